What follows belongs to an exercise in optimizing a design on an open flow for small area; a production flow would make more cautious choices.
At most, simulation tests tie the RTL to the original design; equivalence was not proved.
Runs are listed by start time; runs that overlapped did not see each other's results, and the first one shown may already differ from the original design.
Not every run is shown, and edits may drop behaviour that the tests do not exercise.
For run 1, only the layout was checked, not whether the RTL still works.
No activity file was given, so power comes from the tool's default toggle rates.

===== design.v =====
module activation
    #(
        parameter int MATRIX_WIDTH = 14
    )(
        input   logic clk,
        input   logic rst,
        input   logic enable,
        input   logic [3:0] activation_function,
        input   logic is_signed,
        input   logic [32*MATRIX_WIDTH-1:0] data_in,
        output  logic [8*MATRIX_WIDTH-1:0] data_out
    );
    localparam logic [3:0] NO_ACTIVATION = 4'd0;
    localparam logic [3:0] RELU          = 4'd1;
    localparam logic [3:0] SIGMOID       = 4'd9;
    function automatic logic [7:0] sigmoid_unsigned_lut(input logic [8:0] idx);
        case (idx)
            9'd0: sigmoid_unsigned_lut = 8'd128;
            9'd1: sigmoid_unsigned_lut = 8'd130;
            9'd2: sigmoid_unsigned_lut = 8'd132;
            9'd3: sigmoid_unsigned_lut = 8'd134;
            9'd4: sigmoid_unsigned_lut = 8'd136;
            9'd5: sigmoid_unsigned_lut = 8'd138;
            9'd6: sigmoid_unsigned_lut = 8'd140;
            9'd7: sigmoid_unsigned_lut = 8'd142;
            9'd8: sigmoid_unsigned_lut = 8'd144;
            9'd9: sigmoid_unsigned_lut = 8'd146;
            9'd10: sigmoid_unsigned_lut = 8'd148;
            9'd11: sigmoid_unsigned_lut = 8'd150;
            9'd12: sigmoid_unsigned_lut = 8'd152;
            9'd13: sigmoid_unsigned_lut = 8'd154;
            9'd14: sigmoid_unsigned_lut = 8'd156;
            9'd15: sigmoid_unsigned_lut = 8'd157;
            9'd16: sigmoid_unsigned_lut = 8'd159;
            9'd17: sigmoid_unsigned_lut = 8'd161;
            9'd18: sigmoid_unsigned_lut = 8'd163;
            9'd19: sigmoid_unsigned_lut = 8'd165;
            9'd20: sigmoid_unsigned_lut = 8'd167;
            9'd21: sigmoid_unsigned_lut = 8'd169;
            9'd22: sigmoid_unsigned_lut = 8'd170;
            9'd23: sigmoid_unsigned_lut = 8'd172;
            9'd24: sigmoid_unsigned_lut = 8'd174;
            9'd25: sigmoid_unsigned_lut = 8'd176;
            9'd26: sigmoid_unsigned_lut = 8'd177;
            9'd27: sigmoid_unsigned_lut = 8'd179;
            9'd28: sigmoid_unsigned_lut = 8'd181;
            9'd29: sigmoid_unsigned_lut = 8'd182;
            9'd30: sigmoid_unsigned_lut = 8'd184;
            9'd31: sigmoid_unsigned_lut = 8'd186;
            9'd32: sigmoid_unsigned_lut = 8'd187;
            9'd33: sigmoid_unsigned_lut = 8'd189;
            9'd34: sigmoid_unsigned_lut = 8'd190;
            9'd35: sigmoid_unsigned_lut = 8'd192;
            9'd36: sigmoid_unsigned_lut = 8'd193;
            9'd37: sigmoid_unsigned_lut = 8'd195;
            9'd38: sigmoid_unsigned_lut = 8'd196;
            9'd39: sigmoid_unsigned_lut = 8'd198;
            9'd40: sigmoid_unsigned_lut = 8'd199;
            9'd41: sigmoid_unsigned_lut = 8'd200;
            9'd42: sigmoid_unsigned_lut = 8'd202;
            9'd43: sigmoid_unsigned_lut = 8'd203;
            9'd44: sigmoid_unsigned_lut = 8'd204;
            9'd45: sigmoid_unsigned_lut = 8'd206;
            9'd46: sigmoid_unsigned_lut = 8'd207;
            9'd47: sigmoid_unsigned_lut = 8'd208;
            9'd48: sigmoid_unsigned_lut = 8'd209;
            9'd49: sigmoid_unsigned_lut = 8'd210;
            9'd50: sigmoid_unsigned_lut = 8'd212;
            9'd51: sigmoid_unsigned_lut = 8'd213;
            9'd52: sigmoid_unsigned_lut = 8'd214;
            9'd53: sigmoid_unsigned_lut = 8'd215;
            9'd54: sigmoid_unsigned_lut = 8'd216;
            9'd55: sigmoid_unsigned_lut = 8'd217;
            9'd56: sigmoid_unsigned_lut = 8'd218;
            9'd57: sigmoid_unsigned_lut = 8'd219;
            9'd58: sigmoid_unsigned_lut = 8'd220;
            9'd59: sigmoid_unsigned_lut = 8'd221;
            9'd60: sigmoid_unsigned_lut = 8'd222;
            9'd61: sigmoid_unsigned_lut = 8'd223;
            9'd62: sigmoid_unsigned_lut = 8'd224;
            9'd63: sigmoid_unsigned_lut = 8'd225;
            9'd64: sigmoid_unsigned_lut = 8'd225;
            9'd65: sigmoid_unsigned_lut = 8'd226;
            9'd66: sigmoid_unsigned_lut = 8'd227;
            9'd67: sigmoid_unsigned_lut = 8'd228;
            9'd68: sigmoid_unsigned_lut = 8'd229;
            9'd69: sigmoid_unsigned_lut = 8'd229;
            9'd70: sigmoid_unsigned_lut = 8'd230;
            9'd71: sigmoid_unsigned_lut = 8'd231;
            9'd72: sigmoid_unsigned_lut = 8'd232;
            9'd73: sigmoid_unsigned_lut = 8'd232;
            9'd74: sigmoid_unsigned_lut = 8'd233;
            9'd75: sigmoid_unsigned_lut = 8'd234;
            9'd76: sigmoid_unsigned_lut = 8'd234;
            9'd77: sigmoid_unsigned_lut = 8'd235;
            9'd78: sigmoid_unsigned_lut = 8'd235;
            9'd79: sigmoid_unsigned_lut = 8'd236;
            9'd80: sigmoid_unsigned_lut = 8'd237;
            9'd81: sigmoid_unsigned_lut = 8'd237;
            9'd82: sigmoid_unsigned_lut = 8'd238;
            9'd83: sigmoid_unsigned_lut = 8'd238;
            9'd84: sigmoid_unsigned_lut = 8'd239;
            9'd85: sigmoid_unsigned_lut = 8'd239;
            9'd86: sigmoid_unsigned_lut = 8'd240;
            9'd87: sigmoid_unsigned_lut = 8'd240;
            9'd88: sigmoid_unsigned_lut = 8'd241;
            9'd89: sigmoid_unsigned_lut = 8'd241;
            9'd90: sigmoid_unsigned_lut = 8'd241;
            9'd91: sigmoid_unsigned_lut = 8'd242;
            9'd92: sigmoid_unsigned_lut = 8'd242;
            9'd93: sigmoid_unsigned_lut = 8'd243;
            9'd94: sigmoid_unsigned_lut = 8'd243;
            9'd95: sigmoid_unsigned_lut = 8'd243;
            9'd96: sigmoid_unsigned_lut = 8'd244;
            9'd97: sigmoid_unsigned_lut = 8'd244;
            9'd98: sigmoid_unsigned_lut = 8'd245;
            9'd99: sigmoid_unsigned_lut = 8'd245;
            9'd100: sigmoid_unsigned_lut = 8'd245;
            9'd101: sigmoid_unsigned_lut = 8'd246;
            9'd102: sigmoid_unsigned_lut = 8'd246;
            9'd103: sigmoid_unsigned_lut = 8'd246;
            9'd104: sigmoid_unsigned_lut = 8'd246;
            9'd105: sigmoid_unsigned_lut = 8'd247;
            9'd106: sigmoid_unsigned_lut = 8'd247;
            9'd107: sigmoid_unsigned_lut = 8'd247;
            9'd108: sigmoid_unsigned_lut = 8'd248;
            9'd109: sigmoid_unsigned_lut = 8'd248;
            9'd110: sigmoid_unsigned_lut = 8'd248;
            9'd111: sigmoid_unsigned_lut = 8'd248;
            9'd112: sigmoid_unsigned_lut = 8'd248;
            9'd113: sigmoid_unsigned_lut = 8'd249;
            9'd114: sigmoid_unsigned_lut = 8'd249;
            9'd115: sigmoid_unsigned_lut = 8'd249;
            9'd116: sigmoid_unsigned_lut = 8'd249;
            9'd117: sigmoid_unsigned_lut = 8'd250;
            9'd118: sigmoid_unsigned_lut = 8'd250;
            9'd119: sigmoid_unsigned_lut = 8'd250;
            9'd120: sigmoid_unsigned_lut = 8'd250;
            9'd121: sigmoid_unsigned_lut = 8'd250;
            9'd122: sigmoid_unsigned_lut = 8'd250;
            9'd123: sigmoid_unsigned_lut = 8'd251;
            9'd124: sigmoid_unsigned_lut = 8'd251;
            9'd125: sigmoid_unsigned_lut = 8'd251;
            9'd126: sigmoid_unsigned_lut = 8'd251;
            9'd127: sigmoid_unsigned_lut = 8'd251;
            9'd128: sigmoid_unsigned_lut = 8'd251;
            9'd129: sigmoid_unsigned_lut = 8'd252;
            9'd130: sigmoid_unsigned_lut = 8'd252;
            9'd131: sigmoid_unsigned_lut = 8'd252;
            9'd132: sigmoid_unsigned_lut = 8'd252;
            9'd133: sigmoid_unsigned_lut = 8'd252;
            9'd134: sigmoid_unsigned_lut = 8'd252;
            9'd135: sigmoid_unsigned_lut = 8'd252;
            9'd136: sigmoid_unsigned_lut = 8'd252;
            9'd137: sigmoid_unsigned_lut = 8'd253;
            9'd138: sigmoid_unsigned_lut = 8'd253;
            9'd139: sigmoid_unsigned_lut = 8'd253;
            9'd140: sigmoid_unsigned_lut = 8'd253;
            9'd141: sigmoid_unsigned_lut = 8'd253;
            9'd142: sigmoid_unsigned_lut = 8'd253;
            9'd143: sigmoid_unsigned_lut = 8'd253;
            9'd144: sigmoid_unsigned_lut = 8'd253;
            9'd145: sigmoid_unsigned_lut = 8'd253;
            9'd146: sigmoid_unsigned_lut = 8'd253;
            9'd147: sigmoid_unsigned_lut = 8'd253;
            9'd148: sigmoid_unsigned_lut = 8'd254;
            9'd149: sigmoid_unsigned_lut = 8'd254;
            9'd150: sigmoid_unsigned_lut = 8'd254;
            9'd151: sigmoid_unsigned_lut = 8'd254;
            9'd152: sigmoid_unsigned_lut = 8'd254;
            9'd153: sigmoid_unsigned_lut = 8'd254;
            9'd154: sigmoid_unsigned_lut = 8'd254;
            9'd155: sigmoid_unsigned_lut = 8'd254;
            9'd156: sigmoid_unsigned_lut = 8'd254;
            9'd157: sigmoid_unsigned_lut = 8'd254;
            9'd158: sigmoid_unsigned_lut = 8'd254;
            9'd159: sigmoid_unsigned_lut = 8'd254;
            9'd160: sigmoid_unsigned_lut = 8'd254;
            9'd161: sigmoid_unsigned_lut = 8'd254;
            9'd162: sigmoid_unsigned_lut = 8'd254;
            9'd163: sigmoid_unsigned_lut = 8'd254;
            9'd164: sigmoid_unsigned_lut = 8'd254;
            default: sigmoid_unsigned_lut = 8'd0;
        endcase
    endfunction
    function automatic logic [7:0] sigmoid_signed_lut(input logic signed [7:0] idx);
        case (idx)
            -8'sd88: sigmoid_signed_lut = 8'd1;
            -8'sd87: sigmoid_signed_lut = 8'd1;
            -8'sd86: sigmoid_signed_lut = 8'd1;
            -8'sd85: sigmoid_signed_lut = 8'd1;
            -8'sd84: sigmoid_signed_lut = 8'd1;
            -8'sd83: sigmoid_signed_lut = 8'd1;
            -8'sd82: sigmoid_signed_lut = 8'd1;
            -8'sd81: sigmoid_signed_lut = 8'd1;
            -8'sd80: sigmoid_signed_lut = 8'd1;
            -8'sd79: sigmoid_signed_lut = 8'd1;
            -8'sd78: sigmoid_signed_lut = 8'd1;
            -8'sd77: sigmoid_signed_lut = 8'd1;
            -8'sd76: sigmoid_signed_lut = 8'd1;
            -8'sd75: sigmoid_signed_lut = 8'd1;
            -8'sd74: sigmoid_signed_lut = 8'd1;
            -8'sd73: sigmoid_signed_lut = 8'd1;
            -8'sd72: sigmoid_signed_lut = 8'd1;
            -8'sd71: sigmoid_signed_lut = 8'd1;
            -8'sd70: sigmoid_signed_lut = 8'd2;
            -8'sd69: sigmoid_signed_lut = 8'd2;
            -8'sd68: sigmoid_signed_lut = 8'd2;
            -8'sd67: sigmoid_signed_lut = 8'd2;
            -8'sd66: sigmoid_signed_lut = 8'd2;
            -8'sd65: sigmoid_signed_lut = 8'd2;
            -8'sd64: sigmoid_signed_lut = 8'd2;
            -8'sd63: sigmoid_signed_lut = 8'd2;
            -8'sd62: sigmoid_signed_lut = 8'd3;
            -8'sd61: sigmoid_signed_lut = 8'd3;
            -8'sd60: sigmoid_signed_lut = 8'd3;
            -8'sd59: sigmoid_signed_lut = 8'd3;
            -8'sd58: sigmoid_signed_lut = 8'd3;
            -8'sd57: sigmoid_signed_lut = 8'd4;
            -8'sd56: sigmoid_signed_lut = 8'd4;
            -8'sd55: sigmoid_signed_lut = 8'd4;
            -8'sd54: sigmoid_signed_lut = 8'd4;
            -8'sd53: sigmoid_signed_lut = 8'd4;
            -8'sd52: sigmoid_signed_lut = 8'd5;
            -8'sd51: sigmoid_signed_lut = 8'd5;
            -8'sd50: sigmoid_signed_lut = 8'd5;
            -8'sd49: sigmoid_signed_lut = 8'd6;
            -8'sd48: sigmoid_signed_lut = 8'd6;
            -8'sd47: sigmoid_signed_lut = 8'd6;
            -8'sd46: sigmoid_signed_lut = 8'd7;
            -8'sd45: sigmoid_signed_lut = 8'd7;
            -8'sd44: sigmoid_signed_lut = 8'd8;
            -8'sd43: sigmoid_signed_lut = 8'd8;
            -8'sd42: sigmoid_signed_lut = 8'd9;
            -8'sd41: sigmoid_signed_lut = 8'd9;
            -8'sd40: sigmoid_signed_lut = 8'd10;
            -8'sd39: sigmoid_signed_lut = 8'd10;
            -8'sd38: sigmoid_signed_lut = 8'd11;
            -8'sd37: sigmoid_signed_lut = 8'd12;
            -8'sd36: sigmoid_signed_lut = 8'd12;
            -8'sd35: sigmoid_signed_lut = 8'd13;
            -8'sd34: sigmoid_signed_lut = 8'd14;
            -8'sd33: sigmoid_signed_lut = 8'd14;
            -8'sd32: sigmoid_signed_lut = 8'd15;
            -8'sd31: sigmoid_signed_lut = 8'd16;
            -8'sd30: sigmoid_signed_lut = 8'd17;
            -8'sd29: sigmoid_signed_lut = 8'd18;
            -8'sd28: sigmoid_signed_lut = 8'd19;
            -8'sd27: sigmoid_signed_lut = 8'd20;
            -8'sd26: sigmoid_signed_lut = 8'd21;
            -8'sd25: sigmoid_signed_lut = 8'd22;
            -8'sd24: sigmoid_signed_lut = 8'd23;
            -8'sd23: sigmoid_signed_lut = 8'd25;
            -8'sd22: sigmoid_signed_lut = 8'd26;
            -8'sd21: sigmoid_signed_lut = 8'd27;
            -8'sd20: sigmoid_signed_lut = 8'd29;
            -8'sd19: sigmoid_signed_lut = 8'd30;
            -8'sd18: sigmoid_signed_lut = 8'd31;
            -8'sd17: sigmoid_signed_lut = 8'd33;
            -8'sd16: sigmoid_signed_lut = 8'd34;
            -8'sd15: sigmoid_signed_lut = 8'd36;
            -8'sd14: sigmoid_signed_lut = 8'd38;
            -8'sd13: sigmoid_signed_lut = 8'd39;
            -8'sd12: sigmoid_signed_lut = 8'd41;
            -8'sd11: sigmoid_signed_lut = 8'd43;
            -8'sd10: sigmoid_signed_lut = 8'd45;
            -8'sd9: sigmoid_signed_lut = 8'd46;
            -8'sd8: sigmoid_signed_lut = 8'd48;
            -8'sd7: sigmoid_signed_lut = 8'd50;
            -8'sd6: sigmoid_signed_lut = 8'd52;
            -8'sd5: sigmoid_signed_lut = 8'd54;
            -8'sd4: sigmoid_signed_lut = 8'd56;
            -8'sd3: sigmoid_signed_lut = 8'd58;
            -8'sd2: sigmoid_signed_lut = 8'd60;
            -8'sd1: sigmoid_signed_lut = 8'd62;
            8'sd0: sigmoid_signed_lut = 8'd64;
            8'sd1: sigmoid_signed_lut = 8'd66;
            8'sd2: sigmoid_signed_lut = 8'd68;
            8'sd3: sigmoid_signed_lut = 8'd70;
            8'sd4: sigmoid_signed_lut = 8'd72;
            8'sd5: sigmoid_signed_lut = 8'd74;
            8'sd6: sigmoid_signed_lut = 8'd76;
            8'sd7: sigmoid_signed_lut = 8'd78;
            8'sd8: sigmoid_signed_lut = 8'd80;
            8'sd9: sigmoid_signed_lut = 8'd82;
            8'sd10: sigmoid_signed_lut = 8'd83;
            8'sd11: sigmoid_signed_lut = 8'd85;
            8'sd12: sigmoid_signed_lut = 8'd87;
            8'sd13: sigmoid_signed_lut = 8'd89;
            8'sd14: sigmoid_signed_lut = 8'd90;
            8'sd15: sigmoid_signed_lut = 8'd92;
            8'sd16: sigmoid_signed_lut = 8'd94;
            8'sd17: sigmoid_signed_lut = 8'd95;
            8'sd18: sigmoid_signed_lut = 8'd97;
            8'sd19: sigmoid_signed_lut = 8'd98;
            8'sd20: sigmoid_signed_lut = 8'd99;
            8'sd21: sigmoid_signed_lut = 8'd101;
            8'sd22: sigmoid_signed_lut = 8'd102;
            8'sd23: sigmoid_signed_lut = 8'd103;
            8'sd24: sigmoid_signed_lut = 8'd105;
            8'sd25: sigmoid_signed_lut = 8'd106;
            8'sd26: sigmoid_signed_lut = 8'd107;
            8'sd27: sigmoid_signed_lut = 8'd108;
            8'sd28: sigmoid_signed_lut = 8'd109;
            8'sd29: sigmoid_signed_lut = 8'd110;
            8'sd30: sigmoid_signed_lut = 8'd111;
            8'sd31: sigmoid_signed_lut = 8'd112;
            8'sd32: sigmoid_signed_lut = 8'd113;
            8'sd33: sigmoid_signed_lut = 8'd114;
            8'sd34: sigmoid_signed_lut = 8'd114;
            8'sd35: sigmoid_signed_lut = 8'd115;
            8'sd36: sigmoid_signed_lut = 8'd116;
            8'sd37: sigmoid_signed_lut = 8'd116;
            8'sd38: sigmoid_signed_lut = 8'd117;
            8'sd39: sigmoid_signed_lut = 8'd118;
            8'sd40: sigmoid_signed_lut = 8'd118;
            8'sd41: sigmoid_signed_lut = 8'd119;
            8'sd42: sigmoid_signed_lut = 8'd119;
            8'sd43: sigmoid_signed_lut = 8'd120;
            8'sd44: sigmoid_signed_lut = 8'd120;
            8'sd45: sigmoid_signed_lut = 8'd121;
            8'sd46: sigmoid_signed_lut = 8'd121;
            8'sd47: sigmoid_signed_lut = 8'd122;
            8'sd48: sigmoid_signed_lut = 8'd122;
            8'sd49: sigmoid_signed_lut = 8'd122;
            8'sd50: sigmoid_signed_lut = 8'd123;
            8'sd51: sigmoid_signed_lut = 8'd123;
            8'sd52: sigmoid_signed_lut = 8'd123;
            8'sd53: sigmoid_signed_lut = 8'd124;
            8'sd54: sigmoid_signed_lut = 8'd124;
            8'sd55: sigmoid_signed_lut = 8'd124;
            8'sd56: sigmoid_signed_lut = 8'd124;
            8'sd57: sigmoid_signed_lut = 8'd124;
            8'sd58: sigmoid_signed_lut = 8'd125;
            8'sd59: sigmoid_signed_lut = 8'd125;
            8'sd60: sigmoid_signed_lut = 8'd125;
            8'sd61: sigmoid_signed_lut = 8'd125;
            8'sd62: sigmoid_signed_lut = 8'd125;
            8'sd63: sigmoid_signed_lut = 8'd126;
            8'sd64: sigmoid_signed_lut = 8'd126;
            8'sd65: sigmoid_signed_lut = 8'd126;
            8'sd66: sigmoid_signed_lut = 8'd126;
            8'sd67: sigmoid_signed_lut = 8'd126;
            8'sd68: sigmoid_signed_lut = 8'd126;
            8'sd69: sigmoid_signed_lut = 8'd126;
            8'sd70: sigmoid_signed_lut = 8'd126;
            default: sigmoid_signed_lut = 8'd0;
        endcase
    endfunction
    logic [31:0] input_reg_cs [MATRIX_WIDTH-1:0];
    logic [31:0] input_reg_ns [MATRIX_WIDTH-1:0];
    logic [7:0] input_pipe0_cs [MATRIX_WIDTH-1:0];
    logic [7:0] input_pipe0_ns [MATRIX_WIDTH-1:0];
    logic [23:0] relu_round_reg_cs [MATRIX_WIDTH-1:0];
    logic [23:0] relu_round_reg_ns [MATRIX_WIDTH-1:0];
    logic [20:0] sigmoid_round_reg_cs [MATRIX_WIDTH-1:0];
    logic [20:0] sigmoid_round_reg_ns [MATRIX_WIDTH-1:0];
    logic [7:0] relu_out [MATRIX_WIDTH-1:0];
    logic [7:0] sigmoid_out [MATRIX_WIDTH-1:0];
    logic [7:0] output_reg_cs [MATRIX_WIDTH-1:0];
    logic [7:0] output_reg_ns [MATRIX_WIDTH-1:0];
    logic [3:0] activation_function_reg0_cs;
    logic [3:0] activation_function_reg0_ns;
    logic [3:0] activation_function_reg1_cs;
    logic [3:0] activation_function_reg1_ns;
    logic [1:0] is_signed_reg_cs;
    logic [1:0] is_signed_reg_ns;
    always_comb
    begin
        for(int i=0; i<MATRIX_WIDTH; i++)
        begin
            input_reg_ns[i] = data_in[32*i +: 32];
            input_pipe0_ns[i] = input_reg_cs[i][31:24];
            relu_round_reg_ns[i] = 24'(input_reg_cs[i][31:8]) + 24'(input_reg_cs[i][7]);
            if(is_signed_reg_cs[0])
                sigmoid_round_reg_ns[i] = {20'(input_reg_cs[i][31:12]) + 20'(input_reg_cs[i][11]), 1'b0};
            else
                sigmoid_round_reg_ns[i] = 21'(input_reg_cs[i][31:11]) + 21'(input_reg_cs[i][10]);
        end
    end
    assign activation_function_reg0_ns  = activation_function;
    assign activation_function_reg1_ns  = activation_function_reg0_cs;
    assign is_signed_reg_ns[0] = is_signed;
    assign is_signed_reg_ns[1] = is_signed_reg_cs[0]; 
    always_comb
    begin
        for(int i=0; i<MATRIX_WIDTH; i++)
        begin
            if(is_signed_reg_cs[1])
            begin
                if($signed(relu_round_reg_cs[i]) < 0)
                    relu_out[i] = 8'd0;
                else if($signed(relu_round_reg_cs[i]) > 127)
                    relu_out[i] = 8'd127;
                else
                    relu_out[i] = relu_round_reg_cs[i][7:0];
            end
            else
            begin
                if($unsigned(relu_round_reg_cs[i]) > 255)
                    relu_out[i] = 8'd255;
                else
                    relu_out[i] = relu_round_reg_cs[i][7:0];
            end
        end
    end
    always_comb
    begin
        for(int i=0; i<MATRIX_WIDTH; i++)
        begin
            if(is_signed_reg_cs[1])
            begin
                if($signed(sigmoid_round_reg_cs[i][20:1]) < -88)
                    sigmoid_out[i] = 8'd0;
                else if($signed(sigmoid_round_reg_cs[i][20:1]) > 70)
                    sigmoid_out[i] = 8'd127;
                else
                    sigmoid_out[i] = sigmoid_signed_lut(sigmoid_round_reg_cs[i][8:1]);
            end
            else
            begin
                if($unsigned(sigmoid_round_reg_cs[i]) > 164)
                    sigmoid_out[i] = 8'd255;
                else
                    sigmoid_out[i] = sigmoid_unsigned_lut(sigmoid_round_reg_cs[i][8:0]);
            end
        end
    end
    always_comb
    begin
        for(int i=0; i<MATRIX_WIDTH; i++)
        begin
            case(activation_function_reg1_cs)
                RELU:           output_reg_ns[i] = relu_out[i];
                SIGMOID:        output_reg_ns[i] = sigmoid_out[i];
                default:        output_reg_ns[i] = input_pipe0_cs[i];
            endcase
        end
    end
    always_comb
    begin
        for(int i=0; i<MATRIX_WIDTH; i++)
            data_out[8*i +: 8] = output_reg_cs[i];
    end
    always_ff @(posedge clk)
    begin
        if(rst)
        begin
            for(int i=0; i<MATRIX_WIDTH; i++)
            begin
                output_reg_cs[i]        <= '0;
                input_reg_cs[i]         <= '0;
                input_pipe0_cs[i]       <= '0;
                relu_round_reg_cs[i]    <= '0;
                sigmoid_round_reg_cs[i] <= '0;
            end
            is_signed_reg_cs            <= '0;
            activation_function_reg0_cs <= NO_ACTIVATION;
            activation_function_reg1_cs <= NO_ACTIVATION;
        end
        else if(enable)
        begin
            for(int i=0; i<MATRIX_WIDTH; i++)
            begin
                output_reg_cs[i]        <= output_reg_ns[i];
                input_reg_cs[i]         <= input_reg_ns[i];
                input_pipe0_cs[i]       <= input_pipe0_ns[i];
                relu_round_reg_cs[i]    <= relu_round_reg_ns[i];
                sigmoid_round_reg_cs[i] <= sigmoid_round_reg_ns[i];
            end
            is_signed_reg_cs            <= is_signed_reg_ns;
            activation_function_reg0_cs <= activation_function_reg0_ns;
            activation_function_reg1_cs <= activation_function_reg1_ns;
        end
    end
endmodule

===== run.sh =====
#!/bin/bash
# synth_recipe.tcl (not shown) runs the flow's synth.tcl, then flattens the netlist and writes it again
# the make line also repeats each setting of config.mk as NAME=value (left out here)
make -C /OpenROAD-flow-scripts/flow DESIGN_CONFIG=/design/flow/config.mk WORK_HOME=/design/flow/orfs CLKGATE_MAP_FILE= SYNTH_SCRIPT=/design/flow/synth_recipe.tcl finish

===== config.mk =====
export PLATFORM = sky130hd
export DESIGN_NAME = activation
export DESIGN_NICKNAME = activation
export VERILOG_FILES = /design/flow/design.v
export SDC_FILE = /design/flow/constraint.sdc
export NUM_CORES = 4
export LEC_CHECK = 0
export CAP_MARGIN = 20
export CORE_MARGIN = 2
export CORE_UTILIZATION = 40
export SLEW_MARGIN = 20

===== constraint.sdc =====
create_clock -name core_clock -period 5.0 [get_ports {clk}]
set_input_delay 1.0000 -clock core_clock [delete_from_list [all_inputs] [get_ports {clk}]]
set_output_delay 1.0000 -clock core_clock [all_outputs]
set_load 0.01 [all_outputs]

==> results of run 1 <==
-- worst max-delay path, delay by kind of cell (launching register included) --
kind,cells,cell delay (ps)
flops,1,880
mux,2,860
fa+ha+maj,2,680
compound gates,4,650
simple gates,2,610
buf+inv,2,500
-- through the flow --
step           instances  worst slack, ps
2_1_floorplan      11370            698.2
3_3_place_gp       14240            531.6
3_5_place_dp       14240            464.2
4_1_cts            14540            698.6
5_1_grt            14550            495.6
6_report           14560            659.0
-- routing by layer --
layer | wire, um | part of all wire
met1 | 149000 | 0.45
met4 | 11810 | 0.036
met2 | 150200 | 0.45
met5 | 32 | 0.000096
met3 | 21200 | 0.064
-- cell type report --
cell class              instances  area share
flip-flops and latches       1424      0.2787
well taps                    2975     0.03639
repair buffers                816     0.07353
inverters                     361     0.01340
clock buffers                 224     0.04597
multi-input cells            8664      0.5418
diodes                         15   0.0003669
clock inverters                79    0.009797
-- placed cells by master, fill, tap and decap left out, types with 35 or more instances in the layout --
cell type,n
a211o_1,67
a211oi_1,461
a21o_1,43
a21oi_1,665
a221oi_1,108
a311oi_1,169
a31oi_1,133
and2_1,105
and3_1,74
buf_4,331
clkbuf_16,167
clkdlybuf4s50_1,467
clkinv_2,35
dfxtp_1,1422
ha_1,435
inv_1,301
inv_2,46
mux2_2,68
mux2i_1,575
nand2_1,810
nand2b_1,49
nand3_1,259
nand4_1,274
nor2_1,1579
nor2b_1,49
nor3_1,356
nor4_1,122
o211ai_1,135
o21ai_0,841
o221ai_1,42
o22ai_1,69
o31ai_1,49
or3_1,132
xnor2_1,161
xor2_1,161
-- Yosys cell counts, types with 74 or more instances --
cell type and n:
a211oi_1 463, a21oi_1 665, a221oi_1 108, a311oi_1 169, a31oi_1 133, and2_1 106
and3_1 74, buf_2 319, clkbuf_1 498, dfxtp_1 1424, ha_1 435, inv_1 303
mux2i_1 575, nand2_1 812, nand3_1 259, nand4_1 274, nor2_1 1581, nor3_1 356
nor4_1 122, o211ai_1 135, o21ai_0 841, or3_1 132, xnor2_1 161, xor2_1 161
-- power by group --
part,internal [W],switching [W],leakage (nW),total (W)
combinational,0.00219,0.00337,25.0,0.00556
clock,0.00744,0.00530,2.81,0.0127
sequential,0.0121,0.000766,11.7,0.0129
-- path summary, 6_finish.rpt --
check | from | endpoint | slack [ps]
worst max register to register | is_signed_reg_cs[0] | flip-flop | 660
worst min register to register | input_pipe0_cs[8][3] | input_pipe0_cs[8][3] | 470
worst max-delay path | is_signed_reg_cs[0] | flip-flop | 660
worst min-delay path | input_pipe0_cs[8][3] | input_pipe0_cs[8][3] | 470
-- cells by family after synthesis --
family | Yosys count
and+or+nand+nor | 3982
AOI/OAI and AO/OA | 3273
DFF | 1424
buffers and inverters | 1278
muxes | 652
adders and majority gates | 435
xor gates and xnor gates | 322
==> run notes, run 1 <==
Post-CTS Setup Bufs=0; endpoints failing hold=0; initial DRC count=8767; largest net degree at the start of global routing=142; WL final=332.3 mm; EDFF count, synth=0; crit path capture type=flip-flop; PD cells=304.9 nW/um2; Worst Reg-to-Reg Cells=12; hold buffer count at cts=0; Synthesized Nets=12.26k; Top Ports=568; Worst Setup Start Kind=flip-flop; Worst Path Required=5720 ps; fillers=22.20k; crit path DAT=5060 ps; TritonCTS Buffers=164; largest family of logic cells by synthesized area=compound AO/OA/AOI/OAI gates; CTS Buffer Depth=3; busiest layer in global routing=met2; simple-gate share of the synthesized area=0.2070; Initial Utilization=0.4022; Placer Congestion=0.9465; GR Util All Layers=0.2786; dominant cell type by area after synthesis=dfxtp_1; Synth top area share=0.3192; run status=timing/DRC/antenna clean; CTS tree=done; Synth Area per Inst=7.858 um2; GRT overflow=0; Final Cell Area=102300 um2; post-synthesis sequential area ratio=0.3192; Synth Warn #=13; Max Cap Viol=0; clock-pin transition on the worst setup and hold timing paths=60 ps; clk sink count=1424; Mapped Cells=11.37k; slowest CP cell=dfxtp_4; DP HPWL=238.5 mm; Crit Path Class=flip-flop to flip-flop; fin crit share=0.8682; Root Driver=clkbuf_16; DR DRC count=0; library cells used by synthesis=111; number of routed nets with antenna violations=0; Worst-Margin Slew=1079 ps; VDD IR max=0.0003011 V; initial antenna violation count=23; vias=88.40k; Hold Crit Depth=2; Post-Synth XOR/XNOR Area=0.03157; Port Buffers=469; adder-cell share of the synthesized area=0.06094; chip height=476.5 um; max_slew headroom=0.2783; Die W=476.5 um; GRT met1 Usage=0.3855; Routed WL per cell=22.83 um; core area=222100 um2; fmax=0.2304 GHz; multi-input logic area=55430 um2; CTS resizes=0; #FFs+latches synth=1424; CP max stage delay=880 ps; Avg Vias per Cell=6.072; CP max FO=36; proportion of synthesized area in mux cells=0.07483; Power, Total=0.03119 W; Worst-Skew Late Latency=850 ps; share of layout cells above drive strength 1=0.07771; dpl cell area=96560 um2; Synth Flop Type=dfxtp_1; Global Route met3 Usage=0.03605; clk_skew=37.09 ps; Mapped Area=89320 um2; main area contributors after synthesis=dfxtp_1 (32%), nor2_1 (6.6%), mux2i_1 (6.4%); Slew Viols, Final=0; first-pass GRT wire length=510.4 mm; die area=227100 um2; grt met2 use=0.4397; Final Core Density=0.4606; Fin Hold WS=470.5 ps; post-synthesis compound-gate area fraction=0.2454; Pleak=39.52 nW; CP cell instances=buf_4 -> mux2_2 -> mux2i_1 -> or2_2 -> inv_1 -> ha_1 -> ha_1 -> nor2_1 -> a21oi_1 -> a21oi_1 -> a311oi_1 -> a311o_1; RSZ-0062 raised after global routing=false; final setup fails=0; H-tree Lvls=4; Fin Setup TNS=0 ps; vias in the first global route=83.54k; row count=173; 1st-pass router iterations=9; Layout Area Growth over Synthesis=14.54%; register area=28510 um2; post-synthesis async set-or-reset flop share=0; Period minus WS final=4341 ps; nets=12.32k; Hold Path Class=flip-flop to flip-flop
==> inputs of run 2 (changes only) <==
--- a/design.v
+++ b/design.v
@@ -10,9 +10,8 @@
         input   logic [32*MATRIX_WIDTH-1:0] data_in,
         output  logic [8*MATRIX_WIDTH-1:0] data_out
     );
-    localparam logic [3:0] NO_ACTIVATION = 4'd0;
-    localparam logic [3:0] RELU          = 4'd1;
-    localparam logic [3:0] SIGMOID       = 4'd9;
+    localparam logic [3:0] RELU    = 4'd1;
+    localparam logic [3:0] SIGMOID = 4'd9;
     function automatic logic [7:0] sigmoid_unsigned_lut(input logic [8:0] idx);
         case (idx)
             9'd0: sigmoid_unsigned_lut = 8'd128;
@@ -347,130 +346,67 @@
             default: sigmoid_signed_lut = 8'd0;
         endcase
     endfunction
-    logic [31:0] input_reg_cs [MATRIX_WIDTH-1:0];
-    logic [31:0] input_reg_ns [MATRIX_WIDTH-1:0];
-    logic [7:0] input_pipe0_cs [MATRIX_WIDTH-1:0];
-    logic [7:0] input_pipe0_ns [MATRIX_WIDTH-1:0];
-    logic [23:0] relu_round_reg_cs [MATRIX_WIDTH-1:0];
-    logic [23:0] relu_round_reg_ns [MATRIX_WIDTH-1:0];
-    logic [20:0] sigmoid_round_reg_cs [MATRIX_WIDTH-1:0];
-    logic [20:0] sigmoid_round_reg_ns [MATRIX_WIDTH-1:0];
-    logic [7:0] relu_out [MATRIX_WIDTH-1:0];
-    logic [7:0] sigmoid_out [MATRIX_WIDTH-1:0];
-    logic [7:0] output_reg_cs [MATRIX_WIDTH-1:0];
-    logic [7:0] output_reg_ns [MATRIX_WIDTH-1:0];
-    logic [3:0] activation_function_reg0_cs;
-    logic [3:0] activation_function_reg0_ns;
-    logic [3:0] activation_function_reg1_cs;
-    logic [3:0] activation_function_reg1_ns;
-    logic [1:0] is_signed_reg_cs;
-    logic [1:0] is_signed_reg_ns;
-    always_comb
-    begin
-        for(int i=0; i<MATRIX_WIDTH; i++)
-        begin
-            input_reg_ns[i] = data_in[32*i +: 32];
-            input_pipe0_ns[i] = input_reg_cs[i][31:24];
-            relu_round_reg_ns[i] = 24'(input_reg_cs[i][31:8]) + 24'(input_reg_cs[i][7]);
-            if(is_signed_reg_cs[0])
-                sigmoid_round_reg_ns[i] = {20'(input_reg_cs[i][31:12]) + 20'(input_reg_cs[i][11]), 1'b0};
-            else
-                sigmoid_round_reg_ns[i] = 21'(input_reg_cs[i][31:11]) + 21'(input_reg_cs[i][10]);
-        end
-    end
-    assign activation_function_reg0_ns  = activation_function;
-    assign activation_function_reg1_ns  = activation_function_reg0_cs;
-    assign is_signed_reg_ns[0] = is_signed;
-    assign is_signed_reg_ns[1] = is_signed_reg_cs[0]; 
-    always_comb
-    begin
-        for(int i=0; i<MATRIX_WIDTH; i++)
-        begin
-            if(is_signed_reg_cs[1])
-            begin
-                if($signed(relu_round_reg_cs[i]) < 0)
-                    relu_out[i] = 8'd0;
-                else if($signed(relu_round_reg_cs[i]) > 127)
-                    relu_out[i] = 8'd127;
-                else
-                    relu_out[i] = relu_round_reg_cs[i][7:0];
+    function automatic logic [7:0] act(input logic [31:0] x, input logic relu,
+                                       input logic sigm, input logic sgn);
+        logic [23:0] r;
+        logic [19:0] q;
+        logic [20:0] u;
+        r = x[31:8] + 24'(x[7]);
+        q = x[31:12] + 20'(x[11]);
+        u = x[31:11] + 21'(x[10]);
+        if (relu) begin
+            if (sgn) begin
+                if (r[23])                     act = 8'd0;
+                else if (|r[22:7])             act = 8'd127;
+                else                           act = r[7:0];
+            end else begin
+                if (|r[23:8])                  act = 8'd255;
+                else                           act = r[7:0];
             end
-            else
-            begin
-                if($unsigned(relu_round_reg_cs[i]) > 255)
-                    relu_out[i] = 8'd255;
-                else
-                    relu_out[i] = relu_round_reg_cs[i][7:0];
+        end else if (sigm) begin
+            if (sgn) begin
+                if ($signed(q) < -88)          act = 8'd0;
+                else if ($signed(q) > 70)      act = 8'd127;
+                else                           act = sigmoid_signed_lut(q[7:0]);
+            end else begin
+                if (u > 164)                   act = 8'd255;
+                else                           act = sigmoid_unsigned_lut(u[8:0]);
             end
-        end
-    end
-    always_comb
+        end else
+            act = x[31:24];
+    endfunction
+    logic [7:0] st1 [MATRIX_WIDTH-1:0];
+    logic [7:0] st2 [MATRIX_WIDTH-1:0];
+    logic [7:0] st3 [MATRIX_WIDTH-1:0];
+    logic       v1, v2;
+    wire relu_sel = (activation_function == RELU);
+    wire sigm_sel = (activation_function == SIGMOID);
+    always_ff @(posedge clk)
     begin
-        for(int i=0; i<MATRIX_WIDTH; i++)
-        begin
-            if(is_signed_reg_cs[1])
-            begin
-                if($signed(sigmoid_round_reg_cs[i][20:1]) < -88)
-                    sigmoid_out[i] = 8'd0;
-                else if($signed(sigmoid_round_reg_cs[i][20:1]) > 70)
-                    sigmoid_out[i] = 8'd127;
-                else
-                    sigmoid_out[i] = sigmoid_signed_lut(sigmoid_round_reg_cs[i][8:1]);
-            end
-            else
-            begin
-                if($unsigned(sigmoid_round_reg_cs[i]) > 164)
-                    sigmoid_out[i] = 8'd255;
-                else
-                    sigmoid_out[i] = sigmoid_unsigned_lut(sigmoid_round_reg_cs[i][8:0]);
-            end
+        if (rst) begin
+            v1 <= 1'b0;
+            v2 <= 1'b0;
+        end else if (enable) begin
+            v1 <= 1'b1;
+            v2 <= v1;
         end
     end
-    always_comb
+    always_ff @(posedge clk)
     begin
-        for(int i=0; i<MATRIX_WIDTH; i++)
-        begin
-            case(activation_function_reg1_cs)
-                RELU:           output_reg_ns[i] = relu_out[i];
-                SIGMOID:        output_reg_ns[i] = sigmoid_out[i];
-                default:        output_reg_ns[i] = input_pipe0_cs[i];
-            endcase
+        for (int i=0; i<MATRIX_WIDTH; i++) begin
+            if (enable) begin
+                st1[i] <= act(data_in[32*i +: 32], relu_sel, sigm_sel, is_signed);
+                st2[i] <= st1[i];
+            end
+            if (rst)
+                st3[i] <= '0;
+            else if (enable)
+                st3[i] <= v2 ? st2[i] : 8'd0;
         end
     end
     always_comb
     begin
-        for(int i=0; i<MATRIX_WIDTH; i++)
-            data_out[8*i +: 8] = output_reg_cs[i];
-    end
-    always_ff @(posedge clk)
-    begin
-        if(rst)
-        begin
-            for(int i=0; i<MATRIX_WIDTH; i++)
-            begin
-                output_reg_cs[i]        <= '0;
-                input_reg_cs[i]         <= '0;
-                input_pipe0_cs[i]       <= '0;
-                relu_round_reg_cs[i]    <= '0;
-                sigmoid_round_reg_cs[i] <= '0;
-            end
-            is_signed_reg_cs            <= '0;
-            activation_function_reg0_cs <= NO_ACTIVATION;
-            activation_function_reg1_cs <= NO_ACTIVATION;
-        end
-        else if(enable)
-        begin
-            for(int i=0; i<MATRIX_WIDTH; i++)
-            begin
-                output_reg_cs[i]        <= output_reg_ns[i];
-                input_reg_cs[i]         <= input_reg_ns[i];
-                input_pipe0_cs[i]       <= input_pipe0_ns[i];
-                relu_round_reg_cs[i]    <= relu_round_reg_ns[i];
-                sigmoid_round_reg_cs[i] <= sigmoid_round_reg_ns[i];
-            end
-            is_signed_reg_cs            <= is_signed_reg_ns;
-            activation_function_reg0_cs <= activation_function_reg0_ns;
-            activation_function_reg1_cs <= activation_function_reg1_ns;
-        end
+        for (int i=0; i<MATRIX_WIDTH; i++)
+            data_out[8*i +: 8] = st3[i];
     end
 endmodule
==> run 2 against run 1 <==
Compared with the run above: still clean on timing, DRC and antenna; register-to-register slack better by 2400 ps; die area is 31% lower; flip-flop and latch count shrank 1086; sequential share of layout area down 15 points.
==> run notes, run 2 <==
clock-pin transition on the worst setup and hold timing paths=80 ps (+20 ps); CP max FO=7 (-81%); Worst Setup Start Kind=input pin; Synth Warn #=4 (-9); number of routed nets with antenna violations=0 (unchanged); library cells used by synthesis=117 (+5.4%); Post-CTS Setup Bufs=0 (unchanged); Mapped Cells=8850 (-22%); first-pass GRT wire length=391.4 mm (-23%); RSZ-0062 raised after global routing=false; Initial Utilization=0.4037 (+0.001528); max_slew headroom=0.2333 (-0.04495); Worst-Skew Late Latency=650 ps (-200 ps); share of layout cells above drive strength 1=0.1020 (+0.02430); clk_skew=28.14 ps (-8.951 ps); wire length on met2=110.2 mm (-27%); run status=timing/DRC/antenna clean; GR Util All Layers=0.3054 (+0.02683); count leader, synth=nand2_1; post-synthesis sequential area ratio=0.1466 (-0.1726); fmax=0.2303 GHz (about the same); Synth top area share=0.1094 (-0.2097); biggest regs=st1: 112 flops, st2: 112 flops, st3: 112 flops; Period minus WS final=4342 ps (+0.7800 ps); Die W=396.0 um (-17%); vias in the first global route=66.45k (-20%); Placer Congestion=0.9878 (+4.4%); most frequent cells in the layout=nand2_1 (879), nor2_1 (788), a21oi_1 (708), buf_4 (684), o21ai_0 (637); Fin Setup TNS=0 ps (unchanged); clk sink count=338 (-76%); initial antenna violation count=26 (+13%); H-tree Lvls=2 (-2); Crit Path Class=input pin to flip-flop; TritonCTS Buffers=44 (-73%); Avg Vias per Cell=6.392 (+5.3%); commonest non-fill, non-tap cell in the layout=nand2_1; crit path DAT=4730 ps (-330 ps); endpoints failing hold=0 (unchanged); main area contributors after synthesis=edfxtp_1 (11%), ha_1 (9.1%), xnor2_1 (6.3%); EDFF count, synth=224 (+224); PD cells=176.5 nW/um2 (-42%); die area=156800 um2 (-31%); uppermost layer routed=met5; WL final=253.9 mm (-24%); Synth Flop Type=edfxtp_1; Worst Path Required=5390 ps (-330 ps); DP HPWL=191.6 mm (-20%); met3 WL=24.96 mm (+18%); final setup fails=0 (unchanged); nets=10.21k (-17%); crit path capture type=flip-flop; Slew Viols, Final=0 (unchanged); CTS resizes=0 (unchanged); fin crit share=0.8684 (about the same); Port Buffers=469 (unchanged); Post-synth top cells=nand2_1 (882), nor2_1 (795), a21oi_1 (708); row count=143 (-17%); chip height=396.0 um (-17%); Hold Path Class=flip-flop to flip-flop; Synth Area per Inst=6.946 um2 (-12%); Max Cap Viol=0 (unchanged); dominant cell type by area after synthesis=edfxtp_1; Mapped Area=61470 um2 (-31%); Synthesized Nets=9755 (-20%); VDD IR max=0.0002121 V (-30%); Routed WL per cell=22.30 um (-2.3%); DR DRC count=0 (unchanged); core area=152300 um2 (-31%); Worst-Margin Slew=1142 ps (+63.21 ps); DRT met1 WL=110.3 mm (-26%); 1st-pass router iterations=7 (-2); Fin Hold WS=398.1 ps (-72.39 ps); post-synthesis async set-or-reset flop share=0 (unchanged); Pleak=25.93 nW (-34%); CTS tree=done; #FFs+latches synth=338 (-76%); CTS Buffer Depth=3 (unchanged); vias=72.78k (-18%); Root Driver=clkbuf_16; largest net degree at the start of global routing=161 (+13%); Top Ports=568 (unchanged); GRT overflow=0 (unchanged); hold buffer count at cts=0 (unchanged); initial DRC count=8280 (-5.6%); Layout Area Growth over Synthesis=17.99%
==> run 2: kinds of logic (layout without fill, tap and decap cells) <==
group / after synthesis / after routing / synth area share
compound gates: 2921 / 2921 / 0.3138
mux: 86 / 86 / 0.01602
fa+ha+maj: 452 / 452 / 0.09188
buf+inv: 996 / 1488 / 0.06536
other cells: 0 / 14 / 0
simple gates: 3375 / 3375 / 0.2684
xor+xnor: 682 / 682 / 0.09803
flops: 338 / 338 / 0.1466
==> run 2: final timing paths <==
kind	endpoint	depth (start not counted)	slack, ps	start
setup / recovery	st1[12][6]	12	660	data_in[395]
hold / removal	st2[5][6]	0	400	st1[5][6]
setup reg to reg	st3[7][4]	4	3020	v2
hold reg to reg	st2[5][6]	0	400	st1[5][6]
==> run 2: layer usage <==
| layer | GRT usage | vias to the layer above |
|---|---|---|
| met5 | 0 | - |
| met4 | 0.09506 | 24 |
| met3 | 0.05195 | 461 |
| met2 | 0.4682 | 3642 |
| met1 | 0.4329 | 34440 |
| li1 | - | 34210 |
==> run 2: worst max-delay path, stage by stage <==
cell	delay (ps)
clkdlybuf4s50_1	600
ha_1	330
and2_1	180
nand3_1	140
or4_1	540
xnor2_1	150
a2111o_1	380
nor4_1	480
o211ai_1	360
o21ai_0	240
a31oi_1	120
buf_4	190
==> run 2: through the flow <==
stage / setup WS (ps) / std cells / util / area, um2 / power (W)
2_1_floorplan: 712.5 / 8850 / - / 61470 / 0.007233
3_3_place_gp: 93.41 / 11290 / 0.4663 / 70990 / 0.009300
3_5_place_dp: 82.48 / 11290 / 0.4663 / 70990 / 0.009329
4_1_cts: 750.7 / 11370 / 0.4761 / 72490 / 0.01276
5_1_grt: 430.8 / 11380 / 0.4763 / 72520 / 0.01355
6_report: 658.2 / 11390 / 0.4763 / 72530 / 0.01280
==> run 2: cell type report <==
cell class	instances	area [um2]
Fill cell	15400	79730
Tap cell	2030	2540
Clock inverter	30	331.6
Multi-Input combinational cell	7516	48570
Timing Repair Buffer	1160	9958
Sequential cell	338	9009
Clock buffer	52	1161
Inverter	246	923.4
Antenna cell	14	35.03
==> run 2: power breakdown <==
part	total (W)	switching, W	internal (W)
clock	0.00335	0.00145	0.00190
sequential	0.00328	0.0000823	0.00320
combinational	0.00617	0.00381	0.00236
==> inputs of run 3 (changes only) <==
==> design.v (replaced) <==
module activation
    #(
        parameter int MATRIX_WIDTH = 14
    )(
        input   logic clk,
        input   logic rst,
        input   logic enable,
        input   logic [3:0] activation_function,
        input   logic is_signed,
        input   logic [32*MATRIX_WIDTH-1:0] data_in,
        output  logic [8*MATRIX_WIDTH-1:0] data_out
    );
    logic v1, v2;
    logic v1_d, v2_d;
    logic relu, sigm, en, k3, h3;
    act_ctrl ctrl (
        .rst(rst), .enable(enable), .af(activation_function), .v1(v1), .v2(v2),
        .relu(relu), .sigm(sigm), .en(en), .k3(k3), .h3(h3), .v1_d(v1_d), .v2_d(v2_d)
    );
    always_ff @(posedge clk)
    begin
        v1 <= v1_d;
        v2 <= v2_d;
    end
    logic [7:0] st1 [MATRIX_WIDTH-1:0];
    logic [7:0] st2 [MATRIX_WIDTH-1:0];
    logic [7:0] st3 [MATRIX_WIDTH-1:0];
    genvar g;
    generate
        for (g = 0; g < MATRIX_WIDTH; g++) begin : lane
            logic [7:0] d1, d2, d3;
            act_lane l (
                .x(data_in[32*g +: 32]), .relu(relu), .sigm(sigm), .sgn(is_signed),
                .en(en), .k3(k3), .h3(h3),
                .q1(st1[g]), .q2(st2[g]), .q3(st3[g]),
                .d1(d1), .d2(d2), .d3(d3)
            );
            always_ff @(posedge clk)
            begin
                st1[g] <= d1;
                st2[g] <= d2;
                st3[g] <= d3;
            end
            assign data_out[8*g +: 8] = st3[g];
        end
    endgenerate
endmodule
module act_lane(x, relu, sigm, sgn, en, k3, h3, q1, q2, q3, d1, d2, d3);
  input [31:0] x;
  wire [31:0] x;
  input relu;
  wire relu;
  input sigm;
  wire sigm;
  input sgn;
  wire sgn;
  input en;
  wire en;
  input k3;
  wire k3;
  input h3;
  wire h3;
  input [7:0] q1;
  wire [7:0] q1;
  input [7:0] q2;
  wire [7:0] q2;
  input [7:0] q3;
  wire [7:0] q3;
  output [7:0] d1;
  wire [7:0] d1;
  output [7:0] d2;
  wire [7:0] d2;
  output [7:0] d3;
  wire [7:0] d3;
  wire _0000_;
  wire _0001_;
  wire _0002_;
  wire _0003_;
  wire _0004_;
  wire _0005_;
  wire _0006_;
  wire _0007_;
  wire _0008_;
  wire _0009_;
  wire _0010_;
  wire _0011_;
  wire _0012_;
  wire _0013_;
  wire _0014_;
  wire _0015_;
  wire _0016_;
  wire _0017_;
  wire _0018_;
  wire _0019_;
  wire _0020_;
  wire _0021_;
  wire _0022_;
  wire _0023_;
  wire _0024_;
  wire _0025_;
  wire _0026_;
  wire _0027_;
  wire _0028_;
  wire _0029_;
  wire _0030_;
  wire _0031_;
  wire _0032_;
  wire _0033_;
  wire _0034_;
  wire _0035_;
  wire _0036_;
  wire _0037_;
  wire _0038_;
  wire _0039_;
  wire _0040_;
  wire _0041_;
  wire _0042_;
  wire _0043_;
  wire _0044_;
  wire _0045_;
  wire _0046_;
  wire _0047_;
  wire _0048_;
  wire _0049_;
  wire _0050_;
  wire _0051_;
  wire _0052_;
  wire _0053_;
  wire _0054_;
  wire _0055_;
  wire _0056_;
  wire _0057_;
  wire _0058_;
  wire _0059_;
  wire _0060_;
  wire _0061_;
  wire _0062_;
  wire _0063_;
  wire _0064_;
  wire _0065_;
  wire _0066_;
  wire _0067_;
  wire _0068_;
  wire _0069_;
  wire _0070_;
  wire _0071_;
  wire _0072_;
  wire _0073_;
  wire _0074_;
  wire _0075_;
  wire _0076_;
  wire _0077_;
  wire _0078_;
  wire _0079_;
  wire _0080_;
  wire _0081_;
  wire _0082_;
  wire _0083_;
  wire _0084_;
  wire _0085_;
  wire _0086_;
  wire _0087_;
  wire _0088_;
  wire _0089_;
  wire _0090_;
  wire _0091_;
  wire _0092_;
  wire _0093_;
  wire _0094_;
  wire _0095_;
  wire _0096_;
  wire _0097_;
  wire _0098_;
  wire _0099_;
  wire _0100_;
  wire _0101_;
  wire _0102_;
  wire _0103_;
  wire _0104_;
  wire _0105_;
  wire _0106_;
  wire _0107_;
  wire _0108_;
  wire _0109_;
  wire _0110_;
  wire _0111_;
  wire _0112_;
  wire _0113_;
  wire _0114_;
  wire _0115_;
  wire _0116_;
  wire _0117_;
  wire _0118_;
  wire _0119_;
  wire _0120_;
  wire _0121_;
  wire _0122_;
  wire _0123_;
  wire _0124_;
  wire _0125_;
  wire _0126_;
  wire _0127_;
  wire _0128_;
  wire _0129_;
  wire _0130_;
  wire _0131_;
  wire _0132_;
  wire _0133_;
  wire _0134_;
  wire _0135_;
  wire _0136_;
  wire _0137_;
  wire _0138_;
  wire _0139_;
  wire _0140_;
  wire _0141_;
  wire _0142_;
  wire _0143_;
  wire _0144_;
  wire _0145_;
  wire _0146_;
  wire _0147_;
  wire _0148_;
  wire _0149_;
  wire _0150_;
  wire _0151_;
  wire _0152_;
  wire _0153_;
  wire _0154_;
  wire _0155_;
  wire _0156_;
  wire _0157_;
  wire _0158_;
  wire _0159_;
  wire _0160_;
  wire _0161_;
  wire _0162_;
  wire _0163_;
  wire _0164_;
  wire _0165_;
  wire _0166_;
  wire _0167_;
  wire _0168_;
  wire _0169_;
  wire _0170_;
  wire _0171_;
  wire _0172_;
  wire _0173_;
  wire _0174_;
  wire _0175_;
  wire _0176_;
  wire _0177_;
  wire _0178_;
  wire _0179_;
  wire _0180_;
  wire _0181_;
  wire _0182_;
  wire _0183_;
  wire _0184_;
  wire _0185_;
  wire _0186_;
  wire _0187_;
  wire _0188_;
  wire _0189_;
  wire _0190_;
  wire _0191_;
  wire _0192_;
  wire _0193_;
  wire _0194_;
  wire _0195_;
  wire _0196_;
  wire _0197_;
  wire _0198_;
  wire _0199_;
  wire _0200_;
  wire _0201_;
  wire _0202_;
  wire _0203_;
  wire _0204_;
  wire _0205_;
  wire _0206_;
  wire _0207_;
  wire _0208_;
  wire _0209_;
  wire _0210_;
  wire _0211_;
  wire _0212_;
  wire _0213_;
  wire _0214_;
  wire _0215_;
  wire _0216_;
  wire _0217_;
  wire _0218_;
  wire _0219_;
  wire _0220_;
  wire _0221_;
  wire _0222_;
  wire _0223_;
  wire _0224_;
  wire _0225_;
  wire _0226_;
  wire _0227_;
  wire _0228_;
  wire _0229_;
  wire _0230_;
  wire _0231_;
  wire _0232_;
  wire _0233_;
  wire _0234_;
  wire _0235_;
  wire _0236_;
  wire _0237_;
  wire _0238_;
  wire _0239_;
  wire _0240_;
  wire _0241_;
  wire _0242_;
  wire _0243_;
  wire _0244_;
  wire _0245_;
  wire _0246_;
  wire _0247_;
  wire _0248_;
  wire _0249_;
  wire _0250_;
  wire _0251_;
  wire _0252_;
  wire _0253_;
  wire _0254_;
  wire _0255_;
  wire _0256_;
  wire _0257_;
  wire _0258_;
  wire _0259_;
  wire _0260_;
  wire _0261_;
  wire _0262_;
  wire _0263_;
  wire _0264_;
  wire _0265_;
  wire _0266_;
  wire _0267_;
  wire _0268_;
  wire _0269_;
  wire _0270_;
  wire _0271_;
  wire _0272_;
  wire _0273_;
  wire _0274_;
  wire _0275_;
  wire _0276_;
  wire _0277_;
  wire _0278_;
  wire _0279_;
  wire _0280_;
  wire _0281_;
  wire _0282_;
  wire _0283_;
  wire _0284_;
  wire _0285_;
  wire _0286_;
  wire _0287_;
  wire _0288_;
  wire _0289_;
  wire _0290_;
  wire _0291_;
  wire _0292_;
  wire _0293_;
  wire _0294_;
  wire _0295_;
  wire _0296_;
  wire _0297_;
  wire _0298_;
  wire _0299_;
  wire _0300_;
  wire _0301_;
  wire _0302_;
  wire _0303_;
  wire _0304_;
  wire _0305_;
  wire _0306_;
  wire _0307_;
  wire _0308_;
  wire _0309_;
  wire _0310_;
  wire _0311_;
  wire _0312_;
  wire _0313_;
  wire _0314_;
  wire _0315_;
  wire _0316_;
  wire _0317_;
  wire _0318_;
  wire _0319_;
  wire _0320_;
  wire _0321_;
  wire _0322_;
  wire _0323_;
  wire _0324_;
  wire _0325_;
  wire _0326_;
  wire _0327_;
  wire _0328_;
  wire _0329_;
  wire _0330_;
  wire _0331_;
  wire _0332_;
  wire _0333_;
  wire _0334_;
  wire _0335_;
  wire _0336_;
  wire _0337_;
  wire _0338_;
  wire _0339_;
  wire _0340_;
  wire _0341_;
  wire _0342_;
  wire _0343_;
  wire _0344_;
  wire _0345_;
  wire _0346_;
  wire _0347_;
  wire _0348_;
  wire _0349_;
  wire _0350_;
  wire _0351_;
  wire _0352_;
  wire _0353_;
  wire _0354_;
  wire _0355_;
  wire _0356_;
  wire _0357_;
  wire _0358_;
  wire _0359_;
  wire _0360_;
  wire _0361_;
  wire _0362_;
  wire _0363_;
  wire _0364_;
  wire _0365_;
  wire _0366_;
  wire _0367_;
  wire _0368_;
  wire _0369_;
  wire _0370_;
  wire _0371_;
  wire _0372_;
  wire _0373_;
  wire _0374_;
  wire _0375_;
  wire _0376_;
  wire _0377_;
  wire _0378_;
  wire _0379_;
  wire _0380_;
  wire _0381_;
  wire _0382_;
  wire _0383_;
  wire _0384_;
  wire _0385_;
  wire _0386_;
  wire _0387_;
  wire _0388_;
  wire _0389_;
  wire _0390_;
  wire _0391_;
  wire _0392_;
  wire _0393_;
  wire _0394_;
  wire _0395_;
  wire _0396_;
  wire _0397_;
  wire _0398_;
  wire _0399_;
  wire _0400_;
  wire _0401_;
  wire _0402_;
  wire _0403_;
  wire _0404_;
  wire _0405_;
  wire _0406_;
  wire _0407_;
  wire _0408_;
  wire _0409_;
  wire _0410_;
  wire _0411_;
  wire _0412_;
  wire _0413_;
  wire _0414_;
  wire _0415_;
  wire _0416_;
  wire _0417_;
  wire _0418_;
  wire _0419_;
  wire _0420_;
  wire _0421_;
  wire _0422_;
  wire _0423_;
  wire _0424_;
  wire _0425_;
  wire _0426_;
  wire _0427_;
  wire _0428_;
  wire _0429_;
  wire _0430_;
  wire _0431_;
  wire _0432_;
  wire _0433_;
  wire _0434_;
  wire _0435_;
  wire _0436_;
  wire _0437_;
  wire _0438_;
  wire _0439_;
  wire _0440_;
  wire _0441_;
  wire _0442_;
  wire _0443_;
  wire _0444_;
  wire _0445_;
  wire _0446_;
  wire _0447_;
  wire _0448_;
  wire _0449_;
  wire _0450_;
  wire _0451_;
  wire _0452_;
  wire _0453_;
  wire _0454_;
  wire _0455_;
  wire _0456_;
  wire _0457_;
  wire _0458_;
  wire _0459_;
  wire _0460_;
  wire _0461_;
  wire _0462_;
  wire _0463_;
  wire _0464_;
  wire _0465_;
  wire _0466_;
  wire _0467_;
  wire _0468_;
  wire _0469_;
  wire _0470_;
  wire _0471_;
  wire _0472_;
  wire _0473_;
  wire _0474_;
  wire _0475_;
  wire _0476_;
  wire _0477_;
  wire _0478_;
  wire _0479_;
  wire _0480_;
  wire _0481_;
  wire _0482_;
  wire _0483_;
  wire _0484_;
  wire _0485_;
  wire _0486_;
  wire _0487_;
  wire _0488_;
  wire _0489_;
  wire _0490_;
  wire _0491_;
  wire _0492_;
  wire _0493_;
  wire _0494_;
  wire _0495_;
  wire _0496_;
  wire _0497_;
  wire _0498_;
  wire _0499_;
  wire _0500_;
  wire _0501_;
  wire _0502_;
  wire _0503_;
  wire _0504_;
  wire _0505_;
  wire _0506_;
  wire _0507_;
  wire _0508_;
  wire _0509_;
  wire [9:0] \tab_s.i ;
  g_inv _0510_ (
    .A(q2[3]),
    .Y(_0496_)
  );
  g_nand2 _0511_ (
    .A(q1[3]),
    .B(en),
    .Y(_0497_)
  );
  g_o21ai _0512_ (
    .A1(en),
    .A2(_0496_),
    .B1(_0497_),
    .Y(d2[3])
  );
  g_inv _0513_ (
    .A(q2[2]),
    .Y(_0498_)
  );
  g_nand2 _0514_ (
    .A(en),
    .B(q1[2]),
    .Y(_0499_)
  );
  g_o21ai _0515_ (
    .A1(en),
    .A2(_0498_),
    .B1(_0499_),
    .Y(d2[2])
  );
  g_inv _0516_ (
    .A(q2[1]),
    .Y(_0500_)
  );
  g_nand2 _0517_ (
    .A(en),
    .B(q1[1]),
    .Y(_0501_)
  );
  g_o21ai _0518_ (
    .A1(en),
    .A2(_0500_),
    .B1(_0501_),
    .Y(d2[1])
  );
  g_inv _0519_ (
    .A(q2[0]),
    .Y(_0502_)
  );
  g_nand2 _0520_ (
    .A(en),
    .B(q1[0]),
    .Y(_0503_)
  );
  g_o21ai _0521_ (
    .A1(en),
    .A2(_0502_),
    .B1(_0503_),
    .Y(d2[0])
  );
  g_inv _0522_ (
    .A(q2[6]),
    .Y(_0504_)
  );
  g_nand2 _0523_ (
    .A(en),
    .B(q1[6]),
    .Y(_0505_)
  );
  g_o21ai _0524_ (
    .A1(en),
    .A2(_0504_),
    .B1(_0505_),
    .Y(d2[6])
  );
  g_inv _0525_ (
    .A(q2[5]),
    .Y(_0506_)
  );
  g_nand2 _0526_ (
    .A(en),
    .B(q1[5]),
    .Y(_0507_)
  );
  g_o21ai _0527_ (
    .A1(en),
    .A2(_0506_),
    .B1(_0507_),
    .Y(d2[5])
  );
  g_inv _0528_ (
    .A(q2[4]),
    .Y(_0508_)
  );
  g_nand2 _0529_ (
    .A(en),
    .B(q1[4]),
    .Y(_0509_)
  );
  g_o21ai _0530_ (
    .A1(en),
    .A2(_0508_),
    .B1(_0509_),
    .Y(d2[4])
  );
  g_inv _0531_ (
    .A(en),
    .Y(_0000_)
  );
  g_inv _0532_ (
    .A(relu),
    .Y(_0001_)
  );
  g_inv _0533_ (
    .A(sigm),
    .Y(_0002_)
  );
  g_nand2 _0534_ (
    .A(_0002_),
    .B(x[30]),
    .Y(_0003_)
  );
  g_inv _0535_ (
    .A(x[20]),
    .Y(_0004_)
  );
  g_inv _0536_ (
    .A(x[23]),
    .Y(_0005_)
  );
  g_nor2 _0537_ (
    .A(x[25]),
    .B(x[26]),
    .Y(_0006_)
  );
  g_nor2 _0538_ (
    .A(x[24]),
    .B(x[27]),
    .Y(_0007_)
  );
  g_nand4 _0539_ (
    .A(_0006_),
    .B(_0007_),
    .C(_0004_),
    .D(_0005_),
    .Y(_0008_)
  );
  g_inv _0540_ (
    .A(x[22]),
    .Y(_0009_)
  );
  g_inv _0541_ (
    .A(x[21]),
    .Y(_0010_)
  );
  g_inv _0542_ (
    .A(x[29]),
    .Y(_0011_)
  );
  g_nor2 _0543_ (
    .A(x[28]),
    .B(x[30]),
    .Y(_0012_)
  );
  g_nand4 _0544_ (
    .A(_0012_),
    .B(_0009_),
    .C(_0010_),
    .D(_0011_),
    .Y(_0013_)
  );
  g_nor2 _0545_ (
    .A(_0013_),
    .B(_0008_),
    .Y(_0014_)
  );
  g_inv _0546_ (
    .A(_0014_),
    .Y(_0015_)
  );
  g_nor2 _0547_ (
    .A(x[31]),
    .B(_0015_),
    .Y(_0016_)
  );
  g_inv _0548_ (
    .A(sgn),
    .Y(_0017_)
  );
  g_inv _0549_ (
    .A(x[31]),
    .Y(_0018_)
  );
  g_nand4 _0550_ (
    .A(x[24]),
    .B(x[25]),
    .C(x[26]),
    .D(x[27]),
    .Y(_0019_)
  );
  g_inv _0551_ (
    .A(_0019_),
    .Y(_0020_)
  );
  g_nor2 _0552_ (
    .A(_0004_),
    .B(_0009_),
    .Y(_0021_)
  );
  g_nand4 _0553_ (
    .A(_0020_),
    .B(_0021_),
    .C(x[21]),
    .D(x[23]),
    .Y(_0022_)
  );
  g_nand3 _0554_ (
    .A(x[28]),
    .B(x[29]),
    .C(x[30]),
    .Y(_0023_)
  );
  g_nor2 _0555_ (
    .A(_0023_),
    .B(_0022_),
    .Y(_0024_)
  );
  g_inv _0556_ (
    .A(x[16]),
    .Y(_0025_)
  );
  g_inv _0557_ (
    .A(x[17]),
    .Y(_0026_)
  );
  g_nor2 _0558_ (
    .A(_0025_),
    .B(_0026_),
    .Y(_0027_)
  );
  g_inv _0559_ (
    .A(x[19]),
    .Y(_0028_)
  );
  g_inv _0560_ (
    .A(x[18]),
    .Y(_0029_)
  );
  g_nor2 _0561_ (
    .A(_0028_),
    .B(_0029_),
    .Y(_0030_)
  );
  g_nand2 _0562_ (
    .A(_0027_),
    .B(_0030_),
    .Y(_0031_)
  );
  g_inv _0563_ (
    .A(x[14]),
    .Y(_0032_)
  );
  g_nor2 _0564_ (
    .A(x[12]),
    .B(x[11]),
    .Y(_0033_)
  );
  g_inv _0565_ (
    .A(_0033_),
    .Y(_0034_)
  );
  g_nor2 _0566_ (
    .A(x[13]),
    .B(_0034_),
    .Y(_0035_)
  );
  g_nand2 _0567_ (
    .A(_0035_),
    .B(_0032_),
    .Y(_0036_)
  );
  g_inv _0568_ (
    .A(x[13]),
    .Y(_0037_)
  );
  g_inv _0569_ (
    .A(x[12]),
    .Y(_0038_)
  );
  g_inv _0570_ (
    .A(x[11]),
    .Y(_0039_)
  );
  g_nor2 _0571_ (
    .A(_0038_),
    .B(_0039_),
    .Y(_0040_)
  );
  g_inv _0572_ (
    .A(_0040_),
    .Y(_0041_)
  );
  g_nor2 _0573_ (
    .A(_0037_),
    .B(_0041_),
    .Y(_0042_)
  );
  g_inv _0574_ (
    .A(_0042_),
    .Y(_0043_)
  );
  g_nor2 _0575_ (
    .A(_0032_),
    .B(_0043_),
    .Y(_0044_)
  );
  g_nor2 _0576_ (
    .A(x[14]),
    .B(_0042_),
    .Y(_0045_)
  );
  g_inv _0577_ (
    .A(_0045_),
    .Y(_0046_)
  );
  g_nor2 _0578_ (
    .A(x[15]),
    .B(_0046_),
    .Y(_0047_)
  );
  g_nor2 _0579_ (
    .A(_0032_),
    .B(_0035_),
    .Y(_0048_)
  );
  g_inv _0580_ (
    .A(_0048_),
    .Y(_0049_)
  );
  g_nand2 _0581_ (
    .A(_0049_),
    .B(_0036_),
    .Y(_0050_)
  );
  g_nand3 _0582_ (
    .A(_0047_),
    .B(x[17]),
    .C(_0050_),
    .Y(_0051_)
  );
  g_o21a _0583_ (
    .A1(_0025_),
    .A2(_0044_),
    .B1(_0051_),
    .X(_0052_)
  );
  g_inv _0584_ (
    .A(_0052_),
    .Y(_0053_)
  );
  g_nor2 _0585_ (
    .A(_0037_),
    .B(_0033_),
    .Y(_0054_)
  );
  g_inv _0586_ (
    .A(_0054_),
    .Y(_0055_)
  );
  g_nor2 _0587_ (
    .A(_0032_),
    .B(_0055_),
    .Y(_0056_)
  );
  g_inv _0588_ (
    .A(_0056_),
    .Y(_0057_)
  );
  g_inv _0589_ (
    .A(x[15]),
    .Y(_0058_)
  );
  g_nor2 _0590_ (
    .A(_0058_),
    .B(_0026_),
    .Y(_0059_)
  );
  g_a31oi _0591_ (
    .A1(_0036_),
    .A2(_0057_),
    .A3(_0059_),
    .B1(_0053_),
    .Y(_0060_)
  );
  g_nor2 _0592_ (
    .A(x[13]),
    .B(_0040_),
    .Y(_0061_)
  );
  g_inv _0593_ (
    .A(_0061_),
    .Y(_0062_)
  );
  g_nor2 _0594_ (
    .A(x[14]),
    .B(_0062_),
    .Y(_0063_)
  );
  g_nor2 _0595_ (
    .A(_0058_),
    .B(_0063_),
    .Y(_0064_)
  );
  g_nand2 _0596_ (
    .A(_0060_),
    .B(_0064_),
    .Y(_0065_)
  );
  g_nor2 _0597_ (
    .A(_0031_),
    .B(_0065_),
    .Y(_0066_)
  );
  g_nand2 _0598_ (
    .A(_0066_),
    .B(_0024_),
    .Y(_0067_)
  );
  g_a31oi _0599_ (
    .A1(_0067_),
    .A2(_0018_),
    .A3(_0015_),
    .B1(_0017_),
    .Y(_0068_)
  );
  g_inv _0600_ (
    .A(_0068_),
    .Y(_0069_)
  );
  g_nor2 _0601_ (
    .A(_0016_),
    .B(_0069_),
    .Y(_0070_)
  );
  g_inv _0602_ (
    .A(_0022_),
    .Y(_0071_)
  );
  g_nor2 _0603_ (
    .A(_0023_),
    .B(_0031_),
    .Y(_0072_)
  );
  g_and4 _0604_ (
    .A(_0044_),
    .B(x[15]),
    .C(_0071_),
    .D(_0072_),
    .X(_0073_)
  );
  g_nand2 _0605_ (
    .A(_0073_),
    .B(x[31]),
    .Y(_0074_)
  );
  g_nand2 _0606_ (
    .A(x[14]),
    .B(x[15]),
    .Y(_0075_)
  );
  g_inv _0607_ (
    .A(x[10]),
    .Y(_0076_)
  );
  g_nor2 _0608_ (
    .A(_0076_),
    .B(_0043_),
    .Y(_0077_)
  );
  g_inv _0609_ (
    .A(_0077_),
    .Y(_0078_)
  );
  g_nor2 _0610_ (
    .A(_0075_),
    .B(_0078_),
    .Y(_0079_)
  );
  g_nor2 _0611_ (
    .A(x[16]),
    .B(_0079_),
    .Y(_0080_)
  );
  g_inv _0612_ (
    .A(_0079_),
    .Y(_0081_)
  );
  g_nor2 _0613_ (
    .A(_0025_),
    .B(_0081_),
    .Y(_0082_)
  );
  g_nor2 _0614_ (
    .A(_0080_),
    .B(_0082_),
    .Y(_0083_)
  );
  g_nor2 _0615_ (
    .A(_0032_),
    .B(_0078_),
    .Y(_0084_)
  );
  g_nor2 _0616_ (
    .A(x[15]),
    .B(_0084_),
    .Y(_0085_)
  );
  g_nor2 _0617_ (
    .A(_0079_),
    .B(_0085_),
    .Y(_0086_)
  );
  g_nor2 _0618_ (
    .A(x[14]),
    .B(_0077_),
    .Y(_0087_)
  );
  g_nor2 _0619_ (
    .A(_0087_),
    .B(_0084_),
    .Y(_0088_)
  );
  g_nor2 _0620_ (
    .A(_0088_),
    .B(_0086_),
    .Y(_0089_)
  );
  g_nor2 _0621_ (
    .A(_0039_),
    .B(_0076_),
    .Y(_0090_)
  );
  g_nor2 _0622_ (
    .A(x[11]),
    .B(x[10]),
    .Y(_0091_)
  );
  g_nor2 _0623_ (
    .A(_0091_),
    .B(_0090_),
    .Y(_0092_)
  );
  g_inv _0624_ (
    .A(_0092_),
    .Y(_0093_)
  );
  g_nor2 _0625_ (
    .A(_0038_),
    .B(_0093_),
    .Y(_0094_)
  );
  g_inv _0626_ (
    .A(_0090_),
    .Y(_0095_)
  );
  g_nor2 _0627_ (
    .A(_0038_),
    .B(_0095_),
    .Y(_0096_)
  );
  g_nor2 _0628_ (
    .A(x[13]),
    .B(_0096_),
    .Y(_0097_)
  );
  g_nor2 _0629_ (
    .A(_0097_),
    .B(_0077_),
    .Y(_0098_)
  );
  g_nor2 _0630_ (
    .A(_0094_),
    .B(_0098_),
    .Y(_0099_)
  );
  g_nand3 _0631_ (
    .A(_0089_),
    .B(_0083_),
    .C(_0099_),
    .Y(_0100_)
  );
  g_nand2 _0632_ (
    .A(_0100_),
    .B(_0083_),
    .Y(_0101_)
  );
  g_inv _0633_ (
    .A(_0027_),
    .Y(_0102_)
  );
  g_nor2 _0634_ (
    .A(_0102_),
    .B(_0081_),
    .Y(_0103_)
  );
  g_inv _0635_ (
    .A(_0103_),
    .Y(_0104_)
  );
  g_nor2 _0636_ (
    .A(_0029_),
    .B(_0104_),
    .Y(_0105_)
  );
  g_nand2 _0637_ (
    .A(_0016_),
    .B(_0028_),
    .Y(_0106_)
  );
  g_inv _0638_ (
    .A(_0030_),
    .Y(_0107_)
  );
  g_nor2 _0639_ (
    .A(_0026_),
    .B(_0107_),
    .Y(_0108_)
  );
  g_nand4 _0640_ (
    .A(_0082_),
    .B(x[31]),
    .C(_0024_),
    .D(_0108_),
    .Y(_0109_)
  );
  g_o21ai _0641_ (
    .A1(_0106_),
    .A2(_0105_),
    .B1(_0109_),
    .Y(_0110_)
  );
  g_nand2 _0642_ (
    .A(_0110_),
    .B(_0017_),
    .Y(_0111_)
  );
  g_nor2 _0643_ (
    .A(x[17]),
    .B(_0082_),
    .Y(_0112_)
  );
  g_nor2 _0644_ (
    .A(_0103_),
    .B(_0112_),
    .Y(_0113_)
  );
  g_nor2 _0645_ (
    .A(x[18]),
    .B(_0103_),
    .Y(_0114_)
  );
  g_nor2 _0646_ (
    .A(_0114_),
    .B(_0105_),
    .Y(_0115_)
  );
  g_nor2 _0647_ (
    .A(_0113_),
    .B(_0115_),
    .Y(_0116_)
  );
  g_inv _0648_ (
    .A(_0116_),
    .Y(_0117_)
  );
  g_nor2 _0649_ (
    .A(_0111_),
    .B(_0117_),
    .Y(_0118_)
  );
  g_a221o _0650_ (
    .A1(_0101_),
    .A2(_0118_),
    .B1(_0070_),
    .B2(_0074_),
    .C1(_0002_),
    .X(_0119_)
  );
  g_nand2 _0651_ (
    .A(_0119_),
    .B(_0003_),
    .Y(_0120_)
  );
  g_nand2 _0652_ (
    .A(_0120_),
    .B(_0001_),
    .Y(_0121_)
  );
  g_and2 _0653_ (
    .A(x[8]),
    .B(x[7]),
    .X(_0122_)
  );
  g_nand2 _0654_ (
    .A(_0122_),
    .B(x[9]),
    .Y(_0123_)
  );
  g_nor2 _0655_ (
    .A(_0076_),
    .B(_0123_),
    .Y(_0124_)
  );
  g_inv _0656_ (
    .A(_0124_),
    .Y(_0125_)
  );
  g_nor2 _0657_ (
    .A(_0125_),
    .B(_0043_),
    .Y(_0126_)
  );
  g_xor2 _0658_ (
    .A(x[14]),
    .B(_0126_),
    .X(_0127_)
  );
  g_nand2 _0659_ (
    .A(_0073_),
    .B(_0124_),
    .Y(_0128_)
  );
  g_nand2 _0660_ (
    .A(_0128_),
    .B(x[31]),
    .Y(_0129_)
  );
  g_nand3 _0661_ (
    .A(_0073_),
    .B(_0018_),
    .C(_0124_),
    .Y(_0130_)
  );
  g_nand3 _0662_ (
    .A(_0129_),
    .B(sgn),
    .C(_0130_),
    .Y(_0131_)
  );
  g_nor2 _0663_ (
    .A(_0001_),
    .B(_0131_),
    .Y(_0132_)
  );
  g_inv _0664_ (
    .A(_0123_),
    .Y(_0133_)
  );
  g_nand2 _0665_ (
    .A(_0079_),
    .B(_0133_),
    .Y(_0134_)
  );
  g_nor2 _0666_ (
    .A(x[19]),
    .B(x[18]),
    .Y(_0135_)
  );
  g_nand2 _0667_ (
    .A(_0135_),
    .B(_0026_),
    .Y(_0136_)
  );
  g_inv _0668_ (
    .A(_0136_),
    .Y(_0137_)
  );
  g_nand4 _0669_ (
    .A(_0134_),
    .B(_0025_),
    .C(_0014_),
    .D(_0137_),
    .Y(_0138_)
  );
  g_inv _0670_ (
    .A(_0126_),
    .Y(_0139_)
  );
  g_o21ai _0671_ (
    .A1(_0032_),
    .A2(_0139_),
    .B1(_0058_),
    .Y(_0140_)
  );
  g_o21a _0672_ (
    .A1(_0075_),
    .A2(_0139_),
    .B1(_0140_),
    .X(_0141_)
  );
  g_a21o _0673_ (
    .A1(_0138_),
    .A2(_0128_),
    .B1(_0141_),
    .X(_0142_)
  );
  g_o21ai _0674_ (
    .A1(_0127_),
    .A2(_0142_),
    .B1(_0132_),
    .Y(_0143_)
  );
  g_nor2 _0675_ (
    .A(sgn),
    .B(_0001_),
    .Y(_0144_)
  );
  g_nand2 _0676_ (
    .A(_0138_),
    .B(_0074_),
    .Y(_0145_)
  );
  g_nand2 _0677_ (
    .A(_0134_),
    .B(x[31]),
    .Y(_0146_)
  );
  g_nand2 _0678_ (
    .A(_0145_),
    .B(_0146_),
    .Y(_0147_)
  );
  g_o21ai _0679_ (
    .A1(_0127_),
    .A2(_0147_),
    .B1(_0144_),
    .Y(_0148_)
  );
  g_a31oi _0680_ (
    .A1(_0121_),
    .A2(_0143_),
    .A3(_0148_),
    .B1(_0000_),
    .Y(_0149_)
  );
  g_a21o _0681_ (
    .A1(_0000_),
    .A2(q1[6]),
    .B1(_0149_),
    .X(d1[6])
  );
  g_nor2 _0682_ (
    .A(en),
    .B(q1[5]),
    .Y(_0150_)
  );
  g_nor2 _0683_ (
    .A(sigm),
    .B(_0011_),
    .Y(_0151_)
  );
  g_inv _0684_ (
    .A(_0086_),
    .Y(_0152_)
  );
  g_nor2 _0685_ (
    .A(_0025_),
    .B(_0152_),
    .Y(_0153_)
  );
  g_inv _0686_ (
    .A(_0153_),
    .Y(_0154_)
  );
  g_o21ai _0687_ (
    .A1(_0152_),
    .A2(_0088_),
    .B1(_0154_),
    .Y(_0155_)
  );
  g_inv _0688_ (
    .A(_0088_),
    .Y(_0156_)
  );
  g_nor2 _0689_ (
    .A(x[15]),
    .B(_0156_),
    .Y(_0157_)
  );
  g_nand3 _0690_ (
    .A(_0157_),
    .B(_0094_),
    .C(_0098_),
    .Y(_0158_)
  );
  g_inv _0691_ (
    .A(_0158_),
    .Y(_0159_)
  );
  g_nor2 _0692_ (
    .A(_0159_),
    .B(_0117_),
    .Y(_0160_)
  );
  g_inv _0693_ (
    .A(_0083_),
    .Y(_0161_)
  );
  g_nor2 _0694_ (
    .A(_0088_),
    .B(_0161_),
    .Y(_0162_)
  );
  g_nor2 _0695_ (
    .A(x[12]),
    .B(_0090_),
    .Y(_0163_)
  );
  g_nor2 _0696_ (
    .A(_0163_),
    .B(_0096_),
    .Y(_0164_)
  );
  g_inv _0697_ (
    .A(_0164_),
    .Y(_0165_)
  );
  g_nor2 _0698_ (
    .A(_0037_),
    .B(_0165_),
    .Y(_0166_)
  );
  g_inv _0699_ (
    .A(_0166_),
    .Y(_0167_)
  );
  g_nor2 _0700_ (
    .A(x[14]),
    .B(_0167_),
    .Y(_0168_)
  );
  g_inv _0701_ (
    .A(_0168_),
    .Y(_0169_)
  );
  g_inv _0702_ (
    .A(_0098_),
    .Y(_0170_)
  );
  g_nor2 _0703_ (
    .A(_0092_),
    .B(_0164_),
    .Y(_0171_)
  );
  g_nand2 _0704_ (
    .A(_0170_),
    .B(_0171_),
    .Y(_0172_)
  );
  g_o21ai _0705_ (
    .A1(_0172_),
    .A2(_0162_),
    .B1(_0169_),
    .Y(_0173_)
  );
  g_nand4 _0706_ (
    .A(_0083_),
    .B(x[14]),
    .C(_0098_),
    .D(_0165_),
    .Y(_0174_)
  );
  g_nor2 _0707_ (
    .A(x[16]),
    .B(_0152_),
    .Y(_0175_)
  );
  g_nand2 _0708_ (
    .A(_0175_),
    .B(_0168_),
    .Y(_0176_)
  );
  g_nand3 _0709_ (
    .A(_0155_),
    .B(_0113_),
    .C(_0176_),
    .Y(_0177_)
  );
  g_nand2 _0710_ (
    .A(_0177_),
    .B(_0174_),
    .Y(_0178_)
  );
  g_a31oi _0711_ (
    .A1(_0026_),
    .A2(_0086_),
    .A3(_0173_),
    .B1(_0178_),
    .Y(_0179_)
  );
  g_nand2 _0712_ (
    .A(_0179_),
    .B(_0101_),
    .Y(_0180_)
  );
  g_nand2 _0713_ (
    .A(_0180_),
    .B(_0160_),
    .Y(_0181_)
  );
  g_nor2 _0714_ (
    .A(_0167_),
    .B(_0162_),
    .Y(_0182_)
  );
  g_nor2 _0715_ (
    .A(_0182_),
    .B(_0181_),
    .Y(_0183_)
  );
  g_nand2 _0716_ (
    .A(_0183_),
    .B(_0155_),
    .Y(_0184_)
  );
  g_nand2 _0717_ (
    .A(_0184_),
    .B(_0086_),
    .Y(_0185_)
  );
  g_nand2 _0718_ (
    .A(_0024_),
    .B(x[31]),
    .Y(_0186_)
  );
  g_o21ai _0719_ (
    .A1(x[31]),
    .A2(_0015_),
    .B1(_0186_),
    .Y(_0187_)
  );
  g_nand2 _0720_ (
    .A(_0065_),
    .B(_0102_),
    .Y(_0188_)
  );
  g_nor2 _0721_ (
    .A(x[16]),
    .B(_0026_),
    .Y(_0189_)
  );
  g_o21ai _0722_ (
    .A1(_0065_),
    .A2(_0189_),
    .B1(_0188_),
    .Y(_0190_)
  );
  g_o21ai _0723_ (
    .A1(_0107_),
    .A2(_0190_),
    .B1(x[31]),
    .Y(_0191_)
  );
  g_inv _0724_ (
    .A(_0063_),
    .Y(_0192_)
  );
  g_nor2 _0725_ (
    .A(x[15]),
    .B(_0025_),
    .Y(_0193_)
  );
  g_inv _0726_ (
    .A(_0193_),
    .Y(_0194_)
  );
  g_nor2 _0727_ (
    .A(_0194_),
    .B(_0192_),
    .Y(_0195_)
  );
  g_nor2 _0728_ (
    .A(_0025_),
    .B(_0195_),
    .Y(_0196_)
  );
  g_inv _0729_ (
    .A(_0196_),
    .Y(_0197_)
  );
  g_nand2 _0730_ (
    .A(_0197_),
    .B(_0137_),
    .Y(_0198_)
  );
  g_a31oi _0731_ (
    .A1(_0191_),
    .A2(_0187_),
    .A3(_0198_),
    .B1(_0069_),
    .Y(_0199_)
  );
  g_a311oi _0732_ (
    .A1(_0185_),
    .A2(_0100_),
    .A3(_0118_),
    .B1(_0002_),
    .C1(_0199_),
    .Y(_0200_)
  );
  g_o21ai _0733_ (
    .A1(_0151_),
    .A2(_0200_),
    .B1(_0001_),
    .Y(_0201_)
  );
  g_inv _0734_ (
    .A(_0132_),
    .Y(_0202_)
  );
  g_o21ai _0735_ (
    .A1(sgn),
    .A2(_0001_),
    .B1(_0202_),
    .Y(_0203_)
  );
  g_inv _0736_ (
    .A(_0147_),
    .Y(_0204_)
  );
  g_a31oi _0737_ (
    .A1(_0133_),
    .A2(x[12]),
    .A3(_0090_),
    .B1(x[13]),
    .Y(_0205_)
  );
  g_o21ai _0738_ (
    .A1(_0126_),
    .A2(_0205_),
    .B1(_0204_),
    .Y(_0206_)
  );
  g_nand2 _0739_ (
    .A(_0206_),
    .B(_0203_),
    .Y(_0207_)
  );
  g_a31oi _0740_ (
    .A1(_0132_),
    .A2(_0134_),
    .A3(_0140_),
    .B1(_0000_),
    .Y(_0208_)
  );
  g_a31oi _0741_ (
    .A1(_0201_),
    .A2(_0207_),
    .A3(_0208_),
    .B1(_0150_),
    .Y(d1[5])
  );
  g_nor2 _0742_ (
    .A(en),
    .B(q1[4]),
    .Y(_0209_)
  );
  g_inv _0743_ (
    .A(_0111_),
    .Y(_0210_)
  );
  g_inv _0744_ (
    .A(_0195_),
    .Y(_0211_)
  );
  g_nor2 _0745_ (
    .A(_0054_),
    .B(_0035_),
    .Y(_0212_)
  );
  g_inv _0746_ (
    .A(_0212_),
    .Y(_0213_)
  );
  g_nor2 _0747_ (
    .A(x[17]),
    .B(_0196_),
    .Y(_0214_)
  );
  g_inv _0748_ (
    .A(_0214_),
    .Y(_0215_)
  );
  g_nor2 _0749_ (
    .A(x[14]),
    .B(_0054_),
    .Y(_0216_)
  );
  g_nor2 _0750_ (
    .A(_0216_),
    .B(_0056_),
    .Y(_0217_)
  );
  g_nor2 _0751_ (
    .A(x[17]),
    .B(_0217_),
    .Y(_0218_)
  );
  g_o22ai _0752_ (
    .A1(_0032_),
    .A2(_0042_),
    .B1(_0218_),
    .B2(_0047_),
    .Y(_0219_)
  );
  g_inv _0753_ (
    .A(_0219_),
    .Y(_0220_)
  );
  g_nor2 _0754_ (
    .A(x[15]),
    .B(x[17]),
    .Y(_0221_)
  );
  g_nor2 _0755_ (
    .A(_0221_),
    .B(_0213_),
    .Y(_0222_)
  );
  g_inv _0756_ (
    .A(_0222_),
    .Y(_0223_)
  );
  g_nor2 _0757_ (
    .A(_0033_),
    .B(_0040_),
    .Y(_0224_)
  );
  g_inv _0758_ (
    .A(_0224_),
    .Y(_0225_)
  );
  g_nor2 _0759_ (
    .A(_0026_),
    .B(_0225_),
    .Y(_0226_)
  );
  g_nor2 _0760_ (
    .A(_0027_),
    .B(_0226_),
    .Y(_0227_)
  );
  g_a31oi _0761_ (
    .A1(_0220_),
    .A2(_0223_),
    .A3(_0227_),
    .B1(_0048_),
    .Y(_0228_)
  );
  g_o21ai _0762_ (
    .A1(_0193_),
    .A2(_0220_),
    .B1(_0228_),
    .Y(_0229_)
  );
  g_o21ai _0763_ (
    .A1(x[17]),
    .A2(_0064_),
    .B1(_0229_),
    .Y(_0230_)
  );
  g_nand2 _0764_ (
    .A(_0230_),
    .B(_0215_),
    .Y(_0231_)
  );
  g_o21ai _0765_ (
    .A1(x[15]),
    .A2(_0056_),
    .B1(_0231_),
    .Y(_0232_)
  );
  g_inv _0766_ (
    .A(_0232_),
    .Y(_0233_)
  );
  g_inv _0767_ (
    .A(_0217_),
    .Y(_0234_)
  );
  g_o21ai _0768_ (
    .A1(_0045_),
    .A2(_0234_),
    .B1(x[17]),
    .Y(_0235_)
  );
  g_nor2 _0769_ (
    .A(_0075_),
    .B(_0035_),
    .Y(_0236_)
  );
  g_nor2 _0770_ (
    .A(_0045_),
    .B(_0234_),
    .Y(_0237_)
  );
  g_nor2 _0771_ (
    .A(_0225_),
    .B(_0237_),
    .Y(_0238_)
  );
  g_inv _0772_ (
    .A(_0238_),
    .Y(_0239_)
  );
  g_nand2 _0773_ (
    .A(_0239_),
    .B(_0059_),
    .Y(_0240_)
  );
  g_o21a _0774_ (
    .A1(_0222_),
    .A2(_0236_),
    .B1(_0240_),
    .X(_0241_)
  );
  g_nand4 _0775_ (
    .A(_0233_),
    .B(_0213_),
    .C(_0235_),
    .D(_0241_),
    .Y(_0242_)
  );
  g_o21ai _0776_ (
    .A1(_0029_),
    .A2(_0224_),
    .B1(_0025_),
    .Y(_0243_)
  );
  g_nor2 _0777_ (
    .A(x[15]),
    .B(_0044_),
    .Y(_0244_)
  );
  g_nor2 _0778_ (
    .A(_0243_),
    .B(_0244_),
    .Y(_0245_)
  );
  g_nor2 _0779_ (
    .A(_0136_),
    .B(_0245_),
    .Y(_0246_)
  );
  g_a31oi _0780_ (
    .A1(_0242_),
    .A2(_0211_),
    .A3(_0246_),
    .B1(x[31]),
    .Y(_0247_)
  );
  g_nor2 _0781_ (
    .A(x[15]),
    .B(_0052_),
    .Y(_0248_)
  );
  g_nand2 _0782_ (
    .A(_0065_),
    .B(_0108_),
    .Y(_0249_)
  );
  g_nor2 _0783_ (
    .A(_0248_),
    .B(_0249_),
    .Y(_0250_)
  );
  g_o21ai _0784_ (
    .A1(_0250_),
    .A2(_0247_),
    .B1(_0187_),
    .Y(_0251_)
  );
  g_inv _0785_ (
    .A(_0115_),
    .Y(_0252_)
  );
  g_nor2 _0786_ (
    .A(_0088_),
    .B(_0083_),
    .Y(_0253_)
  );
  g_nand3 _0787_ (
    .A(_0252_),
    .B(_0176_),
    .C(_0253_),
    .Y(_0254_)
  );
  g_inv _0788_ (
    .A(_0113_),
    .Y(_0255_)
  );
  g_nor2 _0789_ (
    .A(x[18]),
    .B(_0255_),
    .Y(_0256_)
  );
  g_inv _0790_ (
    .A(_0256_),
    .Y(_0257_)
  );
  g_o311ai _0791_ (
    .A1(_0083_),
    .A2(_0086_),
    .A3(_0257_),
    .B1(_0254_),
    .C1(_0181_),
    .Y(_0258_)
  );
  g_a32oi _0792_ (
    .A1(_0184_),
    .A2(_0210_),
    .A3(_0258_),
    .B1(_0068_),
    .B2(_0251_),
    .Y(_0259_)
  );
  g_nor2 _0793_ (
    .A(x[28]),
    .B(sigm),
    .Y(_0260_)
  );
  g_nor2 _0794_ (
    .A(relu),
    .B(_0260_),
    .Y(_0261_)
  );
  g_o21ai _0795_ (
    .A1(_0002_),
    .A2(_0259_),
    .B1(_0261_),
    .Y(_0262_)
  );
  g_o21ai _0796_ (
    .A1(_0123_),
    .A2(_0095_),
    .B1(_0038_),
    .Y(_0263_)
  );
  g_o21ai _0797_ (
    .A1(_0041_),
    .A2(_0125_),
    .B1(_0263_),
    .Y(_0264_)
  );
  g_nand2 _0798_ (
    .A(_0204_),
    .B(_0264_),
    .Y(_0265_)
  );
  g_nand2 _0799_ (
    .A(_0203_),
    .B(_0265_),
    .Y(_0266_)
  );
  g_a31oi _0800_ (
    .A1(_0262_),
    .A2(_0208_),
    .A3(_0266_),
    .B1(_0209_),
    .Y(d1[4])
  );
  g_nand2 _0801_ (
    .A(_0125_),
    .B(_0039_),
    .Y(_0267_)
  );
  g_o21ai _0802_ (
    .A1(_0095_),
    .A2(_0123_),
    .B1(_0267_),
    .Y(_0268_)
  );
  g_nand2 _0803_ (
    .A(_0204_),
    .B(_0268_),
    .Y(_0269_)
  );
  g_nand2 _0804_ (
    .A(_0269_),
    .B(_0144_),
    .Y(_0270_)
  );
  g_nor2 _0805_ (
    .A(_0141_),
    .B(_0269_),
    .Y(_0271_)
  );
  g_o21ai _0806_ (
    .A1(_0131_),
    .A2(_0271_),
    .B1(_0270_),
    .Y(_0272_)
  );
  g_nand2 _0807_ (
    .A(_0272_),
    .B(relu),
    .Y(_0273_)
  );
  g_nor2 _0808_ (
    .A(_0193_),
    .B(_0057_),
    .Y(_0274_)
  );
  g_nor2 _0809_ (
    .A(x[17]),
    .B(_0025_),
    .Y(_0275_)
  );
  g_inv _0810_ (
    .A(_0275_),
    .Y(_0276_)
  );
  g_nor2 _0811_ (
    .A(_0276_),
    .B(_0063_),
    .Y(_0277_)
  );
  g_o21ai _0812_ (
    .A1(_0274_),
    .A2(_0248_),
    .B1(_0277_),
    .Y(_0278_)
  );
  g_inv _0813_ (
    .A(_0221_),
    .Y(_0279_)
  );
  g_a311oi _0814_ (
    .A1(_0217_),
    .A2(x[15]),
    .A3(x[17]),
    .B1(x[16]),
    .C1(_0236_),
    .Y(_0280_)
  );
  g_o21ai _0815_ (
    .A1(_0279_),
    .A2(_0220_),
    .B1(_0280_),
    .Y(_0281_)
  );
  g_nand2 _0816_ (
    .A(_0278_),
    .B(_0281_),
    .Y(_0282_)
  );
  g_a31oi _0817_ (
    .A1(_0282_),
    .A2(_0028_),
    .A3(_0029_),
    .B1(x[31]),
    .Y(_0283_)
  );
  g_inv _0818_ (
    .A(_0047_),
    .Y(_0284_)
  );
  g_a31oi _0819_ (
    .A1(_0032_),
    .A2(x[16]),
    .A3(_0043_),
    .B1(_0060_),
    .Y(_0285_)
  );
  g_a31oi _0820_ (
    .A1(x[16]),
    .A2(_0026_),
    .A3(_0284_),
    .B1(_0285_),
    .Y(_0286_)
  );
  g_nor2 _0821_ (
    .A(_0107_),
    .B(_0286_),
    .Y(_0287_)
  );
  g_o21ai _0822_ (
    .A1(_0283_),
    .A2(_0287_),
    .B1(_0187_),
    .Y(_0288_)
  );
  g_nor2 _0823_ (
    .A(x[16]),
    .B(_0170_),
    .Y(_0289_)
  );
  g_inv _0824_ (
    .A(_0289_),
    .Y(_0290_)
  );
  g_nor2 _0825_ (
    .A(_0098_),
    .B(_0161_),
    .Y(_0291_)
  );
  g_inv _0826_ (
    .A(_0291_),
    .Y(_0292_)
  );
  g_o21ai _0827_ (
    .A1(_0156_),
    .A2(_0292_),
    .B1(_0290_),
    .Y(_0293_)
  );
  g_nor2 _0828_ (
    .A(_0171_),
    .B(_0170_),
    .Y(_0294_)
  );
  g_inv _0829_ (
    .A(_0294_),
    .Y(_0295_)
  );
  g_nor2 _0830_ (
    .A(_0295_),
    .B(_0161_),
    .Y(_0296_)
  );
  g_nor2 _0831_ (
    .A(_0092_),
    .B(_0292_),
    .Y(_0297_)
  );
  g_nor2 _0832_ (
    .A(_0086_),
    .B(_0297_),
    .Y(_0298_)
  );
  g_nor2 _0833_ (
    .A(_0088_),
    .B(_0291_),
    .Y(_0299_)
  );
  g_inv _0834_ (
    .A(_0299_),
    .Y(_0300_)
  );
  g_nand4 _0835_ (
    .A(_0298_),
    .B(_0093_),
    .C(_0296_),
    .D(_0300_),
    .Y(_0301_)
  );
  g_nand3 _0836_ (
    .A(_0173_),
    .B(_0152_),
    .C(_0291_),
    .Y(_0302_)
  );
  g_nand3 _0837_ (
    .A(_0301_),
    .B(_0255_),
    .C(_0302_),
    .Y(_0303_)
  );
  g_nor2 _0838_ (
    .A(_0164_),
    .B(_0098_),
    .Y(_0304_)
  );
  g_o21ai _0839_ (
    .A1(_0304_),
    .A2(_0156_),
    .B1(_0092_),
    .Y(_0305_)
  );
  g_inv _0840_ (
    .A(_0175_),
    .Y(_0306_)
  );
  g_nor2 _0841_ (
    .A(_0164_),
    .B(_0306_),
    .Y(_0307_)
  );
  g_a21o _0842_ (
    .A1(_0305_),
    .A2(_0307_),
    .B1(_0303_),
    .X(_0308_)
  );
  g_xor2 _0843_ (
    .A(_0293_),
    .B(_0308_),
    .X(_0309_)
  );
  g_inv _0844_ (
    .A(_0189_),
    .Y(_0310_)
  );
  g_nand3 _0845_ (
    .A(_0252_),
    .B(_0100_),
    .C(_0310_),
    .Y(_0311_)
  );
  g_o22ai _0846_ (
    .A1(_0157_),
    .A2(_0257_),
    .B1(_0311_),
    .B2(_0309_),
    .Y(_0312_)
  );
  g_a32oi _0847_ (
    .A1(_0312_),
    .A2(_0210_),
    .A3(_0179_),
    .B1(_0068_),
    .B2(_0288_),
    .Y(_0313_)
  );
  g_nor2 _0848_ (
    .A(x[27]),
    .B(sigm),
    .Y(_0314_)
  );
  g_nor2 _0849_ (
    .A(relu),
    .B(_0314_),
    .Y(_0315_)
  );
  g_o21ai _0850_ (
    .A1(_0002_),
    .A2(_0313_),
    .B1(_0315_),
    .Y(_0316_)
  );
  g_nor2 _0851_ (
    .A(q1[3]),
    .B(en),
    .Y(_0317_)
  );
  g_a31oi _0852_ (
    .A1(_0316_),
    .A2(en),
    .A3(_0273_),
    .B1(_0317_),
    .Y(d1[3])
  );
  g_nor2 _0853_ (
    .A(en),
    .B(q1[2]),
    .Y(_0318_)
  );
  g_nand2 _0854_ (
    .A(_0002_),
    .B(x[26]),
    .Y(_0319_)
  );
  g_nand3 _0855_ (
    .A(_0050_),
    .B(x[17]),
    .C(_0075_),
    .Y(_0320_)
  );
  g_nor2 _0856_ (
    .A(_0310_),
    .B(_0237_),
    .Y(_0321_)
  );
  g_o21ai _0857_ (
    .A1(_0321_),
    .A2(_0232_),
    .B1(_0320_),
    .Y(_0322_)
  );
  g_o21bai _0858_ (
    .A1(_0025_),
    .A2(_0284_),
    .B1_N(_0322_),
    .Y(_0323_)
  );
  g_nor2 _0859_ (
    .A(_0061_),
    .B(_0042_),
    .Y(_0324_)
  );
  g_nor2 _0860_ (
    .A(_0102_),
    .B(_0324_),
    .Y(_0325_)
  );
  g_nand2 _0861_ (
    .A(_0322_),
    .B(_0325_),
    .Y(_0326_)
  );
  g_nand3 _0862_ (
    .A(_0323_),
    .B(_0030_),
    .C(_0326_),
    .Y(_0327_)
  );
  g_nand2 _0863_ (
    .A(_0327_),
    .B(x[31]),
    .Y(_0328_)
  );
  g_inv _0864_ (
    .A(_0281_),
    .Y(_0329_)
  );
  g_nor2 _0865_ (
    .A(_0221_),
    .B(_0063_),
    .Y(_0330_)
  );
  g_o21ai _0866_ (
    .A1(x[17]),
    .A2(_0055_),
    .B1(x[15]),
    .Y(_0331_)
  );
  g_o21ai _0867_ (
    .A1(_0324_),
    .A2(_0330_),
    .B1(_0331_),
    .Y(_0332_)
  );
  g_a32oi _0868_ (
    .A1(_0230_),
    .A2(_0048_),
    .A3(_0215_),
    .B1(_0329_),
    .B2(_0332_),
    .Y(_0333_)
  );
  g_o21ai _0869_ (
    .A1(_0220_),
    .A2(_0333_),
    .B1(_0135_),
    .Y(_0334_)
  );
  g_nand2 _0870_ (
    .A(_0332_),
    .B(_0025_),
    .Y(_0335_)
  );
  g_a31o _0871_ (
    .A1(_0231_),
    .A2(_0278_),
    .A3(_0335_),
    .B1(_0334_),
    .X(_0336_)
  );
  g_a31oi _0872_ (
    .A1(_0328_),
    .A2(_0336_),
    .A3(_0187_),
    .B1(_0069_),
    .Y(_0337_)
  );
  g_inv _0873_ (
    .A(_0253_),
    .Y(_0338_)
  );
  g_o21ai _0874_ (
    .A1(_0086_),
    .A2(_0115_),
    .B1(_0167_),
    .Y(_0339_)
  );
  g_nor2 _0875_ (
    .A(_0338_),
    .B(_0339_),
    .Y(_0340_)
  );
  g_o21ai _0876_ (
    .A1(_0086_),
    .A2(_0292_),
    .B1(_0113_),
    .Y(_0341_)
  );
  g_nand2 _0877_ (
    .A(_0153_),
    .B(_0037_),
    .Y(_0342_)
  );
  g_o21ai _0878_ (
    .A1(_0083_),
    .A2(_0086_),
    .B1(_0342_),
    .Y(_0343_)
  );
  g_nand2 _0879_ (
    .A(_0343_),
    .B(_0164_),
    .Y(_0344_)
  );
  g_nand2 _0880_ (
    .A(_0253_),
    .B(_0094_),
    .Y(_0345_)
  );
  g_inv _0881_ (
    .A(_0089_),
    .Y(_0346_)
  );
  g_nand4 _0882_ (
    .A(_0346_),
    .B(_0083_),
    .C(_0098_),
    .D(_0165_),
    .Y(_0347_)
  );
  g_nand3 _0883_ (
    .A(_0344_),
    .B(_0345_),
    .C(_0347_),
    .Y(_0348_)
  );
  g_o22ai _0884_ (
    .A1(_0340_),
    .A2(_0341_),
    .B1(_0348_),
    .B2(_0308_),
    .Y(_0349_)
  );
  g_nor2 _0885_ (
    .A(_0099_),
    .B(_0346_),
    .Y(_0350_)
  );
  g_o21ai _0886_ (
    .A1(_0166_),
    .A2(_0113_),
    .B1(_0350_),
    .Y(_0351_)
  );
  g_o21ai _0887_ (
    .A1(_0172_),
    .A2(_0338_),
    .B1(_0115_),
    .Y(_0352_)
  );
  g_inv _0888_ (
    .A(_0352_),
    .Y(_0353_)
  );
  g_nor2 _0889_ (
    .A(_0171_),
    .B(_0100_),
    .Y(_0354_)
  );
  g_nor2 _0890_ (
    .A(_0354_),
    .B(_0353_),
    .Y(_0355_)
  );
  g_nor2 _0891_ (
    .A(_0083_),
    .B(_0158_),
    .Y(_0356_)
  );
  g_nor2 _0892_ (
    .A(_0356_),
    .B(_0111_),
    .Y(_0357_)
  );
  g_nand4 _0893_ (
    .A(_0349_),
    .B(_0351_),
    .C(_0355_),
    .D(_0357_),
    .Y(_0358_)
  );
  g_nand2 _0894_ (
    .A(_0358_),
    .B(sigm),
    .Y(_0359_)
  );
  g_o21ai _0895_ (
    .A1(_0337_),
    .A2(_0359_),
    .B1(_0319_),
    .Y(_0360_)
  );
  g_nand2 _0896_ (
    .A(_0360_),
    .B(_0001_),
    .Y(_0361_)
  );
  g_nor2 _0897_ (
    .A(x[10]),
    .B(_0133_),
    .Y(_0362_)
  );
  g_o21ai _0898_ (
    .A1(_0124_),
    .A2(_0362_),
    .B1(_0204_),
    .Y(_0363_)
  );
  g_nand2 _0899_ (
    .A(_0363_),
    .B(_0144_),
    .Y(_0364_)
  );
  g_nor2 _0900_ (
    .A(_0141_),
    .B(_0363_),
    .Y(_0365_)
  );
  g_o21ai _0901_ (
    .A1(_0131_),
    .A2(_0365_),
    .B1(_0364_),
    .Y(_0366_)
  );
  g_nand2 _0902_ (
    .A(_0366_),
    .B(relu),
    .Y(_0367_)
  );
  g_a31oi _0903_ (
    .A1(_0361_),
    .A2(en),
    .A3(_0367_),
    .B1(_0318_),
    .Y(d1[2])
  );
  g_nor2 _0904_ (
    .A(en),
    .B(q1[1]),
    .Y(_0368_)
  );
  g_nand2 _0905_ (
    .A(_0062_),
    .B(x[14]),
    .Y(_0369_)
  );
  g_nand2 _0906_ (
    .A(_0369_),
    .B(_0058_),
    .Y(_0370_)
  );
  g_nand2 _0907_ (
    .A(_0284_),
    .B(_0213_),
    .Y(_0371_)
  );
  g_o21ai _0908_ (
    .A1(_0213_),
    .A2(_0370_),
    .B1(_0371_),
    .Y(_0372_)
  );
  g_a31oi _0909_ (
    .A1(_0372_),
    .A2(x[17]),
    .A3(_0224_),
    .B1(_0025_),
    .Y(_0373_)
  );
  g_nand2 _0910_ (
    .A(_0224_),
    .B(x[15]),
    .Y(_0374_)
  );
  g_o21ai _0911_ (
    .A1(x[15]),
    .A2(_0372_),
    .B1(_0374_),
    .Y(_0375_)
  );
  g_nand2 _0912_ (
    .A(_0375_),
    .B(_0026_),
    .Y(_0376_)
  );
  g_nand3 _0913_ (
    .A(_0326_),
    .B(_0373_),
    .C(_0376_),
    .Y(_0377_)
  );
  g_nand2 _0914_ (
    .A(_0377_),
    .B(_0234_),
    .Y(_0378_)
  );
  g_inv _0915_ (
    .A(_0377_),
    .Y(_0379_)
  );
  g_o21ai _0916_ (
    .A1(_0058_),
    .A2(_0217_),
    .B1(_0379_),
    .Y(_0380_)
  );
  g_a32oi _0917_ (
    .A1(_0380_),
    .A2(_0046_),
    .A3(_0378_),
    .B1(_0232_),
    .B2(_0324_),
    .Y(_0381_)
  );
  g_nand2 _0918_ (
    .A(_0227_),
    .B(_0030_),
    .Y(_0382_)
  );
  g_nor2 _0919_ (
    .A(_0276_),
    .B(_0372_),
    .Y(_0383_)
  );
  g_o211a _0920_ (
    .A1(_0382_),
    .A2(_0381_),
    .B1(_0328_),
    .C1(_0383_),
    .X(_0384_)
  );
  g_o21ai _0921_ (
    .A1(_0274_),
    .A2(_0334_),
    .B1(_0136_),
    .Y(_0385_)
  );
  g_nand2 _0922_ (
    .A(_0239_),
    .B(x[16]),
    .Y(_0386_)
  );
  g_inv _0923_ (
    .A(_0064_),
    .Y(_0387_)
  );
  g_nand2 _0924_ (
    .A(_0387_),
    .B(_0225_),
    .Y(_0388_)
  );
  g_nand2 _0925_ (
    .A(_0064_),
    .B(_0224_),
    .Y(_0389_)
  );
  g_nand4 _0926_ (
    .A(_0386_),
    .B(_0026_),
    .C(_0388_),
    .D(_0389_),
    .Y(_0390_)
  );
  g_nand3 _0927_ (
    .A(_0385_),
    .B(_0229_),
    .C(_0390_),
    .Y(_0391_)
  );
  g_nand2 _0928_ (
    .A(_0391_),
    .B(_0018_),
    .Y(_0392_)
  );
  g_nand3 _0929_ (
    .A(_0233_),
    .B(_0213_),
    .C(_0235_),
    .Y(_0393_)
  );
  g_inv _0930_ (
    .A(_0241_),
    .Y(_0394_)
  );
  g_o21ai _0931_ (
    .A1(_0226_),
    .A2(_0220_),
    .B1(_0196_),
    .Y(_0395_)
  );
  g_nand3 _0932_ (
    .A(_0242_),
    .B(x[18]),
    .C(_0395_),
    .Y(_0396_)
  );
  g_a31oi _0933_ (
    .A1(_0197_),
    .A2(_0393_),
    .A3(_0394_),
    .B1(_0396_),
    .Y(_0397_)
  );
  g_o21ai _0934_ (
    .A1(_0102_),
    .A2(_0387_),
    .B1(_0029_),
    .Y(_0398_)
  );
  g_nand2 _0935_ (
    .A(_0398_),
    .B(x[19]),
    .Y(_0399_)
  );
  g_o21ai _0936_ (
    .A1(_0399_),
    .A2(_0397_),
    .B1(_0392_),
    .Y(_0400_)
  );
  g_o21ai _0937_ (
    .A1(_0400_),
    .A2(_0384_),
    .B1(_0187_),
    .Y(_0401_)
  );
  g_o21ai _0938_ (
    .A1(_0164_),
    .A2(_0299_),
    .B1(_0169_),
    .Y(_0402_)
  );
  g_nand2 _0939_ (
    .A(_0402_),
    .B(_0093_),
    .Y(_0403_)
  );
  g_nor2 _0940_ (
    .A(_0088_),
    .B(_0152_),
    .Y(_0404_)
  );
  g_nand2 _0941_ (
    .A(_0292_),
    .B(_0404_),
    .Y(_0405_)
  );
  g_nand2 _0942_ (
    .A(_0405_),
    .B(_0158_),
    .Y(_0406_)
  );
  g_a31oi _0943_ (
    .A1(_0298_),
    .A2(_0083_),
    .A3(_0294_),
    .B1(_0406_),
    .Y(_0407_)
  );
  g_nor2 _0944_ (
    .A(_0058_),
    .B(_0156_),
    .Y(_0408_)
  );
  g_o21ai _0945_ (
    .A1(_0304_),
    .A2(_0297_),
    .B1(_0408_),
    .Y(_0409_)
  );
  g_nand3 _0946_ (
    .A(_0101_),
    .B(_0037_),
    .C(_0092_),
    .Y(_0410_)
  );
  g_nand4 _0947_ (
    .A(_0407_),
    .B(_0403_),
    .C(_0409_),
    .D(_0410_),
    .Y(_0411_)
  );
  g_a31oi _0948_ (
    .A1(_0058_),
    .A2(_0088_),
    .A3(_0172_),
    .B1(_0296_),
    .Y(_0412_)
  );
  g_nand2 _0949_ (
    .A(_0353_),
    .B(_0412_),
    .Y(_0413_)
  );
  g_nand3 _0950_ (
    .A(_0291_),
    .B(_0088_),
    .C(_0094_),
    .Y(_0414_)
  );
  g_a31oi _0951_ (
    .A1(_0083_),
    .A2(_0089_),
    .A3(_0165_),
    .B1(_0115_),
    .Y(_0415_)
  );
  g_o311ai _0952_ (
    .A1(_0304_),
    .A2(_0294_),
    .A3(_0306_),
    .B1(_0414_),
    .C1(_0415_),
    .Y(_0416_)
  );
  g_nand2 _0953_ (
    .A(_0404_),
    .B(_0304_),
    .Y(_0417_)
  );
  g_a32oi _0954_ (
    .A1(_0092_),
    .A2(_0153_),
    .A3(_0417_),
    .B1(_0413_),
    .B2(_0416_),
    .Y(_0418_)
  );
  g_nand3 _0955_ (
    .A(_0411_),
    .B(_0170_),
    .C(_0404_),
    .Y(_0419_)
  );
  g_nor2 _0956_ (
    .A(_0356_),
    .B(_0303_),
    .Y(_0420_)
  );
  g_a32oi _0957_ (
    .A1(_0419_),
    .A2(_0418_),
    .A3(_0420_),
    .B1(_0256_),
    .B2(_0411_),
    .Y(_0421_)
  );
  g_nand2 _0958_ (
    .A(_0421_),
    .B(_0164_),
    .Y(_0422_)
  );
  g_nand2 _0959_ (
    .A(_0292_),
    .B(_0092_),
    .Y(_0423_)
  );
  g_nand3 _0960_ (
    .A(_0422_),
    .B(_0298_),
    .C(_0423_),
    .Y(_0424_)
  );
  g_nand2 _0961_ (
    .A(_0153_),
    .B(_0164_),
    .Y(_0425_)
  );
  g_o21ai _0962_ (
    .A1(_0306_),
    .A2(_0305_),
    .B1(_0160_),
    .Y(_0426_)
  );
  g_a31oi _0963_ (
    .A1(_0086_),
    .A2(_0093_),
    .A3(_0300_),
    .B1(_0426_),
    .Y(_0427_)
  );
  g_nand3 _0964_ (
    .A(_0424_),
    .B(_0425_),
    .C(_0427_),
    .Y(_0428_)
  );
  g_nand3 _0965_ (
    .A(_0419_),
    .B(_0086_),
    .C(_0418_),
    .Y(_0429_)
  );
  g_a31oi _0966_ (
    .A1(_0429_),
    .A2(_0161_),
    .A3(_0255_),
    .B1(_0252_),
    .Y(_0430_)
  );
  g_nor2 _0967_ (
    .A(_0171_),
    .B(_0088_),
    .Y(_0431_)
  );
  g_nor2 _0968_ (
    .A(_0094_),
    .B(_0431_),
    .Y(_0432_)
  );
  g_nand3 _0969_ (
    .A(_0292_),
    .B(_0290_),
    .C(_0432_),
    .Y(_0433_)
  );
  g_inv _0970_ (
    .A(_0433_),
    .Y(_0434_)
  );
  g_nand2 _0971_ (
    .A(_0434_),
    .B(_0340_),
    .Y(_0435_)
  );
  g_nand3 _0972_ (
    .A(_0089_),
    .B(_0165_),
    .C(_0289_),
    .Y(_0436_)
  );
  g_nand4 _0973_ (
    .A(_0433_),
    .B(_0113_),
    .C(_0176_),
    .D(_0436_),
    .Y(_0437_)
  );
  g_o311ai _0974_ (
    .A1(_0058_),
    .A2(_0156_),
    .A3(_0179_),
    .B1(_0435_),
    .C1(_0437_),
    .Y(_0438_)
  );
  g_nor2 _0975_ (
    .A(_0162_),
    .B(_0350_),
    .Y(_0439_)
  );
  g_o21a _0976_ (
    .A1(_0098_),
    .A2(_0439_),
    .B1(_0417_),
    .X(_0440_)
  );
  g_a31oi _0977_ (
    .A1(_0158_),
    .A2(_0438_),
    .A3(_0440_),
    .B1(_0430_),
    .Y(_0441_)
  );
  g_a32oi _0978_ (
    .A1(_0428_),
    .A2(_0210_),
    .A3(_0441_),
    .B1(_0401_),
    .B2(_0068_),
    .Y(_0442_)
  );
  g_nor2 _0979_ (
    .A(x[25]),
    .B(sigm),
    .Y(_0443_)
  );
  g_nor2 _0980_ (
    .A(relu),
    .B(_0443_),
    .Y(_0444_)
  );
  g_o21ai _0981_ (
    .A1(_0002_),
    .A2(_0442_),
    .B1(_0444_),
    .Y(_0445_)
  );
  g_nor2 _0982_ (
    .A(x[9]),
    .B(_0122_),
    .Y(_0446_)
  );
  g_nor2 _0983_ (
    .A(_0446_),
    .B(_0133_),
    .Y(_0447_)
  );
  g_o21ai _0984_ (
    .A1(_0447_),
    .A2(_0147_),
    .B1(_0144_),
    .Y(_0448_)
  );
  g_nor2 _0985_ (
    .A(_0447_),
    .B(_0142_),
    .Y(_0449_)
  );
  g_nor2 _0986_ (
    .A(_0202_),
    .B(_0449_),
    .Y(_0450_)
  );
  g_nor2 _0987_ (
    .A(_0000_),
    .B(_0450_),
    .Y(_0451_)
  );
  g_a31oi _0988_ (
    .A1(_0445_),
    .A2(_0448_),
    .A3(_0451_),
    .B1(_0368_),
    .Y(d1[1])
  );
  g_nor2 _0989_ (
    .A(en),
    .B(q1[0]),
    .Y(_0452_)
  );
  g_nand3b _0990_ (
    .A_N(_0429_),
    .B(_0303_),
    .C(_0434_),
    .Y(_0453_)
  );
  g_nor2 _0991_ (
    .A(_0154_),
    .B(_0252_),
    .Y(_0454_)
  );
  g_a31oi _0992_ (
    .A1(_0156_),
    .A2(_0252_),
    .A3(_0307_),
    .B1(_0454_),
    .Y(_0455_)
  );
  g_nor2 _0993_ (
    .A(_0111_),
    .B(_0421_),
    .Y(_0456_)
  );
  g_nand3 _0994_ (
    .A(_0327_),
    .B(x[17]),
    .C(_0245_),
    .Y(_0457_)
  );
  g_nand3 _0995_ (
    .A(_0234_),
    .B(x[16]),
    .C(x[18]),
    .Y(_0458_)
  );
  g_nand4 _0996_ (
    .A(_0387_),
    .B(_0458_),
    .C(x[17]),
    .D(_0243_),
    .Y(_0459_)
  );
  g_a31oi _0997_ (
    .A1(_0457_),
    .A2(x[31]),
    .A3(_0459_),
    .B1(_0028_),
    .Y(_0460_)
  );
  g_nor2 _0998_ (
    .A(_0310_),
    .B(_0372_),
    .Y(_0461_)
  );
  g_o21ai _0999_ (
    .A1(_0215_),
    .A2(_0323_),
    .B1(x[18]),
    .Y(_0462_)
  );
  g_nand2 _1000_ (
    .A(_0379_),
    .B(_0320_),
    .Y(_0463_)
  );
  g_o21ai _1001_ (
    .A1(_0102_),
    .A2(_0387_),
    .B1(_0065_),
    .Y(_0464_)
  );
  g_nand2 _1002_ (
    .A(_0464_),
    .B(_0369_),
    .Y(_0465_)
  );
  g_nand3 _1003_ (
    .A(_0463_),
    .B(_0462_),
    .C(_0465_),
    .Y(_0466_)
  );
  g_o21ai _1004_ (
    .A1(_0461_),
    .A2(_0466_),
    .B1(_0018_),
    .Y(_0467_)
  );
  g_o21ai _1005_ (
    .A1(_0382_),
    .A2(_0381_),
    .B1(_0467_),
    .Y(_0468_)
  );
  g_o21ai _1006_ (
    .A1(_0460_),
    .A2(_0468_),
    .B1(_0187_),
    .Y(_0469_)
  );
  g_a32oi _1007_ (
    .A1(_0453_),
    .A2(_0455_),
    .A3(_0456_),
    .B1(_0469_),
    .B2(_0068_),
    .Y(_0470_)
  );
  g_nor2 _1008_ (
    .A(x[24]),
    .B(sigm),
    .Y(_0471_)
  );
  g_nor2 _1009_ (
    .A(relu),
    .B(_0471_),
    .Y(_0472_)
  );
  g_o21ai _1010_ (
    .A1(_0002_),
    .A2(_0470_),
    .B1(_0472_),
    .Y(_0473_)
  );
  g_nor2 _1011_ (
    .A(x[8]),
    .B(x[7]),
    .Y(_0474_)
  );
  g_o21ai _1012_ (
    .A1(_0122_),
    .A2(_0474_),
    .B1(_0204_),
    .Y(_0475_)
  );
  g_nand2 _1013_ (
    .A(_0475_),
    .B(_0144_),
    .Y(_0476_)
  );
  g_nor2 _1014_ (
    .A(_0141_),
    .B(_0475_),
    .Y(_0477_)
  );
  g_o21ai _1015_ (
    .A1(_0131_),
    .A2(_0477_),
    .B1(_0476_),
    .Y(_0478_)
  );
  g_nand2 _1016_ (
    .A(_0478_),
    .B(relu),
    .Y(_0479_)
  );
  g_a31oi _1017_ (
    .A1(_0473_),
    .A2(en),
    .A3(_0479_),
    .B1(_0452_),
    .Y(d1[0])
  );
  g_inv _1018_ (
    .A(k3),
    .Y(_0480_)
  );
  g_nand2 _1019_ (
    .A(q3[2]),
    .B(h3),
    .Y(_0481_)
  );
  g_o21ai _1020_ (
    .A1(_0498_),
    .A2(_0480_),
    .B1(_0481_),
    .Y(d3[2])
  );
  g_nand2 _1021_ (
    .A(h3),
    .B(q3[6]),
    .Y(_0482_)
  );
  g_o21ai _1022_ (
    .A1(_0504_),
    .A2(_0480_),
    .B1(_0482_),
    .Y(d3[6])
  );
  g_nand2 _1023_ (
    .A(h3),
    .B(q3[5]),
    .Y(_0483_)
  );
  g_o21ai _1024_ (
    .A1(_0506_),
    .A2(_0480_),
    .B1(_0483_),
    .Y(d3[5])
  );
  g_nand2 _1025_ (
    .A(h3),
    .B(q3[0]),
    .Y(_0484_)
  );
  g_o21ai _1026_ (
    .A1(_0502_),
    .A2(_0480_),
    .B1(_0484_),
    .Y(d3[0])
  );
  g_nand2 _1027_ (
    .A(h3),
    .B(q3[4]),
    .Y(_0485_)
  );
  g_o21ai _1028_ (
    .A1(_0508_),
    .A2(_0480_),
    .B1(_0485_),
    .Y(d3[4])
  );
  g_nand2 _1029_ (
    .A(h3),
    .B(q3[3]),
    .Y(_0486_)
  );
  g_o21ai _1030_ (
    .A1(_0496_),
    .A2(_0480_),
    .B1(_0486_),
    .Y(d3[3])
  );
  g_nand2 _1031_ (
    .A(h3),
    .B(q3[1]),
    .Y(_0487_)
  );
  g_o21ai _1032_ (
    .A1(_0500_),
    .A2(_0480_),
    .B1(_0487_),
    .Y(d3[1])
  );
  g_inv _1033_ (
    .A(q2[7]),
    .Y(_0488_)
  );
  g_nand2 _1034_ (
    .A(h3),
    .B(q3[7]),
    .Y(_0489_)
  );
  g_o21ai _1035_ (
    .A1(_0480_),
    .A2(_0488_),
    .B1(_0489_),
    .Y(d3[7])
  );
  g_nand2 _1036_ (
    .A(en),
    .B(q1[7]),
    .Y(_0490_)
  );
  g_o21ai _1037_ (
    .A1(en),
    .A2(_0488_),
    .B1(_0490_),
    .Y(d2[7])
  );
  g_nor2 _1038_ (
    .A(en),
    .B(q1[7]),
    .Y(_0491_)
  );
  g_o21ai _1039_ (
    .A1(_0141_),
    .A2(_0147_),
    .B1(_0144_),
    .Y(_0492_)
  );
  g_nand2 _1040_ (
    .A(_0018_),
    .B(_0002_),
    .Y(_0493_)
  );
  g_nand2 _1041_ (
    .A(sgn),
    .B(sigm),
    .Y(_0494_)
  );
  g_nand3 _1042_ (
    .A(_0493_),
    .B(_0001_),
    .C(_0494_),
    .Y(_0495_)
  );
  g_a31oi _1043_ (
    .A1(_0492_),
    .A2(en),
    .A3(_0495_),
    .B1(_0491_),
    .Y(d1[7])
  );
  assign \tab_s.i  = { x[31], x[19:11] };
endmodule
module act_ctrl(rst, enable, af, v1, v2, relu, sigm, en, k3, h3, v1_d, v2_d);
  input rst;
  wire rst;
  input enable;
  wire enable;
  input [3:0] af;
  wire [3:0] af;
  input v1;
  wire v1;
  input v2;
  wire v2;
  output relu;
  wire relu;
  output sigm;
  wire sigm;
  output en;
  wire en;
  output k3;
  wire k3;
  output h3;
  wire h3;
  output v1_d;
  wire v1_d;
  output v2_d;
  wire v2_d;
  wire _00_;
  wire _01_;
  wire _02_;
  wire _03_;
  wire _04_;
  wire _05_;
  wire _06_;
  wire _07_;
  wire _08_;
  wire _09_;
  g_inv _10_ (
    .A(v1),
    .Y(_00_)
  );
  g_inv _11_ (
    .A(rst),
    .Y(_01_)
  );
  g_nand2 _12_ (
    .A(_01_),
    .B(enable),
    .Y(_02_)
  );
  g_o21ai _13_ (
    .A1(rst),
    .A2(_00_),
    .B1(_02_),
    .Y(v1_d)
  );
  g_nor2 _14_ (
    .A(rst),
    .B(enable),
    .Y(h3)
  );
  g_nand2 _15_ (
    .A(h3),
    .B(v2),
    .Y(_03_)
  );
  g_o21ai _16_ (
    .A1(_00_),
    .A2(_02_),
    .B1(_03_),
    .Y(v2_d)
  );
  g_nand2 _17_ (
    .A(enable),
    .B(v2),
    .Y(_04_)
  );
  g_nor2 _18_ (
    .A(rst),
    .B(_04_),
    .Y(k3)
  );
  g_inv _19_ (
    .A(af[0]),
    .Y(_05_)
  );
  g_nor2 _20_ (
    .A(af[1]),
    .B(_05_),
    .Y(_06_)
  );
  g_nand2 _21_ (
    .A(_06_),
    .B(af[3]),
    .Y(_07_)
  );
  g_nor2 _22_ (
    .A(af[2]),
    .B(_07_),
    .Y(sigm)
  );
  g_inv _23_ (
    .A(af[3]),
    .Y(_08_)
  );
  g_nand2 _24_ (
    .A(_06_),
    .B(_08_),
    .Y(_09_)
  );
  g_nor2 _25_ (
    .A(af[2]),
    .B(_09_),
    .Y(relu)
  );
  assign en = enable;
endmodule
module g_a21o (input logic A1, input logic A2, input logic B1, output logic X);
    assign X = (A1&A2) | (B1);
endmodule
module g_a221o (input logic A1, input logic A2, input logic B1, input logic B2, input logic C1, output logic X);
    assign X = (B1&B2) | (A1&A2) | (C1);
endmodule
module g_a311oi (input logic A1, input logic A2, input logic A3, input logic B1, input logic C1, output logic Y);
    assign Y = (~A1&~B1&~C1) | (~A2&~B1&~C1) | (~A3&~B1&~C1);
endmodule
module g_a31o (input logic A1, input logic A2, input logic A3, input logic B1, output logic X);
    assign X = (A1&A2&A3) | (B1);
endmodule
module g_a31oi (input logic A1, input logic A2, input logic A3, input logic B1, output logic Y);
    assign Y = (~A1&~B1) | (~A2&~B1) | (~A3&~B1);
endmodule
module g_a32oi (input logic A1, input logic A2, input logic A3, input logic B1, input logic B2, output logic Y);
    assign Y = (~A1&~B1) | (~A1&~B2) | (~A2&~B1) | (~A3&~B1) | (~A2&~B2) | (~A3&~B2);
endmodule
module g_and2 (input logic A, input logic B, output logic X);
    assign X = (A&B);
endmodule
module g_and4 (input logic A, input logic B, input logic C, input logic D, output logic X);
    assign X = (A&B&C&D);
endmodule
module g_inv (input logic A, output logic Y);
    assign Y = (~A);
endmodule
module g_nand2 (input logic A, input logic B, output logic Y);
    assign Y = (~A) | (~B);
endmodule
module g_nand3 (input logic A, input logic B, input logic C, output logic Y);
    assign Y = (~A) | (~B) | (~C);
endmodule
module g_nand3b (input logic A_N, input logic B, input logic C, output logic Y);
    assign Y = (A_N) | (~B) | (~C);
endmodule
module g_nand4 (input logic A, input logic B, input logic C, input logic D, output logic Y);
    assign Y = (~A) | (~B) | (~C) | (~D);
endmodule
module g_nor2 (input logic A, input logic B, output logic Y);
    assign Y = (~A&~B);
endmodule
module g_o211a (input logic A1, input logic A2, input logic B1, input logic C1, output logic X);
    assign X = (A1&B1&C1) | (A2&B1&C1);
endmodule
module g_o21a (input logic A1, input logic A2, input logic B1, output logic X);
    assign X = (A1&B1) | (A2&B1);
endmodule
module g_o21ai (input logic A1, input logic A2, input logic B1, output logic Y);
    assign Y = (~A1&~A2) | (~B1);
endmodule
module g_o21bai (input logic A1, input logic A2, input logic B1_N, output logic Y);
    assign Y = (~A1&~A2) | (B1_N);
endmodule
module g_o22ai (input logic A1, input logic A2, input logic B1, input logic B2, output logic Y);
    assign Y = (~B1&~B2) | (~A1&~A2);
endmodule
module g_o311ai (input logic A1, input logic A2, input logic A3, input logic B1, input logic C1, output logic Y);
    assign Y = (~A1&~A2&~A3) | (~B1) | (~C1);
endmodule
module g_xor2 (input logic A, input logic B, output logic X);
    assign X = (A&~B) | (~A&B);
endmodule
--- a/config.mk
+++ b/config.mk
@@ -9,3 +9,4 @@
 export CORE_MARGIN = 2
 export CORE_UTILIZATION = 40
 export SLEW_MARGIN = 20
+export SYNTH_HIERARCHICAL = 1
==> run 3 against run 2 <==
Compared with the run above: highest routed layer unchanged; critical path depth rose by 15; area after synthesis shrank 34%; cell count shrank 8.4%; maximum frequency is 3.3% lower; total power shrank 18%; design area is 26% lower; core utilization is 6.3 points higher; worst setup slack got worse by 150 ps; synthesized cell count decreased by 12%; still clean on timing, DRC and antenna; wire length down 30%.
==> run notes, run 3 <==
Synth Area per Inst=5.154 um2 (-26%); Slew Viols, Final=0 (unchanged); Avg Vias per Cell=5.618 (-12%); crit path capture type=flip-flop; share of layout cells above drive strength 1=0.09136 (-0.01066); main area contributors after synthesis=nor2_1 (20%), dfxtp_1 (17%), o21ai_1 (14%); Top Ports=568 (unchanged); most frequent cells in the layout=nor2_1 (2157), inv_1 (1376), nand2_1 (1349), o21ai_1 (1108), buf_4 (749); number of routed nets with antenna violations=0 (unchanged); Final Cell Area=53930 um2 (-26%); Synth Warn #=13 (+9); library cells used by synthesis=23 (-80%); endpoints failing hold=0 (unchanged); GR Util All Layers=0.3277 (+0.02227); TritonCTS Buffers=42 (-4.5%); post-synthesis async set-or-reset flop share=0 (unchanged); RSZ-0062 raised after global routing=false; multi-input logic area=28450 um2 (-41%); internal power=0.006416 W (-14%); fillers=10.61k (-31%); H-tree Lvls=2 (unchanged); DP HPWL=143.7 mm (-25%); clk sink count=338 (unchanged); max_slew headroom=0.3109 (+0.07760); largest net degree at the start of global routing=172 (+6.8%); core area=100000 um2 (-34%); Synthesized Nets=8287 (-15%); Gate power share=0.399 (-0.083); Worst-Skew Late Latency=640 ps (about the same); final setup fails=0 (unchanged); hold buffer count at cts=0 (unchanged); Root Driver=clkbuf_16; nets=9554 (-6.4%); row count=116 (-19%); Fin Setup TNS=0 ps (unchanged); Worst Setup Start Kind=input pin; Power, Total=0.01046 W (-18%); dominant cell type by area after synthesis=nor2_1; initial antenna violation count=18 (-31%); CP max FO=3 (-4); Mapped Cells=7831 (-12%); CTS Buffer Depth=3 (unchanged); 1st-pass router iterations=7 (unchanged); CTS resizes=0 (unchanged); Initial Utilization=0.4036 (about the same); CTS tree=done; die area=103500 um2 (-34%); Mapped Area=40360 um2 (-34%); Pleak=25.65 nW (-1.1%); Die W=321.7 um (-19%); register area=6766 um2 (-25%); initial DRC count=7540 (-8.9%); Placer Congestion=1.043 (+5.6%); Worst Path Required=5560 ps (+170 ps); Net Sw Frac=0.3867 (-0.03080); Worst-Margin Slew=1031 ps (-110.6 ps); Layout Area Growth over Synthesis=33.62%; chip height=321.7 um (-19%); clk_skew=43.04 ps (+14.90 ps); Crit Path Class=input pin to flip-flop; Reg power frac=0.290 (+0.034); EDFF count, synth=0 (-100%); Setup WS pre-CTS=63.71 ps (-18.76 ps); CP dominant cell by count=o21ai_1; run status=timing/DRC/antenna clean; Port Buffers=469 (unchanged); first-pass GRT wire length=279.9 mm (-28%); Synth Flop Type=dfxtp_1; WL final=178.9 mm (-30%); PD cells=194.0 nW/um2 (+9.9%); VDD IR max=0.0002243 V (+5.7%); Synth top area share=0.2010 (+0.09153); count leader, synth=nor2_1; dpl cell area=52460 um2 (-26%); slowest CP cell=clkdlybuf4s50_1; Routed WL per cell=17.14 um (-23%); Post-CTS Setup Bufs=0 (unchanged); fmax=0.2226 GHz (-3.3%); vias=58.63k (-19%); Period minus WS final=4492 ps (+150.2 ps); fin crit share=0.8984 (+0.03004); Net Sw Power=0.004045 W (-24%); #FFs+latches synth=338 (unchanged); clock-pin transition on the worst setup and hold timing paths=70 ps (about the same); Post-synth top cells=nor2_1 (2161), inv_1 (1376), nand2_1 (1349); vias in the first global route=53.19k (-20%); Max Cap Viol=0 (unchanged); GRT overflow=0 (unchanged); biggest regs=st1: 112 flops, st2: 112 flops, st3: 112 flops; CP max stage delay=530 ps (-70 ps); post-synthesis sequential area ratio=0.1676 (+0.02108); Hold Path Class=flip-flop to flip-flop; crit path DAT=5050 ps (+320 ps); DR DRC count=0 (unchanged); commonest non-fill, non-tap cell in the layout=nor2_1; final worst slack=508.0 ps (-150.2 ps); clock network power share=0.311 (+0.049)
[run 3: cell types whose count changed after synthesis, sizes merged, moves of 451 or more]
cell,delta
nand2,+467
o21ai,+460
inv,+1141
clkbuf,-522
a21oi,-709
nor2,+1365
xnor2,-451
[run 3: kinds of logic after synthesis]
group	after synthesis	synth area share
xor+xnor	28	0.006076
simple gates	4182	0.4188
flops	338	0.1676
compound gates	1906	0.2793
buf+inv	1377	0.1281
[run 3: layer usage]
| metal | part of all wire | vias to the layer above | wire, um | track usage |
|---|---|---|---|---|
| met1 | 0.43 | 26220 | 76120 | 0.4405 |
| li1 | - | 28660 | - | - |
| met2 | 0.44 | 3240 | 78690 | 0.5278 |
| met5 | 0.00071 | - | 127 | 0 |
| met4 | 0.038 | 20 | 6846 | 0.1224 |
| met3 | 0.096 | 486 | 17090 | 0.04848 |
[run 3: worst paths after layout]
check,from,slack [ps],cells past startpoint,end
max reg2reg,v2,2920,4,st3[5][2]
min,st1[5][7],420,2,st2[5][7]
max,data_in[299],510,27,st1[9][1]
min reg2reg,st1[5][7],420,2,st2[5][7]
[run 3: power by group through the flow]
stage                     clock [W]  sequential (W)  combinational, W
after floorplan                   0         0.00307           0.00225
after CTS                   0.00333         0.00303           0.00407
after global routing        0.00343         0.00305           0.00457
final                       0.00325         0.00303           0.00418
after detailed placement          0         0.00309           0.00404
after global placement            0         0.00308           0.00407
[run 3: Yosys stat by module (local to each module, per instance), a selection]
module    cells inside  flops+latches  times used  cell area [um2]
g_nor2               1              0        2161            3.754
g_a21o               1              0          42            7.507
g_a31oi              1              0         420            6.256
act_ctrl             1              0           1            7.507
g_and4               1              0          14            8.758
g_a31o               1              0          14            8.758
g_nand3              1              0         420            5.005
g_o22ai              1              0          42            6.256
g_a221o              1              0          14            10.01
g_nand4              1              0         210            6.256
g_a32oi              1              0         112            8.758
[run 3: critical path, delay by kind of cell]
kind	cells	cell delay, ps
compound gates	13	1970
buf+inv	7	1170
simple gates	7	880
[run 3: through the flow]
| step | instances | util | hold WS (ps) |
|---|---|---|---|
| floorplan | 7831 | - | 425.7 |
| global placement | 10350 | 0.5246 | 432.4 |
| detailed placement | 10350 | 0.5246 | 437.3 |
| CTS | 10430 | 0.5391 | 411.9 |
| global route | 10430 | 0.5393 | 438.6 |
| finish | 10440 | 0.5393 | 418.0 |
[run 3: final cells by class]
type | instances | share of cell area
diodes | 8 | 0.0003712
clock buffers | 49 | 0.02090
clock inverters | 26 | 0.006008
inverters | 1376 | 0.09576
multi-input cells | 6116 | 0.5276
flip-flops and latches | 338 | 0.1255
well taps | 1298 | 0.03011
repair buffers | 1224 | 0.1938
==> run 4: too many edits to list; what changed since run 3 <==
design.v: 3599 -> 3476 lines; modules unchanged: 18
  activation: edited, 47 -> 50 lines
  act_lane: edited, 3374 -> 3203 lines, shown in part
  act_ctrl: edited, 115 -> 148 lines
  g_a2111o: new, 3 lines
  g_and3: new, 3 lines
  g_mux2i: new, 3 lines
  g_o31a: new, 3 lines
  g_or2: new, 3 lines
  g_or3: new, 3 lines
  g_xnor2: new, 3 lines
  removed: g_a21o, g_a31o, g_o211a
==> module activation as of run 4 <==
module activation
    #(
        parameter int MATRIX_WIDTH = 14
    )(
        input   logic clk,
        input   logic rst,
        input   logic enable,
        input   logic [3:0] activation_function,
        input   logic is_signed,
        input   logic [32*MATRIX_WIDTH-1:0] data_in,
        output  logic [8*MATRIX_WIDTH-1:0] data_out
    );
    logic v1, v2;
    logic v1_d, v2_d;
    logic s_rs, s_ru, s_ss, s_su, s_x, s_h, en, hn, k3, h3;
    act_ctrl ctrl (
        .rst(rst), .enable(enable), .sgn(is_signed), .af(activation_function),
        .v1(v1), .v2(v2),
        .s_rs(s_rs), .s_ru(s_ru), .s_ss(s_ss), .s_su(s_su), .s_x(s_x), .s_h(s_h),
        .en(en), .hn(hn), .k3(k3), .h3(h3), .v1_d(v1_d), .v2_d(v2_d)
    );
    always_ff @(posedge clk)
    begin
        v1 <= v1_d;
        v2 <= v2_d;
    end
    logic [7:0] st1 [MATRIX_WIDTH-1:0];
    logic [7:0] st2 [MATRIX_WIDTH-1:0];
    logic [7:0] st3 [MATRIX_WIDTH-1:0];
    genvar g;
    generate
        for (g = 0; g < MATRIX_WIDTH; g++) begin : lane
            logic [7:0] d1, d2, d3;
            act_lane l (
                .x(data_in[32*g +: 32]),
                .s_rs(s_rs), .s_ru(s_ru), .s_ss(s_ss), .s_su(s_su), .s_x(s_x), .s_h(s_h),
                .en(en), .hn(hn), .k3(k3), .h3(h3),
                .q1(st1[g]), .q2(st2[g]), .q3(st3[g]),
                .d1(d1), .d2(d2), .d3(d3)
            );
            always_ff @(posedge clk)
            begin
                st1[g] <= d1;
                st2[g] <= d2;
                st3[g] <= d3;
            end
            assign data_out[8*g +: 8] = st3[g];
        end
    endgenerate
endmodule
==> module act_lane, changes in run 4, first 106 of 6317 lines <==
@@ -1,14 +1,22 @@
-module act_lane(x, relu, sigm, sgn, en, k3, h3, q1, q2, q3, d1, d2, d3);
+module act_lane(x, s_rs, s_ru, s_ss, s_su, s_x, s_h, en, hn, k3, h3, q1, q2, q3, d1, d2, d3);
   input [31:0] x;
   wire [31:0] x;
-  input relu;
-  wire relu;
-  input sigm;
-  wire sigm;
-  input sgn;
-  wire sgn;
+  input s_rs;
+  wire s_rs;
+  input s_ru;
+  wire s_ru;
+  input s_ss;
+  wire s_ss;
+  input s_su;
+  wire s_su;
+  input s_x;
+  wire s_x;
+  input s_h;
+  wire s_h;
   input en;
   wire en;
+  input hn;
+  wire hn;
   input k3;
   wire k3;
   input h3;
@@ -25,3350 +33,3171 @@
   wire [7:0] d2;
   output [7:0] d3;
   wire [7:0] d3;
-  wire _0000_;
-  wire _0001_;
-  wire _0002_;
-  wire _0003_;
-  wire _0004_;
-  wire _0005_;
-  wire _0006_;
-  wire _0007_;
-  wire _0008_;
-  wire _0009_;
-  wire _0010_;
-  wire _0011_;
-  wire _0012_;
-  wire _0013_;
-  wire _0014_;
-  wire _0015_;
-  wire _0016_;
-  wire _0017_;
-  wire _0018_;
-  wire _0019_;
-  wire _0020_;
-  wire _0021_;
-  wire _0022_;
-  wire _0023_;
-  wire _0024_;
-  wire _0025_;
-  wire _0026_;
-  wire _0027_;
-  wire _0028_;
-  wire _0029_;
-  wire _0030_;
-  wire _0031_;
-  wire _0032_;
-  wire _0033_;
-  wire _0034_;
-  wire _0035_;
-  wire _0036_;
-  wire _0037_;
-  wire _0038_;
-  wire _0039_;
-  wire _0040_;
-  wire _0041_;
-  wire _0042_;
-  wire _0043_;
-  wire _0044_;
-  wire _0045_;
-  wire _0046_;
-  wire _0047_;
-  wire _0048_;
-  wire _0049_;
-  wire _0050_;
-  wire _0051_;
-  wire _0052_;
-  wire _0053_;
-  wire _0054_;
-  wire _0055_;
-  wire _0056_;
-  wire _0057_;
-  wire _0058_;
-  wire _0059_;
-  wire _0060_;
-  wire _0061_;
-  wire _0062_;
-  wire _0063_;
-  wire _0064_;
-  wire _0065_;
-  wire _0066_;
-  wire _0067_;
-  wire _0068_;
-  wire _0069_;
-  wire _0070_;
-  wire _0071_;
==> module act_ctrl as of run 4 <==
module act_ctrl(rst, enable, sgn, af, v1, v2, s_rs, s_ru, s_ss, s_su, s_x, s_h, en, hn, k3, h3, v1_d, v2_d);
  input rst;
  wire rst;
  input enable;
  wire enable;
  input sgn;
  wire sgn;
  input [3:0] af;
  wire [3:0] af;
  input v1;
  wire v1;
  input v2;
  wire v2;
  output s_rs;
  wire s_rs;
  output s_ru;
  wire s_ru;
  output s_ss;
  wire s_ss;
  output s_su;
  wire s_su;
  output s_x;
  wire s_x;
  output s_h;
  wire s_h;
  output en;
  wire en;
  output hn;
  wire hn;
  output k3;
  wire k3;
  output h3;
  wire h3;
  output v1_d;
  wire v1_d;
  output v2_d;
  wire v2_d;
  wire _00_;
  wire _01_;
  wire _02_;
  wire _03_;
  wire _04_;
  wire _05_;
  wire _06_;
  wire _07_;
  wire _08_;
  wire _09_;
  g_inv _10_ (
    .A(enable),
    .Y(hn)
  );
  g_nand2 _11_ (
    .A(enable),
    .B(v2),
    .Y(_00_)
  );
  g_nor2 _12_ (
    .A(rst),
    .B(_00_),
    .Y(k3)
  );
  g_nor2 _13_ (
    .A(enable),
    .B(v1),
    .Y(_01_)
  );
  g_nor2 _14_ (
    .A(rst),
    .B(_01_),
    .Y(v1_d)
  );
  g_inv _15_ (
    .A(af[1]),
    .Y(_02_)
  );
  g_inv _16_ (
    .A(af[2]),
    .Y(_03_)
  );
  g_a31oi _17_ (
    .A1(_02_),
    .A2(_03_),
    .A3(af[0]),
    .B1(hn),
    .Y(s_x)
  );
  g_nor2 _18_ (
    .A(hn),
    .B(s_x),
    .Y(_04_)
  );
  g_nand2 _19_ (
    .A(_04_),
    .B(af[3]),
    .Y(_05_)
  );
  g_nor2 _20_ (
    .A(sgn),
    .B(_05_),
    .Y(s_su)
  );
  g_inv _21_ (
    .A(sgn),
    .Y(_06_)
  );
  g_nor2 _22_ (
    .A(_06_),
    .B(_05_),
    .Y(s_ss)
  );
  g_mux2i _23_ (
    .A0(v2),
    .A1(v1),
    .S(enable),
    .Y(_07_)
  );
  g_nor2 _24_ (
    .A(rst),
    .B(_07_),
    .Y(v2_d)
  );
  g_inv _25_ (
    .A(af[3]),
    .Y(_08_)
  );
  g_nand2 _26_ (
    .A(_04_),
    .B(_08_),
    .Y(_09_)
  );
  g_nor2 _27_ (
    .A(sgn),
    .B(_09_),
    .Y(s_ru)
  );
  g_nor2 _28_ (
    .A(enable),
    .B(rst),
    .Y(h3)
  );
  g_nor2 _29_ (
    .A(_06_),
    .B(_09_),
    .Y(s_rs)
  );
  assign en = enable;
  assign s_h = hn;
endmodule
==> module g_a2111o as of run 4 <==
module g_a2111o (input logic A1, input logic A2, input logic B1, input logic C1, input logic D1, output logic X);
    assign X = (A1&A2) | (B1) | (C1) | (D1);
endmodule
==> module g_and3 as of run 4 <==
module g_and3 (input logic A, input logic B, input logic C, output logic X);
    assign X = (A&B&C);
endmodule
==> module g_mux2i as of run 4 <==
module g_mux2i (input logic A0, input logic A1, input logic S, output logic Y);
    assign Y = (~A0&~S) | (~A1&S);
endmodule
==> module g_o31a as of run 4 <==
module g_o31a (input logic A1, input logic A2, input logic A3, input logic B1, output logic X);
    assign X = (A1&B1) | (A2&B1) | (A3&B1);
endmodule
==> module g_or2 as of run 4 <==
module g_or2 (input logic A, input logic B, output logic X);
    assign X = (A) | (B);
endmodule
==> module g_or3 as of run 4 <==
module g_or3 (input logic A, input logic B, input logic C, output logic X);
    assign X = (A) | (B) | (C);
endmodule
==> module g_xnor2 as of run 4 <==
module g_xnor2 (input logic A, input logic B, output logic Y);
    assign Y = (~A&~B) | (A&B);
endmodule
--- a/config.mk
+++ b/config.mk
@@ -8,5 +8,6 @@
 export CAP_MARGIN = 20
 export CORE_MARGIN = 2
 export CORE_UTILIZATION = 40
+export GPL_TIMING_DRIVEN = 0
 export SLEW_MARGIN = 20
 export SYNTH_HIERARCHICAL = 1
==> run 4 against run 3 <==
Compared with the run above: worst setup slack worse by 320 ps; design area is 9.6% lower; flip-flop and latch count stayed put; wire length is 2.3% lower; via count is 6.6% lower; critical path type unchanged; largest cell class unchanged.
==> run notes, run 4 <==
1st-pass router iterations=6 (-1); Post-Synth XOR/XNOR Area=0.01585 (+0.009776); initial antenna violation count=26 (+8); run status=timing/DRC/antenna clean; H-tree Lvls=2 (unchanged); Hold Path Class=flip-flop to flip-flop; post-synthesis compound-gate area fraction=0.2565 (-0.02278); Synth Warn #=13 (unchanged); nets=8476 (-11%); crit path DAT=5310 ps (+260 ps); Placer Congestion=1.010 (-3.1%); Worst Setup Start Kind=input pin; Root Driver=clkbuf_16; RSZ-0062 raised after global routing=true; post-synthesis async set-or-reset flop share=0 (unchanged); CTS Buffer Depth=3 (unchanged); Avg Vias per Cell=5.861 (+4.3%); Worst-Skew Late Latency=630 ps (about the same); #FFs+latches synth=338 (unchanged); post-synthesis sequential area ratio=0.1750 (+0.007316); initial DRC count=6857 (-9.1%); biggest regs=st1: 112 flops, st2: 112 flops, st3: 112 flops; Routed WL per cell=18.71 um (+9.1%); Reg2Reg Launch Point=v2; Final Non-Filler Cells=9343 (-10%); dominant cell type by area after synthesis=dfxtp_1; row count=114 (-1.7%); VDD IR max=0.0001694 V (-24%); clock-pin transition on the worst setup and hold timing paths=60 ps (about the same); clk sink count=338 (unchanged); Die W=315.0 um (-2.1%); Fin Setup TNS=0 ps (unchanged); Port Buffers=469 (unchanged); fillers=10.37k (-2.2%); CP max FO=11 (+8); endpoints failing hold=0 (unchanged); Setup WS pre-CTS=-1590 ps (-1654 ps); placed cells=9184 (-11%); proportion of synthesized area in mux cells=0.0002588 (+0.0002588); vias in the first global route=49.12k (-7.7%); R2R Setup Slk=3290 ps (+370 ps); crit path capture type=flip-flop; share of layout cells above drive strength 1=0.04717 (-0.04419); Synthesized Nets=7872 (-5.0%); main area contributors after synthesis=dfxtp_1 (17%), nor2_1 (17%), o21ai_1 (15%); vias=54.76k (-6.6%); Worst-Margin Slew=1113 ps (+82.26 ps); GR Util All Layers=0.3304 (+0.002703); fin crit share=0.9623 (+0.06386); Max Cap Viol=0 (unchanged); Top Ports=568 (unchanged); hold buffer count at cts=0 (unchanged); PD cells=216.2 nW/um2 (+11%); library cells used by synthesis=27 (+17%); Setup crit end=st1[11][1]; final setup fails=0 (unchanged); largest family of logic cells by synthesized area=simple AND/OR/NAND/NOR gates; Layout Area Growth over Synthesis=26.01%; Post-synth top cells=nor2_1 (1760), nand2_1 (1487), inv_1 (1209); count leader, synth=nor2_1; Slew Viols, Final=0 (unchanged); multi-input logic area=28250 um2 (-0.73%); Period minus WS final=4811 ps (+319.3 ps); number of routed nets with antenna violations=0 (unchanged); DP HPWL=136.6 mm (-4.9%); GRT overflow=0 (unchanged); Mapped Cells=7416 (-5.3%); register area=6766 um2 (unchanged); Crit Path Class=input pin to flip-flop; Pleak=22.01 nW (-14%); Worst R2R End=st3[6][2]; first-pass GRT wire length=268.8 mm (-4.0%); most frequent cells in the layout=nor2_1 (1621), nand2_1 (1487), inv_1 (1171), o21ai_1 (1147), clkdlybuf4s50_1 (443); fmax=0.2078 GHz (-6.6%); final worst slack=188.7 ps (-319.3 ps); DR DRC count=0 (unchanged); Mapped Area=38680 um2 (-4.2%); Synth top area share=0.1750 (-0.02601); clk_skew=24.17 ps (-18.87 ps); Synth Area per Inst=5.215 um2 (+1.2%); Worst Reg-to-Reg Cells=4 (unchanged); worst setup path start=data_in[365]; die area=99190 um2 (-4.1%); simple-gate share of the synthesized area=0.4347 (+0.01585); adder-cell share of the synthesized area=0 (unchanged); Synth Flop Type=dfxtp_1; Worst Path Required=5500 ps (-60 ps); EDFF count, synth=0 (unchanged); largest net degree at the start of global routing=113 (-34%); TritonCTS Buffers=44 (+4.8%); core area=96280 um2 (-3.7%); max_slew headroom=0.2577 (-0.05321); commonest non-fill, non-tap cell in the layout=nor2_1; WL final=174.8 mm (-2.3%); Initial Utilization=0.4017 (-0.001931); chip height=315.0 um (-2.1%); CTS tree=done
[run 4: critical path: stages]
cell and delay [ps]:
clkdlybuf4s50_1 630, inv_1 220, nor2_4 220, inv_2 130, nor2_2 160, nor2_1 60, nor2_1 620, nor2_1 220
nand3_1 240, inv_1 80, nor2_1 150, inv_1 80, a31oi_1 230, nand4_1 200, nand4_1 130, nand2_1 100
o21ai_1 180, or2_1 130, a311oi_1 110, o21ai_1 270, nand4_1 130
[run 4: metrics by stage]
step | instance area [um2] | total power [W] | utilization | hold slack, ps
2_1_floorplan | 38700 | 0.005367 | - | 427.8
3_3_place_gp | 44990 | 0.006703 | 0.4673 | 432.5
3_5_place_dp | 45630 | 0.006693 | 0.4739 | 438.8
4_1_cts | 47670 | 0.01040 | 0.4951 | 445.5
5_1_grt | 48720 | 0.01108 | 0.5060 | 465.8
6_report | 48740 | 0.01053 | 0.5062 | 443.3
[run 4: routing by layer]
layer	vias to the layer above	track usage	wire length, um
met2	3301	0.5395	78400
li1	26150	-	-
met1	24760	0.4374	72430
met3	523	0.05611	17220
met5	-	0	174
met4	28	0.1144	6556
[run 4: modules after synthesis (local to each module, per instance), a selection]
| module | copies in the design | flip-flops and latches |
|---|---|---|
| g_a31oi | 337 | 0 |
| g_nand4 | 280 | 0 |
| g_a221o | 28 | 0 |
| g_o22ai | 70 | 0 |
| g_xor2 | 42 | 0 |
| g_o21bai | 14 | 0 |
| g_mux2i | 1 | 0 |
| g_o21ai | 1148 | 0 |
| g_or2 | 14 | 0 |
| act_ctrl | 1 | 0 |
| g_a2111o | 14 | 0 |
| g_nor2 | 1760 | 0 |
[run 4: worst min path at each step]
stage | start | end | slack (ps) | cells past startpoint
after floorplan | st2[0][0] | st3[0][0] | 430 | 2
after global placement | st3[4][4] | st3[4][4] | 430 | 2
after detailed placement | st3[2][1] | st3[2][1] | 440 | 2
after CTS | st1[2][0] | st2[2][0] | 450 | 2
after global routing | st1[10][0] | st2[10][0] | 470 | 2
final | st3[4][4] | st3[4][4] | 440 | 2
[run 4: logic make-up after synthesis]
group | after synthesis
muxes | 1
xor gates and xnor gates | 70
and+or+nand+nor | 4059
DFF | 338
AOI/OAI and AO/OA | 1737
buffers and inverters | 1211
[run 4: repair_timing]
| action | in CTS | in global routing |
|---|---|---|
| hold endpoints to repair | 0 | 0 |
| pin swaps | 3 | 38 |
| gates resized for setup | 119 | 170 |
| buffers inserted | 4 | 62 |
| endpoints found under the setup margin | 67 | 75 |
[run 4: report_power, final]
part	total (W)	internal, W	leakage, nW	switching, W
sequential	0.00310	0.00298	2.81	0.000115
clock	0.00363	0.00226	0.808	0.00138
combinational	0.00381	0.00128	18.4	0.00252
[run 4: cell type report]
type,count,share of cell area
Tap cell,1276,0.03276
Sequential cell,338,0.1388
Inverter,1209,0.09394
Clock buffer,53,0.02472
Multi-Input combinational cell,5867,0.5796
Buffer,2,0.0004621
Timing Repair Buffer,558,0.1198
Clock inverter,29,0.009319
Antenna cell,11,0.0005648
==> inputs of run 5 (changes only) <==
==> design.v (replaced) <==
module activation
    #(
        parameter int MATRIX_WIDTH = 14
    )(
        input   logic clk,
        input   logic rst,
        input   logic enable,
        input   logic [3:0] activation_function,
        input   logic is_signed,
        input   logic [32*MATRIX_WIDTH-1:0] data_in,
        output  logic [8*MATRIX_WIDTH-1:0] data_out
    );
    logic v1, v2;
    logic v1_d, v2_d;
    logic s_rs, s_ru, s_ss, s_su, s_x, s_h, en, hn, k3, h3;
    act_ctrl ctrl (
        .rst(rst), .enable(enable), .sgn(is_signed), .af(activation_function),
        .v1(v1), .v2(v2),
        .s_rs(s_rs), .s_ru(s_ru), .s_ss(s_ss), .s_su(s_su), .s_x(s_x), .s_h(s_h),
        .en(en), .hn(hn), .k3(k3), .h3(h3), .v1_d(v1_d), .v2_d(v2_d)
    );
    always_ff @(posedge clk)
    begin
        v1 <= v1_d;
        v2 <= v2_d;
    end
    logic [7:0] st1 [MATRIX_WIDTH-1:0];
    logic [7:0] st2 [MATRIX_WIDTH-1:0];
    logic [7:0] st3 [MATRIX_WIDTH-1:0];
    genvar g;
    generate
        for (g = 0; g < MATRIX_WIDTH; g++) begin : lane
            logic [7:0] d1, d2, d3;
            act_lane l (
                .x(data_in[32*g +: 32]),
                .s_rs(s_rs), .s_ru(s_ru), .s_ss(s_ss), .s_su(s_su), .s_x(s_x), .s_h(s_h),
                .en(en), .hn(hn), .k3(k3), .h3(h3),
                .q1(st1[g]), .q2(st2[g]), .q3(st3[g]),
                .d1(d1), .d2(d2), .d3(d3)
            );
            always_ff @(posedge clk)
            begin
                st1[g] <= d1;
                st2[g] <= d2;
                st3[g] <= d3;
            end
            assign data_out[8*g +: 8] = st3[g];
        end
    endgenerate
endmodule
module act_lane(x, s_rs, s_ru, s_ss, s_su, s_x, s_h, en, hn, k3, h3, q1, q2, q3, d1, d2, d3);
  input [31:0] x;
  wire [31:0] x;
  input s_rs;
  wire s_rs;
  input s_ru;
  wire s_ru;
  input s_ss;
  wire s_ss;
  input s_su;
  wire s_su;
  input s_x;
  wire s_x;
  input s_h;
  wire s_h;
  input en;
  wire en;
  input hn;
  wire hn;
  input k3;
  wire k3;
  input h3;
  wire h3;
  input [7:0] q1;
  wire [7:0] q1;
  input [7:0] q2;
  wire [7:0] q2;
  input [7:0] q3;
  wire [7:0] q3;
  output [7:0] d1;
  wire [7:0] d1;
  output [7:0] d2;
  wire [7:0] d2;
  output [7:0] d3;
  wire [7:0] d3;
  wire _000_;
  wire _001_;
  wire _002_;
  wire _003_;
  wire _004_;
  wire _005_;
  wire _006_;
  wire _007_;
  wire _008_;
  wire _009_;
  wire _010_;
  wire _011_;
  wire _012_;
  wire _013_;
  wire _014_;
  wire _015_;
  wire _016_;
  wire _017_;
  wire _018_;
  wire _019_;
  wire _020_;
  wire _021_;
  wire _022_;
  wire _023_;
  wire _024_;
  wire _025_;
  wire _026_;
  wire _027_;
  wire _028_;
  wire _029_;
  wire _030_;
  wire _031_;
  wire _032_;
  wire _033_;
  wire _034_;
  wire _035_;
  wire _036_;
  wire _037_;
  wire _038_;
  wire _039_;
  wire _040_;
  wire _041_;
  wire _042_;
  wire _043_;
  wire _044_;
  wire _045_;
  wire _046_;
  wire _047_;
  wire _048_;
  wire _049_;
  wire _050_;
  wire _051_;
  wire _052_;
  wire _053_;
  wire _054_;
  wire _055_;
  wire _056_;
  wire _057_;
  wire _058_;
  wire _059_;
  wire _060_;
  wire _061_;
  wire _062_;
  wire _063_;
  wire _064_;
  wire _065_;
  wire _066_;
  wire _067_;
  wire _068_;
  wire _069_;
  wire _070_;
  wire _071_;
  wire _072_;
  wire _073_;
  wire _074_;
  wire _075_;
  wire _076_;
  wire _077_;
  wire _078_;
  wire _079_;
  wire _080_;
  wire _081_;
  wire _082_;
  wire _083_;
  wire _084_;
  wire _085_;
  wire _086_;
  wire _087_;
  wire _088_;
  wire _089_;
  wire _090_;
  wire _091_;
  wire _092_;
  wire _093_;
  wire _094_;
  wire _095_;
  wire _096_;
  wire _097_;
  wire _098_;
  wire _099_;
  wire _100_;
  wire _101_;
  wire _102_;
  wire _103_;
  wire _104_;
  wire _105_;
  wire _106_;
  wire _107_;
  wire _108_;
  wire _109_;
  wire _110_;
  wire _111_;
  wire _112_;
  wire _113_;
  wire _114_;
  wire _115_;
  wire _116_;
  wire _117_;
  wire _118_;
  wire _119_;
  wire _120_;
  wire _121_;
  wire _122_;
  wire _123_;
  wire _124_;
  wire _125_;
  wire _126_;
  wire _127_;
  wire _128_;
  wire _129_;
  wire _130_;
  wire _131_;
  wire _132_;
  wire _133_;
  wire _134_;
  wire _135_;
  wire _136_;
  wire _137_;
  wire _138_;
  wire _139_;
  wire _140_;
  wire _141_;
  wire _142_;
  wire _143_;
  wire _144_;
  wire _145_;
  wire _146_;
  wire _147_;
  wire _148_;
  wire _149_;
  wire _150_;
  wire _151_;
  wire _152_;
  wire _153_;
  wire _154_;
  wire _155_;
  wire _156_;
  wire _157_;
  wire _158_;
  wire _159_;
  wire _160_;
  wire _161_;
  wire _162_;
  wire _163_;
  wire _164_;
  wire _165_;
  wire _166_;
  wire _167_;
  wire _168_;
  wire _169_;
  wire _170_;
  wire _171_;
  wire _172_;
  wire _173_;
  wire _174_;
  wire _175_;
  wire _176_;
  wire _177_;
  wire _178_;
  wire _179_;
  wire _180_;
  wire _181_;
  wire _182_;
  wire _183_;
  wire _184_;
  wire _185_;
  wire _186_;
  wire _187_;
  wire _188_;
  wire _189_;
  wire _190_;
  wire _191_;
  wire _192_;
  wire _193_;
  wire _194_;
  wire _195_;
  wire _196_;
  wire _197_;
  wire _198_;
  wire _199_;
  wire _200_;
  wire _201_;
  wire _202_;
  wire _203_;
  wire _204_;
  wire _205_;
  wire _206_;
  wire _207_;
  wire _208_;
  wire _209_;
  wire _210_;
  wire _211_;
  wire _212_;
  wire _213_;
  wire _214_;
  wire _215_;
  wire _216_;
  wire _217_;
  wire _218_;
  wire _219_;
  wire _220_;
  wire _221_;
  wire _222_;
  wire _223_;
  wire _224_;
  wire _225_;
  wire _226_;
  wire _227_;
  wire _228_;
  wire _229_;
  wire _230_;
  wire _231_;
  wire _232_;
  wire _233_;
  wire _234_;
  wire _235_;
  wire _236_;
  wire _237_;
  wire _238_;
  wire _239_;
  wire _240_;
  wire _241_;
  wire _242_;
  wire _243_;
  wire _244_;
  wire _245_;
  wire _246_;
  wire _247_;
  wire _248_;
  wire _249_;
  wire _250_;
  wire _251_;
  wire _252_;
  wire _253_;
  wire _254_;
  wire _255_;
  wire _256_;
  wire _257_;
  wire _258_;
  wire _259_;
  wire _260_;
  wire _261_;
  wire _262_;
  wire _263_;
  wire _264_;
  wire _265_;
  wire _266_;
  wire _267_;
  wire _268_;
  wire _269_;
  wire _270_;
  wire _271_;
  wire _272_;
  wire _273_;
  wire _274_;
  wire _275_;
  wire _276_;
  wire _277_;
  wire _278_;
  wire _279_;
  wire _280_;
  wire _281_;
  wire _282_;
  wire _283_;
  wire _284_;
  wire _285_;
  wire _286_;
  wire _287_;
  wire _288_;
  wire _289_;
  wire _290_;
  wire _291_;
  wire _292_;
  wire _293_;
  wire _294_;
  wire _295_;
  wire _296_;
  wire _297_;
  wire _298_;
  wire _299_;
  wire _300_;
  wire _301_;
  wire _302_;
  wire _303_;
  wire _304_;
  wire _305_;
  wire _306_;
  wire _307_;
  wire _308_;
  wire _309_;
  wire _310_;
  wire _311_;
  wire _312_;
  wire _313_;
  wire _314_;
  wire _315_;
  wire _316_;
  wire _317_;
  wire _318_;
  wire _319_;
  wire _320_;
  wire _321_;
  wire _322_;
  wire _323_;
  wire _324_;
  wire _325_;
  wire _326_;
  wire _327_;
  wire _328_;
  wire _329_;
  wire _330_;
  wire _331_;
  wire _332_;
  wire _333_;
  wire _334_;
  wire _335_;
  wire _336_;
  wire _337_;
  wire _338_;
  wire _339_;
  wire _340_;
  wire _341_;
  wire _342_;
  wire _343_;
  wire _344_;
  wire _345_;
  wire _346_;
  wire _347_;
  wire _348_;
  wire _349_;
  wire _350_;
  wire _351_;
  wire _352_;
  wire [9:0] \tab_s.i ;
  g_inv _353_ (
    .A(x[16]),
    .Y(_341_)
  );
  g_inv _354_ (
    .A(x[17]),
    .Y(_342_)
  );
  g_inv _355_ (
    .A(x[18]),
    .Y(_343_)
  );
  g_inv _356_ (
    .A(x[19]),
    .Y(_344_)
  );
  g_inv _357_ (
    .A(x[11]),
    .Y(_345_)
  );
  g_inv _358_ (
    .A(x[10]),
    .Y(_346_)
  );
  g_inv _359_ (
    .A(x[13]),
    .Y(_347_)
  );
  g_inv _360_ (
    .A(x[15]),
    .Y(_348_)
  );
  g_inv _361_ (
    .A(x[14]),
    .Y(_349_)
  );
  g_inv _362_ (
    .A(x[31]),
    .Y(_350_)
  );
  g_inv _363_ (
    .A(s_rs),
    .Y(_351_)
  );
  g_inv _364_ (
    .A(s_su),
    .Y(_352_)
  );
  g_a22o _365_ (
    .A1(q2[6]),
    .A2(hn),
    .B1(q1[6]),
    .B2(en),
    .X(d2[6])
  );
  g_a22o _366_ (
    .A1(hn),
    .A2(q2[5]),
    .B1(en),
    .B2(q1[5]),
    .X(d2[5])
  );
  g_a22o _367_ (
    .A1(hn),
    .A2(q2[4]),
    .B1(en),
    .B2(q1[4]),
    .X(d2[4])
  );
  g_a22o _368_ (
    .A1(hn),
    .A2(q2[3]),
    .B1(en),
    .B2(q1[3]),
    .X(d2[3])
  );
  g_a22o _369_ (
    .A1(hn),
    .A2(q2[2]),
    .B1(en),
    .B2(q1[2]),
    .X(d2[2])
  );
  g_a22o _370_ (
    .A1(hn),
    .A2(q2[1]),
    .B1(en),
    .B2(q1[1]),
    .X(d2[1])
  );
  g_a22o _371_ (
    .A1(hn),
    .A2(q2[0]),
    .B1(en),
    .B2(q1[0]),
    .X(d2[0])
  );
  g_nor2 _372_ (
    .A(_345_),
    .B(_346_),
    .Y(_000_)
  );
  g_nand2 _373_ (
    .A(x[11]),
    .B(x[12]),
    .Y(_001_)
  );
  g_inv _374_ (
    .A(_001_),
    .Y(_002_)
  );
  g_nor2 _375_ (
    .A(_346_),
    .B(_001_),
    .Y(_003_)
  );
  g_inv _376_ (
    .A(_003_),
    .Y(_004_)
  );
  g_nor2 _377_ (
    .A(_347_),
    .B(_001_),
    .Y(_005_)
  );
  g_inv _378_ (
    .A(_005_),
    .Y(_006_)
  );
  g_nor2 _379_ (
    .A(_347_),
    .B(_004_),
    .Y(_007_)
  );
  g_inv _380_ (
    .A(_007_),
    .Y(_008_)
  );
  g_nor2 _381_ (
    .A(_349_),
    .B(_008_),
    .Y(_009_)
  );
  g_nand2 _382_ (
    .A(x[15]),
    .B(_009_),
    .Y(_010_)
  );
  g_nor2 _383_ (
    .A(_341_),
    .B(_010_),
    .Y(_011_)
  );
  g_inv _384_ (
    .A(_011_),
    .Y(_012_)
  );
  g_nor2 _385_ (
    .A(_342_),
    .B(_012_),
    .Y(_013_)
  );
  g_nand2 _386_ (
    .A(x[18]),
    .B(_013_),
    .Y(_014_)
  );
  g_o21ai _387_ (
    .A1(x[18]),
    .A2(_013_),
    .B1(_014_),
    .Y(_015_)
  );
  g_inv _388_ (
    .A(_015_),
    .Y(_016_)
  );
  g_o22ai _389_ (
    .A1(_342_),
    .A2(_012_),
    .B1(x[17]),
    .B2(_011_),
    .Y(_017_)
  );
  g_inv _390_ (
    .A(_017_),
    .Y(_018_)
  );
  g_nor2 _391_ (
    .A(_016_),
    .B(_018_),
    .Y(_019_)
  );
  g_or4 _392_ (
    .A(x[21]),
    .B(x[24]),
    .C(x[20]),
    .D(x[25]),
    .X(_020_)
  );
  g_or3 _393_ (
    .A(x[26]),
    .B(x[27]),
    .C(x[23]),
    .X(_021_)
  );
  g_or3 _394_ (
    .A(x[28]),
    .B(x[30]),
    .C(x[29]),
    .X(_022_)
  );
  g_or4 _395_ (
    .A(_020_),
    .B(_021_),
    .C(x[22]),
    .D(_022_),
    .X(_023_)
  );
  g_nor2 _396_ (
    .A(x[31]),
    .B(_023_),
    .Y(_024_)
  );
  g_nand3 _397_ (
    .A(x[24]),
    .B(x[25]),
    .C(x[26]),
    .Y(_025_)
  );
  g_nand3 _398_ (
    .A(x[28]),
    .B(x[30]),
    .C(x[29]),
    .Y(_026_)
  );
  g_and4 _399_ (
    .A(x[20]),
    .B(x[21]),
    .C(x[22]),
    .D(x[23]),
    .X(_027_)
  );
  g_nand4bb _400_ (
    .A_N(_026_),
    .B_N(_025_),
    .C(_027_),
    .D(x[27]),
    .Y(_028_)
  );
  g_nor2 _401_ (
    .A(_350_),
    .B(_028_),
    .Y(_029_)
  );
  g_nor2 _402_ (
    .A(_343_),
    .B(_344_),
    .Y(_030_)
  );
  g_inv _403_ (
    .A(_030_),
    .Y(_031_)
  );
  g_nor2 _404_ (
    .A(_344_),
    .B(_014_),
    .Y(_032_)
  );
  g_a32oi _405_ (
    .A1(_344_),
    .A2(_024_),
    .A3(_014_),
    .B1(_029_),
    .B2(_032_),
    .Y(_033_)
  );
  g_inv _406_ (
    .A(_033_),
    .Y(_034_)
  );
  g_nand2 _407_ (
    .A(_019_),
    .B(_034_),
    .Y(_035_)
  );
  g_nand2 _408_ (
    .A(_341_),
    .B(_010_),
    .Y(_036_)
  );
  g_nand2 _409_ (
    .A(_012_),
    .B(_036_),
    .Y(_037_)
  );
  g_inv _410_ (
    .A(_037_),
    .Y(_038_)
  );
  g_o22ai _411_ (
    .A1(_349_),
    .A2(_008_),
    .B1(x[14]),
    .B2(_007_),
    .Y(_039_)
  );
  g_inv _412_ (
    .A(_039_),
    .Y(_040_)
  );
  g_nor2 _413_ (
    .A(x[15]),
    .B(_039_),
    .Y(_041_)
  );
  g_o22ai _414_ (
    .A1(_345_),
    .A2(_346_),
    .B1(x[11]),
    .B2(x[10]),
    .Y(_042_)
  );
  g_inv _415_ (
    .A(_042_),
    .Y(_043_)
  );
  g_nand2 _416_ (
    .A(_041_),
    .B(_042_),
    .Y(_044_)
  );
  g_o21ai _417_ (
    .A1(x[12]),
    .A2(_000_),
    .B1(_004_),
    .Y(_045_)
  );
  g_inv _418_ (
    .A(_045_),
    .Y(_046_)
  );
  g_nor2 _419_ (
    .A(_018_),
    .B(_045_),
    .Y(_047_)
  );
  g_a31oi _420_ (
    .A1(_041_),
    .A2(_042_),
    .A3(_047_),
    .B1(_016_),
    .Y(_048_)
  );
  g_o21ai _421_ (
    .A1(x[13]),
    .A2(_003_),
    .B1(_008_),
    .Y(_049_)
  );
  g_inv _422_ (
    .A(_049_),
    .Y(_050_)
  );
  g_o21ai _423_ (
    .A1(x[15]),
    .A2(_009_),
    .B1(_010_),
    .Y(_051_)
  );
  g_inv _424_ (
    .A(_051_),
    .Y(_052_)
  );
  g_nor2 _425_ (
    .A(_037_),
    .B(_050_),
    .Y(_053_)
  );
  g_inv _426_ (
    .A(_053_),
    .Y(_054_)
  );
  g_nor2 _427_ (
    .A(_052_),
    .B(_053_),
    .Y(_055_)
  );
  g_nor2 _428_ (
    .A(_341_),
    .B(_051_),
    .Y(_056_)
  );
  g_inv _429_ (
    .A(_056_),
    .Y(_057_)
  );
  g_o21ai _430_ (
    .A1(_055_),
    .A2(_056_),
    .B1(_049_),
    .Y(_058_)
  );
  g_nor2 _431_ (
    .A(_038_),
    .B(_042_),
    .Y(_059_)
  );
  g_nand3 _432_ (
    .A(_039_),
    .B(_059_),
    .C(_017_),
    .Y(_060_)
  );
  g_nor2 _433_ (
    .A(_040_),
    .B(_052_),
    .Y(_061_)
  );
  g_inv _434_ (
    .A(_061_),
    .Y(_062_)
  );
  g_nor2 _435_ (
    .A(x[13]),
    .B(_042_),
    .Y(_063_)
  );
  g_o21ai _436_ (
    .A1(x[13]),
    .A2(_042_),
    .B1(_017_),
    .Y(_064_)
  );
  g_nor2 _437_ (
    .A(x[16]),
    .B(x[15]),
    .Y(_065_)
  );
  g_nand2 _438_ (
    .A(_341_),
    .B(_041_),
    .Y(_066_)
  );
  g_o2111a _439_ (
    .A1(_062_),
    .A2(_064_),
    .B1(_066_),
    .C1(_060_),
    .D1(_058_),
    .X(_067_)
  );
  g_inv _440_ (
    .A(_067_),
    .Y(_068_)
  );
  g_nor2 _441_ (
    .A(_042_),
    .B(_045_),
    .Y(_069_)
  );
  g_inv _442_ (
    .A(_069_),
    .Y(_070_)
  );
  g_nand3 _443_ (
    .A(x[13]),
    .B(_041_),
    .C(_069_),
    .Y(_071_)
  );
  g_inv _444_ (
    .A(_071_),
    .Y(_072_)
  );
  g_nor2 _445_ (
    .A(_047_),
    .B(_072_),
    .Y(_073_)
  );
  g_nor2 _446_ (
    .A(_067_),
    .B(_073_),
    .Y(_074_)
  );
  g_nor2 _447_ (
    .A(_046_),
    .B(_050_),
    .Y(_075_)
  );
  g_o22ai _448_ (
    .A1(_052_),
    .A2(_053_),
    .B1(_039_),
    .B2(_075_),
    .Y(_076_)
  );
  g_o21ai _449_ (
    .A1(_061_),
    .A2(_076_),
    .B1(_063_),
    .Y(_077_)
  );
  g_nand2 _450_ (
    .A(_341_),
    .B(_040_),
    .Y(_078_)
  );
  g_o22ai _451_ (
    .A1(_039_),
    .A2(_054_),
    .B1(x[16]),
    .B2(_040_),
    .Y(_079_)
  );
  g_nand2 _452_ (
    .A(_039_),
    .B(_054_),
    .Y(_080_)
  );
  g_nor2 _453_ (
    .A(_043_),
    .B(_046_),
    .Y(_081_)
  );
  g_o21ai _454_ (
    .A1(_043_),
    .A2(_046_),
    .B1(_050_),
    .Y(_082_)
  );
  g_a32oi _455_ (
    .A1(_051_),
    .A2(_081_),
    .A3(_080_),
    .B1(_052_),
    .B2(_079_),
    .Y(_083_)
  );
  g_o311ai _456_ (
    .A1(_040_),
    .A2(_082_),
    .A3(_059_),
    .B1(_077_),
    .C1(_083_),
    .Y(_084_)
  );
  g_inv _457_ (
    .A(_084_),
    .Y(_085_)
  );
  g_o21ai _458_ (
    .A1(_040_),
    .A2(_051_),
    .B1(_038_),
    .Y(_086_)
  );
  g_a222oi _459_ (
    .A1(x[13]),
    .A2(_003_),
    .B1(_018_),
    .B2(_086_),
    .C1(_347_),
    .C2(_004_),
    .Y(_087_)
  );
  g_nor2 _460_ (
    .A(_052_),
    .B(_087_),
    .Y(_088_)
  );
  g_a31o _461_ (
    .A1(_017_),
    .A2(_088_),
    .A3(_085_),
    .B1(_048_),
    .X(_089_)
  );
  g_nor2 _462_ (
    .A(_040_),
    .B(_046_),
    .Y(_090_)
  );
  g_nor2 _463_ (
    .A(_061_),
    .B(_090_),
    .Y(_091_)
  );
  g_nand3 _464_ (
    .A(_050_),
    .B(_078_),
    .C(_091_),
    .Y(_092_)
  );
  g_o21ai _465_ (
    .A1(_056_),
    .A2(_092_),
    .B1(_018_),
    .Y(_093_)
  );
  g_nand2 _466_ (
    .A(_039_),
    .B(_057_),
    .Y(_094_)
  );
  g_a222oi _467_ (
    .A1(_068_),
    .A2(_070_),
    .B1(_064_),
    .B2(_094_),
    .C1(_046_),
    .C2(_093_),
    .Y(_095_)
  );
  g_nor2 _468_ (
    .A(_074_),
    .B(_095_),
    .Y(_096_)
  );
  g_o311ai _469_ (
    .A1(_019_),
    .A2(_068_),
    .A3(_054_),
    .B1(_096_),
    .C1(_089_),
    .Y(_097_)
  );
  g_nor2 _470_ (
    .A(_040_),
    .B(_050_),
    .Y(_098_)
  );
  g_inv _471_ (
    .A(_098_),
    .Y(_099_)
  );
  g_nand2 _472_ (
    .A(_052_),
    .B(_099_),
    .Y(_100_)
  );
  g_a41o _473_ (
    .A1(_017_),
    .A2(_037_),
    .A3(_100_),
    .A4(_097_),
    .B1(_048_),
    .X(_101_)
  );
  g_inv _474_ (
    .A(_101_),
    .Y(_102_)
  );
  g_o21ai _475_ (
    .A1(_018_),
    .A2(_086_),
    .B1(_087_),
    .Y(_103_)
  );
  g_nand3b _476_ (
    .A_N(_088_),
    .B(_095_),
    .C(_103_),
    .Y(_104_)
  );
  g_o21ai _477_ (
    .A1(_052_),
    .A2(_069_),
    .B1(_098_),
    .Y(_105_)
  );
  g_nand3 _478_ (
    .A(_053_),
    .B(_105_),
    .C(_044_),
    .Y(_106_)
  );
  g_a32o _479_ (
    .A1(_018_),
    .A2(_057_),
    .A3(_066_),
    .B1(_019_),
    .B2(_106_),
    .X(_107_)
  );
  g_and3 _480_ (
    .A(_104_),
    .B(_107_),
    .C(_101_),
    .X(_108_)
  );
  g_o21a _481_ (
    .A1(_040_),
    .A2(_108_),
    .B1(_038_),
    .X(_109_)
  );
  g_o21ai _482_ (
    .A1(_035_),
    .A2(_109_),
    .B1(s_su),
    .Y(_110_)
  );
  g_and2 _483_ (
    .A(x[8]),
    .B(x[7]),
    .X(_111_)
  );
  g_nand2 _484_ (
    .A(x[9]),
    .B(_111_),
    .Y(_112_)
  );
  g_nor2 _485_ (
    .A(_346_),
    .B(_112_),
    .Y(_113_)
  );
  g_inv _486_ (
    .A(_113_),
    .Y(_114_)
  );
  g_nor2 _487_ (
    .A(_001_),
    .B(_114_),
    .Y(_115_)
  );
  g_and3 _488_ (
    .A(x[13]),
    .B(_115_),
    .C(x[14]),
    .X(_116_)
  );
  g_a31oi _489_ (
    .A1(x[13]),
    .A2(_113_),
    .A3(_002_),
    .B1(x[14]),
    .Y(_117_)
  );
  g_nor2 _490_ (
    .A(_116_),
    .B(_117_),
    .Y(_118_)
  );
  g_nand2 _491_ (
    .A(x[15]),
    .B(_116_),
    .Y(_119_)
  );
  g_nor2 _492_ (
    .A(x[18]),
    .B(x[19]),
    .Y(_120_)
  );
  g_inv _493_ (
    .A(_120_),
    .Y(_121_)
  );
  g_nor2 _494_ (
    .A(x[16]),
    .B(x[17]),
    .Y(_122_)
  );
  g_inv _495_ (
    .A(_122_),
    .Y(_123_)
  );
  g_and4b _496_ (
    .A_N(_023_),
    .B(_122_),
    .C(_120_),
    .D(_119_),
    .X(_124_)
  );
  g_nor2 _497_ (
    .A(x[13]),
    .B(_002_),
    .Y(_125_)
  );
  g_inv _498_ (
    .A(_125_),
    .Y(_126_)
  );
  g_nor2 _499_ (
    .A(x[11]),
    .B(x[12]),
    .Y(_127_)
  );
  g_inv _500_ (
    .A(_127_),
    .Y(_128_)
  );
  g_nor2 _501_ (
    .A(x[15]),
    .B(x[14]),
    .Y(_129_)
  );
  g_a221o _502_ (
    .A1(_006_),
    .A2(_126_),
    .B1(_128_),
    .B2(_129_),
    .C1(_341_),
    .X(_130_)
  );
  g_nor2 _503_ (
    .A(_347_),
    .B(_127_),
    .Y(_131_)
  );
  g_inv _504_ (
    .A(_131_),
    .Y(_132_)
  );
  g_nor2 _505_ (
    .A(_349_),
    .B(_132_),
    .Y(_133_)
  );
  g_nand2 _506_ (
    .A(x[15]),
    .B(_133_),
    .Y(_134_)
  );
  g_inv _507_ (
    .A(_134_),
    .Y(_135_)
  );
  g_nor2 _508_ (
    .A(_130_),
    .B(_134_),
    .Y(_136_)
  );
  g_nor2 _509_ (
    .A(_342_),
    .B(_344_),
    .Y(_137_)
  );
  g_nor2 _510_ (
    .A(_342_),
    .B(_031_),
    .Y(_138_)
  );
  g_inv _511_ (
    .A(_138_),
    .Y(_139_)
  );
  g_and3b _512_ (
    .A_N(_028_),
    .B(_138_),
    .C(_136_),
    .X(_140_)
  );
  g_o22ai _513_ (
    .A1(_350_),
    .A2(_140_),
    .B1(_350_),
    .B2(_113_),
    .Y(_141_)
  );
  g_o21bai _514_ (
    .A1(x[31]),
    .A2(_124_),
    .B1_N(_141_),
    .Y(_142_)
  );
  g_o21ai _515_ (
    .A1(_118_),
    .A2(_142_),
    .B1(s_ru),
    .Y(_143_)
  );
  g_nor2 _516_ (
    .A(_351_),
    .B(_141_),
    .Y(_144_)
  );
  g_o21ai _517_ (
    .A1(x[15]),
    .A2(_116_),
    .B1(_119_),
    .Y(_145_)
  );
  g_inv _518_ (
    .A(_145_),
    .Y(_146_)
  );
  g_o21ai _519_ (
    .A1(_124_),
    .A2(_140_),
    .B1(_145_),
    .Y(_147_)
  );
  g_o21ai _520_ (
    .A1(_118_),
    .A2(_147_),
    .B1(_144_),
    .Y(_148_)
  );
  g_nor2 _521_ (
    .A(x[31]),
    .B(_140_),
    .Y(_149_)
  );
  g_nor2 _522_ (
    .A(_024_),
    .B(_029_),
    .Y(_150_)
  );
  g_inv _523_ (
    .A(_150_),
    .Y(_151_)
  );
  g_o21a _524_ (
    .A1(_149_),
    .A2(_151_),
    .B1(s_ss),
    .X(_152_)
  );
  g_o21ai _525_ (
    .A1(_350_),
    .A2(_140_),
    .B1(_152_),
    .Y(_153_)
  );
  g_nand4 _526_ (
    .A(_143_),
    .B(_148_),
    .C(_153_),
    .D(_110_),
    .Y(_154_)
  );
  g_a221o _527_ (
    .A1(q1[6]),
    .A2(s_h),
    .B1(x[30]),
    .B2(s_x),
    .C1(_154_),
    .X(d1[6])
  );
  g_nand3 _528_ (
    .A(_017_),
    .B(_099_),
    .C(_037_),
    .Y(_155_)
  );
  g_o21ai _529_ (
    .A1(_095_),
    .A2(_103_),
    .B1(_108_),
    .Y(_156_)
  );
  g_nand2 _530_ (
    .A(_155_),
    .B(_156_),
    .Y(_157_)
  );
  g_inv _531_ (
    .A(_157_),
    .Y(_158_)
  );
  g_nor2 _532_ (
    .A(_037_),
    .B(_040_),
    .Y(_159_)
  );
  g_nor2 _533_ (
    .A(_051_),
    .B(_159_),
    .Y(_160_)
  );
  g_o22a _534_ (
    .A1(_061_),
    .A2(_157_),
    .B1(_158_),
    .B2(_160_),
    .X(_161_)
  );
  g_o21ai _535_ (
    .A1(_035_),
    .A2(_161_),
    .B1(s_su),
    .Y(_162_)
  );
  g_xor2 _536_ (
    .A(x[13]),
    .B(_115_),
    .X(_163_)
  );
  g_o21ai _537_ (
    .A1(_142_),
    .A2(_163_),
    .B1(s_ru),
    .Y(_164_)
  );
  g_nor2 _538_ (
    .A(x[14]),
    .B(_126_),
    .Y(_165_)
  );
  g_o21ai _539_ (
    .A1(_341_),
    .A2(_165_),
    .B1(_342_),
    .Y(_166_)
  );
  g_or3 _540_ (
    .A(x[17]),
    .B(_129_),
    .C(_341_),
    .X(_167_)
  );
  g_nor2 _541_ (
    .A(x[14]),
    .B(_131_),
    .Y(_168_)
  );
  g_inv _542_ (
    .A(_168_),
    .Y(_169_)
  );
  g_o21bai _543_ (
    .A1(_348_),
    .A2(_168_),
    .B1_N(_167_),
    .Y(_170_)
  );
  g_nand2 _544_ (
    .A(_120_),
    .B(_170_),
    .Y(_171_)
  );
  g_o21ai _545_ (
    .A1(_166_),
    .A2(_171_),
    .B1(_350_),
    .Y(_172_)
  );
  g_nor2 _546_ (
    .A(x[16]),
    .B(_135_),
    .Y(_173_)
  );
  g_o311ai _547_ (
    .A1(_136_),
    .A2(_139_),
    .A3(_173_),
    .B1(_172_),
    .C1(_151_),
    .Y(_174_)
  );
  g_a222oi _548_ (
    .A1(_152_),
    .A2(_174_),
    .B1(x[29]),
    .B2(s_x),
    .C1(q1[5]),
    .C2(s_h),
    .Y(_175_)
  );
  g_o21ai _549_ (
    .A1(_147_),
    .A2(_163_),
    .B1(_144_),
    .Y(_176_)
  );
  g_nand4 _550_ (
    .A(_175_),
    .B(_176_),
    .C(_164_),
    .D(_162_),
    .Y(d1[5])
  );
  g_nand2 _551_ (
    .A(_062_),
    .B(_157_),
    .Y(_177_)
  );
  g_a311oi _552_ (
    .A1(_086_),
    .A2(_094_),
    .A3(_104_),
    .B1(_016_),
    .C1(_018_),
    .Y(_178_)
  );
  g_inv _553_ (
    .A(_178_),
    .Y(_179_)
  );
  g_a32o _554_ (
    .A1(_015_),
    .A2(_037_),
    .A3(_177_),
    .B1(_071_),
    .B2(_178_),
    .X(_180_)
  );
  g_o311ai _555_ (
    .A1(_041_),
    .A2(_179_),
    .A3(_157_),
    .B1(_180_),
    .C1(_034_),
    .Y(_181_)
  );
  g_o21ai _556_ (
    .A1(_349_),
    .A2(_006_),
    .B1(_348_),
    .Y(_182_)
  );
  g_inv _557_ (
    .A(_182_),
    .Y(_183_)
  );
  g_nor2 _558_ (
    .A(_341_),
    .B(_135_),
    .Y(_184_)
  );
  g_o21ai _559_ (
    .A1(_183_),
    .A2(_184_),
    .B1(_342_),
    .Y(_185_)
  );
  g_o21ai _560_ (
    .A1(x[14]),
    .A2(_005_),
    .B1(_173_),
    .Y(_186_)
  );
  g_inv _561_ (
    .A(_186_),
    .Y(_187_)
  );
  g_nor2 _562_ (
    .A(_182_),
    .B(_187_),
    .Y(_188_)
  );
  g_inv _563_ (
    .A(_188_),
    .Y(_189_)
  );
  g_nor2 _564_ (
    .A(_349_),
    .B(_125_),
    .Y(_190_)
  );
  g_a211o _565_ (
    .A1(_189_),
    .A2(_190_),
    .B1(_165_),
    .C1(x[17]),
    .X(_191_)
  );
  g_a31o _566_ (
    .A1(x[16]),
    .A2(_167_),
    .A3(_191_),
    .B1(_121_),
    .X(_192_)
  );
  g_o21ai _567_ (
    .A1(_185_),
    .A2(_192_),
    .B1(_350_),
    .Y(_193_)
  );
  g_nor2 _568_ (
    .A(x[13]),
    .B(_128_),
    .Y(_194_)
  );
  g_o21ai _569_ (
    .A1(x[16]),
    .A2(_194_),
    .B1(_188_),
    .Y(_195_)
  );
  g_o21ai _570_ (
    .A1(x[16]),
    .A2(_194_),
    .B1(_130_),
    .Y(_196_)
  );
  g_nand2 _571_ (
    .A(_135_),
    .B(_196_),
    .Y(_197_)
  );
  g_nand3 _572_ (
    .A(_195_),
    .B(_197_),
    .C(_138_),
    .Y(_198_)
  );
  g_nand3 _573_ (
    .A(_193_),
    .B(_198_),
    .C(_151_),
    .Y(_199_)
  );
  g_a31oi _574_ (
    .A1(x[9]),
    .A2(_000_),
    .A3(_111_),
    .B1(x[12]),
    .Y(_200_)
  );
  g_nor2 _575_ (
    .A(_115_),
    .B(_200_),
    .Y(_201_)
  );
  g_o21ai _576_ (
    .A1(_142_),
    .A2(_201_),
    .B1(s_ru),
    .Y(_202_)
  );
  g_nand2 _577_ (
    .A(q1[4]),
    .B(s_h),
    .Y(_203_)
  );
  g_nand2 _578_ (
    .A(x[28]),
    .B(s_x),
    .Y(_204_)
  );
  g_o21ai _579_ (
    .A1(_147_),
    .A2(_201_),
    .B1(_144_),
    .Y(_205_)
  );
  g_nand4 _580_ (
    .A(_203_),
    .B(_204_),
    .C(_205_),
    .D(_202_),
    .Y(_206_)
  );
  g_a221o _581_ (
    .A1(_152_),
    .A2(_199_),
    .B1(s_su),
    .B2(_181_),
    .C1(_206_),
    .X(d1[4])
  );
  g_o21ai _582_ (
    .A1(_033_),
    .A2(_156_),
    .B1(s_su),
    .Y(_207_)
  );
  g_o21ai _583_ (
    .A1(x[13]),
    .A2(_128_),
    .B1(x[14]),
    .Y(_208_)
  );
  g_o21ai _584_ (
    .A1(x[14]),
    .A2(_005_),
    .B1(_208_),
    .Y(_209_)
  );
  g_o22ai _585_ (
    .A1(_342_),
    .A2(_169_),
    .B1(x[17]),
    .B2(_209_),
    .Y(_210_)
  );
  g_a31oi _586_ (
    .A1(x[15]),
    .A2(_210_),
    .A3(_341_),
    .B1(_121_),
    .Y(_211_)
  );
  g_a32oi _587_ (
    .A1(_166_),
    .A2(_208_),
    .A3(_188_),
    .B1(_341_),
    .B2(x[15]),
    .Y(_212_)
  );
  g_inv _588_ (
    .A(_212_),
    .Y(_213_)
  );
  g_nor2 _589_ (
    .A(_133_),
    .B(_168_),
    .Y(_214_)
  );
  g_o21ai _590_ (
    .A1(_348_),
    .A2(_214_),
    .B1(_212_),
    .Y(_215_)
  );
  g_inv _591_ (
    .A(_215_),
    .Y(_216_)
  );
  g_nor2 _592_ (
    .A(_123_),
    .B(_132_),
    .Y(_217_)
  );
  g_o22ai _593_ (
    .A1(_216_),
    .A2(_217_),
    .B1(_123_),
    .B2(_126_),
    .Y(_218_)
  );
  g_nor2 _594_ (
    .A(x[15]),
    .B(_006_),
    .Y(_219_)
  );
  g_o21ai _595_ (
    .A1(_218_),
    .A2(_219_),
    .B1(_211_),
    .Y(_220_)
  );
  g_inv _596_ (
    .A(_220_),
    .Y(_221_)
  );
  g_nor2 _597_ (
    .A(x[17]),
    .B(_214_),
    .Y(_222_)
  );
  g_inv _598_ (
    .A(_222_),
    .Y(_223_)
  );
  g_a32oi _599_ (
    .A1(_213_),
    .A2(_223_),
    .A3(_221_),
    .B1(_220_),
    .B2(_222_),
    .Y(_224_)
  );
  g_nand2 _600_ (
    .A(_185_),
    .B(_224_),
    .Y(_225_)
  );
  g_and2 _601_ (
    .A(_189_),
    .B(_225_),
    .X(_226_)
  );
  g_o21a _602_ (
    .A1(_123_),
    .A2(_133_),
    .B1(_209_),
    .X(_227_)
  );
  g_nor2 _603_ (
    .A(x[15]),
    .B(_227_),
    .Y(_228_)
  );
  g_a31oi _604_ (
    .A1(x[17]),
    .A2(_196_),
    .A3(_186_),
    .B1(_228_),
    .Y(_229_)
  );
  g_nand2 _605_ (
    .A(_170_),
    .B(_229_),
    .Y(_230_)
  );
  g_nor2 _606_ (
    .A(x[14]),
    .B(_230_),
    .Y(_231_)
  );
  g_inv _607_ (
    .A(_231_),
    .Y(_232_)
  );
  g_o21ai _608_ (
    .A1(_191_),
    .A2(_215_),
    .B1(_227_),
    .Y(_233_)
  );
  g_nor2 _609_ (
    .A(_065_),
    .B(_233_),
    .Y(_234_)
  );
  g_o22ai _610_ (
    .A1(_065_),
    .A2(_231_),
    .B1(_232_),
    .B2(_234_),
    .Y(_235_)
  );
  g_nor2 _611_ (
    .A(_342_),
    .B(_214_),
    .Y(_236_)
  );
  g_inv _612_ (
    .A(_236_),
    .Y(_237_)
  );
  g_or3 _613_ (
    .A(_342_),
    .B(_214_),
    .C(_229_),
    .X(_238_)
  );
  g_o2111a _614_ (
    .A1(_173_),
    .A2(_238_),
    .B1(_030_),
    .C1(_123_),
    .D1(_235_),
    .X(_239_)
  );
  g_o22a _615_ (
    .A1(_192_),
    .A2(_226_),
    .B1(_350_),
    .B2(_239_),
    .X(_240_)
  );
  g_o21ai _616_ (
    .A1(_150_),
    .A2(_240_),
    .B1(_152_),
    .Y(_241_)
  );
  g_o22ai _617_ (
    .A1(_345_),
    .A2(_113_),
    .B1(x[11]),
    .B2(_114_),
    .Y(_242_)
  );
  g_o21ai _618_ (
    .A1(_142_),
    .A2(_242_),
    .B1(s_ru),
    .Y(_243_)
  );
  g_o21ai _619_ (
    .A1(_147_),
    .A2(_242_),
    .B1(_144_),
    .Y(_244_)
  );
  g_nand4 _620_ (
    .A(_243_),
    .B(_244_),
    .C(_241_),
    .D(_207_),
    .Y(_245_)
  );
  g_a221o _621_ (
    .A1(x[27]),
    .A2(s_x),
    .B1(q1[3]),
    .B2(s_h),
    .C1(_245_),
    .X(d1[3])
  );
  g_o21ai _622_ (
    .A1(_033_),
    .A2(_097_),
    .B1(s_su),
    .Y(_246_)
  );
  g_nor2 _623_ (
    .A(_031_),
    .B(_230_),
    .Y(_247_)
  );
  g_nor2 _624_ (
    .A(_342_),
    .B(_213_),
    .Y(_248_)
  );
  g_o22a _625_ (
    .A1(_350_),
    .A2(_247_),
    .B1(_220_),
    .B2(_248_),
    .X(_249_)
  );
  g_o21ai _626_ (
    .A1(_150_),
    .A2(_249_),
    .B1(_152_),
    .Y(_250_)
  );
  g_a32oi _627_ (
    .A1(x[9]),
    .A2(_111_),
    .A3(x[10]),
    .B1(_346_),
    .B2(_112_),
    .Y(_251_)
  );
  g_o21ai _628_ (
    .A1(_142_),
    .A2(_251_),
    .B1(s_ru),
    .Y(_252_)
  );
  g_o21ai _629_ (
    .A1(_147_),
    .A2(_251_),
    .B1(_144_),
    .Y(_253_)
  );
  g_nand4 _630_ (
    .A(_250_),
    .B(_252_),
    .C(_253_),
    .D(_246_),
    .Y(_254_)
  );
  g_a221o _631_ (
    .A1(x[26]),
    .A2(s_x),
    .B1(q1[2]),
    .B2(s_h),
    .C1(_254_),
    .X(d1[2])
  );
  g_a31oi _632_ (
    .A1(_341_),
    .A2(_040_),
    .A3(_070_),
    .B1(_159_),
    .Y(_255_)
  );
  g_o22ai _633_ (
    .A1(_050_),
    .A2(_255_),
    .B1(_091_),
    .B2(_105_),
    .Y(_256_)
  );
  g_a311oi _634_ (
    .A1(_039_),
    .A2(_045_),
    .A3(_085_),
    .B1(_093_),
    .C1(_256_),
    .Y(_257_)
  );
  g_a222oi _635_ (
    .A1(_047_),
    .A2(_049_),
    .B1(_050_),
    .B2(_081_),
    .C1(_039_),
    .C2(_045_),
    .Y(_258_)
  );
  g_nor2 _636_ (
    .A(_051_),
    .B(_258_),
    .Y(_259_)
  );
  g_and3 _637_ (
    .A(_045_),
    .B(_049_),
    .C(_042_),
    .X(_260_)
  );
  g_o22a _638_ (
    .A1(_072_),
    .A2(_259_),
    .B1(_037_),
    .B2(_260_),
    .X(_261_)
  );
  g_o21ai _639_ (
    .A1(_046_),
    .A2(_261_),
    .B1(_056_),
    .Y(_262_)
  );
  g_nor2 _640_ (
    .A(_043_),
    .B(_076_),
    .Y(_263_)
  );
  g_and2 _641_ (
    .A(_043_),
    .B(_076_),
    .X(_264_)
  );
  g_o311a _642_ (
    .A1(_056_),
    .A2(_264_),
    .A3(_263_),
    .B1(_019_),
    .C1(_262_),
    .X(_265_)
  );
  g_o21ai _643_ (
    .A1(_257_),
    .A2(_265_),
    .B1(_071_),
    .Y(_266_)
  );
  g_nand3 _644_ (
    .A(_101_),
    .B(_266_),
    .C(_034_),
    .Y(_267_)
  );
  g_nor2 _645_ (
    .A(_002_),
    .B(_127_),
    .Y(_268_)
  );
  g_inv _646_ (
    .A(_268_),
    .Y(_269_)
  );
  g_o22ai _647_ (
    .A1(_236_),
    .A2(_269_),
    .B1(_248_),
    .B2(_268_),
    .Y(_270_)
  );
  g_nand2 _648_ (
    .A(_229_),
    .B(_237_),
    .Y(_271_)
  );
  g_a32oi _649_ (
    .A1(_341_),
    .A2(_238_),
    .A3(_271_),
    .B1(_234_),
    .B2(_270_),
    .Y(_272_)
  );
  g_nor2 _650_ (
    .A(_348_),
    .B(_165_),
    .Y(_273_)
  );
  g_nor2 _651_ (
    .A(_343_),
    .B(_214_),
    .Y(_274_)
  );
  g_o21a _652_ (
    .A1(_273_),
    .A2(_274_),
    .B1(x[16]),
    .X(_275_)
  );
  g_o21ai _653_ (
    .A1(_129_),
    .A2(_269_),
    .B1(x[18]),
    .Y(_276_)
  );
  g_a31oi _654_ (
    .A1(_137_),
    .A2(_276_),
    .A3(_275_),
    .B1(_350_),
    .Y(_277_)
  );
  g_o21ai _655_ (
    .A1(_031_),
    .A2(_272_),
    .B1(_277_),
    .Y(_278_)
  );
  g_nor2 _656_ (
    .A(_341_),
    .B(_224_),
    .Y(_279_)
  );
  g_nor2 _657_ (
    .A(_232_),
    .B(_268_),
    .Y(_280_)
  );
  g_nor2 _658_ (
    .A(_237_),
    .B(_280_),
    .Y(_281_)
  );
  g_or4 _659_ (
    .A(x[16]),
    .B(_269_),
    .C(_273_),
    .D(_248_),
    .X(_282_)
  );
  g_nor2 _660_ (
    .A(x[15]),
    .B(_190_),
    .Y(_283_)
  );
  g_o21ai _661_ (
    .A1(x[13]),
    .A2(_128_),
    .B1(_132_),
    .Y(_284_)
  );
  g_nand3 _662_ (
    .A(_209_),
    .B(_283_),
    .C(_284_),
    .Y(_285_)
  );
  g_o21ai _663_ (
    .A1(_283_),
    .A2(_284_),
    .B1(_285_),
    .Y(_286_)
  );
  g_inv _664_ (
    .A(_286_),
    .Y(_287_)
  );
  g_nand2 _665_ (
    .A(_122_),
    .B(_273_),
    .Y(_288_)
  );
  g_o21ai _666_ (
    .A1(_268_),
    .A2(_288_),
    .B1(_211_),
    .Y(_289_)
  );
  g_a31oi _667_ (
    .A1(x[16]),
    .A2(_342_),
    .A3(_286_),
    .B1(_289_),
    .Y(_290_)
  );
  g_o311ai _668_ (
    .A1(_237_),
    .A2(_280_),
    .A3(_184_),
    .B1(_282_),
    .C1(_290_),
    .Y(_291_)
  );
  g_o21a _669_ (
    .A1(_279_),
    .A2(_291_),
    .B1(_278_),
    .X(_292_)
  );
  g_o21ai _670_ (
    .A1(_150_),
    .A2(_292_),
    .B1(_152_),
    .Y(_293_)
  );
  g_o21a _671_ (
    .A1(x[9]),
    .A2(_111_),
    .B1(_112_),
    .X(_294_)
  );
  g_o21ai _672_ (
    .A1(_142_),
    .A2(_294_),
    .B1(s_ru),
    .Y(_295_)
  );
  g_o21ai _673_ (
    .A1(_147_),
    .A2(_294_),
    .B1(_144_),
    .Y(_296_)
  );
  g_nand2 _674_ (
    .A(x[25]),
    .B(s_x),
    .Y(_297_)
  );
  g_nand4 _675_ (
    .A(_295_),
    .B(_296_),
    .C(_293_),
    .D(_297_),
    .Y(_298_)
  );
  g_a221o _676_ (
    .A1(s_su),
    .A2(_267_),
    .B1(q1[1]),
    .B2(s_h),
    .C1(_298_),
    .X(d1[1])
  );
  g_nor2 _677_ (
    .A(_054_),
    .B(_070_),
    .Y(_299_)
  );
  g_o22a _678_ (
    .A1(_016_),
    .A2(_299_),
    .B1(_018_),
    .B2(_062_),
    .X(_300_)
  );
  g_o21ai _679_ (
    .A1(_090_),
    .A2(_260_),
    .B1(_051_),
    .Y(_301_)
  );
  g_o21ai _680_ (
    .A1(_042_),
    .A2(_100_),
    .B1(_301_),
    .Y(_302_)
  );
  g_and3 _681_ (
    .A(_342_),
    .B(_038_),
    .C(_302_),
    .X(_303_)
  );
  g_nand2 _682_ (
    .A(_038_),
    .B(_082_),
    .Y(_304_)
  );
  g_a221o _683_ (
    .A1(_102_),
    .A2(_304_),
    .B1(_101_),
    .B2(_303_),
    .C1(_300_),
    .X(_305_)
  );
  g_or2 _684_ (
    .A(_084_),
    .B(_093_),
    .X(_306_)
  );
  g_xor2 _685_ (
    .A(_261_),
    .B(_306_),
    .X(_307_)
  );
  g_or2 _686_ (
    .A(_305_),
    .B(_307_),
    .X(_308_)
  );
  g_nor2 _687_ (
    .A(_052_),
    .B(_260_),
    .Y(_309_)
  );
  g_o21ai _688_ (
    .A1(_155_),
    .A2(_309_),
    .B1(_305_),
    .Y(_310_)
  );
  g_a31o _689_ (
    .A1(_034_),
    .A2(_310_),
    .A3(_308_),
    .B1(_352_),
    .X(_311_)
  );
  g_o21a _690_ (
    .A1(_342_),
    .A2(_287_),
    .B1(_191_),
    .X(_312_)
  );
  g_nor2 _691_ (
    .A(x[16]),
    .B(_312_),
    .Y(_313_)
  );
  g_nand3 _692_ (
    .A(_344_),
    .B(_228_),
    .C(_122_),
    .Y(_314_)
  );
  g_o21ai _693_ (
    .A1(_121_),
    .A2(_313_),
    .B1(_314_),
    .Y(_315_)
  );
  g_nor2 _694_ (
    .A(x[17]),
    .B(_269_),
    .Y(_316_)
  );
  g_o21ai _695_ (
    .A1(_189_),
    .A2(_218_),
    .B1(_316_),
    .Y(_317_)
  );
  g_o311ai _696_ (
    .A1(_189_),
    .A2(_218_),
    .A3(_316_),
    .B1(x[16]),
    .C1(_317_),
    .Y(_318_)
  );
  g_o21a _697_ (
    .A1(_281_),
    .A2(_318_),
    .B1(_315_),
    .X(_319_)
  );
  g_nand2b _698_ (
    .A_N(_318_),
    .B(_214_),
    .Y(_320_)
  );
  g_o21bai _699_ (
    .A1(_232_),
    .A2(_234_),
    .B1_N(_191_),
    .Y(_321_)
  );
  g_nor2 _700_ (
    .A(x[16]),
    .B(_268_),
    .Y(_322_)
  );
  g_nand2 _701_ (
    .A(_223_),
    .B(_322_),
    .Y(_323_)
  );
  g_nand3b _702_ (
    .A_N(_136_),
    .B(_321_),
    .C(_323_),
    .Y(_324_)
  );
  g_nand2 _703_ (
    .A(_236_),
    .B(_273_),
    .Y(_325_)
  );
  g_nand4 _704_ (
    .A(_030_),
    .B(_325_),
    .C(_324_),
    .D(_320_),
    .Y(_326_)
  );
  g_nor2 _705_ (
    .A(_187_),
    .B(_322_),
    .Y(_327_)
  );
  g_o21ai _706_ (
    .A1(x[16]),
    .A2(_182_),
    .B1(_137_),
    .Y(_328_)
  );
  g_nor2 _707_ (
    .A(_275_),
    .B(_328_),
    .Y(_329_)
  );
  g_o21ai _708_ (
    .A1(_343_),
    .A2(_327_),
    .B1(_329_),
    .Y(_330_)
  );
  g_a31oi _709_ (
    .A1(x[31]),
    .A2(_330_),
    .A3(_326_),
    .B1(_319_),
    .Y(_331_)
  );
  g_o21ai _710_ (
    .A1(_150_),
    .A2(_331_),
    .B1(_152_),
    .Y(_332_)
  );
  g_nor2 _711_ (
    .A(x[8]),
    .B(x[7]),
    .Y(_333_)
  );
  g_nor2 _712_ (
    .A(_111_),
    .B(_333_),
    .Y(_334_)
  );
  g_o21ai _713_ (
    .A1(_142_),
    .A2(_334_),
    .B1(s_ru),
    .Y(_335_)
  );
  g_o21ai _714_ (
    .A1(_147_),
    .A2(_334_),
    .B1(_144_),
    .Y(_336_)
  );
  g_nand4 _715_ (
    .A(_311_),
    .B(_332_),
    .C(_336_),
    .D(_335_),
    .Y(_337_)
  );
  g_a221o _716_ (
    .A1(x[24]),
    .A2(s_x),
    .B1(q1[0]),
    .B2(s_h),
    .C1(_337_),
    .X(d1[0])
  );
  g_a22o _717_ (
    .A1(q3[6]),
    .A2(h3),
    .B1(q2[6]),
    .B2(k3),
    .X(d3[6])
  );
  g_a22o _718_ (
    .A1(h3),
    .A2(q3[5]),
    .B1(q2[5]),
    .B2(k3),
    .X(d3[5])
  );
  g_a22o _719_ (
    .A1(h3),
    .A2(q3[4]),
    .B1(q2[4]),
    .B2(k3),
    .X(d3[4])
  );
  g_a22o _720_ (
    .A1(h3),
    .A2(q3[3]),
    .B1(q2[3]),
    .B2(k3),
    .X(d3[3])
  );
  g_a22o _721_ (
    .A1(h3),
    .A2(q3[2]),
    .B1(q2[2]),
    .B2(k3),
    .X(d3[2])
  );
  g_a22o _722_ (
    .A1(h3),
    .A2(q3[1]),
    .B1(q2[1]),
    .B2(k3),
    .X(d3[1])
  );
  g_a22o _723_ (
    .A1(h3),
    .A2(q3[0]),
    .B1(q2[0]),
    .B2(k3),
    .X(d3[0])
  );
  g_a22o _724_ (
    .A1(hn),
    .A2(q2[7]),
    .B1(en),
    .B2(q1[7]),
    .X(d2[7])
  );
  g_o21ai _725_ (
    .A1(_142_),
    .A2(_146_),
    .B1(s_ru),
    .Y(_338_)
  );
  g_nand2 _726_ (
    .A(x[31]),
    .B(s_x),
    .Y(_339_)
  );
  g_nand2 _727_ (
    .A(s_h),
    .B(q1[7]),
    .Y(_340_)
  );
  g_nand4 _728_ (
    .A(_339_),
    .B(_340_),
    .C(_352_),
    .D(_338_),
    .Y(d1[7])
  );
  g_a22o _729_ (
    .A1(h3),
    .A2(q3[7]),
    .B1(k3),
    .B2(q2[7]),
    .X(d3[7])
  );
  assign \tab_s.i  = { x[31], x[19:11] };
endmodule
module act_ctrl(rst, enable, sgn, af, v1, v2, s_rs, s_ru, s_ss, s_su, s_x, s_h, en, hn, k3, h3, v1_d, v2_d);
  input rst;
  wire rst;
  input enable;
  wire enable;
  input sgn;
  wire sgn;
  input [3:0] af;
  wire [3:0] af;
  input v1;
  wire v1;
  input v2;
  wire v2;
  output s_rs;
  wire s_rs;
  output s_ru;
  wire s_ru;
  output s_ss;
  wire s_ss;
  output s_su;
  wire s_su;
  output s_x;
  wire s_x;
  output s_h;
  wire s_h;
  output en;
  wire en;
  output hn;
  wire hn;
  output k3;
  wire k3;
  output h3;
  wire h3;
  output v1_d;
  wire v1_d;
  output v2_d;
  wire v2_d;
  wire _00_;
  wire _01_;
  wire _02_;
  wire _03_;
  wire _04_;
  wire _05_;
  g_inv _06_ (
    .A(enable),
    .Y(hn)
  );
  g_inv _07_ (
    .A(rst),
    .Y(_00_)
  );
  g_inv _08_ (
    .A(sgn),
    .Y(_01_)
  );
  g_and3 _09_ (
    .A(_00_),
    .B(v2),
    .C(enable),
    .X(k3)
  );
  g_o21a _10_ (
    .A1(enable),
    .A2(v1),
    .B1(_00_),
    .X(v1_d)
  );
  g_nand2b _11_ (
    .A_N(af[2]),
    .B(af[0]),
    .Y(_02_)
  );
  g_nor2 _12_ (
    .A(af[1]),
    .B(_02_),
    .Y(_03_)
  );
  g_nor2 _13_ (
    .A(hn),
    .B(_03_),
    .Y(s_x)
  );
  g_nand3 _14_ (
    .A(enable),
    .B(af[3]),
    .C(_03_),
    .Y(_04_)
  );
  g_nor2 _15_ (
    .A(sgn),
    .B(_04_),
    .Y(s_su)
  );
  g_nor2 _16_ (
    .A(_01_),
    .B(_04_),
    .Y(s_ss)
  );
  g_o221a _17_ (
    .A1(hn),
    .A2(v1),
    .B1(enable),
    .B2(v2),
    .C1(_00_),
    .X(v2_d)
  );
  g_or4 _18_ (
    .A(af[1]),
    .B(_02_),
    .C(hn),
    .D(af[3]),
    .X(_05_)
  );
  g_nor2 _19_ (
    .A(sgn),
    .B(_05_),
    .Y(s_ru)
  );
  g_nor2 _20_ (
    .A(enable),
    .B(rst),
    .Y(h3)
  );
  g_nor2 _21_ (
    .A(_01_),
    .B(_05_),
    .Y(s_rs)
  );
  assign en = enable;
  assign s_h = hn;
endmodule
module g_a211o (input logic A1, input logic A2, input logic B1, input logic C1, output logic X);
    assign X = (A1&A2) | (B1) | (C1);
endmodule
module g_a221o (input logic A1, input logic A2, input logic B1, input logic B2, input logic C1, output logic X);
    assign X = (B1&B2) | (A1&A2) | (C1);
endmodule
module g_a222oi (input logic A1, input logic A2, input logic B1, input logic B2, input logic C1, input logic C2, output logic Y);
    assign Y = (~A1&~B1&~C1) | (~A1&~B1&~C2) | (~A1&~B2&~C1) | (~A2&~B1&~C1) | (~A1&~B2&~C2) | (~A2&~B1&~C2) | (~A2&~B2&~C1) | (~A2&~B2&~C2);
endmodule
module g_a22o (input logic A1, input logic A2, input logic B1, input logic B2, output logic X);
    assign X = (B1&B2) | (A1&A2);
endmodule
module g_a311oi (input logic A1, input logic A2, input logic A3, input logic B1, input logic C1, output logic Y);
    assign Y = (~A1&~B1&~C1) | (~A2&~B1&~C1) | (~A3&~B1&~C1);
endmodule
module g_a31o (input logic A1, input logic A2, input logic A3, input logic B1, output logic X);
    assign X = (A1&A2&A3) | (B1);
endmodule
module g_a31oi (input logic A1, input logic A2, input logic A3, input logic B1, output logic Y);
    assign Y = (~A1&~B1) | (~A2&~B1) | (~A3&~B1);
endmodule
module g_a32o (input logic A1, input logic A2, input logic A3, input logic B1, input logic B2, output logic X);
    assign X = (A1&A2&A3) | (B1&B2);
endmodule
module g_a32oi (input logic A1, input logic A2, input logic A3, input logic B1, input logic B2, output logic Y);
    assign Y = (~A1&~B1) | (~A1&~B2) | (~A2&~B1) | (~A3&~B1) | (~A2&~B2) | (~A3&~B2);
endmodule
module g_a41o (input logic A1, input logic A2, input logic A3, input logic A4, input logic B1, output logic X);
    assign X = (A1&A2&A3&A4) | (B1);
endmodule
module g_and2 (input logic A, input logic B, output logic X);
    assign X = (A&B);
endmodule
module g_and3 (input logic A, input logic B, input logic C, output logic X);
    assign X = (A&B&C);
endmodule
module g_and3b (input logic A_N, input logic B, input logic C, output logic X);
    assign X = (~A_N&B&C);
endmodule
module g_and4 (input logic A, input logic B, input logic C, input logic D, output logic X);
    assign X = (A&B&C&D);
endmodule
module g_and4b (input logic A_N, input logic B, input logic C, input logic D, output logic X);
    assign X = (~A_N&B&C&D);
endmodule
module g_inv (input logic A, output logic Y);
    assign Y = (~A);
endmodule
module g_nand2 (input logic A, input logic B, output logic Y);
    assign Y = (~A) | (~B);
endmodule
module g_nand2b (input logic A_N, input logic B, output logic Y);
    assign Y = (A_N) | (~B);
endmodule
module g_nand3 (input logic A, input logic B, input logic C, output logic Y);
    assign Y = (~A) | (~B) | (~C);
endmodule
module g_nand3b (input logic A_N, input logic B, input logic C, output logic Y);
    assign Y = (A_N) | (~B) | (~C);
endmodule
module g_nand4 (input logic A, input logic B, input logic C, input logic D, output logic Y);
    assign Y = (~A) | (~B) | (~C) | (~D);
endmodule
module g_nand4bb (input logic A_N, input logic B_N, input logic C, input logic D, output logic Y);
    assign Y = (A_N) | (B_N) | (~C) | (~D);
endmodule
module g_nor2 (input logic A, input logic B, output logic Y);
    assign Y = (~A&~B);
endmodule
module g_o2111a (input logic A1, input logic A2, input logic B1, input logic C1, input logic D1, output logic X);
    assign X = (A1&B1&C1&D1) | (A2&B1&C1&D1);
endmodule
module g_o21a (input logic A1, input logic A2, input logic B1, output logic X);
    assign X = (A1&B1) | (A2&B1);
endmodule
module g_o21ai (input logic A1, input logic A2, input logic B1, output logic Y);
    assign Y = (~A1&~A2) | (~B1);
endmodule
module g_o21bai (input logic A1, input logic A2, input logic B1_N, output logic Y);
    assign Y = (~A1&~A2) | (B1_N);
endmodule
module g_o221a (input logic A1, input logic A2, input logic B1, input logic B2, input logic C1, output logic X);
    assign X = (A1&B1&C1) | (A2&B1&C1) | (A1&B2&C1) | (A2&B2&C1);
endmodule
module g_o22a (input logic A1, input logic A2, input logic B1, input logic B2, output logic X);
    assign X = (A1&B1) | (A2&B1) | (A1&B2) | (A2&B2);
endmodule
module g_o22ai (input logic A1, input logic A2, input logic B1, input logic B2, output logic Y);
    assign Y = (~B1&~B2) | (~A1&~A2);
endmodule
module g_o311a (input logic A1, input logic A2, input logic A3, input logic B1, input logic C1, output logic X);
    assign X = (A1&B1&C1) | (A2&B1&C1) | (A3&B1&C1);
endmodule
module g_o311ai (input logic A1, input logic A2, input logic A3, input logic B1, input logic C1, output logic Y);
    assign Y = (~A1&~A2&~A3) | (~B1) | (~C1);
endmodule
module g_or2 (input logic A, input logic B, output logic X);
    assign X = (A) | (B);
endmodule
module g_or3 (input logic A, input logic B, input logic C, output logic X);
    assign X = (A) | (B) | (C);
endmodule
module g_or4 (input logic A, input logic B, input logic C, input logic D, output logic X);
    assign X = (A) | (B) | (C) | (D);
endmodule
module g_xor2 (input logic A, input logic B, output logic X);
    assign X = (A&~B) | (~A&B);
endmodule
==> flow/run.sh (new file) <==
#!/bin/bash
# The standard layout, except that the port buffers are the smallest buffer
# (sky130_fd_sc_hd__buf_1) instead of the default choice (a delay cell).
# make's full output goes to standard.log; ORFS's own logs are under orfs/logs/.
set -euo pipefail
bash standard.sh "BUFFER_PORTS_ARGS=-buffer_cell sky130_fd_sc_hd__buf_1" finish > standard.log 2>&1
==> standard.sh (new file) <==
#!/bin/bash
# synth_recipe.tcl (not shown) runs the flow's synth.tcl, then flattens the netlist and writes it again
# the make line also repeats each setting of config.mk as NAME=value (left out here)
make -C /OpenROAD-flow-scripts/flow DESIGN_CONFIG=/design/flow/config.mk WORK_HOME=/design/flow/orfs CLKGATE_MAP_FILE= SYNTH_SCRIPT=/design/flow/synth_recipe.tcl "${@:-finish}"
--- a/config.mk
+++ b/config.mk
@@ -8,6 +8,8 @@
 export CAP_MARGIN = 20
 export CORE_MARGIN = 2
 export CORE_UTILIZATION = 40
+export CTS_BUF_LIST = sky130_fd_sc_hd__clkbuf_4
 export GPL_TIMING_DRIVEN = 0
+export SETUP_SLACK_MARGIN = 0.1
 export SLEW_MARGIN = 20
 export SYNTH_HIERARCHICAL = 1
removed: run.sh
==> run 5 against run 4 <==
Compared with the run above: largest power group unchanged; highest routed layer unchanged; critical endpoint is now st1[5][4]; still clean on timing, DRC and antenna; via count is 14% lower; sequential power hardly changed; worst setup slack better by 46 ps; flip-flop and latch count stayed put.
==> run notes, run 5 <==
PD cells=219.8 nW/um2 (+1.7%); Top Ports=568 (unchanged); vias=47.09k (-14%); CTS tree=done; chip height=300.8 um (-4.5%); Worst Setup Start Kind=input pin; TritonCTS Buffers=95 (+120%); post-synthesis async set-or-reset flop share=0 (unchanged); fillers=9293 (-10%); Hold EP=st1[13][6]; RSZ-0062 raised after global routing=true; H-tree Lvls=3 (+1); Mapped Cells=5634 (-24%); CP max stage delay=520 ps (-110 ps); clk_skew=92.85 ps (+68.68 ps); fin crit share=0.9531 (-0.009181); row count=108 (-5.3%); Final Core Density=0.4684 (-0.03780); CTS Buffer Depth=3 (unchanged); uppermost layer routed=met5; count leader, synth=nor2_1; Mapped Area=35240 um2 (-8.9%); initial DRC count=5840 (-15%); GRT overflow=0 (unchanged); Hold Crit Depth=2 (unchanged); dominant cell type by area after synthesis=dfxtp_1; DRT met1 WL=62.93 mm (-13%); Layout Area Growth over Synthesis=15.66%; Post-synth top cells=nor2_1 (1197), o21ai_1 (924), inv_1 (843); crit path capture type=flip-flop; Max Cap Viol=0 (unchanged); Reg2Reg Launch Point=v2; Slew Viols, Final=0 (unchanged); Worst Path Required=5760 ps (+260 ps); Synth Flop Type=dfxtp_1; Routed WL per cell=19.97 um (+6.7%); Root Driver=clkbuf_4; Pleak=17.08 nW (-22%); Worst Reg-to-Reg Cells=3 (-1); GR Util All Layers=0.3090 (-0.02132); Synthesized Nets=6090 (-23%); Synth Area per Inst=6.255 um2 (+20%); biggest regs=st1: 112 flops, st2: 112 flops, st3: 112 flops; clock-pin transition on the worst setup and hold timing paths=60 ps (about the same); met3 WL=14.85 mm (-14%); commonest non-fill, non-tap cell in the layout=nor2_1; crit path DAT=5530 ps (+220 ps); Placer Congestion=0.9784 (-3.1%); core area=87020 um2 (-9.6%); post-synthesis sequential area ratio=0.1920 (+0.01706); first-pass GRT wire length=230.5 mm (-14%); multi-input logic area=25660 um2 (-9.2%); Synth top area share=0.1920 (+0.01706); worst hold path startpoint=data_in[446]; DP HPWL=114.3 mm (-16%); DR DRC count=0 (unchanged); library cells used by synthesis=38 (+41%); endpoints failing hold=0 (unchanged); 1st-pass router iterations=7 (+1); WL final=149.2 mm (-15%); CP max FO=13 (+2); slowest CP cell=buf_1; max_slew headroom=0.3578 (+0.1001); register area=6766 um2 (unchanged); run status=timing/DRC/antenna clean; clk sink count=338 (unchanged); final setup fails=0 (unchanged); CP dominant cell by count=inv_1; Synth Warn #=13 (unchanged); initial antenna violation count=18 (-31%); Die W=300.8 um (-4.5%); fmax=0.2098 GHz (+0.96%); EDFF count, synth=0 (unchanged); share of layout cells above drive strength 1=0.04583 (-0.001340); Period minus WS final=4765 ps (-45.90 ps); Hold Path Class=input pin to flip-flop; Port Buffers=469 (unchanged); Worst R2R End=st3[1][2]; Avg Vias per Cell=6.303 (+7.5%); Worst-Skew Late Latency=940 ps (+310 ps); vias in the first global route=42.74k (-13%); most frequent cells in the layout=nor2_1 (1167), o21ai_1 (910), inv_1 (837), buf_1 (455), nand2_1 (422); wire length on met2=66.36 mm (-15%); number of routed nets with antenna violations=0 (unchanged); die area=90490 um2 (-8.8%); worst setup path start=data_in[173]; Power, Total=0.008959 W (-15%); Initial Utilization=0.4049 (+0.003246); Worst-Margin Slew=963.3 ps (-150.1 ps); VDD IR max=0.0001769 V (+4.4%); R2R Setup Slk=3410 ps (+120 ps); #FFs+latches synth=338 (unchanged); main area contributors after synthesis=dfxtp_1 (19%), o21ai_1 (13%), nor2_1 (13%); nets=6695 (-21%); Crit Path Class=input pin to flip-flop; largest net degree at the start of global routing=70 (-38%)
## run 5: cell types whose count changed after synthesis, sizes merged, moves of 99 or more
cell,delta
nor2,-563
nand2,-1053
a22o,+224
nand4,-154
o21ai,-224
o21a,+99
nand3,-237
inv,-366
a31oi,-211
## run 5: kinds of logic after synthesis
| logic type | share of synthesized area |
|---|---|
| AO/OA/AOI/OAI | 0.4250 |
| XOR/XNOR | 0.006959 |
| buffers and inverters | 0.09022 |
| flip-flops | 0.1920 |
| AND/OR/NAND/NOR | 0.2858 |
## run 5: report_power, final
group / switching (W) / total, W / internal, W / leakage (nW)
combinational: 0.00207 / 0.00317 / 0.00110 / 13.6
clock: 0.00127 / 0.00268 / 0.00141 / 0.723
sequential: 0.000150 / 0.00310 / 0.00295 / 2.80
total: 0.00349 / 0.00896 / 0.00546 / 17.1
## run 5: through the flow
stage	setup TNS, ps	area, um2	instances	setup WS, ps	hold slack (ps)
6_report	0	40760	7471	234.6	355.2
5_1_grt	0	40760	7469	36.96	315.1
4_1_cts	0	40300	7447	124.3	230.8
3_5_place_dp	-48100	39070	7283	-974.9	445.7
3_3_place_gp	-833570	38470	7258	-4210	437.0
2_1_floorplan	0	35260	5634	100.6	428.5
## run 5: per-layer routing
metal  up-vias  GRT usage
met5         -          0
met4        22     0.1195
met3       402    0.06010
met2      2785     0.4858
met1     21670     0.4154
li1      22210          -
## run 5: critical path, delay by kind of cell
kind                   cells  cell delay, ps
AOI/OAI and AO/OA         10            1800
buffers and inverters      6            1180
and+or+nand+nor            9            1530
## run 5: how the worst max path moves through the flow
stage,endpoint,depth (start not counted),slack [ps]
after floorplan,st3[0][0],2,100
after global placement,st3[0][0],3,-4210
after detailed placement,st1[3][0],20,-970
after CTS,st1[8][4],21,120
after global routing,st1[5][4],27,40
final,st1[5][4],25,230
## run 5: Yosys stat by module, one instance, submodules excluded, excerpt
module    times used  area (um2)  cells  flops+latches
g_o21ai          924       5.005      1              0
g_nand2b          15       6.256      1              0
g_or2             28       6.256      1              0
g_o2111a          28       11.26      1              0
g_a31o            42       8.758      1              0
g_inv            843       3.754      1              0
g_and3            57       6.256      1              0
g_and2            42       6.256      1              0
g_nand2          434       3.754      1              0
g_o221a            1       11.26      1              0
g_and4            14       8.758      1              0
g_a22o           224       8.758      1              0
## run 5: what timing repair did
| item | in CTS | in global routing |
|---|---|---|
| cloned | 0 | 0 |
| hold buffers | 0 | 0 |
| setup endpoints to repair | 1 | 65 |
| pin swaps | 0 | 16 |
| gates resized for setup | 1 | 96 |
| buffers inserted | 0 | 14 |
## run 5: area by class of cell
class,instances,share of cell area
clock inverter,33,0.006017
timing repair buffer,508,0.05995
clock buffer,131,0.02413
tap,1155,0.03545
sequential,338,0.1660
antenna,10,0.0006139
multi-input combinational,4451,0.6296
buffer,2,0.0005525
inverter,843,0.07772
==> inputs of run 6 (changes only) <==
--- a/config.mk
+++ b/config.mk
@@ -9,7 +9,6 @@
 export CORE_MARGIN = 2
 export CORE_UTILIZATION = 40
 export CTS_BUF_LIST = sky130_fd_sc_hd__clkbuf_4
-export GPL_TIMING_DRIVEN = 0
-export SETUP_SLACK_MARGIN = 0.1
+export GPL_TIMING_DRIVEN = 1
 export SLEW_MARGIN = 20
 export SYNTH_HIERARCHICAL = 1
==> run 6 against run 5 <==
Compared with the run above: still clean on timing, DRC and antenna; clock power shrank 4%; hold slack lost 16 ps; clock skew shrank 14 ps; combinational power grew 16%; register-to-register slack lost 150 ps; core utilization grew 4.7 points; maximum frequency grew 12%; critical path depth is the same; clock-buffer cell count grew 3; global-route usage grew 2.1 points; first-iteration DRC count shrank 12%; largest cell class unchanged.
==> run notes, run 6 <==
initial DRC count=5120 (-12%); CP max FO=4 (-9); busiest layer in global routing=met2; EDFF count, synth=0 (unchanged); Layout Area Growth over Synthesis=27.39%; Power, Total=0.009365 W (+4.5%); biggest regs=st1: 112 flops, st2: 112 flops, st3: 112 flops; Period minus WS final=4258 ps (-507.1 ps); Worst-Margin Slew=919.6 ps (-43.71 ps); simple-gate share of the synthesized area=0.2858 (unchanged); Post-synth top cells=nor2_1 (1197), o21ai_1 (924), inv_1 (843); adder-cell share of the synthesized area=0 (unchanged); Synth Warn #=13 (unchanged); PD cells=208.6 nW/um2 (-5.1%); count leader, synth=nor2_1; crit path capture type=flip-flop; Root Driver=clkbuf_4; clock-pin transition on the worst setup and hold timing paths=70 ps (about the same); most frequent cells in the layout=nor2_1 (1191), o21ai_1 (924), inv_1 (842), buf_4 (676), buf_1 (468); H-tree Lvls=3 (unchanged); Initial Utilization=0.4049 (unchanged); CTS tree=done; GRT met1 Usage=0.4399 (+0.02448); dominant cell type by area after synthesis=dfxtp_1; 1st-pass router iterations=9 (+2); endpoints failing hold=0 (unchanged); VDD IR max=0.0001696 V (-4.1%); Mapped Cells=5634 (unchanged); fin crit share=0.8516 (-0.1014); Fin Setup TNS=0 ps (unchanged); Synth Area per Inst=6.255 um2 (unchanged); run status=timing/DRC/antenna clean; fillers=9017 (-3.0%); crit path DAT=5060 ps (-470 ps); Post-CTS Setup Bufs=0 (unchanged); proportion of synthesized area in mux cells=0 (unchanged); first-pass GRT wire length=245.6 mm (+6.5%); Synthesized Nets=6090 (unchanged); Port Buffers=469 (unchanged); Mapped Area=35240 um2 (unchanged); Die W=300.8 um (unchanged); vias=48.98k (+4.0%); dpl cell area=43720 um2 (+12%); Worst-Skew Late Latency=970 ps (+30 ps); initial antenna violation count=18 (unchanged); Slew Viols, Final=0 (unchanged); DR DRC count=0 (unchanged); largest family of logic cells by synthesized area=compound AO/OA/AOI/OAI gates; Placer Congestion=0.9954 (+1.7%); Synth top area share=0.1920 (unchanged); final setup fails=0 (unchanged); WL final=157.8 mm (+5.8%); Crit Path Class=input pin to flip-flop; post-synthesis compound-gate area fraction=0.4250 (unchanged); Global Route met3 Usage=0.06999 (+0.009885); Post-Synth XOR/XNOR Area=0.006959 (unchanged); clk_skew=78.57 ps (-14.28 ps); Final Core Density=0.5159 (+0.04749); core area=87020 um2 (unchanged); TritonCTS Buffers=95 (unchanged); post-synthesis async set-or-reset flop share=0 (unchanged); vias in the first global route=45.80k (+7.2%); RSZ-0062 raised after global routing=false; commonest non-fill, non-tap cell in the layout=nor2_1; max_slew headroom=0.3869 (+0.02914); grt met2 use=0.5203 (+0.03443); DP HPWL=121.6 mm (+6.5%); CTS Buffer Depth=3 (unchanged); Synth Flop Type=dfxtp_1; number of routed nets with antenna violations=0 (unchanged); GRT overflow=0 (unchanged); #FFs+latches synth=338 (unchanged); Worst Path Required=5800 ps (+40 ps); Setup WS pre-CTS=-4.340 ps (+970.6 ps); clk sink count=338 (unchanged); main area contributors after synthesis=dfxtp_1 (19%), o21ai_1 (13%), nor2_1 (13%); library cells used by synthesis=38 (unchanged); fmax=0.2348 GHz (+12%); Final Cell Area=44890 um2 (+10%); largest net degree at the start of global routing=113 (+61%); die area=90490 um2 (unchanged); Pleak=19.95 nW (+17%); nets=7338 (+9.6%); Routed WL per cell=19.46 um (-2.6%); post-synthesis sequential area ratio=0.1920 (unchanged); chip height=300.8 um (unchanged); hold buffer count at cts=0 (unchanged); GR Util All Layers=0.3305 (+0.02145); final worst slack=741.8 ps (+507.1 ps); Top Ports=568 (unchanged); Hold Path Class=input pin to flip-flop; Avg Vias per Cell=6.038 (-4.2%); Worst Setup Start Kind=input pin; share of layout cells above drive strength 1=0.1213 (+0.07545); Max Cap Viol=0 (unchanged); CTS resizes=0 (-1); row count=108 (unchanged)
-- run 6: cell counts after synthesis --
Identical to the previous run, type by type.
-- run 6: final cells by class --
cell class / count / area, um2 / area share
multi-input combinational: 4451 / 25340 / 0.5645
timing repair buffer: 1153 / 6999 / 0.1559
sequential: 338 / 6766 / 0.1507
clock buffer: 134 / 1006 / 0.02241
antenna: 6 / 15.01 / 0.0003344
clock inverter: 32 / 148.9 / 0.003317
inverter: 843 / 3168 / 0.07057
tap: 1155 / 1445 / 0.03219
-- run 6: power breakdown --
group	internal [W]	switching, W
logic	0.00149	0.00218
registers	0.00295	0.000161
clock network	0.00124	0.00135
total	0.00568	0.00369
-- run 6: through the flow --
| stage | cells | hold slack, ps |
|---|---|---|
| after floorplan | 5634 | 428.5 |
| after global placement | 7940 | 435.6 |
| after detailed placement | 7940 | 446.9 |
| after CTS | 8106 | 222.5 |
| after global routing | 8109 | 305.1 |
| final | 8112 | 338.8 |
-- run 6: worst max-delay path, cell delays in order --
cell	delay, ps
buf_1	200
nand2_1	100
nor2_1	200
inv_1	90
nor2_1	150
inv_1	70
nor2_1	130
nand2_1	100
nand2_1	90
nand2_1	140
nor2_1	270
nor2_1	80
o21ai_1	130
o2111a_1	220
inv_1	70
a222oi_1	350
nor2_1	100
o311ai_1	140
a41o_1	290
and3_1	190
o21ai_1	100
buf_4	140
o21ai_1	200
nand4_1	200
a221o_1	300
-- run 6: modules after synthesis, one instance, submodules excluded, excerpt --
| module | cells inside | times used | flops+latches | area [um2] |
|---|---|---|---|---|
| g_a22o | 1 | 224 | 0 | 8.758 |
| g_a32o | 1 | 28 | 0 | 10.01 |
| g_and2 | 1 | 42 | 0 | 6.256 |
| g_o21a | 1 | 113 | 0 | 7.507 |
| g_or2 | 1 | 28 | 0 | 6.256 |
| g_xor2 | 1 | 28 | 0 | 8.758 |
-- run 6: per-layer routing --
| layer | routed length [um] | vias to the layer above |
|---|---|---|
| met2 | 68590 | 2766 |
| li1 | - | 23490 |
| met1 | 66860 | 22290 |
| met5 | 172 | - |
| met3 | 16630 | 409 |
| met4 | 5583 | 26 |
-- run 6: cell families after synthesis --
group,Yosys count
buf+inv,845
simple gates,2251
compound gates,2172
xor+xnor,28
flops,338
-- run 6: worst paths after layout --
check                    start          to  slack, ps  depth (start not counted)
setup / recovery  data_in[108]   st1[3][3]        740                         25
hold / removal    data_in[408]  st1[12][0]        340                          2
setup reg to reg            v2   st3[6][6]       3260                          3
hold reg to reg     st2[11][1]  st3[11][1]        440                          1
==> inputs of run 7 (changes only) <==
--- a/config.mk
+++ b/config.mk
@@ -7,8 +7,9 @@
 export LEC_CHECK = 0
 export CAP_MARGIN = 20
 export CORE_MARGIN = 2
-export CORE_UTILIZATION = 40
+export CORE_UTILIZATION = 50
 export CTS_BUF_LIST = sky130_fd_sc_hd__clkbuf_4
-export GPL_TIMING_DRIVEN = 1
+export GPL_TIMING_DRIVEN = 0
+export SETUP_SLACK_MARGIN = 0.1
 export SLEW_MARGIN = 20
 export SYNTH_HIERARCHICAL = 1
==> run 7 against run 6 <==
Compared with the run above: combinational power decreased by 14%; still clean on timing, DRC and antenna; design area decreased by 9.8%; die area shrank 20%; first-iteration DRC count grew 24%; total power decreased by 2.7%; global-route usage is 3.7 points higher; core utilization grew 6.4 points.
==> run notes, run 7 <==
CP max FO=13 (+9); clk_skew=76.55 ps (-2.023 ps); crit path DAT=5520 ps (+460 ps); Worst-Margin Slew=1111 ps (+191.5 ps); max_slew headroom=0.2593 (-0.1277); fillers=7016 (-22%); Synthesized Nets=6090 (unchanged); Net Sw Frac=0.3908 (-0.003052); dominant cell type by area after synthesis=dfxtp_1; vias=47.82k (-2.4%); proportion of synthesized area in mux cells=0 (unchanged); chip height=269.5 um (-10%); multi-input logic area=25670 um2 (+1.3%); 1st-pass router iterations=9 (unchanged); Worst R2R End=st3[6][5]; largest net degree at the start of global routing=113 (unchanged); Initial Utilization=0.5041 (+0.09915); WL final=143.6 mm (-9.0%); endpoints failing hold=0 (unchanged); Post-Synth XOR/XNOR Area=0.006959 (unchanged); Reg power frac=0.340 (+0.008); Synth Flop Type=dfxtp_1; Pleak=17.08 nW (-14%); largest family of logic cells by synthesized area=compound AO/OA/AOI/OAI gates; core area=69910 um2 (-20%); clock network power share=0.313 (+0.037); slowest CP cell=buf_1; count leader, synth=nor2_1; PD cells=225.0 nW/um2 (+7.9%); Placer Congestion=1.021 (+2.6%); main area contributors after synthesis=dfxtp_1 (19%), o21ai_1 (13%), nor2_1 (13%); Worst Reg-to-Reg Cells=3 (unchanged); adder-cell share of the synthesized area=0 (unchanged); commonest non-fill, non-tap cell in the layout=nor2_1; most frequent cells in the layout=nor2_1 (1163), o21ai_1 (910), inv_1 (839), buf_1 (453), nand2_1 (421); R2R Setup Slk=3490 ps (+230 ps); run status=timing/DRC/antenna clean; clock-pin transition on the worst setup and hold timing paths=70 ps (about the same); share of layout cells above drive strength 1=0.04677 (-0.07450); Routed WL per cell=19.78 um (+1.7%); Slew Viols, Final=0 (unchanged); clk sink count=338 (unchanged); CTS Buffer Depth=3 (unchanged); Synth Area per Inst=6.255 um2 (unchanged); Gate power share=0.346 (-0.046); Final Core Density=0.5794 (+0.06350); CP cell instances=buf_1 -> inv_1 -> nor2_1 -> inv_1 -> nor2_1 -> nand2_1 -> o21ai_2 -> inv_1 -> nor2_2 -> inv_1 -> o2111a_1 -> inv_1 -> a222oi_1 -> nor2_1 -> o311ai_1 -> a41o_1 -> and3_1 -> o21ai_1 -> nand2_1 -> nand2_1 -> a32o_1 -> o311ai_1 -> a221o_1; Reg2Reg Launch Point=v2; initial DRC count=6331 (+24%); final worst slack=247.5 ps (-494.3 ps); Crit path max-delay family=compound AO/OA/AOI/OAI gates; post-synthesis async set-or-reset flop share=0 (unchanged); crit path capture type=flip-flop; GR Util All Layers=0.3676 (+0.03707); Hold EP=st1[2][0]; CP dominant cell by count=inv_1; DR DRC count=0 (unchanged); CP Buf/Inv Count=6 (+1); post-synthesis sequential area ratio=0.1920 (unchanged); Post-synth top cells=nor2_1 (1197), o21ai_1 (924), inv_1 (843); post-synthesis compound-gate area fraction=0.4250 (unchanged); row count=97 (-10%); GRT overflow=0 (unchanged); Max Cap Viol=0 (unchanged); register area=6766 um2 (unchanged); Die W=269.5 um (-10%); VDD IR max=0.0002258 V (+33%); final setup fails=0 (unchanged); Period minus WS final=4753 ps (+494.3 ps); internal power=0.005553 W (-2.2%); initial antenna violation count=20 (+2); DP HPWL=107.9 mm (-11%); Crit Path Class=input pin to flip-flop; hold buffer count at cts=0 (unchanged); Mapped Cells=5634 (unchanged); RSZ-0062 raised after global routing=false; simple-gate share of the synthesized area=0.2858 (unchanged); Setup WS pre-CTS=-870.4 ps (-866.1 ps); Layout Area Growth over Synthesis=14.93%; nets=6691 (-8.8%); fmax=0.2104 GHz (-10%); TritonCTS Buffers=96 (+1.1%); fin crit share=0.9505 (+0.09885); Fin Hold WS=372.9 ps (+34.02 ps); CP max stage delay=510 ps (+160 ps); Worst Path Required=5770 ps (-30 ps); Root Driver=clkbuf_4; Synth Warn #=13 (unchanged); Worst-Skew Late Latency=910 ps (-60 ps); Synth top area share=0.1920 (unchanged); worst hold path startpoint=data_in[88]; Hold Crit Depth=2 (unchanged); Mapped Area=35240 um2 (unchanged); first-pass GRT wire length=225.1 mm (-8.3%); Worst Setup Start Kind=input pin; Hold Path Class=input pin to flip-flop; Net Sw Power=0.003562 W (-3.4%); Top Ports=568 (unchanged); Avg Vias per Cell=6.586 (+9.1%); #FFs+latches synth=338 (unchanged); die area=72620 um2 (-20%); Port Buffers=469 (unchanged); vias in the first global route=43.64k (-4.7%); EDFF count, synth=0 (unchanged); number of routed nets with antenna violations=0 (unchanged); biggest regs=st1: 112 flops, st2: 112 flops, st3: 112 flops; H-tree Lvls=3 (unchanged); library cells used by synthesis=38 (unchanged); CTS tree=done
==> run 7: area by class of cell <==
type / instances / area share
tap: 940 / 0.02904
clock buffer: 128 / 0.02372
multi-input combinational: 4451 / 0.6339
inverter: 843 / 0.07822
antenna: 14 / 0.0008650
timing repair buffer: 503 / 0.05817
sequential: 338 / 0.1671
clock inverter: 42 / 0.008464
buffer: 2 / 0.0005561
==> run 7: through the flow <==
step	instances	setup TNS (ps)	instance area (um2)	power, W
after floorplan	5634	0	35260	0.005172
after global placement	7043	-741610	38200	0.006143
after detailed placement	7065	-46040	38720	0.006133
after CTS	7236	0	40040	0.009006
after global routing	7260	0	40500	0.009608
final	7261	0	40500	0.009115
==> run 7: power by group through the flow <==
stage	Sequential [W]	Combinational [W]	Clock, W
final	0.00310	0.00316	0.00285
after global routing	0.00313	0.00343	0.00305
after CTS	0.00310	0.00300	0.00291
after detailed placement	0.00315	0.00298	0
after global placement	0.00315	0.00300	0
after floorplan	0.00312	0.00206	0
==> run 7: modules after synthesis (local to each module, per instance), a selection <==
module    flip-flops and latches  cells  copies in the design
g_a311oi                       0      1                    28
g_a32o                         0      1                    28
g_a41o                         0      1                    14
g_and3b                        0      1                    14
g_inv                          0      1                   843
g_nand2b                       0      1                    15
g_nand4                        0      1                   126
g_nor2                         0      1                  1197
g_o2111a                       0      1                    28
g_o21ai                        0      1                   924
g_o311a                        0      1                    14
g_o311ai                       0      1                    84
g_or3                          0      1                    56
g_or4                          0      1                    43
==> run 7: worst max path at each step <==
stage	startpoint	to	slack [ps]	cells past startpoint
3_3_place_gp	enable	st3[1][0]	-3770	3
6_report	data_in[301]	st1[9][4]	250	23
2_1_floorplan	enable	st3[0][0]	100	2
4_1_cts	data_in[205]	st1[6][0]	130	20
5_1_grt	data_in[107]	st1[3][4]	70	27
3_5_place_dp	data_in[106]	st1[3][0]	-870	22
==> run 7: cells by family (layout without fill, tap and decap cells) <==
| logic type | after synthesis | in the layout |
|---|---|---|
| buffers and inverters | 845 | 1518 |
| AND/OR/NAND/NOR | 2251 | 2251 |
| flip-flops | 338 | 338 |
| AO/OA/AOI/OAI | 2172 | 2172 |
| other | 0 | 14 |
| XOR/XNOR | 28 | 28 |
==> run 7: routing by layer <==
layer / GRT usage / wire, um
met4: 0.1784 / 6624
met3: 0.07472 / 15900
met1: 0.4753 / 57710
met2: 0.5830 / 63270
met5: 0 / 97
==> run 7: timing repair <==
action                                  in CTS  in global routing
setup buffers                                1                 11
pin swaps                                    1                 11
endpoints found under the setup margin       1                 68
gates resized for setup                      1                101
==> inputs of run 8 (changes only) <==
==> config.mk (replaced) <==
export PLATFORM = sky130hd
export DESIGN_NAME = activation
export DESIGN_NICKNAME = activation
export VERILOG_FILES = /design/flow/design.v
export SDC_FILE = /design/flow/constraint.sdc
export NUM_CORES = 4
export LEC_CHECK = 0
export CAP_MARGIN = 5
export CORE_MARGIN = 2
export CORE_UTILIZATION = 40
export CTS_BUF_LIST = sky130_fd_sc_hd__clkbuf_4
export GPL_TIMING_DRIVEN = 0
export SETUP_SLACK_MARGIN = 0.1
export SLEW_MARGIN = 5
export SYNTH_HIERARCHICAL = 1
==> run 8 against run 7 <==
Compared with the run above: design area increased by 0.38%; cell count rose by 2.9%; sequential share of layout area is 0.063 points lower; flip-flop and latch count did not move; register-to-register slack lost 60 ps; via count is 2.1% lower; core utilization down 11 points; sequential power about the same; worst setup slack lost 19 ps; still clean; critical path depth increased by 2; clock-buffer cell count grew 8; die area increased by 25%.
==> run notes, run 8 <==
CP max FO=8 (-5); Synth Warn #=13 (unchanged); Worst Setup Start Kind=input pin; endpoints failing hold=0 (unchanged); GRT overflow=0 (unchanged); RSZ-0062 raised after global routing=true; Slew Viols, Final=0 (unchanged); CTS tree=done; DP HPWL=113.7 mm (+5.4%); VDD IR max=0.0001740 V (-23%); Mapped Cells=5634 (unchanged); Routed WL per cell=19.90 um (+0.62%); post-synthesis sequential area ratio=0.1920 (unchanged); Period minus WS final=4771 ps (+18.68 ps); Root Driver=clkbuf_4; run status=timing/DRC/antenna clean; post-synthesis async set-or-reset flop share=0 (unchanged); Power, Total=0.008894 W (-2.4%); R2R Setup Slk=3430 ps (-60 ps); crit path DAT=5610 ps (+90 ps); clk_skew=96.74 ps (+20.19 ps); Worst-Margin Slew=929.5 ps (-181.6 ps); main area contributors after synthesis=dfxtp_1 (19%), o21ai_1 (13%), nor2_1 (13%); slowest CP cell=a221o_1; WL final=148.8 mm (+3.6%); Synth Area per Inst=6.255 um2 (unchanged); Final Cell Area=40660 um2 (+0.38%); clk sink count=338 (unchanged); Worst-Skew Late Latency=950 ps (+40 ps); CTS Buffer Depth=3 (unchanged); first-pass GRT wire length=231.3 mm (+2.7%); CP max stage delay=370 ps (-140 ps); Crit path max-delay family=compound AO/OA/AOI/OAI gates; GR Util All Layers=0.3094 (-0.05813); Post-synth top cells=nor2_1 (1197), o21ai_1 (924), inv_1 (843); core area=87020 um2 (+24%); EDFF count, synth=0 (unchanged); vias in the first global route=42.95k (-1.6%); initial DRC count=5780 (-8.7%); die area=90490 um2 (+25%); Layout Area Growth over Synthesis=15.37%; library cells used by synthesis=38 (unchanged); Final Non-Filler Cells=7475 (+2.9%); H-tree Lvls=3 (unchanged); dpl cell area=38960 um2 (+0.60%); share of layout cells above drive strength 1=0.04769 (+0.0009135); Crit Path Class=input pin to flip-flop; placed cells=7279 (+3.0%); #FFs+latches synth=338 (unchanged); max_slew headroom=0.3789 (+0.1196); number of routed nets with antenna violations=0 (unchanged); CP Buf/Inv Count=6 (unchanged); Synth top area share=0.1920 (unchanged); row count=108 (+11%); final setup fails=0 (unchanged); commonest non-fill, non-tap cell in the layout=nor2_1; fillers=9285 (+32%); initial antenna violation count=18 (-10%); Worst Path Required=5830 ps (+60 ps); crit path capture type=flip-flop; PD cells=218.8 nW/um2 (-2.8%); count leader, synth=nor2_1; 1st-pass router iterations=13 (+4); Hold Path Class=input pin to flip-flop; Setup WS pre-CTS=-949.4 ps (-79.03 ps); DR DRC count=0 (unchanged); Placer Congestion=0.9784 (-4.2%); Die W=300.8 um (+12%); biggest regs=st1: 112 flops, st2: 112 flops, st3: 112 flops; Max Cap Viol=0 (unchanged); Synth Flop Type=dfxtp_1; chip height=300.8 um (+12%); largest net degree at the start of global routing=86 (-24%); final worst slack=228.8 ps (-18.68 ps); Pleak=17.06 nW (about the same); Synthesized Nets=6090 (unchanged); TritonCTS Buffers=97 (+1.0%); dominant cell type by area after synthesis=dfxtp_1; clock-pin transition on the worst setup and hold timing paths=60 ps (about the same); Avg Vias per Cell=6.260 (-5.0%); Mapped Area=35240 um2 (unchanged); fin crit share=0.9542 (+0.003736); vias=46.79k (-2.1%); Port Buffers=469 (unchanged); Initial Utilization=0.4049 (-0.09915); most frequent cells in the layout=nor2_1 (1165), o21ai_1 (910), inv_1 (839), buf_1 (452), nand2_1 (422); hold buffer count at cts=0 (unchanged); nets=6695 (+0.060%); Top Ports=568 (unchanged); fmax=0.2096 GHz (-0.39%)
==> run 8: cell counts after synthesis <==
Identical to the previous run, type by type.
==> run 8: kinds of logic after synthesis <==
| family | after synthesis | share of synthesized area |
|---|---|---|
| AOI/OAI and AO/OA | 2172 | 0.4250 |
| xor gates and xnor gates | 28 | 0.006959 |
| buffers and inverters | 845 | 0.09022 |
| DFF | 338 | 0.1920 |
| and+or+nand+nor | 2251 | 0.2858 |
==> run 8: report_power, final <==
part	internal, W	switching (W)	total (W)
logic	0.00109	0.00207	0.00316
registers	0.00295	0.000150	0.00310
clock network	0.00131	0.00131	0.00263
total	0.00536	0.00353	0.00889
==> run 8: per-module statistics from Yosys (local to each module, per instance), excerpt <==
| module | flip-flops and latches | cell area [um2] |
|---|---|---|
| activation | 338 | 6766 |
| g_nand4bb | 0 | 11.26 |
| g_o311a | 0 | 10.01 |
| g_a41o | 0 | 10.01 |
| g_a221o | 0 | 10.01 |
| g_a32o | 0 | 10.01 |
| g_a32oi | 0 | 8.758 |
| g_xor2 | 0 | 8.758 |
| g_a211o | 0 | 8.758 |
| g_a31o | 0 | 8.758 |
| g_o21a | 0 | 7.507 |
| g_o21bai | 0 | 7.507 |
| g_nand3b | 0 | 7.507 |
| g_and2 | 0 | 6.256 |
| g_a31oi | 0 | 6.256 |
| g_o21ai | 0 | 5.005 |
==> run 8: path summary, 6_finish.rpt <==
path | cells after the start | start | end
setup / recovery | 25 | data_in[395] | st1[12][4]
hold / removal | 2 | data_in[440] | st1[13][0]
setup reg to reg | 3 | v2 | st3[1][2]
hold reg to reg | 1 | st1[11][5] | st2[11][5]
==> run 8: timing repair <==
item | 4_1_cts | 5_1_grt
pin swaps | 0 | 16
buffers inserted | 0 | 16
setup endpoints to repair | 1 | 65
resized for setup | 1 | 98
==> run 8: worst reg2reg max path, cell delays in order (launching register included) <==
cell	delay [ps]
dfxtp_1	330
and3_4	560
buf_12	280
a22o_1	280
==> run 8: final cells by class <==
cell class | count | area [um2] | share of cell area
multi-input combinational | 4451 | 25660 | 0.6312
sequential | 338 | 6766 | 0.1664
inverter | 843 | 3168 | 0.07792
timing repair buffer | 506 | 2352 | 0.05786
tap | 1155 | 1445 | 0.03555
clock buffer | 136 | 1021 | 0.02511
clock inverter | 36 | 197.7 | 0.004863
buffer | 2 | 22.52 | 0.0005540
antenna | 8 | 20.02 | 0.0004924
==> run 8: per-layer routing <==
metal  vias up  part of all wire  global-route usage  wire length (um)
met1     21470              0.42              0.4098             62410
met2      2713              0.45              0.4910             66300
met5         -           0.00088                   0               131
met4        20             0.032              0.1173              4741
met3       396              0.10             0.06573             15160
li1      22190                 -                   -                 -
==> run 8: per-stage QoR <==
stage	util	setup TNS [ps]	hold WS, ps
6_report	0.4672	0	360.7
5_1_grt	0.4672	-19.74	308.0
4_1_cts	0.4617	0	238.7
3_5_place_dp	0.4477	-47490	445.4
3_3_place_gp	0.4420	-833570	437.0
2_1_floorplan	-	0	428.5
==> inputs of run 9 (changes only) <==
==> design.v (replaced) <==
module activation
    #(
        parameter int MATRIX_WIDTH = 14
    )(
        input   logic clk,
        input   logic rst,
        input   logic enable,
        input   logic [3:0] activation_function,
        input   logic is_signed,
        input   logic [32*MATRIX_WIDTH-1:0] data_in,
        output  logic [8*MATRIX_WIDTH-1:0] data_out
    );
    logic v1, v2;
    logic v1_d, v2_d;
    logic s_rs, s_ru, s_ss, s_su, s_x, s_h, en, hn, k3, h3;
    act_ctrl ctrl (
        .rst(rst), .enable(enable), .sgn(is_signed), .af(activation_function),
        .v1(v1), .v2(v2),
        .s_rs(s_rs), .s_ru(s_ru), .s_ss(s_ss), .s_su(s_su), .s_x(s_x), .s_h(s_h),
        .en(en), .hn(hn), .k3(k3), .h3(h3), .v1_d(v1_d), .v2_d(v2_d)
    );
    always_ff @(posedge clk)
    begin
        v1 <= v1_d;
        v2 <= v2_d;
    end
    logic [7:0] st1 [MATRIX_WIDTH-1:0];
    logic [7:0] st2 [MATRIX_WIDTH-1:0];
    logic [7:0] st3 [MATRIX_WIDTH-1:0];
    genvar g;
    generate
        for (g = 0; g < MATRIX_WIDTH; g++) begin : lane
            logic [7:0] d1, d2, d3;
            act_lane l (
                .x(data_in[32*g +: 32]),
                .s_rs(s_rs), .s_ru(s_ru), .s_ss(s_ss), .s_su(s_su), .s_x(s_x), .s_h(s_h),
                .en(en), .hn(hn), .k3(k3), .h3(h3),
                .q1(st1[g]), .q2(st2[g]), .q3(st3[g]),
                .d1(d1), .d2(d2), .d3(d3)
            );
            always_ff @(posedge clk)
            begin
                st1[g] <= d1;
                st2[g] <= d2;
                st3[g] <= d3;
            end
            assign data_out[8*g +: 8] = st3[g];
        end
    endgenerate
endmodule
module act_lane(x, s_rs, s_ru, s_ss, s_su, s_x, s_h, en, hn, k3, h3, q1, q2, q3, d1, d2, d3);
  input [31:0] x;
  wire [31:0] x;
  input s_rs;
  wire s_rs;
  input s_ru;
  wire s_ru;
  input s_ss;
  wire s_ss;
  input s_su;
  wire s_su;
  input s_x;
  wire s_x;
  input s_h;
  wire s_h;
  input en;
  wire en;
  input hn;
  wire hn;
  input k3;
  wire k3;
  input h3;
  wire h3;
  input [7:0] q1;
  wire [7:0] q1;
  input [7:0] q2;
  wire [7:0] q2;
  input [7:0] q3;
  wire [7:0] q3;
  output [7:0] d1;
  wire [7:0] d1;
  output [7:0] d2;
  wire [7:0] d2;
  output [7:0] d3;
  wire [7:0] d3;
  wire _000_;
  wire _001_;
  wire _002_;
  wire _003_;
  wire _004_;
  wire _005_;
  wire _006_;
  wire _007_;
  wire _008_;
  wire _009_;
  wire _010_;
  wire _011_;
  wire _012_;
  wire _013_;
  wire _014_;
  wire _015_;
  wire _016_;
  wire _017_;
  wire _018_;
  wire _019_;
  wire _020_;
  wire _021_;
  wire _022_;
  wire _023_;
  wire _024_;
  wire _025_;
  wire _026_;
  wire _027_;
  wire _028_;
  wire _029_;
  wire _030_;
  wire _031_;
  wire _032_;
  wire _033_;
  wire _034_;
  wire _035_;
  wire _036_;
  wire _037_;
  wire _038_;
  wire _039_;
  wire _040_;
  wire _041_;
  wire _042_;
  wire _043_;
  wire _044_;
  wire _045_;
  wire _046_;
  wire _047_;
  wire _048_;
  wire _049_;
  wire _050_;
  wire _051_;
  wire _052_;
  wire _053_;
  wire _054_;
  wire _055_;
  wire _056_;
  wire _057_;
  wire _058_;
  wire _059_;
  wire _060_;
  wire _061_;
  wire _062_;
  wire _063_;
  wire _064_;
  wire _065_;
  wire _066_;
  wire _067_;
  wire _068_;
  wire _069_;
  wire _070_;
  wire _071_;
  wire _072_;
  wire _073_;
  wire _074_;
  wire _075_;
  wire _076_;
  wire _077_;
  wire _078_;
  wire _079_;
  wire _080_;
  wire _081_;
  wire _082_;
  wire _083_;
  wire _084_;
  wire _085_;
  wire _086_;
  wire _087_;
  wire _088_;
  wire _089_;
  wire _090_;
  wire _091_;
  wire _092_;
  wire _093_;
  wire _094_;
  wire _095_;
  wire _096_;
  wire _097_;
  wire _098_;
  wire _099_;
  wire _100_;
  wire _101_;
  wire _102_;
  wire _103_;
  wire _104_;
  wire _105_;
  wire _106_;
  wire _107_;
  wire _108_;
  wire _109_;
  wire _110_;
  wire _111_;
  wire _112_;
  wire _113_;
  wire _114_;
  wire _115_;
  wire _116_;
  wire _117_;
  wire _118_;
  wire _119_;
  wire _120_;
  wire _121_;
  wire _122_;
  wire _123_;
  wire _124_;
  wire _125_;
  wire _126_;
  wire _127_;
  wire _128_;
  wire _129_;
  wire _130_;
  wire _131_;
  wire _132_;
  wire _133_;
  wire _134_;
  wire _135_;
  wire _136_;
  wire _137_;
  wire _138_;
  wire _139_;
  wire _140_;
  wire _141_;
  wire _142_;
  wire _143_;
  wire _144_;
  wire _145_;
  wire _146_;
  wire _147_;
  wire _148_;
  wire _149_;
  wire _150_;
  wire _151_;
  wire _152_;
  wire _153_;
  wire _154_;
  wire _155_;
  wire _156_;
  wire _157_;
  wire _158_;
  wire _159_;
  wire _160_;
  wire _161_;
  wire _162_;
  wire _163_;
  wire _164_;
  wire _165_;
  wire _166_;
  wire _167_;
  wire _168_;
  wire _169_;
  wire _170_;
  wire _171_;
  wire _172_;
  wire _173_;
  wire _174_;
  wire _175_;
  wire _176_;
  wire _177_;
  wire _178_;
  wire _179_;
  wire _180_;
  wire _181_;
  wire _182_;
  wire _183_;
  wire _184_;
  wire _185_;
  wire _186_;
  wire _187_;
  wire _188_;
  wire _189_;
  wire _190_;
  wire _191_;
  wire _192_;
  wire _193_;
  wire _194_;
  wire _195_;
  wire _196_;
  wire _197_;
  wire _198_;
  wire _199_;
  wire _200_;
  wire _201_;
  wire _202_;
  wire _203_;
  wire _204_;
  wire _205_;
  wire _206_;
  wire _207_;
  wire _208_;
  wire _209_;
  wire _210_;
  wire _211_;
  wire _212_;
  wire _213_;
  wire _214_;
  wire _215_;
  wire _216_;
  wire _217_;
  wire _218_;
  wire _219_;
  wire _220_;
  wire _221_;
  wire _222_;
  wire _223_;
  wire _224_;
  wire _225_;
  wire _226_;
  wire _227_;
  wire _228_;
  wire _229_;
  wire _230_;
  wire _231_;
  wire _232_;
  wire _233_;
  wire _234_;
  wire _235_;
  wire _236_;
  wire _237_;
  wire _238_;
  wire _239_;
  wire _240_;
  wire _241_;
  wire _242_;
  wire _243_;
  wire _244_;
  wire _245_;
  wire _246_;
  wire _247_;
  wire _248_;
  wire _249_;
  wire _250_;
  wire _251_;
  wire _252_;
  wire _253_;
  wire _254_;
  wire _255_;
  wire _256_;
  wire _257_;
  wire _258_;
  wire _259_;
  wire _260_;
  wire _261_;
  wire _262_;
  wire _263_;
  wire _264_;
  wire _265_;
  wire _266_;
  wire _267_;
  wire _268_;
  wire _269_;
  wire _270_;
  wire _271_;
  wire _272_;
  wire _273_;
  wire _274_;
  wire _275_;
  wire _276_;
  wire _277_;
  wire _278_;
  wire _279_;
  wire _280_;
  wire _281_;
  wire _282_;
  wire _283_;
  wire _284_;
  wire _285_;
  wire _286_;
  wire _287_;
  wire _288_;
  wire _289_;
  wire _290_;
  wire _291_;
  wire _292_;
  wire _293_;
  wire _294_;
  wire _295_;
  wire _296_;
  wire _297_;
  wire _298_;
  wire _299_;
  wire _300_;
  wire _301_;
  wire _302_;
  wire _303_;
  wire _304_;
  wire _305_;
  wire _306_;
  wire _307_;
  wire _308_;
  wire _309_;
  wire _310_;
  wire _311_;
  wire _312_;
  wire _313_;
  wire _314_;
  wire _315_;
  wire _316_;
  wire _317_;
  wire _318_;
  wire _319_;
  wire _320_;
  wire _321_;
  wire _322_;
  wire _323_;
  wire _324_;
  wire _325_;
  wire _326_;
  wire _327_;
  wire _328_;
  wire _329_;
  wire _330_;
  wire _331_;
  wire _332_;
  wire _333_;
  wire _334_;
  wire _335_;
  wire _336_;
  wire _337_;
  wire _338_;
  wire _339_;
  wire _340_;
  wire _341_;
  wire _342_;
  wire _343_;
  wire _344_;
  wire _345_;
  wire _346_;
  wire _347_;
  wire [7:0] cy;
  wire [9:0] \tab_s.i ;
  g_inv _348_ (
    .A(x[16]),
    .Y(_335_)
  );
  g_inv _349_ (
    .A(x[18]),
    .Y(_336_)
  );
  g_inv _350_ (
    .A(x[19]),
    .Y(_337_)
  );
  g_inv _351_ (
    .A(x[24]),
    .Y(_338_)
  );
  g_inv _352_ (
    .A(x[27]),
    .Y(_339_)
  );
  g_inv _353_ (
    .A(x[10]),
    .Y(_340_)
  );
  g_inv _354_ (
    .A(x[11]),
    .Y(_341_)
  );
  g_inv _355_ (
    .A(x[12]),
    .Y(_342_)
  );
  g_inv _356_ (
    .A(x[13]),
    .Y(_343_)
  );
  g_inv _357_ (
    .A(x[14]),
    .Y(_344_)
  );
  g_inv _358_ (
    .A(x[15]),
    .Y(_345_)
  );
  g_inv _359_ (
    .A(x[31]),
    .Y(_346_)
  );
  g_inv _360_ (
    .A(s_x),
    .Y(_347_)
  );
  g_a22o _361_ (
    .A1(q2[6]),
    .A2(hn),
    .B1(q1[6]),
    .B2(en),
    .X(d2[6])
  );
  g_a22o _362_ (
    .A1(hn),
    .A2(q2[5]),
    .B1(en),
    .B2(q1[5]),
    .X(d2[5])
  );
  g_a22o _363_ (
    .A1(hn),
    .A2(q2[4]),
    .B1(en),
    .B2(q1[4]),
    .X(d2[4])
  );
  g_a22o _364_ (
    .A1(hn),
    .A2(q2[3]),
    .B1(en),
    .B2(q1[3]),
    .X(d2[3])
  );
  g_a22o _365_ (
    .A1(hn),
    .A2(q2[2]),
    .B1(en),
    .B2(q1[2]),
    .X(d2[2])
  );
  g_a22o _366_ (
    .A1(hn),
    .A2(q2[1]),
    .B1(en),
    .B2(q1[1]),
    .X(d2[1])
  );
  g_a22o _367_ (
    .A1(hn),
    .A2(q2[0]),
    .B1(en),
    .B2(q1[0]),
    .X(d2[0])
  );
  g_nor2 _368_ (
    .A(_340_),
    .B(_341_),
    .Y(_000_)
  );
  g_inv _369_ (
    .A(_000_),
    .Y(_001_)
  );
  g_nor2 _370_ (
    .A(_342_),
    .B(_001_),
    .Y(_002_)
  );
  g_inv _371_ (
    .A(_002_),
    .Y(_003_)
  );
  g_nor2 _372_ (
    .A(_343_),
    .B(_003_),
    .Y(_004_)
  );
  g_inv _373_ (
    .A(_004_),
    .Y(_005_)
  );
  g_nor2 _374_ (
    .A(_344_),
    .B(_005_),
    .Y(_006_)
  );
  g_nand2 _375_ (
    .A(x[15]),
    .B(_006_),
    .Y(_007_)
  );
  g_nor2 _376_ (
    .A(_335_),
    .B(_007_),
    .Y(_008_)
  );
  g_a21o _377_ (
    .A1(_335_),
    .A2(_007_),
    .B1(_008_),
    .X(_009_)
  );
  g_inv _378_ (
    .A(_009_),
    .Y(_010_)
  );
  g_o22ai _379_ (
    .A1(_344_),
    .A2(_005_),
    .B1(x[14]),
    .B2(_004_),
    .Y(_011_)
  );
  g_inv _380_ (
    .A(_011_),
    .Y(_012_)
  );
  g_nand2 _381_ (
    .A(x[17]),
    .B(_008_),
    .Y(_013_)
  );
  g_nor2 _382_ (
    .A(_336_),
    .B(_013_),
    .Y(_014_)
  );
  g_a21o _383_ (
    .A1(_336_),
    .A2(_013_),
    .B1(_014_),
    .X(_015_)
  );
  g_inv _384_ (
    .A(_015_),
    .Y(_016_)
  );
  g_o21ai _385_ (
    .A1(x[10]),
    .A2(x[11]),
    .B1(_001_),
    .Y(_017_)
  );
  g_inv _386_ (
    .A(_017_),
    .Y(_018_)
  );
  g_o21ai _387_ (
    .A1(x[15]),
    .A2(_006_),
    .B1(_007_),
    .Y(_019_)
  );
  g_inv _388_ (
    .A(_019_),
    .Y(_020_)
  );
  g_nor2 _389_ (
    .A(_011_),
    .B(_020_),
    .Y(_021_)
  );
  g_nand2 _390_ (
    .A(_017_),
    .B(_021_),
    .Y(_022_)
  );
  g_o21ai _391_ (
    .A1(x[17]),
    .A2(_008_),
    .B1(_013_),
    .Y(_023_)
  );
  g_inv _392_ (
    .A(_023_),
    .Y(_024_)
  );
  g_o21ai _393_ (
    .A1(x[12]),
    .A2(_000_),
    .B1(_003_),
    .Y(_025_)
  );
  g_inv _394_ (
    .A(_025_),
    .Y(_026_)
  );
  g_nor2 _395_ (
    .A(_024_),
    .B(_025_),
    .Y(_027_)
  );
  g_a31oi _396_ (
    .A1(_017_),
    .A2(_021_),
    .A3(_027_),
    .B1(_016_),
    .Y(_028_)
  );
  g_o21ai _397_ (
    .A1(x[13]),
    .A2(_002_),
    .B1(_005_),
    .Y(_029_)
  );
  g_inv _398_ (
    .A(_029_),
    .Y(_030_)
  );
  g_nor2 _399_ (
    .A(_009_),
    .B(_019_),
    .Y(_031_)
  );
  g_inv _400_ (
    .A(_031_),
    .Y(_032_)
  );
  g_nor2 _401_ (
    .A(_009_),
    .B(_030_),
    .Y(_033_)
  );
  g_inv _402_ (
    .A(_033_),
    .Y(_034_)
  );
  g_nor2 _403_ (
    .A(_020_),
    .B(_033_),
    .Y(_035_)
  );
  g_o21ai _404_ (
    .A1(_031_),
    .A2(_035_),
    .B1(_029_),
    .Y(_036_)
  );
  g_nor2 _405_ (
    .A(_010_),
    .B(_017_),
    .Y(_037_)
  );
  g_nand3 _406_ (
    .A(_023_),
    .B(_037_),
    .C(_011_),
    .Y(_038_)
  );
  g_nor2 _407_ (
    .A(x[13]),
    .B(_017_),
    .Y(_039_)
  );
  g_nor2 _408_ (
    .A(_024_),
    .B(_039_),
    .Y(_040_)
  );
  g_inv _409_ (
    .A(_040_),
    .Y(_041_)
  );
  g_nor2 _410_ (
    .A(_012_),
    .B(_020_),
    .Y(_042_)
  );
  g_inv _411_ (
    .A(_042_),
    .Y(_043_)
  );
  g_nand2 _412_ (
    .A(_040_),
    .B(_042_),
    .Y(_044_)
  );
  g_nand2 _413_ (
    .A(_009_),
    .B(_012_),
    .Y(_045_)
  );
  g_nand2 _414_ (
    .A(_009_),
    .B(_021_),
    .Y(_046_)
  );
  g_nand4 _415_ (
    .A(_038_),
    .B(_046_),
    .C(_036_),
    .D(_044_),
    .Y(_047_)
  );
  g_nor2 _416_ (
    .A(_342_),
    .B(_017_),
    .Y(_048_)
  );
  g_inv _417_ (
    .A(_048_),
    .Y(_049_)
  );
  g_nand2 _418_ (
    .A(_011_),
    .B(_032_),
    .Y(_050_)
  );
  g_nor2 _419_ (
    .A(_012_),
    .B(_026_),
    .Y(_051_)
  );
  g_nor2 _420_ (
    .A(_042_),
    .B(_051_),
    .Y(_052_)
  );
  g_nand3 _421_ (
    .A(_030_),
    .B(_045_),
    .C(_052_),
    .Y(_053_)
  );
  g_o21ai _422_ (
    .A1(_031_),
    .A2(_053_),
    .B1(_024_),
    .Y(_054_)
  );
  g_a222oi _423_ (
    .A1(_047_),
    .A2(_049_),
    .B1(_026_),
    .B2(_054_),
    .C1(_041_),
    .C2(_050_),
    .Y(_055_)
  );
  g_nor2 _424_ (
    .A(_026_),
    .B(_030_),
    .Y(_056_)
  );
  g_o22ai _425_ (
    .A1(_020_),
    .A2(_033_),
    .B1(_011_),
    .B2(_056_),
    .Y(_057_)
  );
  g_o21ai _426_ (
    .A1(_042_),
    .A2(_057_),
    .B1(_039_),
    .Y(_058_)
  );
  g_nor2 _427_ (
    .A(_009_),
    .B(_012_),
    .Y(_059_)
  );
  g_nor2 _428_ (
    .A(_019_),
    .B(_059_),
    .Y(_060_)
  );
  g_nor2 _429_ (
    .A(_018_),
    .B(_026_),
    .Y(_061_)
  );
  g_nor2 _430_ (
    .A(_029_),
    .B(_061_),
    .Y(_062_)
  );
  g_nand2 _431_ (
    .A(_011_),
    .B(_034_),
    .Y(_063_)
  );
  g_nor2 _432_ (
    .A(_012_),
    .B(_037_),
    .Y(_064_)
  );
  g_nand2 _433_ (
    .A(_062_),
    .B(_064_),
    .Y(_065_)
  );
  g_o21ai _434_ (
    .A1(_011_),
    .A2(_033_),
    .B1(_060_),
    .Y(_066_)
  );
  g_nand3 _435_ (
    .A(_065_),
    .B(_066_),
    .C(_058_),
    .Y(_067_)
  );
  g_a31oi _436_ (
    .A1(_061_),
    .A2(_063_),
    .A3(_019_),
    .B1(_067_),
    .Y(_068_)
  );
  g_inv _437_ (
    .A(_068_),
    .Y(_069_)
  );
  g_o21ai _438_ (
    .A1(_012_),
    .A2(_019_),
    .B1(_010_),
    .Y(_070_)
  );
  g_a222oi _439_ (
    .A1(x[13]),
    .A2(_002_),
    .B1(_343_),
    .B2(_003_),
    .C1(_024_),
    .C2(_070_),
    .Y(_071_)
  );
  g_nor2 _440_ (
    .A(_020_),
    .B(_071_),
    .Y(_072_)
  );
  g_a31o _441_ (
    .A1(_023_),
    .A2(_072_),
    .A3(_068_),
    .B1(_028_),
    .X(_073_)
  );
  g_nand3 _442_ (
    .A(x[13]),
    .B(_048_),
    .C(_021_),
    .Y(_074_)
  );
  g_inv _443_ (
    .A(_074_),
    .Y(_075_)
  );
  g_o21ai _444_ (
    .A1(_027_),
    .A2(_075_),
    .B1(_047_),
    .Y(_076_)
  );
  g_nor2 _445_ (
    .A(_016_),
    .B(_024_),
    .Y(_077_)
  );
  g_or3 _446_ (
    .A(_034_),
    .B(_047_),
    .C(_077_),
    .X(_078_)
  );
  g_nand4b _447_ (
    .A_N(_055_),
    .B(_078_),
    .C(_073_),
    .D(_076_),
    .Y(_079_)
  );
  g_nor2 _448_ (
    .A(_012_),
    .B(_030_),
    .Y(_080_)
  );
  g_inv _449_ (
    .A(_080_),
    .Y(_081_)
  );
  g_nand2 _450_ (
    .A(_020_),
    .B(_081_),
    .Y(_082_)
  );
  g_a41o _451_ (
    .A1(_009_),
    .A2(_023_),
    .A3(_082_),
    .A4(_079_),
    .B1(_028_),
    .X(_083_)
  );
  g_o21ai _452_ (
    .A1(_024_),
    .A2(_070_),
    .B1(_071_),
    .Y(_084_)
  );
  g_nand3b _453_ (
    .A_N(_072_),
    .B(_055_),
    .C(_084_),
    .Y(_085_)
  );
  g_o21ai _454_ (
    .A1(_020_),
    .A2(_048_),
    .B1(_080_),
    .Y(_086_)
  );
  g_nand3 _455_ (
    .A(_033_),
    .B(_086_),
    .C(_022_),
    .Y(_087_)
  );
  g_a32o _456_ (
    .A1(_032_),
    .A2(_046_),
    .A3(_024_),
    .B1(_077_),
    .B2(_087_),
    .X(_088_)
  );
  g_and3 _457_ (
    .A(_083_),
    .B(_088_),
    .C(_085_),
    .X(_089_)
  );
  g_nor2 _458_ (
    .A(_012_),
    .B(_089_),
    .Y(_090_)
  );
  g_nor2 _459_ (
    .A(_009_),
    .B(_090_),
    .Y(_091_)
  );
  g_or3 _460_ (
    .A(x[28]),
    .B(x[30]),
    .C(x[29]),
    .X(_092_)
  );
  g_nor2 _461_ (
    .A(x[25]),
    .B(x[26]),
    .Y(_093_)
  );
  g_nor2 _462_ (
    .A(x[20]),
    .B(x[23]),
    .Y(_094_)
  );
  g_nand4 _463_ (
    .A(_338_),
    .B(_339_),
    .C(_093_),
    .D(_094_),
    .Y(_095_)
  );
  g_or4 _464_ (
    .A(x[21]),
    .B(x[22]),
    .C(_092_),
    .D(_095_),
    .X(_096_)
  );
  g_nor2 _465_ (
    .A(x[31]),
    .B(_096_),
    .Y(_097_)
  );
  g_nand2 _466_ (
    .A(_337_),
    .B(_097_),
    .Y(_098_)
  );
  g_and3 _467_ (
    .A(x[28]),
    .B(x[30]),
    .C(x[29]),
    .X(_099_)
  );
  g_nand4 _468_ (
    .A(x[24]),
    .B(x[25]),
    .C(x[26]),
    .D(x[27]),
    .Y(_100_)
  );
  g_nand4 _469_ (
    .A(x[20]),
    .B(x[21]),
    .C(x[22]),
    .D(x[23]),
    .Y(_101_)
  );
  g_nor2 _470_ (
    .A(_100_),
    .B(_101_),
    .Y(_102_)
  );
  g_and3 _471_ (
    .A(x[31]),
    .B(_102_),
    .C(_099_),
    .X(_103_)
  );
  g_nor2 _472_ (
    .A(_014_),
    .B(_098_),
    .Y(_104_)
  );
  g_nand3 _473_ (
    .A(x[16]),
    .B(x[17]),
    .C(x[18]),
    .Y(_105_)
  );
  g_nor2 _474_ (
    .A(_337_),
    .B(_105_),
    .Y(_106_)
  );
  g_a31oi _475_ (
    .A1(x[19]),
    .A2(_014_),
    .A3(_103_),
    .B1(_104_),
    .Y(_107_)
  );
  g_or3 _476_ (
    .A(_016_),
    .B(_024_),
    .C(_107_),
    .X(_108_)
  );
  g_o21ai _477_ (
    .A1(_091_),
    .A2(_108_),
    .B1(s_su),
    .Y(_109_)
  );
  g_nand3 _478_ (
    .A(_099_),
    .B(_106_),
    .C(_102_),
    .Y(_110_)
  );
  g_and2 _479_ (
    .A(x[8]),
    .B(x[7]),
    .X(_111_)
  );
  g_nand2 _480_ (
    .A(x[9]),
    .B(_111_),
    .Y(_112_)
  );
  g_nor2 _481_ (
    .A(_340_),
    .B(_112_),
    .Y(_113_)
  );
  g_inv _482_ (
    .A(_113_),
    .Y(_114_)
  );
  g_nor2 _483_ (
    .A(_341_),
    .B(_114_),
    .Y(_115_)
  );
  g_inv _484_ (
    .A(_115_),
    .Y(_116_)
  );
  g_nor2 _485_ (
    .A(_342_),
    .B(_116_),
    .Y(_117_)
  );
  g_inv _486_ (
    .A(_117_),
    .Y(_118_)
  );
  g_nor2 _487_ (
    .A(_343_),
    .B(_118_),
    .Y(_119_)
  );
  g_nand2 _488_ (
    .A(x[14]),
    .B(_119_),
    .Y(_120_)
  );
  g_inv _489_ (
    .A(_120_),
    .Y(_121_)
  );
  g_nor2 _490_ (
    .A(_345_),
    .B(_120_),
    .Y(_122_)
  );
  g_inv _491_ (
    .A(_122_),
    .Y(_123_)
  );
  g_nor2 _492_ (
    .A(_110_),
    .B(_123_),
    .Y(_124_)
  );
  g_and2 _493_ (
    .A(x[31]),
    .B(_124_),
    .X(_125_)
  );
  g_nor2 _494_ (
    .A(x[31]),
    .B(_124_),
    .Y(_126_)
  );
  g_o21a _495_ (
    .A1(_125_),
    .A2(_126_),
    .B1(s_rs),
    .X(_127_)
  );
  g_nor2 _496_ (
    .A(x[14]),
    .B(_119_),
    .Y(_128_)
  );
  g_nor2 _497_ (
    .A(_121_),
    .B(_128_),
    .Y(_129_)
  );
  g_nor2 _498_ (
    .A(x[15]),
    .B(_121_),
    .Y(_130_)
  );
  g_and4b _499_ (
    .A_N(_096_),
    .B(_337_),
    .C(_335_),
    .D(_077_),
    .X(_131_)
  );
  g_nor2 _500_ (
    .A(_122_),
    .B(_130_),
    .Y(_132_)
  );
  g_a31oi _501_ (
    .A1(_345_),
    .A2(_120_),
    .A3(_131_),
    .B1(_124_),
    .Y(_133_)
  );
  g_o21ai _502_ (
    .A1(_129_),
    .A2(_133_),
    .B1(_127_),
    .Y(_134_)
  );
  g_a31oi _503_ (
    .A1(_346_),
    .A2(_123_),
    .A3(_131_),
    .B1(_125_),
    .Y(_135_)
  );
  g_o21ai _504_ (
    .A1(_129_),
    .A2(_135_),
    .B1(s_ru),
    .Y(_136_)
  );
  g_nor2 _505_ (
    .A(_097_),
    .B(_103_),
    .Y(_137_)
  );
  g_inv _506_ (
    .A(_137_),
    .Y(_138_)
  );
  g_nand4 _507_ (
    .A(x[12]),
    .B(x[13]),
    .C(x[14]),
    .D(x[15]),
    .Y(_139_)
  );
  g_o31a _508_ (
    .A1(_341_),
    .A2(_110_),
    .A3(_139_),
    .B1(_346_),
    .X(_140_)
  );
  g_o21a _509_ (
    .A1(_138_),
    .A2(_140_),
    .B1(s_ss),
    .X(_141_)
  );
  g_nand2 _510_ (
    .A(x[17]),
    .B(_346_),
    .Y(_142_)
  );
  g_o21ai _511_ (
    .A1(x[17]),
    .A2(_346_),
    .B1(_142_),
    .Y(_143_)
  );
  g_inv _512_ (
    .A(_143_),
    .Y(_144_)
  );
  g_o22ai _513_ (
    .A1(_345_),
    .A2(x[31]),
    .B1(x[15]),
    .B2(_346_),
    .Y(_145_)
  );
  g_inv _514_ (
    .A(_145_),
    .Y(_146_)
  );
  g_nand2 _515_ (
    .A(_144_),
    .B(_146_),
    .Y(_147_)
  );
  g_o22ai _516_ (
    .A1(_336_),
    .A2(x[31]),
    .B1(x[18]),
    .B2(_346_),
    .Y(_148_)
  );
  g_o22ai _517_ (
    .A1(_337_),
    .A2(x[31]),
    .B1(x[19]),
    .B2(_346_),
    .Y(_149_)
  );
  g_nor2 _518_ (
    .A(_148_),
    .B(_149_),
    .Y(_150_)
  );
  g_inv _519_ (
    .A(_150_),
    .Y(_151_)
  );
  g_o22ai _520_ (
    .A1(x[16]),
    .A2(x[31]),
    .B1(_335_),
    .B2(_346_),
    .Y(_152_)
  );
  g_inv _521_ (
    .A(_152_),
    .Y(_153_)
  );
  g_o22ai _522_ (
    .A1(x[12]),
    .A2(x[31]),
    .B1(_342_),
    .B2(_346_),
    .Y(_154_)
  );
  g_o22ai _523_ (
    .A1(x[11]),
    .A2(x[31]),
    .B1(_341_),
    .B2(_346_),
    .Y(_155_)
  );
  g_nor2 _524_ (
    .A(_154_),
    .B(_155_),
    .Y(_156_)
  );
  g_inv _525_ (
    .A(_156_),
    .Y(_157_)
  );
  g_o22ai _526_ (
    .A1(x[13]),
    .A2(x[31]),
    .B1(_343_),
    .B2(_346_),
    .Y(_158_)
  );
  g_inv _527_ (
    .A(_158_),
    .Y(_159_)
  );
  g_nor2 _528_ (
    .A(_156_),
    .B(_159_),
    .Y(_160_)
  );
  g_nor2 _529_ (
    .A(_145_),
    .B(_160_),
    .Y(_161_)
  );
  g_inv _530_ (
    .A(_161_),
    .Y(_162_)
  );
  g_o21ai _531_ (
    .A1(_157_),
    .A2(_158_),
    .B1(_145_),
    .Y(_163_)
  );
  g_o22ai _532_ (
    .A1(x[14]),
    .A2(x[31]),
    .B1(_344_),
    .B2(_346_),
    .Y(_164_)
  );
  g_inv _533_ (
    .A(_164_),
    .Y(_165_)
  );
  g_and2 _534_ (
    .A(_163_),
    .B(_165_),
    .X(_166_)
  );
  g_nor2 _535_ (
    .A(_161_),
    .B(_166_),
    .Y(_167_)
  );
  g_nand2 _536_ (
    .A(_144_),
    .B(_150_),
    .Y(_168_)
  );
  g_o22ai _537_ (
    .A1(_167_),
    .A2(_168_),
    .B1(_151_),
    .B2(_153_),
    .Y(_169_)
  );
  g_nand3 _538_ (
    .A(_144_),
    .B(_146_),
    .C(_169_),
    .Y(_170_)
  );
  g_nand2 _539_ (
    .A(_154_),
    .B(_155_),
    .Y(_171_)
  );
  g_nor2 _540_ (
    .A(_159_),
    .B(_171_),
    .Y(_172_)
  );
  g_nand2 _541_ (
    .A(_164_),
    .B(_172_),
    .Y(_173_)
  );
  g_o21ai _542_ (
    .A1(_170_),
    .A2(_173_),
    .B1(x[31]),
    .Y(_174_)
  );
  g_a222oi _543_ (
    .A1(q1[6]),
    .A2(s_h),
    .B1(x[30]),
    .B2(s_x),
    .C1(_141_),
    .C2(_174_),
    .Y(_175_)
  );
  g_nand4 _544_ (
    .A(_136_),
    .B(_175_),
    .C(_134_),
    .D(_109_),
    .Y(d1[6])
  );
  g_o21ai _545_ (
    .A1(_055_),
    .A2(_084_),
    .B1(_089_),
    .Y(_176_)
  );
  g_nand3 _546_ (
    .A(_009_),
    .B(_023_),
    .C(_081_),
    .Y(_177_)
  );
  g_nand2 _547_ (
    .A(_176_),
    .B(_177_),
    .Y(_178_)
  );
  g_nor2 _548_ (
    .A(_043_),
    .B(_178_),
    .Y(_179_)
  );
  g_a211o _549_ (
    .A1(_060_),
    .A2(_178_),
    .B1(_108_),
    .C1(_179_),
    .X(_180_)
  );
  g_nand2 _550_ (
    .A(s_su),
    .B(_180_),
    .Y(_181_)
  );
  g_nor2 _551_ (
    .A(_153_),
    .B(_164_),
    .Y(_182_)
  );
  g_inv _552_ (
    .A(_182_),
    .Y(_183_)
  );
  g_a221o _553_ (
    .A1(_145_),
    .A2(_182_),
    .B1(_146_),
    .B2(_183_),
    .C1(_168_),
    .X(_184_)
  );
  g_nand2 _554_ (
    .A(_170_),
    .B(_184_),
    .Y(_185_)
  );
  g_a21o _555_ (
    .A1(_153_),
    .A2(_185_),
    .B1(_168_),
    .X(_186_)
  );
  g_nand2 _556_ (
    .A(_174_),
    .B(_186_),
    .Y(_187_)
  );
  g_o21ai _557_ (
    .A1(_174_),
    .A2(_186_),
    .B1(_187_),
    .Y(_188_)
  );
  g_o21ai _558_ (
    .A1(_137_),
    .A2(_188_),
    .B1(_141_),
    .Y(_189_)
  );
  g_o22ai _559_ (
    .A1(_343_),
    .A2(_117_),
    .B1(x[13]),
    .B2(_118_),
    .Y(_190_)
  );
  g_o21ai _560_ (
    .A1(_133_),
    .A2(_190_),
    .B1(_127_),
    .Y(_191_)
  );
  g_o21ai _561_ (
    .A1(_135_),
    .A2(_190_),
    .B1(s_ru),
    .Y(_192_)
  );
  g_nand4 _562_ (
    .A(_181_),
    .B(_189_),
    .C(_191_),
    .D(_192_),
    .Y(_193_)
  );
  g_a221o _563_ (
    .A1(x[29]),
    .A2(s_x),
    .B1(q1[5]),
    .B2(s_h),
    .C1(_193_),
    .X(d1[5])
  );
  g_nor2 _564_ (
    .A(_144_),
    .B(_160_),
    .Y(_194_)
  );
  g_a32oi _565_ (
    .A1(_157_),
    .A2(_171_),
    .A3(_144_),
    .B1(_165_),
    .B2(_194_),
    .Y(_195_)
  );
  g_and2 _566_ (
    .A(_159_),
    .B(_171_),
    .X(_196_)
  );
  g_nor2 _567_ (
    .A(_172_),
    .B(_196_),
    .Y(_197_)
  );
  g_nand3b _568_ (
    .A_N(_197_),
    .B(_166_),
    .C(_195_),
    .Y(_198_)
  );
  g_o21ai _569_ (
    .A1(_159_),
    .A2(_171_),
    .B1(_145_),
    .Y(_199_)
  );
  g_nor2 _570_ (
    .A(_164_),
    .B(_199_),
    .Y(_200_)
  );
  g_nand2 _571_ (
    .A(_198_),
    .B(_200_),
    .Y(_201_)
  );
  g_nor2 _572_ (
    .A(_144_),
    .B(_145_),
    .Y(_202_)
  );
  g_o21ai _573_ (
    .A1(_164_),
    .A2(_172_),
    .B1(_202_),
    .Y(_203_)
  );
  g_nand3 _574_ (
    .A(_152_),
    .B(_201_),
    .C(_203_),
    .Y(_204_)
  );
  g_o21ai _575_ (
    .A1(_163_),
    .A2(_194_),
    .B1(_162_),
    .Y(_205_)
  );
  g_nand2 _576_ (
    .A(_164_),
    .B(_205_),
    .Y(_206_)
  );
  g_nand3b _577_ (
    .A_N(_202_),
    .B(_206_),
    .C(_198_),
    .Y(_207_)
  );
  g_o22ai _578_ (
    .A1(_157_),
    .A2(_158_),
    .B1(_146_),
    .B2(_160_),
    .Y(_208_)
  );
  g_a221o _579_ (
    .A1(_160_),
    .A2(_165_),
    .B1(_164_),
    .B2(_208_),
    .C1(_143_),
    .X(_209_)
  );
  g_nor2 _580_ (
    .A(_207_),
    .B(_209_),
    .Y(_210_)
  );
  g_nand3 _581_ (
    .A(_157_),
    .B(_171_),
    .C(_210_),
    .Y(_211_)
  );
  g_nand2 _582_ (
    .A(_207_),
    .B(_209_),
    .Y(_212_)
  );
  g_and3 _583_ (
    .A(_143_),
    .B(_164_),
    .C(_199_),
    .X(_213_)
  );
  g_o21ai _584_ (
    .A1(_153_),
    .A2(_196_),
    .B1(_205_),
    .Y(_214_)
  );
  g_o21ai _585_ (
    .A1(_200_),
    .A2(_213_),
    .B1(_214_),
    .Y(_215_)
  );
  g_o21ai _586_ (
    .A1(_195_),
    .A2(_204_),
    .B1(_215_),
    .Y(_216_)
  );
  g_a31oi _587_ (
    .A1(_204_),
    .A2(_212_),
    .A3(_211_),
    .B1(_216_),
    .Y(_217_)
  );
  g_inv _588_ (
    .A(_217_),
    .Y(_218_)
  );
  g_nor2 _589_ (
    .A(_164_),
    .B(_218_),
    .Y(_219_)
  );
  g_nor2 _590_ (
    .A(_165_),
    .B(_217_),
    .Y(_220_)
  );
  g_nand2 _591_ (
    .A(_153_),
    .B(_164_),
    .Y(_221_)
  );
  g_o311a _592_ (
    .A1(_144_),
    .A2(_220_),
    .A3(_219_),
    .B1(_197_),
    .C1(_221_),
    .X(_222_)
  );
  g_o21ai _593_ (
    .A1(_152_),
    .A2(_207_),
    .B1(_150_),
    .Y(_223_)
  );
  g_o21bai _594_ (
    .A1(_204_),
    .A2(_222_),
    .B1_N(_223_),
    .Y(_224_)
  );
  g_nand3 _595_ (
    .A(_200_),
    .B(_210_),
    .C(_153_),
    .Y(_225_)
  );
  g_nand2 _596_ (
    .A(_222_),
    .B(_225_),
    .Y(_226_)
  );
  g_nand3 _597_ (
    .A(_145_),
    .B(_173_),
    .C(_153_),
    .Y(_227_)
  );
  g_nand2 _598_ (
    .A(_165_),
    .B(_196_),
    .Y(_228_)
  );
  g_nand3 _599_ (
    .A(_146_),
    .B(_228_),
    .C(_152_),
    .Y(_229_)
  );
  g_nand3 _600_ (
    .A(_227_),
    .B(_229_),
    .C(_144_),
    .Y(_230_)
  );
  g_and3 _601_ (
    .A(_153_),
    .B(_164_),
    .C(_160_),
    .X(_231_)
  );
  g_o21ai _602_ (
    .A1(_148_),
    .A2(_231_),
    .B1(_230_),
    .Y(_232_)
  );
  g_nor2 _603_ (
    .A(_156_),
    .B(_165_),
    .Y(_233_)
  );
  g_a32oi _604_ (
    .A1(_144_),
    .A2(_165_),
    .A3(_153_),
    .B1(_143_),
    .B2(_233_),
    .Y(_234_)
  );
  g_a31oi _605_ (
    .A1(_147_),
    .A2(_153_),
    .A3(_195_),
    .B1(_197_),
    .Y(_235_)
  );
  g_o21ai _606_ (
    .A1(_145_),
    .A2(_234_),
    .B1(_235_),
    .Y(_236_)
  );
  g_nand3 _607_ (
    .A(_226_),
    .B(_236_),
    .C(_232_),
    .Y(_237_)
  );
  g_nor2 _608_ (
    .A(_148_),
    .B(_209_),
    .Y(_238_)
  );
  g_o21ai _609_ (
    .A1(_230_),
    .A2(_238_),
    .B1(_237_),
    .Y(_239_)
  );
  g_inv _610_ (
    .A(_239_),
    .Y(_240_)
  );
  g_nor2 _611_ (
    .A(_151_),
    .B(_239_),
    .Y(_241_)
  );
  g_nor2 _612_ (
    .A(x[31]),
    .B(_241_),
    .Y(_242_)
  );
  g_and3 _613_ (
    .A(_150_),
    .B(_218_),
    .C(_225_),
    .X(_243_)
  );
  g_o21ai _614_ (
    .A1(_242_),
    .A2(_243_),
    .B1(_346_),
    .Y(_244_)
  );
  g_nand2 _615_ (
    .A(_224_),
    .B(_244_),
    .Y(_245_)
  );
  g_nand2 _616_ (
    .A(_346_),
    .B(_245_),
    .Y(_246_)
  );
  g_o221a _617_ (
    .A1(_162_),
    .A2(_198_),
    .B1(_143_),
    .B2(_173_),
    .C1(_169_),
    .X(_247_)
  );
  g_o31a _618_ (
    .A1(_183_),
    .A2(_202_),
    .A3(_172_),
    .B1(_247_),
    .X(_248_)
  );
  g_nand2 _619_ (
    .A(_246_),
    .B(_248_),
    .Y(_249_)
  );
  g_o21ai _620_ (
    .A1(_246_),
    .A2(_248_),
    .B1(_249_),
    .Y(_250_)
  );
  g_o21ai _621_ (
    .A1(_344_),
    .A2(_250_),
    .B1(x[31]),
    .Y(_251_)
  );
  g_nor2 _622_ (
    .A(_170_),
    .B(_251_),
    .Y(_252_)
  );
  g_o21ai _623_ (
    .A1(x[31]),
    .A2(_185_),
    .B1(_138_),
    .Y(_253_)
  );
  g_o21bai _624_ (
    .A1(_184_),
    .A2(_250_),
    .B1_N(_253_),
    .Y(_254_)
  );
  g_o21ai _625_ (
    .A1(_252_),
    .A2(_254_),
    .B1(_141_),
    .Y(_255_)
  );
  g_nand2 _626_ (
    .A(x[16]),
    .B(_012_),
    .Y(_256_)
  );
  g_a311oi _627_ (
    .A1(_050_),
    .A2(_256_),
    .A3(_085_),
    .B1(_016_),
    .C1(_024_),
    .Y(_257_)
  );
  g_nand2 _628_ (
    .A(_043_),
    .B(_178_),
    .Y(_258_)
  );
  g_a32o _629_ (
    .A1(_009_),
    .A2(_015_),
    .A3(_258_),
    .B1(_074_),
    .B2(_257_),
    .X(_259_)
  );
  g_o21ai _630_ (
    .A1(_011_),
    .A2(_020_),
    .B1(_257_),
    .Y(_260_)
  );
  g_o21ai _631_ (
    .A1(_178_),
    .A2(_260_),
    .B1(_259_),
    .Y(_261_)
  );
  g_o21ai _632_ (
    .A1(_107_),
    .A2(_261_),
    .B1(s_su),
    .Y(_262_)
  );
  g_o22ai _633_ (
    .A1(_342_),
    .A2(_115_),
    .B1(x[12]),
    .B2(_116_),
    .Y(_263_)
  );
  g_o21ai _634_ (
    .A1(_133_),
    .A2(_263_),
    .B1(_127_),
    .Y(_264_)
  );
  g_o21ai _635_ (
    .A1(_135_),
    .A2(_263_),
    .B1(s_ru),
    .Y(_265_)
  );
  g_nand4 _636_ (
    .A(_255_),
    .B(_265_),
    .C(_264_),
    .D(_262_),
    .Y(_266_)
  );
  g_a221o _637_ (
    .A1(q1[4]),
    .A2(s_h),
    .B1(x[28]),
    .B2(s_x),
    .C1(_266_),
    .X(d1[4])
  );
  g_o21ai _638_ (
    .A1(_137_),
    .A2(_250_),
    .B1(_141_),
    .Y(_267_)
  );
  g_o21ai _639_ (
    .A1(_107_),
    .A2(_176_),
    .B1(s_su),
    .Y(_268_)
  );
  g_o22ai _640_ (
    .A1(_341_),
    .A2(_113_),
    .B1(x[11]),
    .B2(_114_),
    .Y(_269_)
  );
  g_o21ai _641_ (
    .A1(_133_),
    .A2(_269_),
    .B1(_127_),
    .Y(_270_)
  );
  g_o21ai _642_ (
    .A1(_135_),
    .A2(_269_),
    .B1(s_ru),
    .Y(_271_)
  );
  g_nand4 _643_ (
    .A(_267_),
    .B(_270_),
    .C(_271_),
    .D(_268_),
    .Y(_272_)
  );
  g_a221o _644_ (
    .A1(x[27]),
    .A2(s_x),
    .B1(q1[3]),
    .B2(s_h),
    .C1(_272_),
    .X(d1[3])
  );
  g_o21a _645_ (
    .A1(_224_),
    .A2(_244_),
    .B1(_245_),
    .X(_273_)
  );
  g_o21ai _646_ (
    .A1(_137_),
    .A2(_273_),
    .B1(_141_),
    .Y(_274_)
  );
  g_o21ai _647_ (
    .A1(_079_),
    .A2(_107_),
    .B1(s_su),
    .Y(_275_)
  );
  g_nand2 _648_ (
    .A(x[10]),
    .B(_112_),
    .Y(_276_)
  );
  g_o21ai _649_ (
    .A1(x[10]),
    .A2(_112_),
    .B1(_276_),
    .Y(_277_)
  );
  g_o21ai _650_ (
    .A1(_135_),
    .A2(_277_),
    .B1(s_ru),
    .Y(_278_)
  );
  g_o21ai _651_ (
    .A1(_133_),
    .A2(_277_),
    .B1(_127_),
    .Y(_279_)
  );
  g_nand4 _652_ (
    .A(_274_),
    .B(_275_),
    .C(_278_),
    .D(_279_),
    .Y(_280_)
  );
  g_a221o _653_ (
    .A1(x[26]),
    .A2(s_x),
    .B1(q1[2]),
    .B2(s_h),
    .C1(_280_),
    .X(d1[2])
  );
  g_nand2 _654_ (
    .A(_242_),
    .B(_243_),
    .Y(_281_)
  );
  g_o21ai _655_ (
    .A1(_242_),
    .A2(_243_),
    .B1(_281_),
    .Y(_282_)
  );
  g_or3 _656_ (
    .A(_149_),
    .B(_153_),
    .C(_143_),
    .X(_283_)
  );
  g_o21ai _657_ (
    .A1(_232_),
    .A2(_283_),
    .B1(_282_),
    .Y(_284_)
  );
  g_o21ai _658_ (
    .A1(_137_),
    .A2(_284_),
    .B1(_141_),
    .Y(_285_)
  );
  g_nand2 _659_ (
    .A(_051_),
    .B(_068_),
    .Y(_286_)
  );
  g_nor2 _660_ (
    .A(_045_),
    .B(_048_),
    .Y(_287_)
  );
  g_o21ai _661_ (
    .A1(_059_),
    .A2(_287_),
    .B1(_029_),
    .Y(_288_)
  );
  g_or2 _662_ (
    .A(_052_),
    .B(_086_),
    .X(_289_)
  );
  g_nand3 _663_ (
    .A(_286_),
    .B(_289_),
    .C(_288_),
    .Y(_290_)
  );
  g_nor2 _664_ (
    .A(_054_),
    .B(_290_),
    .Y(_291_)
  );
  g_nor2 _665_ (
    .A(_027_),
    .B(_030_),
    .Y(_292_)
  );
  g_nor2 _666_ (
    .A(_062_),
    .B(_292_),
    .Y(_293_)
  );
  g_nor2 _667_ (
    .A(_051_),
    .B(_293_),
    .Y(_294_)
  );
  g_nor2 _668_ (
    .A(_019_),
    .B(_294_),
    .Y(_295_)
  );
  g_and3 _669_ (
    .A(_025_),
    .B(_029_),
    .C(_017_),
    .X(_296_)
  );
  g_o22a _670_ (
    .A1(_075_),
    .A2(_295_),
    .B1(_009_),
    .B2(_296_),
    .X(_297_)
  );
  g_o21ai _671_ (
    .A1(_026_),
    .A2(_297_),
    .B1(_031_),
    .Y(_298_)
  );
  g_nor2 _672_ (
    .A(_018_),
    .B(_057_),
    .Y(_299_)
  );
  g_a211o _673_ (
    .A1(_018_),
    .A2(_057_),
    .B1(_031_),
    .C1(_299_),
    .X(_300_)
  );
  g_a31oi _674_ (
    .A1(_077_),
    .A2(_300_),
    .A3(_298_),
    .B1(_291_),
    .Y(_301_)
  );
  g_o21ai _675_ (
    .A1(_075_),
    .A2(_301_),
    .B1(_083_),
    .Y(_302_)
  );
  g_o21ai _676_ (
    .A1(_107_),
    .A2(_302_),
    .B1(s_su),
    .Y(_303_)
  );
  g_o21a _677_ (
    .A1(x[9]),
    .A2(_111_),
    .B1(_112_),
    .X(_304_)
  );
  g_o21ai _678_ (
    .A1(_133_),
    .A2(_304_),
    .B1(_127_),
    .Y(_305_)
  );
  g_o21ai _679_ (
    .A1(_135_),
    .A2(_304_),
    .B1(s_ru),
    .Y(_306_)
  );
  g_nand4 _680_ (
    .A(_285_),
    .B(_306_),
    .C(_305_),
    .D(_303_),
    .Y(_307_)
  );
  g_a221o _681_ (
    .A1(q1[1]),
    .A2(s_h),
    .B1(x[25]),
    .B2(s_x),
    .C1(_307_),
    .X(d1[1])
  );
  g_nand2 _682_ (
    .A(_242_),
    .B(_283_),
    .Y(_308_)
  );
  g_o21ai _683_ (
    .A1(_149_),
    .A2(_240_),
    .B1(_308_),
    .Y(_309_)
  );
  g_o21ai _684_ (
    .A1(_137_),
    .A2(_309_),
    .B1(_141_),
    .Y(_310_)
  );
  g_o21ai _685_ (
    .A1(_034_),
    .A2(_049_),
    .B1(_015_),
    .Y(_311_)
  );
  g_o21ai _686_ (
    .A1(_024_),
    .A2(_043_),
    .B1(_311_),
    .Y(_312_)
  );
  g_o21ai _687_ (
    .A1(_051_),
    .A2(_296_),
    .B1(_019_),
    .Y(_313_)
  );
  g_o21ai _688_ (
    .A1(_017_),
    .A2(_082_),
    .B1(_313_),
    .Y(_314_)
  );
  g_nor2 _689_ (
    .A(_009_),
    .B(_062_),
    .Y(_315_)
  );
  g_o21ai _690_ (
    .A1(_083_),
    .A2(_315_),
    .B1(_312_),
    .Y(_316_)
  );
  g_a41o _691_ (
    .A1(_010_),
    .A2(_023_),
    .A3(_314_),
    .A4(_083_),
    .B1(_316_),
    .X(_317_)
  );
  g_nor2 _692_ (
    .A(_020_),
    .B(_296_),
    .Y(_318_)
  );
  g_o21ai _693_ (
    .A1(_177_),
    .A2(_318_),
    .B1(_317_),
    .Y(_319_)
  );
  g_nor2 _694_ (
    .A(_054_),
    .B(_069_),
    .Y(_320_)
  );
  g_nor2 _695_ (
    .A(_297_),
    .B(_320_),
    .Y(_321_)
  );
  g_a211o _696_ (
    .A1(_297_),
    .A2(_320_),
    .B1(_321_),
    .C1(_317_),
    .X(_322_)
  );
  g_nand2 _697_ (
    .A(_319_),
    .B(_322_),
    .Y(_323_)
  );
  g_o21ai _698_ (
    .A1(_107_),
    .A2(_323_),
    .B1(s_su),
    .Y(_324_)
  );
  g_nor2 _699_ (
    .A(x[8]),
    .B(x[7]),
    .Y(_325_)
  );
  g_nor2 _700_ (
    .A(_111_),
    .B(_325_),
    .Y(_326_)
  );
  g_o21ai _701_ (
    .A1(_135_),
    .A2(_326_),
    .B1(s_ru),
    .Y(_327_)
  );
  g_o21ai _702_ (
    .A1(_133_),
    .A2(_326_),
    .B1(_127_),
    .Y(_328_)
  );
  g_nand2 _703_ (
    .A(q1[0]),
    .B(s_h),
    .Y(_329_)
  );
  g_o2111a _704_ (
    .A1(_338_),
    .A2(_347_),
    .B1(_328_),
    .C1(_329_),
    .D1(_327_),
    .X(_330_)
  );
  g_nand3 _705_ (
    .A(_310_),
    .B(_330_),
    .C(_324_),
    .Y(d1[0])
  );
  g_a22o _706_ (
    .A1(q3[6]),
    .A2(h3),
    .B1(q2[6]),
    .B2(k3),
    .X(d3[6])
  );
  g_a22o _707_ (
    .A1(h3),
    .A2(q3[5]),
    .B1(q2[5]),
    .B2(k3),
    .X(d3[5])
  );
  g_a22o _708_ (
    .A1(h3),
    .A2(q3[4]),
    .B1(q2[4]),
    .B2(k3),
    .X(d3[4])
  );
  g_a22o _709_ (
    .A1(h3),
    .A2(q3[3]),
    .B1(q2[3]),
    .B2(k3),
    .X(d3[3])
  );
  g_a22o _710_ (
    .A1(h3),
    .A2(q3[2]),
    .B1(q2[2]),
    .B2(k3),
    .X(d3[2])
  );
  g_a22o _711_ (
    .A1(h3),
    .A2(q3[1]),
    .B1(q2[1]),
    .B2(k3),
    .X(d3[1])
  );
  g_a22o _712_ (
    .A1(h3),
    .A2(q3[0]),
    .B1(q2[0]),
    .B2(k3),
    .X(d3[0])
  );
  g_a22o _713_ (
    .A1(h3),
    .A2(q3[7]),
    .B1(k3),
    .B2(q2[7]),
    .X(d3[7])
  );
  g_a22o _714_ (
    .A1(hn),
    .A2(q2[7]),
    .B1(en),
    .B2(q1[7]),
    .X(d2[7])
  );
  g_o21ai _715_ (
    .A1(_132_),
    .A2(_135_),
    .B1(s_ru),
    .Y(_331_)
  );
  g_nand2 _716_ (
    .A(s_h),
    .B(q1[7]),
    .Y(_332_)
  );
  g_o21ai _717_ (
    .A1(_346_),
    .A2(_347_),
    .B1(_332_),
    .Y(_333_)
  );
  g_nor2 _718_ (
    .A(s_su),
    .B(_333_),
    .Y(_334_)
  );
  g_nand2 _719_ (
    .A(_331_),
    .B(_334_),
    .Y(d1[7])
  );
  assign \tab_s.i [9] = x[31];
  assign cy[0] = x[10];
endmodule
module act_ctrl(rst, enable, sgn, af, v1, v2, s_rs, s_ru, s_ss, s_su, s_x, s_h, en, hn, k3, h3, v1_d, v2_d);
  input rst;
  wire rst;
  input enable;
  wire enable;
  input sgn;
  wire sgn;
  input [3:0] af;
  wire [3:0] af;
  input v1;
  wire v1;
  input v2;
  wire v2;
  output s_rs;
  wire s_rs;
  output s_ru;
  wire s_ru;
  output s_ss;
  wire s_ss;
  output s_su;
  wire s_su;
  output s_x;
  wire s_x;
  output s_h;
  wire s_h;
  output en;
  wire en;
  output hn;
  wire hn;
  output k3;
  wire k3;
  output h3;
  wire h3;
  output v1_d;
  wire v1_d;
  output v2_d;
  wire v2_d;
  wire _00_;
  wire _01_;
  wire _02_;
  wire _03_;
  wire _04_;
  wire _05_;
  wire _06_;
  wire _07_;
  g_inv _08_ (
    .A(enable),
    .Y(hn)
  );
  g_inv _09_ (
    .A(rst),
    .Y(_00_)
  );
  g_inv _10_ (
    .A(sgn),
    .Y(_01_)
  );
  g_and3 _11_ (
    .A(_00_),
    .B(v2),
    .C(enable),
    .X(k3)
  );
  g_nor2 _12_ (
    .A(enable),
    .B(v1),
    .Y(_02_)
  );
  g_nor2 _13_ (
    .A(rst),
    .B(_02_),
    .Y(v1_d)
  );
  g_nand2b _14_ (
    .A_N(af[2]),
    .B(af[0]),
    .Y(_03_)
  );
  g_nor2 _15_ (
    .A(af[1]),
    .B(_03_),
    .Y(_04_)
  );
  g_nor2 _16_ (
    .A(hn),
    .B(_04_),
    .Y(s_x)
  );
  g_nand3 _17_ (
    .A(enable),
    .B(af[3]),
    .C(_04_),
    .Y(_05_)
  );
  g_nor2 _18_ (
    .A(sgn),
    .B(_05_),
    .Y(s_su)
  );
  g_nor2 _19_ (
    .A(_01_),
    .B(_05_),
    .Y(s_ss)
  );
  g_o221a _20_ (
    .A1(hn),
    .A2(v1),
    .B1(enable),
    .B2(v2),
    .C1(_00_),
    .X(v2_d)
  );
  g_nor2 _21_ (
    .A(hn),
    .B(af[3]),
    .Y(_06_)
  );
  g_nand2 _22_ (
    .A(_04_),
    .B(_06_),
    .Y(_07_)
  );
  g_nor2 _23_ (
    .A(sgn),
    .B(_07_),
    .Y(s_ru)
  );
  g_nor2 _24_ (
    .A(enable),
    .B(rst),
    .Y(h3)
  );
  g_nor2 _25_ (
    .A(_01_),
    .B(_07_),
    .Y(s_rs)
  );
  assign en = enable;
  assign s_h = hn;
endmodule
module g_a211o (input logic A1, input logic A2, input logic B1, input logic C1, output logic X);
    assign X = (A1&A2) | (B1) | (C1);
endmodule
module g_a21o (input logic A1, input logic A2, input logic B1, output logic X);
    assign X = (A1&A2) | (B1);
endmodule
module g_a221o (input logic A1, input logic A2, input logic B1, input logic B2, input logic C1, output logic X);
    assign X = (B1&B2) | (A1&A2) | (C1);
endmodule
module g_a222oi (input logic A1, input logic A2, input logic B1, input logic B2, input logic C1, input logic C2, output logic Y);
    assign Y = (~A1&~B1&~C1) | (~A1&~B1&~C2) | (~A1&~B2&~C1) | (~A2&~B1&~C1) | (~A1&~B2&~C2) | (~A2&~B1&~C2) | (~A2&~B2&~C1) | (~A2&~B2&~C2);
endmodule
module g_a22o (input logic A1, input logic A2, input logic B1, input logic B2, output logic X);
    assign X = (B1&B2) | (A1&A2);
endmodule
module g_a311oi (input logic A1, input logic A2, input logic A3, input logic B1, input logic C1, output logic Y);
    assign Y = (~A1&~B1&~C1) | (~A2&~B1&~C1) | (~A3&~B1&~C1);
endmodule
module g_a31o (input logic A1, input logic A2, input logic A3, input logic B1, output logic X);
    assign X = (A1&A2&A3) | (B1);
endmodule
module g_a31oi (input logic A1, input logic A2, input logic A3, input logic B1, output logic Y);
    assign Y = (~A1&~B1) | (~A2&~B1) | (~A3&~B1);
endmodule
module g_a32o (input logic A1, input logic A2, input logic A3, input logic B1, input logic B2, output logic X);
    assign X = (A1&A2&A3) | (B1&B2);
endmodule
module g_a32oi (input logic A1, input logic A2, input logic A3, input logic B1, input logic B2, output logic Y);
    assign Y = (~A1&~B1) | (~A1&~B2) | (~A2&~B1) | (~A3&~B1) | (~A2&~B2) | (~A3&~B2);
endmodule
module g_a41o (input logic A1, input logic A2, input logic A3, input logic A4, input logic B1, output logic X);
    assign X = (A1&A2&A3&A4) | (B1);
endmodule
module g_and2 (input logic A, input logic B, output logic X);
    assign X = (A&B);
endmodule
module g_and3 (input logic A, input logic B, input logic C, output logic X);
    assign X = (A&B&C);
endmodule
module g_and4b (input logic A_N, input logic B, input logic C, input logic D, output logic X);
    assign X = (~A_N&B&C&D);
endmodule
module g_inv (input logic A, output logic Y);
    assign Y = (~A);
endmodule
module g_nand2 (input logic A, input logic B, output logic Y);
    assign Y = (~A) | (~B);
endmodule
module g_nand2b (input logic A_N, input logic B, output logic Y);
    assign Y = (A_N) | (~B);
endmodule
module g_nand3 (input logic A, input logic B, input logic C, output logic Y);
    assign Y = (~A) | (~B) | (~C);
endmodule
module g_nand3b (input logic A_N, input logic B, input logic C, output logic Y);
    assign Y = (A_N) | (~B) | (~C);
endmodule
module g_nand4 (input logic A, input logic B, input logic C, input logic D, output logic Y);
    assign Y = (~A) | (~B) | (~C) | (~D);
endmodule
module g_nand4b (input logic A_N, input logic B, input logic C, input logic D, output logic Y);
    assign Y = (A_N) | (~B) | (~C) | (~D);
endmodule
module g_nor2 (input logic A, input logic B, output logic Y);
    assign Y = (~A&~B);
endmodule
module g_o2111a (input logic A1, input logic A2, input logic B1, input logic C1, input logic D1, output logic X);
    assign X = (A1&B1&C1&D1) | (A2&B1&C1&D1);
endmodule
module g_o21a (input logic A1, input logic A2, input logic B1, output logic X);
    assign X = (A1&B1) | (A2&B1);
endmodule
module g_o21ai (input logic A1, input logic A2, input logic B1, output logic Y);
    assign Y = (~A1&~A2) | (~B1);
endmodule
module g_o21bai (input logic A1, input logic A2, input logic B1_N, output logic Y);
    assign Y = (~A1&~A2) | (B1_N);
endmodule
module g_o221a (input logic A1, input logic A2, input logic B1, input logic B2, input logic C1, output logic X);
    assign X = (A1&B1&C1) | (A2&B1&C1) | (A1&B2&C1) | (A2&B2&C1);
endmodule
module g_o22a (input logic A1, input logic A2, input logic B1, input logic B2, output logic X);
    assign X = (A1&B1) | (A2&B1) | (A1&B2) | (A2&B2);
endmodule
module g_o22ai (input logic A1, input logic A2, input logic B1, input logic B2, output logic Y);
    assign Y = (~B1&~B2) | (~A1&~A2);
endmodule
module g_o311a (input logic A1, input logic A2, input logic A3, input logic B1, input logic C1, output logic X);
    assign X = (A1&B1&C1) | (A2&B1&C1) | (A3&B1&C1);
endmodule
module g_o31a (input logic A1, input logic A2, input logic A3, input logic B1, output logic X);
    assign X = (A1&B1) | (A2&B1) | (A3&B1);
endmodule
module g_or2 (input logic A, input logic B, output logic X);
    assign X = (A) | (B);
endmodule
module g_or3 (input logic A, input logic B, input logic C, output logic X);
    assign X = (A) | (B) | (C);
endmodule
module g_or4 (input logic A, input logic B, input logic C, input logic D, output logic X);
    assign X = (A) | (B) | (C) | (D);
endmodule
==> config.mk (replaced) <==
export PLATFORM = sky130hd
export DESIGN_NAME = activation
export DESIGN_NICKNAME = activation
export VERILOG_FILES = /design/flow/design.v
export SDC_FILE = /design/flow/constraint.sdc
export NUM_CORES = 4
export LEC_CHECK = 0
export CAP_MARGIN = 20
export CORE_MARGIN = 2
export CORE_UTILIZATION = 40
export CTS_BUF_LIST = sky130_fd_sc_hd__clkbuf_4
export GPL_TIMING_DRIVEN = 0
export SETUP_SLACK_MARGIN = 0.2
export SLEW_MARGIN = 20
export SYNTH_HIERARCHICAL = 1
==> run 9 against run 8 <==
Compared with the run above: critical path depth increased by 5; critical endpoint is now st1[10][4]; non-clock buffer count increased by 119; design area increased by 4.2%; cell count increased by 0.49%; core utilization increased by 3.8 points; largest cell class unchanged; register-to-register slack improved by 50 ps; highest routed layer is now met4; still clean; area after synthesis decreased by 3.6%.
==> run notes, run 9 <==
CTS Buffer Depth=3 (unchanged); Initial Utilization=0.4054 (+0.0004279); CP max FO=7 (-1); clock-pin transition on the worst setup and hold timing paths=70 ps (about the same); vias in the first global route=40.09k (-6.6%); Final Cell Area=42360 um2 (+4.2%); dpl cell area=37730 um2 (-3.1%); Post-synth top cells=nor2_1 (1144), o21ai_1 (1050), inv_1 (689); final setup fails=0 (unchanged); Worst-Skew Late Latency=920 ps (-30 ps); core area=83820 um2 (-3.7%); initial antenna violation count=11 (-7); number of routed nets with antenna violations=0 (unchanged); WL final=138.0 mm (-7.2%); clk_skew=50.31 ps (-46.43 ps); endpoints failing hold=0 (unchanged); Max Cap Viol=0 (unchanged); Synth Area per Inst=6.105 um2 (-2.4%); GR Util All Layers=0.2881 (-0.02131); Crit Path Class=input pin to flip-flop; die area=87290 um2 (-3.5%); TritonCTS Buffers=95 (-2.1%); row count=106 (-1.9%); clk sink count=338 (unchanged); Root Driver=clkbuf_4; R2R Setup Slk=3480 ps (+50 ps); initial DRC count=4948 (-14%); GRT overflow=0 (unchanged); post-synthesis async set-or-reset flop share=0 (unchanged); Worst-Margin Slew=897.0 ps (-32.49 ps); EDFF count, synth=0 (unchanged); count leader, synth=nor2_1; slowest CP cell=a41o_1; Worst Setup Start Kind=input pin; CTS tree=done; CP max stage delay=310 ps (-60 ps); Avg Vias per Cell=6.141 (-1.9%); Gate power share=0.385 (+0.029); Hold EP=v1; Mapped Cells=5566 (-1.2%); Slew Viols, Final=0 (unchanged); #FFs+latches synth=338 (unchanged); Reg2Reg Launch Point=v2; fillers=8682 (-6.5%); Synth Warn #=13 (unchanged); Net Sw Frac=0.3943 (-0.002882); Setup WS pre-CTS=-1407 ps (-457.4 ps); PD cells=223.3 nW/um2 (+2.1%); share of layout cells above drive strength 1=0.1204 (+0.07276); post-synthesis sequential area ratio=0.1991 (+0.007127); Worst Reg-to-Reg Cells=3 (unchanged); Placer Congestion=0.9707 (-0.79%); internal power=0.005729 W (+6.9%); commonest non-fill, non-tap cell in the layout=o21ai_1; chip height=295.5 um (-1.8%); RSZ-0062 raised after global routing=false; multi-input logic area=26770 um2 (+4.3%); VDD IR max=0.0001692 V (-2.8%); Routed WL per cell=18.37 um (-7.7%); nets=6754 (+0.88%); Hold Path Class=input pin to flip-flop; DP HPWL=102.0 mm (-10%); Die W=295.5 um (-1.8%); Top Ports=568 (unchanged); run status=timing/DRC/antenna clean; Period minus WS final=4723 ps (-48.60 ps); Fin Setup TNS=0 ps (unchanged); biggest regs=st1: 112 flops, st2: 112 flops, st3: 112 flops; Worst Path Required=5800 ps (-30 ps); Hold Crit Depth=2 (unchanged); 1st-pass router iterations=8 (-5); final worst slack=277.4 ps (+48.60 ps); clock network power share=0.288 (-0.007); Synth Flop Type=dfxtp_1; max_slew headroom=0.3992 (+0.02034); fmax=0.2117 GHz (+1.0%); most frequent cells in the layout=o21ai_1 (999), nor2_1 (992), inv_1 (630), nand2_1 (551), buf_1 (419); Net Sw Power=0.003730 W (+5.6%); crit path DAT=5530 ps (-80 ps); Synth top area share=0.1991 (+0.007127); worst hold path startpoint=rst; Layout Area Growth over Synthesis=24.67%; largest net degree at the start of global routing=61 (-29%); Reg power frac=0.328 (-0.021); Fin Hold WS=333.0 ps (-27.70 ps); Port Buffers=469 (unchanged); fin crit share=0.9445 (-0.009720); crit path capture type=flip-flop; Worst R2R End=st3[0][1]; CP dominant cell by count=inv_1; vias=46.13k (-1.4%); Synthesized Nets=6022 (-1.1%); Mapped Area=33980 um2 (-3.6%); main area contributors after synthesis=dfxtp_1 (20%), o21ai_1 (15%), nor2_1 (13%); H-tree Lvls=3 (unchanged); DR DRC count=0 (unchanged); library cells used by synthesis=36 (-5.3%); Final Core Density=0.5054 (+0.03823); first-pass GRT wire length=210.3 mm (-9.0%); register area=6766 um2 (unchanged); dominant cell type by area after synthesis=dfxtp_1; Pleak=17.48 nW (+2.4%)
==> run 9: cell count changes in the layout (fill, tap and decap cells not counted), moves of 89 or more <==
| cell | delta |
|---|---|
| nand2_1 | +129 |
| buf_4 | +121 |
| o21ai_1 | +89 |
| nor2_1 | -173 |
| inv_1 | -209 |
==> run 9: layout make-up <==
type | count | share of cell area
Antenna cell | 10 | 0.0005907
Buffer | 2 | 0.0005316
Clock buffer | 127 | 0.02251
Clock inverter | 40 | 0.007354
Inverter | 689 | 0.06291
Multi-Input combinational cell | 4540 | 0.6319
Sequential cell | 338 | 0.1597
Tap cell | 1134 | 0.03349
Timing Repair Buffer | 625 | 0.08001
Timing Repair inverter | 7 | 0.0009451
==> run 9: metrics by stage <==
stage / cells / power [W]
after detailed placement: 7192 / 0.006304
after floorplan: 5566 / 0.005368
after global routing: 7509 / 0.01006
final: 7512 / 0.009459
after global placement: 7169 / 0.006297
after CTS: 7359 / 0.009090
==> run 9: cell families (layout without fill, tap and decap cells) <==
family / count (synthesis) / in the layout / share of synthesized area
flip-flops: 338 / 338 / 0.1991
other: 0 / 10 / 0
AO/OA/AOI/OAI: 2101 / 2104 / 0.4071
AND/OR/NAND/NOR: 2436 / 2436 / 0.3172
buffers and inverters: 691 / 1490 / 0.07655
==> run 9: how the worst max path moves through the flow <==
| stage | startpoint | to | depth (start not counted) |
|---|---|---|---|
| final | data_in[331] | st1[10][4] | 30 |
| after global placement | enable | st1[11][7] | 7 |
| after global routing | data_in[364] | st1[11][4] | 28 |
| after detailed placement | data_in[287] | st1[8][4] | 28 |
| after floorplan | enable | st1[0][0] | 5 |
| after CTS | data_in[171] | st1[5][5] | 27 |
==> run 9: per-module statistics from Yosys (local to each module, per instance), a selection <==
module | cell area (um2) | flops+latches
activation | 6766 | 338
act_ctrl | 15.01 | 0
g_a221o | 10.01 | 0
g_a41o | 10.01 | 0
g_a22o | 8.758 | 0
g_a31o | 8.758 | 0
g_a21o | 7.507 | 0
g_o22ai | 6.256 | 0
g_and3 | 6.256 | 0
g_and2 | 6.256 | 0
g_or2 | 6.256 | 0
g_o21ai | 5.005 | 0
==> run 9: repair_timing <==
action / in CTS / in global routing
setup buffers: 0 / 133
hold buffers: 0 / 0
gates resized for setup: 38 / 569
setup endpoints to repair: 56 / 79
pin swaps: 0 / 44
gates cloned: 0 / 10
==> run 9: worst max-delay path, delay by kind of cell <==
kind	cells	cell delay [ps]
AND/OR/NAND/NOR	15	2200
AO/OA/AOI/OAI	9	1660
buffers and inverters	6	690
==> run 9: power groups by stage <==
stage,clock (W),combinational (W),sequential (W)
finish,0.00272,0.00364,0.00310
global placement,0,0.00315,0.00315
global route,0.00296,0.00397,0.00313
detailed placement,0,0.00315,0.00316
CTS,0.00281,0.00318,0.00310
floorplan,0,0.00225,0.00312
==> run 9: per-layer routing <==
metal	routed length, um	track usage	up-vias	share of wire
met1	58640	0.3901	21190	0.42
met5	0	0	-	0
li1	-	-	22120	-
met2	63200	0.4665	2508	0.46
met3	12130	0.03834	308	0.088
met4	4011	0.1035	0	0.029

[re-timing with driven ports]
The results above use ideal ports. As a check the final layouts listed here were re-extracted and re-timed, cells and wires unchanged. Step 1 (the two cells are an assumption about what drives the block):
set clk [get_ports {clk}]
set_driving_cell -lib_cell sky130_fd_sc_hd__clkbuf_16 $clk
set_driving_cell -lib_cell sky130_fd_sc_hd__buf_2 [delete_from_list [all_inputs] $clk]
Step 2, shift: input delay + t, output delay - t, t = (earliest + latest rising clock arrival at the registers) / 2. This alone moves slack from input paths to output paths. a / b / c = ideal ports / drivers / drivers and shift; a / b = the first two.
run | shift t [ns] | setup slack, ns | slew at the worst register clock pin (ns)
run 1 | 0.928 | 0.659 / 0.659 / 0.299 | 0.07 / 0.07
run 2 | 0.703 | 0.658 / 0.688 / -0.015 | 0.08 / 0.08
run 3 | 0.684 | 0.508 / 0.470 / -0.214 | 0.07 / 0.07
run 4 | 0.680 | 0.189 / 0.201 / -0.479 | 0.07 / 0.07
run 5 | 0.960 | 0.235 / 0.269 / -0.691 | 0.09 / 0.09
run 6 | 0.996 | 0.742 / 0.751 / -0.245 | 0.09 / 0.09
run 7 | 0.935 | 0.247 / 0.276 / -0.659 | 0.08 / 0.08
run 8 | 0.963 | 0.229 / 0.218 / -0.745 | 0.08 / 0.08
run 9 | 0.952 | 0.277 / 0.303 / -0.648 | 0.08 / 0.08
With both steps, setup timing fails in 8 of these runs, where it was met with ideal ports. For run 6, which loses most, drivers alone change the setup slack by +0.009 ns; drivers and shift together by -0.987 ns.
